Source: an optimization exercise on an open RTL-to-GDS flow (aim: small area, a short achievable clock period and few clock cycles per item). Production flows keep margins and buffers that such runs may drop.
The RTL was checked by simulation tests, not by an equivalence proof against the original design.
Order is by start time. A run may have started before the one above it ended, and the first run may already hold edits.
Some runs may be left out. An edit can pass the tests and still lose a function that they never use.
Power figures rest on the tool's default switching activity, not on a simulated workload.

File: flow/run.sh
#!/bin/bash
# synth_recipe.tcl (not shown) runs the flow's synth.tcl, then flattens the netlist and writes it again
# the make line also repeats each setting of config.mk as NAME=value (left out here)
make -C /OpenROAD-flow-scripts/flow DESIGN_CONFIG=/design/flow/config.mk WORK_HOME=/design/flow/orfs CLKGATE_MAP_FILE= SYNTH_SCRIPT=/design/flow/synth_recipe.tcl finish
File: flow/config.mk
export PLATFORM = sky130hd
export DESIGN_NAME = MUL_radix_4
export DESIGN_NICKNAME = MUL_radix_4
export VERILOG_FILES = /design/flow/design.v
export SDC_FILE = /design/flow/constraint.sdc
export NUM_CORES = 4
export LEC_CHECK = 0
export CAP_MARGIN = 20
export CORE_MARGIN = 2
export CORE_UTILIZATION = 40
export SLEW_MARGIN = 20
File: flow/constraint.sdc
create_clock -name core_clock -period 8.0 [get_ports {clock}]
set_input_delay 1.6000 -clock core_clock [delete_from_list [all_inputs] [get_ports {clock}]]
set_output_delay 1.6000 -clock core_clock [all_outputs]
set_load 0.01 [all_outputs]
File: flow/design.v
module MUL_radix_4 (
  input clock, reset,
  input flush,
  output in_ready,
  input in_valid,
  input [1:0] in_sign,
  input [31:0] in_a, in_b,
  input out_ready,
  output out_valid,
  output [63:0] out_prod
);
  reg [5:0] state, state_next;
  wire st_idle = state == 0;
  wire st_hold = state == 6'd34;
  reg [33:0] a, a_next;
  reg [33:0] b, b_next;
  wire [67:0] s = {a, 34'b0};
  wire [67:0] ds = {s[66:0], 1'b0};
  wire [67:0] ms = {~a + 1, 34'b0};
  wire [67:0] mds = {ms[66:0], 1'b0};
  reg [67:0] prod, prod_next;
  reg [67:0] prod_next_add;
  always_comb begin
    case ({b[state+1], b[state], b[state-1]})
      3'b001, 3'b010 : prod_next_add = s;
      3'b011         : prod_next_add = ds;
      3'b100         : prod_next_add = mds;
      3'b101, 3'b110 : prod_next_add = ms;
      default        : prod_next_add = 0;
    endcase
  end
  wire [67:0] prod_next_uns = prod + prod_next_add;
  always @(posedge clock) begin
    if (reset) begin
      state <= 0;
    end else begin
      state <= state_next;
      prod <= prod_next;
      a <= a_next;
      b <= b_next;
    end
  end
  wire [33:0] in_sa = {{2{in_sign[1] & in_a[31]}}, in_a};
  wire [67:0] in_s = {in_sa, 34'b0};
  wire [67:0] in_ms = {~in_sa + 1, 34'b0};
  always_comb begin
    state_next = state;
    prod_next = prod;
    a_next = a;
    b_next = b;
    if (in_ready & in_valid) begin
      state_next = flush ? 0 : 6'd2;
      case (in_b[1:0])
        2'b01: prod_next = {{2{in_s[67]}}, in_s[67:2]};
        2'b10: prod_next = {in_ms[67], in_ms[67:1]};
        2'b11: prod_next = {{2{in_ms[67]}}, in_ms[67:2]};
        default: prod_next = 0;
      endcase
      a_next = in_sa;
      b_next = {{2{in_sign[0] & in_b[31]}}, in_b};
    end
    if (st_idle) begin
      if (in_valid) ;
    end else if (st_hold) begin
      if (flush | out_ready) begin
        state_next = 0;
      end
    end else begin
      if (flush) begin
        state_next = 0;
      end else begin
        state_next = state + 6'd2;
        prod_next = {{2{prod_next_uns[67]}}, prod_next_uns[67:2]};
      end
    end
  end
  assign in_ready = st_idle;
  assign out_valid = st_hold;
  assign out_prod = prod[63:0];
endmodule
==> results.sh, run 1 <==
export IMPL_run_status="complete, no violations"
export IMPL_grt_start_max_net_pins=57
export IMPL_fmax_mhz=145.5
export IMPL_cp_required_ns=8.27
export IMPL_postCtsSetupRepairBufs=0
export IMPL_endpoint="prod[67]"
export IMPL_global_route_met1_usage_pct=31.54
export IMPL_clk_path_buf_depth=2
export IMPL_insertion_delay_ns=0.44
export IMPL_post_route_antenna_net_violation_count=0
export IMPL_tritoncts="done"
export IMPL_final_count_of_pins_violating_max_slew=0
export IMPL_first_pass_grt_wire_length_um=52380
export IMPL_fin_nets=1401
export IMPL_relSlewSlack_pct=39.30
export IMPL_rows=62
export IMPL_grt_overflow_total=0
export IMPL_first_global_vias=9403
export IMPL_initial_antenna_violation_count=0
export IMPL_count_of_final_setup_violators=0
export IMPL_post_dp_hpwl_um=23480
export IMPL_tritoncts_num_buffers=17
export IMPL_powerDensity_nw_per_um2=203.7
export IMPL_area_inside_the_core_boundary_sq_um=28630
export IMPL_vdd_ir_drop_worst_v=0.0001289
export IMPL_grt_util_all_layers_pct=21.79
export IMPL_timing_setup_tns_ns=0
export IMPL_timing_rr_start="state[0]"
export IMPL_minimum_clock_period_after_layout_ns=6.872
export IMPL_num_antenna_cells=0
export IMPL_timing_final_crit_share_pct=85.90
export IMPL_synth_ff_latch_count=140
export IMPL_design_die_area_sq_um=30330
export IMPL_h_tree_depth=4
export IMPL_power_leakage_nw=4.707
export IMPL_cp_launch_point="state[0]"
export IMPL_io_pin_count=137
export IMPL_cts_sink_count=140
export IMPL_grt_setup_unrepaired="false"
export IMPL_layout_commonest_cell="sky130_fd_sc_hd__nand2_1"
export IMPL_post_route_cell_area_sq_um=13370
export IMPL_post_cts_hold_buffer_count=0
export IMPL_critical_path_peak_fanout=26
export IMPL_synth_cell_type_count=80
export IMPL_post_synthesis_cell_area_sq_um=11580
export IMPL_layout_drive_gt1_share_pct=7.296
export IMPL_seq_area_frac_synth_pct=35.79
export IMPL_critical_path_class="flop to flop"
export IMPL_vias_per_cell=5.849
export IMPL_area_delta_synth_final_pct=15.48
export IMPL_count_of_port_buffers_added_during_placement=136
export IMPL_synthArstFlopShare_pct=0
export IMPL_cp_arrival_ns=7.15
export IMPL_worst_pin_slew_ns=0.9084
export IMPL_detail_route_drc_violations=0
export IMPL_dr_first_iter_drc_count=924
export IMPL_detailroute_via_count=9862
export IMPL_busiest_layer="met2"
export IMPL_cts_resized_gates=0
export IMPL_worst_r2r_cell_count=22
export IMPL_wl_per_cell_um=19.58
export IMPL_worst_r2r_endpoint="prod[67]"
export IMPL_endpoint_kind="flop"
export IMPL_synth_net_count=1369
export IMPL_cts_clock_pin_slew_for_the_worst_setup_and_hold_paths_ns=0.08
export IMPL_critPathLaunchType="flop"
export IMPL_number_of_optimization_iterations_in_the_first_detailed_route_pass=5
export IMPL_place_area_sq_um=12770
export IMPL_globalplace_congestion=0.9034
export IMPL_ctsRootBufferMaster="sky130_fd_sc_hd__clkbuf_16"
export IMPL_leading_cell_types_in_the_layout_fill_and_taps_excluded="156 x sky130_fd_sc_hd__nand2_1, 136 x sky130_fd_sc_hd__clkdlybuf4s50_1, 134 x sky130_fd_sc_hd__edfxtp_1, 94 x sky130_fd_sc_hd__nor2_1, 88 x sky130_fd_sc_hd__a21oi_1"
export IMPL_synth_instances=1257
export IMPL_post_synth_cell_area_avg_sq_um=9.212
export IMPL_use_met2_pct=33.90
export IMPL_synth_edff_count=134
export IMPL_route_final_wire_length_um=33010
export IMPL_worst_hold_path_type="flop to flop"
export IMPL_floorplan_initialDensity_pct=40.45
export IMPL_yosysWarnings=1
export IMPL_chipHeight_um=174.1
export IMPL_final_hold_viol_count=0
export IMPL_die_width_um=174.1
export IMPL_rrSetupSlack_ns=1.13
export IMPL_grt_use_met3_pct=2.800
export IMPL_number_of_max_cap_violations=0
export IMPL_clock_skew_final_ns=0.01337
export IMPL_ys_flop_type="sky130_fd_sc_hd__edfxtp_1"
export IMPL_final_core_utilization_pct=46.72
worst min-delay path by stage:
stage	start	to	slack [ns]	cells after the start
final	prod[0]	prod[0]	0.63	2
after global routing	prod[0]	prod[0]	0.67	2
after CTS	prod[0]	prod[0]	0.64	2
after detailed placement	prod[0]	prod[0]	0.62	2
after global placement	prod[0]	prod[0]	0.62	2
after floorplan	prod[64]	prod[64]	0.58	2
stage by stage:
step           cells  total power, mW  setup WS, ns  hold WS [ns]
2_1_floorplan   1257            1.634         2.022        0.5842
3_3_place_gp    1654            1.891         1.361        0.6175
3_5_place_dp    1654            1.896         1.199        0.6246
4_1_cts         1686            2.730         1.164        0.6427
5_1_grt         1686            2.874        0.5519        0.6732
6_report        1686            2.725         1.128        0.6336
synth_stat cells (all sizes together), types with 5 or more instances:
cell | n | area, sq um
nand2 | 156 | 585.6
or2 | 6 | 37.54
o211ai | 26 | 195.2
a221o | 28 | 280.3
and2 | 6 | 37.54
buf | 78 | 559.3
inv | 26 | 97.59
or3 | 30 | 187.7
nand4 | 5 | 31.28
o21ai | 80 | 400.4
edfxtp | 134 | 4024
a32oi | 5 | 43.79
nor3b | 10 | 75.07
nand3 | 18 | 90.09
nor4 | 11 | 87.59
and3 | 7 | 43.79
nand2b | 14 | 87.58
o22ai | 9 | 56.30
or4 | 7 | 56.30
mux4 | 26 | 630.6
xor2 | 53 | 464.2
a31oi | 7 | 43.79
a21o | 21 | 158.9
xnor2 | 66 | 578.1
dfxtp | 6 | 120.1
o21a | 5 | 37.54
mux2 | 8 | 93.84
a21oi | 89 | 449.2
o311ai | 9 | 78.83
a21boi | 5 | 37.54
nor2 | 95 | 356.6
a221oi | 8 | 70.07
clkbuf | 60 | 226.5
ha | 40 | 500.5
o31ai | 5 | 37.54
nor3 | 44 | 225.2
flip-flops by register name, summed over array words and instances (netlist names):
signal	cells
b	33
state	6
a	33
prod	68
worst max-delay path, stage by stage, from the launching register on:
cell                       delay (ns)
sky130_fd_sc_hd__dfxtp_1         0.31
sky130_fd_sc_hd__buf_4           0.31
sky130_fd_sc_hd__inv_1           0.17
sky130_fd_sc_hd__ha_1            0.53
sky130_fd_sc_hd__mux4_1          0.40
sky130_fd_sc_hd__mux2_2          0.30
sky130_fd_sc_hd__a222oi_1        0.44
sky130_fd_sc_hd__a21oi_2         0.24
sky130_fd_sc_hd__nor2_1          0.25
sky130_fd_sc_hd__nand2_1         0.35
sky130_fd_sc_hd__buf_4           0.34
sky130_fd_sc_hd__o311ai_0        0.50
sky130_fd_sc_hd__ha_1            0.39
sky130_fd_sc_hd__a21oi_1         0.20
sky130_fd_sc_hd__nor2_1          0.06
sky130_fd_sc_hd__or3_1           0.36
sky130_fd_sc_hd__a41oi_1         0.22
sky130_fd_sc_hd__o41ai_1         0.12
sky130_fd_sc_hd__o211ai_1        0.26
sky130_fd_sc_hd__a21oi_1         0.14
sky130_fd_sc_hd__or3_1           0.38
sky130_fd_sc_hd__and3_1          0.19
sky130_fd_sc_hd__nor4_2          0.20
per-layer routing:
metal | part of all wire, % | wire (um) | vias up
li1 | - | - | 4690
met1 | 47 | 15400 | 4741
met2 | 45 | 14880 | 384
met5 | 0 | 0 | -
met4 | 2.1 | 697 | 0
met3 | 6.1 | 2028 | 47
cell type report:
cell class / count / area [sq um]
repair buffers: 151 / 1474
multi-input cells: 952 / 6566
inverters: 27 / 101.3
flip-flops and latches: 140 / 4144
well taps: 384 / 480.5
fillers: 2699 / 15250
clock inverters: 15 / 181.4
clock buffers: 17 / 425.4
cell families (layout without fill, tap and decap cells):
family          count (synthesis)  in the layout  share of synthesized area (%)
compound gates                329            329                          18.79
simple gates                  426            426                          17.64
mux                            36             36                          6.429
flops                         140            140                          35.79
xor+xnor                      120            120                          9.195
fa+ha+maj                      41             41                          4.495
buf+inv                       165            210                          7.661
power breakdown:
| group | internal, mW | switching, mW | leakage (nW) |
|---|---|---|---|
| Combinational | 0.420 | 0.519 | 3.07 |
| Sequential | 0.887 | 0.0672 | 1.34 |
| Clock | 0.426 | 0.406 | 0.297 |
| Total | 1.73 | 0.992 | 4.71 |
Testbench counts, summed over its fixed seeds: cycles 9,216, items 512.
==> run 2: changes to the inputs <==
==> flow/design.v (replaced) <==
module MUL_radix_4 (
  input clock, reset,
  input flush,
  output in_ready,
  input in_valid,
  input [1:0] in_sign,
  input [31:0] in_a, in_b,
  input out_ready,
  output out_valid,
  output [63:0] out_prod
);
  reg v0, v1;
  reg [31:0] a, b;
  reg as, bs;
  wire en1 = ~v1 | out_ready;
  wire en0 = ~v0 | en1;
  assign in_ready = en0;
  assign out_valid = v1;
  always @(posedge clock) begin
    if (reset | flush) begin
      v0 <= 1'b0;
      v1 <= 1'b0;
    end else begin
      if (en0) v0 <= in_valid;
      if (en1) v1 <= v0;
    end
    if (en0) begin
      a <= in_a;
      b <= in_b;
      as <= in_sign[1] & in_a[31];
      bs <= in_sign[0] & in_b[31];
    end
  end
  wire [34:0] ax = {as, as, a, 1'b0};      
  wire [34:0] bx = {bs, bs, b, 1'b0};      
  wire [16:0] neg, one, two;
  wire [33:0] pp [0:16];
  genvar j;
  generate for (j = 0; j < 17; j = j + 1) begin : g_pp
    wire x2 = bx[2*j+2], x1 = bx[2*j+1], x0 = bx[2*j];
    assign neg[j] = x2;
    assign one[j] = x1 ^ x0;
    assign two[j] = (x2 & ~x1 & ~x0) | (~x2 & x1 & x0);
    assign pp[j] = (({34{one[j]}} & ax[34:1]) | ({34{two[j]}} & ax[33:0])) ^ {34{neg[j]}};
  end endgenerate
  wire s1, k2;
  wire s3, k4;
  wire s5, k6;
  wire s7, k8;
  wire s9, k10;
  wire s11, k12;
  wire s13, k14;
  wire s15, k16;
  wire s17, k18;
  wire s19, k20;
  wire s21, k22;
  wire s23, k24;
  wire s25, k26;
  wire s27, k28;
  wire s29, k30;
  wire s31, k32;
  wire s33, k34;
  wire s35, k36;
  wire s37, k38;
  wire s39, k40;
  wire s41, k42;
  wire s43, k44;
  wire s45, k46;
  wire s47, k48;
  wire s49, k50;
  wire s51, k52;
  wire s53, k54;
  wire s55, k56;
  wire s57, k58;
  wire s59, k60;
  wire s61, k62;
  wire s63, k64;
  wire s65, k66;
  wire s67, k68;
  wire s69, k70;
  wire s71, k72;
  wire s73, k74;
  wire s75, k76;
  wire s77, k78;
  wire s79, k80;
  wire s81, k82;
  wire s83, k84;
  wire s85, k86;
  wire s87, k88;
  wire s89, k90;
  wire s91, k92;
  wire s93, k94;
  wire s95, k96;
  wire s97, k98;
  wire s99, k100;
  wire s101, k102;
  wire s103, k104;
  wire s105, k106;
  wire s107, k108;
  wire s109, k110;
  wire s111, k112;
  wire s113, k114;
  wire s115, k116;
  wire s117, k118;
  wire s119, k120;
  wire s121, k122;
  wire s123, k124;
  wire s125, k126;
  wire s127, k128;
  wire s129, k130;
  wire s131, k132;
  wire s133, k134;
  wire s135, k136;
  wire s137, k138;
  wire s139, k140;
  wire s141, k142;
  wire s143, k144;
  wire s145, k146;
  wire s147, k148;
  wire s149, k150;
  wire s151, k152;
  wire s153, k154;
  wire s155, k156;
  wire s157, k158;
  wire s159, k160;
  wire s161, k162;
  wire s163, k164;
  wire s165, k166;
  wire s167, k168;
  wire s169, k170;
  wire s171, k172;
  wire s173, k174;
  wire s175, k176;
  wire s177, k178;
  wire s179, k180;
  wire s181, k182;
  wire s183, k184;
  wire s185, k186;
  wire s187, k188;
  wire s189, k190;
  wire s191, k192;
  wire s193, k194;
  wire s195, k196;
  wire s197, k198;
  wire s199, k200;
  wire s201, k202;
  wire s203, k204;
  wire s205, k206;
  wire s207, k208;
  wire s209, k210;
  wire s211, k212;
  wire s213, k214;
  wire s215, k216;
  wire s217, k218;
  wire s219, k220;
  wire s221, k222;
  wire s223, k224;
  wire s225, k226;
  wire s227, k228;
  wire s229, k230;
  wire s231, k232;
  wire s233, k234;
  wire s235, k236;
  wire s237, k238;
  wire s239, k240;
  wire s241, k242;
  wire s243, k244;
  wire s245, k246;
  wire s247, k248;
  wire s249, k250;
  wire s251, k252;
  wire s253, k254;
  wire s255, k256;
  wire s257, k258;
  wire s259, k260;
  wire s261, k262;
  wire s263, k264;
  wire s265, k266;
  wire s267, k268;
  wire s269, k270;
  wire s271, k272;
  wire s273, k274;
  wire s275, k276;
  wire s277, k278;
  wire s279, k280;
  wire s281, k282;
  wire s283, k284;
  wire s285, k286;
  wire s287, k288;
  wire s289, k290;
  wire s291, k292;
  wire s293, k294;
  wire s295, k296;
  wire s297, k298;
  wire s299, k300;
  wire s301, k302;
  wire s303, k304;
  wire s305, k306;
  wire s307, k308;
  wire s309, k310;
  wire s311, k312;
  wire s313, k314;
  wire s315, k316;
  wire s317, k318;
  wire s319, k320;
  wire s321, k322;
  wire s323, k324;
  wire s325, k326;
  wire s327, k328;
  wire s329, k330;
  wire s331, k332;
  wire s333, k334;
  wire s335, k336;
  wire s337, k338;
  wire s339, k340;
  wire s341, k342;
  wire s343, k344;
  wire s345, k346;
  wire s347, k348;
  wire s349, k350;
  wire s351, k352;
  wire s353, k354;
  wire s355, k356;
  wire s357, k358;
  wire s359, k360;
  wire s361, k362;
  wire s363, k364;
  wire s365, k366;
  wire s367, k368;
  wire s369, k370;
  wire s371, k372;
  wire s373, k374;
  wire s375, k376;
  wire s377, k378;
  wire s379, k380;
  wire s381, k382;
  wire s383, k384;
  wire s385, k386;
  wire s387, k388;
  wire s389, k390;
  wire s391, k392;
  wire s393, k394;
  wire s395, k396;
  wire s397, k398;
  wire s399, k400;
  wire s401, k402;
  wire s403, k404;
  wire s405, k406;
  wire s407, k408;
  wire s409, k410;
  wire s411, k412;
  wire s413, k414;
  wire s415, k416;
  wire s417, k418;
  wire s419, k420;
  wire s421, k422;
  wire s423, k424;
  wire s425, k426;
  wire s427, k428;
  wire s429, k430;
  wire s431, k432;
  wire s433, k434;
  wire s435, k436;
  wire s437, k438;
  wire s439, k440;
  wire s441, k442;
  wire s443, k444;
  wire s445, k446;
  wire s447, k448;
  wire s449, k450;
  wire s451, k452;
  wire s453, k454;
  wire s455, k456;
  wire s457, k458;
  wire s459, k460;
  wire s461, k462;
  wire s463, k464;
  wire s465, k466;
  wire s467, k468;
  wire s469, k470;
  wire s471, k472;
  wire s473, k474;
  wire s475, k476;
  wire s477, k478;
  wire s479, k480;
  wire s481, k482;
  wire s483, k484;
  wire s485, k486;
  wire s487, k488;
  wire s489, k490;
  wire s491, k492;
  wire s493, k494;
  wire s495, k496;
  wire s497, k498;
  wire s499, k500;
  wire s501, k502;
  wire s503, k504;
  wire s505, k506;
  wire s507, k508;
  wire s509, k510;
  wire s511, k512;
  wire s513, k514;
  wire s515, k516;
  wire s517, k518;
  wire s519, k520;
  wire s521, k522;
  wire s523, k524;
  wire s525, k526;
  wire s527, k528;
  wire s529, k530;
  wire s531, k532;
  wire s533, k534;
  wire s535, k536;
  wire s537, k538;
  wire s539, k540;
  wire s541, k542;
  wire s543, k544;
  wire s545, k546;
  wire s547, k548;
  wire s549, k550;
  wire s551, k552;
  wire s553, k554;
  wire s555, k556;
  wire s557, k558;
  wire s559, k560;
  wire s561, k562;
  wire s563, k564;
  wire s565, k566;
  wire s567, k568;
  wire s569, k570;
  wire s571, k572;
  wire s573, k574;
  wire s575, k576;
  wire s577, k578;
  wire s579, k580;
  wire s581, k582;
  wire s583, k584;
  wire s585, k586;
  wire s587, k588;
  wire s589, k590;
  wire s591, k592;
  wire s593, k594;
  wire s595, k596;
  wire s597, k598;
  wire s599, k600;
  wire s601, k602;
  wire s603, k604;
  wire s605, k606;
  wire s607, k608;
  wire s609, k610;
  wire s611, k612;
  wire s613, k614;
  wire s615, k616;
  wire s617, k618;
  wire s619, k620;
  wire s621, k622;
  wire s623, k624;
  wire s625, k626;
  wire s627, k628;
  wire s629, k630;
  wire s631, k632;
  wire s633, k634;
  wire s635, k636;
  wire s637, k638;
  wire s639, k640;
  wire s641, k642;
  wire s643, k644;
  wire s645, k646;
  wire s647, k648;
  wire s649, k650;
  wire s651, k652;
  wire s653, k654;
  wire s655, k656;
  wire s657, k658;
  wire s659, k660;
  wire s661, k662;
  wire s663, k664;
  wire s665, k666;
  wire s667, k668;
  wire s669, k670;
  wire s671, k672;
  wire s673, k674;
  wire s675, k676;
  wire s677, k678;
  wire s679, k680;
  wire s681, k682;
  wire s683, k684;
  wire s685, k686;
  wire s687, k688;
  wire s689, k690;
  wire s691, k692;
  wire s693, k694;
  wire s695, k696;
  wire s697, k698;
  wire s699, k700;
  wire s701, k702;
  wire s703, k704;
  wire s705, k706;
  wire s707, k708;
  wire s709, k710;
  wire s711, k712;
  wire s713, k714;
  wire s715, k716;
  wire s717, k718;
  wire s719, k720;
  wire s721, k722;
  wire s723, k724;
  wire s725, k726;
  wire s727, k728;
  wire s729, k730;
  wire s731, k732;
  wire s733, k734;
  wire s735, k736;
  wire s737, k738;
  wire s739, k740;
  wire s741, k742;
  wire s743, k744;
  wire s745, k746;
  wire s747, k748;
  wire s749, k750;
  wire s751, k752;
  wire s753, k754;
  wire s755, k756;
  wire s757, k758;
  wire s759, k760;
  wire s761, k762;
  wire s763, k764;
  wire s765, k766;
  wire s767, k768;
  wire s769, k770;
  wire s771, k772;
  wire s773, k774;
  wire s775, k776;
  wire s777, k778;
  wire s779, k780;
  wire s781, k782;
  wire s783, k784;
  wire s785, k786;
  wire s787, k788;
  wire s789, k790;
  wire s791, k792;
  wire s793, k794;
  wire s795, k796;
  wire s797, k798;
  wire s799, k800;
  wire s801, k802;
  wire s803, k804;
  wire s805, k806;
  wire s807, k808;
  wire s809, k810;
  wire s811, k812;
  wire s813, k814;
  wire s815, k816;
  wire s817, k818;
  wire s819, k820;
  wire s821, k822;
  wire s823, k824;
  wire s825, k826;
  wire s827, k828;
  wire s829, k830;
  wire s831, k832;
  wire s833, k834;
  wire s835, k836;
  wire s837, k838;
  wire s839, k840;
  wire s841, k842;
  wire s843, k844;
  wire s845, k846;
  wire s847, k848;
  wire s849, k850;
  wire s851, k852;
  wire s853, k854;
  wire s855, k856;
  wire s857, k858;
  wire s859, k860;
  wire s861, k862;
  wire s863, k864;
  wire s865, k866;
  wire s867, k868;
  wire s869, k870;
  wire s871, k872;
  wire s873, k874;
  wire s875, k876;
  wire s877, k878;
  wire s879, k880;
  wire s881, k882;
  wire s883, k884;
  wire s885, k886;
  wire s887, k888;
  wire s889, k890;
  wire s891, k892;
  wire s893, k894;
  wire s895, k896;
  wire s897, k898;
  wire s899, k900;
  wire s901, k902;
  wire s903, k904;
  wire s905, k906;
  wire s907, k908;
  wire s909, k910;
  wire s911, k912;
  wire s913, k914;
  wire s915, k916;
  wire s917, k918;
  wire s919, k920;
  wire s921, k922;
  wire s923, k924;
  wire s925, k926;
  wire s927, k928;
  wire s929, k930;
  wire s931, k932;
  wire s933, k934;
  wire s935, k936;
  wire s937, k938;
  wire s939, k940;
  wire s941, k942;
  wire s943, k944;
  wire s945, k946;
  wire s947, k948;
  wire s949, k950;
  wire s951, k952;
  wire s953, k954;
  wire s955, k956;
  wire s957, k958;
  wire s959, k960;
  wire s961, k962;
  wire s963, k964;
  wire s965, k966;
  wire s967, k968;
  wire s969, k970;
  wire s971, k972;
  wire s973, k974;
  wire s975, k976;
  wire s977, k978;
  wire s979, k980;
  wire s981, k982;
  wire s983, k984;
  wire s985, k986;
  wire s987, k988;
  wire s989, k990;
  wire s991, k992;
  wire s993, k994;
  wire s995, k996;
  wire s997, k998;
  wire s999, k1000;
  wire s1001, k1002;
  wire s1003, k1004;
  wire s1005, k1006;
  wire s1007, k1008;
  wire s1009, k1010;
  wire s1011, k1012;
  wire s1013, k1014;
  wire s1015, k1016;
  wire s1017, k1018;
  wire s1019, k1020;
  wire s1021, k1022;
  wire s1023, k1024;
  wire s1025, k1026;
  wire s1027, k1028;
  wire s1029, k1030;
  wire s1031, k1032;
  wire s1033, k1034;
  wire s1035, k1036;
  wire s1037, k1038;
  wire s1039, k1040;
  wire s1041, k1042;
  wire s1043, k1044;
  wire s1045, k1046;
  wire s1047, k1048;
  wire s1049, k1050;
  wire s1051, k1052;
  wire s1053, k1054;
  wire s1055, k1056;
  wire s1057, k1058;
  wire s1059, k1060;
  wire s1061, k1062;
  wire s1063, k1064;
  wire s1065, k1066;
  wire s1067, k1068;
  wire s1069, k1070;
  wire s1071, k1072;
  wire s1073, k1074;
  wire s1075, k1076;
  wire s1077, k1078;
  wire s1079, k1080;
  wire s1081, k1082;
  wire s1083, k1084;
  assign s1 = neg[1] ^ pp[0][2];
  assign k2 = neg[1] & pp[0][2];
  assign s3 = pp[0][3] ^ pp[1][1];
  assign k4 = pp[0][3] & pp[1][1];
  assign s5 = neg[2] ^ pp[0][4] ^ pp[1][2];
  assign k6 = (neg[2] & pp[0][4]) | (neg[2] & pp[1][2]) | (pp[0][4] & pp[1][2]);
  assign s7 = pp[2][0] ^ k4;
  assign k8 = pp[2][0] & k4;
  assign s9 = pp[0][5] ^ pp[1][3] ^ pp[2][1];
  assign k10 = (pp[0][5] & pp[1][3]) | (pp[0][5] & pp[2][1]) | (pp[1][3] & pp[2][1]);
  assign s11 = k6 ^ s9;
  assign k12 = k6 & s9;
  assign s13 = neg[3] ^ pp[0][6] ^ pp[1][4];
  assign k14 = (neg[3] & pp[0][6]) | (neg[3] & pp[1][4]) | (pp[0][6] & pp[1][4]);
  assign s15 = pp[2][2] ^ pp[3][0] ^ k10;
  assign k16 = (pp[2][2] & pp[3][0]) | (pp[2][2] & k10) | (pp[3][0] & k10);
  assign s17 = s13 ^ k12;
  assign k18 = s13 & k12;
  assign s19 = pp[0][7] ^ pp[1][5] ^ pp[2][3];
  assign k20 = (pp[0][7] & pp[1][5]) | (pp[0][7] & pp[2][3]) | (pp[1][5] & pp[2][3]);
  assign s21 = pp[3][1] ^ k14 ^ s19;
  assign k22 = (pp[3][1] & k14) | (pp[3][1] & s19) | (k14 & s19);
  assign s23 = k16 ^ s21;
  assign k24 = k16 & s21;
  assign s25 = neg[4] ^ pp[0][8] ^ pp[1][6];
  assign k26 = (neg[4] & pp[0][8]) | (neg[4] & pp[1][6]) | (pp[0][8] & pp[1][6]);
  assign s27 = pp[2][4] ^ pp[3][2] ^ pp[4][0];
  assign k28 = (pp[2][4] & pp[3][2]) | (pp[2][4] & pp[4][0]) | (pp[3][2] & pp[4][0]);
  assign s29 = k20 ^ s25 ^ s27;
  assign k30 = (k20 & s25) | (k20 & s27) | (s25 & s27);
  assign s31 = k22 ^ s29;
  assign k32 = k22 & s29;
  assign s33 = pp[0][9] ^ pp[1][7] ^ pp[2][5];
  assign k34 = (pp[0][9] & pp[1][7]) | (pp[0][9] & pp[2][5]) | (pp[1][7] & pp[2][5]);
  assign s35 = pp[3][3] ^ pp[4][1] ^ k26;
  assign k36 = (pp[3][3] & pp[4][1]) | (pp[3][3] & k26) | (pp[4][1] & k26);
  assign s37 = k28 ^ s33 ^ k30;
  assign k38 = (k28 & s33) | (k28 & k30) | (s33 & k30);
  assign s39 = s35 ^ k32;
  assign k40 = s35 & k32;
  assign s41 = neg[5] ^ pp[0][10] ^ pp[1][8];
  assign k42 = (neg[5] & pp[0][10]) | (neg[5] & pp[1][8]) | (pp[0][10] & pp[1][8]);
  assign s43 = pp[2][6] ^ pp[3][4] ^ pp[4][2];
  assign k44 = (pp[2][6] & pp[3][4]) | (pp[2][6] & pp[4][2]) | (pp[3][4] & pp[4][2]);
  assign s45 = pp[5][0] ^ k34 ^ s41;
  assign k46 = (pp[5][0] & k34) | (pp[5][0] & s41) | (k34 & s41);
  assign s47 = s43 ^ k36 ^ s45;
  assign k48 = (s43 & k36) | (s43 & s45) | (k36 & s45);
  assign s49 = k38 ^ s47;
  assign k50 = k38 & s47;
  assign s51 = pp[0][11] ^ pp[1][9] ^ pp[2][7];
  assign k52 = (pp[0][11] & pp[1][9]) | (pp[0][11] & pp[2][7]) | (pp[1][9] & pp[2][7]);
  assign s53 = pp[3][5] ^ pp[4][3] ^ pp[5][1];
  assign k54 = (pp[3][5] & pp[4][3]) | (pp[3][5] & pp[5][1]) | (pp[4][3] & pp[5][1]);
  assign s55 = k42 ^ k44 ^ s51;
  assign k56 = (k42 & k44) | (k42 & s51) | (k44 & s51);
  assign s57 = s53 ^ k46 ^ s55;
  assign k58 = (s53 & k46) | (s53 & s55) | (k46 & s55);
  assign s59 = k48 ^ s57;
  assign k60 = k48 & s57;
  assign s61 = neg[6] ^ pp[0][12] ^ pp[1][10];
  assign k62 = (neg[6] & pp[0][12]) | (neg[6] & pp[1][10]) | (pp[0][12] & pp[1][10]);
  assign s63 = pp[2][8] ^ pp[3][6] ^ pp[4][4];
  assign k64 = (pp[2][8] & pp[3][6]) | (pp[2][8] & pp[4][4]) | (pp[3][6] & pp[4][4]);
  assign s65 = pp[5][2] ^ pp[6][0] ^ k52;
  assign k66 = (pp[5][2] & pp[6][0]) | (pp[5][2] & k52) | (pp[6][0] & k52);
  assign s67 = k54 ^ s61 ^ s63;
  assign k68 = (k54 & s61) | (k54 & s63) | (s61 & s63);
  assign s69 = k56 ^ s65 ^ s67;
  assign k70 = (k56 & s65) | (k56 & s67) | (s65 & s67);
  assign s71 = k58 ^ s69;
  assign k72 = k58 & s69;
  assign s73 = pp[0][13] ^ pp[1][11] ^ pp[2][9];
  assign k74 = (pp[0][13] & pp[1][11]) | (pp[0][13] & pp[2][9]) | (pp[1][11] & pp[2][9]);
  assign s75 = pp[3][7] ^ pp[4][5] ^ pp[5][3];
  assign k76 = (pp[3][7] & pp[4][5]) | (pp[3][7] & pp[5][3]) | (pp[4][5] & pp[5][3]);
  assign s77 = pp[6][1] ^ k62 ^ k64;
  assign k78 = (pp[6][1] & k62) | (pp[6][1] & k64) | (k62 & k64);
  assign s79 = s73 ^ s75 ^ k66;
  assign k80 = (s73 & s75) | (s73 & k66) | (s75 & k66);
  assign s81 = k68 ^ s77 ^ s79;
  assign k82 = (k68 & s77) | (k68 & s79) | (s77 & s79);
  assign s83 = k70 ^ k72;
  assign k84 = k70 & k72;
  assign s85 = neg[7] ^ pp[0][14] ^ pp[1][12];
  assign k86 = (neg[7] & pp[0][14]) | (neg[7] & pp[1][12]) | (pp[0][14] & pp[1][12]);
  assign s87 = pp[2][10] ^ pp[3][8] ^ pp[4][6];
  assign k88 = (pp[2][10] & pp[3][8]) | (pp[2][10] & pp[4][6]) | (pp[3][8] & pp[4][6]);
  assign s89 = pp[5][4] ^ pp[6][2] ^ pp[7][0];
  assign k90 = (pp[5][4] & pp[6][2]) | (pp[5][4] & pp[7][0]) | (pp[6][2] & pp[7][0]);
  assign s91 = k74 ^ k76 ^ s85;
  assign k92 = (k74 & k76) | (k74 & s85) | (k76 & s85);
  assign s93 = s87 ^ s89 ^ k78;
  assign k94 = (s87 & s89) | (s87 & k78) | (s89 & k78);
  assign s95 = s91 ^ k80 ^ s93;
  assign k96 = (s91 & k80) | (s91 & s93) | (k80 & s93);
  assign s97 = k82 ^ s95;
  assign k98 = k82 & s95;
  assign s99 = pp[0][15] ^ pp[1][13] ^ pp[2][11];
  assign k100 = (pp[0][15] & pp[1][13]) | (pp[0][15] & pp[2][11]) | (pp[1][13] & pp[2][11]);
  assign s101 = pp[3][9] ^ pp[4][7] ^ pp[5][5];
  assign k102 = (pp[3][9] & pp[4][7]) | (pp[3][9] & pp[5][5]) | (pp[4][7] & pp[5][5]);
  assign s103 = pp[6][3] ^ pp[7][1] ^ k86;
  assign k104 = (pp[6][3] & pp[7][1]) | (pp[6][3] & k86) | (pp[7][1] & k86);
  assign s105 = k88 ^ k90 ^ s99;
  assign k106 = (k88 & k90) | (k88 & s99) | (k90 & s99);
  assign s107 = s101 ^ k92 ^ s103;
  assign k108 = (s101 & k92) | (s101 & s103) | (k92 & s103);
  assign s109 = s105 ^ k94 ^ s107;
  assign k110 = (s105 & k94) | (s105 & s107) | (k94 & s107);
  assign s111 = k96 ^ s109;
  assign k112 = k96 & s109;
  assign s113 = neg[8] ^ pp[0][16] ^ pp[1][14];
  assign k114 = (neg[8] & pp[0][16]) | (neg[8] & pp[1][14]) | (pp[0][16] & pp[1][14]);
  assign s115 = pp[2][12] ^ pp[3][10] ^ pp[4][8];
  assign k116 = (pp[2][12] & pp[3][10]) | (pp[2][12] & pp[4][8]) | (pp[3][10] & pp[4][8]);
  assign s117 = pp[5][6] ^ pp[6][4] ^ pp[7][2];
  assign k118 = (pp[5][6] & pp[6][4]) | (pp[5][6] & pp[7][2]) | (pp[6][4] & pp[7][2]);
  assign s119 = pp[8][0] ^ k100 ^ k102;
  assign k120 = (pp[8][0] & k100) | (pp[8][0] & k102) | (k100 & k102);
  assign s121 = s113 ^ s115 ^ s117;
  assign k122 = (s113 & s115) | (s113 & s117) | (s115 & s117);
  assign s123 = k104 ^ k106 ^ s119;
  assign k124 = (k104 & k106) | (k104 & s119) | (k106 & s119);
  assign s125 = s121 ^ k108 ^ s123;
  assign k126 = (s121 & k108) | (s121 & s123) | (k108 & s123);
  assign s127 = k110 ^ s125;
  assign k128 = k110 & s125;
  assign s129 = pp[0][17] ^ pp[1][15] ^ pp[2][13];
  assign k130 = (pp[0][17] & pp[1][15]) | (pp[0][17] & pp[2][13]) | (pp[1][15] & pp[2][13]);
  assign s131 = pp[3][11] ^ pp[4][9] ^ pp[5][7];
  assign k132 = (pp[3][11] & pp[4][9]) | (pp[3][11] & pp[5][7]) | (pp[4][9] & pp[5][7]);
  assign s133 = pp[6][5] ^ pp[7][3] ^ pp[8][1];
  assign k134 = (pp[6][5] & pp[7][3]) | (pp[6][5] & pp[8][1]) | (pp[7][3] & pp[8][1]);
  assign s135 = k114 ^ k116 ^ k118;
  assign k136 = (k114 & k116) | (k114 & k118) | (k116 & k118);
  assign s137 = s129 ^ s131 ^ s133;
  assign k138 = (s129 & s131) | (s129 & s133) | (s131 & s133);
  assign s139 = k120 ^ k122 ^ s135;
  assign k140 = (k120 & k122) | (k120 & s135) | (k122 & s135);
  assign s141 = s137 ^ k124 ^ s139;
  assign k142 = (s137 & k124) | (s137 & s139) | (k124 & s139);
  assign s143 = k126 ^ s141;
  assign k144 = k126 & s141;
  assign s145 = neg[9] ^ pp[0][18] ^ pp[1][16];
  assign k146 = (neg[9] & pp[0][18]) | (neg[9] & pp[1][16]) | (pp[0][18] & pp[1][16]);
  assign s147 = pp[2][14] ^ pp[3][12] ^ pp[4][10];
  assign k148 = (pp[2][14] & pp[3][12]) | (pp[2][14] & pp[4][10]) | (pp[3][12] & pp[4][10]);
  assign s149 = pp[5][8] ^ pp[6][6] ^ pp[7][4];
  assign k150 = (pp[5][8] & pp[6][6]) | (pp[5][8] & pp[7][4]) | (pp[6][6] & pp[7][4]);
  assign s151 = pp[8][2] ^ pp[9][0] ^ k130;
  assign k152 = (pp[8][2] & pp[9][0]) | (pp[8][2] & k130) | (pp[9][0] & k130);
  assign s153 = k132 ^ k134 ^ s145;
  assign k154 = (k132 & k134) | (k132 & s145) | (k134 & s145);
  assign s155 = s147 ^ s149 ^ k136;
  assign k156 = (s147 & s149) | (s147 & k136) | (s149 & k136);
  assign s157 = k138 ^ s151 ^ s153;
  assign k158 = (k138 & s151) | (k138 & s153) | (s151 & s153);
  assign s159 = k140 ^ s155 ^ s157;
  assign k160 = (k140 & s155) | (k140 & s157) | (s155 & s157);
  assign s161 = k142 ^ s159;
  assign k162 = k142 & s159;
  assign s163 = pp[0][19] ^ pp[1][17] ^ pp[2][15];
  assign k164 = (pp[0][19] & pp[1][17]) | (pp[0][19] & pp[2][15]) | (pp[1][17] & pp[2][15]);
  assign s165 = pp[3][13] ^ pp[4][11] ^ pp[5][9];
  assign k166 = (pp[3][13] & pp[4][11]) | (pp[3][13] & pp[5][9]) | (pp[4][11] & pp[5][9]);
  assign s167 = pp[6][7] ^ pp[7][5] ^ pp[8][3];
  assign k168 = (pp[6][7] & pp[7][5]) | (pp[6][7] & pp[8][3]) | (pp[7][5] & pp[8][3]);
  assign s169 = pp[9][1] ^ k146 ^ k148;
  assign k170 = (pp[9][1] & k146) | (pp[9][1] & k148) | (k146 & k148);
  assign s171 = k150 ^ s163 ^ s165;
  assign k172 = (k150 & s163) | (k150 & s165) | (s163 & s165);
  assign s173 = s167 ^ k152 ^ k154;
  assign k174 = (s167 & k152) | (s167 & k154) | (k152 & k154);
  assign s175 = s169 ^ s171 ^ k156;
  assign k176 = (s169 & s171) | (s169 & k156) | (s171 & k156);
  assign s177 = k158 ^ s173 ^ s175;
  assign k178 = (k158 & s173) | (k158 & s175) | (s173 & s175);
  assign s179 = k160 ^ s177;
  assign k180 = k160 & s177;
  assign s181 = neg[10] ^ pp[0][20] ^ pp[1][18];
  assign k182 = (neg[10] & pp[0][20]) | (neg[10] & pp[1][18]) | (pp[0][20] & pp[1][18]);
  assign s183 = pp[2][16] ^ pp[3][14] ^ pp[4][12];
  assign k184 = (pp[2][16] & pp[3][14]) | (pp[2][16] & pp[4][12]) | (pp[3][14] & pp[4][12]);
  assign s185 = pp[5][10] ^ pp[6][8] ^ pp[7][6];
  assign k186 = (pp[5][10] & pp[6][8]) | (pp[5][10] & pp[7][6]) | (pp[6][8] & pp[7][6]);
  assign s187 = pp[8][4] ^ pp[9][2] ^ pp[10][0];
  assign k188 = (pp[8][4] & pp[9][2]) | (pp[8][4] & pp[10][0]) | (pp[9][2] & pp[10][0]);
  assign s189 = k164 ^ k166 ^ k168;
  assign k190 = (k164 & k166) | (k164 & k168) | (k166 & k168);
  assign s191 = s181 ^ s183 ^ s185;
  assign k192 = (s181 & s183) | (s181 & s185) | (s183 & s185);
  assign s193 = s187 ^ k170 ^ k172;
  assign k194 = (s187 & k170) | (s187 & k172) | (k170 & k172);
  assign s195 = s189 ^ s191 ^ k174;
  assign k196 = (s189 & s191) | (s189 & k174) | (s191 & k174);
  assign s197 = s193 ^ k176 ^ s195;
  assign k198 = (s193 & k176) | (s193 & s195) | (k176 & s195);
  assign s199 = k178 ^ s197;
  assign k200 = k178 & s197;
  assign s201 = pp[0][21] ^ pp[1][19] ^ pp[2][17];
  assign k202 = (pp[0][21] & pp[1][19]) | (pp[0][21] & pp[2][17]) | (pp[1][19] & pp[2][17]);
  assign s203 = pp[3][15] ^ pp[4][13] ^ pp[5][11];
  assign k204 = (pp[3][15] & pp[4][13]) | (pp[3][15] & pp[5][11]) | (pp[4][13] & pp[5][11]);
  assign s205 = pp[6][9] ^ pp[7][7] ^ pp[8][5];
  assign k206 = (pp[6][9] & pp[7][7]) | (pp[6][9] & pp[8][5]) | (pp[7][7] & pp[8][5]);
  assign s207 = pp[9][3] ^ pp[10][1] ^ k182;
  assign k208 = (pp[9][3] & pp[10][1]) | (pp[9][3] & k182) | (pp[10][1] & k182);
  assign s209 = k184 ^ k186 ^ k188;
  assign k210 = (k184 & k186) | (k184 & k188) | (k186 & k188);
  assign s211 = s201 ^ s203 ^ s205;
  assign k212 = (s201 & s203) | (s201 & s205) | (s203 & s205);
  assign s213 = k190 ^ k192 ^ s207;
  assign k214 = (k190 & k192) | (k190 & s207) | (k192 & s207);
  assign s215 = s209 ^ s211 ^ k194;
  assign k216 = (s209 & s211) | (s209 & k194) | (s211 & k194);
  assign s217 = s213 ^ k196 ^ s215;
  assign k218 = (s213 & k196) | (s213 & s215) | (k196 & s215);
  assign s219 = k198 ^ s217;
  assign k220 = k198 & s217;
  assign s221 = neg[11] ^ pp[0][22] ^ pp[1][20];
  assign k222 = (neg[11] & pp[0][22]) | (neg[11] & pp[1][20]) | (pp[0][22] & pp[1][20]);
  assign s223 = pp[2][18] ^ pp[3][16] ^ pp[4][14];
  assign k224 = (pp[2][18] & pp[3][16]) | (pp[2][18] & pp[4][14]) | (pp[3][16] & pp[4][14]);
  assign s225 = pp[5][12] ^ pp[6][10] ^ pp[7][8];
  assign k226 = (pp[5][12] & pp[6][10]) | (pp[5][12] & pp[7][8]) | (pp[6][10] & pp[7][8]);
  assign s227 = pp[8][6] ^ pp[9][4] ^ pp[10][2];
  assign k228 = (pp[8][6] & pp[9][4]) | (pp[8][6] & pp[10][2]) | (pp[9][4] & pp[10][2]);
  assign s229 = pp[11][0] ^ k202 ^ k204;
  assign k230 = (pp[11][0] & k202) | (pp[11][0] & k204) | (k202 & k204);
  assign s231 = k206 ^ s221 ^ s223;
  assign k232 = (k206 & s221) | (k206 & s223) | (s221 & s223);
  assign s233 = s225 ^ s227 ^ k208;
  assign k234 = (s225 & s227) | (s225 & k208) | (s227 & k208);
  assign s235 = k210 ^ k212 ^ s229;
  assign k236 = (k210 & k212) | (k210 & s229) | (k212 & s229);
  assign s237 = s231 ^ k214 ^ s233;
  assign k238 = (s231 & k214) | (s231 & s233) | (k214 & s233);
  assign s239 = s235 ^ k216 ^ s237;
  assign k240 = (s235 & k216) | (s235 & s237) | (k216 & s237);
  assign s241 = k218 ^ s239;
  assign k242 = k218 & s239;
  assign s243 = pp[0][23] ^ pp[1][21] ^ pp[2][19];
  assign k244 = (pp[0][23] & pp[1][21]) | (pp[0][23] & pp[2][19]) | (pp[1][21] & pp[2][19]);
  assign s245 = pp[3][17] ^ pp[4][15] ^ pp[5][13];
  assign k246 = (pp[3][17] & pp[4][15]) | (pp[3][17] & pp[5][13]) | (pp[4][15] & pp[5][13]);
  assign s247 = pp[6][11] ^ pp[7][9] ^ pp[8][7];
  assign k248 = (pp[6][11] & pp[7][9]) | (pp[6][11] & pp[8][7]) | (pp[7][9] & pp[8][7]);
  assign s249 = pp[9][5] ^ pp[10][3] ^ pp[11][1];
  assign k250 = (pp[9][5] & pp[10][3]) | (pp[9][5] & pp[11][1]) | (pp[10][3] & pp[11][1]);
  assign s251 = k222 ^ k224 ^ k226;
  assign k252 = (k222 & k224) | (k222 & k226) | (k224 & k226);
  assign s253 = k228 ^ s243 ^ s245;
  assign k254 = (k228 & s243) | (k228 & s245) | (s243 & s245);
  assign s255 = s247 ^ s249 ^ k230;
  assign k256 = (s247 & s249) | (s247 & k230) | (s249 & k230);
  assign s257 = k232 ^ s251 ^ s253;
  assign k258 = (k232 & s251) | (k232 & s253) | (s251 & s253);
  assign s259 = k234 ^ k236 ^ s255;
  assign k260 = (k234 & k236) | (k234 & s255) | (k236 & s255);
  assign s261 = s257 ^ k238 ^ s259;
  assign k262 = (s257 & k238) | (s257 & s259) | (k238 & s259);
  assign s263 = k240 ^ s261;
  assign k264 = k240 & s261;
  assign s265 = neg[12] ^ pp[0][24] ^ pp[1][22];
  assign k266 = (neg[12] & pp[0][24]) | (neg[12] & pp[1][22]) | (pp[0][24] & pp[1][22]);
  assign s267 = pp[2][20] ^ pp[3][18] ^ pp[4][16];
  assign k268 = (pp[2][20] & pp[3][18]) | (pp[2][20] & pp[4][16]) | (pp[3][18] & pp[4][16]);
  assign s269 = pp[5][14] ^ pp[6][12] ^ pp[7][10];
  assign k270 = (pp[5][14] & pp[6][12]) | (pp[5][14] & pp[7][10]) | (pp[6][12] & pp[7][10]);
  assign s271 = pp[8][8] ^ pp[9][6] ^ pp[10][4];
  assign k272 = (pp[8][8] & pp[9][6]) | (pp[8][8] & pp[10][4]) | (pp[9][6] & pp[10][4]);
  assign s273 = pp[11][2] ^ pp[12][0] ^ k244;
  assign k274 = (pp[11][2] & pp[12][0]) | (pp[11][2] & k244) | (pp[12][0] & k244);
  assign s275 = k246 ^ k248 ^ k250;
  assign k276 = (k246 & k248) | (k246 & k250) | (k248 & k250);
  assign s277 = s265 ^ s267 ^ s269;
  assign k278 = (s265 & s267) | (s265 & s269) | (s267 & s269);
  assign s279 = s271 ^ k252 ^ k254;
  assign k280 = (s271 & k252) | (s271 & k254) | (k252 & k254);
  assign s281 = s273 ^ s275 ^ s277;
  assign k282 = (s273 & s275) | (s273 & s277) | (s275 & s277);
  assign s283 = k256 ^ k258 ^ s279;
  assign k284 = (k256 & k258) | (k256 & s279) | (k258 & s279);
  assign s285 = s281 ^ k260 ^ s283;
  assign k286 = (s281 & k260) | (s281 & s283) | (k260 & s283);
  assign s287 = k262 ^ s285;
  assign k288 = k262 & s285;
  assign s289 = pp[0][25] ^ pp[1][23] ^ pp[2][21];
  assign k290 = (pp[0][25] & pp[1][23]) | (pp[0][25] & pp[2][21]) | (pp[1][23] & pp[2][21]);
  assign s291 = pp[3][19] ^ pp[4][17] ^ pp[5][15];
  assign k292 = (pp[3][19] & pp[4][17]) | (pp[3][19] & pp[5][15]) | (pp[4][17] & pp[5][15]);
  assign s293 = pp[6][13] ^ pp[7][11] ^ pp[8][9];
  assign k294 = (pp[6][13] & pp[7][11]) | (pp[6][13] & pp[8][9]) | (pp[7][11] & pp[8][9]);
  assign s295 = pp[9][7] ^ pp[10][5] ^ pp[11][3];
  assign k296 = (pp[9][7] & pp[10][5]) | (pp[9][7] & pp[11][3]) | (pp[10][5] & pp[11][3]);
  assign s297 = pp[12][1] ^ k266 ^ k268;
  assign k298 = (pp[12][1] & k266) | (pp[12][1] & k268) | (k266 & k268);
  assign s299 = k270 ^ k272 ^ s289;
  assign k300 = (k270 & k272) | (k270 & s289) | (k272 & s289);
  assign s301 = s291 ^ s293 ^ s295;
  assign k302 = (s291 & s293) | (s291 & s295) | (s293 & s295);
  assign s303 = k274 ^ k276 ^ k278;
  assign k304 = (k274 & k276) | (k274 & k278) | (k276 & k278);
  assign s305 = s297 ^ s299 ^ s301;
  assign k306 = (s297 & s299) | (s297 & s301) | (s299 & s301);
  assign s307 = k280 ^ k282 ^ s303;
  assign k308 = (k280 & k282) | (k280 & s303) | (k282 & s303);
  assign s309 = s305 ^ k284 ^ s307;
  assign k310 = (s305 & k284) | (s305 & s307) | (k284 & s307);
  assign s311 = k286 ^ s309;
  assign k312 = k286 & s309;
  assign s313 = neg[13] ^ pp[0][26] ^ pp[1][24];
  assign k314 = (neg[13] & pp[0][26]) | (neg[13] & pp[1][24]) | (pp[0][26] & pp[1][24]);
  assign s315 = pp[2][22] ^ pp[3][20] ^ pp[4][18];
  assign k316 = (pp[2][22] & pp[3][20]) | (pp[2][22] & pp[4][18]) | (pp[3][20] & pp[4][18]);
  assign s317 = pp[5][16] ^ pp[6][14] ^ pp[7][12];
  assign k318 = (pp[5][16] & pp[6][14]) | (pp[5][16] & pp[7][12]) | (pp[6][14] & pp[7][12]);
  assign s319 = pp[8][10] ^ pp[9][8] ^ pp[10][6];
  assign k320 = (pp[8][10] & pp[9][8]) | (pp[8][10] & pp[10][6]) | (pp[9][8] & pp[10][6]);
  assign s321 = pp[11][4] ^ pp[12][2] ^ pp[13][0];
  assign k322 = (pp[11][4] & pp[12][2]) | (pp[11][4] & pp[13][0]) | (pp[12][2] & pp[13][0]);
  assign s323 = k290 ^ k292 ^ k294;
  assign k324 = (k290 & k292) | (k290 & k294) | (k292 & k294);
  assign s325 = k296 ^ s313 ^ s315;
  assign k326 = (k296 & s313) | (k296 & s315) | (s313 & s315);
  assign s327 = s317 ^ s319 ^ s321;
  assign k328 = (s317 & s319) | (s317 & s321) | (s319 & s321);
  assign s329 = k298 ^ k300 ^ k302;
  assign k330 = (k298 & k300) | (k298 & k302) | (k300 & k302);
  assign s331 = s323 ^ s325 ^ s327;
  assign k332 = (s323 & s325) | (s323 & s327) | (s325 & s327);
  assign s333 = k304 ^ k306 ^ s329;
  assign k334 = (k304 & k306) | (k304 & s329) | (k306 & s329);
  assign s335 = s331 ^ k308 ^ s333;
  assign k336 = (s331 & k308) | (s331 & s333) | (k308 & s333);
  assign s337 = k310 ^ s335;
  assign k338 = k310 & s335;
  assign s339 = pp[0][27] ^ pp[1][25] ^ pp[2][23];
  assign k340 = (pp[0][27] & pp[1][25]) | (pp[0][27] & pp[2][23]) | (pp[1][25] & pp[2][23]);
  assign s341 = pp[3][21] ^ pp[4][19] ^ pp[5][17];
  assign k342 = (pp[3][21] & pp[4][19]) | (pp[3][21] & pp[5][17]) | (pp[4][19] & pp[5][17]);
  assign s343 = pp[6][15] ^ pp[7][13] ^ pp[8][11];
  assign k344 = (pp[6][15] & pp[7][13]) | (pp[6][15] & pp[8][11]) | (pp[7][13] & pp[8][11]);
  assign s345 = pp[9][9] ^ pp[10][7] ^ pp[11][5];
  assign k346 = (pp[9][9] & pp[10][7]) | (pp[9][9] & pp[11][5]) | (pp[10][7] & pp[11][5]);
  assign s347 = pp[12][3] ^ pp[13][1] ^ k314;
  assign k348 = (pp[12][3] & pp[13][1]) | (pp[12][3] & k314) | (pp[13][1] & k314);
  assign s349 = k316 ^ k318 ^ k320;
  assign k350 = (k316 & k318) | (k316 & k320) | (k318 & k320);
  assign s351 = k322 ^ s339 ^ s341;
  assign k352 = (k322 & s339) | (k322 & s341) | (s339 & s341);
  assign s353 = s343 ^ s345 ^ k324;
  assign k354 = (s343 & s345) | (s343 & k324) | (s345 & k324);
  assign s355 = k326 ^ k328 ^ s347;
  assign k356 = (k326 & k328) | (k326 & s347) | (k328 & s347);
  assign s357 = s349 ^ s351 ^ k330;
  assign k358 = (s349 & s351) | (s349 & k330) | (s351 & k330);
  assign s359 = s353 ^ k332 ^ s355;
  assign k360 = (s353 & k332) | (s353 & s355) | (k332 & s355);
  assign s361 = k334 ^ s357 ^ s359;
  assign k362 = (k334 & s357) | (k334 & s359) | (s357 & s359);
  assign s363 = k336 ^ s361;
  assign k364 = k336 & s361;
  assign s365 = neg[14] ^ pp[0][28] ^ pp[1][26];
  assign k366 = (neg[14] & pp[0][28]) | (neg[14] & pp[1][26]) | (pp[0][28] & pp[1][26]);
  assign s367 = pp[2][24] ^ pp[3][22] ^ pp[4][20];
  assign k368 = (pp[2][24] & pp[3][22]) | (pp[2][24] & pp[4][20]) | (pp[3][22] & pp[4][20]);
  assign s369 = pp[5][18] ^ pp[6][16] ^ pp[7][14];
  assign k370 = (pp[5][18] & pp[6][16]) | (pp[5][18] & pp[7][14]) | (pp[6][16] & pp[7][14]);
  assign s371 = pp[8][12] ^ pp[9][10] ^ pp[10][8];
  assign k372 = (pp[8][12] & pp[9][10]) | (pp[8][12] & pp[10][8]) | (pp[9][10] & pp[10][8]);
  assign s373 = pp[11][6] ^ pp[12][4] ^ pp[13][2];
  assign k374 = (pp[11][6] & pp[12][4]) | (pp[11][6] & pp[13][2]) | (pp[12][4] & pp[13][2]);
  assign s375 = pp[14][0] ^ k340 ^ k342;
  assign k376 = (pp[14][0] & k340) | (pp[14][0] & k342) | (k340 & k342);
  assign s377 = k344 ^ k346 ^ s365;
  assign k378 = (k344 & k346) | (k344 & s365) | (k346 & s365);
  assign s379 = s367 ^ s369 ^ s371;
  assign k380 = (s367 & s369) | (s367 & s371) | (s369 & s371);
  assign s381 = s373 ^ k348 ^ k350;
  assign k382 = (s373 & k348) | (s373 & k350) | (k348 & k350);
  assign s383 = k352 ^ s375 ^ s377;
  assign k384 = (k352 & s375) | (k352 & s377) | (s375 & s377);
  assign s385 = s379 ^ k354 ^ k356;
  assign k386 = (s379 & k354) | (s379 & k356) | (k354 & k356);
  assign s387 = s381 ^ s383 ^ k358;
  assign k388 = (s381 & s383) | (s381 & k358) | (s383 & k358);
  assign s389 = k360 ^ s385 ^ s387;
  assign k390 = (k360 & s385) | (k360 & s387) | (s385 & s387);
  assign s391 = k362 ^ k364;
  assign k392 = k362 & k364;
  assign s393 = pp[0][29] ^ pp[1][27] ^ pp[2][25];
  assign k394 = (pp[0][29] & pp[1][27]) | (pp[0][29] & pp[2][25]) | (pp[1][27] & pp[2][25]);
  assign s395 = pp[3][23] ^ pp[4][21] ^ pp[5][19];
  assign k396 = (pp[3][23] & pp[4][21]) | (pp[3][23] & pp[5][19]) | (pp[4][21] & pp[5][19]);
  assign s397 = pp[6][17] ^ pp[7][15] ^ pp[8][13];
  assign k398 = (pp[6][17] & pp[7][15]) | (pp[6][17] & pp[8][13]) | (pp[7][15] & pp[8][13]);
  assign s399 = pp[9][11] ^ pp[10][9] ^ pp[11][7];
  assign k400 = (pp[9][11] & pp[10][9]) | (pp[9][11] & pp[11][7]) | (pp[10][9] & pp[11][7]);
  assign s401 = pp[12][5] ^ pp[13][3] ^ pp[14][1];
  assign k402 = (pp[12][5] & pp[13][3]) | (pp[12][5] & pp[14][1]) | (pp[13][3] & pp[14][1]);
  assign s403 = k366 ^ k368 ^ k370;
  assign k404 = (k366 & k368) | (k366 & k370) | (k368 & k370);
  assign s405 = k372 ^ k374 ^ s393;
  assign k406 = (k372 & k374) | (k372 & s393) | (k374 & s393);
  assign s407 = s395 ^ s397 ^ s399;
  assign k408 = (s395 & s397) | (s395 & s399) | (s397 & s399);
  assign s409 = s401 ^ k376 ^ k378;
  assign k410 = (s401 & k376) | (s401 & k378) | (k376 & k378);
  assign s411 = k380 ^ s403 ^ s405;
  assign k412 = (k380 & s403) | (k380 & s405) | (s403 & s405);
  assign s413 = s407 ^ k382 ^ k384;
  assign k414 = (s407 & k382) | (s407 & k384) | (k382 & k384);
  assign s415 = s409 ^ s411 ^ k386;
  assign k416 = (s409 & s411) | (s409 & k386) | (s411 & k386);
  assign s417 = s413 ^ k388 ^ s415;
  assign k418 = (s413 & k388) | (s413 & s415) | (k388 & s415);
  assign s419 = k390 ^ s417;
  assign k420 = k390 & s417;
  assign s421 = neg[15] ^ pp[0][30] ^ pp[1][28];
  assign k422 = (neg[15] & pp[0][30]) | (neg[15] & pp[1][28]) | (pp[0][30] & pp[1][28]);
  assign s423 = pp[2][26] ^ pp[3][24] ^ pp[4][22];
  assign k424 = (pp[2][26] & pp[3][24]) | (pp[2][26] & pp[4][22]) | (pp[3][24] & pp[4][22]);
  assign s425 = pp[5][20] ^ pp[6][18] ^ pp[7][16];
  assign k426 = (pp[5][20] & pp[6][18]) | (pp[5][20] & pp[7][16]) | (pp[6][18] & pp[7][16]);
  assign s427 = pp[8][14] ^ pp[9][12] ^ pp[10][10];
  assign k428 = (pp[8][14] & pp[9][12]) | (pp[8][14] & pp[10][10]) | (pp[9][12] & pp[10][10]);
  assign s429 = pp[11][8] ^ pp[12][6] ^ pp[13][4];
  assign k430 = (pp[11][8] & pp[12][6]) | (pp[11][8] & pp[13][4]) | (pp[12][6] & pp[13][4]);
  assign s431 = pp[14][2] ^ pp[15][0] ^ k394;
  assign k432 = (pp[14][2] & pp[15][0]) | (pp[14][2] & k394) | (pp[15][0] & k394);
  assign s433 = k396 ^ k398 ^ k400;
  assign k434 = (k396 & k398) | (k396 & k400) | (k398 & k400);
  assign s435 = k402 ^ s421 ^ s423;
  assign k436 = (k402 & s421) | (k402 & s423) | (s421 & s423);
  assign s437 = s425 ^ s427 ^ s429;
  assign k438 = (s425 & s427) | (s425 & s429) | (s427 & s429);
  assign s439 = k404 ^ k406 ^ k408;
  assign k440 = (k404 & k406) | (k404 & k408) | (k406 & k408);
  assign s441 = s431 ^ s433 ^ s435;
  assign k442 = (s431 & s433) | (s431 & s435) | (s433 & s435);
  assign s443 = s437 ^ k410 ^ k412;
  assign k444 = (s437 & k410) | (s437 & k412) | (k410 & k412);
  assign s445 = s439 ^ s441 ^ k414;
  assign k446 = (s439 & s441) | (s439 & k414) | (s441 & k414);
  assign s447 = s443 ^ k416 ^ s445;
  assign k448 = (s443 & k416) | (s443 & s445) | (k416 & s445);
  assign s449 = k418 ^ s447;
  assign k450 = k418 & s447;
  assign s451 = pp[0][31] ^ pp[1][29] ^ pp[2][27];
  assign k452 = (pp[0][31] & pp[1][29]) | (pp[0][31] & pp[2][27]) | (pp[1][29] & pp[2][27]);
  assign s453 = pp[3][25] ^ pp[4][23] ^ pp[5][21];
  assign k454 = (pp[3][25] & pp[4][23]) | (pp[3][25] & pp[5][21]) | (pp[4][23] & pp[5][21]);
  assign s455 = pp[6][19] ^ pp[7][17] ^ pp[8][15];
  assign k456 = (pp[6][19] & pp[7][17]) | (pp[6][19] & pp[8][15]) | (pp[7][17] & pp[8][15]);
  assign s457 = pp[9][13] ^ pp[10][11] ^ pp[11][9];
  assign k458 = (pp[9][13] & pp[10][11]) | (pp[9][13] & pp[11][9]) | (pp[10][11] & pp[11][9]);
  assign s459 = pp[12][7] ^ pp[13][5] ^ pp[14][3];
  assign k460 = (pp[12][7] & pp[13][5]) | (pp[12][7] & pp[14][3]) | (pp[13][5] & pp[14][3]);
  assign s461 = pp[15][1] ^ k422 ^ k424;
  assign k462 = (pp[15][1] & k422) | (pp[15][1] & k424) | (k422 & k424);
  assign s463 = k426 ^ k428 ^ k430;
  assign k464 = (k426 & k428) | (k426 & k430) | (k428 & k430);
  assign s465 = s451 ^ s453 ^ s455;
  assign k466 = (s451 & s453) | (s451 & s455) | (s453 & s455);
  assign s467 = s457 ^ s459 ^ k432;
  assign k468 = (s457 & s459) | (s457 & k432) | (s459 & k432);
  assign s469 = k434 ^ k436 ^ k438;
  assign k470 = (k434 & k436) | (k434 & k438) | (k436 & k438);
  assign s471 = s461 ^ s463 ^ s465;
  assign k472 = (s461 & s463) | (s461 & s465) | (s463 & s465);
  assign s473 = k440 ^ s467 ^ k442;
  assign k474 = (k440 & s467) | (k440 & k442) | (s467 & k442);
  assign s475 = s469 ^ s471 ^ k444;
  assign k476 = (s469 & s471) | (s469 & k444) | (s471 & k444);
  assign s477 = s473 ^ k446 ^ s475;
  assign k478 = (s473 & k446) | (s473 & s475) | (k446 & s475);
  assign s479 = k448 ^ s477;
  assign k480 = k448 & s477;
  assign s481 = neg[16] ^ pp[0][32] ^ pp[1][30];
  assign k482 = (neg[16] & pp[0][32]) | (neg[16] & pp[1][30]) | (pp[0][32] & pp[1][30]);
  assign s483 = pp[2][28] ^ pp[3][26] ^ pp[4][24];
  assign k484 = (pp[2][28] & pp[3][26]) | (pp[2][28] & pp[4][24]) | (pp[3][26] & pp[4][24]);
  assign s485 = pp[5][22] ^ pp[6][20] ^ pp[7][18];
  assign k486 = (pp[5][22] & pp[6][20]) | (pp[5][22] & pp[7][18]) | (pp[6][20] & pp[7][18]);
  assign s487 = pp[8][16] ^ pp[9][14] ^ pp[10][12];
  assign k488 = (pp[8][16] & pp[9][14]) | (pp[8][16] & pp[10][12]) | (pp[9][14] & pp[10][12]);
  assign s489 = pp[11][10] ^ pp[12][8] ^ pp[13][6];
  assign k490 = (pp[11][10] & pp[12][8]) | (pp[11][10] & pp[13][6]) | (pp[12][8] & pp[13][6]);
  assign s491 = pp[14][4] ^ pp[15][2] ^ pp[16][0];
  assign k492 = (pp[14][4] & pp[15][2]) | (pp[14][4] & pp[16][0]) | (pp[15][2] & pp[16][0]);
  assign s493 = k452 ^ k454 ^ k456;
  assign k494 = (k452 & k454) | (k452 & k456) | (k454 & k456);
  assign s495 = k458 ^ k460 ^ s481;
  assign k496 = (k458 & k460) | (k458 & s481) | (k460 & s481);
  assign s497 = s483 ^ s485 ^ s487;
  assign k498 = (s483 & s485) | (s483 & s487) | (s485 & s487);
  assign s499 = s489 ^ s491 ^ k462;
  assign k500 = (s489 & s491) | (s489 & k462) | (s491 & k462);
  assign s501 = k464 ^ k466 ^ s493;
  assign k502 = (k464 & k466) | (k464 & s493) | (k466 & s493);
  assign s503 = s495 ^ s497 ^ k468;
  assign k504 = (s495 & s497) | (s495 & k468) | (s497 & k468);
  assign s505 = k470 ^ s499 ^ k472;
  assign k506 = (k470 & s499) | (k470 & k472) | (s499 & k472);
  assign s507 = s501 ^ s503 ^ k474;
  assign k508 = (s501 & s503) | (s501 & k474) | (s503 & k474);
  assign s509 = s505 ^ k476 ^ s507;
  assign k510 = (s505 & k476) | (s505 & s507) | (k476 & s507);
  assign s511 = k478 ^ s509;
  assign k512 = k478 & s509;
  assign s513 = pp[1][31] ^ pp[2][29] ^ pp[3][27];
  assign k514 = (pp[1][31] & pp[2][29]) | (pp[1][31] & pp[3][27]) | (pp[2][29] & pp[3][27]);
  assign s515 = pp[4][25] ^ pp[5][23] ^ pp[6][21];
  assign k516 = (pp[4][25] & pp[5][23]) | (pp[4][25] & pp[6][21]) | (pp[5][23] & pp[6][21]);
  assign s517 = pp[7][19] ^ pp[8][17] ^ pp[9][15];
  assign k518 = (pp[7][19] & pp[8][17]) | (pp[7][19] & pp[9][15]) | (pp[8][17] & pp[9][15]);
  assign s519 = pp[10][13] ^ pp[11][11] ^ pp[12][9];
  assign k520 = (pp[10][13] & pp[11][11]) | (pp[10][13] & pp[12][9]) | (pp[11][11] & pp[12][9]);
  assign s521 = pp[13][7] ^ pp[14][5] ^ pp[15][3];
  assign k522 = (pp[13][7] & pp[14][5]) | (pp[13][7] & pp[15][3]) | (pp[14][5] & pp[15][3]);
  assign s523 = pp[16][1] ^ pp[0][33] ^ k482;
  assign k524 = (pp[16][1] & pp[0][33]) | (pp[16][1] & k482) | (pp[0][33] & k482);
  assign s525 = k484 ^ k486 ^ k488;
  assign k526 = (k484 & k486) | (k484 & k488) | (k486 & k488);
  assign s527 = k490 ^ k492 ^ s513;
  assign k528 = (k490 & k492) | (k490 & s513) | (k492 & s513);
  assign s529 = s515 ^ s517 ^ s519;
  assign k530 = (s515 & s517) | (s515 & s519) | (s517 & s519);
  assign s531 = s521 ^ k494 ^ k496;
  assign k532 = (s521 & k494) | (s521 & k496) | (k494 & k496);
  assign s533 = k498 ^ s523 ^ s525;
  assign k534 = (k498 & s523) | (k498 & s525) | (s523 & s525);
  assign s535 = s527 ^ s529 ^ k500;
  assign k536 = (s527 & s529) | (s527 & k500) | (s529 & k500);
  assign s537 = k502 ^ s531 ^ s533;
  assign k538 = (k502 & s531) | (k502 & s533) | (s531 & s533);
  assign s539 = k504 ^ s535 ^ k506;
  assign k540 = (k504 & s535) | (k504 & k506) | (s535 & k506);
  assign s541 = s537 ^ k508 ^ s539;
  assign k542 = (s537 & k508) | (s537 & s539) | (k508 & s539);
  assign s543 = k510 ^ s541;
  assign k544 = k510 & s541;
  assign s545 = pp[2][30] ^ pp[3][28] ^ pp[4][26];
  assign k546 = (pp[2][30] & pp[3][28]) | (pp[2][30] & pp[4][26]) | (pp[3][28] & pp[4][26]);
  assign s547 = pp[5][24] ^ pp[6][22] ^ pp[7][20];
  assign k548 = (pp[5][24] & pp[6][22]) | (pp[5][24] & pp[7][20]) | (pp[6][22] & pp[7][20]);
  assign s549 = pp[8][18] ^ pp[9][16] ^ pp[10][14];
  assign k550 = (pp[8][18] & pp[9][16]) | (pp[8][18] & pp[10][14]) | (pp[9][16] & pp[10][14]);
  assign s551 = pp[11][12] ^ pp[12][10] ^ pp[13][8];
  assign k552 = (pp[11][12] & pp[12][10]) | (pp[11][12] & pp[13][8]) | (pp[12][10] & pp[13][8]);
  assign s553 = pp[14][6] ^ pp[15][4] ^ pp[16][2];
  assign k554 = (pp[14][6] & pp[15][4]) | (pp[14][6] & pp[16][2]) | (pp[15][4] & pp[16][2]);
  assign s555 = ~pp[0][33] ^ ~pp[1][32] ^ k514;
  assign k556 = (~pp[0][33] & ~pp[1][32]) | (~pp[0][33] & k514) | (~pp[1][32] & k514);
  assign s557 = k516 ^ k518 ^ k520;
  assign k558 = (k516 & k518) | (k516 & k520) | (k518 & k520);
  assign s559 = k522 ^ s545 ^ s547;
  assign k560 = (k522 & s545) | (k522 & s547) | (s545 & s547);
  assign s561 = s549 ^ s551 ^ s553;
  assign k562 = (s549 & s551) | (s549 & s553) | (s551 & s553);
  assign s563 = k524 ^ k526 ^ k528;
  assign k564 = (k524 & k526) | (k524 & k528) | (k526 & k528);
  assign s565 = k530 ^ s555 ^ s557;
  assign k566 = (k530 & s555) | (k530 & s557) | (s555 & s557);
  assign s567 = s559 ^ s561 ^ k532;
  assign k568 = (s559 & s561) | (s559 & k532) | (s561 & k532);
  assign s569 = k534 ^ s563 ^ s565;
  assign k570 = (k534 & s563) | (k534 & s565) | (s563 & s565);
  assign s571 = k536 ^ k538 ^ s567;
  assign k572 = (k536 & k538) | (k536 & s567) | (k538 & s567);
  assign s573 = s569 ^ k540 ^ s571;
  assign k574 = (s569 & k540) | (s569 & s571) | (k540 & s571);
  assign s575 = k542 ^ s573;
  assign k576 = k542 & s573;
  assign s577 = ~pp[1][33] ^ pp[2][31] ^ pp[3][29];
  assign k578 = (~pp[1][33] & pp[2][31]) | (~pp[1][33] & pp[3][29]) | (pp[2][31] & pp[3][29]);
  assign s579 = pp[4][27] ^ pp[5][25] ^ pp[6][23];
  assign k580 = (pp[4][27] & pp[5][25]) | (pp[4][27] & pp[6][23]) | (pp[5][25] & pp[6][23]);
  assign s581 = pp[7][21] ^ pp[8][19] ^ pp[9][17];
  assign k582 = (pp[7][21] & pp[8][19]) | (pp[7][21] & pp[9][17]) | (pp[8][19] & pp[9][17]);
  assign s583 = pp[10][15] ^ pp[11][13] ^ pp[12][11];
  assign k584 = (pp[10][15] & pp[11][13]) | (pp[10][15] & pp[12][11]) | (pp[11][13] & pp[12][11]);
  assign s585 = pp[13][9] ^ pp[14][7] ^ pp[15][5];
  assign k586 = (pp[13][9] & pp[14][7]) | (pp[13][9] & pp[15][5]) | (pp[14][7] & pp[15][5]);
  assign s587 = pp[16][3] ^ pp[1][32] ^ k546;
  assign k588 = (pp[16][3] & pp[1][32]) | (pp[16][3] & k546) | (pp[1][32] & k546);
  assign s589 = k548 ^ k550 ^ k552;
  assign k590 = (k548 & k550) | (k548 & k552) | (k550 & k552);
  assign s591 = k554 ^ s577 ^ s579;
  assign k592 = (k554 & s577) | (k554 & s579) | (s577 & s579);
  assign s593 = s581 ^ s583 ^ s585;
  assign k594 = (s581 & s583) | (s581 & s585) | (s583 & s585);
  assign s595 = k556 ^ k558 ^ k560;
  assign k596 = (k556 & k558) | (k556 & k560) | (k558 & k560);
  assign s597 = k562 ^ s587 ^ s589;
  assign k598 = (k562 & s587) | (k562 & s589) | (s587 & s589);
  assign s599 = s591 ^ s593 ^ k564;
  assign k600 = (s591 & s593) | (s591 & k564) | (s593 & k564);
  assign s601 = k566 ^ s595 ^ s597;
  assign k602 = (k566 & s595) | (k566 & s597) | (s595 & s597);
  assign s603 = k568 ^ k570 ^ s599;
  assign k604 = (k568 & k570) | (k568 & s599) | (k570 & s599);
  assign s605 = s601 ^ k572 ^ s603;
  assign k606 = (s601 & k572) | (s601 & s603) | (k572 & s603);
  assign s607 = k574 ^ s605;
  assign k608 = k574 & s605;
  assign s609 = pp[3][30] ^ pp[4][28] ^ pp[5][26];
  assign k610 = (pp[3][30] & pp[4][28]) | (pp[3][30] & pp[5][26]) | (pp[4][28] & pp[5][26]);
  assign s611 = pp[6][24] ^ pp[7][22] ^ pp[8][20];
  assign k612 = (pp[6][24] & pp[7][22]) | (pp[6][24] & pp[8][20]) | (pp[7][22] & pp[8][20]);
  assign s613 = pp[9][18] ^ pp[10][16] ^ pp[11][14];
  assign k614 = (pp[9][18] & pp[10][16]) | (pp[9][18] & pp[11][14]) | (pp[10][16] & pp[11][14]);
  assign s615 = pp[12][12] ^ pp[13][10] ^ pp[14][8];
  assign k616 = (pp[12][12] & pp[13][10]) | (pp[12][12] & pp[14][8]) | (pp[13][10] & pp[14][8]);
  assign s617 = pp[15][6] ^ pp[16][4] ^ ~pp[2][32];
  assign k618 = (pp[15][6] & pp[16][4]) | (pp[15][6] & ~pp[2][32]) | (pp[16][4] & ~pp[2][32]);
  assign s619 = k578 ^ k580 ^ k582;
  assign k620 = (k578 & k580) | (k578 & k582) | (k580 & k582);
  assign s621 = k584 ^ k586 ^ s609;
  assign k622 = (k584 & k586) | (k584 & s609) | (k586 & s609);
  assign s623 = s611 ^ s613 ^ s615;
  assign k624 = (s611 & s613) | (s611 & s615) | (s613 & s615);
  assign s625 = s617 ^ k588 ^ k590;
  assign k626 = (s617 & k588) | (s617 & k590) | (k588 & k590);
  assign s627 = k592 ^ k594 ^ s619;
  assign k628 = (k592 & k594) | (k592 & s619) | (k594 & s619);
  assign s629 = s621 ^ s623 ^ k596;
  assign k630 = (s621 & s623) | (s621 & k596) | (s623 & k596);
  assign s631 = k598 ^ s625 ^ s627;
  assign k632 = (k598 & s625) | (k598 & s627) | (s625 & s627);
  assign s633 = k600 ^ k602 ^ s629;
  assign k634 = (k600 & k602) | (k600 & s629) | (k602 & s629);
  assign s635 = s631 ^ k604 ^ s633;
  assign k636 = (s631 & k604) | (s631 & s633) | (k604 & s633);
  assign s637 = k606 ^ s635;
  assign k638 = k606 & s635;
  assign s639 = ~pp[2][33] ^ pp[3][31] ^ pp[4][29];
  assign k640 = (~pp[2][33] & pp[3][31]) | (~pp[2][33] & pp[4][29]) | (pp[3][31] & pp[4][29]);
  assign s641 = pp[5][27] ^ pp[6][25] ^ pp[7][23];
  assign k642 = (pp[5][27] & pp[6][25]) | (pp[5][27] & pp[7][23]) | (pp[6][25] & pp[7][23]);
  assign s643 = pp[8][21] ^ pp[9][19] ^ pp[10][17];
  assign k644 = (pp[8][21] & pp[9][19]) | (pp[8][21] & pp[10][17]) | (pp[9][19] & pp[10][17]);
  assign s645 = pp[11][15] ^ pp[12][13] ^ pp[13][11];
  assign k646 = (pp[11][15] & pp[12][13]) | (pp[11][15] & pp[13][11]) | (pp[12][13] & pp[13][11]);
  assign s647 = pp[14][9] ^ pp[15][7] ^ pp[16][5];
  assign k648 = (pp[14][9] & pp[15][7]) | (pp[14][9] & pp[16][5]) | (pp[15][7] & pp[16][5]);
  assign s649 = pp[2][32] ^ k610 ^ k612;
  assign k650 = (pp[2][32] & k610) | (pp[2][32] & k612) | (k610 & k612);
  assign s651 = k614 ^ k616 ^ k618;
  assign k652 = (k614 & k616) | (k614 & k618) | (k616 & k618);
  assign s653 = s639 ^ s641 ^ s643;
  assign k654 = (s639 & s641) | (s639 & s643) | (s641 & s643);
  assign s655 = s645 ^ s647 ^ k620;
  assign k656 = (s645 & s647) | (s645 & k620) | (s647 & k620);
  assign s657 = k622 ^ k624 ^ s649;
  assign k658 = (k622 & k624) | (k622 & s649) | (k624 & s649);
  assign s659 = s651 ^ s653 ^ k626;
  assign k660 = (s651 & s653) | (s651 & k626) | (s653 & k626);
  assign s661 = k628 ^ s655 ^ s657;
  assign k662 = (k628 & s655) | (k628 & s657) | (s655 & s657);
  assign s663 = k630 ^ s659 ^ k632;
  assign k664 = (k630 & s659) | (k630 & k632) | (s659 & k632);
  assign s665 = s661 ^ k634 ^ s663;
  assign k666 = (s661 & k634) | (s661 & s663) | (k634 & s663);
  assign s667 = k636 ^ s665;
  assign k668 = k636 & s665;
  assign s669 = pp[4][30] ^ pp[5][28] ^ pp[6][26];
  assign k670 = (pp[4][30] & pp[5][28]) | (pp[4][30] & pp[6][26]) | (pp[5][28] & pp[6][26]);
  assign s671 = pp[7][24] ^ pp[8][22] ^ pp[9][20];
  assign k672 = (pp[7][24] & pp[8][22]) | (pp[7][24] & pp[9][20]) | (pp[8][22] & pp[9][20]);
  assign s673 = pp[10][18] ^ pp[11][16] ^ pp[12][14];
  assign k674 = (pp[10][18] & pp[11][16]) | (pp[10][18] & pp[12][14]) | (pp[11][16] & pp[12][14]);
  assign s675 = pp[13][12] ^ pp[14][10] ^ pp[15][8];
  assign k676 = (pp[13][12] & pp[14][10]) | (pp[13][12] & pp[15][8]) | (pp[14][10] & pp[15][8]);
  assign s677 = pp[16][6] ^ ~pp[3][32] ^ k640;
  assign k678 = (pp[16][6] & ~pp[3][32]) | (pp[16][6] & k640) | (~pp[3][32] & k640);
  assign s679 = k642 ^ k644 ^ k646;
  assign k680 = (k642 & k644) | (k642 & k646) | (k644 & k646);
  assign s681 = k648 ^ s669 ^ s671;
  assign k682 = (k648 & s669) | (k648 & s671) | (s669 & s671);
  assign s683 = s673 ^ s675 ^ k650;
  assign k684 = (s673 & s675) | (s673 & k650) | (s675 & k650);
  assign s685 = k652 ^ k654 ^ s677;
  assign k686 = (k652 & k654) | (k652 & s677) | (k654 & s677);
  assign s687 = s679 ^ s681 ^ k656;
  assign k688 = (s679 & s681) | (s679 & k656) | (s681 & k656);
  assign s689 = k658 ^ s683 ^ s685;
  assign k690 = (k658 & s683) | (k658 & s685) | (s683 & s685);
  assign s691 = k660 ^ s687 ^ k662;
  assign k692 = (k660 & s687) | (k660 & k662) | (s687 & k662);
  assign s693 = s689 ^ k664 ^ s691;
  assign k694 = (s689 & k664) | (s689 & s691) | (k664 & s691);
  assign s695 = k666 ^ s693;
  assign k696 = k666 & s693;
  assign s697 = ~pp[3][33] ^ pp[4][31] ^ pp[5][29];
  assign k698 = (~pp[3][33] & pp[4][31]) | (~pp[3][33] & pp[5][29]) | (pp[4][31] & pp[5][29]);
  assign s699 = pp[6][27] ^ pp[7][25] ^ pp[8][23];
  assign k700 = (pp[6][27] & pp[7][25]) | (pp[6][27] & pp[8][23]) | (pp[7][25] & pp[8][23]);
  assign s701 = pp[9][21] ^ pp[10][19] ^ pp[11][17];
  assign k702 = (pp[9][21] & pp[10][19]) | (pp[9][21] & pp[11][17]) | (pp[10][19] & pp[11][17]);
  assign s703 = pp[12][15] ^ pp[13][13] ^ pp[14][11];
  assign k704 = (pp[12][15] & pp[13][13]) | (pp[12][15] & pp[14][11]) | (pp[13][13] & pp[14][11]);
  assign s705 = pp[15][9] ^ pp[16][7] ^ pp[3][32];
  assign k706 = (pp[15][9] & pp[16][7]) | (pp[15][9] & pp[3][32]) | (pp[16][7] & pp[3][32]);
  assign s707 = k670 ^ k672 ^ k674;
  assign k708 = (k670 & k672) | (k670 & k674) | (k672 & k674);
  assign s709 = k676 ^ s697 ^ s699;
  assign k710 = (k676 & s697) | (k676 & s699) | (s697 & s699);
  assign s711 = s701 ^ s703 ^ s705;
  assign k712 = (s701 & s703) | (s701 & s705) | (s703 & s705);
  assign s713 = k678 ^ k680 ^ k682;
  assign k714 = (k678 & k680) | (k678 & k682) | (k680 & k682);
  assign s715 = s707 ^ s709 ^ s711;
  assign k716 = (s707 & s709) | (s707 & s711) | (s709 & s711);
  assign s717 = k684 ^ k686 ^ s713;
  assign k718 = (k684 & k686) | (k684 & s713) | (k686 & s713);
  assign s719 = s715 ^ k688 ^ k690;
  assign k720 = (s715 & k688) | (s715 & k690) | (k688 & k690);
  assign s721 = s717 ^ k692 ^ s719;
  assign k722 = (s717 & k692) | (s717 & s719) | (k692 & s719);
  assign s723 = k694 ^ s721;
  assign k724 = k694 & s721;
  assign s725 = pp[5][30] ^ pp[6][28] ^ pp[7][26];
  assign k726 = (pp[5][30] & pp[6][28]) | (pp[5][30] & pp[7][26]) | (pp[6][28] & pp[7][26]);
  assign s727 = pp[8][24] ^ pp[9][22] ^ pp[10][20];
  assign k728 = (pp[8][24] & pp[9][22]) | (pp[8][24] & pp[10][20]) | (pp[9][22] & pp[10][20]);
  assign s729 = pp[11][18] ^ pp[12][16] ^ pp[13][14];
  assign k730 = (pp[11][18] & pp[12][16]) | (pp[11][18] & pp[13][14]) | (pp[12][16] & pp[13][14]);
  assign s731 = pp[14][12] ^ pp[15][10] ^ pp[16][8];
  assign k732 = (pp[14][12] & pp[15][10]) | (pp[14][12] & pp[16][8]) | (pp[15][10] & pp[16][8]);
  assign s733 = ~pp[4][32] ^ k698 ^ k700;
  assign k734 = (~pp[4][32] & k698) | (~pp[4][32] & k700) | (k698 & k700);
  assign s735 = k702 ^ k704 ^ k706;
  assign k736 = (k702 & k704) | (k702 & k706) | (k704 & k706);
  assign s737 = s725 ^ s727 ^ s729;
  assign k738 = (s725 & s727) | (s725 & s729) | (s727 & s729);
  assign s739 = s731 ^ k708 ^ k710;
  assign k740 = (s731 & k708) | (s731 & k710) | (k708 & k710);
  assign s741 = k712 ^ s733 ^ s735;
  assign k742 = (k712 & s733) | (k712 & s735) | (s733 & s735);
  assign s743 = s737 ^ k714 ^ k716;
  assign k744 = (s737 & k714) | (s737 & k716) | (k714 & k716);
  assign s745 = s739 ^ s741 ^ k718;
  assign k746 = (s739 & s741) | (s739 & k718) | (s741 & k718);
  assign s747 = s743 ^ k720 ^ s745;
  assign k748 = (s743 & k720) | (s743 & s745) | (k720 & s745);
  assign s749 = k722 ^ s747;
  assign k750 = k722 & s747;
  assign s751 = ~pp[4][33] ^ pp[5][31] ^ pp[6][29];
  assign k752 = (~pp[4][33] & pp[5][31]) | (~pp[4][33] & pp[6][29]) | (pp[5][31] & pp[6][29]);
  assign s753 = pp[7][27] ^ pp[8][25] ^ pp[9][23];
  assign k754 = (pp[7][27] & pp[8][25]) | (pp[7][27] & pp[9][23]) | (pp[8][25] & pp[9][23]);
  assign s755 = pp[10][21] ^ pp[11][19] ^ pp[12][17];
  assign k756 = (pp[10][21] & pp[11][19]) | (pp[10][21] & pp[12][17]) | (pp[11][19] & pp[12][17]);
  assign s757 = pp[13][15] ^ pp[14][13] ^ pp[15][11];
  assign k758 = (pp[13][15] & pp[14][13]) | (pp[13][15] & pp[15][11]) | (pp[14][13] & pp[15][11]);
  assign s759 = pp[16][9] ^ pp[4][32] ^ k726;
  assign k760 = (pp[16][9] & pp[4][32]) | (pp[16][9] & k726) | (pp[4][32] & k726);
  assign s761 = k728 ^ k730 ^ k732;
  assign k762 = (k728 & k730) | (k728 & k732) | (k730 & k732);
  assign s763 = s751 ^ s753 ^ s755;
  assign k764 = (s751 & s753) | (s751 & s755) | (s753 & s755);
  assign s765 = s757 ^ k734 ^ k736;
  assign k766 = (s757 & k734) | (s757 & k736) | (k734 & k736);
  assign s767 = k738 ^ s759 ^ s761;
  assign k768 = (k738 & s759) | (k738 & s761) | (s759 & s761);
  assign s769 = s763 ^ k740 ^ k742;
  assign k770 = (s763 & k740) | (s763 & k742) | (k740 & k742);
  assign s771 = s765 ^ s767 ^ k744;
  assign k772 = (s765 & s767) | (s765 & k744) | (s767 & k744);
  assign s773 = s769 ^ k746 ^ s771;
  assign k774 = (s769 & k746) | (s769 & s771) | (k746 & s771);
  assign s775 = k748 ^ s773;
  assign k776 = k748 & s773;
  assign s777 = pp[6][30] ^ pp[7][28] ^ pp[8][26];
  assign k778 = (pp[6][30] & pp[7][28]) | (pp[6][30] & pp[8][26]) | (pp[7][28] & pp[8][26]);
  assign s779 = pp[9][24] ^ pp[10][22] ^ pp[11][20];
  assign k780 = (pp[9][24] & pp[10][22]) | (pp[9][24] & pp[11][20]) | (pp[10][22] & pp[11][20]);
  assign s781 = pp[12][18] ^ pp[13][16] ^ pp[14][14];
  assign k782 = (pp[12][18] & pp[13][16]) | (pp[12][18] & pp[14][14]) | (pp[13][16] & pp[14][14]);
  assign s783 = pp[15][12] ^ pp[16][10] ^ ~pp[5][32];
  assign k784 = (pp[15][12] & pp[16][10]) | (pp[15][12] & ~pp[5][32]) | (pp[16][10] & ~pp[5][32]);
  assign s785 = k752 ^ k754 ^ k756;
  assign k786 = (k752 & k754) | (k752 & k756) | (k754 & k756);
  assign s787 = k758 ^ s777 ^ s779;
  assign k788 = (k758 & s777) | (k758 & s779) | (s777 & s779);
  assign s789 = s781 ^ s783 ^ k760;
  assign k790 = (s781 & s783) | (s781 & k760) | (s783 & k760);
  assign s791 = k762 ^ k764 ^ s785;
  assign k792 = (k762 & k764) | (k762 & s785) | (k764 & s785);
  assign s793 = s787 ^ k766 ^ k768;
  assign k794 = (s787 & k766) | (s787 & k768) | (k766 & k768);
  assign s795 = s789 ^ s791 ^ k770;
  assign k796 = (s789 & s791) | (s789 & k770) | (s791 & k770);
  assign s797 = s793 ^ k772 ^ s795;
  assign k798 = (s793 & k772) | (s793 & s795) | (k772 & s795);
  assign s799 = k774 ^ s797;
  assign k800 = k774 & s797;
  assign s801 = ~pp[5][33] ^ pp[6][31] ^ pp[7][29];
  assign k802 = (~pp[5][33] & pp[6][31]) | (~pp[5][33] & pp[7][29]) | (pp[6][31] & pp[7][29]);
  assign s803 = pp[8][27] ^ pp[9][25] ^ pp[10][23];
  assign k804 = (pp[8][27] & pp[9][25]) | (pp[8][27] & pp[10][23]) | (pp[9][25] & pp[10][23]);
  assign s805 = pp[11][21] ^ pp[12][19] ^ pp[13][17];
  assign k806 = (pp[11][21] & pp[12][19]) | (pp[11][21] & pp[13][17]) | (pp[12][19] & pp[13][17]);
  assign s807 = pp[14][15] ^ pp[15][13] ^ pp[16][11];
  assign k808 = (pp[14][15] & pp[15][13]) | (pp[14][15] & pp[16][11]) | (pp[15][13] & pp[16][11]);
  assign s809 = pp[5][32] ^ k778 ^ k780;
  assign k810 = (pp[5][32] & k778) | (pp[5][32] & k780) | (k778 & k780);
  assign s811 = k782 ^ k784 ^ s801;
  assign k812 = (k782 & k784) | (k782 & s801) | (k784 & s801);
  assign s813 = s803 ^ s805 ^ s807;
  assign k814 = (s803 & s805) | (s803 & s807) | (s805 & s807);
  assign s815 = k786 ^ k788 ^ s809;
  assign k816 = (k786 & k788) | (k786 & s809) | (k788 & s809);
  assign s817 = s811 ^ s813 ^ k790;
  assign k818 = (s811 & s813) | (s811 & k790) | (s813 & k790);
  assign s819 = k792 ^ s815 ^ k794;
  assign k820 = (k792 & s815) | (k792 & k794) | (s815 & k794);
  assign s821 = s817 ^ k796 ^ s819;
  assign k822 = (s817 & k796) | (s817 & s819) | (k796 & s819);
  assign s823 = k798 ^ s821;
  assign k824 = k798 & s821;
  assign s825 = pp[7][30] ^ pp[8][28] ^ pp[9][26];
  assign k826 = (pp[7][30] & pp[8][28]) | (pp[7][30] & pp[9][26]) | (pp[8][28] & pp[9][26]);
  assign s827 = pp[10][24] ^ pp[11][22] ^ pp[12][20];
  assign k828 = (pp[10][24] & pp[11][22]) | (pp[10][24] & pp[12][20]) | (pp[11][22] & pp[12][20]);
  assign s829 = pp[13][18] ^ pp[14][16] ^ pp[15][14];
  assign k830 = (pp[13][18] & pp[14][16]) | (pp[13][18] & pp[15][14]) | (pp[14][16] & pp[15][14]);
  assign s831 = pp[16][12] ^ ~pp[6][32] ^ k802;
  assign k832 = (pp[16][12] & ~pp[6][32]) | (pp[16][12] & k802) | (~pp[6][32] & k802);
  assign s833 = k804 ^ k806 ^ k808;
  assign k834 = (k804 & k806) | (k804 & k808) | (k806 & k808);
  assign s835 = s825 ^ s827 ^ s829;
  assign k836 = (s825 & s827) | (s825 & s829) | (s827 & s829);
  assign s837 = k810 ^ k812 ^ k814;
  assign k838 = (k810 & k812) | (k810 & k814) | (k812 & k814);
  assign s839 = s831 ^ s833 ^ s835;
  assign k840 = (s831 & s833) | (s831 & s835) | (s833 & s835);
  assign s841 = k816 ^ s837 ^ s839;
  assign k842 = (k816 & s837) | (k816 & s839) | (s837 & s839);
  assign s843 = k818 ^ s841 ^ k820;
  assign k844 = (k818 & s841) | (k818 & k820) | (s841 & k820);
  assign s845 = k822 ^ s843;
  assign k846 = k822 & s843;
  assign s847 = ~pp[6][33] ^ pp[7][31] ^ pp[8][29];
  assign k848 = (~pp[6][33] & pp[7][31]) | (~pp[6][33] & pp[8][29]) | (pp[7][31] & pp[8][29]);
  assign s849 = pp[9][27] ^ pp[10][25] ^ pp[11][23];
  assign k850 = (pp[9][27] & pp[10][25]) | (pp[9][27] & pp[11][23]) | (pp[10][25] & pp[11][23]);
  assign s851 = pp[12][21] ^ pp[13][19] ^ pp[14][17];
  assign k852 = (pp[12][21] & pp[13][19]) | (pp[12][21] & pp[14][17]) | (pp[13][19] & pp[14][17]);
  assign s853 = pp[15][15] ^ pp[16][13] ^ pp[6][32];
  assign k854 = (pp[15][15] & pp[16][13]) | (pp[15][15] & pp[6][32]) | (pp[16][13] & pp[6][32]);
  assign s855 = k826 ^ k828 ^ k830;
  assign k856 = (k826 & k828) | (k826 & k830) | (k828 & k830);
  assign s857 = s847 ^ s849 ^ s851;
  assign k858 = (s847 & s849) | (s847 & s851) | (s849 & s851);
  assign s859 = s853 ^ k832 ^ k834;
  assign k860 = (s853 & k832) | (s853 & k834) | (k832 & k834);
  assign s861 = k836 ^ s855 ^ s857;
  assign k862 = (k836 & s855) | (k836 & s857) | (s855 & s857);
  assign s863 = k838 ^ s859 ^ k840;
  assign k864 = (k838 & s859) | (k838 & k840) | (s859 & k840);
  assign s865 = s861 ^ k842 ^ s863;
  assign k866 = (s861 & k842) | (s861 & s863) | (k842 & s863);
  assign s867 = s865 ^ k844;
  assign k868 = s865 & k844;
  assign s869 = pp[8][30] ^ pp[9][28] ^ pp[10][26];
  assign k870 = (pp[8][30] & pp[9][28]) | (pp[8][30] & pp[10][26]) | (pp[9][28] & pp[10][26]);
  assign s871 = pp[11][24] ^ pp[12][22] ^ pp[13][20];
  assign k872 = (pp[11][24] & pp[12][22]) | (pp[11][24] & pp[13][20]) | (pp[12][22] & pp[13][20]);
  assign s873 = pp[14][18] ^ pp[15][16] ^ pp[16][14];
  assign k874 = (pp[14][18] & pp[15][16]) | (pp[14][18] & pp[16][14]) | (pp[15][16] & pp[16][14]);
  assign s875 = ~pp[7][32] ^ k848 ^ k850;
  assign k876 = (~pp[7][32] & k848) | (~pp[7][32] & k850) | (k848 & k850);
  assign s877 = k852 ^ k854 ^ s869;
  assign k878 = (k852 & k854) | (k852 & s869) | (k854 & s869);
  assign s879 = s871 ^ s873 ^ k856;
  assign k880 = (s871 & s873) | (s871 & k856) | (s873 & k856);
  assign s881 = k858 ^ s875 ^ s877;
  assign k882 = (k858 & s875) | (k858 & s877) | (s875 & s877);
  assign s883 = k860 ^ s879 ^ k862;
  assign k884 = (k860 & s879) | (k860 & k862) | (s879 & k862);
  assign s885 = s881 ^ k864 ^ s883;
  assign k886 = (s881 & k864) | (s881 & s883) | (k864 & s883);
  assign s887 = k866 ^ s885;
  assign k888 = k866 & s885;
  assign s889 = ~pp[7][33] ^ pp[8][31] ^ pp[9][29];
  assign k890 = (~pp[7][33] & pp[8][31]) | (~pp[7][33] & pp[9][29]) | (pp[8][31] & pp[9][29]);
  assign s891 = pp[10][27] ^ pp[11][25] ^ pp[12][23];
  assign k892 = (pp[10][27] & pp[11][25]) | (pp[10][27] & pp[12][23]) | (pp[11][25] & pp[12][23]);
  assign s893 = pp[13][21] ^ pp[14][19] ^ pp[15][17];
  assign k894 = (pp[13][21] & pp[14][19]) | (pp[13][21] & pp[15][17]) | (pp[14][19] & pp[15][17]);
  assign s895 = pp[16][15] ^ pp[7][32] ^ k870;
  assign k896 = (pp[16][15] & pp[7][32]) | (pp[16][15] & k870) | (pp[7][32] & k870);
  assign s897 = k872 ^ k874 ^ s889;
  assign k898 = (k872 & k874) | (k872 & s889) | (k874 & s889);
  assign s899 = s891 ^ s893 ^ k876;
  assign k900 = (s891 & s893) | (s891 & k876) | (s893 & k876);
  assign s901 = k878 ^ s895 ^ s897;
  assign k902 = (k878 & s895) | (k878 & s897) | (s895 & s897);
  assign s903 = k880 ^ s899 ^ k882;
  assign k904 = (k880 & s899) | (k880 & k882) | (s899 & k882);
  assign s905 = s901 ^ k884 ^ s903;
  assign k906 = (s901 & k884) | (s901 & s903) | (k884 & s903);
  assign s907 = k886 ^ s905;
  assign k908 = k886 & s905;
  assign s909 = pp[9][30] ^ pp[10][28] ^ pp[11][26];
  assign k910 = (pp[9][30] & pp[10][28]) | (pp[9][30] & pp[11][26]) | (pp[10][28] & pp[11][26]);
  assign s911 = pp[12][24] ^ pp[13][22] ^ pp[14][20];
  assign k912 = (pp[12][24] & pp[13][22]) | (pp[12][24] & pp[14][20]) | (pp[13][22] & pp[14][20]);
  assign s913 = pp[15][18] ^ pp[16][16] ^ ~pp[8][32];
  assign k914 = (pp[15][18] & pp[16][16]) | (pp[15][18] & ~pp[8][32]) | (pp[16][16] & ~pp[8][32]);
  assign s915 = k890 ^ k892 ^ k894;
  assign k916 = (k890 & k892) | (k890 & k894) | (k892 & k894);
  assign s917 = s909 ^ s911 ^ s913;
  assign k918 = (s909 & s911) | (s909 & s913) | (s911 & s913);
  assign s919 = k896 ^ k898 ^ s915;
  assign k920 = (k896 & k898) | (k896 & s915) | (k898 & s915);
  assign s921 = s917 ^ k900 ^ k902;
  assign k922 = (s917 & k900) | (s917 & k902) | (k900 & k902);
  assign s923 = s919 ^ k904 ^ s921;
  assign k924 = (s919 & k904) | (s919 & s921) | (k904 & s921);
  assign s925 = k906 ^ s923;
  assign k926 = k906 & s923;
  assign s927 = ~pp[8][33] ^ pp[9][31] ^ pp[10][29];
  assign k928 = (~pp[8][33] & pp[9][31]) | (~pp[8][33] & pp[10][29]) | (pp[9][31] & pp[10][29]);
  assign s929 = pp[11][27] ^ pp[12][25] ^ pp[13][23];
  assign k930 = (pp[11][27] & pp[12][25]) | (pp[11][27] & pp[13][23]) | (pp[12][25] & pp[13][23]);
  assign s931 = pp[14][21] ^ pp[15][19] ^ pp[16][17];
  assign k932 = (pp[14][21] & pp[15][19]) | (pp[14][21] & pp[16][17]) | (pp[15][19] & pp[16][17]);
  assign s933 = pp[8][32] ^ k910 ^ k912;
  assign k934 = (pp[8][32] & k910) | (pp[8][32] & k912) | (k910 & k912);
  assign s935 = k914 ^ s927 ^ s929;
  assign k936 = (k914 & s927) | (k914 & s929) | (s927 & s929);
  assign s937 = s931 ^ k916 ^ k918;
  assign k938 = (s931 & k916) | (s931 & k918) | (k916 & k918);
  assign s939 = s933 ^ s935 ^ k920;
  assign k940 = (s933 & s935) | (s933 & k920) | (s935 & k920);
  assign s941 = s937 ^ k922 ^ s939;
  assign k942 = (s937 & k922) | (s937 & s939) | (k922 & s939);
  assign s943 = k924 ^ s941;
  assign k944 = k924 & s941;
  assign s945 = pp[10][30] ^ pp[11][28] ^ pp[12][26];
  assign k946 = (pp[10][30] & pp[11][28]) | (pp[10][30] & pp[12][26]) | (pp[11][28] & pp[12][26]);
  assign s947 = pp[13][24] ^ pp[14][22] ^ pp[15][20];
  assign k948 = (pp[13][24] & pp[14][22]) | (pp[13][24] & pp[15][20]) | (pp[14][22] & pp[15][20]);
  assign s949 = pp[16][18] ^ ~pp[9][32] ^ k928;
  assign k950 = (pp[16][18] & ~pp[9][32]) | (pp[16][18] & k928) | (~pp[9][32] & k928);
  assign s951 = k930 ^ k932 ^ s945;
  assign k952 = (k930 & k932) | (k930 & s945) | (k932 & s945);
  assign s953 = s947 ^ k934 ^ k936;
  assign k954 = (s947 & k934) | (s947 & k936) | (k934 & k936);
  assign s955 = s949 ^ s951 ^ k938;
  assign k956 = (s949 & s951) | (s949 & k938) | (s951 & k938);
  assign s957 = s953 ^ k940 ^ s955;
  assign k958 = (s953 & k940) | (s953 & s955) | (k940 & s955);
  assign s959 = k942 ^ s957;
  assign k960 = k942 & s957;
  assign s961 = ~pp[9][33] ^ pp[10][31] ^ pp[11][29];
  assign k962 = (~pp[9][33] & pp[10][31]) | (~pp[9][33] & pp[11][29]) | (pp[10][31] & pp[11][29]);
  assign s963 = pp[12][27] ^ pp[13][25] ^ pp[14][23];
  assign k964 = (pp[12][27] & pp[13][25]) | (pp[12][27] & pp[14][23]) | (pp[13][25] & pp[14][23]);
  assign s965 = pp[15][21] ^ pp[16][19] ^ pp[9][32];
  assign k966 = (pp[15][21] & pp[16][19]) | (pp[15][21] & pp[9][32]) | (pp[16][19] & pp[9][32]);
  assign s967 = k946 ^ k948 ^ s961;
  assign k968 = (k946 & k948) | (k946 & s961) | (k948 & s961);
  assign s969 = s963 ^ s965 ^ k950;
  assign k970 = (s963 & s965) | (s963 & k950) | (s965 & k950);
  assign s971 = k952 ^ s967 ^ k954;
  assign k972 = (k952 & s967) | (k952 & k954) | (s967 & k954);
  assign s973 = s969 ^ k956 ^ s971;
  assign k974 = (s969 & k956) | (s969 & s971) | (k956 & s971);
  assign s975 = k958 ^ s973;
  assign k976 = k958 & s973;
  assign s977 = pp[11][30] ^ pp[12][28] ^ pp[13][26];
  assign k978 = (pp[11][30] & pp[12][28]) | (pp[11][30] & pp[13][26]) | (pp[12][28] & pp[13][26]);
  assign s979 = pp[14][24] ^ pp[15][22] ^ pp[16][20];
  assign k980 = (pp[14][24] & pp[15][22]) | (pp[14][24] & pp[16][20]) | (pp[15][22] & pp[16][20]);
  assign s981 = ~pp[10][32] ^ k962 ^ k964;
  assign k982 = (~pp[10][32] & k962) | (~pp[10][32] & k964) | (k962 & k964);
  assign s983 = k966 ^ s977 ^ s979;
  assign k984 = (k966 & s977) | (k966 & s979) | (s977 & s979);
  assign s985 = k968 ^ s981 ^ s983;
  assign k986 = (k968 & s981) | (k968 & s983) | (s981 & s983);
  assign s987 = k970 ^ s985 ^ k972;
  assign k988 = (k970 & s985) | (k970 & k972) | (s985 & k972);
  assign s989 = k974 ^ s987;
  assign k990 = k974 & s987;
  assign s991 = ~pp[10][33] ^ pp[11][31] ^ pp[12][29];
  assign k992 = (~pp[10][33] & pp[11][31]) | (~pp[10][33] & pp[12][29]) | (pp[11][31] & pp[12][29]);
  assign s993 = pp[13][27] ^ pp[14][25] ^ pp[15][23];
  assign k994 = (pp[13][27] & pp[14][25]) | (pp[13][27] & pp[15][23]) | (pp[14][25] & pp[15][23]);
  assign s995 = pp[16][21] ^ pp[10][32] ^ k978;
  assign k996 = (pp[16][21] & pp[10][32]) | (pp[16][21] & k978) | (pp[10][32] & k978);
  assign s997 = k980 ^ s991 ^ s993;
  assign k998 = (k980 & s991) | (k980 & s993) | (s991 & s993);
  assign s999 = k982 ^ k984 ^ s995;
  assign k1000 = (k982 & k984) | (k982 & s995) | (k984 & s995);
  assign s1001 = s997 ^ k986 ^ s999;
  assign k1002 = (s997 & k986) | (s997 & s999) | (k986 & s999);
  assign s1003 = s1001 ^ k988;
  assign k1004 = s1001 & k988;
  assign s1005 = pp[12][30] ^ pp[13][28] ^ pp[14][26];
  assign k1006 = (pp[12][30] & pp[13][28]) | (pp[12][30] & pp[14][26]) | (pp[13][28] & pp[14][26]);
  assign s1007 = pp[15][24] ^ pp[16][22] ^ ~pp[11][32];
  assign k1008 = (pp[15][24] & pp[16][22]) | (pp[15][24] & ~pp[11][32]) | (pp[16][22] & ~pp[11][32]);
  assign s1009 = k992 ^ k994 ^ s1005;
  assign k1010 = (k992 & k994) | (k992 & s1005) | (k994 & s1005);
  assign s1011 = s1007 ^ k996 ^ k998;
  assign k1012 = (s1007 & k996) | (s1007 & k998) | (k996 & k998);
  assign s1013 = s1009 ^ k1000 ^ s1011;
  assign k1014 = (s1009 & k1000) | (s1009 & s1011) | (k1000 & s1011);
  assign s1015 = k1002 ^ s1013;
  assign k1016 = k1002 & s1013;
  assign s1017 = ~pp[11][33] ^ pp[12][31] ^ pp[13][29];
  assign k1018 = (~pp[11][33] & pp[12][31]) | (~pp[11][33] & pp[13][29]) | (pp[12][31] & pp[13][29]);
  assign s1019 = pp[14][27] ^ pp[15][25] ^ pp[16][23];
  assign k1020 = (pp[14][27] & pp[15][25]) | (pp[14][27] & pp[16][23]) | (pp[15][25] & pp[16][23]);
  assign s1021 = pp[11][32] ^ k1006 ^ k1008;
  assign k1022 = (pp[11][32] & k1006) | (pp[11][32] & k1008) | (k1006 & k1008);
  assign s1023 = s1017 ^ s1019 ^ k1010;
  assign k1024 = (s1017 & s1019) | (s1017 & k1010) | (s1019 & k1010);
  assign s1025 = s1021 ^ k1012 ^ s1023;
  assign k1026 = (s1021 & k1012) | (s1021 & s1023) | (k1012 & s1023);
  assign s1027 = k1014 ^ s1025;
  assign k1028 = k1014 & s1025;
  assign s1029 = pp[13][30] ^ pp[14][28] ^ pp[15][26];
  assign k1030 = (pp[13][30] & pp[14][28]) | (pp[13][30] & pp[15][26]) | (pp[14][28] & pp[15][26]);
  assign s1031 = pp[16][24] ^ ~pp[12][32] ^ k1018;
  assign k1032 = (pp[16][24] & ~pp[12][32]) | (pp[16][24] & k1018) | (~pp[12][32] & k1018);
  assign s1033 = k1020 ^ s1029 ^ k1022;
  assign k1034 = (k1020 & s1029) | (k1020 & k1022) | (s1029 & k1022);
  assign s1035 = s1031 ^ k1024 ^ s1033;
  assign k1036 = (s1031 & k1024) | (s1031 & s1033) | (k1024 & s1033);
  assign s1037 = k1026 ^ s1035;
  assign k1038 = k1026 & s1035;
  assign s1039 = ~pp[12][33] ^ pp[13][31] ^ pp[14][29];
  assign k1040 = (~pp[12][33] & pp[13][31]) | (~pp[12][33] & pp[14][29]) | (pp[13][31] & pp[14][29]);
  assign s1041 = pp[15][27] ^ pp[16][25] ^ pp[12][32];
  assign k1042 = (pp[15][27] & pp[16][25]) | (pp[15][27] & pp[12][32]) | (pp[16][25] & pp[12][32]);
  assign s1043 = k1030 ^ s1039 ^ s1041;
  assign k1044 = (k1030 & s1039) | (k1030 & s1041) | (s1039 & s1041);
  assign s1045 = k1032 ^ s1043 ^ k1034;
  assign k1046 = (k1032 & s1043) | (k1032 & k1034) | (s1043 & k1034);
  assign s1047 = k1036 ^ s1045;
  assign k1048 = k1036 & s1045;
  assign s1049 = pp[14][30] ^ pp[15][28] ^ pp[16][26];
  assign k1050 = (pp[14][30] & pp[15][28]) | (pp[14][30] & pp[16][26]) | (pp[15][28] & pp[16][26]);
  assign s1051 = ~pp[13][32] ^ k1040 ^ k1042;
  assign k1052 = (~pp[13][32] & k1040) | (~pp[13][32] & k1042) | (k1040 & k1042);
  assign s1053 = s1049 ^ k1044 ^ s1051;
  assign k1054 = (s1049 & k1044) | (s1049 & s1051) | (k1044 & s1051);
  assign s1055 = s1053 ^ k1046;
  assign k1056 = s1053 & k1046;
  assign s1057 = ~pp[13][33] ^ pp[14][31] ^ pp[15][29];
  assign k1058 = (~pp[13][33] & pp[14][31]) | (~pp[13][33] & pp[15][29]) | (pp[14][31] & pp[15][29]);
  assign s1059 = pp[16][27] ^ pp[13][32] ^ k1050;
  assign k1060 = (pp[16][27] & pp[13][32]) | (pp[16][27] & k1050) | (pp[13][32] & k1050);
  assign s1061 = s1057 ^ k1052 ^ s1059;
  assign k1062 = (s1057 & k1052) | (s1057 & s1059) | (k1052 & s1059);
  assign s1063 = k1054 ^ s1061;
  assign k1064 = k1054 & s1061;
  assign s1065 = pp[15][30] ^ pp[16][28] ^ ~pp[14][32];
  assign k1066 = (pp[15][30] & pp[16][28]) | (pp[15][30] & ~pp[14][32]) | (pp[16][28] & ~pp[14][32]);
  assign s1067 = k1058 ^ s1065 ^ k1060;
  assign k1068 = (k1058 & s1065) | (k1058 & k1060) | (s1065 & k1060);
  assign s1069 = k1062 ^ s1067;
  assign k1070 = k1062 & s1067;
  assign s1071 = ~pp[14][33] ^ pp[15][31] ^ pp[16][29];
  assign k1072 = (~pp[14][33] & pp[15][31]) | (~pp[14][33] & pp[16][29]) | (pp[15][31] & pp[16][29]);
  assign s1073 = pp[14][32] ^ k1066 ^ s1071;
  assign k1074 = (pp[14][32] & k1066) | (pp[14][32] & s1071) | (k1066 & s1071);
  assign s1075 = s1073 ^ k1068;
  assign k1076 = s1073 & k1068;
  assign s1077 = pp[16][30] ^ ~pp[15][32] ^ k1072;
  assign k1078 = (pp[16][30] & ~pp[15][32]) | (pp[16][30] & k1072) | (~pp[15][32] & k1072);
  assign s1079 = k1074 ^ s1077;
  assign k1080 = k1074 & s1077;
  assign s1081 = ~pp[15][33] ^ pp[16][31] ^ pp[15][32];
  assign k1082 = (~pp[15][33] & pp[16][31]) | (~pp[15][33] & pp[15][32]) | (pp[16][31] & pp[15][32]);
  assign s1083 = s1081 ^ k1078;
  assign k1084 = s1081 & k1078;
  reg [63:0] sa, sb;
  always @(posedge clock) begin
    if (en1) begin
      sa[0] <= pp[0][0];
      sb[0] <= neg[0];
      sa[1] <= pp[0][1];
      sa[2] <= pp[1][0];
      sb[2] <= s1;
      sa[3] <= k2;
      sb[3] <= s3;
      sa[4] <= s5;
      sb[4] <= s7;
      sa[5] <= k8;
      sb[5] <= s11;
      sa[6] <= s15;
      sb[6] <= s17;
      sa[7] <= k18;
      sb[7] <= s23;
      sa[8] <= k24;
      sb[8] <= s31;
      sa[9] <= s37;
      sb[9] <= s39;
      sa[10] <= k40;
      sb[10] <= s49;
      sa[11] <= k50;
      sb[11] <= s59;
      sa[12] <= k60;
      sb[12] <= s71;
      sa[13] <= s81;
      sb[13] <= s83;
      sa[14] <= k84;
      sb[14] <= s97;
      sa[15] <= k98;
      sb[15] <= s111;
      sa[16] <= k112;
      sb[16] <= s127;
      sa[17] <= k128;
      sb[17] <= s143;
      sa[18] <= k144;
      sb[18] <= s161;
      sa[19] <= k162;
      sb[19] <= s179;
      sa[20] <= k180;
      sb[20] <= s199;
      sa[21] <= k200;
      sb[21] <= s219;
      sa[22] <= k220;
      sb[22] <= s241;
      sa[23] <= k242;
      sb[23] <= s263;
      sa[24] <= k264;
      sb[24] <= s287;
      sa[25] <= k288;
      sb[25] <= s311;
      sa[26] <= k312;
      sb[26] <= s337;
      sa[27] <= k338;
      sb[27] <= s363;
      sa[28] <= s389;
      sb[28] <= s391;
      sa[29] <= k392;
      sb[29] <= s419;
      sa[30] <= k420;
      sb[30] <= s449;
      sa[31] <= k450;
      sb[31] <= s479;
      sa[32] <= k480;
      sb[32] <= s511;
      sa[33] <= k512;
      sb[33] <= s543;
      sa[34] <= k544;
      sb[34] <= s575;
      sa[35] <= k576;
      sb[35] <= s607;
      sa[36] <= k608;
      sb[36] <= s637;
      sa[37] <= k638;
      sb[37] <= s667;
      sa[38] <= k668;
      sb[38] <= s695;
      sa[39] <= k696;
      sb[39] <= s723;
      sa[40] <= k724;
      sb[40] <= s749;
      sa[41] <= k750;
      sb[41] <= s775;
      sa[42] <= k776;
      sb[42] <= s799;
      sa[43] <= k800;
      sb[43] <= s823;
      sa[44] <= k824;
      sb[44] <= s845;
      sa[45] <= k846;
      sb[45] <= s867;
      sa[46] <= k868;
      sb[46] <= s887;
      sa[47] <= k888;
      sb[47] <= s907;
      sa[48] <= k908;
      sb[48] <= s925;
      sa[49] <= k926;
      sb[49] <= s943;
      sa[50] <= k944;
      sb[50] <= s959;
      sa[51] <= k960;
      sb[51] <= s975;
      sa[52] <= k976;
      sb[52] <= s989;
      sa[53] <= k990;
      sb[53] <= s1003;
      sa[54] <= k1004;
      sb[54] <= s1015;
      sa[55] <= k1016;
      sb[55] <= s1027;
      sa[56] <= k1028;
      sb[56] <= s1037;
      sa[57] <= k1038;
      sb[57] <= s1047;
      sa[58] <= k1048;
      sb[58] <= s1055;
      sa[59] <= k1056;
      sb[59] <= s1063;
      sa[60] <= k1064;
      sb[60] <= s1069;
      sa[61] <= k1070;
      sb[61] <= s1075;
      sa[62] <= k1076;
      sb[62] <= s1079;
      sa[63] <= k1080;
      sb[63] <= s1083;
    end
  end
  wire [63:0] fa_ = {sa[63], sa[62], sa[61], sa[60], sa[59], sa[58], sa[57], sa[56], sa[55], sa[54], sa[53], sa[52], sa[51], sa[50], sa[49], sa[48], sa[47], sa[46], sa[45], sa[44], sa[43], sa[42], sa[41], sa[40], sa[39], sa[38], sa[37], sa[36], sa[35], sa[34], sa[33], sa[32], sa[31], sa[30], sa[29], sa[28], sa[27], sa[26], sa[25], sa[24], sa[23], sa[22], sa[21], sa[20], sa[19], sa[18], sa[17], sa[16], sa[15], sa[14], sa[13], sa[12], sa[11], sa[10], sa[9], sa[8], sa[7], sa[6], sa[5], sa[4], sa[3], sa[2], sa[1], sa[0]};
  wire [63:0] fb_ = {sb[63], sb[62], sb[61], sb[60], sb[59], sb[58], sb[57], sb[56], sb[55], sb[54], sb[53], sb[52], sb[51], sb[50], sb[49], sb[48], sb[47], sb[46], sb[45], sb[44], sb[43], sb[42], sb[41], sb[40], sb[39], sb[38], sb[37], sb[36], sb[35], sb[34], sb[33], sb[32], sb[31], sb[30], sb[29], sb[28], sb[27], sb[26], sb[25], sb[24], sb[23], sb[22], sb[21], sb[20], sb[19], sb[18], sb[17], sb[16], sb[15], sb[14], sb[13], sb[12], sb[11], sb[10], sb[9], sb[8], sb[7], sb[6], sb[5], sb[4], sb[3], sb[2], 1'b0, sb[0]};
  assign out_prod = fa_ + fb_;
endmodule
==> run 2 against run 1 <==
  * Non-clock buffer count is 151 higher
  * Total power grew to 6.6 times the previous value
  * Setup slack better by 0.46 ns
  * Critical path depth is 10 lower
  * Sequential power grew to 2.6 times the previous value
  * Die area grew to 3.6 times the previous value
  * Routed wire length grew to 5.3 times the previous value
  * Global-route usage is 9.9 points higher
  * Cell count grew to 3.9 times the previous value
==> results.sh, run 2 <==
export IMPL_n_fill_cell=10550
export IMPL_run_status="complete, no violations"
export IMPL_tritoncts="done"
export IMPL_design_die_area_sq_um=107700
export IMPL_switching_share_pct=51.95
export IMPL_synth_net_count=6181
export IMPL_synthArstFlopShare_pct=0
export IMPL_grt_util_all_layers_pct=31.71
export IMPL_synth_commonest_cells="728 x sky130_fd_sc_hd__a21oi_1, 574 x sky130_fd_sc_hd__clkbuf_1, 516 x sky130_fd_sc_hd__inv_1, 502 x sky130_fd_sc_hd__nand2_1, 479 x sky130_fd_sc_hd__fa_1"
export IMPL_dr_first_iter_drc_count=6546
export IMPL_vdd_ir_drop_worst_v=0.0003083
export IMPL_largest_register_ffs=64
export IMPL_largest_register="sa"
export IMPL_ys_flop_type="sky130_fd_sc_hd__edfxtp_1"
export IMPL_cpMaxStageDelayCell="sky130_fd_sc_hd__nor3_1"
export IMPL_critical_path_peak_fanout=4
export IMPL_worst_hold_path_type="flop to flop"
export IMPL_leading_cell_type_by_number_of_instances_after_synthesis="sky130_fd_sc_hd__a21oi_1"
export IMPL_chipHeight_um=328.2
export IMPL_area_inside_the_core_boundary_sq_um=103900
export IMPL_h_tree_depth=4
export IMPL_rows=118
export IMPL_post_synthesis_cell_area_sq_um=42030
export IMPL_comb_power_share_pct=80.6
export IMPL_detailroute_via_count=42250
export IMPL_count_of_port_buffers_added_during_placement=136
export IMPL_initial_antenna_violation_count=10
export IMPL_leading_cell_types_in_the_layout_fill_and_taps_excluded="728 x sky130_fd_sc_hd__a21oi_1, 515 x sky130_fd_sc_hd__inv_1, 501 x sky130_fd_sc_hd__nand2_1, 479 x sky130_fd_sc_hd__fa_1, 421 x sky130_fd_sc_hd__nor2_1"
export IMPL_powerDensity_nw_per_um2=403.8
export IMPL_globalplace_congestion=0.9526
export IMPL_hp_start="v0"
export IMPL_min_delay_worst_endpoint="v1"
export IMPL_post_route_antenna_net_violation_count=0
export IMPL_critical_path_top_delay_family="compound AO/OA/AOI/OAI gates"
export IMPL_layout_drive_gt1_share_pct=4.584
export IMPL_worst_r2r_cell_count=15
export IMPL_cts_clock_pin_slew_for_the_worst_setup_and_hold_paths_ns=0.08
export IMPL_route_final_wire_length_um=174200
export IMPL_cell_with_the_most_instances_on_the_worst_path="sky130_fd_sc_hd__o21ai_0"
export IMPL_timing_critical_path_buf_inv=1
export IMPL_min_delay_path_depth=2
export IMPL_crit_path_max_incr_delay_ns=0.61
export IMPL_grt_start_max_net_pins=159
export IMPL_critical_path_class="flop to primary output"
export IMPL_synth_ff_latch_count=195
export IMPL_post_dp_hpwl_um=124400
export IMPL_reg_top3="sa: 64 flops, sb: 63 flops"
export IMPL_final_hold_viol_count=0
export IMPL_count_of_final_setup_violators=0
export IMPL_clock_skew_final_ns=0.03478
export IMPL_final_count_of_pins_violating_max_slew=0
export IMPL_synth_cell_type_count=62
export IMPL_fmax_mhz=156.0
export IMPL_insertion_delay_ns=0.56
export IMPL_grt_setup_unrepaired="false"
export IMPL_floorplan_initialDensity_pct=40.44
export IMPL_p_int_mw=8.645
export IMPL_post_route_cell_area_sq_um=44550
export IMPL_worst_pin_slew_ns=1.200
export IMPL_minimum_clock_period_after_layout_ns=6.409
export IMPL_cts_resized_gates=0
export IMPL_ctsRootBufferMaster="sky130_fd_sc_hd__clkbuf_16"
export IMPL_timing_setup_tns_ns=0
export IMPL_synth_instances=5507
export IMPL_clk_path_buf_depth=2
export IMPL_critPathLaunchType="flop"
export IMPL_number_of_max_cap_violations=0
export IMPL_cp_required_ns=6.40
export IMPL_grt_overflow_total=0
export IMPL_number_of_optimization_iterations_in_the_first_detailed_route_pass=6
export IMPL_timing_final_crit_share_pct=80.12
export IMPL_power_frac_clock_pct=5.5
export IMPL_power_leakage_nw=17.46
export IMPL_rrSetupSlack_ns=1.69
export IMPL_yosysWarnings=1
export IMPL_first_pass_grt_wire_length_um=257400
export IMPL_area_delta_synth_final_pct=6.001
export IMPL_synth_area_top_cells="sky130_fd_sc_hd__fa_1 23%, sky130_fd_sc_hd__edfxtp_1 14%, sky130_fd_sc_hd__a21oi_1 8.7%, sky130_fd_sc_hd__clkbuf_1 5.1%, sky130_fd_sc_hd__inv_1 4.6%"
export IMPL_synth_edff_count=193
export IMPL_tritoncts_num_buffers=17
export IMPL_netlist_area_leader_share_pct=22.81
export IMPL_relSlewSlack_pct=20.00
export IMPL_post_cts_hold_buffer_count=0
export IMPL_first_global_vias=38090
export IMPL_vias_per_cell=6.471
export IMPL_io_pin_count=137
export IMPL_cts_sink_count=195
export IMPL_detail_route_drc_violations=0
export IMPL_worst_r2r_endpoint="sb[33]"
export IMPL_postCtsSetupRepairBufs=0
export IMPL_cp_cell_instances="ha_1 -> o21ai_1 -> o21ai_0 -> a21o_1 -> a41o_1 -> a311oi_1 -> nor3_1 -> a21oi_1 -> o21ai_0 -> a31oi_1 -> a221oi_1 -> clkdlybuf4s50_1"
export IMPL_seq_area_frac_synth_pct=13.88
export IMPL_cp_arrival_ns=4.81
export IMPL_layout_commonest_cell="sky130_fd_sc_hd__a21oi_1"
export IMPL_place_area_sq_um=43930
export IMPL_switching_power_mw=9.346
export IMPL_fin_nets=5809
export IMPL_wl_per_cell_um=26.67
export IMPL_endpoint_kind="primary output"
export IMPL_timing_rr_start="b[19]"
export IMPL_power_sequential_fraction_pct=13.9
export IMPL_post_synth_cell_area_avg_sq_um=7.632
export IMPL_cell_type_with_the_largest_total_area_after_synthesis="sky130_fd_sc_hd__fa_1"
export IMPL_die_width_um=328.2
-- run 2: cell count changes in the layout (fill, tap and decap cells not counted), moves of 76 or more --
cell,delta
sky130_fd_sc_hd__a21oi_1,+640
sky130_fd_sc_hd__inv_1,+490
sky130_fd_sc_hd__fa_1,+478
sky130_fd_sc_hd__nand2_1,+345
sky130_fd_sc_hd__nor2_1,+327
sky130_fd_sc_hd__o22ai_1,+235
sky130_fd_sc_hd__o21ai_0,+228
sky130_fd_sc_hd__a22oi_1,+226
sky130_fd_sc_hd__a211oi_1,+169
sky130_fd_sc_hd__buf_4,+141
sky130_fd_sc_hd__maj3_1,+114
sky130_fd_sc_hd__a221oi_1,+97
sky130_fd_sc_hd__ha_1,+84
sky130_fd_sc_hd__nor2b_1,+76
-- run 2: kinds of logic (layout without fill, tap and decap cells) --
kind of cell / count (synthesis) / after routing / synth area share (%)
XOR/XNOR: 125 / 125 / 2.605
other: 0 / 2 / 0
multiplexers: 39 / 39 / 0.9705
AO/OA/AOI/OAI: 2076 / 2076 / 31.18
buffers and inverters: 1228 / 869 / 10.97
adder cells (fa/ha/maj): 717 / 717 / 29.22
AND/OR/NAND/NOR: 1127 / 1127 / 11.17
flip-flops: 195 / 195 / 13.88
-- run 2: worst max-delay path by stage --
stage,from,end,slack (ns),cells after the start
4_1_cts,sb[3],out_prod[60],1.50,12
3_5_place_dp,b[25],sb[31],1.83,16
6_report,sb[3],out_prod[60],1.59,12
2_1_floorplan,b[13],sb[38],2.71,14
5_1_grt,sa[0],out_prod[60],1.32,13
3_3_place_gp,b[17],sb[31],1.82,14
-- run 2: power groups by stage --
stage	Combinational [mW]	Clock (mW)	Sequential, mW
4_1_cts	14.3	1.02	2.50
3_3_place_gp	14.1	0	2.53
2_1_floorplan	8.42	0	2.45
3_5_place_dp	14.2	0	2.53
5_1_grt	16.2	1.03	2.53
6_report	14.5	0.983	2.50
-- run 2: worst register-to-register path: stages, from the launching register on --
cell	delay (ns)
sky130_fd_sc_hd__edfxtp_1	0.79
sky130_fd_sc_hd__clkinv_1	0.36
sky130_fd_sc_hd__nor2_1	0.70
sky130_fd_sc_hd__nor2_1	0.09
sky130_fd_sc_hd__a211oi_1	0.24
sky130_fd_sc_hd__nor2_1	0.06
sky130_fd_sc_hd__a221oi_1	0.87
sky130_fd_sc_hd__fa_1	0.44
sky130_fd_sc_hd__fa_1	0.19
sky130_fd_sc_hd__inv_1	0.06
sky130_fd_sc_hd__fa_1	0.42
sky130_fd_sc_hd__fa_1	0.48
sky130_fd_sc_hd__fa_1	0.52
sky130_fd_sc_hd__fa_1	0.54
sky130_fd_sc_hd__inv_1	0.04
sky130_fd_sc_hd__ha_1	0.28
-- run 2: routing by layer --
layer  routed length (um)  GRT usage, %  vias to the layer above  part of all wire (%)
met5                   83             0                        -                 0.048
met4                 6955         11.50                       12                   4.0
met3                24370         9.203                      377                    14
met1                70010         44.97                    20370                    40
met2                72740         45.59                     2913                    42
li1                     -             -                    18580                     -
-- run 2: layout make-up --
cell class	count	area [sq um]	share of cell area (%)
antenna	2	5.005	0.01123
multi-input combinational	4084	31630	71.00
clock buffer	17	425.4	0.9548
timing repair buffer	302	2733	6.133
inverter	535	2011	4.513
clock inverter	15	186.4	0.4184
sequential	195	5836	13.10
tap	1380	1727	3.876
-- run 2: per-stage QoR --
stage                     total power, mW  util, %  setup WS [ns]  instances  hold slack, ns
after CTS                           17.84    42.86          1.504       6528          0.5411
after detailed placement            16.75    42.27          1.832       6496          0.5273
after global routing                19.79    42.86          1.319       6529          0.5739
final                               17.99    42.86          1.591       6530          0.5408
after global placement              16.60    42.27          1.823       6496          0.5255
after floorplan                     10.87        -          2.707       5507          0.4244
Testbench counts for the RTL of run 2, summed over its fixed seeds: cycles 528, items 512.
==> run 3: changes to the inputs <==
==> flow/design.v (replaced) <==
module MUL_radix_4 (
  input clock, reset,
  input flush,
  output in_ready,
  input in_valid,
  input [1:0] in_sign,
  input [31:0] in_a, in_b,
  input out_ready,
  output out_valid,
  output [63:0] out_prod
);
  reg v0, v1, v2;
  reg full;               
  wire en2 = ~v2 | out_ready;
  wire en1 = ~v1 | en2;
  wire en0 = ~v0 | en1;
  assign in_ready = ~full | out_ready;
  assign out_valid = v2;
  wire kill = reset | flush;
  wire v0n = ~kill & (en0 ? in_valid : v0);
  wire v1n = ~kill & (en1 ? v0 : v1);
  wire v2n = ~kill & (en2 ? v1 : v2);
  always @(posedge clock) begin
    v0 <= v0n;
    v1 <= v1n;
    v2 <= v2n;
    full <= v0n & v1n & v2n;
  end
  wire sa_in = in_sign[1] & in_a[31];
  wire sb_in = in_sign[0] & in_b[31];
  wire [34:0] ae_in = {{3{sa_in}}, in_a};
  wire [34:0] a3_in = ae_in + {ae_in[33:0], 1'b0};
  wire [35:0] bx_in = {{3{sb_in}}, in_b, 1'b0};    
  reg [32:0] a;           
  reg [34:0] a3;          
  reg [10:0] neg, sel1, sel2, sel3, sel4;
  wire [10:0] neg_in, sel1_in, sel2_in, sel3_in, sel4_in;
  genvar j;
  generate for (j = 0; j < 11; j = j + 1) begin : g_rec
    wire x3 = bx_in[3*j+3], x2 = bx_in[3*j+2], x1 = bx_in[3*j+1], x0 = bx_in[3*j];
    wire y2 = x2 ^ x3, y1 = x1 ^ x3, y0 = x0 ^ x3;
    assign neg_in[j] = x3;
    assign sel1_in[j] = ~y2 & (y1 ^ y0);
    assign sel2_in[j] = (~y2 & y1 & y0) | (y2 & ~y1 & ~y0);
    assign sel3_in[j] = y2 & (y1 ^ y0);
    assign sel4_in[j] = y2 & y1 & y0;
  end endgenerate
  always @(posedge clock) begin
    if (en0) begin
      a <= ae_in[32:0];
      a3 <= a3_in;
      neg <= neg_in;
      sel1 <= sel1_in;
      sel2 <= sel2_in;
      sel3 <= sel3_in;
      sel4 <= sel4_in;
    end
  end
  wire [34:0] m1 = {{2{a[32]}}, a};
  wire [34:0] m2 = {a[32], a, 1'b0};
  wire [34:0] m4 = {a, 2'b0};
  wire [34:0] pp [0:10];
  generate for (j = 0; j < 11; j = j + 1) begin : g_pp
    assign pp[j] = (({35{sel1[j]}} & m1) | ({35{sel2[j]}} & m2) |
                    ({35{sel3[j]}} & a3) | ({35{sel4[j]}} & m4)) ^ {35{neg[j]}};
  end endgenerate
  wire s1, k2;
  wire s3, k4;
  wire s5, k6;
  wire s7, k8;
  wire s9, k10;
  wire s11, k12;
  wire s13, k14;
  wire s15, k16;
  wire s17, k18;
  wire s19, k20;
  wire s21, k22;
  wire s23, k24;
  wire s25, k26;
  wire s27, k28;
  wire s29, k30;
  wire s31, k32;
  wire s33, k34;
  wire s35, k36;
  wire s37, k38;
  wire s39, k40;
  wire s41, k42;
  wire s43, k44;
  wire s45, k46;
  wire s47, k48;
  wire s49, k50;
  wire s51, k52;
  wire s53, k54;
  wire s55, k56;
  wire s57, k58;
  wire s59, k60;
  wire s61, k62;
  wire s63, k64;
  wire s65, k66;
  wire s67, k68;
  wire s69, k70;
  wire s71, k72;
  wire s73, k74;
  wire s75, k76;
  wire s77, k78;
  wire s79, k80;
  wire s81, k82;
  wire s83, k84;
  wire s85, k86;
  wire s87, k88;
  wire s89, k90;
  wire s91, k92;
  wire s93, k94;
  wire s95, k96;
  wire s97, k98;
  wire s99, k100;
  wire s101, k102;
  wire s103, k104;
  wire s105, k106;
  wire s107, k108;
  wire s109, k110;
  wire s111, k112;
  wire s113, k114;
  wire s115, k116;
  wire s117, k118;
  wire s119, k120;
  wire s121, k122;
  wire s123, k124;
  wire s125, k126;
  wire s127, k128;
  wire s129, k130;
  wire s131, k132;
  wire s133, k134;
  wire s135, k136;
  wire s137, k138;
  wire s139, k140;
  wire s141, k142;
  wire s143, k144;
  wire s145, k146;
  wire s147, k148;
  wire s149, k150;
  wire s151, k152;
  wire s153, k154;
  wire s155, k156;
  wire s157, k158;
  wire s159, k160;
  wire s161, k162;
  wire s163, k164;
  wire s165, k166;
  wire s167, k168;
  wire s169, k170;
  wire s171, k172;
  wire s173, k174;
  wire s175, k176;
  wire s177, k178;
  wire s179, k180;
  wire s181, k182;
  wire s183, k184;
  wire s185, k186;
  wire s187, k188;
  wire s189, k190;
  wire s191, k192;
  wire s193, k194;
  wire s195, k196;
  wire s197, k198;
  wire s199, k200;
  wire s201, k202;
  wire s203, k204;
  wire s205, k206;
  wire s207, k208;
  wire s209, k210;
  wire s211, k212;
  wire s213, k214;
  wire s215, k216;
  wire s217, k218;
  wire s219, k220;
  wire s221, k222;
  wire s223, k224;
  wire s225, k226;
  wire s227, k228;
  wire s229, k230;
  wire s231, k232;
  wire s233, k234;
  wire s235, k236;
  wire s237, k238;
  wire s239, k240;
  wire s241, k242;
  wire s243, k244;
  wire s245, k246;
  wire s247, k248;
  wire s249, k250;
  wire s251, k252;
  wire s253, k254;
  wire s255, k256;
  wire s257, k258;
  wire s259, k260;
  wire s261, k262;
  wire s263, k264;
  wire s265, k266;
  wire s267, k268;
  wire s269, k270;
  wire s271, k272;
  wire s273, k274;
  wire s275, k276;
  wire s277, k278;
  wire s279, k280;
  wire s281, k282;
  wire s283, k284;
  wire s285, k286;
  wire s287, k288;
  wire s289, k290;
  wire s291, k292;
  wire s293, k294;
  wire s295, k296;
  wire s297, k298;
  wire s299, k300;
  wire s301, k302;
  wire s303, k304;
  wire s305, k306;
  wire s307, k308;
  wire s309, k310;
  wire s311, k312;
  wire s313, k314;
  wire s315, k316;
  wire s317, k318;
  wire s319, k320;
  wire s321, k322;
  wire s323, k324;
  wire s325, k326;
  wire s327, k328;
  wire s329, k330;
  wire s331, k332;
  wire s333, k334;
  wire s335, k336;
  wire s337, k338;
  wire s339, k340;
  wire s341, k342;
  wire s343, k344;
  wire s345, k346;
  wire s347, k348;
  wire s349, k350;
  wire s351, k352;
  wire s353, k354;
  wire s355, k356;
  wire s357, k358;
  wire s359, k360;
  wire s361, k362;
  wire s363, k364;
  wire s365, k366;
  wire s367, k368;
  wire s369, k370;
  wire s371, k372;
  wire s373, k374;
  wire s375, k376;
  wire s377, k378;
  wire s379, k380;
  wire s381, k382;
  wire s383, k384;
  wire s385, k386;
  wire s387, k388;
  wire s389, k390;
  wire s391, k392;
  wire s393, k394;
  wire s395, k396;
  wire s397, k398;
  wire s399, k400;
  wire s401, k402;
  wire s403, k404;
  wire s405, k406;
  wire s407, k408;
  wire s409, k410;
  wire s411, k412;
  wire s413, k414;
  wire s415, k416;
  wire s417, k418;
  wire s419, k420;
  wire s421, k422;
  wire s423, k424;
  wire s425, k426;
  wire s427, k428;
  wire s429, k430;
  wire s431, k432;
  wire s433, k434;
  wire s435, k436;
  wire s437, k438;
  wire s439, k440;
  wire s441, k442;
  wire s443, k444;
  wire s445, k446;
  wire s447, k448;
  wire s449, k450;
  wire s451, k452;
  wire s453, k454;
  wire s455, k456;
  wire s457, k458;
  wire s459, k460;
  wire s461, k462;
  wire s463, k464;
  wire s465, k466;
  wire s467, k468;
  wire s469, k470;
  wire s471, k472;
  wire s473, k474;
  wire s475, k476;
  wire s477, k478;
  wire s479, k480;
  wire s481, k482;
  wire s483, k484;
  wire s485, k486;
  wire s487, k488;
  wire s489, k490;
  wire s491, k492;
  wire s493, k494;
  wire s495, k496;
  wire s497, k498;
  wire s499, k500;
  wire s501, k502;
  wire s503, k504;
  wire s505, k506;
  wire s507, k508;
  wire s509, k510;
  wire s511, k512;
  wire s513, k514;
  wire s515, k516;
  wire s517, k518;
  wire s519, k520;
  wire s521, k522;
  wire s523, k524;
  wire s525, k526;
  wire s527, k528;
  wire s529, k530;
  wire s531, k532;
  wire s533, k534;
  wire s535, k536;
  wire s537, k538;
  wire s539, k540;
  wire s541, k542;
  wire s543, k544;
  wire s545, k546;
  wire s547, k548;
  wire s549, k550;
  wire s551, k552;
  wire s553, k554;
  wire s555, k556;
  wire s557, k558;
  wire s559, k560;
  wire s561, k562;
  wire s563, k564;
  wire s565, k566;
  wire s567, k568;
  wire s569, k570;
  wire s571, k572;
  wire s573, k574;
  wire s575, k576;
  mul_ha us1 (neg[2], pp[0][6], s1, k2);
  mul_ha us3 (pp[0][7], pp[1][4], s3, k4);
  mul_ha us5 (pp[0][8], pp[1][5], s5, k6);
  mul_fa us7 (neg[3], pp[0][9], pp[1][6], s7, k8);
  mul_ha us9 (pp[2][3], pp[3][0], s9, k10);
  mul_fa us11 (pp[0][10], pp[1][7], pp[2][4], s11, k12);
  mul_ha us13 (pp[3][1], k10, s13, k14);
  mul_fa us15 (pp[0][11], pp[1][8], pp[2][5], s15, k16);
  mul_ha us17 (pp[3][2], k12, s17, k18);
  mul_fa us19 (neg[4], pp[0][12], pp[1][9], s19, k20);
  mul_fa us21 (pp[2][6], pp[3][3], pp[4][0], s21, k22);
  mul_ha us23 (k16, s19, s23, k24);
  mul_fa us25 (pp[0][13], pp[1][10], pp[2][7], s25, k26);
  mul_fa us27 (pp[3][4], pp[4][1], k20, s27, k28);
  mul_ha us29 (k22, s25, s29, k30);
  mul_fa us31 (pp[0][14], pp[1][11], pp[2][8], s31, k32);
  mul_fa us33 (pp[3][5], pp[4][2], k26, s33, k34);
  mul_ha us35 (s31, k28, s35, k36);
  mul_fa us37 (neg[5], pp[0][15], pp[1][12], s37, k38);
  mul_fa us39 (pp[2][9], pp[3][6], pp[4][3], s39, k40);
  mul_fa us41 (pp[5][0], k32, s37, s41, k42);
  mul_ha us43 (s39, k34, s43, k44);
  mul_fa us45 (pp[0][16], pp[1][13], pp[2][10], s45, k46);
  mul_fa us47 (pp[3][7], pp[4][4], pp[5][1], s47, k48);
  mul_fa us49 (k38, k40, s45, s49, k50);
  mul_ha us51 (s47, k42, s51, k52);
  mul_fa us53 (pp[0][17], pp[1][14], pp[2][11], s53, k54);
  mul_fa us55 (pp[3][8], pp[4][5], pp[5][2], s55, k56);
  mul_fa us57 (k46, k48, s53, s57, k58);
  mul_ha us59 (s55, k50, s59, k60);
  mul_fa us61 (neg[6], pp[0][18], pp[1][15], s61, k62);
  mul_fa us63 (pp[2][12], pp[3][9], pp[4][6], s63, k64);
  mul_fa us65 (pp[5][3], pp[6][0], k54, s65, k66);
  mul_fa us67 (k56, s61, s63, s67, k68);
  mul_ha us69 (k58, s65, s69, k70);
  mul_fa us71 (pp[0][19], pp[1][16], pp[2][13], s71, k72);
  mul_fa us73 (pp[3][10], pp[4][7], pp[5][4], s73, k74);
  mul_fa us75 (pp[6][1], k62, k64, s75, k76);
  mul_fa us77 (s71, s73, k66, s77, k78);
  mul_ha us79 (k68, s75, s79, k80);
  mul_fa us81 (pp[0][20], pp[1][17], pp[2][14], s81, k82);
  mul_fa us83 (pp[3][11], pp[4][8], pp[5][5], s83, k84);
  mul_fa us85 (pp[6][2], k72, k74, s85, k86);
  mul_fa us87 (s81, s83, k76, s87, k88);
  mul_ha us89 (s85, k80, s89, k90);
  mul_fa us91 (neg[7], pp[0][21], pp[1][18], s91, k92);
  mul_fa us93 (pp[2][15], pp[3][12], pp[4][9], s93, k94);
  mul_fa us95 (pp[5][6], pp[6][3], pp[7][0], s95, k96);
  mul_fa us97 (k82, k84, s91, s97, k98);
  mul_fa us99 (s93, s95, k86, s99, k100);
  mul_ha us101 (s97, k88, s101, k102);
  mul_fa us103 (pp[0][22], pp[1][19], pp[2][16], s103, k104);
  mul_fa us105 (pp[3][13], pp[4][10], pp[5][7], s105, k106);
  mul_fa us107 (pp[6][4], pp[7][1], k92, s107, k108);
  mul_fa us109 (k94, k96, s103, s109, k110);
  mul_fa us111 (s105, k98, s107, s111, k112);
  mul_ha us113 (s109, k100, s113, k114);
  mul_fa us115 (pp[0][23], pp[1][20], pp[2][17], s115, k116);
  mul_fa us117 (pp[3][14], pp[4][11], pp[5][8], s117, k118);
  mul_fa us119 (pp[6][5], pp[7][2], k104, s119, k120);
  mul_fa us121 (k106, s115, s117, s121, k122);
  mul_fa us123 (k108, k110, s119, s123, k124);
  mul_ha us125 (s121, k112, s125, k126);
  mul_fa us127 (neg[8], pp[0][24], pp[1][21], s127, k128);
  mul_fa us129 (pp[2][18], pp[3][15], pp[4][12], s129, k130);
  mul_fa us131 (pp[5][9], pp[6][6], pp[7][3], s131, k132);
  mul_fa us133 (pp[8][0], k116, k118, s133, k134);
  mul_fa us135 (s127, s129, s131, s135, k136);
  mul_fa us137 (k120, k122, s133, s137, k138);
  mul_ha us139 (s135, k124, s139, k140);
  mul_fa us141 (pp[0][25], pp[1][22], pp[2][19], s141, k142);
  mul_fa us143 (pp[3][16], pp[4][13], pp[5][10], s143, k144);
  mul_fa us145 (pp[6][7], pp[7][4], pp[8][1], s145, k146);
  mul_fa us147 (k128, k130, k132, s147, k148);
  mul_fa us149 (s141, s143, s145, s149, k150);
  mul_fa us151 (k134, k136, s147, s151, k152);
  mul_ha us153 (s149, k138, s153, k154);
  mul_fa us155 (pp[0][26], pp[1][23], pp[2][20], s155, k156);
  mul_fa us157 (pp[3][17], pp[4][14], pp[5][11], s157, k158);
  mul_fa us159 (pp[6][8], pp[7][5], pp[8][2], s159, k160);
  mul_fa us161 (k142, k144, k146, s161, k162);
  mul_fa us163 (s155, s157, s159, s163, k164);
  mul_fa us165 (k148, k150, s161, s165, k166);
  mul_ha us167 (s163, k152, s167, k168);
  mul_fa us169 (neg[9], pp[0][27], pp[1][24], s169, k170);
  mul_fa us171 (pp[2][21], pp[3][18], pp[4][15], s171, k172);
  mul_fa us173 (pp[5][12], pp[6][9], pp[7][6], s173, k174);
  mul_fa us175 (pp[8][3], pp[9][0], k156, s175, k176);
  mul_fa us177 (k158, k160, s169, s177, k178);
  mul_fa us179 (s171, s173, k162, s179, k180);
  mul_fa us181 (k164, s175, s177, s181, k182);
  mul_ha us183 (k166, s179, s183, k184);
  mul_fa us185 (pp[0][28], pp[1][25], pp[2][22], s185, k186);
  mul_fa us187 (pp[3][19], pp[4][16], pp[5][13], s187, k188);
  mul_fa us189 (pp[6][10], pp[7][7], pp[8][4], s189, k190);
  mul_fa us191 (pp[9][1], k170, k172, s191, k192);
  mul_fa us193 (k174, s185, s187, s193, k194);
  mul_fa us195 (s189, k176, k178, s195, k196);
  mul_fa us197 (s191, s193, k180, s197, k198);
  mul_ha us199 (k182, s195, s199, k200);
  mul_fa us201 (pp[0][29], pp[1][26], pp[2][23], s201, k202);
  mul_fa us203 (pp[3][20], pp[4][17], pp[5][14], s203, k204);
  mul_fa us205 (pp[6][11], pp[7][8], pp[8][5], s205, k206);
  mul_fa us207 (pp[9][2], k186, k188, s207, k208);
  mul_fa us209 (k190, s201, s203, s209, k210);
  mul_fa us211 (s205, k192, k194, s211, k212);
  mul_fa us213 (s207, s209, k196, s213, k214);
  mul_ha us215 (s211, k198, s215, k216);
  mul_fa us217 (neg[10], pp[0][30], pp[1][27], s217, k218);
  mul_fa us219 (pp[2][24], pp[3][21], pp[4][18], s219, k220);
  mul_fa us221 (pp[5][15], pp[6][12], pp[7][9], s221, k222);
  mul_fa us223 (pp[8][6], pp[9][3], pp[10][0], s223, k224);
  mul_fa us225 (k202, k204, k206, s225, k226);
  mul_fa us227 (s217, s219, s221, s227, k228);
  mul_fa us229 (s223, k208, k210, s229, k230);
  mul_fa us231 (s225, s227, k212, s231, k232);
  mul_ha us233 (s229, k214, s233, k234);
  mul_fa us235 (pp[0][31], pp[1][28], pp[2][25], s235, k236);
  mul_fa us237 (pp[3][22], pp[4][19], pp[5][16], s237, k238);
  mul_fa us239 (pp[6][13], pp[7][10], pp[8][7], s239, k240);
  mul_fa us241 (pp[9][4], pp[10][1], k218, s241, k242);
  mul_fa us243 (k220, k222, k224, s243, k244);
  mul_fa us245 (s235, s237, s239, s245, k246);
  mul_fa us247 (k226, k228, s241, s247, k248);
  mul_fa us249 (s243, s245, k230, s249, k250);
  mul_ha us251 (s247, k232, s251, k252);
  mul_fa us253 (pp[0][32], pp[1][29], pp[2][26], s253, k254);
  mul_fa us255 (pp[3][23], pp[4][20], pp[5][17], s255, k256);
  mul_fa us257 (pp[6][14], pp[7][11], pp[8][8], s257, k258);
  mul_fa us259 (pp[9][5], pp[10][2], k236, s259, k260);
  mul_fa us261 (k238, k240, s253, s261, k262);
  mul_fa us263 (s255, s257, k242, s263, k264);
  mul_fa us265 (k244, k246, s259, s265, k266);
  mul_fa us267 (s261, k248, s263, s267, k268);
  mul_ha us269 (s265, k250, s269, k270);
  mul_fa us271 (pp[0][33], pp[1][30], pp[2][27], s271, k272);
  mul_fa us273 (pp[3][24], pp[4][21], pp[5][18], s273, k274);
  mul_fa us275 (pp[6][15], pp[7][12], pp[8][9], s275, k276);
  mul_fa us277 (pp[9][6], pp[10][3], k254, s277, k278);
  mul_fa us279 (k256, k258, s271, s279, k280);
  mul_fa us281 (s273, s275, k260, s281, k282);
  mul_fa us283 (k262, s277, s279, s283, k284);
  mul_fa us285 (k264, k266, s281, s285, k286);
  mul_ha us287 (s283, k268, s287, k288);
  mul_fa us289 (pp[1][31], pp[2][28], pp[3][25], s289, k290);
  mul_fa us291 (pp[4][22], pp[5][19], pp[6][16], s291, k292);
  mul_fa us293 (pp[7][13], pp[8][10], pp[9][7], s293, k294);
  mul_fa us295 (pp[10][4], pp[0][34], k272, s295, k296);
  mul_fa us297 (k274, k276, s289, s297, k298);
  mul_fa us299 (s291, s293, k278, s299, k300);
  mul_fa us301 (k280, s295, s297, s301, k302);
  mul_fa us303 (k282, s299, k284, s303, k304);
  mul_ha us305 (s301, k286, s305, k306);
  mul_fa us307 (pp[2][29], pp[3][26], pp[4][23], s307, k308);
  mul_fa us309 (pp[5][20], pp[6][17], pp[7][14], s309, k310);
  mul_fa us311 (pp[8][11], pp[9][8], pp[10][5], s311, k312);
  mul_fa us313 (~pp[0][34], ~pp[1][32], k290, s313, k314);
  mul_fa us315 (k292, k294, s307, s315, k316);
  mul_fa us317 (s309, s311, k296, s317, k318);
  mul_fa us319 (k298, s313, s315, s319, k320);
  mul_fa us321 (k300, s317, k302, s321, k322);
  mul_ha us323 (s319, k304, s323, k324);
  mul_fa us325 (pp[2][30], pp[3][27], pp[4][24], s325, k326);
  mul_fa us327 (pp[5][21], pp[6][18], pp[7][15], s327, k328);
  mul_fa us329 (pp[8][12], pp[9][9], pp[10][6], s329, k330);
  mul_fa us331 (pp[1][32], ~pp[1][33], k308, s331, k332);
  mul_fa us333 (k310, k312, s325, s333, k334);
  mul_fa us335 (s327, s329, k314, s335, k336);
  mul_fa us337 (k316, s331, s333, s337, k338);
  mul_fa us339 (k318, s335, k320, s339, k340);
  mul_ha us341 (s337, k322, s341, k342);
  mul_fa us343 (~pp[1][34], pp[2][31], pp[3][28], s343, k344);
  mul_fa us345 (pp[4][25], pp[5][22], pp[6][19], s345, k346);
  mul_fa us347 (pp[7][16], pp[8][13], pp[9][10], s347, k348);
  mul_fa us349 (pp[10][7], pp[1][33], k326, s349, k350);
  mul_fa us351 (k328, k330, s343, s351, k352);
  mul_fa us353 (s345, s347, k332, s353, k354);
  mul_fa us355 (k334, s349, s351, s355, k356);
  mul_fa us357 (k336, s353, k338, s357, k358);
  mul_ha us359 (s355, k340, s359, k360);
  mul_fa us361 (pp[3][29], pp[4][26], pp[5][23], s361, k362);
  mul_fa us363 (pp[6][20], pp[7][17], pp[8][14], s363, k364);
  mul_fa us365 (pp[9][11], pp[10][8], ~pp[2][32], s365, k366);
  mul_fa us367 (k344, k346, k348, s367, k368);
  mul_fa us369 (s361, s363, s365, s369, k370);
  mul_fa us371 (k350, k352, s367, s371, k372);
  mul_fa us373 (s369, k354, k356, s373, k374);
  mul_ha us375 (s371, k358, s375, k376);
  mul_fa us377 (pp[3][30], pp[4][27], pp[5][24], s377, k378);
  mul_fa us379 (pp[6][21], pp[7][18], pp[8][15], s379, k380);
  mul_fa us381 (pp[9][12], pp[10][9], pp[2][32], s381, k382);
  mul_fa us383 (~pp[2][33], k362, k364, s383, k384);
  mul_fa us385 (k366, s377, s379, s385, k386);
  mul_fa us387 (s381, k368, k370, s387, k388);
  mul_fa us389 (s383, s385, k372, s389, k390);
  mul_ha us391 (s387, k374, s391, k392);
  mul_fa us393 (~pp[2][34], pp[3][31], pp[4][28], s393, k394);
  mul_fa us395 (pp[5][25], pp[6][22], pp[7][19], s395, k396);
  mul_fa us397 (pp[8][16], pp[9][13], pp[10][10], s397, k398);
  mul_fa us399 (pp[2][33], k378, k380, s399, k400);
  mul_fa us401 (k382, s393, s395, s401, k402);
  mul_fa us403 (s397, k384, k386, s403, k404);
  mul_fa us405 (s399, s401, k388, s405, k406);
  mul_ha us407 (s403, k390, s407, k408);
  mul_fa us409 (pp[4][29], pp[5][26], pp[6][23], s409, k410);
  mul_fa us411 (pp[7][20], pp[8][17], pp[9][14], s411, k412);
  mul_fa us413 (pp[10][11], ~pp[3][32], k394, s413, k414);
  mul_fa us415 (k396, k398, s409, s415, k416);
  mul_fa us417 (s411, k400, k402, s417, k418);
  mul_fa us419 (s413, s415, k404, s419, k420);
  mul_ha us421 (s417, k406, s421, k422);
  mul_fa us423 (pp[4][30], pp[5][27], pp[6][24], s423, k424);
  mul_fa us425 (pp[7][21], pp[8][18], pp[9][15], s425, k426);
  mul_fa us427 (pp[10][12], pp[3][32], ~pp[3][33], s427, k428);
  mul_fa us429 (k410, k412, s423, s429, k430);
  mul_fa us431 (s425, s427, k414, s431, k432);
  mul_fa us433 (k416, s429, k418, s433, k434);
  mul_ha us435 (s431, k420, s435, k436);
  mul_fa us437 (~pp[3][34], pp[4][31], pp[5][28], s437, k438);
  mul_fa us439 (pp[6][25], pp[7][22], pp[8][19], s439, k440);
  mul_fa us441 (pp[9][16], pp[10][13], pp[3][33], s441, k442);
  mul_fa us443 (k424, k426, k428, s443, k444);
  mul_fa us445 (s437, s439, s441, s445, k446);
  mul_fa us447 (k430, s443, s445, s447, k448);
  mul_ha us449 (k432, s447, s449, k450);
  mul_fa us451 (pp[5][29], pp[6][26], pp[7][23], s451, k452);
  mul_fa us453 (pp[8][20], pp[9][17], pp[10][14], s453, k454);
  mul_fa us455 (~pp[4][32], k438, k440, s455, k456);
  mul_fa us457 (k442, s451, s453, s457, k458);
  mul_fa us459 (k444, k446, s455, s459, k460);
  mul_ha us461 (s457, k448, s461, k462);
  mul_fa us463 (pp[5][30], pp[6][27], pp[7][24], s463, k464);
  mul_fa us465 (pp[8][21], pp[9][18], pp[10][15], s465, k466);
  mul_fa us467 (pp[4][32], ~pp[4][33], k452, s467, k468);
  mul_fa us469 (k454, s463, s465, s469, k470);
  mul_fa us471 (k456, k458, s467, s471, k472);
  mul_ha us473 (s469, k460, s473, k474);
  mul_fa us475 (~pp[4][34], pp[5][31], pp[6][28], s475, k476);
  mul_fa us477 (pp[7][25], pp[8][22], pp[9][19], s477, k478);
  mul_fa us479 (pp[10][16], pp[4][33], k464, s479, k480);
  mul_fa us481 (k466, s475, s477, s481, k482);
  mul_fa us483 (k468, k470, s479, s483, k484);
  mul_ha us485 (s481, k472, s485, k486);
  mul_fa us487 (pp[6][29], pp[7][26], pp[8][23], s487, k488);
  mul_fa us489 (pp[9][20], pp[10][17], ~pp[5][32], s489, k490);
  mul_fa us491 (k476, k478, s487, s491, k492);
  mul_fa us493 (s489, k480, k482, s493, k494);
  mul_ha us495 (s491, k484, s495, k496);
  mul_fa us497 (pp[6][30], pp[7][27], pp[8][24], s497, k498);
  mul_fa us499 (pp[9][21], pp[10][18], pp[5][32], s499, k500);
  mul_fa us501 (~pp[5][33], k488, k490, s501, k502);
  mul_fa us503 (s497, s499, k492, s503, k504);
  mul_ha us505 (s501, k494, s505, k506);
  mul_fa us507 (~pp[5][34], pp[6][31], pp[7][28], s507, k508);
  mul_fa us509 (pp[8][25], pp[9][22], pp[10][19], s509, k510);
  mul_fa us511 (pp[5][33], k498, k500, s511, k512);
  mul_fa us513 (s507, s509, k502, s513, k514);
  mul_ha us515 (s511, k504, s515, k516);
  mul_fa us517 (pp[7][29], pp[8][26], pp[9][23], s517, k518);
  mul_fa us519 (pp[10][20], ~pp[6][32], k508, s519, k520);
  mul_fa us521 (k510, s517, k512, s521, k522);
  mul_ha us523 (s519, k514, s523, k524);
  mul_fa us525 (pp[7][30], pp[8][27], pp[9][24], s525, k526);
  mul_fa us527 (pp[10][21], pp[6][32], ~pp[6][33], s527, k528);
  mul_fa us529 (k518, s525, s527, s529, k530);
  mul_ha us531 (k520, s529, s531, k532);
  mul_fa us533 (~pp[6][34], pp[7][31], pp[8][28], s533, k534);
  mul_fa us535 (pp[9][25], pp[10][22], pp[6][33], s535, k536);
  mul_fa us537 (k526, k528, s533, s537, k538);
  mul_ha us539 (s535, k530, s539, k540);
  mul_fa us541 (pp[8][29], pp[9][26], pp[10][23], s541, k542);
  mul_fa us543 (~pp[7][32], k534, k536, s543, k544);
  mul_ha us545 (s541, k538, s545, k546);
  mul_fa us547 (pp[8][30], pp[9][27], pp[10][24], s547, k548);
  mul_fa us549 (pp[7][32], ~pp[7][33], k542, s549, k550);
  mul_ha us551 (s547, k544, s551, k552);
  mul_fa us553 (~pp[7][34], pp[8][31], pp[9][28], s553, k554);
  mul_fa us555 (pp[10][25], pp[7][33], k548, s555, k556);
  mul_ha us557 (s553, k550, s557, k558);
  mul_fa us559 (pp[9][29], pp[10][26], ~pp[8][32], s559, k560);
  mul_ha us561 (k554, s559, s561, k562);
  mul_fa us563 (pp[9][30], pp[10][27], pp[8][32], s563, k564);
  mul_ha us565 (~pp[8][33], k560, s565, k566);
  mul_fa us567 (~pp[8][34], pp[9][31], pp[10][28], s567, k568);
  mul_ha us569 (pp[8][33], k564, s569, k570);
  mul_ha us571 (pp[10][29], ~pp[9][32], s571, k572);
  mul_ha us573 (pp[10][30], pp[9][32], s573, k574);
  mul_ha us575 (~pp[9][34], pp[10][31], s575, k576);
  reg [63:0] c0, c1, c2;
  always @(posedge clock) begin
    if (en1) begin
      c0[0] <= pp[0][0];
      c1[0] <= neg[0];
      c0[1] <= pp[0][1];
      c0[2] <= pp[0][2];
      c0[3] <= pp[0][3];
      c1[3] <= pp[1][0];
      c2[3] <= neg[1];
      c0[4] <= pp[0][4];
      c1[4] <= pp[1][1];
      c0[5] <= pp[0][5];
      c1[5] <= pp[1][2];
      c0[6] <= pp[1][3];
      c1[6] <= pp[2][0];
      c2[6] <= s1;
      c0[7] <= pp[2][1];
      c1[7] <= k2;
      c2[7] <= s3;
      c0[8] <= pp[2][2];
      c1[8] <= k4;
      c2[8] <= s5;
      c0[9] <= k6;
      c1[9] <= s7;
      c2[9] <= s9;
      c0[10] <= k8;
      c1[10] <= s11;
      c2[10] <= s13;
      c0[11] <= s15;
      c1[11] <= k14;
      c2[11] <= s17;
      c0[12] <= s21;
      c1[12] <= k18;
      c2[12] <= s23;
      c0[13] <= k24;
      c1[13] <= s27;
      c2[13] <= s29;
      c0[14] <= k30;
      c1[14] <= s33;
      c2[14] <= s35;
      c0[15] <= s41;
      c1[15] <= k36;
      c2[15] <= s43;
      c0[16] <= s49;
      c1[16] <= k44;
      c2[16] <= s51;
      c0[17] <= s57;
      c1[17] <= k52;
      c2[17] <= s59;
      c0[18] <= s67;
      c1[18] <= k60;
      c2[18] <= s69;
      c0[19] <= k70;
      c1[19] <= s77;
      c2[19] <= s79;
      c0[20] <= k78;
      c1[20] <= s87;
      c2[20] <= s89;
      c0[21] <= s99;
      c1[21] <= k90;
      c2[21] <= s101;
      c0[22] <= s111;
      c1[22] <= k102;
      c2[22] <= s113;
      c0[23] <= s123;
      c1[23] <= k114;
      c2[23] <= s125;
      c0[24] <= s137;
      c1[24] <= k126;
      c2[24] <= s139;
      c0[25] <= s151;
      c1[25] <= k140;
      c2[25] <= s153;
      c0[26] <= s165;
      c1[26] <= k154;
      c2[26] <= s167;
      c0[27] <= s181;
      c1[27] <= k168;
      c2[27] <= s183;
      c0[28] <= k184;
      c1[28] <= s197;
      c2[28] <= s199;
      c0[29] <= k200;
      c1[29] <= s213;
      c2[29] <= s215;
      c0[30] <= s231;
      c1[30] <= k216;
      c2[30] <= s233;
      c0[31] <= s249;
      c1[31] <= k234;
      c2[31] <= s251;
      c0[32] <= s267;
      c1[32] <= k252;
      c2[32] <= s269;
      c0[33] <= s285;
      c1[33] <= k270;
      c2[33] <= s287;
      c0[34] <= s303;
      c1[34] <= k288;
      c2[34] <= s305;
      c0[35] <= s321;
      c1[35] <= k306;
      c2[35] <= s323;
      c0[36] <= s339;
      c1[36] <= k324;
      c2[36] <= s341;
      c0[37] <= s357;
      c1[37] <= k342;
      c2[37] <= s359;
      c0[38] <= s373;
      c1[38] <= k360;
      c2[38] <= s375;
      c0[39] <= s389;
      c1[39] <= k376;
      c2[39] <= s391;
      c0[40] <= s405;
      c1[40] <= k392;
      c2[40] <= s407;
      c0[41] <= s419;
      c1[41] <= k408;
      c2[41] <= s421;
      c0[42] <= s433;
      c1[42] <= k422;
      c2[42] <= s435;
      c0[43] <= k434;
      c1[43] <= k436;
      c2[43] <= s449;
      c0[44] <= s459;
      c1[44] <= k450;
      c2[44] <= s461;
      c0[45] <= s471;
      c1[45] <= k462;
      c2[45] <= s473;
      c0[46] <= s483;
      c1[46] <= k474;
      c2[46] <= s485;
      c0[47] <= s493;
      c1[47] <= k486;
      c2[47] <= s495;
      c0[48] <= s503;
      c1[48] <= k496;
      c2[48] <= s505;
      c0[49] <= s513;
      c1[49] <= k506;
      c2[49] <= s515;
      c0[50] <= s521;
      c1[50] <= k516;
      c2[50] <= s523;
      c0[51] <= k522;
      c1[51] <= k524;
      c2[51] <= s531;
      c0[52] <= s537;
      c1[52] <= k532;
      c2[52] <= s539;
      c0[53] <= s543;
      c1[53] <= k540;
      c2[53] <= s545;
      c0[54] <= s549;
      c1[54] <= k546;
      c2[54] <= s551;
      c0[55] <= s555;
      c1[55] <= k552;
      c2[55] <= s557;
      c0[56] <= k556;
      c1[56] <= k558;
      c2[56] <= s561;
      c0[57] <= s563;
      c1[57] <= k562;
      c2[57] <= s565;
      c0[58] <= s567;
      c1[58] <= k566;
      c2[58] <= s569;
      c0[59] <= k568;
      c1[59] <= k570;
      c2[59] <= s571;
      c0[60] <= ~pp[9][33];
      c1[60] <= k572;
      c2[60] <= s573;
      c0[61] <= pp[9][33];
      c1[61] <= k574;
      c2[61] <= s575;
      c0[62] <= k576;
      c1[62] <= ~pp[10][32];
      c0[63] <= pp[10][32];
      c1[63] <= ~pp[10][33];
    end
  end
  wire [63:0] r0 = {c0[63], c0[62], c0[61], c0[60], c0[59], c0[58], c0[57], c0[56], c0[55], c0[54], c0[53], c0[52], c0[51], c0[50], c0[49], c0[48], c0[47], c0[46], c0[45], c0[44], c0[43], c0[42], c0[41], c0[40], c0[39], c0[38], c0[37], c0[36], c0[35], c0[34], c0[33], c0[32], c0[31], c0[30], c0[29], c0[28], c0[27], c0[26], c0[25], c0[24], c0[23], c0[22], c0[21], c0[20], c0[19], c0[18], c0[17], c0[16], c0[15], c0[14], c0[13], c0[12], c0[11], c0[10], c0[9], c0[8], c0[7], c0[6], c0[5], c0[4], c0[3], c0[2], c0[1], c0[0]};
  wire [63:0] r1 = {c1[63], c1[62], c1[61], c1[60], c1[59], c1[58], c1[57], c1[56], c1[55], c1[54], c1[53], c1[52], c1[51], c1[50], c1[49], c1[48], c1[47], c1[46], c1[45], c1[44], c1[43], c1[42], c1[41], c1[40], c1[39], c1[38], c1[37], c1[36], c1[35], c1[34], c1[33], c1[32], c1[31], c1[30], c1[29], c1[28], c1[27], c1[26], c1[25], c1[24], c1[23], c1[22], c1[21], c1[20], c1[19], c1[18], c1[17], c1[16], c1[15], c1[14], c1[13], c1[12], c1[11], c1[10], c1[9], c1[8], c1[7], c1[6], c1[5], c1[4], c1[3], 1'b0, 1'b0, c1[0]};
  wire [63:0] r2 = {1'b0, 1'b0, c2[61], c2[60], c2[59], c2[58], c2[57], c2[56], c2[55], c2[54], c2[53], c2[52], c2[51], c2[50], c2[49], c2[48], c2[47], c2[46], c2[45], c2[44], c2[43], c2[42], c2[41], c2[40], c2[39], c2[38], c2[37], c2[36], c2[35], c2[34], c2[33], c2[32], c2[31], c2[30], c2[29], c2[28], c2[27], c2[26], c2[25], c2[24], c2[23], c2[22], c2[21], c2[20], c2[19], c2[18], c2[17], c2[16], c2[15], c2[14], c2[13], c2[12], c2[11], c2[10], c2[9], c2[8], c2[7], c2[6], 1'b0, 1'b0, c2[3], 1'b0, 1'b0, 1'b0};
  wire s577, k578;
  wire s579, k580;
  wire s581, k582;
  wire s583, k584;
  wire s585, k586;
  wire s587, k588;
  wire s589, k590;
  wire s591, k592;
  wire s593, k594;
  wire s595, k596;
  wire s597, k598;
  wire s599, k600;
  wire s601, k602;
  wire s603, k604;
  wire s605, k606;
  wire s607, k608;
  wire s609, k610;
  wire s611, k612;
  wire s613, k614;
  wire s615, k616;
  wire s617, k618;
  wire s619, k620;
  wire s621, k622;
  wire s623, k624;
  wire s625, k626;
  wire s627, k628;
  wire s629, k630;
  wire s631, k632;
  wire s633, k634;
  wire s635, k636;
  wire s637, k638;
  wire s639, k640;
  wire s641, k642;
  wire s643, k644;
  wire s645, k646;
  wire s647, k648;
  wire s649, k650;
  wire s651, k652;
  wire s653, k654;
  wire s655, k656;
  wire s657, k658;
  wire s659, k660;
  wire s661, k662;
  wire s663, k664;
  wire s665, k666;
  wire s667, k668;
  wire s669, k670;
  wire s671, k672;
  wire s673, k674;
  wire s675, k676;
  wire s677, k678;
  wire s679, k680;
  wire s681, k682;
  wire s683, k684;
  wire s685, k686;
  wire s687, k688;
  wire s689, k690;
  wire s691, k692;
  wire s693, k694;
  wire s695, k696;
  wire s697, k698;
  mul_ha us577 (c0[3], c1[3], s577, k578);
  mul_ha us579 (c0[4], c1[4], s579, k580);
  mul_ha us581 (c0[5], c1[5], s581, k582);
  mul_fa us583 (c0[6], c1[6], c2[6], s583, k584);
  mul_fa us585 (c0[7], c1[7], c2[7], s585, k586);
  mul_fa us587 (c0[8], c1[8], c2[8], s587, k588);
  mul_fa us589 (c0[9], c1[9], c2[9], s589, k590);
  mul_fa us591 (c0[10], c1[10], c2[10], s591, k592);
  mul_fa us593 (c0[11], c1[11], c2[11], s593, k594);
  mul_fa us595 (c0[12], c1[12], c2[12], s595, k596);
  mul_fa us597 (c0[13], c1[13], c2[13], s597, k598);
  mul_fa us599 (c0[14], c1[14], c2[14], s599, k600);
  mul_fa us601 (c0[15], c1[15], c2[15], s601, k602);
  mul_fa us603 (c0[16], c1[16], c2[16], s603, k604);
  mul_fa us605 (c0[17], c1[17], c2[17], s605, k606);
  mul_fa us607 (c0[18], c1[18], c2[18], s607, k608);
  mul_fa us609 (c0[19], c1[19], c2[19], s609, k610);
  mul_fa us611 (c0[20], c1[20], c2[20], s611, k612);
  mul_fa us613 (c0[21], c1[21], c2[21], s613, k614);
  mul_fa us615 (c0[22], c1[22], c2[22], s615, k616);
  mul_fa us617 (c0[23], c1[23], c2[23], s617, k618);
  mul_fa us619 (c0[24], c1[24], c2[24], s619, k620);
  mul_fa us621 (c0[25], c1[25], c2[25], s621, k622);
  mul_fa us623 (c0[26], c1[26], c2[26], s623, k624);
  mul_fa us625 (c0[27], c1[27], c2[27], s625, k626);
  mul_fa us627 (c0[28], c1[28], c2[28], s627, k628);
  mul_fa us629 (c0[29], c1[29], c2[29], s629, k630);
  mul_fa us631 (c0[30], c1[30], c2[30], s631, k632);
  mul_fa us633 (c0[31], c1[31], c2[31], s633, k634);
  mul_fa us635 (c0[32], c1[32], c2[32], s635, k636);
  mul_fa us637 (c0[33], c1[33], c2[33], s637, k638);
  mul_fa us639 (c0[34], c1[34], c2[34], s639, k640);
  mul_fa us641 (c0[35], c1[35], c2[35], s641, k642);
  mul_fa us643 (c0[36], c1[36], c2[36], s643, k644);
  mul_fa us645 (c0[37], c1[37], c2[37], s645, k646);
  mul_fa us647 (c0[38], c1[38], c2[38], s647, k648);
  mul_fa us649 (c0[39], c1[39], c2[39], s649, k650);
  mul_fa us651 (c0[40], c1[40], c2[40], s651, k652);
  mul_fa us653 (c0[41], c1[41], c2[41], s653, k654);
  mul_fa us655 (c0[42], c1[42], c2[42], s655, k656);
  mul_fa us657 (c0[43], c1[43], c2[43], s657, k658);
  mul_fa us659 (c0[44], c1[44], c2[44], s659, k660);
  mul_fa us661 (c0[45], c1[45], c2[45], s661, k662);
  mul_fa us663 (c0[46], c1[46], c2[46], s663, k664);
  mul_fa us665 (c0[47], c1[47], c2[47], s665, k666);
  mul_fa us667 (c0[48], c1[48], c2[48], s667, k668);
  mul_fa us669 (c0[49], c1[49], c2[49], s669, k670);
  mul_fa us671 (c0[50], c1[50], c2[50], s671, k672);
  mul_fa us673 (c0[51], c1[51], c2[51], s673, k674);
  mul_fa us675 (c0[52], c1[52], c2[52], s675, k676);
  mul_fa us677 (c0[53], c1[53], c2[53], s677, k678);
  mul_fa us679 (c0[54], c1[54], c2[54], s679, k680);
  mul_fa us681 (c0[55], c1[55], c2[55], s681, k682);
  mul_fa us683 (c0[56], c1[56], c2[56], s683, k684);
  mul_fa us685 (c0[57], c1[57], c2[57], s685, k686);
  mul_fa us687 (c0[58], c1[58], c2[58], s687, k688);
  mul_fa us689 (c0[59], c1[59], c2[59], s689, k690);
  mul_fa us691 (c0[60], c1[60], c2[60], s691, k692);
  mul_fa us693 (c0[61], c1[61], c2[61], s693, k694);
  mul_ha us695 (c0[62], c1[62], s695, k696);
  mul_ha us697 (c0[63], c1[63], s697, k698);
  wire [63:0] ra = {k696, k694, k692, k690, k688, k686, k684, k682, k680, k678, k676, k674, k672, k670, k668, k666, k664, k662, k660, k658, k656, k654, k652, k650, k648, k646, k644, k642, k640, k638, k636, k634, k632, k630, k628, k626, k624, k622, k620, k618, k616, k614, k612, k610, k608, k606, k604, k602, k600, k598, k596, k594, k592, k590, k588, k586, k584, k582, k580, k578, c2[3], c0[2], c0[1], c0[0]};
  wire [63:0] rb = {s697, s695, s693, s691, s689, s687, s685, s683, s681, s679, s677, s675, s673, s671, s669, s667, s665, s663, s661, s659, s657, s655, s653, s651, s649, s647, s645, s643, s641, s639, s637, s635, s633, s631, s629, s627, s625, s623, s621, s619, s617, s615, s613, s611, s609, s607, s605, s603, s601, s599, s597, s595, s593, s591, s589, s587, s585, s583, s581, s579, s577, 1'b0, 1'b0, c1[0]};
  wire [63:0] sum = ra + rb;
  reg [63:0] prod;
  always @(posedge clock) begin
    if (en2) prod <= sum;
  end
  assign out_prod = prod;
endmodule
module mul_fa (input x, y, z, output s, c);
  assign s = x ^ y ^ z;
  assign c = (x & y) | (x & z) | (y & z);
endmodule
module mul_ha (input x, y, output s, c);
  assign s = x ^ y;
  assign c = x & y;
endmodule
==> flow/flow/run.sh (new file) <==
#!/bin/bash
# The standard layout (standard.sh, unchanged synthesis), with the port buffers that
# buffer_ports inserts made plain buf_4 cells instead of its default delay-cell choice.
set -euo pipefail
echo 'export BUFFER_PORTS_ARGS = -buffer_cell sky130_fd_sc_hd__buf_4' >> config.mk
bash standard.sh > standard.log 2>&1
==> flow/standard.sh (new file) <==
#!/bin/bash
# synth_recipe.tcl (not shown) runs the flow's synth.tcl, then flattens the netlist and writes it again
# the make line also repeats each setting of config.mk as NAME=value (left out here)
make -C /OpenROAD-flow-scripts/flow DESIGN_CONFIG=/design/flow/config.mk WORK_HOME=/design/flow/orfs CLKGATE_MAP_FILE= SYNTH_SCRIPT=/design/flow/synth_recipe.tcl "${@:-finish}"
--- a/flow/config.mk
+++ b/flow/config.mk
@@ -9,3 +9,6 @@
 export CORE_MARGIN = 2
-export CORE_UTILIZATION = 40
+export CORE_UTILIZATION = 30
+export SETUP_SLACK_MARGIN = 4.4
 export SLEW_MARGIN = 20
+export SYNTH_HIERARCHICAL = 1
+export BUFFER_PORTS_ARGS = -buffer_cell sky130_fd_sc_hd__buf_4
removed: flow/run.sh
==> run 3 against run 2 <==
  * Sequential share of layout area increased by 13 points
  * Combinational power decreased by 5%
  * Via count decreased by 32%
  * Die area increased by 11%
  * Register-to-register slack improved by 2.6 ns
  * Hold slack got worse by 0.0082 ns
==> results.sh, run 3 <==
export IMPL_timing_critical_path_buf_inv=2
export IMPL_post_synth_cell_area_avg_sq_um=11.07
export IMPL_synth_edff_count=368
export IMPL_dr_first_iter_drc_count=4064
export IMPL_layout_commonest_cell="sky130_fd_sc_hd__xnor2_1"
export IMPL_count_of_port_buffers_added_during_placement=136
export IMPL_crit_path_max_incr_delay_ns=0.54
export IMPL_grt_overflow_total=0
export IMPL_final_hold_viol_count=0
export IMPL_leading_cell_types_in_the_layout_fill_and_taps_excluded="424 x sky130_fd_sc_hd__xnor2_1, 368 x sky130_fd_sc_hd__edfxtp_1, 331 x sky130_fd_sc_hd__a22o_1, 274 x sky130_fd_sc_hd__buf_4, 212 x sky130_fd_sc_hd__a221oi_1"
export IMPL_yosys_area_share_xor_xnor_pct=12.35
export IMPL_die_width_um=345.8
export IMPL_clk_path_buf_depth=3
export IMPL_critical_path_top_delay_family="adder cells"
export IMPL_vdd_ir_drop_worst_v=0.0002253
export IMPL_powerDensity_nw_per_um2=470.9
export IMPL_critPathLaunchType="flop"
export IMPL_cts_clock_pin_slew_for_the_worst_setup_and_hold_paths_ns=0.06
export IMPL_minimum_clock_period_after_layout_ns=3.663
export IMPL_cp_arrival_ns=4.01
export IMPL_synthArstFlopShare_pct=0
export IMPL_yosys_mux_area_fraction_pct=0
export IMPL_floorplan_initialDensity_pct=30.19
export IMPL_critical_path_depth=9
export IMPL_yosys_area_share_adder_pct=22.01
export IMPL_detailroute_via_count=28800
export IMPL_worst_pin_slew_ns=0.9863
export IMPL_synth_cell_type_count=66
export IMPL_ys_flop_type="sky130_fd_sc_hd__edfxtp_1"
export IMPL_reg_top3="c0: 64 flops, prod: 64 flops, c1: 62 flops"
export IMPL_critical_path_peak_fanout=12
export IMPL_first_global_vias=28360
export IMPL_timing_setup_tns_ns=0
export IMPL_endpoint_kind="flop"
export IMPL_relSlewSlack_pct=34.24
export IMPL_layout_drive_gt1_share_pct=24.18
export IMPL_synth_ff_latch_count=372
export IMPL_synthesized_area_fraction_occupied_by_ao_oa_aoi_and_oai_cells_pct=24.08
export IMPL_h_tree_depth=2
export IMPL_cts_sink_count=372
export IMPL_count_of_final_setup_violators=0
export IMPL_rrSetupSlack_ns=4.34
export IMPL_ctsRootBufferMaster="sky130_fd_sc_hd__clkbuf_16"
export IMPL_worst_r2r_endpoint="c2[35]"
export IMPL_post_dp_hpwl_um=80270
export IMPL_area_inside_the_core_boundary_sq_um=116000
export IMPL_insertion_delay_ns=0.61
export IMPL_grt_setup_unrepaired="true"
export IMPL_rows=125
export IMPL_netlist_area_leader_share_pct=31.54
export IMPL_detail_route_drc_violations=0
export IMPL_number_of_optimization_iterations_in_the_first_detailed_route_pass=9
export IMPL_fmax_mhz=273.0
export IMPL_area_delta_synth_final_pct=20.65
export IMPL_synth_simple_area_share_pct=4.831
export IMPL_grt_start_max_net_pins=160
export IMPL_numPlacedInstances=4511
export IMPL_final_count_of_pins_violating_max_slew=0
export IMPL_yosysWarnings=7
export IMPL_grt_util_all_layers_pct=20.87
export IMPL_worst_r2r_cell_count=9
export IMPL_synth_area_top_cells="sky130_fd_sc_hd__edfxtp_1 32%, sky130_fd_sc_hd__fa_1 17%, sky130_fd_sc_hd__xnor2_1 11%, sky130_fd_sc_hd__a221oi_1 8.3%, sky130_fd_sc_hd__a22o_1 8.3%"
export IMPL_leading_cell_type_by_number_of_instances_after_synthesis="sky130_fd_sc_hd__xnor2_1"
export IMPL_synth_top_family_by_area="compound AO/OA/AOI/OAI gates"
export IMPL_seq_area_frac_synth_pct=31.77
export IMPL_run_status="complete, no violations"
export IMPL_final_cell_count_no_fill=4722
export IMPL_post_synthesis_cell_area_sq_um=35040
export IMPL_clock_skew_final_ns=0.01903
export IMPL_globalplace_congestion=0.8855
export IMPL_timing_final_crit_share_pct=45.79
export IMPL_final_core_utilization_pct=36.43
export IMPL_post_route_antenna_net_violation_count=0
export IMPL_tritoncts="done"
export IMPL_endpoint="c2[35]"
export IMPL_cpMaxStageDelayCell="sky130_fd_sc_hd__fa_1"
export IMPL_first_pass_grt_wire_length_um=190400
export IMPL_tritoncts_num_buffers=44
export IMPL_worst_hold_path_type="flop to flop"
export IMPL_vias_per_cell=6.099
export IMPL_fin_nets=3676
export IMPL_critical_path_class="flop to flop"
export IMPL_hp_start="v1"
export IMPL_power_leakage_nw=15.29
export IMPL_timing_rr_start="a[7]"
export IMPL_cp_cell_instances="buf_8 -> buf_4 -> a221oi_2 -> xnor2_1 -> fa_2 -> fa_1 -> fa_2 -> fa_1 -> ha_1"
export IMPL_io_pin_count=137
export IMPL_cp_required_ns=8.35
export IMPL_chipHeight_um=345.8
export IMPL_cp_launch_point="a[7]"
export IMPL_number_of_max_cap_violations=0
export IMPL_route_final_wire_length_um=131200
export IMPL_cell_type_with_the_largest_total_area_after_synthesis="sky130_fd_sc_hd__edfxtp_1"
export IMPL_synth_net_count=3680
export IMPL_design_die_area_sq_um=119600
export IMPL_wl_per_cell_um=27.78
export IMPL_synth_instances=3166
export IMPL_total_power_mw=19.91
export IMPL_initial_antenna_violation_count=6
export IMPL_synth_commonest_cells="428 x sky130_fd_sc_hd__xnor2_1, 390 x sky130_fd_sc_hd__clkbuf_1, 368 x sky130_fd_sc_hd__edfxtp_1, 331 x sky130_fd_sc_hd__a221oi_1, 331 x sky130_fd_sc_hd__a22o_1"
## run 3: cells by family (layout without fill, tap and decap cells)
kind of cell / after synthesis / after routing
compound gates: 1060 / 1060
xor+xnor: 494 / 494
buf+inv: 463 / 494
fa+ha+maj: 443 / 443
flops: 372 / 372
simple gates: 334 / 334
other cells: 0 / 1
## run 3: where the power goes
group / leakage [nW] / internal (mW) / switching (mW) / total [mW]
registers: 4.03 / 3.66 / 0.338 / 4.00
logic: 10.5 / 5.79 / 8.00 / 13.8
clock network: 0.736 / 1.26 / 0.853 / 2.12
## run 3: timing repair
item,in CTS,in global routing
cloned,9,5
setup endpoints to repair,85,73
buffers inserted,96,19
pin swaps,59,124
gates resized for setup,223,195
hold buffers,0,0
## run 3: metal layers
layer,part of all wire (%),up-vias,GRT usage (%)
li1,-,12030,-
met3,13,613,6.670
met5,0.097,-,0.4402
met4,6.7,10,10.12
met1,38,13970,27.00
met2,42,2174,31.38
## run 3: how the worst min path moves through the flow
stage	endpoint	depth (start not counted)
floorplan	c1[0]	0
global placement	v2	2
detailed placement	v2	2
CTS	v2	2
global route	prod[0]	1
finish	v2	2
## run 3: final cells by class
class | instances | area [sq um]
Multi-Input combinational cell | 2331 | 23880
Clock buffer | 53 | 1187
Timing Repair Buffer | 365 | 3640
Tap cell | 1524 | 1907
Inverter | 48 | 183.9
Fill cell | 11240 | 73770
Antenna cell | 1 | 2.502
Clock inverter | 28 | 341.6
Sequential cell | 372 | 11130
## run 3: modules after synthesis (local to each module, per instance)
module       cell area (sq um)  flops+latches  cells inside  times used
mul_fa                   20.02              0             1         288
mul_ha                   12.51              0             1          61
MUL_radix_4              28510            372          2817           1
## run 3: metrics by stage
stage | worst slack [ns] | hold WS [ns] | area, sq um
global route | 4.269 | 0.5700 | 42280
detailed placement | 3.556 | 0.5169 | 37500
floorplan | 3.017 | 0.4244 | 35420
CTS | 4.319 | 0.5338 | 41070
finish | 4.337 | 0.5326 | 42280
global placement | 3.533 | 0.5193 | 37500
## run 3: worst register-to-register path: cells and delay by family, from the launching register on
family | cells | cell delay [ns]
buf+inv | 2 | 0.38
fa+ha+maj | 5 | 2.12
compound gates | 1 | 0.27
flops | 1 | 0.50
xor+xnor | 1 | 0.15
Testbench counts for the RTL of run 3, summed over its fixed seeds: cycles 536, items 512.
==> run 4: changes to the inputs <==
==> flow/design.v (replaced) <==
module MUL_radix_4 (
  input clock, reset,
  input flush,
  output in_ready,
  input in_valid,
  input [1:0] in_sign,
  input [31:0] in_a, in_b,
  input out_ready,
  output out_valid,
  output [63:0] out_prod
);
  reg v0, v1, v2;
  reg full;               
  wire en2 = ~v2 | out_ready;
  wire en1 = ~v1 | en2;
  wire en0 = ~v0 | en1;
  assign in_ready = ~full | out_ready;
  assign out_valid = v2;
  wire kill = reset | flush;
  wire v0n = ~kill & (en0 ? in_valid : v0);
  wire v1n = ~kill & (en1 ? v0 : v1);
  wire v2n = ~kill & (en2 ? v1 : v2);
  always @(posedge clock) begin
    v0 <= v0n;
    v1 <= v1n;
    v2 <= v2n;
    full <= v0n & v1n & v2n;
  end
  wire sa_in = in_sign[1] & in_a[31];
  wire sb_in = in_sign[0] & in_b[31];
  wire [34:0] ae_in = {{3{sa_in}}, in_a};
  wire [34:0] ae2_in = {ae_in[33:0], 1'b0};
  wire [34:0] a3_in;
  wire [34:0] tg0 = ae_in & ae2_in, tp0 = ae_in ^ ae2_in;
  wire tG1 = tg0[1] | (tp0[1] & tg0[0]); wire tP1 = tp0[1] & tp0[0];
  wire tG2 = tg0[3] | (tp0[3] & tg0[2]); wire tP2 = tp0[3] & tp0[2];
  wire tG3 = tg0[5] | (tp0[5] & tg0[4]); wire tP3 = tp0[5] & tp0[4];
  wire tG4 = tg0[7] | (tp0[7] & tg0[6]); wire tP4 = tp0[7] & tp0[6];
  wire tG5 = tg0[9] | (tp0[9] & tg0[8]); wire tP5 = tp0[9] & tp0[8];
  wire tG6 = tg0[11] | (tp0[11] & tg0[10]); wire tP6 = tp0[11] & tp0[10];
  wire tG7 = tg0[13] | (tp0[13] & tg0[12]); wire tP7 = tp0[13] & tp0[12];
  wire tG8 = tg0[15] | (tp0[15] & tg0[14]); wire tP8 = tp0[15] & tp0[14];
  wire tG9 = tg0[17] | (tp0[17] & tg0[16]); wire tP9 = tp0[17] & tp0[16];
  wire tG10 = tg0[19] | (tp0[19] & tg0[18]); wire tP10 = tp0[19] & tp0[18];
  wire tG11 = tg0[21] | (tp0[21] & tg0[20]); wire tP11 = tp0[21] & tp0[20];
  wire tG12 = tg0[23] | (tp0[23] & tg0[22]); wire tP12 = tp0[23] & tp0[22];
  wire tG13 = tg0[25] | (tp0[25] & tg0[24]); wire tP13 = tp0[25] & tp0[24];
  wire tG14 = tg0[27] | (tp0[27] & tg0[26]); wire tP14 = tp0[27] & tp0[26];
  wire tG15 = tg0[29] | (tp0[29] & tg0[28]); wire tP15 = tp0[29] & tp0[28];
  wire tG16 = tg0[31] | (tp0[31] & tg0[30]); wire tP16 = tp0[31] & tp0[30];
  wire tG17 = tg0[33] | (tp0[33] & tg0[32]); wire tP17 = tp0[33] & tp0[32];
  wire tG18 = tg0[2] | (tp0[2] & tG1); wire tP18 = tp0[2] & tP1;
  wire tG19 = tG2 | (tP2 & tG1); wire tP19 = tP2 & tP1;
  wire tG20 = tg0[6] | (tp0[6] & tG3); wire tP20 = tp0[6] & tP3;
  wire tG21 = tG4 | (tP4 & tG3); wire tP21 = tP4 & tP3;
  wire tG22 = tg0[10] | (tp0[10] & tG5); wire tP22 = tp0[10] & tP5;
  wire tG23 = tG6 | (tP6 & tG5); wire tP23 = tP6 & tP5;
  wire tG24 = tg0[14] | (tp0[14] & tG7); wire tP24 = tp0[14] & tP7;
  wire tG25 = tG8 | (tP8 & tG7); wire tP25 = tP8 & tP7;
  wire tG26 = tg0[18] | (tp0[18] & tG9); wire tP26 = tp0[18] & tP9;
  wire tG27 = tG10 | (tP10 & tG9); wire tP27 = tP10 & tP9;
  wire tG28 = tg0[22] | (tp0[22] & tG11); wire tP28 = tp0[22] & tP11;
  wire tG29 = tG12 | (tP12 & tG11); wire tP29 = tP12 & tP11;
  wire tG30 = tg0[26] | (tp0[26] & tG13); wire tP30 = tp0[26] & tP13;
  wire tG31 = tG14 | (tP14 & tG13); wire tP31 = tP14 & tP13;
  wire tG32 = tg0[30] | (tp0[30] & tG15); wire tP32 = tp0[30] & tP15;
  wire tG33 = tG16 | (tP16 & tG15); wire tP33 = tP16 & tP15;
  wire tG34 = tg0[34] | (tp0[34] & tG17); wire tP34 = tp0[34] & tP17;
  wire tG35 = tg0[4] | (tp0[4] & tG19); wire tP35 = tp0[4] & tP19;
  wire tG36 = tG3 | (tP3 & tG19); wire tP36 = tP3 & tP19;
  wire tG37 = tG20 | (tP20 & tG19); wire tP37 = tP20 & tP19;
  wire tG38 = tG21 | (tP21 & tG19); wire tP38 = tP21 & tP19;
  wire tG39 = tg0[12] | (tp0[12] & tG23); wire tP39 = tp0[12] & tP23;
  wire tG40 = tG7 | (tP7 & tG23); wire tP40 = tP7 & tP23;
  wire tG41 = tG24 | (tP24 & tG23); wire tP41 = tP24 & tP23;
  wire tG42 = tG25 | (tP25 & tG23); wire tP42 = tP25 & tP23;
  wire tG43 = tg0[20] | (tp0[20] & tG27); wire tP43 = tp0[20] & tP27;
  wire tG44 = tG11 | (tP11 & tG27); wire tP44 = tP11 & tP27;
  wire tG45 = tG28 | (tP28 & tG27); wire tP45 = tP28 & tP27;
  wire tG46 = tG29 | (tP29 & tG27); wire tP46 = tP29 & tP27;
  wire tG47 = tg0[28] | (tp0[28] & tG31); wire tP47 = tp0[28] & tP31;
  wire tG48 = tG15 | (tP15 & tG31); wire tP48 = tP15 & tP31;
  wire tG49 = tG32 | (tP32 & tG31); wire tP49 = tP32 & tP31;
  wire tG50 = tG33 | (tP33 & tG31); wire tP50 = tP33 & tP31;
  wire tG51 = tg0[8] | (tp0[8] & tG38); wire tP51 = tp0[8] & tP38;
  wire tG52 = tG5 | (tP5 & tG38); wire tP52 = tP5 & tP38;
  wire tG53 = tG22 | (tP22 & tG38); wire tP53 = tP22 & tP38;
  wire tG54 = tG23 | (tP23 & tG38); wire tP54 = tP23 & tP38;
  wire tG55 = tG39 | (tP39 & tG38); wire tP55 = tP39 & tP38;
  wire tG56 = tG40 | (tP40 & tG38); wire tP56 = tP40 & tP38;
  wire tG57 = tG41 | (tP41 & tG38); wire tP57 = tP41 & tP38;
  wire tG58 = tG42 | (tP42 & tG38); wire tP58 = tP42 & tP38;
  wire tG59 = tg0[24] | (tp0[24] & tG46); wire tP59 = tp0[24] & tP46;
  wire tG60 = tG13 | (tP13 & tG46); wire tP60 = tP13 & tP46;
  wire tG61 = tG30 | (tP30 & tG46); wire tP61 = tP30 & tP46;
  wire tG62 = tG31 | (tP31 & tG46); wire tP62 = tP31 & tP46;
  wire tG63 = tG47 | (tP47 & tG46); wire tP63 = tP47 & tP46;
  wire tG64 = tG48 | (tP48 & tG46); wire tP64 = tP48 & tP46;
  wire tG65 = tG49 | (tP49 & tG46); wire tP65 = tP49 & tP46;
  wire tG66 = tG50 | (tP50 & tG46); wire tP66 = tP50 & tP46;
  wire tG67 = tg0[16] | (tp0[16] & tG58); wire tP67 = tp0[16] & tP58;
  wire tG68 = tG9 | (tP9 & tG58); wire tP68 = tP9 & tP58;
  wire tG69 = tG26 | (tP26 & tG58); wire tP69 = tP26 & tP58;
  wire tG70 = tG27 | (tP27 & tG58); wire tP70 = tP27 & tP58;
  wire tG71 = tG43 | (tP43 & tG58); wire tP71 = tP43 & tP58;
  wire tG72 = tG44 | (tP44 & tG58); wire tP72 = tP44 & tP58;
  wire tG73 = tG45 | (tP45 & tG58); wire tP73 = tP45 & tP58;
  wire tG74 = tG46 | (tP46 & tG58); wire tP74 = tP46 & tP58;
  wire tG75 = tG59 | (tP59 & tG58); wire tP75 = tP59 & tP58;
  wire tG76 = tG60 | (tP60 & tG58); wire tP76 = tP60 & tP58;
  wire tG77 = tG61 | (tP61 & tG58); wire tP77 = tP61 & tP58;
  wire tG78 = tG62 | (tP62 & tG58); wire tP78 = tP62 & tP58;
  wire tG79 = tG63 | (tP63 & tG58); wire tP79 = tP63 & tP58;
  wire tG80 = tG64 | (tP64 & tG58); wire tP80 = tP64 & tP58;
  wire tG81 = tG65 | (tP65 & tG58); wire tP81 = tP65 & tP58;
  wire tG82 = tG66 | (tP66 & tG58); wire tP82 = tP66 & tP58;
  wire tG83 = tg0[32] | (tp0[32] & tG82); wire tP83 = tp0[32] & tP82;
  wire tG84 = tG17 | (tP17 & tG82); wire tP84 = tP17 & tP82;
  wire tG85 = tG34 | (tP34 & tG82); wire tP85 = tP34 & tP82;
  assign a3_in = {tp0[34] ^ tG84, tp0[33] ^ tG83, tp0[32] ^ tG82, tp0[31] ^ tG81, tp0[30] ^ tG80, tp0[29] ^ tG79, tp0[28] ^ tG78, tp0[27] ^ tG77, tp0[26] ^ tG76, tp0[25] ^ tG75, tp0[24] ^ tG74, tp0[23] ^ tG73, tp0[22] ^ tG72, tp0[21] ^ tG71, tp0[20] ^ tG70, tp0[19] ^ tG69, tp0[18] ^ tG68, tp0[17] ^ tG67, tp0[16] ^ tG58, tp0[15] ^ tG57, tp0[14] ^ tG56, tp0[13] ^ tG55, tp0[12] ^ tG54, tp0[11] ^ tG53, tp0[10] ^ tG52, tp0[9] ^ tG51, tp0[8] ^ tG38, tp0[7] ^ tG37, tp0[6] ^ tG36, tp0[5] ^ tG35, tp0[4] ^ tG19, tp0[3] ^ tG18, tp0[2] ^ tG1, tp0[1] ^ tg0[0], tp0[0]};
  wire [35:0] bx_in = {{3{sb_in}}, in_b, 1'b0};    
  reg [32:0] a;           
  reg [34:0] a3;          
  reg [10:0] neg, sel1, sel2, sel3, sel4;
  wire [10:0] neg_in, sel1_in, sel2_in, sel3_in, sel4_in;
  genvar j;
  generate for (j = 0; j < 11; j = j + 1) begin : g_rec
    wire x3 = bx_in[3*j+3], x2 = bx_in[3*j+2], x1 = bx_in[3*j+1], x0 = bx_in[3*j];
    wire y2 = x2 ^ x3, y1 = x1 ^ x3, y0 = x0 ^ x3;
    assign neg_in[j] = x3;
    assign sel1_in[j] = ~y2 & (y1 ^ y0);
    assign sel2_in[j] = (~y2 & y1 & y0) | (y2 & ~y1 & ~y0);
    assign sel3_in[j] = y2 & (y1 ^ y0);
    assign sel4_in[j] = y2 & y1 & y0;
  end endgenerate
  always @(posedge clock) begin
    if (en0) begin
      a <= ae_in[32:0];
      a3 <= a3_in;
      neg <= neg_in;
      sel1 <= sel1_in;
      sel2 <= sel2_in;
      sel3 <= sel3_in;
      sel4 <= sel4_in;
    end
  end
  wire [34:0] m1 = {{2{a[32]}}, a};
  wire [34:0] m2 = {a[32], a, 1'b0};
  wire [34:0] m4 = {a, 2'b0};
  wire [34:0] pp [0:10];
  generate for (j = 0; j < 11; j = j + 1) begin : g_pp
    assign pp[j] = (({35{sel1[j]}} & m1) | ({35{sel2[j]}} & m2) |
                    ({35{sel3[j]}} & a3) | ({35{sel4[j]}} & m4)) ^ {35{neg[j]}};
  end endgenerate
  wire s1, k2;
  wire s3, k4;
  wire s5, k6;
  wire s7, k8;
  wire s9, k10;
  wire s11, k12;
  wire s13, k14;
  wire s15, k16;
  wire s17, k18;
  wire s19, k20;
  wire s21, k22;
  wire s23, k24;
  wire s25, k26;
  wire s27, k28;
  wire s29, k30;
  wire s31, k32;
  wire s33, k34;
  wire s35, k36;
  wire s37, k38;
  wire s39, k40;
  wire s41, k42;
  wire s43, k44;
  wire s45, k46;
  wire s47, k48;
  wire s49, k50;
  wire s51, k52;
  wire s53, k54;
  wire s55, k56;
  wire s57, k58;
  wire s59, k60;
  wire s61, k62;
  wire s63, k64;
  wire s65, k66;
  wire s67, k68;
  wire s69, k70;
  wire s71, k72;
  wire s73, k74;
  wire s75, k76;
  wire s77, k78;
  wire s79, k80;
  wire s81, k82;
  wire s83, k84;
  wire s85, k86;
  wire s87, k88;
  wire s89, k90;
  wire s91, k92;
  wire s93, k94;
  wire s95, k96;
  wire s97, k98;
  wire s99, k100;
  wire s101, k102;
  wire s103, k104;
  wire s105, k106;
  wire s107, k108;
  wire s109, k110;
  wire s111, k112;
  wire s113, k114;
  wire s115, k116;
  wire s117, k118;
  wire s119, k120;
  wire s121, k122;
  wire s123, k124;
  wire s125, k126;
  wire s127, k128;
  wire s129, k130;
  wire s131, k132;
  wire s133, k134;
  wire s135, k136;
  wire s137, k138;
  wire s139, k140;
  wire s141, k142;
  wire s143, k144;
  wire s145, k146;
  wire s147, k148;
  wire s149, k150;
  wire s151, k152;
  wire s153, k154;
  wire s155, k156;
  wire s157, k158;
  wire s159, k160;
  wire s161, k162;
  wire s163, k164;
  wire s165, k166;
  wire s167, k168;
  wire s169, k170;
  wire s171, k172;
  wire s173, k174;
  wire s175, k176;
  wire s177, k178;
  wire s179, k180;
  wire s181, k182;
  wire s183, k184;
  wire s185, k186;
  wire s187, k188;
  wire s189, k190;
  wire s191, k192;
  wire s193, k194;
  wire s195, k196;
  wire s197, k198;
  wire s199, k200;
  wire s201, k202;
  wire s203, k204;
  wire s205, k206;
  wire s207, k208;
  wire s209, k210;
  wire s211, k212;
  wire s213, k214;
  wire s215, k216;
  wire s217, k218;
  wire s219, k220;
  wire s221, k222;
  wire s223, k224;
  wire s225, k226;
  wire s227, k228;
  wire s229, k230;
  wire s231, k232;
  wire s233, k234;
  wire s235, k236;
  wire s237, k238;
  wire s239, k240;
  wire s241, k242;
  wire s243, k244;
  wire s245, k246;
  wire s247, k248;
  wire s249, k250;
  wire s251, k252;
  wire s253, k254;
  wire s255, k256;
  wire s257, k258;
  wire s259, k260;
  wire s261, k262;
  wire s263, k264;
  wire s265, k266;
  wire s267, k268;
  wire s269, k270;
  wire s271, k272;
  wire s273, k274;
  wire s275, k276;
  wire s277, k278;
  wire s279, k280;
  wire s281, k282;
  wire s283, k284;
  wire s285, k286;
  wire s287, k288;
  wire s289, k290;
  wire s291, k292;
  wire s293, k294;
  wire s295, k296;
  wire s297, k298;
  wire s299, k300;
  wire s301, k302;
  wire s303, k304;
  wire s305, k306;
  wire s307, k308;
  wire s309, k310;
  wire s311, k312;
  wire s313, k314;
  wire s315, k316;
  wire s317, k318;
  wire s319, k320;
  wire s321, k322;
  wire s323, k324;
  wire s325, k326;
  wire s327, k328;
  wire s329, k330;
  wire s331, k332;
  wire s333, k334;
  wire s335, k336;
  wire s337, k338;
  wire s339, k340;
  wire s341, k342;
  wire s343, k344;
  wire s345, k346;
  wire s347, k348;
  wire s349, k350;
  wire s351, k352;
  wire s353, k354;
  wire s355, k356;
  wire s357, k358;
  wire s359, k360;
  wire s361, k362;
  wire s363, k364;
  wire s365, k366;
  wire s367, k368;
  wire s369, k370;
  wire s371, k372;
  wire s373, k374;
  wire s375, k376;
  wire s377, k378;
  wire s379, k380;
  wire s381, k382;
  wire s383, k384;
  wire s385, k386;
  wire s387, k388;
  wire s389, k390;
  wire s391, k392;
  wire s393, k394;
  wire s395, k396;
  wire s397, k398;
  wire s399, k400;
  wire s401, k402;
  wire s403, k404;
  wire s405, k406;
  wire s407, k408;
  wire s409, k410;
  wire s411, k412;
  wire s413, k414;
  wire s415, k416;
  wire s417, k418;
  wire s419, k420;
  wire s421, k422;
  wire s423, k424;
  wire s425, k426;
  wire s427, k428;
  wire s429, k430;
  wire s431, k432;
  wire s433, k434;
  wire s435, k436;
  wire s437, k438;
  wire s439, k440;
  wire s441, k442;
  wire s443, k444;
  wire s445, k446;
  wire s447, k448;
  wire s449, k450;
  wire s451, k452;
  wire s453, k454;
  wire s455, k456;
  wire s457, k458;
  wire s459, k460;
  wire s461, k462;
  wire s463, k464;
  wire s465, k466;
  wire s467, k468;
  wire s469, k470;
  wire s471, k472;
  wire s473, k474;
  wire s475, k476;
  wire s477, k478;
  wire s479, k480;
  wire s481, k482;
  wire s483, k484;
  wire s485, k486;
  wire s487, k488;
  wire s489, k490;
  wire s491, k492;
  wire s493, k494;
  wire s495, k496;
  wire s497, k498;
  wire s499, k500;
  wire s501, k502;
  wire s503, k504;
  wire s505, k506;
  wire s507, k508;
  wire s509, k510;
  wire s511, k512;
  wire s513, k514;
  wire s515, k516;
  wire s517, k518;
  wire s519, k520;
  wire s521, k522;
  wire s523, k524;
  wire s525, k526;
  wire s527, k528;
  wire s529, k530;
  wire s531, k532;
  wire s533, k534;
  wire s535, k536;
  wire s537, k538;
  wire s539, k540;
  wire s541, k542;
  wire s543, k544;
  wire s545, k546;
  wire s547, k548;
  wire s549, k550;
  wire s551, k552;
  wire s553, k554;
  wire s555, k556;
  wire s557, k558;
  wire s559, k560;
  wire s561, k562;
  wire s563, k564;
  wire s565, k566;
  wire s567, k568;
  wire s569, k570;
  wire s571, k572;
  wire s573, k574;
  wire s575, k576;
  wire s577, k578;
  wire s579, k580;
  wire s581, k582;
  wire s583, k584;
  wire s585, k586;
  wire s587, k588;
  wire s589, k590;
  wire s591, k592;
  wire s593, k594;
  wire s595, k596;
  wire s597, k598;
  wire s599, k600;
  wire s601, k602;
  wire s603, k604;
  wire s605, k606;
  wire s607, k608;
  wire s609, k610;
  wire s611, k612;
  wire s613, k614;
  mul_ha us1 (neg[1], pp[0][3], s1, k2);
  mul_ha us3 (pp[0][4], pp[1][1], s3, k4);
  mul_ha us5 (pp[0][5], pp[1][2], s5, k6);
  mul_fa us7 (neg[2], pp[0][6], pp[1][3], s7, k8);
  mul_ha us9 (pp[2][0], k6, s9, k10);
  mul_fa us11 (pp[0][7], pp[1][4], pp[2][1], s11, k12);
  mul_ha us13 (k8, s11, s13, k14);
  mul_fa us15 (pp[0][8], pp[1][5], pp[2][2], s15, k16);
  mul_ha us17 (k12, s15, s17, k18);
  mul_fa us19 (neg[3], pp[0][9], pp[1][6], s19, k20);
  mul_fa us21 (pp[2][3], pp[3][0], k16, s21, k22);
  mul_ha us23 (s19, k18, s23, k24);
  mul_fa us25 (pp[0][10], pp[1][7], pp[2][4], s25, k26);
  mul_fa us27 (pp[3][1], k20, s25, s27, k28);
  mul_ha us29 (k22, s27, s29, k30);
  mul_fa us31 (pp[0][11], pp[1][8], pp[2][5], s31, k32);
  mul_fa us33 (pp[3][2], k26, s31, s33, k34);
  mul_ha us35 (k28, s33, s35, k36);
  mul_fa us37 (neg[4], pp[0][12], pp[1][9], s37, k38);
  mul_fa us39 (pp[2][6], pp[3][3], pp[4][0], s39, k40);
  mul_fa us41 (k32, s37, s39, s41, k42);
  mul_ha us43 (k34, s41, s43, k44);
  mul_fa us45 (pp[0][13], pp[1][10], pp[2][7], s45, k46);
  mul_fa us47 (pp[3][4], pp[4][1], k38, s47, k48);
  mul_fa us49 (k40, s45, k42, s49, k50);
  mul_ha us51 (s47, k44, s51, k52);
  mul_fa us53 (pp[0][14], pp[1][11], pp[2][8], s53, k54);
  mul_fa us55 (pp[3][5], pp[4][2], k46, s55, k56);
  mul_fa us57 (s53, k48, s55, s57, k58);
  mul_ha us59 (k50, s57, s59, k60);
  mul_fa us61 (neg[5], pp[0][15], pp[1][12], s61, k62);
  mul_fa us63 (pp[2][9], pp[3][6], pp[4][3], s63, k64);
  mul_fa us65 (pp[5][0], k54, s61, s65, k66);
  mul_fa us67 (s63, k56, s65, s67, k68);
  mul_ha us69 (k58, s67, s69, k70);
  mul_fa us71 (pp[0][16], pp[1][13], pp[2][10], s71, k72);
  mul_fa us73 (pp[3][7], pp[4][4], pp[5][1], s73, k74);
  mul_fa us75 (k62, k64, s71, s75, k76);
  mul_fa us77 (s73, k66, s75, s77, k78);
  mul_ha us79 (k68, s77, s79, k80);
  mul_fa us81 (pp[0][17], pp[1][14], pp[2][11], s81, k82);
  mul_fa us83 (pp[3][8], pp[4][5], pp[5][2], s83, k84);
  mul_fa us85 (k72, k74, s81, s85, k86);
  mul_fa us87 (s83, k76, s85, s87, k88);
  mul_ha us89 (k78, s87, s89, k90);
  mul_fa us91 (neg[6], pp[0][18], pp[1][15], s91, k92);
  mul_fa us93 (pp[2][12], pp[3][9], pp[4][6], s93, k94);
  mul_fa us95 (pp[5][3], pp[6][0], k82, s95, k96);
  mul_fa us97 (k84, s91, s93, s97, k98);
  mul_fa us99 (k86, s95, s97, s99, k100);
  mul_ha us101 (k88, s99, s101, k102);
  mul_fa us103 (pp[0][19], pp[1][16], pp[2][13], s103, k104);
  mul_fa us105 (pp[3][10], pp[4][7], pp[5][4], s105, k106);
  mul_fa us107 (pp[6][1], k92, k94, s107, k108);
  mul_fa us109 (s103, s105, k96, s109, k110);
  mul_fa us111 (k98, s107, s109, s111, k112);
  mul_ha us113 (k100, k102, s113, k114);
  mul_fa us115 (pp[0][20], pp[1][17], pp[2][14], s115, k116);
  mul_fa us117 (pp[3][11], pp[4][8], pp[5][5], s117, k118);
  mul_fa us119 (pp[6][2], k104, k106, s119, k120);
  mul_fa us121 (s115, s117, k108, s121, k122);
  mul_fa us123 (s119, k110, s121, s123, k124);
  mul_ha us125 (k112, s123, s125, k126);
  mul_fa us127 (neg[7], pp[0][21], pp[1][18], s127, k128);
  mul_fa us129 (pp[2][15], pp[3][12], pp[4][9], s129, k130);
  mul_fa us131 (pp[5][6], pp[6][3], pp[7][0], s131, k132);
  mul_fa us133 (k116, k118, s127, s133, k134);
  mul_fa us135 (s129, s131, k120, s135, k136);
  mul_fa us137 (s133, k122, s135, s137, k138);
  mul_ha us139 (k124, s137, s139, k140);
  mul_fa us141 (pp[0][22], pp[1][19], pp[2][16], s141, k142);
  mul_fa us143 (pp[3][13], pp[4][10], pp[5][7], s143, k144);
  mul_fa us145 (pp[6][4], pp[7][1], k128, s145, k146);
  mul_fa us147 (k130, k132, s141, s147, k148);
  mul_fa us149 (s143, k134, s145, s149, k150);
  mul_fa us151 (s147, k136, s149, s151, k152);
  mul_fa us153 (pp[0][23], pp[1][20], pp[2][17], s153, k154);
  mul_fa us155 (pp[3][14], pp[4][11], pp[5][8], s155, k156);
  mul_fa us157 (pp[6][5], pp[7][2], k142, s157, k158);
  mul_fa us159 (k144, s153, s155, s159, k160);
  mul_fa us161 (k146, k148, s157, s161, k162);
  mul_ha us163 (s159, k150, s163, k164);
  mul_fa us165 (neg[8], pp[0][24], pp[1][21], s165, k166);
  mul_fa us167 (pp[2][18], pp[3][15], pp[4][12], s167, k168);
  mul_fa us169 (pp[5][9], pp[6][6], pp[7][3], s169, k170);
  mul_fa us171 (pp[8][0], k154, k156, s171, k172);
  mul_fa us173 (s165, s167, s169, s173, k174);
  mul_fa us175 (k158, k160, s171, s175, k176);
  mul_ha us177 (s173, k162, s177, k178);
  mul_fa us179 (pp[0][25], pp[1][22], pp[2][19], s179, k180);
  mul_fa us181 (pp[3][16], pp[4][13], pp[5][10], s181, k182);
  mul_fa us183 (pp[6][7], pp[7][4], pp[8][1], s183, k184);
  mul_fa us185 (k166, k168, k170, s185, k186);
  mul_fa us187 (s179, s181, s183, s187, k188);
  mul_fa us189 (k172, k174, s185, s189, k190);
  mul_ha us191 (s187, k176, s191, k192);
  mul_fa us193 (pp[0][26], pp[1][23], pp[2][20], s193, k194);
  mul_fa us195 (pp[3][17], pp[4][14], pp[5][11], s195, k196);
  mul_fa us197 (pp[6][8], pp[7][5], pp[8][2], s197, k198);
  mul_fa us199 (k180, k182, k184, s199, k200);
  mul_fa us201 (s193, s195, s197, s201, k202);
  mul_fa us203 (k186, k188, s199, s203, k204);
  mul_ha us205 (s201, k190, s205, k206);
  mul_fa us207 (neg[9], pp[0][27], pp[1][24], s207, k208);
  mul_fa us209 (pp[2][21], pp[3][18], pp[4][15], s209, k210);
  mul_fa us211 (pp[5][12], pp[6][9], pp[7][6], s211, k212);
  mul_fa us213 (pp[8][3], pp[9][0], k194, s213, k214);
  mul_fa us215 (k196, k198, s207, s215, k216);
  mul_fa us217 (s209, s211, k200, s217, k218);
  mul_fa us219 (k202, s213, s215, s219, k220);
  mul_ha us221 (k204, s217, s221, k222);
  mul_fa us223 (pp[0][28], pp[1][25], pp[2][22], s223, k224);
  mul_fa us225 (pp[3][19], pp[4][16], pp[5][13], s225, k226);
  mul_fa us227 (pp[6][10], pp[7][7], pp[8][4], s227, k228);
  mul_fa us229 (pp[9][1], k208, k210, s229, k230);
  mul_fa us231 (k212, s223, s225, s231, k232);
  mul_fa us233 (s227, k214, k216, s233, k234);
  mul_fa us235 (s229, s231, k218, s235, k236);
  mul_ha us237 (k220, s233, s237, k238);
  mul_fa us239 (pp[0][29], pp[1][26], pp[2][23], s239, k240);
  mul_fa us241 (pp[3][20], pp[4][17], pp[5][14], s241, k242);
  mul_fa us243 (pp[6][11], pp[7][8], pp[8][5], s243, k244);
  mul_fa us245 (pp[9][2], k224, k226, s245, k246);
  mul_fa us247 (k228, s239, s241, s247, k248);
  mul_fa us249 (s243, k230, k232, s249, k250);
  mul_fa us251 (s245, s247, k234, s251, k252);
  mul_ha us253 (s249, k236, s253, k254);
  mul_fa us255 (neg[10], pp[0][30], pp[1][27], s255, k256);
  mul_fa us257 (pp[2][24], pp[3][21], pp[4][18], s257, k258);
  mul_fa us259 (pp[5][15], pp[6][12], pp[7][9], s259, k260);
  mul_fa us261 (pp[8][6], pp[9][3], pp[10][0], s261, k262);
  mul_fa us263 (k240, k242, k244, s263, k264);
  mul_fa us265 (s255, s257, s259, s265, k266);
  mul_fa us267 (s261, k246, k248, s267, k268);
  mul_fa us269 (s263, s265, k250, s269, k270);
  mul_ha us271 (s267, k252, s271, k272);
  mul_fa us273 (pp[0][31], pp[1][28], pp[2][25], s273, k274);
  mul_fa us275 (pp[3][22], pp[4][19], pp[5][16], s275, k276);
  mul_fa us277 (pp[6][13], pp[7][10], pp[8][7], s277, k278);
  mul_fa us279 (pp[9][4], pp[10][1], k256, s279, k280);
  mul_fa us281 (k258, k260, k262, s281, k282);
  mul_fa us283 (s273, s275, s277, s283, k284);
  mul_fa us285 (k264, k266, s279, s285, k286);
  mul_fa us287 (s281, s283, k268, s287, k288);
  mul_ha us289 (s285, k270, s289, k290);
  mul_fa us291 (pp[0][32], pp[1][29], pp[2][26], s291, k292);
  mul_fa us293 (pp[3][23], pp[4][20], pp[5][17], s293, k294);
  mul_fa us295 (pp[6][14], pp[7][11], pp[8][8], s295, k296);
  mul_fa us297 (pp[9][5], pp[10][2], k274, s297, k298);
  mul_fa us299 (k276, k278, s291, s299, k300);
  mul_fa us301 (s293, s295, k280, s301, k302);
  mul_fa us303 (k282, k284, s297, s303, k304);
  mul_fa us305 (s299, k286, s301, s305, k306);
  mul_ha us307 (s303, k288, s307, k308);
  mul_fa us309 (pp[0][33], pp[1][30], pp[2][27], s309, k310);
  mul_fa us311 (pp[3][24], pp[4][21], pp[5][18], s311, k312);
  mul_fa us313 (pp[6][15], pp[7][12], pp[8][9], s313, k314);
  mul_fa us315 (pp[9][6], pp[10][3], k292, s315, k316);
  mul_fa us317 (k294, k296, s309, s317, k318);
  mul_fa us319 (s311, s313, k298, s319, k320);
  mul_fa us321 (k300, s315, s317, s321, k322);
  mul_fa us323 (k302, k304, s319, s323, k324);
  mul_ha us325 (s321, k306, s325, k326);
  mul_fa us327 (pp[1][31], pp[2][28], pp[3][25], s327, k328);
  mul_fa us329 (pp[4][22], pp[5][19], pp[6][16], s329, k330);
  mul_fa us331 (pp[7][13], pp[8][10], pp[9][7], s331, k332);
  mul_fa us333 (pp[10][4], pp[0][34], k310, s333, k334);
  mul_fa us335 (k312, k314, s327, s335, k336);
  mul_fa us337 (s329, s331, k316, s337, k338);
  mul_fa us339 (k318, s333, s335, s339, k340);
  mul_fa us341 (k320, s337, k322, s341, k342);
  mul_ha us343 (s339, k324, s343, k344);
  mul_fa us345 (pp[2][29], pp[3][26], pp[4][23], s345, k346);
  mul_fa us347 (pp[5][20], pp[6][17], pp[7][14], s347, k348);
  mul_fa us349 (pp[8][11], pp[9][8], pp[10][5], s349, k350);
  mul_fa us351 (~pp[0][34], ~pp[1][32], k328, s351, k352);
  mul_fa us353 (k330, k332, s345, s353, k354);
  mul_fa us355 (s347, s349, k334, s355, k356);
  mul_fa us357 (k336, s351, s353, s357, k358);
  mul_fa us359 (k338, s355, k340, s359, k360);
  mul_ha us361 (s357, k342, s361, k362);
  mul_fa us363 (pp[2][30], pp[3][27], pp[4][24], s363, k364);
  mul_fa us365 (pp[5][21], pp[6][18], pp[7][15], s365, k366);
  mul_fa us367 (pp[8][12], pp[9][9], pp[10][6], s367, k368);
  mul_fa us369 (pp[1][32], ~pp[1][33], k346, s369, k370);
  mul_fa us371 (k348, k350, s363, s371, k372);
  mul_fa us373 (s365, s367, k352, s373, k374);
  mul_fa us375 (k354, s369, s371, s375, k376);
  mul_fa us377 (k356, s373, k358, s377, k378);
  mul_ha us379 (s375, k360, s379, k380);
  mul_fa us381 (~pp[1][34], pp[2][31], pp[3][28], s381, k382);
  mul_fa us383 (pp[4][25], pp[5][22], pp[6][19], s383, k384);
  mul_fa us385 (pp[7][16], pp[8][13], pp[9][10], s385, k386);
  mul_fa us387 (pp[10][7], pp[1][33], k364, s387, k388);
  mul_fa us389 (k366, k368, s381, s389, k390);
  mul_fa us391 (s383, s385, k370, s391, k392);
  mul_fa us393 (k372, s387, s389, s393, k394);
  mul_fa us395 (k374, s391, k376, s395, k396);
  mul_ha us397 (s393, k378, s397, k398);
  mul_fa us399 (pp[3][29], pp[4][26], pp[5][23], s399, k400);
  mul_fa us401 (pp[6][20], pp[7][17], pp[8][14], s401, k402);
  mul_fa us403 (pp[9][11], pp[10][8], ~pp[2][32], s403, k404);
  mul_fa us405 (k382, k384, k386, s405, k406);
  mul_fa us407 (s399, s401, s403, s407, k408);
  mul_fa us409 (k388, k390, s405, s409, k410);
  mul_fa us411 (s407, k392, k394, s411, k412);
  mul_ha us413 (s409, k396, s413, k414);
  mul_fa us415 (pp[3][30], pp[4][27], pp[5][24], s415, k416);
  mul_fa us417 (pp[6][21], pp[7][18], pp[8][15], s417, k418);
  mul_fa us419 (pp[9][12], pp[10][9], pp[2][32], s419, k420);
  mul_fa us421 (~pp[2][33], k400, k402, s421, k422);
  mul_fa us423 (k404, s415, s417, s423, k424);
  mul_fa us425 (s419, k406, k408, s425, k426);
  mul_fa us427 (s421, s423, k410, s427, k428);
  mul_ha us429 (s425, k412, s429, k430);
  mul_fa us431 (~pp[2][34], pp[3][31], pp[4][28], s431, k432);
  mul_fa us433 (pp[5][25], pp[6][22], pp[7][19], s433, k434);
  mul_fa us435 (pp[8][16], pp[9][13], pp[10][10], s435, k436);
  mul_fa us437 (pp[2][33], k416, k418, s437, k438);
  mul_fa us439 (k420, s431, s433, s439, k440);
  mul_fa us441 (s435, k422, k424, s441, k442);
  mul_fa us443 (s437, s439, k426, s443, k444);
  mul_ha us445 (s441, k428, s445, k446);
  mul_fa us447 (pp[4][29], pp[5][26], pp[6][23], s447, k448);
  mul_fa us449 (pp[7][20], pp[8][17], pp[9][14], s449, k450);
  mul_fa us451 (pp[10][11], ~pp[3][32], k432, s451, k452);
  mul_fa us453 (k434, k436, s447, s453, k454);
  mul_fa us455 (s449, k438, k440, s455, k456);
  mul_fa us457 (s451, s453, k442, s457, k458);
  mul_ha us459 (s455, k444, s459, k460);
  mul_fa us461 (pp[4][30], pp[5][27], pp[6][24], s461, k462);
  mul_fa us463 (pp[7][21], pp[8][18], pp[9][15], s463, k464);
  mul_fa us465 (pp[10][12], pp[3][32], ~pp[3][33], s465, k466);
  mul_fa us467 (k448, k450, s461, s467, k468);
  mul_fa us469 (s463, s465, k452, s469, k470);
  mul_fa us471 (k454, s467, k456, s471, k472);
  mul_ha us473 (s469, k458, s473, k474);
  mul_fa us475 (~pp[3][34], pp[4][31], pp[5][28], s475, k476);
  mul_fa us477 (pp[6][25], pp[7][22], pp[8][19], s477, k478);
  mul_fa us479 (pp[9][16], pp[10][13], pp[3][33], s479, k480);
  mul_fa us481 (k462, k464, k466, s481, k482);
  mul_fa us483 (s475, s477, s479, s483, k484);
  mul_fa us485 (k468, s481, s483, s485, k486);
  mul_ha us487 (k470, s485, s487, k488);
  mul_fa us489 (pp[5][29], pp[6][26], pp[7][23], s489, k490);
  mul_fa us491 (pp[8][20], pp[9][17], pp[10][14], s491, k492);
  mul_fa us493 (~pp[4][32], k476, k478, s493, k494);
  mul_fa us495 (k480, s489, s491, s495, k496);
  mul_fa us497 (k482, k484, s493, s497, k498);
  mul_fa us499 (s495, k486, s497, s499, k500);
  mul_fa us501 (pp[5][30], pp[6][27], pp[7][24], s501, k502);
  mul_fa us503 (pp[8][21], pp[9][18], pp[10][15], s503, k504);
  mul_fa us505 (pp[4][32], ~pp[4][33], k490, s505, k506);
  mul_fa us507 (k492, s501, s503, s507, k508);
  mul_fa us509 (k494, k496, s505, s509, k510);
  mul_fa us511 (s507, k498, s509, s511, k512);
  mul_fa us513 (~pp[4][34], pp[5][31], pp[6][28], s513, k514);
  mul_fa us515 (pp[7][25], pp[8][22], pp[9][19], s515, k516);
  mul_fa us517 (pp[10][16], pp[4][33], k502, s517, k518);
  mul_fa us519 (k504, s513, s515, s519, k520);
  mul_fa us521 (k506, k508, s517, s521, k522);
  mul_fa us523 (s519, k510, s521, s523, k524);
  mul_fa us525 (pp[6][29], pp[7][26], pp[8][23], s525, k526);
  mul_fa us527 (pp[9][20], pp[10][17], ~pp[5][32], s527, k528);
  mul_fa us529 (k514, k516, s525, s529, k530);
  mul_fa us531 (s527, k518, k520, s531, k532);
  mul_fa us533 (s529, k522, s531, s533, k534);
  mul_fa us535 (pp[6][30], pp[7][27], pp[8][24], s535, k536);
  mul_fa us537 (pp[9][21], pp[10][18], pp[5][32], s537, k538);
  mul_fa us539 (~pp[5][33], k526, k528, s539, k540);
  mul_fa us541 (s535, s537, k530, s541, k542);
  mul_fa us543 (s539, k532, s541, s543, k544);
  mul_fa us545 (~pp[5][34], pp[6][31], pp[7][28], s545, k546);
  mul_fa us547 (pp[8][25], pp[9][22], pp[10][19], s547, k548);
  mul_fa us549 (pp[5][33], k536, k538, s549, k550);
  mul_fa us551 (s545, s547, k540, s551, k552);
  mul_fa us553 (s549, k542, s551, s553, k554);
  mul_fa us555 (pp[7][29], pp[8][26], pp[9][23], s555, k556);
  mul_fa us557 (pp[10][20], ~pp[6][32], k546, s557, k558);
  mul_fa us559 (k548, s555, k550, s559, k560);
  mul_fa us561 (s557, k552, s559, s561, k562);
  mul_fa us563 (pp[7][30], pp[8][27], pp[9][24], s563, k564);
  mul_fa us565 (pp[10][21], pp[6][32], ~pp[6][33], s565, k566);
  mul_fa us567 (k556, s563, s565, s567, k568);
  mul_fa us569 (k558, s567, k560, s569, k570);
  mul_fa us571 (~pp[6][34], pp[7][31], pp[8][28], s571, k572);
  mul_fa us573 (pp[9][25], pp[10][22], pp[6][33], s573, k574);
  mul_fa us575 (k564, k566, s571, s575, k576);
  mul_fa us577 (s573, k568, s575, s577, k578);
  mul_fa us579 (pp[8][29], pp[9][26], pp[10][23], s579, k580);
  mul_fa us581 (~pp[7][32], k572, k574, s581, k582);
  mul_fa us583 (s579, k576, s581, s583, k584);
  mul_fa us585 (pp[8][30], pp[9][27], pp[10][24], s585, k586);
  mul_fa us587 (pp[7][32], ~pp[7][33], k580, s587, k588);
  mul_fa us589 (s585, k582, s587, s589, k590);
  mul_fa us591 (~pp[7][34], pp[8][31], pp[9][28], s591, k592);
  mul_fa us593 (pp[10][25], pp[7][33], k586, s593, k594);
  mul_fa us595 (s591, k588, s593, s595, k596);
  mul_fa us597 (pp[9][29], pp[10][26], ~pp[8][32], s597, k598);
  mul_fa us599 (k592, s597, k594, s599, k600);
  mul_fa us601 (pp[9][30], pp[10][27], pp[8][32], s601, k602);
  mul_fa us603 (~pp[8][33], k598, s601, s603, k604);
  mul_fa us605 (~pp[8][34], pp[9][31], pp[10][28], s605, k606);
  mul_fa us607 (pp[8][33], k602, s605, s607, k608);
  mul_fa us609 (pp[10][29], ~pp[9][32], k606, s609, k610);
  mul_fa us611 (pp[10][30], pp[9][32], ~pp[9][33], s611, k612);
  mul_fa us613 (~pp[9][34], pp[10][31], pp[9][33], s613, k614);
  reg [63:0] c0, c1, c2;
  always @(posedge clock) begin
    if (en1) begin
      c0[0] <= pp[0][0];
      c1[0] <= neg[0];
      c0[1] <= pp[0][1];
      c0[2] <= pp[0][2];
      c0[3] <= pp[1][0];
      c1[3] <= s1;
      c0[4] <= k2;
      c1[4] <= s3;
      c0[5] <= k4;
      c1[5] <= s5;
      c0[6] <= s7;
      c1[6] <= s9;
      c0[7] <= k10;
      c1[7] <= s13;
      c0[8] <= k14;
      c1[8] <= s17;
      c0[9] <= s21;
      c1[9] <= s23;
      c0[10] <= k24;
      c1[10] <= s29;
      c0[11] <= k30;
      c1[11] <= s35;
      c0[12] <= k36;
      c1[12] <= s43;
      c0[13] <= s49;
      c1[13] <= s51;
      c0[14] <= k52;
      c1[14] <= s59;
      c0[15] <= k60;
      c1[15] <= s69;
      c0[16] <= k70;
      c1[16] <= s79;
      c0[17] <= k80;
      c1[17] <= s89;
      c0[18] <= k90;
      c1[18] <= s101;
      c0[19] <= s111;
      c1[19] <= s113;
      c0[20] <= k114;
      c1[20] <= s125;
      c0[21] <= k126;
      c1[21] <= s139;
      c0[22] <= k138;
      c1[22] <= k140;
      c2[22] <= s151;
      c0[23] <= s161;
      c1[23] <= k152;
      c2[23] <= s163;
      c0[24] <= s175;
      c1[24] <= k164;
      c2[24] <= s177;
      c0[25] <= s189;
      c1[25] <= k178;
      c2[25] <= s191;
      c0[26] <= s203;
      c1[26] <= k192;
      c2[26] <= s205;
      c0[27] <= s219;
      c1[27] <= k206;
      c2[27] <= s221;
      c0[28] <= k222;
      c1[28] <= s235;
      c2[28] <= s237;
      c0[29] <= k238;
      c1[29] <= s251;
      c2[29] <= s253;
      c0[30] <= s269;
      c1[30] <= k254;
      c2[30] <= s271;
      c0[31] <= s287;
      c1[31] <= k272;
      c2[31] <= s289;
      c0[32] <= s305;
      c1[32] <= k290;
      c2[32] <= s307;
      c0[33] <= s323;
      c1[33] <= k308;
      c2[33] <= s325;
      c0[34] <= s341;
      c1[34] <= k326;
      c2[34] <= s343;
      c0[35] <= s359;
      c1[35] <= k344;
      c2[35] <= s361;
      c0[36] <= s377;
      c1[36] <= k362;
      c2[36] <= s379;
      c0[37] <= s395;
      c1[37] <= k380;
      c2[37] <= s397;
      c0[38] <= s411;
      c1[38] <= k398;
      c2[38] <= s413;
      c0[39] <= s427;
      c1[39] <= k414;
      c2[39] <= s429;
      c0[40] <= s443;
      c1[40] <= k430;
      c2[40] <= s445;
      c0[41] <= s457;
      c1[41] <= k446;
      c2[41] <= s459;
      c0[42] <= s471;
      c1[42] <= k460;
      c2[42] <= s473;
      c0[43] <= k472;
      c1[43] <= k474;
      c2[43] <= s487;
      c0[44] <= k488;
      c1[44] <= s499;
      c0[45] <= k500;
      c1[45] <= s511;
      c0[46] <= k512;
      c1[46] <= s523;
      c0[47] <= k524;
      c1[47] <= s533;
      c0[48] <= k534;
      c1[48] <= s543;
      c0[49] <= k544;
      c1[49] <= s553;
      c0[50] <= k554;
      c1[50] <= s561;
      c0[51] <= k562;
      c1[51] <= s569;
      c0[52] <= k570;
      c1[52] <= s577;
      c0[53] <= k578;
      c1[53] <= s583;
      c0[54] <= k584;
      c1[54] <= s589;
      c0[55] <= k590;
      c1[55] <= s595;
      c0[56] <= k596;
      c1[56] <= s599;
      c0[57] <= k600;
      c1[57] <= s603;
      c0[58] <= k604;
      c1[58] <= s607;
      c0[59] <= k608;
      c1[59] <= s609;
      c0[60] <= k610;
      c1[60] <= s611;
      c0[61] <= k612;
      c1[61] <= s613;
      c0[62] <= k614;
      c1[62] <= ~pp[10][32];
      c0[63] <= pp[10][32];
      c1[63] <= ~pp[10][33];
    end
  end
  wire [63:0] r0 = {c0[63], c0[62], c0[61], c0[60], c0[59], c0[58], c0[57], c0[56], c0[55], c0[54], c0[53], c0[52], c0[51], c0[50], c0[49], c0[48], c0[47], c0[46], c0[45], c0[44], c0[43], c0[42], c0[41], c0[40], c0[39], c0[38], c0[37], c0[36], c0[35], c0[34], c0[33], c0[32], c0[31], c0[30], c0[29], c0[28], c0[27], c0[26], c0[25], c0[24], c0[23], c0[22], c0[21], c0[20], c0[19], c0[18], c0[17], c0[16], c0[15], c0[14], c0[13], c0[12], c0[11], c0[10], c0[9], c0[8], c0[7], c0[6], c0[5], c0[4], c0[3], c0[2], c0[1], c0[0]};
  wire [63:0] r1 = {c1[63], c1[62], c1[61], c1[60], c1[59], c1[58], c1[57], c1[56], c1[55], c1[54], c1[53], c1[52], c1[51], c1[50], c1[49], c1[48], c1[47], c1[46], c1[45], c1[44], c1[43], c1[42], c1[41], c1[40], c1[39], c1[38], c1[37], c1[36], c1[35], c1[34], c1[33], c1[32], c1[31], c1[30], c1[29], c1[28], c1[27], c1[26], c1[25], c1[24], c1[23], c1[22], c1[21], c1[20], c1[19], c1[18], c1[17], c1[16], c1[15], c1[14], c1[13], c1[12], c1[11], c1[10], c1[9], c1[8], c1[7], c1[6], c1[5], c1[4], c1[3], 1'b0, 1'b0, c1[0]};
  wire [63:0] r2 = {1'b0, 1'b0, 1'b0, 1'b0, 1'b0, 1'b0, 1'b0, 1'b0, 1'b0, 1'b0, 1'b0, 1'b0, 1'b0, 1'b0, 1'b0, 1'b0, 1'b0, 1'b0, 1'b0, 1'b0, c2[43], c2[42], c2[41], c2[40], c2[39], c2[38], c2[37], c2[36], c2[35], c2[34], c2[33], c2[32], c2[31], c2[30], c2[29], c2[28], c2[27], c2[26], c2[25], c2[24], c2[23], c2[22], 1'b0, 1'b0, 1'b0, 1'b0, 1'b0, 1'b0, 1'b0, 1'b0, 1'b0, 1'b0, 1'b0, 1'b0, 1'b0, 1'b0, 1'b0, 1'b0, 1'b0, 1'b0, 1'b0, 1'b0, 1'b0, 1'b0};
  wire s615, k616;
  wire s617, k618;
  wire s619, k620;
  wire s621, k622;
  wire s623, k624;
  wire s625, k626;
  wire s627, k628;
  wire s629, k630;
  wire s631, k632;
  wire s633, k634;
  wire s635, k636;
  wire s637, k638;
  wire s639, k640;
  wire s641, k642;
  wire s643, k644;
  wire s645, k646;
  wire s647, k648;
  wire s649, k650;
  wire s651, k652;
  wire s653, k654;
  wire s655, k656;
  wire s657, k658;
  wire s659, k660;
  wire s661, k662;
  wire s663, k664;
  wire s665, k666;
  wire s667, k668;
  wire s669, k670;
  wire s671, k672;
  wire s673, k674;
  wire s675, k676;
  wire s677, k678;
  wire s679, k680;
  wire s681, k682;
  wire s683, k684;
  wire s685, k686;
  wire s687, k688;
  wire s689, k690;
  wire s691, k692;
  wire s693, k694;
  wire s695, k696;
  wire s697, k698;
  mul_ha us615 (c0[22], c1[22], s615, k616);
  mul_fa us617 (c0[23], c1[23], c2[23], s617, k618);
  mul_fa us619 (c0[24], c1[24], c2[24], s619, k620);
  mul_fa us621 (c0[25], c1[25], c2[25], s621, k622);
  mul_fa us623 (c0[26], c1[26], c2[26], s623, k624);
  mul_fa us625 (c0[27], c1[27], c2[27], s625, k626);
  mul_fa us627 (c0[28], c1[28], c2[28], s627, k628);
  mul_fa us629 (c0[29], c1[29], c2[29], s629, k630);
  mul_fa us631 (c0[30], c1[30], c2[30], s631, k632);
  mul_fa us633 (c0[31], c1[31], c2[31], s633, k634);
  mul_fa us635 (c0[32], c1[32], c2[32], s635, k636);
  mul_fa us637 (c0[33], c1[33], c2[33], s637, k638);
  mul_fa us639 (c0[34], c1[34], c2[34], s639, k640);
  mul_fa us641 (c0[35], c1[35], c2[35], s641, k642);
  mul_fa us643 (c0[36], c1[36], c2[36], s643, k644);
  mul_fa us645 (c0[37], c1[37], c2[37], s645, k646);
  mul_fa us647 (c0[38], c1[38], c2[38], s647, k648);
  mul_fa us649 (c0[39], c1[39], c2[39], s649, k650);
  mul_fa us651 (c0[40], c1[40], c2[40], s651, k652);
  mul_fa us653 (c0[41], c1[41], c2[41], s653, k654);
  mul_fa us655 (c0[42], c1[42], c2[42], s655, k656);
  mul_fa us657 (c0[43], c1[43], c2[43], s657, k658);
  mul_ha us659 (c0[44], c1[44], s659, k660);
  mul_ha us661 (c0[45], c1[45], s661, k662);
  mul_ha us663 (c0[46], c1[46], s663, k664);
  mul_ha us665 (c0[47], c1[47], s665, k666);
  mul_ha us667 (c0[48], c1[48], s667, k668);
  mul_ha us669 (c0[49], c1[49], s669, k670);
  mul_ha us671 (c0[50], c1[50], s671, k672);
  mul_ha us673 (c0[51], c1[51], s673, k674);
  mul_ha us675 (c0[52], c1[52], s675, k676);
  mul_ha us677 (c0[53], c1[53], s677, k678);
  mul_ha us679 (c0[54], c1[54], s679, k680);
  mul_ha us681 (c0[55], c1[55], s681, k682);
  mul_ha us683 (c0[56], c1[56], s683, k684);
  mul_ha us685 (c0[57], c1[57], s685, k686);
  mul_ha us687 (c0[58], c1[58], s687, k688);
  mul_ha us689 (c0[59], c1[59], s689, k690);
  mul_ha us691 (c0[60], c1[60], s691, k692);
  mul_ha us693 (c0[61], c1[61], s693, k694);
  mul_ha us695 (c0[62], c1[62], s695, k696);
  mul_ha us697 (c0[63], c1[63], s697, k698);
  wire [63:0] ra = {k696, k694, k692, k690, k688, k686, k684, k682, k680, k678, k676, k674, k672, k670, k668, k666, k664, k662, k660, k658, k656, k654, k652, k650, k648, k646, k644, k642, k640, k638, k636, k634, k632, k630, k628, k626, k624, k622, k620, k618, k616, c2[22], c0[21], c0[20], c0[19], c0[18], c0[17], c0[16], c0[15], c0[14], c0[13], c0[12], c0[11], c0[10], c0[9], c0[8], c0[7], c0[6], c0[5], c0[4], c0[3], c0[2], c0[1], c0[0]};
  wire [63:0] rb = {s697, s695, s693, s691, s689, s687, s685, s683, s681, s679, s677, s675, s673, s671, s669, s667, s665, s663, s661, s659, s657, s655, s653, s651, s649, s647, s645, s643, s641, s639, s637, s635, s633, s631, s629, s627, s625, s623, s621, s619, s617, s615, c1[21], c1[20], c1[19], c1[18], c1[17], c1[16], c1[15], c1[14], c1[13], c1[12], c1[11], c1[10], c1[9], c1[8], c1[7], c1[6], c1[5], c1[4], c1[3], 1'b0, 1'b0, c1[0]};
  wire [63:0] sum = ra + rb;
  reg [63:0] prod;
  always @(posedge clock) begin
    if (en2) prod <= sum;
  end
  assign out_prod = prod;
endmodule
module mul_fa (input x, y, z, output s, c);
  assign s = x ^ y ^ z;
  assign c = (x & y) | (x & z) | (y & z);
endmodule
module mul_ha (input x, y, output s, c);
  assign s = x ^ y;
  assign c = x & y;
endmodule
--- a/flow/config.mk
+++ b/flow/config.mk
@@ -9,4 +9,4 @@
 export CORE_MARGIN = 2
-export CORE_UTILIZATION = 30
-export SETUP_SLACK_MARGIN = 4.4
+export CORE_UTILIZATION = 45
+export SETUP_SLACK_MARGIN = 4.3
 export SLEW_MARGIN = 20
==> run 4 against run 3 <==
  * Still clean on timing, DRC and antenna
  * Flip-flop and latch count decreased by 35
  * Total power decreased by 11%
  * Routed wire length decreased by 2.8%
  * Register-to-register slack got worse by 0.13 ns
  * Maximum frequency decreased by 3.5%
  * Largest power group unchanged
==> results.sh, run 4 <==
export IMPL_run_status="complete, no violations"
export IMPL_synth_instances=3044
export IMPL_cp_arrival_ns=4.13
export IMPL_endpoint_kind="flop"
export IMPL_vdd_ir_drop_worst_v=0.0002446
export IMPL_area_delta_synth_final_pct=18.31
export IMPL_post_route_antenna_net_violation_count=0
export IMPL_area_inside_the_core_boundary_sq_um=74200
export IMPL_minimum_clock_period_after_layout_ns=3.797
export IMPL_globalplace_congestion=0.9239
export IMPL_post_cts_hold_buffer_count=0
export IMPL_relSlewSlack_pct=38.84
export IMPL_grt_setup_unrepaired="true"
export IMPL_total_power_mw=17.78
export IMPL_tritoncts_num_buffers=40
export IMPL_critical_path_class="flop to flop"
export IMPL_critical_path_peak_fanout=17
export IMPL_layout_commonest_cell="sky130_fd_sc_hd__xnor2_1"
export IMPL_chipHeight_um=277.4
export IMPL_vias_per_cell=7.038
export IMPL_timing_final_crit_share_pct=47.46
export IMPL_timing_hold_ws_ns=0.5257
export IMPL_leading_cell_type_by_number_of_instances_after_synthesis="sky130_fd_sc_hd__xnor2_1"
export IMPL_synth_commonest_cells="417 x sky130_fd_sc_hd__xnor2_1, 401 x sky130_fd_sc_hd__clkbuf_1, 334 x sky130_fd_sc_hd__a221oi_1, 333 x sky130_fd_sc_hd__edfxtp_1, 332 x sky130_fd_sc_hd__a22o_1"
export IMPL_cts_sink_count=337
export IMPL_power_frac_clock_pct=10.0
export IMPL_powerDensity_nw_per_um2=446.8
export IMPL_seq_area_frac_synth_pct=29.97
export IMPL_route_final_wire_length_um=127500
export IMPL_design_die_area_sq_um=76930
export IMPL_power_leakage_nw=14.70
export IMPL_cp_required_ns=8.33
export IMPL_layout_drive_gt1_share_pct=25.32
export IMPL_dr_first_iter_drc_count=4120
export IMPL_io_pin_count=137
export IMPL_count_of_port_buffers_added_during_placement=136
export IMPL_clock_skew_final_ns=0.04107
export IMPL_netlist_area_leader_share_pct=29.73
export IMPL_rows=100
export IMPL_synth_area_top_cells="sky130_fd_sc_hd__edfxtp_1 30%, sky130_fd_sc_hd__fa_1 17%, sky130_fd_sc_hd__xnor2_1 11%, sky130_fd_sc_hd__a221oi_1 8.7%, sky130_fd_sc_hd__a22o_1 8.6%"
export IMPL_leading_cell_types_in_the_layout_fill_and_taps_excluded="412 x sky130_fd_sc_hd__xnor2_1, 333 x sky130_fd_sc_hd__edfxtp_1, 332 x sky130_fd_sc_hd__a22o_1, 278 x sky130_fd_sc_hd__buf_4, 185 x sky130_fd_sc_hd__fa_1"
export IMPL_grt_util_all_layers_pct=31.21
export IMPL_insertion_delay_ns=0.59
export IMPL_power_sequential_fraction_pct=20.2
export IMPL_post_dp_hpwl_um=75130
export IMPL_timing_setup_tns_ns=0
export IMPL_switching_power_mw=8.095
export IMPL_switching_share_pct=45.53
export IMPL_post_synth_cell_area_avg_sq_um=11.05
export IMPL_grt_start_max_net_pins=77
export IMPL_cell_type_with_the_largest_total_area_after_synthesis="sky130_fd_sc_hd__edfxtp_1"
export IMPL_critPathLaunchType="flop"
export IMPL_final_count_of_pins_violating_max_slew=0
export IMPL_yosysWarnings=7
export IMPL_n_fill_cell=6297
export IMPL_h_tree_depth=2
export IMPL_wl_per_cell_um=31.67
export IMPL_ctsRootBufferMaster="sky130_fd_sc_hd__clkbuf_16"
export IMPL_cts_clock_pin_slew_for_the_worst_setup_and_hold_paths_ns=0.06
export IMPL_clk_path_buf_depth=3
export IMPL_dp_worst_setup_slack_ns=3.369
export IMPL_reg_top3="c0: 64 flops, prod: 64 flops, c1: 62 flops"
export IMPL_p_int_mw=9.683
export IMPL_layout_setup_ws_ns=4.203
export IMPL_first_global_vias=27810
export IMPL_first_pass_grt_wire_length_um=182200
export IMPL_final_hold_viol_count=0
export IMPL_comb_power_share_pct=69.8
export IMPL_number_of_optimization_iterations_in_the_first_detailed_route_pass=10
export IMPL_place_area_sq_um=35040
export IMPL_initial_antenna_violation_count=3
export IMPL_fmax_mhz=263.4
export IMPL_fin_nets=3544
export IMPL_detail_route_drc_violations=0
export IMPL_die_width_um=277.4
export IMPL_synth_edff_count=333
export IMPL_floorplan_initialDensity_pct=45.33
export IMPL_worst_hold_path_type="flop to flop"
export IMPL_count_of_final_setup_violators=0
export IMPL_detailroute_via_count=28340
export IMPL_ys_flop_type="sky130_fd_sc_hd__edfxtp_1"
export IMPL_synth_ff_latch_count=337
export IMPL_tritoncts="done"
export IMPL_grt_overflow_total=0
export IMPL_synth_net_count=3562
export IMPL_synthArstFlopShare_pct=0
export IMPL_post_route_cell_area_sq_um=39790
export IMPL_worst_pin_slew_ns=0.9174
export IMPL_number_of_max_cap_violations=0
export IMPL_post_synthesis_cell_area_sq_um=33630
export IMPL_synth_cell_type_count=68
-- run 4: cell types whose count changed after synthesis, sizes merged, moves of 8 or more --
cell / previous run / this run
nand4: 21 / 33
clkbuf: 390 / 401
a21oi: 122 / 86
o21a: 14 / 6
nor2: 68 / 42
a31oi: 7 / 15
xnor2: 428 / 417
nor3: 19 / 9
nand2: 110 / 82
edfxtp: 368 / 333
o21ai: 90 / 74
-- run 4: Yosys stat by module (local to each module, per instance) --
module,cells inside,copies in the design,cell area [sq um],flip-flops and latches
MUL_radix_4,2695,1,27100,337
mul_ha,1,61,12.51,0
mul_fa,1,288,20.02,0
-- run 4: stage by stage --
| stage | std cells | util [%] |
|---|---|---|
| after global placement | 3817 | 47.23 |
| after global routing | 4026 | 53.62 |
| after CTS | 3987 | 51.39 |
| after detailed placement | 3817 | 47.23 |
| final | 4027 | 53.62 |
| after floorplan | 3044 | - |
-- run 4: critical path, cell delays in order (launching register included) --
cell,delay (ns)
sky130_fd_sc_hd__edfxtp_1,0.41
sky130_fd_sc_hd__buf_4,0.17
sky130_fd_sc_hd__buf_4,0.16
sky130_fd_sc_hd__clkbuf_16,0.21
sky130_fd_sc_hd__a22o_1,0.25
sky130_fd_sc_hd__a221oi_2,0.23
sky130_fd_sc_hd__xnor2_1,0.19
sky130_fd_sc_hd__fa_2,0.52
sky130_fd_sc_hd__fa_2,0.62
sky130_fd_sc_hd__fa_2,0.47
sky130_fd_sc_hd__ha_1,0.30
-- run 4: routing by layer --
layer	global-route usage, %	wire, um
met2	43.94	51150
met5	0	115
met1	43.09	49990
met3	11.60	19130
met4	12.79	7130
-- run 4: kinds of logic (layout without fill, tap and decap cells) --
family | after synthesis | after routing | share of synthesized area, %
flip-flops | 337 | 337 | 29.97
other | 0 | 1 | 0
adder cells (fa/ha/maj) | 447 | 447 | 23.15
buffers and inverters | 478 | 491 | 5.413
AO/OA/AOI/OAI | 995 | 995 | 23.89
AND/OR/NAND/NOR | 297 | 297 | 4.818
XOR/XNOR | 490 | 490 | 12.76
-- run 4: area by class of cell --
class                      instances  area, sq um  area share, %
multi-input combinational       2229        23480          59.02
sequential                       337        10080          25.33
timing repair buffer             369         3561          8.950
tap                              969         1212          3.047
clock buffer                      54         1096          2.755
inverter                          49        187.7         0.4717
clock inverter                    19        166.4         0.4183
antenna                            1        2.502       0.006290
-- run 4: final timing paths --
check               start     end  slack [ns]  cells after the start
setup reg to reg  sel3[4]  c1[20]        4.20                     10
hold reg to reg        v1      v2        0.53                      2
setup / recovery  sel3[4]  c1[20]        4.20                     10
hold / removal         v1      v2        0.53                      2
-- run 4: power by group through the flow --
| stage | logic, mW | clock network, mW | registers (mW) |
|---|---|---|---|
| global route | 13.4 | 1.88 | 3.67 |
| floorplan | 7.10 | 0 | 3.66 |
| detailed placement | 10.7 | 0 | 3.82 |
| CTS | 11.4 | 1.82 | 3.61 |
| finish | 12.4 | 1.78 | 3.60 |
| global placement | 10.6 | 0 | 3.80 |
-- run 4: repair_timing --
action	4_1_cts	5_1_grt
gates cloned	3	11
setup endpoints to repair	73	73
gates resized for setup	209	251
pin swaps	55	119
buffers inserted	94	28
Testbench counts for the RTL of run 4, summed over its fixed seeds: cycles 536, items 512.
==> run 5: changes to the inputs <==
--- a/flow/config.mk
+++ b/flow/config.mk
@@ -9,3 +9,3 @@
 export CORE_MARGIN = 2
-export CORE_UTILIZATION = 45
+export CORE_UTILIZATION = 55
 export SETUP_SLACK_MARGIN = 4.3
@@ -13,2 +13,3 @@
 export SYNTH_HIERARCHICAL = 1
+export TNS_END_PERCENT = 10
 export BUFFER_PORTS_ARGS = -buffer_cell sky130_fd_sc_hd__buf_4
==> run 5 against run 4 <==
  * Area after synthesis did not move
  * Largest power group unchanged
  * Flip-flop and latch count stayed put
  * Critical endpoint is now c2[31]
  * Design area decreased by 3.5%
  * Register-to-register slack got worse by 0.07 ns
  * Non-clock buffer count decreased by 22
  * Routed wire length shrank 6.3%
  * Sequential power about the same
  * Global-route usage is 5.5 points higher
  * Largest cell class unchanged
  * Setup slack worse by 0.073 ns
==> results.sh, run 5 <==
export IMPL_final_hold_viol_count=0
export IMPL_post_dp_hpwl_um=71970
export IMPL_synth_area_top_cells="sky130_fd_sc_hd__edfxtp_1 30%, sky130_fd_sc_hd__fa_1 17%, sky130_fd_sc_hd__xnor2_1 11%, sky130_fd_sc_hd__a221oi_1 8.7%, sky130_fd_sc_hd__a22o_1 8.6%"
export IMPL_die_width_um=251.3
export IMPL_h_tree_depth=2
export IMPL_fmax_mhz=258.4
export IMPL_busiest_layer="met2"
export IMPL_worst_r2r_cell_count=9
export IMPL_chipHeight_um=251.3
export IMPL_numPlacedInstances=3627
export IMPL_cts_sink_count=337
export IMPL_cp_required_ns=8.31
export IMPL_min_delay_path_depth=2
export IMPL_worst_hold_path_type="flop to flop"
export IMPL_rrSetupSlack_ns=4.13
export IMPL_grt_setup_unrepaired="true"
export IMPL_timing_final_crit_share_pct=48.38
export IMPL_rows=90
export IMPL_number_of_optimization_iterations_in_the_first_detailed_route_pass=7
export IMPL_run_status="complete, no violations"
export IMPL_synth_edff_count=333
export IMPL_synth_cell_type_count=68
export IMPL_yosys_mux_area_fraction_pct=0
export IMPL_design_die_area_sq_um=63140
export IMPL_area_delta_synth_final_pct=14.17
export IMPL_detail_route_drc_violations=0
export IMPL_first_global_vias=27400
export IMPL_cts_clock_pin_slew_for_the_worst_setup_and_hold_paths_ns=0.06
export IMPL_initial_antenna_violation_count=3
export IMPL_vdd_ir_drop_worst_v=0.0002165
export IMPL_tritoncts_num_buffers=39
export IMPL_cell_type_with_the_largest_total_area_after_synthesis="sky130_fd_sc_hd__edfxtp_1"
export IMPL_dr_first_iter_drc_count=3866
export IMPL_seq_area_frac_synth_pct=29.97
export IMPL_floorplan_initialDensity_pct=55.72
export IMPL_clk_path_buf_depth=3
export IMPL_layout_setup_ws_ns=4.129
export IMPL_yosys_area_share_adder_pct=23.15
export IMPL_ctsRootBufferMaster="sky130_fd_sc_hd__clkbuf_16"
export IMPL_final_cell_count_no_fill=3813
export IMPL_leading_cell_type_by_number_of_instances_after_synthesis="sky130_fd_sc_hd__xnor2_1"
export IMPL_count_of_final_setup_violators=0
export IMPL_clock_skew_final_ns=0.02737
export IMPL_synth_top_family_by_area="compound AO/OA/AOI/OAI gates"
export IMPL_grt_overflow_total=0
export IMPL_netlist_area_leader_share_pct=29.73
export IMPL_grt_use_met3_pct=15.65
export IMPL_timing_hold_ws_ns=0.5210
export IMPL_final_count_of_pins_violating_max_slew=0
export IMPL_vias_per_cell=7.382
export IMPL_critical_path_peak_fanout=33
export IMPL_fin_nets=3521
export IMPL_use_met2_pct=50.97
export IMPL_detailroute_via_count=28150
export IMPL_cp_arrival_ns=4.18
export IMPL_post_synthesis_cell_area_sq_um=33630
export IMPL_grt_start_max_net_pins=82
export IMPL_ys_flop_type="sky130_fd_sc_hd__edfxtp_1"
export IMPL_route_final_wire_length_um=119500
export IMPL_dp_worst_setup_slack_ns=3.056
export IMPL_first_pass_grt_wire_length_um=175000
export IMPL_layout_drive_gt1_share_pct=19.80
export IMPL_area_inside_the_core_boundary_sq_um=60360
export IMPL_post_cts_hold_buffer_count=0
export IMPL_total_power_mw=17.21
export IMPL_critical_path_class="flop to flop"
export IMPL_synth_instances=3044
export IMPL_count_of_port_buffers_added_during_placement=136
export IMPL_yosysWarnings=7
export IMPL_leading_cell_types_in_the_layout_fill_and_taps_excluded="412 x sky130_fd_sc_hd__xnor2_1, 333 x sky130_fd_sc_hd__edfxtp_1, 332 x sky130_fd_sc_hd__a22o_1, 275 x sky130_fd_sc_hd__buf_4, 249 x sky130_fd_sc_hd__a221oi_1"
export IMPL_global_route_met1_usage_pct=50.32
export IMPL_n_fill_cell=4784
export IMPL_critPathLaunchType="flop"
export IMPL_reg_top3="c0: 64 flops, prod: 64 flops, c1: 62 flops"
export IMPL_grt_util_all_layers_pct=36.71
export IMPL_tritoncts="done"
export IMPL_endpoint_kind="flop"
export IMPL_synth_net_count=3562
export IMPL_synth_commonest_cells="417 x sky130_fd_sc_hd__xnor2_1, 401 x sky130_fd_sc_hd__clkbuf_1, 334 x sky130_fd_sc_hd__a221oi_1, 333 x sky130_fd_sc_hd__edfxtp_1, 332 x sky130_fd_sc_hd__a22o_1"
export IMPL_post_synth_cell_area_avg_sq_um=11.05
export IMPL_insertion_delay_ns=0.57
export IMPL_power_leakage_nw=14.40
export IMPL_yosys_area_share_xor_xnor_pct=12.76
export IMPL_post_route_antenna_net_violation_count=0
export IMPL_number_of_max_cap_violations=0
export IMPL_globalplace_congestion=0.9366
export IMPL_io_pin_count=137
export IMPL_synthesized_area_fraction_occupied_by_ao_oa_aoi_and_oai_cells_pct=23.89
export IMPL_worst_pin_slew_ns=0.9860
export IMPL_timing_setup_tns_ns=0
export IMPL_wl_per_cell_um=31.35
export IMPL_synth_ff_latch_count=337
export IMPL_powerDensity_nw_per_um2=448.3
export IMPL_synthArstFlopShare_pct=0
export IMPL_layout_commonest_cell="sky130_fd_sc_hd__xnor2_1"
export IMPL_minimum_clock_period_after_layout_ns=3.871
export IMPL_relSlewSlack_pct=34.27
export IMPL_synth_simple_area_share_pct=4.818
[run 5: cell counts after synthesis]
Identical to the previous run, type by type.
[run 5: where the power goes]
part	leakage (nW)	internal [mW]	switching (mW)
Sequential	3.65	3.37	0.236
Combinational	10.2	5.04	6.83
Clock	0.595	1.02	0.719
Total	14.4	9.42	7.79
[run 5: timing repair]
action / in CTS / in global routing
hold endpoints to repair: 0 / 0
gates cloned: 3 / 2
gates resized for setup: 153 / 146
pin swaps: 41 / 59
endpoints found under the setup margin: 80 / 77
buffers inserted: 93 / 19
[run 5: path summary, 6_finish.rpt]
kind                                to  startpoint
worst min-delay path                v2          v1
worst max-delay path            c2[31]       a[23]
worst max register to register  c2[31]       a[23]
worst min register to register      v2          v1
[run 5: cell type report]
type	instances	area (sq um)	area share, %
multi-input cells	2229	22760	59.29
flip-flops and latches	337	10080	26.25
repair buffers	347	3154	8.215
clock buffers	44	994.7	2.591
well taps	782	978.4	2.548
clock inverters	24	234.0	0.6094
inverters	49	187.7	0.4888
diodes	1	2.502	0.006517
[run 5: metal layers]
metal | up-vias | share of wire (%) | wire length, um
li1 | 11500 | - | -
met1 | 13740 | 39 | 46970
met2 | 2350 | 40 | 47520
met3 | 556 | 16 | 18550
met4 | 6 | 5.3 | 6365
met5 | - | 0.11 | 137
[run 5: cells by family after synthesis]
group                      Yosys count
AOI/OAI and AO/OA                  995
buffers and inverters              478
DFF                                337
and+or+nand+nor                    297
adders and majority gates          447
xor gates and xnor gates           490
[run 5: modules after synthesis (local to each module, per instance)]
module	flip-flops and latches	cells inside	times used	area, sq um
mul_ha	0	1	61	12.51
MUL_radix_4	337	2695	1	27100
mul_fa	0	1	288	20.02
[run 5: metrics by stage]
stage / instance area [sq um] / util, %
after floorplan: 33650 / -
after global routing: 38390 / 63.61
after CTS: 37440 / 62.03
after detailed placement: 34720 / 57.52
after global placement: 34720 / 57.52
final: 38400 / 63.61
[run 5: critical path, cell delays in order, from the launching register on]
cell and delay, ns:
sky130_fd_sc_hd__edfxtp_1 0.40, sky130_fd_sc_hd__buf_8 0.22, sky130_fd_sc_hd__a22o_1 0.24, sky130_fd_sc_hd__a221oi_1 0.32
sky130_fd_sc_hd__xnor2_1 0.21, sky130_fd_sc_hd__fa_2 0.52, sky130_fd_sc_hd__fa_1 0.46, sky130_fd_sc_hd__fa_1 0.46
sky130_fd_sc_hd__fa_2 0.45, sky130_fd_sc_hd__ha_1 0.32
==> run 6: changes to the inputs <==
==> flow/flow/run.sh (replaced) <==
#!/bin/bash
# The standard layout (standard.sh, unchanged synthesis), with the port buffers that
# buffer_ports inserts made plain buf_2 cells instead of its default delay-cell choice.
set -euo pipefail
echo 'export BUFFER_PORTS_ARGS = -buffer_cell sky130_fd_sc_hd__buf_2' >> config.mk
bash standard.sh > standard.log 2>&1
--- a/flow/config.mk
+++ b/flow/config.mk
@@ -14,2 +14,2 @@
 export TNS_END_PERCENT = 10
-export BUFFER_PORTS_ARGS = -buffer_cell sky130_fd_sc_hd__buf_4
+export BUFFER_PORTS_ARGS = -buffer_cell sky130_fd_sc_hd__buf_2
==> run 6 against run 5 <==
  * Design area decreased by 1.2%
  * Core utilization decreased by 0.76 points
  * Still clean on timing, DRC and antenna
  * Sequential share of layout area increased by 0.32 points
  * Hold slack got worse by 0.0082 ns
  * Setup slack improved by 0.036 ns
  * Cell count unchanged
  * Non-clock buffer count increased by 1
  * Area after synthesis unchanged
  * Sequential power about the same
  * Critical path depth unchanged
  * Clock skew decreased by 0.0055 ns
  * Flip-flop and latch count unchanged
==> results.sh, run 6 <==
export IMPL_first_global_vias=27460
export IMPL_cp_required_ns=8.31
export IMPL_critical_path_class="flop to flop"
export IMPL_timing_hold_ws_ns=0.5128
export IMPL_cpMaxStageDelayCell="sky130_fd_sc_hd__fa_2"
export IMPL_critical_path_peak_fanout=18
export IMPL_cp_arrival_ns=4.14
export IMPL_final_count_of_pins_violating_max_slew=0
export IMPL_globalplace_congestion=0.9213
export IMPL_minimum_clock_period_after_layout_ns=3.834
export IMPL_cts_clock_pin_slew_for_the_worst_setup_and_hold_paths_ns=0.05
export IMPL_grt_setup_unrepaired="true"
export IMPL_clk_path_buf_depth=3
export IMPL_insertion_delay_ns=0.57
export IMPL_timing_setup_tns_ns=0
export IMPL_area_inside_the_core_boundary_sq_um=60360
export IMPL_cp_launch_point="sel3[0]"
export IMPL_reg_top3="c0: 64 flops, prod: 64 flops, c1: 62 flops"
export IMPL_worst_hold_path_type="flop to flop"
export IMPL_yosys_area_share_xor_xnor_pct=12.76
export IMPL_cts_sink_count=337
export IMPL_tritoncts="done"
export IMPL_powerDensity_nw_per_um2=453.6
export IMPL_h_tree_depth=2
export IMPL_io_pin_count=137
export IMPL_post_route_antenna_net_violation_count=0
export IMPL_worst_r2r_cell_count=9
export IMPL_detailroute_via_count=28240
export IMPL_dr_first_iter_drc_count=3841
export IMPL_synth_cell_type_count=68
export IMPL_switching_power_mw=7.863
export IMPL_synthArstFlopShare_pct=0
export IMPL_endpoint_kind="flop"
export IMPL_rows=90
export IMPL_yosys_area_share_adder_pct=23.15
export IMPL_count_of_port_buffers_added_during_placement=136
export IMPL_floorplan_initialDensity_pct=55.72
export IMPL_synth_top_family_by_area="compound AO/OA/AOI/OAI gates"
export IMPL_count_of_final_setup_violators=0
export IMPL_grt_start_max_net_pins=68
export IMPL_synth_area_top_cells="sky130_fd_sc_hd__edfxtp_1 30%, sky130_fd_sc_hd__fa_1 17%, sky130_fd_sc_hd__xnor2_1 11%, sky130_fd_sc_hd__a221oi_1 8.7%, sky130_fd_sc_hd__a22o_1 8.6%"
export IMPL_ctsRootBufferMaster="sky130_fd_sc_hd__clkbuf_16"
export IMPL_worst_pin_slew_ns=0.8834
export IMPL_relSlewSlack_pct=41.11
export IMPL_vias_per_cell=7.407
export IMPL_timing_rr_start="sel3[0]"
export IMPL_final_hold_viol_count=0
export IMPL_endpoint="c2[31]"
export IMPL_post_cts_hold_buffer_count=0
export IMPL_seq_area_frac_synth_pct=29.97
export IMPL_leading_cell_types_in_the_layout_fill_and_taps_excluded="413 x sky130_fd_sc_hd__xnor2_1, 333 x sky130_fd_sc_hd__edfxtp_1, 332 x sky130_fd_sc_hd__a22o_1, 252 x sky130_fd_sc_hd__a221oi_1, 234 x sky130_fd_sc_hd__fa_1"
export IMPL_detail_route_drc_violations=0
export IMPL_final_core_utilization_pct=62.85
export IMPL_crit_path_max_incr_delay_ns=0.51
export IMPL_rrSetupSlack_ns=4.17
export IMPL_clock_skew_final_ns=0.02190
export IMPL_post_synthesis_cell_area_sq_um=33630
export IMPL_first_pass_grt_wire_length_um=179600
export IMPL_grt_overflow_total=0
export IMPL_chipHeight_um=251.3
export IMPL_synth_edff_count=333
export IMPL_fin_nets=3522
export IMPL_yosys_mux_area_fraction_pct=0
export IMPL_comb_power_share_pct=69.5
export IMPL_ys_flop_type="sky130_fd_sc_hd__edfxtp_1"
export IMPL_netlist_area_leader_share_pct=29.73
export IMPL_area_delta_synth_final_pct=12.81
export IMPL_cell_type_with_the_largest_total_area_after_synthesis="sky130_fd_sc_hd__edfxtp_1"
export IMPL_post_dp_hpwl_um=72230
export IMPL_power_sequential_fraction_pct=20.9
export IMPL_route_final_wire_length_um=122300
export IMPL_leading_cell_type_by_number_of_instances_after_synthesis="sky130_fd_sc_hd__xnor2_1"
export IMPL_worst_r2r_endpoint="c2[31]"
export IMPL_cp_cell_instances="buf_12 -> a22o_1 -> a221oi_1 -> xnor2_1 -> fa_2 -> fa_2 -> fa_1 -> fa_1 -> ha_1"
export IMPL_synth_simple_area_share_pct=4.818
export IMPL_synth_net_count=3562
export IMPL_critPathLaunchType="flop"
export IMPL_tritoncts_num_buffers=39
export IMPL_grt_util_all_layers_pct=37.83
export IMPL_run_status="complete, no violations"
export IMPL_initial_antenna_violation_count=0
export IMPL_layout_commonest_cell="sky130_fd_sc_hd__xnor2_1"
export IMPL_layout_drive_gt1_share_pct=19.79
export IMPL_wl_per_cell_um=32.08
export IMPL_power_leakage_nw=14.23
export IMPL_yosysWarnings=7
export IMPL_number_of_max_cap_violations=0
export IMPL_die_width_um=251.3
export IMPL_vdd_ir_drop_worst_v=0.0002136
export IMPL_synth_commonest_cells="417 x sky130_fd_sc_hd__xnor2_1, 401 x sky130_fd_sc_hd__clkbuf_1, 334 x sky130_fd_sc_hd__a221oi_1, 333 x sky130_fd_sc_hd__edfxtp_1, 332 x sky130_fd_sc_hd__a22o_1"
export IMPL_synthesized_area_fraction_occupied_by_ao_oa_aoi_and_oai_cells_pct=23.89
export IMPL_p_int_mw=9.345
export IMPL_synth_instances=3044
export IMPL_power_frac_clock_pct=9.6
export IMPL_post_synth_cell_area_avg_sq_um=11.05
export IMPL_synth_ff_latch_count=337
export IMPL_number_of_optimization_iterations_in_the_first_detailed_route_pass=8
export IMPL_fmax_mhz=260.8
export IMPL_switching_share_pct=45.69
export IMPL_timing_final_crit_share_pct=47.93
export IMPL_design_die_area_sq_um=63140
==> run 6: cell counts after synthesis <==
Identical to the previous run, type by type.
==> run 6: layer usage <==
metal	part of all wire (%)	wire length, um	vias to the layer above	track usage (%)
met5	0.097	119	-	0.9266
met3	16	19650	588	17.79
li1	-	-	11490	-
met1	39	47580	13840	51.68
met4	5.4	6599	4	15.15
met2	40	48370	2325	51.52
==> run 6: timing repair <==
action	CTS	global route
resized for setup	177	124
endpoints found under the setup margin	74	145
gates cloned	4	2
pin swaps	46	49
setup buffers	98	13
==> run 6: Yosys stat by module (local to each module, per instance) <==
module       cells inside  cell area [sq um]  flip-flops and latches
mul_ha                  1              12.51                       0
MUL_radix_4          2695              27100                     337
mul_fa                  1              20.02                       0
==> run 6: cell families after synthesis <==
logic type               count (synthesis)
AND/OR/NAND/NOR                        297
buffers and inverters                  478
AO/OA/AOI/OAI                          995
flip-flops                             337
XOR/XNOR                               490
adder cells (fa/ha/maj)                447
==> run 6: worst min path at each step <==
| stage | cells after the start | start | slack (ns) | end |
|---|---|---|---|---|
| finish | 2 | v1 | 0.51 | v2 |
| global route | 2 | v1 | 0.54 | v2 |
| CTS | 2 | v1 | 0.51 | v2 |
| detailed placement | 2 | v1 | 0.50 | v2 |
| global placement | 2 | v1 | 0.48 | v2 |
| floorplan | 0 | neg[0] | 0.42 | c1[0] |
==> run 6: layout make-up <==
cell class                      count  area [sq um]
Multi-Input combinational cell   2229         22670
Fill cell                        4823         22420
Timing Repair Buffer              348          2860
Inverter                           49         187.7
Clock inverter                     21         156.4
Clock buffer                       43         991.0
Tap cell                          782         978.4
Antenna cell                        4         10.01
Sequential cell                   337         10080
==> run 6: per-stage QoR <==
stage                     cell area, sq um  total power, mW  cells  setup slack [ns]
after global placement               34390            14.18   3628             3.085
final                                37940            17.21   3813             4.166
after floorplan                      33650            10.76   3044             3.532
after global routing                 37930            18.30   3809             4.135
after detailed placement             34390            14.36   3628             3.075
after CTS                            37200            16.44   3794             4.239
==> run 6: power groups by stage <==
stage	sequential, mW	clock [mW]	combinational (mW)
finish	3.59	1.66	12.0
floorplan	3.66	0	7.09
global placement	3.80	0	10.4
global route	3.66	1.75	12.9
CTS	3.60	1.69	11.1
detailed placement	3.81	0	10.5
==> run 6: worst max-delay path, delay by kind of cell, from the launching register on <==
family / cells / cell delay [ns]
buf+inv: 1 / 0.20
fa+ha+maj: 5 / 2.21
compound gates: 2 / 0.51
xor+xnor: 1 / 0.20
flops: 1 / 0.44
==> run 7: changes to the inputs <==
--- a/flow/config.mk
+++ b/flow/config.mk
@@ -9,3 +9,3 @@
 export CORE_MARGIN = 2
-export CORE_UTILIZATION = 55
+export CORE_UTILIZATION = 35
 export SETUP_SLACK_MARGIN = 4.3
==> run 7 against run 6 <==
  * Highest routed layer unchanged
  * Still clean on timing, DRC and antenna
  * Non-clock buffer count down 11
  * Area after synthesis unchanged
  * Clock skew about the same
  * Clock power up 13%
  * Largest power group unchanged
  * Register-to-register slack better by 0.04 ns
  * Maximum frequency up 1.2%
  * Count of clock-buffer cells in the layout up 4
  * Flip-flop and latch count unchanged
  * Setup slack better by 0.045 ns
  * Largest cell class unchanged
  * Critical endpoint is now c2[38]
==> results.sh, run 7 <==
export IMPL_run_status="complete, no violations"
export IMPL_post_route_antenna_net_violation_count=0
export IMPL_timing_final_crit_share_pct=47.37
export IMPL_detailroute_via_count=27600
export IMPL_critical_path_class="flop to flop"
export IMPL_floorplan_initialDensity_pct=35.34
export IMPL_grt_util_all_layers_pct=23.49
export IMPL_grt_setup_unrepaired="true"
export IMPL_p_int_mw=9.282
export IMPL_ys_flop_type="sky130_fd_sc_hd__edfxtp_1"
export IMPL_area_inside_the_core_boundary_sq_um=95150
export IMPL_synth_edff_count=333
export IMPL_netlist_area_leader_share_pct=29.73
export IMPL_globalplace_congestion=0.8793
export IMPL_post_dp_hpwl_um=73420
export IMPL_critPathLaunchType="flop"
export IMPL_switching_share_pct=45.33
export IMPL_leading_cell_type_by_number_of_instances_after_synthesis="sky130_fd_sc_hd__xnor2_1"
export IMPL_reg_top3="c0: 64 flops, prod: 64 flops, c1: 62 flops"
export IMPL_total_power_mw=16.98
export IMPL_cell_with_the_most_instances_on_the_worst_path="sky130_fd_sc_hd__fa_1"
export IMPL_final_hold_viol_count=0
export IMPL_synth_area_top_cells="sky130_fd_sc_hd__edfxtp_1 30%, sky130_fd_sc_hd__fa_1 17%, sky130_fd_sc_hd__xnor2_1 11%, sky130_fd_sc_hd__a221oi_1 8.7%, sky130_fd_sc_hd__a22o_1 8.6%"
export IMPL_detail_route_drc_violations=0
export IMPL_synth_net_count=3562
export IMPL_endpoint_kind="flop"
export IMPL_chipHeight_um=314.0
export IMPL_count_of_port_buffers_added_during_placement=136
export IMPL_power_leakage_nw=14.29
export IMPL_crit_path_max_incr_delay_ns=0.60
export IMPL_synth_commonest_cells="417 x sky130_fd_sc_hd__xnor2_1, 401 x sky130_fd_sc_hd__clkbuf_1, 334 x sky130_fd_sc_hd__a221oi_1, 333 x sky130_fd_sc_hd__edfxtp_1, 332 x sky130_fd_sc_hd__a22o_1"
export IMPL_fin_nets=3512
export IMPL_synth_instances=3044
export IMPL_cts_sink_count=337
export IMPL_dr_first_iter_drc_count=3852
export IMPL_vdd_ir_drop_worst_v=0.0002173
export IMPL_grt_overflow_total=0
export IMPL_switching_power_mw=7.698
export IMPL_leading_cell_types_in_the_layout_fill_and_taps_excluded="414 x sky130_fd_sc_hd__xnor2_1, 333 x sky130_fd_sc_hd__edfxtp_1, 332 x sky130_fd_sc_hd__a22o_1, 239 x sky130_fd_sc_hd__fa_1, 235 x sky130_fd_sc_hd__a221oi_1"
export IMPL_count_of_final_setup_violators=0
export IMPL_post_synthesis_cell_area_sq_um=33630
export IMPL_synthArstFlopShare_pct=0
export IMPL_design_die_area_sq_um=98580
export IMPL_insertion_delay_ns=0.60
export IMPL_power_frac_clock_pct=11.1
export IMPL_tritoncts="done"
export IMPL_layout_commonest_cell="sky130_fd_sc_hd__xnor2_1"
export IMPL_cp_required_ns=8.33
export IMPL_worst_pin_slew_ns=0.9439
export IMPL_synth_cell_type_count=68
export IMPL_power_sequential_fraction_pct=21.3
export IMPL_seq_area_frac_synth_pct=29.97
export IMPL_tritoncts_num_buffers=40
export IMPL_synth_ff_latch_count=337
export IMPL_cp_arrival_ns=4.12
export IMPL_grt_start_max_net_pins=78
export IMPL_critical_path_peak_fanout=11
export IMPL_rows=113
export IMPL_wl_per_cell_um=27.91
export IMPL_area_delta_synth_final_pct=15.22
export IMPL_number_of_max_cap_violations=0
export IMPL_cp_cell_instances="buf_4 -> buf_12 -> a22o_1 -> a221oi_1 -> xnor2_1 -> fa_1 -> fa_1 -> fa_1 -> fa_1 -> ha_1"
export IMPL_clk_path_buf_depth=3
export IMPL_n_fill_cell=8975
export IMPL_h_tree_depth=2
export IMPL_first_global_vias=27330
export IMPL_minimum_clock_period_after_layout_ns=3.790
export IMPL_comb_power_share_pct=67.7
export IMPL_ctsRootBufferMaster="sky130_fd_sc_hd__clkbuf_16"
export IMPL_busiest_layer="met2"
export IMPL_grt_use_met3_pct=8.781
export IMPL_initial_antenna_violation_count=2
export IMPL_fmax_mhz=263.9
export IMPL_worst_hold_path_type="flop to flop"
export IMPL_global_route_met1_usage_pct=31.80
export IMPL_io_pin_count=137
export IMPL_vias_per_cell=6.432
export IMPL_final_count_of_pins_violating_max_slew=0
export IMPL_number_of_optimization_iterations_in_the_first_detailed_route_pass=6
export IMPL_yosysWarnings=7
export IMPL_cell_type_with_the_largest_total_area_after_synthesis="sky130_fd_sc_hd__edfxtp_1"
export IMPL_die_width_um=314.0
export IMPL_clock_skew_final_ns=0.02231
export IMPL_first_pass_grt_wire_length_um=176800
export IMPL_layout_drive_gt1_share_pct=20.17
export IMPL_cpMaxStageDelayCell="sky130_fd_sc_hd__fa_1"
export IMPL_relSlewSlack_pct=37.07
export IMPL_timing_critical_path_buf_inv=2
export IMPL_post_synth_cell_area_avg_sq_um=11.05
export IMPL_cts_clock_pin_slew_for_the_worst_setup_and_hold_paths_ns=0.06
export IMPL_powerDensity_nw_per_um2=438.2
export IMPL_timing_setup_tns_ns=0
export IMPL_use_met2_pct=33.48
export IMPL_route_final_wire_length_um=119800
export IMPL_critical_path_top_delay_family="adder cells"
-- run 7: final timing paths --
path	start	to	slack (ns)	cells after the start
max reg2reg	sel4[3]	c2[38]	4.21	10
min	v1	v2	0.51	2
min reg2reg	v1	v2	0.51	2
max	sel4[3]	c2[38]	4.21	10
-- run 7: kinds of logic (layout without fill, tap and decap cells) --
kind of cell	Yosys count	count (layout)	synth area share, %
other	0	1	0
AO/OA/AOI/OAI	995	995	23.89
buffers and inverters	478	459	5.413
adder cells (fa/ha/maj)	447	447	23.15
XOR/XNOR	490	490	12.76
AND/OR/NAND/NOR	297	297	4.818
flip-flops	337	337	29.97
-- run 7: worst reg2reg max path: stages, from the launching register on --
cell                       delay [ns]
sky130_fd_sc_hd__edfxtp_1        0.37
sky130_fd_sc_hd__buf_4           0.19
sky130_fd_sc_hd__buf_12          0.17
sky130_fd_sc_hd__a22o_1          0.18
sky130_fd_sc_hd__a221oi_1        0.29
sky130_fd_sc_hd__xnor2_1         0.15
sky130_fd_sc_hd__fa_1            0.60
sky130_fd_sc_hd__fa_1            0.46
sky130_fd_sc_hd__fa_1            0.43
sky130_fd_sc_hd__fa_1            0.41
sky130_fd_sc_hd__ha_1            0.29
-- run 7: cell type report --
type,count,area (sq um),area share [%]
Sequential cell,337,10080,26.01
Multi-Input combinational cell,2229,22760,58.75
Tap cell,1265,1583,4.085
Antenna cell,1,2.502,0.006458
Clock inverter,26,292.8,0.7556
Inverter,49,187.7,0.4844
Clock buffer,47,1049,2.706
Timing Repair Buffer,337,2789,7.198
-- run 7: power groups by stage --
stage | Clock, mW | Combinational, mW | Sequential (mW)
5_1_grt | 1.99 | 12.5 | 3.68
3_5_place_dp | 0 | 10.4 | 3.84
3_3_place_gp | 0 | 10.3 | 3.83
6_report | 1.88 | 11.5 | 3.61
4_1_cts | 1.93 | 11.0 | 3.63
2_1_floorplan | 0 | 7.09 | 3.66
-- run 7: metrics by stage --
step	hold WS, ns	setup WS [ns]	util [%]	cell area, sq um	std cells
3_3_place_gp	0.4923	3.010	36.77	34980	4110
2_1_floorplan	0.4244	3.532	-	33650	3044
6_report	0.5144	4.210	40.72	38750	4291
3_5_place_dp	0.5063	2.976	36.77	34980	4110
4_1_cts	0.5166	4.211	39.78	37850	4280
5_1_grt	0.5546	4.147	40.72	38740	4290
-- run 7: per-module statistics from Yosys (local to each module, per instance) --
module,times used,flops+latches
mul_ha,61,0
mul_fa,288,0
MUL_radix_4,1,337
-- run 7: layer usage --
metal / vias up / share of wire (%) / routed length, um
met1: 13470 / 40 / 47940
li1: 11480 / - / -
met5: - / 0.022 / 26
met4: 4 / 5.2 / 6187
met2: 2151 / 41 / 49290
met3: 497 / 14 / 16310
-- run 7: what timing repair did --
| action | CTS | global route |
|---|---|---|
| endpoints found under the hold margin | 0 | 0 |
| setup endpoints to repair | 83 | 72 |
| cloned | 3 | 2 |
| hold buffers | 0 | 0 |
| resized for setup | 154 | 165 |
| buffers inserted | 94 | 8 |
| pin swaps | 37 | 48 |
==> run 8: changes to the inputs <==
==> flow/design.v (replaced) <==
module MUL_radix_4 (
  input clock, reset,
  input flush,
  output in_ready,
  input in_valid,
  input [1:0] in_sign,
  input [31:0] in_a, in_b,
  input out_ready,
  output out_valid,
  output [63:0] out_prod
);
  reg v0, v1, v2;
  reg full;               
  wire en2 = ~v2 | out_ready;
  wire en1 = ~v1 | en2;
  wire en0 = ~v0 | en1;
  assign in_ready = ~full | out_ready;
  assign out_valid = v2;
  wire kill = reset | flush;
  wire v0n = ~kill & (en0 ? in_valid : v0);
  wire v1n = ~kill & (en1 ? v0 : v1);
  wire v2n = ~kill & (en2 ? v1 : v2);
  always @(posedge clock) begin
    v0 <= v0n;
    v1 <= v1n;
    v2 <= v2n;
    full <= v0n & v1n & v2n;
  end
  wire sa_in = in_sign[1] & in_a[31];
  wire sb_in = in_sign[0] & in_b[31];
  wire [34:0] ae_in = {{3{sa_in}}, in_a};
  wire [34:0] ae2_in = {ae_in[33:0], 1'b0};
  wire [34:0] a3_in;
  wire [34:0] tg0 = ae_in & ae2_in, tp0 = ae_in ^ ae2_in;
  wire tG1 = tg0[1] | (tp0[1] & tg0[0]); wire tP1 = tp0[1] & tp0[0];
  wire tG2 = tg0[3] | (tp0[3] & tg0[2]); wire tP2 = tp0[3] & tp0[2];
  wire tG3 = tg0[5] | (tp0[5] & tg0[4]); wire tP3 = tp0[5] & tp0[4];
  wire tG4 = tg0[7] | (tp0[7] & tg0[6]); wire tP4 = tp0[7] & tp0[6];
  wire tG5 = tg0[9] | (tp0[9] & tg0[8]); wire tP5 = tp0[9] & tp0[8];
  wire tG6 = tg0[11] | (tp0[11] & tg0[10]); wire tP6 = tp0[11] & tp0[10];
  wire tG7 = tg0[13] | (tp0[13] & tg0[12]); wire tP7 = tp0[13] & tp0[12];
  wire tG8 = tg0[15] | (tp0[15] & tg0[14]); wire tP8 = tp0[15] & tp0[14];
  wire tG9 = tg0[17] | (tp0[17] & tg0[16]); wire tP9 = tp0[17] & tp0[16];
  wire tG10 = tg0[19] | (tp0[19] & tg0[18]); wire tP10 = tp0[19] & tp0[18];
  wire tG11 = tg0[21] | (tp0[21] & tg0[20]); wire tP11 = tp0[21] & tp0[20];
  wire tG12 = tg0[23] | (tp0[23] & tg0[22]); wire tP12 = tp0[23] & tp0[22];
  wire tG13 = tg0[25] | (tp0[25] & tg0[24]); wire tP13 = tp0[25] & tp0[24];
  wire tG14 = tg0[27] | (tp0[27] & tg0[26]); wire tP14 = tp0[27] & tp0[26];
  wire tG15 = tg0[29] | (tp0[29] & tg0[28]); wire tP15 = tp0[29] & tp0[28];
  wire tG16 = tg0[31] | (tp0[31] & tg0[30]); wire tP16 = tp0[31] & tp0[30];
  wire tG17 = tg0[33] | (tp0[33] & tg0[32]); wire tP17 = tp0[33] & tp0[32];
  wire tG18 = tg0[2] | (tp0[2] & tG1); wire tP18 = tp0[2] & tP1;
  wire tG19 = tG2 | (tP2 & tG1); wire tP19 = tP2 & tP1;
  wire tG20 = tg0[6] | (tp0[6] & tG3); wire tP20 = tp0[6] & tP3;
  wire tG21 = tG4 | (tP4 & tG3); wire tP21 = tP4 & tP3;
  wire tG22 = tg0[10] | (tp0[10] & tG5); wire tP22 = tp0[10] & tP5;
  wire tG23 = tG6 | (tP6 & tG5); wire tP23 = tP6 & tP5;
  wire tG24 = tg0[14] | (tp0[14] & tG7); wire tP24 = tp0[14] & tP7;
  wire tG25 = tG8 | (tP8 & tG7); wire tP25 = tP8 & tP7;
  wire tG26 = tg0[18] | (tp0[18] & tG9); wire tP26 = tp0[18] & tP9;
  wire tG27 = tG10 | (tP10 & tG9); wire tP27 = tP10 & tP9;
  wire tG28 = tg0[22] | (tp0[22] & tG11); wire tP28 = tp0[22] & tP11;
  wire tG29 = tG12 | (tP12 & tG11); wire tP29 = tP12 & tP11;
  wire tG30 = tg0[26] | (tp0[26] & tG13); wire tP30 = tp0[26] & tP13;
  wire tG31 = tG14 | (tP14 & tG13); wire tP31 = tP14 & tP13;
  wire tG32 = tg0[30] | (tp0[30] & tG15); wire tP32 = tp0[30] & tP15;
  wire tG33 = tG16 | (tP16 & tG15); wire tP33 = tP16 & tP15;
  wire tG34 = tg0[34] | (tp0[34] & tG17); wire tP34 = tp0[34] & tP17;
  wire tG35 = tg0[4] | (tp0[4] & tG19); wire tP35 = tp0[4] & tP19;
  wire tG36 = tG3 | (tP3 & tG19); wire tP36 = tP3 & tP19;
  wire tG37 = tG20 | (tP20 & tG19); wire tP37 = tP20 & tP19;
  wire tG38 = tG21 | (tP21 & tG19); wire tP38 = tP21 & tP19;
  wire tG39 = tg0[12] | (tp0[12] & tG23); wire tP39 = tp0[12] & tP23;
  wire tG40 = tG7 | (tP7 & tG23); wire tP40 = tP7 & tP23;
  wire tG41 = tG24 | (tP24 & tG23); wire tP41 = tP24 & tP23;
  wire tG42 = tG25 | (tP25 & tG23); wire tP42 = tP25 & tP23;
  wire tG43 = tg0[20] | (tp0[20] & tG27); wire tP43 = tp0[20] & tP27;
  wire tG44 = tG11 | (tP11 & tG27); wire tP44 = tP11 & tP27;
  wire tG45 = tG28 | (tP28 & tG27); wire tP45 = tP28 & tP27;
  wire tG46 = tG29 | (tP29 & tG27); wire tP46 = tP29 & tP27;
  wire tG47 = tg0[28] | (tp0[28] & tG31); wire tP47 = tp0[28] & tP31;
  wire tG48 = tG15 | (tP15 & tG31); wire tP48 = tP15 & tP31;
  wire tG49 = tG32 | (tP32 & tG31); wire tP49 = tP32 & tP31;
  wire tG50 = tG33 | (tP33 & tG31); wire tP50 = tP33 & tP31;
  wire tG51 = tg0[8] | (tp0[8] & tG38); wire tP51 = tp0[8] & tP38;
  wire tG52 = tG5 | (tP5 & tG38); wire tP52 = tP5 & tP38;
  wire tG53 = tG22 | (tP22 & tG38); wire tP53 = tP22 & tP38;
  wire tG54 = tG23 | (tP23 & tG38); wire tP54 = tP23 & tP38;
  wire tG55 = tG39 | (tP39 & tG38); wire tP55 = tP39 & tP38;
  wire tG56 = tG40 | (tP40 & tG38); wire tP56 = tP40 & tP38;
  wire tG57 = tG41 | (tP41 & tG38); wire tP57 = tP41 & tP38;
  wire tG58 = tG42 | (tP42 & tG38); wire tP58 = tP42 & tP38;
  wire tG59 = tg0[24] | (tp0[24] & tG46); wire tP59 = tp0[24] & tP46;
  wire tG60 = tG13 | (tP13 & tG46); wire tP60 = tP13 & tP46;
  wire tG61 = tG30 | (tP30 & tG46); wire tP61 = tP30 & tP46;
  wire tG62 = tG31 | (tP31 & tG46); wire tP62 = tP31 & tP46;
  wire tG63 = tG47 | (tP47 & tG46); wire tP63 = tP47 & tP46;
  wire tG64 = tG48 | (tP48 & tG46); wire tP64 = tP48 & tP46;
  wire tG65 = tG49 | (tP49 & tG46); wire tP65 = tP49 & tP46;
  wire tG66 = tG50 | (tP50 & tG46); wire tP66 = tP50 & tP46;
  wire tG67 = tg0[16] | (tp0[16] & tG58); wire tP67 = tp0[16] & tP58;
  wire tG68 = tG9 | (tP9 & tG58); wire tP68 = tP9 & tP58;
  wire tG69 = tG26 | (tP26 & tG58); wire tP69 = tP26 & tP58;
  wire tG70 = tG27 | (tP27 & tG58); wire tP70 = tP27 & tP58;
  wire tG71 = tG43 | (tP43 & tG58); wire tP71 = tP43 & tP58;
  wire tG72 = tG44 | (tP44 & tG58); wire tP72 = tP44 & tP58;
  wire tG73 = tG45 | (tP45 & tG58); wire tP73 = tP45 & tP58;
  wire tG74 = tG46 | (tP46 & tG58); wire tP74 = tP46 & tP58;
  wire tG75 = tG59 | (tP59 & tG58); wire tP75 = tP59 & tP58;
  wire tG76 = tG60 | (tP60 & tG58); wire tP76 = tP60 & tP58;
  wire tG77 = tG61 | (tP61 & tG58); wire tP77 = tP61 & tP58;
  wire tG78 = tG62 | (tP62 & tG58); wire tP78 = tP62 & tP58;
  wire tG79 = tG63 | (tP63 & tG58); wire tP79 = tP63 & tP58;
  wire tG80 = tG64 | (tP64 & tG58); wire tP80 = tP64 & tP58;
  wire tG81 = tG65 | (tP65 & tG58); wire tP81 = tP65 & tP58;
  wire tG82 = tG66 | (tP66 & tG58); wire tP82 = tP66 & tP58;
  wire tG83 = tg0[32] | (tp0[32] & tG82); wire tP83 = tp0[32] & tP82;
  wire tG84 = tG17 | (tP17 & tG82); wire tP84 = tP17 & tP82;
  wire tG85 = tG34 | (tP34 & tG82); wire tP85 = tP34 & tP82;
  assign a3_in = {tp0[34] ^ tG84, tp0[33] ^ tG83, tp0[32] ^ tG82, tp0[31] ^ tG81, tp0[30] ^ tG80, tp0[29] ^ tG79, tp0[28] ^ tG78, tp0[27] ^ tG77, tp0[26] ^ tG76, tp0[25] ^ tG75, tp0[24] ^ tG74, tp0[23] ^ tG73, tp0[22] ^ tG72, tp0[21] ^ tG71, tp0[20] ^ tG70, tp0[19] ^ tG69, tp0[18] ^ tG68, tp0[17] ^ tG67, tp0[16] ^ tG58, tp0[15] ^ tG57, tp0[14] ^ tG56, tp0[13] ^ tG55, tp0[12] ^ tG54, tp0[11] ^ tG53, tp0[10] ^ tG52, tp0[9] ^ tG51, tp0[8] ^ tG38, tp0[7] ^ tG37, tp0[6] ^ tG36, tp0[5] ^ tG35, tp0[4] ^ tG19, tp0[3] ^ tG18, tp0[2] ^ tG1, tp0[1] ^ tg0[0], tp0[0]};
  wire [35:0] bx_in = {{3{sb_in}}, in_b, 1'b0};    
  reg [32:0] a;           
  reg [34:0] a3;          
  reg [10:0] neg, sel1, sel2, sel3, sel4;
  wire [10:0] neg_in, sel1_in, sel2_in, sel3_in, sel4_in;
  genvar j;
  generate for (j = 0; j < 11; j = j + 1) begin : g_rec
    wire x3 = bx_in[3*j+3], x2 = bx_in[3*j+2], x1 = bx_in[3*j+1], x0 = bx_in[3*j];
    wire y2 = x2 ^ x3, y1 = x1 ^ x3, y0 = x0 ^ x3;
    assign neg_in[j] = x3;
    assign sel1_in[j] = ~y2 & (y1 ^ y0);
    assign sel2_in[j] = (~y2 & y1 & y0) | (y2 & ~y1 & ~y0);
    assign sel3_in[j] = y2 & (y1 ^ y0);
    assign sel4_in[j] = y2 & y1 & y0;
  end endgenerate
  always @(posedge clock) begin
    if (en0) begin
      a <= ae_in[32:0];
      a3 <= a3_in;
      neg <= neg_in;
      sel1 <= sel1_in;
      sel2 <= sel2_in;
      sel3 <= sel3_in;
      sel4 <= sel4_in;
    end
  end
  wire [34:0] m1 = {{2{a[32]}}, a};
  wire [34:0] m2 = {a[32], a, 1'b0};
  wire [34:0] m4 = {a, 2'b0};
  wire [34:0] pp [0:10];
  generate for (j = 0; j < 11; j = j + 1) begin : g_pp
    assign pp[j] = (({35{sel1[j]}} & m1) | ({35{sel2[j]}} & m2) |
                    ({35{sel3[j]}} & a3) | ({35{sel4[j]}} & m4)) ^ {35{neg[j]}};
  end endgenerate
  wire s1, k2;
  wire s3, k4;
  wire s5, k6;
  wire s7, k8;
  wire s9, k10;
  wire s11, k12;
  wire s13, k14;
  wire s15, k16;
  wire s17, k18;
  wire s19, k20;
  wire s21, k22;
  wire s23, k24;
  wire s25, k26;
  wire s27, k28;
  wire s29, k30;
  wire s31, k32;
  wire s33, k34;
  wire s35, k36;
  wire s37, k38;
  wire s39, k40;
  wire s41, k42;
  wire s43, k44;
  wire s45, k46;
  wire s47, k48;
  wire s49, k50;
  wire s51, k52;
  wire s53, k54;
  wire s55, k56;
  wire s57, k58;
  wire s59, k60;
  wire s61, k62;
  wire s63, k64;
  wire s65, k66;
  wire s67, k68;
  wire s69, k70;
  wire s71, k72;
  wire s73, k74;
  wire s75, k76;
  wire s77, k78;
  wire s79, k80;
  wire s81, k82;
  wire s83, k84;
  wire s85, k86;
  wire s87, k88;
  wire s89, k90;
  wire s91, k92;
  wire s93, k94;
  wire s95, k96;
  wire s97, k98;
  wire s99, k100;
  wire s101, k102;
  wire s103, k104;
  wire s105, k106;
  wire s107, k108;
  wire s109, k110;
  wire s111, k112;
  wire s113, k114;
  wire s115, k116;
  wire s117, k118;
  wire s119, k120;
  wire s121, k122;
  wire s123, k124;
  wire s125, k126;
  wire s127, k128;
  wire s129, k130;
  wire s131, k132;
  wire s133, k134;
  wire s135, k136;
  wire s137, k138;
  wire s139, k140;
  wire s141, k142;
  wire s143, k144;
  wire s145, k146;
  wire s147, k148;
  wire s149, k150;
  wire s151, k152;
  wire s153, k154;
  wire s155, k156;
  wire s157, k158;
  wire s159, k160;
  wire s161, k162;
  wire s163, k164;
  wire s165, k166;
  wire s167, k168;
  wire s169, k170;
  wire s171, k172;
  wire s173, k174;
  wire s175, k176;
  wire s177, k178;
  wire s179, k180;
  wire s181, k182;
  wire s183, k184;
  wire s185, k186;
  wire s187, k188;
  wire s189, k190;
  wire s191, k192;
  wire s193, k194;
  wire s195, k196;
  wire s197, k198;
  wire s199, k200;
  wire s201, k202;
  wire s203, k204;
  wire s205, k206;
  wire s207, k208;
  wire s209, k210;
  wire s211, k212;
  wire s213, k214;
  wire s215, k216;
  wire s217, k218;
  wire s219, k220;
  wire s221, k222;
  wire s223, k224;
  wire s225, k226;
  wire s227, k228;
  wire s229, k230;
  wire s231, k232;
  wire s233, k234;
  wire s235, k236;
  wire s237, k238;
  wire s239, k240;
  wire s241, k242;
  wire s243, k244;
  wire s245, k246;
  wire s247, k248;
  wire s249, k250;
  wire s251, k252;
  wire s253, k254;
  wire s255, k256;
  wire s257, k258;
  wire s259, k260;
  wire s261, k262;
  wire s263, k264;
  wire s265, k266;
  wire s267, k268;
  wire s269, k270;
  wire s271, k272;
  wire s273, k274;
  wire s275, k276;
  wire s277, k278;
  wire s279, k280;
  wire s281, k282;
  wire s283, k284;
  wire s285, k286;
  wire s287, k288;
  wire s289, k290;
  wire s291, k292;
  wire s293, k294;
  wire s295, k296;
  wire s297, k298;
  wire s299, k300;
  wire s301, k302;
  wire s303, k304;
  wire s305, k306;
  wire s307, k308;
  wire s309, k310;
  wire s311, k312;
  wire s313, k314;
  wire s315, k316;
  wire s317, k318;
  wire s319, k320;
  wire s321, k322;
  wire s323, k324;
  wire s325, k326;
  wire s327, k328;
  wire s329, k330;
  wire s331, k332;
  wire s333, k334;
  wire s335, k336;
  wire s337, k338;
  wire s339, k340;
  wire s341, k342;
  wire s343, k344;
  wire s345, k346;
  wire s347, k348;
  wire s349, k350;
  wire s351, k352;
  wire s353, k354;
  wire s355, k356;
  wire s357, k358;
  wire s359, k360;
  wire s361, k362;
  wire s363, k364;
  wire s365, k366;
  wire s367, k368;
  wire s369, k370;
  wire s371, k372;
  wire s373, k374;
  wire s375, k376;
  wire s377, k378;
  wire s379, k380;
  wire s381, k382;
  wire s383, k384;
  wire s385, k386;
  wire s387, k388;
  wire s389, k390;
  wire s391, k392;
  wire s393, k394;
  wire s395, k396;
  wire s397, k398;
  wire s399, k400;
  wire s401, k402;
  wire s403, k404;
  wire s405, k406;
  wire s407, k408;
  wire s409, k410;
  wire s411, k412;
  wire s413, k414;
  wire s415, k416;
  wire s417, k418;
  wire s419, k420;
  wire s421, k422;
  wire s423, k424;
  wire s425, k426;
  wire s427, k428;
  wire s429, k430;
  wire s431, k432;
  wire s433, k434;
  wire s435, k436;
  wire s437, k438;
  wire s439, k440;
  wire s441, k442;
  wire s443, k444;
  wire s445, k446;
  wire s447, k448;
  wire s449, k450;
  wire s451, k452;
  wire s453, k454;
  wire s455, k456;
  wire s457, k458;
  wire s459, k460;
  wire s461, k462;
  wire s463, k464;
  wire s465, k466;
  wire s467, k468;
  wire s469, k470;
  wire s471, k472;
  wire s473, k474;
  wire s475, k476;
  wire s477, k478;
  wire s479, k480;
  wire s481, k482;
  wire s483, k484;
  wire s485, k486;
  wire s487, k488;
  wire s489, k490;
  wire s491, k492;
  wire s493, k494;
  wire s495, k496;
  wire s497, k498;
  wire s499, k500;
  wire s501, k502;
  wire s503, k504;
  wire s505, k506;
  wire s507, k508;
  wire s509, k510;
  wire s511, k512;
  wire s513, k514;
  wire s515, k516;
  wire s517, k518;
  wire s519, k520;
  wire s521, k522;
  wire s523, k524;
  wire s525, k526;
  wire s527, k528;
  wire s529, k530;
  wire s531, k532;
  wire s533, k534;
  wire s535, k536;
  wire s537, k538;
  wire s539, k540;
  wire s541, k542;
  wire s543, k544;
  wire s545, k546;
  wire s547, k548;
  wire s549, k550;
  wire s551, k552;
  wire s553, k554;
  wire s555, k556;
  wire s557, k558;
  wire s559, k560;
  wire s561, k562;
  wire s563, k564;
  wire s565, k566;
  wire s567, k568;
  wire s569, k570;
  wire s571, k572;
  wire s573, k574;
  wire s575, k576;
  wire s577, k578;
  wire s579, k580;
  wire s581, k582;
  wire s583, k584;
  wire s585, k586;
  wire s587, k588;
  wire s589, k590;
  wire s591, k592;
  wire s593, k594;
  wire s595, k596;
  wire s597, k598;
  wire s599, k600;
  wire s601, k602;
  wire s603, k604;
  wire s605, k606;
  wire s607, k608;
  wire s609, k610;
  wire s611, k612;
  wire s613, k614;
  wire s615, k616;
  wire s617, k618;
  wire s619, k620;
  mul_ha us1 (neg[1], pp[0][3], s1, k2);
  mul_ha us3 (pp[0][4], pp[1][1], s3, k4);
  mul_ha us5 (pp[0][5], pp[1][2], s5, k6);
  mul_ha us7 (neg[2], pp[0][6], s7, k8);
  mul_fa us9 (pp[1][3], pp[2][0], k6, s9, k10);
  mul_ha us11 (pp[0][7], pp[1][4], s11, k12);
  mul_fa us13 (pp[2][1], k8, s11, s13, k14);
  mul_ha us15 (pp[0][8], pp[1][5], s15, k16);
  mul_fa us17 (pp[2][2], k12, s15, s17, k18);
  mul_ha us19 (neg[3], pp[0][9], s19, k20);
  mul_fa us21 (pp[1][6], pp[2][3], pp[3][0], s21, k22);
  mul_fa us23 (k16, s19, s21, s23, k24);
  mul_ha us25 (pp[0][10], pp[1][7], s25, k26);
  mul_fa us27 (pp[2][4], pp[3][1], k20, s27, k28);
  mul_fa us29 (s25, k22, s27, s29, k30);
  mul_ha us31 (pp[0][11], pp[1][8], s31, k32);
  mul_fa us33 (pp[2][5], pp[3][2], k26, s33, k34);
  mul_fa us35 (s31, k28, s33, s35, k36);
  mul_ha us37 (neg[4], pp[0][12], s37, k38);
  mul_fa us39 (pp[1][9], pp[2][6], pp[3][3], s39, k40);
  mul_fa us41 (pp[4][0], k32, s37, s41, k42);
  mul_fa us43 (s39, k34, s41, s43, k44);
  mul_ha us45 (pp[0][13], pp[1][10], s45, k46);
  mul_fa us47 (pp[2][7], pp[3][4], pp[4][1], s47, k48);
  mul_fa us49 (k38, s45, k40, s49, k50);
  mul_fa us51 (s47, k42, s49, s51, k52);
  mul_ha us53 (pp[0][14], pp[1][11], s53, k54);
  mul_fa us55 (pp[2][8], pp[3][5], pp[4][2], s55, k56);
  mul_fa us57 (k46, s53, k48, s57, k58);
  mul_fa us59 (s55, k50, s57, s59, k60);
  mul_ha us61 (neg[5], pp[0][15], s61, k62);
  mul_fa us63 (pp[1][12], pp[2][9], pp[3][6], s63, k64);
  mul_fa us65 (pp[4][3], pp[5][0], k54, s65, k66);
  mul_fa us67 (s61, k56, s63, s67, k68);
  mul_fa us69 (k58, s65, s67, s69, k70);
  mul_ha us71 (pp[0][16], pp[1][13], s71, k72);
  mul_fa us73 (pp[2][10], pp[3][7], pp[4][4], s73, k74);
  mul_fa us75 (pp[5][1], k62, s71, s75, k76);
  mul_fa us77 (k64, s73, k66, s77, k78);
  mul_fa us79 (s75, k68, s77, s79, k80);
  mul_ha us81 (pp[0][17], pp[1][14], s81, k82);
  mul_fa us83 (pp[2][11], pp[3][8], pp[4][5], s83, k84);
  mul_fa us85 (pp[5][2], k72, s81, s85, k86);
  mul_fa us87 (k74, s83, k76, s87, k88);
  mul_fa us89 (s85, k78, s87, s89, k90);
  mul_ha us91 (neg[6], pp[0][18], s91, k92);
  mul_fa us93 (pp[1][15], pp[2][12], pp[3][9], s93, k94);
  mul_fa us95 (pp[4][6], pp[5][3], pp[6][0], s95, k96);
  mul_fa us97 (k82, s91, k84, s97, k98);
  mul_fa us99 (s93, s95, k86, s99, k100);
  mul_fa us101 (s97, k88, s99, s101, k102);
  mul_ha us103 (pp[0][19], pp[1][16], s103, k104);
  mul_fa us105 (pp[2][13], pp[3][10], pp[4][7], s105, k106);
  mul_fa us107 (pp[5][4], pp[6][1], k92, s107, k108);
  mul_fa us109 (s103, k94, k96, s109, k110);
  mul_fa us111 (s105, k98, s107, s111, k112);
  mul_fa us113 (s109, k100, s111, s113, k114);
  mul_ha us115 (pp[0][20], pp[1][17], s115, k116);
  mul_fa us117 (pp[2][14], pp[3][11], pp[4][8], s117, k118);
  mul_fa us119 (pp[5][5], pp[6][2], k104, s119, k120);
  mul_fa us121 (s115, k106, s117, s121, k122);
  mul_fa us123 (k108, k110, s119, s123, k124);
  mul_fa us125 (s121, k112, s123, s125, k126);
  mul_ha us127 (neg[7], pp[0][21], s127, k128);
  mul_fa us129 (pp[1][18], pp[2][15], pp[3][12], s129, k130);
  mul_fa us131 (pp[4][9], pp[5][6], pp[6][3], s131, k132);
  mul_fa us133 (pp[7][0], k116, s127, s133, k134);
  mul_fa us135 (k118, s129, s131, s135, k136);
  mul_fa us137 (k120, s133, k122, s137, k138);
  mul_fa us139 (s135, k124, s137, s139, k140);
  mul_ha us141 (pp[0][22], pp[1][19], s141, k142);
  mul_fa us143 (pp[2][16], pp[3][13], pp[4][10], s143, k144);
  mul_fa us145 (pp[5][7], pp[6][4], pp[7][1], s145, k146);
  mul_fa us147 (k128, s141, k130, s147, k148);
  mul_fa us149 (k132, s143, s145, s149, k150);
  mul_fa us151 (k134, k136, s147, s151, k152);
  mul_fa us153 (s149, k138, s151, s153, k154);
  mul_ha us155 (pp[0][23], pp[1][20], s155, k156);
  mul_fa us157 (pp[2][17], pp[3][14], pp[4][11], s157, k158);
  mul_fa us159 (pp[5][8], pp[6][5], pp[7][2], s159, k160);
  mul_fa us161 (k142, s155, k144, s161, k162);
  mul_fa us163 (k146, s157, s159, s163, k164);
  mul_fa us165 (k148, k150, s161, s165, k166);
  mul_fa us167 (s163, k152, s165, s167, k168);
  mul_ha us169 (neg[8], pp[0][24], s169, k170);
  mul_fa us171 (pp[1][21], pp[2][18], pp[3][15], s171, k172);
  mul_fa us173 (pp[4][12], pp[5][9], pp[6][6], s173, k174);
  mul_fa us175 (pp[7][3], pp[8][0], k156, s175, k176);
  mul_fa us177 (s169, k158, k160, s177, k178);
  mul_fa us179 (s171, s173, k162, s179, k180);
  mul_fa us181 (s175, k164, s177, s181, k182);
  mul_fa us183 (k166, s179, s181, s183, k184);
  mul_fa us185 (pp[0][25], pp[1][22], pp[2][19], s185, k186);
  mul_fa us187 (pp[3][16], pp[4][13], pp[5][10], s187, k188);
  mul_fa us189 (pp[6][7], pp[7][4], pp[8][1], s189, k190);
  mul_fa us191 (k170, k172, k174, s191, k192);
  mul_fa us193 (s185, s187, s189, s193, k194);
  mul_fa us195 (k176, k178, s191, s195, k196);
  mul_fa us197 (s193, k180, k182, s197, k198);
  mul_ha us199 (pp[0][26], pp[1][23], s199, k200);
  mul_fa us201 (pp[2][20], pp[3][17], pp[4][14], s201, k202);
  mul_fa us203 (pp[5][11], pp[6][8], pp[7][5], s203, k204);
  mul_fa us205 (pp[8][2], s199, k186, s205, k206);
  mul_fa us207 (k188, k190, s201, s207, k208);
  mul_fa us209 (s203, k192, k194, s209, k210);
  mul_fa us211 (s205, s207, k196, s211, k212);
  mul_ha us213 (neg[9], pp[0][27], s213, k214);
  mul_fa us215 (pp[1][24], pp[2][21], pp[3][18], s215, k216);
  mul_fa us217 (pp[4][15], pp[5][12], pp[6][9], s217, k218);
  mul_fa us219 (pp[7][6], pp[8][3], pp[9][0], s219, k220);
  mul_fa us221 (k200, s213, k202, s221, k222);
  mul_fa us223 (k204, s215, s217, s223, k224);
  mul_fa us225 (s219, k206, k208, s225, k226);
  mul_fa us227 (s221, s223, k210, s227, k228);
  mul_ha us229 (pp[0][28], pp[1][25], s229, k230);
  mul_fa us231 (pp[2][22], pp[3][19], pp[4][16], s231, k232);
  mul_fa us233 (pp[5][13], pp[6][10], pp[7][7], s233, k234);
  mul_fa us235 (pp[8][4], pp[9][1], k214, s235, k236);
  mul_fa us237 (s229, k216, k218, s237, k238);
  mul_fa us239 (k220, s231, s233, s239, k240);
  mul_fa us241 (k222, s235, k224, s241, k242);
  mul_fa us243 (s237, s239, k226, s243, k244);
  mul_ha us245 (pp[0][29], pp[1][26], s245, k246);
  mul_fa us247 (pp[2][23], pp[3][20], pp[4][17], s247, k248);
  mul_fa us249 (pp[5][14], pp[6][11], pp[7][8], s249, k250);
  mul_fa us251 (pp[8][5], pp[9][2], k230, s251, k252);
  mul_fa us253 (s245, k232, k234, s253, k254);
  mul_fa us255 (s247, s249, k236, s255, k256);
  mul_fa us257 (k238, s251, k240, s257, k258);
  mul_fa us259 (s253, s255, k242, s259, k260);
  mul_ha us261 (neg[10], pp[0][30], s261, k262);
  mul_fa us263 (pp[1][27], pp[2][24], pp[3][21], s263, k264);
  mul_fa us265 (pp[4][18], pp[5][15], pp[6][12], s265, k266);
  mul_fa us267 (pp[7][9], pp[8][6], pp[9][3], s267, k268);
  mul_fa us269 (pp[10][0], k246, s261, s269, k270);
  mul_fa us271 (k248, k250, s263, s271, k272);
  mul_fa us273 (s265, s267, k252, s273, k274);
  mul_fa us275 (k254, s269, s271, s275, k276);
  mul_fa us277 (k256, s273, k258, s277, k278);
  mul_ha us279 (pp[0][31], pp[1][28], s279, k280);
  mul_fa us281 (pp[2][25], pp[3][22], pp[4][19], s281, k282);
  mul_fa us283 (pp[5][16], pp[6][13], pp[7][10], s283, k284);
  mul_fa us285 (pp[8][7], pp[9][4], pp[10][1], s285, k286);
  mul_fa us287 (k262, s279, k264, s287, k288);
  mul_fa us289 (k266, k268, s281, s289, k290);
  mul_fa us291 (s283, s285, k270, s291, k292);
  mul_fa us293 (k272, s287, s289, s293, k294);
  mul_fa us295 (k274, s291, k276, s295, k296);
  mul_ha us297 (pp[0][32], pp[1][29], s297, k298);
  mul_fa us299 (pp[2][26], pp[3][23], pp[4][20], s299, k300);
  mul_fa us301 (pp[5][17], pp[6][14], pp[7][11], s301, k302);
  mul_fa us303 (pp[8][8], pp[9][5], pp[10][2], s303, k304);
  mul_fa us305 (k280, s297, k282, s305, k306);
  mul_fa us307 (k284, k286, s299, s307, k308);
  mul_fa us309 (s301, s303, k288, s309, k310);
  mul_fa us311 (k290, s305, s307, s311, k312);
  mul_fa us313 (k292, s309, k294, s313, k314);
  mul_ha us315 (pp[0][33], pp[1][30], s315, k316);
  mul_fa us317 (pp[2][27], pp[3][24], pp[4][21], s317, k318);
  mul_fa us319 (pp[5][18], pp[6][15], pp[7][12], s319, k320);
  mul_fa us321 (pp[8][9], pp[9][6], pp[10][3], s321, k322);
  mul_fa us323 (k298, s315, k300, s323, k324);
  mul_fa us325 (k302, k304, s317, s325, k326);
  mul_fa us327 (s319, s321, k306, s327, k328);
  mul_fa us329 (k308, s323, s325, s329, k330);
  mul_fa us331 (k310, s327, k312, s331, k332);
  mul_ha us333 (pp[1][31], pp[2][28], s333, k334);
  mul_fa us335 (pp[3][25], pp[4][22], pp[5][19], s335, k336);
  mul_fa us337 (pp[6][16], pp[7][13], pp[8][10], s337, k338);
  mul_fa us339 (pp[9][7], pp[10][4], pp[0][34], s339, k340);
  mul_fa us341 (k316, s333, k318, s341, k342);
  mul_fa us343 (k320, k322, s335, s343, k344);
  mul_fa us345 (s337, s339, k324, s345, k346);
  mul_fa us347 (k326, s341, s343, s347, k348);
  mul_fa us349 (k328, s345, k330, s349, k350);
  mul_ha us351 (pp[2][29], pp[3][26], s351, k352);
  mul_fa us353 (pp[4][23], pp[5][20], pp[6][17], s353, k354);
  mul_fa us355 (pp[7][14], pp[8][11], pp[9][8], s355, k356);
  mul_fa us357 (pp[10][5], ~pp[0][34], ~pp[1][32], s357, k358);
  mul_fa us359 (k334, s351, k336, s359, k360);
  mul_fa us361 (k338, k340, s353, s361, k362);
  mul_fa us363 (s355, s357, k342, s363, k364);
  mul_fa us365 (k344, s359, s361, s365, k366);
  mul_fa us367 (k346, s363, k348, s367, k368);
  mul_ha us369 (pp[2][30], pp[3][27], s369, k370);
  mul_fa us371 (pp[4][24], pp[5][21], pp[6][18], s371, k372);
  mul_fa us373 (pp[7][15], pp[8][12], pp[9][9], s373, k374);
  mul_fa us375 (pp[10][6], pp[1][32], ~pp[1][33], s375, k376);
  mul_fa us377 (k352, s369, k354, s377, k378);
  mul_fa us379 (k356, k358, s371, s379, k380);
  mul_fa us381 (s373, s375, k360, s381, k382);
  mul_fa us383 (k362, s377, s379, s383, k384);
  mul_fa us385 (k364, s381, k366, s385, k386);
  mul_ha us387 (~pp[1][34], pp[2][31], s387, k388);
  mul_fa us389 (pp[3][28], pp[4][25], pp[5][22], s389, k390);
  mul_fa us391 (pp[6][19], pp[7][16], pp[8][13], s391, k392);
  mul_fa us393 (pp[9][10], pp[10][7], pp[1][33], s393, k394);
  mul_fa us395 (k370, s387, k372, s395, k396);
  mul_fa us397 (k374, k376, s389, s397, k398);
  mul_fa us399 (s391, s393, k378, s399, k400);
  mul_fa us401 (k380, s395, s397, s401, k402);
  mul_fa us403 (k382, s399, k384, s403, k404);
  mul_ha us405 (pp[3][29], pp[4][26], s405, k406);
  mul_fa us407 (pp[5][23], pp[6][20], pp[7][17], s407, k408);
  mul_fa us409 (pp[8][14], pp[9][11], pp[10][8], s409, k410);
  mul_fa us411 (~pp[2][32], k388, s405, s411, k412);
  mul_fa us413 (k390, k392, k394, s413, k414);
  mul_fa us415 (s407, s409, k396, s415, k416);
  mul_fa us417 (s411, k398, s413, s417, k418);
  mul_fa us419 (k400, s415, k402, s419, k420);
  mul_ha us421 (pp[3][30], pp[4][27], s421, k422);
  mul_fa us423 (pp[5][24], pp[6][21], pp[7][18], s423, k424);
  mul_fa us425 (pp[8][15], pp[9][12], pp[10][9], s425, k426);
  mul_fa us427 (pp[2][32], ~pp[2][33], k406, s427, k428);
  mul_fa us429 (s421, k408, k410, s429, k430);
  mul_fa us431 (s423, s425, k412, s431, k432);
  mul_fa us433 (k414, s427, s429, s433, k434);
  mul_fa us435 (k416, s431, k418, s435, k436);
  mul_ha us437 (~pp[2][34], pp[3][31], s437, k438);
  mul_fa us439 (pp[4][28], pp[5][25], pp[6][22], s439, k440);
  mul_fa us441 (pp[7][19], pp[8][16], pp[9][13], s441, k442);
  mul_fa us443 (pp[10][10], pp[2][33], k422, s443, k444);
  mul_fa us445 (s437, k424, k426, s445, k446);
  mul_fa us447 (s439, s441, k428, s447, k448);
  mul_fa us449 (k430, s443, s445, s449, k450);
  mul_fa us451 (k432, s447, k434, s451, k452);
  mul_ha us453 (pp[4][29], pp[5][26], s453, k454);
  mul_fa us455 (pp[6][23], pp[7][20], pp[8][17], s455, k456);
  mul_fa us457 (pp[9][14], pp[10][11], ~pp[3][32], s457, k458);
  mul_fa us459 (k438, s453, k440, s459, k460);
  mul_fa us461 (k442, s455, s457, s461, k462);
  mul_fa us463 (k444, k446, s459, s463, k464);
  mul_fa us465 (s461, k448, k450, s465, k466);
  mul_fa us467 (pp[4][30], pp[5][27], pp[6][24], s467, k468);
  mul_fa us469 (pp[7][21], pp[8][18], pp[9][15], s469, k470);
  mul_fa us471 (pp[10][12], pp[3][32], ~pp[3][33], s471, k472);
  mul_fa us473 (k454, k456, k458, s473, k474);
  mul_fa us475 (s467, s469, s471, s475, k476);
  mul_fa us477 (k460, k462, s473, s477, k478);
  mul_fa us479 (s475, k464, s477, s479, k480);
  mul_fa us481 (~pp[3][34], pp[4][31], pp[5][28], s481, k482);
  mul_fa us483 (pp[6][25], pp[7][22], pp[8][19], s483, k484);
  mul_fa us485 (pp[9][16], pp[10][13], pp[3][33], s485, k486);
  mul_fa us487 (k468, k470, k472, s487, k488);
  mul_fa us489 (s481, s483, s485, s489, k490);
  mul_fa us491 (k474, k476, s487, s491, k492);
  mul_fa us493 (s489, k478, s491, s493, k494);
  mul_fa us495 (pp[5][29], pp[6][26], pp[7][23], s495, k496);
  mul_fa us497 (pp[8][20], pp[9][17], pp[10][14], s497, k498);
  mul_fa us499 (~pp[4][32], k482, k484, s499, k500);
  mul_fa us501 (k486, s495, s497, s501, k502);
  mul_fa us503 (k488, k490, s499, s503, k504);
  mul_fa us505 (s501, k492, s503, s505, k506);
  mul_fa us507 (pp[5][30], pp[6][27], pp[7][24], s507, k508);
  mul_fa us509 (pp[8][21], pp[9][18], pp[10][15], s509, k510);
  mul_fa us511 (pp[4][32], ~pp[4][33], k496, s511, k512);
  mul_fa us513 (k498, s507, s509, s513, k514);
  mul_fa us515 (k500, k502, s511, s515, k516);
  mul_fa us517 (s513, k504, s515, s517, k518);
  mul_fa us519 (~pp[4][34], pp[5][31], pp[6][28], s519, k520);
  mul_fa us521 (pp[7][25], pp[8][22], pp[9][19], s521, k522);
  mul_fa us523 (pp[10][16], pp[4][33], k508, s523, k524);
  mul_fa us525 (k510, s519, s521, s525, k526);
  mul_fa us527 (k512, k514, s523, s527, k528);
  mul_fa us529 (s525, k516, s527, s529, k530);
  mul_fa us531 (pp[6][29], pp[7][26], pp[8][23], s531, k532);
  mul_fa us533 (pp[9][20], pp[10][17], ~pp[5][32], s533, k534);
  mul_fa us535 (k520, k522, s531, s535, k536);
  mul_fa us537 (s533, k524, k526, s537, k538);
  mul_fa us539 (s535, k528, s537, s539, k540);
  mul_fa us541 (pp[6][30], pp[7][27], pp[8][24], s541, k542);
  mul_fa us543 (pp[9][21], pp[10][18], pp[5][32], s543, k544);
  mul_fa us545 (~pp[5][33], k532, k534, s545, k546);
  mul_fa us547 (s541, s543, k536, s547, k548);
  mul_fa us549 (s545, k538, s547, s549, k550);
  mul_fa us551 (~pp[5][34], pp[6][31], pp[7][28], s551, k552);
  mul_fa us553 (pp[8][25], pp[9][22], pp[10][19], s553, k554);
  mul_fa us555 (pp[5][33], k542, k544, s555, k556);
  mul_fa us557 (s551, s553, k546, s557, k558);
  mul_fa us559 (s555, k548, s557, s559, k560);
  mul_fa us561 (pp[7][29], pp[8][26], pp[9][23], s561, k562);
  mul_fa us563 (pp[10][20], ~pp[6][32], k552, s563, k564);
  mul_fa us565 (k554, s561, k556, s565, k566);
  mul_fa us567 (s563, k558, s565, s567, k568);
  mul_fa us569 (pp[7][30], pp[8][27], pp[9][24], s569, k570);
  mul_fa us571 (pp[10][21], pp[6][32], ~pp[6][33], s571, k572);
  mul_fa us573 (k562, s569, s571, s573, k574);
  mul_fa us575 (k564, s573, k566, s575, k576);
  mul_fa us577 (~pp[6][34], pp[7][31], pp[8][28], s577, k578);
  mul_fa us579 (pp[9][25], pp[10][22], pp[6][33], s579, k580);
  mul_fa us581 (k570, k572, s577, s581, k582);
  mul_fa us583 (s579, k574, s581, s583, k584);
  mul_fa us585 (pp[8][29], pp[9][26], pp[10][23], s585, k586);
  mul_fa us587 (~pp[7][32], k578, k580, s587, k588);
  mul_fa us589 (s585, k582, s587, s589, k590);
  mul_fa us591 (pp[8][30], pp[9][27], pp[10][24], s591, k592);
  mul_fa us593 (pp[7][32], ~pp[7][33], k586, s593, k594);
  mul_fa us595 (s591, k588, s593, s595, k596);
  mul_fa us597 (~pp[7][34], pp[8][31], pp[9][28], s597, k598);
  mul_fa us599 (pp[10][25], pp[7][33], k592, s599, k600);
  mul_fa us601 (s597, k594, s599, s601, k602);
  mul_fa us603 (pp[9][29], pp[10][26], ~pp[8][32], s603, k604);
  mul_fa us605 (k598, s603, k600, s605, k606);
  mul_fa us607 (pp[9][30], pp[10][27], pp[8][32], s607, k608);
  mul_fa us609 (~pp[8][33], k604, s607, s609, k610);
  mul_fa us611 (~pp[8][34], pp[9][31], pp[10][28], s611, k612);
  mul_fa us613 (pp[8][33], k608, s611, s613, k614);
  mul_fa us615 (pp[10][29], ~pp[9][32], k612, s615, k616);
  mul_fa us617 (pp[10][30], pp[9][32], ~pp[9][33], s617, k618);
  mul_fa us619 (~pp[9][34], pp[10][31], pp[9][33], s619, k620);
  reg [63:0] c0, c1, c2;
  always @(posedge clock) begin
    if (en1) begin
      c0[0] <= pp[0][0];
      c1[0] <= neg[0];
      c0[1] <= pp[0][1];
      c0[2] <= pp[0][2];
      c0[3] <= pp[1][0];
      c1[3] <= s1;
      c0[4] <= k2;
      c1[4] <= s3;
      c0[5] <= k4;
      c1[5] <= s5;
      c0[6] <= s7;
      c1[6] <= s9;
      c0[7] <= k10;
      c1[7] <= s13;
      c0[8] <= k14;
      c1[8] <= s17;
      c0[9] <= k18;
      c1[9] <= s23;
      c0[10] <= k24;
      c1[10] <= s29;
      c0[11] <= k30;
      c1[11] <= s35;
      c0[12] <= k36;
      c1[12] <= s43;
      c0[13] <= k44;
      c1[13] <= s51;
      c0[14] <= k52;
      c1[14] <= s59;
      c0[15] <= k60;
      c1[15] <= s69;
      c0[16] <= k70;
      c1[16] <= s79;
      c0[17] <= k80;
      c1[17] <= s89;
      c0[18] <= k90;
      c1[18] <= s101;
      c0[19] <= k102;
      c1[19] <= s113;
      c0[20] <= k114;
      c1[20] <= s125;
      c0[21] <= k126;
      c1[21] <= s139;
      c0[22] <= k140;
      c1[22] <= s153;
      c0[23] <= k154;
      c1[23] <= s167;
      c0[24] <= k168;
      c1[24] <= s183;
      c0[25] <= s195;
      c1[25] <= k184;
      c2[25] <= s197;
      c0[26] <= s209;
      c1[26] <= k198;
      c2[26] <= s211;
      c0[27] <= s225;
      c1[27] <= k212;
      c2[27] <= s227;
      c0[28] <= s241;
      c1[28] <= k228;
      c2[28] <= s243;
      c0[29] <= s257;
      c1[29] <= k244;
      c2[29] <= s259;
      c0[30] <= s275;
      c1[30] <= k260;
      c2[30] <= s277;
      c0[31] <= s293;
      c1[31] <= k278;
      c2[31] <= s295;
      c0[32] <= s311;
      c1[32] <= k296;
      c2[32] <= s313;
      c0[33] <= s329;
      c1[33] <= k314;
      c2[33] <= s331;
      c0[34] <= s347;
      c1[34] <= k332;
      c2[34] <= s349;
      c0[35] <= s365;
      c1[35] <= k350;
      c2[35] <= s367;
      c0[36] <= s383;
      c1[36] <= k368;
      c2[36] <= s385;
      c0[37] <= s401;
      c1[37] <= k386;
      c2[37] <= s403;
      c0[38] <= s417;
      c1[38] <= k404;
      c2[38] <= s419;
      c0[39] <= s433;
      c1[39] <= k420;
      c2[39] <= s435;
      c0[40] <= s449;
      c1[40] <= k436;
      c2[40] <= s451;
      c0[41] <= s463;
      c1[41] <= k452;
      c2[41] <= s465;
      c0[42] <= k466;
      c1[42] <= s479;
      c0[43] <= k480;
      c1[43] <= s493;
      c0[44] <= k494;
      c1[44] <= s505;
      c0[45] <= k506;
      c1[45] <= s517;
      c0[46] <= k518;
      c1[46] <= s529;
      c0[47] <= k530;
      c1[47] <= s539;
      c0[48] <= k540;
      c1[48] <= s549;
      c0[49] <= k550;
      c1[49] <= s559;
      c0[50] <= k560;
      c1[50] <= s567;
      c0[51] <= k568;
      c1[51] <= s575;
      c0[52] <= k576;
      c1[52] <= s583;
      c0[53] <= k584;
      c1[53] <= s589;
      c0[54] <= k590;
      c1[54] <= s595;
      c0[55] <= k596;
      c1[55] <= s601;
      c0[56] <= k602;
      c1[56] <= s605;
      c0[57] <= k606;
      c1[57] <= s609;
      c0[58] <= k610;
      c1[58] <= s613;
      c0[59] <= k614;
      c1[59] <= s615;
      c0[60] <= k616;
      c1[60] <= s617;
      c0[61] <= k618;
      c1[61] <= s619;
      c0[62] <= k620;
      c1[62] <= ~pp[10][32];
      c0[63] <= pp[10][32];
      c1[63] <= ~pp[10][33];
    end
  end
  wire [63:0] r0 = {c0[63], c0[62], c0[61], c0[60], c0[59], c0[58], c0[57], c0[56], c0[55], c0[54], c0[53], c0[52], c0[51], c0[50], c0[49], c0[48], c0[47], c0[46], c0[45], c0[44], c0[43], c0[42], c0[41], c0[40], c0[39], c0[38], c0[37], c0[36], c0[35], c0[34], c0[33], c0[32], c0[31], c0[30], c0[29], c0[28], c0[27], c0[26], c0[25], c0[24], c0[23], c0[22], c0[21], c0[20], c0[19], c0[18], c0[17], c0[16], c0[15], c0[14], c0[13], c0[12], c0[11], c0[10], c0[9], c0[8], c0[7], c0[6], c0[5], c0[4], c0[3], c0[2], c0[1], c0[0]};
  wire [63:0] r1 = {c1[63], c1[62], c1[61], c1[60], c1[59], c1[58], c1[57], c1[56], c1[55], c1[54], c1[53], c1[52], c1[51], c1[50], c1[49], c1[48], c1[47], c1[46], c1[45], c1[44], c1[43], c1[42], c1[41], c1[40], c1[39], c1[38], c1[37], c1[36], c1[35], c1[34], c1[33], c1[32], c1[31], c1[30], c1[29], c1[28], c1[27], c1[26], c1[25], c1[24], c1[23], c1[22], c1[21], c1[20], c1[19], c1[18], c1[17], c1[16], c1[15], c1[14], c1[13], c1[12], c1[11], c1[10], c1[9], c1[8], c1[7], c1[6], c1[5], c1[4], c1[3], 1'b0, 1'b0, c1[0]};
  wire [63:0] r2 = {1'b0, 1'b0, 1'b0, 1'b0, 1'b0, 1'b0, 1'b0, 1'b0, 1'b0, 1'b0, 1'b0, 1'b0, 1'b0, 1'b0, 1'b0, 1'b0, 1'b0, 1'b0, 1'b0, 1'b0, 1'b0, 1'b0, c2[41], c2[40], c2[39], c2[38], c2[37], c2[36], c2[35], c2[34], c2[33], c2[32], c2[31], c2[30], c2[29], c2[28], c2[27], c2[26], c2[25], 1'b0, 1'b0, 1'b0, 1'b0, 1'b0, 1'b0, 1'b0, 1'b0, 1'b0, 1'b0, 1'b0, 1'b0, 1'b0, 1'b0, 1'b0, 1'b0, 1'b0, 1'b0, 1'b0, 1'b0, 1'b0, 1'b0, 1'b0, 1'b0, 1'b0};
  wire s621, k622;
  wire s623, k624;
  wire s625, k626;
  wire s627, k628;
  wire s629, k630;
  wire s631, k632;
  wire s633, k634;
  wire s635, k636;
  wire s637, k638;
  wire s639, k640;
  wire s641, k642;
  wire s643, k644;
  wire s645, k646;
  wire s647, k648;
  wire s649, k650;
  wire s651, k652;
  wire s653, k654;
  wire s655, k656;
  wire s657, k658;
  wire s659, k660;
  wire s661, k662;
  wire s663, k664;
  wire s665, k666;
  wire s667, k668;
  wire s669, k670;
  wire s671, k672;
  wire s673, k674;
  wire s675, k676;
  wire s677, k678;
  wire s679, k680;
  wire s681, k682;
  wire s683, k684;
  wire s685, k686;
  wire s687, k688;
  wire s689, k690;
  wire s691, k692;
  wire s693, k694;
  wire s695, k696;
  wire s697, k698;
  mul_ha us621 (c0[25], c1[25], s621, k622);
  mul_fa us623 (c0[26], c1[26], c2[26], s623, k624);
  mul_fa us625 (c0[27], c1[27], c2[27], s625, k626);
  mul_fa us627 (c0[28], c1[28], c2[28], s627, k628);
  mul_fa us629 (c0[29], c1[29], c2[29], s629, k630);
  mul_fa us631 (c0[30], c1[30], c2[30], s631, k632);
  mul_fa us633 (c0[31], c1[31], c2[31], s633, k634);
  mul_fa us635 (c0[32], c1[32], c2[32], s635, k636);
  mul_fa us637 (c0[33], c1[33], c2[33], s637, k638);
  mul_fa us639 (c0[34], c1[34], c2[34], s639, k640);
  mul_fa us641 (c0[35], c1[35], c2[35], s641, k642);
  mul_fa us643 (c0[36], c1[36], c2[36], s643, k644);
  mul_fa us645 (c0[37], c1[37], c2[37], s645, k646);
  mul_fa us647 (c0[38], c1[38], c2[38], s647, k648);
  mul_fa us649 (c0[39], c1[39], c2[39], s649, k650);
  mul_fa us651 (c0[40], c1[40], c2[40], s651, k652);
  mul_fa us653 (c0[41], c1[41], c2[41], s653, k654);
  mul_ha us655 (c0[42], c1[42], s655, k656);
  mul_ha us657 (c0[43], c1[43], s657, k658);
  mul_ha us659 (c0[44], c1[44], s659, k660);
  mul_ha us661 (c0[45], c1[45], s661, k662);
  mul_ha us663 (c0[46], c1[46], s663, k664);
  mul_ha us665 (c0[47], c1[47], s665, k666);
  mul_ha us667 (c0[48], c1[48], s667, k668);
  mul_ha us669 (c0[49], c1[49], s669, k670);
  mul_ha us671 (c0[50], c1[50], s671, k672);
  mul_ha us673 (c0[51], c1[51], s673, k674);
  mul_ha us675 (c0[52], c1[52], s675, k676);
  mul_ha us677 (c0[53], c1[53], s677, k678);
  mul_ha us679 (c0[54], c1[54], s679, k680);
  mul_ha us681 (c0[55], c1[55], s681, k682);
  mul_ha us683 (c0[56], c1[56], s683, k684);
  mul_ha us685 (c0[57], c1[57], s685, k686);
  mul_ha us687 (c0[58], c1[58], s687, k688);
  mul_ha us689 (c0[59], c1[59], s689, k690);
  mul_ha us691 (c0[60], c1[60], s691, k692);
  mul_ha us693 (c0[61], c1[61], s693, k694);
  mul_ha us695 (c0[62], c1[62], s695, k696);
  mul_ha us697 (c0[63], c1[63], s697, k698);
  wire [63:0] ra = {k696, k694, k692, k690, k688, k686, k684, k682, k680, k678, k676, k674, k672, k670, k668, k666, k664, k662, k660, k658, k656, k654, k652, k650, k648, k646, k644, k642, k640, k638, k636, k634, k632, k630, k628, k626, k624, k622, c2[25], c0[24], c0[23], c0[22], c0[21], c0[20], c0[19], c0[18], c0[17], c0[16], c0[15], c0[14], c0[13], c0[12], c0[11], c0[10], c0[9], c0[8], c0[7], c0[6], c0[5], c0[4], c0[3], c0[2], c0[1], c0[0]};
  wire [63:0] rb = {s697, s695, s693, s691, s689, s687, s685, s683, s681, s679, s677, s675, s673, s671, s669, s667, s665, s663, s661, s659, s657, s655, s653, s651, s649, s647, s645, s643, s641, s639, s637, s635, s633, s631, s629, s627, s625, s623, s621, c1[24], c1[23], c1[22], c1[21], c1[20], c1[19], c1[18], c1[17], c1[16], c1[15], c1[14], c1[13], c1[12], c1[11], c1[10], c1[9], c1[8], c1[7], c1[6], c1[5], c1[4], c1[3], 1'b0, 1'b0, c1[0]};
  wire [63:0] sum = ra + rb;
  reg [63:0] prod;
  always @(posedge clock) begin
    if (en2) prod <= sum;
  end
  assign out_prod = prod;
endmodule
module mul_fa (input x, y, z, output s, c);
  assign s = x ^ y ^ z;
  assign c = (x & y) | (x & z) | (y & z);
endmodule
module mul_ha (input x, y, output s, c);
  assign s = x ^ y;
  assign c = x & y;
endmodule
--- a/flow/config.mk
+++ b/flow/config.mk
@@ -9,3 +9,3 @@
 export CORE_MARGIN = 2
-export CORE_UTILIZATION = 35
+export CORE_UTILIZATION = 40
 export SETUP_SLACK_MARGIN = 4.3
==> run 8 against run 7 <==
  * Clock power down 4%
  * Core utilization up 4.1 points
  * Flip-flop and latch count down 5
  * Via count increased by 0.14%
==> results.sh, run 8 <==
export IMPL_run_status="complete, no violations"
export IMPL_multi_input_area_sq_um=22240
export IMPL_dp_worst_setup_slack_ns=2.882
export IMPL_seq_area_frac_synth_pct=29.64
export IMPL_final_count_of_pins_violating_max_slew=0
export IMPL_timing_final_crit_share_pct=47.29
export IMPL_ctsRootBufferMaster="sky130_fd_sc_hd__clkbuf_16"
export IMPL_grt_overflow_total=0
export IMPL_chipHeight_um=293.4
export IMPL_total_power_mw=17.34
export IMPL_post_cts_hold_buffer_count=0
export IMPL_detail_route_drc_violations=0
export IMPL_layout_commonest_cell="sky130_fd_sc_hd__xnor2_1"
export IMPL_sequential_cell_area_sq_um=9930
export IMPL_power_leakage_nw=13.83
export IMPL_rows=106
export IMPL_timing_setup_tns_ns=0
export IMPL_relSlewSlack_pct=32.44
export IMPL_switching_power_mw=8.131
export IMPL_comb_power_share_pct=69.1
export IMPL_area_delta_synth_final_pct=11.50
export IMPL_worst_r2r_endpoint="c1[23]"
export IMPL_number_of_optimization_iterations_in_the_first_detailed_route_pass=6
export IMPL_yosysWarnings=7
export IMPL_leading_cell_types_in_the_layout_fill_and_taps_excluded="420 x sky130_fd_sc_hd__xnor2_1, 331 x sky130_fd_sc_hd__a22o_1, 328 x sky130_fd_sc_hd__edfxtp_1, 313 x sky130_fd_sc_hd__a221oi_1, 280 x sky130_fd_sc_hd__fa_1"
export IMPL_cts_clock_pin_slew_for_the_worst_setup_and_hold_paths_ns=0.06
export IMPL_wl_per_cell_um=29.44
export IMPL_grt_util_all_layers_pct=27.61
export IMPL_cts_sink_count=332
export IMPL_powerDensity_nw_per_um2=464.1
export IMPL_post_route_cell_area_sq_um=37350
export IMPL_dr_first_iter_drc_count=3571
export IMPL_min_delay_worst_endpoint="prod[0]"
export IMPL_floorplan_initialDensity_pct=40.22
export IMPL_switching_share_pct=46.90
export IMPL_worst_pin_slew_ns=1.013
export IMPL_post_synthesis_cell_area_sq_um=33500
export IMPL_vias_per_cell=6.718
export IMPL_synth_cell_type_count=70
export IMPL_detailroute_via_count=27640
export IMPL_post_synth_cell_area_avg_sq_um=10.96
export IMPL_grt_setup_unrepaired="true"
export IMPL_rrSetupSlack_ns=4.22
export IMPL_initial_antenna_violation_count=4
export IMPL_design_die_area_sq_um=86080
export IMPL_place_area_sq_um=34700
export IMPL_synth_ff_latch_count=332
export IMPL_cp_arrival_ns=4.06
export IMPL_worst_r2r_cell_count=8
export IMPL_reg_top3="c0: 64 flops, prod: 64 flops, c1: 62 flops"
export IMPL_layout_setup_ws_ns=4.217
export IMPL_critPathLaunchType="flop"
export IMPL_count_of_port_buffers_added_during_placement=136
export IMPL_min_delay_path_depth=1
export IMPL_post_route_antenna_net_violation_count=0
export IMPL_synth_area_top_cells="sky130_fd_sc_hd__edfxtp_1 29%, sky130_fd_sc_hd__fa_1 17%, sky130_fd_sc_hd__xnor2_1 11%, sky130_fd_sc_hd__a221oi_1 8.7%, sky130_fd_sc_hd__a22o_1 8.7%"
export IMPL_number_of_max_cap_violations=0
export IMPL_tritoncts="done"
export IMPL_n_fill_cell=7649
export IMPL_power_sequential_fraction_pct=20.5
export IMPL_worst_hold_path_type="flop to flop"
export IMPL_critical_path_class="flop to flop"
export IMPL_io_pin_count=137
export IMPL_leading_cell_type_by_number_of_instances_after_synthesis="sky130_fd_sc_hd__xnor2_1"
export IMPL_h_tree_depth=2
export IMPL_endpoint_kind="flop"
export IMPL_die_width_um=293.4
export IMPL_minimum_clock_period_after_layout_ns=3.783
export IMPL_fmax_mhz=264.3
export IMPL_vdd_ir_drop_worst_v=0.0002371
export IMPL_area_inside_the_core_boundary_sq_um=83290
export IMPL_first_global_vias=27570
export IMPL_p_int_mw=9.206
export IMPL_layout_drive_gt1_share_pct=15.90
export IMPL_synth_commonest_cells="421 x sky130_fd_sc_hd__xnor2_1, 395 x sky130_fd_sc_hd__clkbuf_1, 333 x sky130_fd_sc_hd__a221oi_1, 331 x sky130_fd_sc_hd__a22o_1, 328 x sky130_fd_sc_hd__edfxtp_1"
export IMPL_final_hold_viol_count=0
export IMPL_count_of_final_setup_violators=0
export IMPL_netlist_area_leader_share_pct=29.40
export IMPL_grt_start_max_net_pins=84
export IMPL_clk_path_buf_depth=3
export IMPL_synthArstFlopShare_pct=0
export IMPL_insertion_delay_ns=0.59
export IMPL_power_frac_clock_pct=10.4
export IMPL_post_dp_hpwl_um=76660
export IMPL_cell_type_with_the_largest_total_area_after_synthesis="sky130_fd_sc_hd__edfxtp_1"
export IMPL_clock_skew_final_ns=0.03981
export IMPL_synth_edff_count=328
export IMPL_first_pass_grt_wire_length_um=180800
export IMPL_hp_start="c1[0]"
export IMPL_ys_flop_type="sky130_fd_sc_hd__edfxtp_1"
export IMPL_tritoncts_num_buffers=39
export IMPL_timing_rr_start="sel4[2]"
export IMPL_critical_path_peak_fanout=33
export IMPL_route_final_wire_length_um=121100
export IMPL_globalplace_congestion=0.9195
export IMPL_cp_required_ns=8.27
export IMPL_fin_nets=3521
export IMPL_synth_net_count=3576
export IMPL_synth_instances=3058
-- run 8: changes by cell type in the layout (fill, tap and decap cells not counted), moves of 15 or more --
cell / previous run / this run
sky130_fd_sc_hd__a221oi_2: 100 / 22
sky130_fd_sc_hd__fa_1: 239 / 280
sky130_fd_sc_hd__fa_2: 53 / 12
sky130_fd_sc_hd__nand2_1: 81 / 96
sky130_fd_sc_hd__a221oi_1: 235 / 313
sky130_fd_sc_hd__nor2_1: 42 / 58
-- run 8: worst max-delay path, stage by stage, from the launching register on --
cell	delay (ns)
sky130_fd_sc_hd__edfxtp_1	0.32
sky130_fd_sc_hd__buf_4	0.44
sky130_fd_sc_hd__a22o_1	0.23
sky130_fd_sc_hd__a221oi_2	0.05
sky130_fd_sc_hd__xnor2_1	0.36
sky130_fd_sc_hd__fa_1	0.53
sky130_fd_sc_hd__fa_1	0.48
sky130_fd_sc_hd__fa_1	0.57
sky130_fd_sc_hd__fa_1	0.49
-- run 8: what timing repair did --
item / CTS / global route
resized for setup: 42 / 92
setup endpoints to repair: 75 / 73
pin swaps: 18 / 22
endpoints found under the hold margin: 0 / 0
buffers inserted: 80 / 8
-- run 8: metrics by stage --
step | instances | utilization, % | hold slack [ns]
2_1_floorplan | 3058 | - | 0.4244
3_3_place_gp | 3954 | 41.67 | 0.4836
3_5_place_dp | 3954 | 41.67 | 0.5159
4_1_cts | 4104 | 44.30 | 0.5444
5_1_grt | 4113 | 44.84 | 0.5691
6_report | 4114 | 44.85 | 0.5419
-- run 8: routing by layer --
metal	GRT usage (%)	vias to the layer above	share of wire (%)
met4	9.557	2	4.1
met3	9.924	415	14
met2	40.63	2071	42
met1	37.48	13670	40
met5	0	-	0.015
li1	-	11480	-
-- run 8: kinds of logic (layout without fill, tap and decap cells) --
kind of cell    count (synthesis)  after routing  share of synthesized area (%)
buf+inv                       470            444                          5.326
simple gates                  313            313                          4.840
xor+xnor                      490            490                          12.81
compound gates               1006           1006                          24.15
fa+ha+maj                     447            447                          23.24
flops                         332            332                          29.64
other cells                     0              2                              0
-- run 8: worst max-delay path by stage --
stage / from / to / cells after the start / slack [ns]
6_report: sel4[2] / c1[23] / 8 / 4.22
2_1_floorplan: out_ready / c0[0] / 3 / 3.62
3_5_place_dp: in_a[1] / a3[33] / 13 / 2.88
5_1_grt: in_a[13] / a3[33] / 13 / 4.17
3_3_place_gp: in_a[1] / a3[33] / 13 / 2.85
4_1_cts: a3[25] / c1[44] / 7 / 4.24
-- run 8: final cells by class --
| cell class | count | share of cell area (%) |
|---|---|---|
| Multi-Input combinational cell | 2256 | 59.53 |
| Sequential cell | 332 | 26.58 |
| Timing Repair Buffer | 320 | 6.254 |
| Tap cell | 1080 | 3.618 |
| Clock buffer | 45 | 2.787 |
| Clock inverter | 25 | 0.6632 |
| Inverter | 54 | 0.5527 |
| Antenna cell | 2 | 0.01340 |
-- run 8: power by group through the flow --
| stage | Sequential [mW] | Clock, mW | Combinational (mW) |
|---|---|---|---|
| after global routing | 3.62 | 1.92 | 12.9 |
| after detailed placement | 3.77 | 0 | 11.0 |
| after global placement | 3.76 | 0 | 10.9 |
| final | 3.55 | 1.81 | 12.0 |
| after floorplan | 3.60 | 0 | 7.18 |
| after CTS | 3.57 | 1.85 | 11.5 |
-- run 8: per-module statistics from Yosys, one instance, submodules excluded --
module / times used / area [sq um] / cells inside
mul_ha: 61 / 12.51 / 1
mul_fa: 288 / 20.02 / 1
MUL_radix_4: 1 / 26970 / 2709
Testbench counts for the RTL of run 8, summed over its fixed seeds: cycles 536, items 512.
==> run 9: changes to the inputs <==
--- a/flow/config.mk
+++ b/flow/config.mk
@@ -9,3 +9,3 @@
 export CORE_MARGIN = 2
-export CORE_UTILIZATION = 40
+export CORE_UTILIZATION = 32
 export SETUP_SLACK_MARGIN = 4.3
==> run 9 against run 8 <==
  * Design area rose by 1.1%
  * First-iteration DRC count fell by 1.8%
  * Count of clock-buffer cells in the layout did not move
  * Setup slack improved by 0.046 ns
  * Global-route usage fell by 6.8 points
  * Critical path depth did not move
  * Largest cell class unchanged
  * Cell count rose by 7.2%
  * Hold slack got worse by 0.032 ns
  * Highest routed layer unchanged
==> results.sh, run 9 <==
export IMPL_run_status="complete, no violations"
export IMPL_vdd_ir_drop_worst_v=0.0002747
export IMPL_post_route_antenna_net_violation_count=0
export IMPL_clock_skew_final_ns=0.02693
export IMPL_final_count_of_pins_violating_max_slew=0
export IMPL_count_of_port_buffers_added_during_placement=136
export IMPL_number_of_max_cap_violations=0
export IMPL_comb_power_share_pct=67.9
export IMPL_layout_commonest_cell="sky130_fd_sc_hd__xnor2_1"
export IMPL_floorplan_initialDensity_pct=32.32
export IMPL_seq_area_frac_synth_pct=29.64
export IMPL_worst_pin_slew_ns=0.9790
export IMPL_cts_sink_count=332
export IMPL_synthArstFlopShare_pct=0
export IMPL_area_delta_synth_final_pct=12.77
export IMPL_endpoint_kind="flop"
export IMPL_power_frac_clock_pct=11.1
export IMPL_power_sequential_fraction_pct=21.1
export IMPL_post_synth_cell_area_avg_sq_um=10.96
export IMPL_synth_commonest_cells="421 x sky130_fd_sc_hd__xnor2_1, 395 x sky130_fd_sc_hd__clkbuf_1, 333 x sky130_fd_sc_hd__a221oi_1, 331 x sky130_fd_sc_hd__a22o_1, 328 x sky130_fd_sc_hd__edfxtp_1"
export IMPL_synth_edff_count=328
export IMPL_cp_required_ns=8.30
export IMPL_reg_top3="c0: 64 flops, prod: 64 flops, c1: 62 flops"
export IMPL_relSlewSlack_pct=34.73
export IMPL_grt_setup_unrepaired="true"
export IMPL_ys_flop_type="sky130_fd_sc_hd__edfxtp_1"
export IMPL_synth_instances=3058
export IMPL_min_delay_path_depth=0
export IMPL_met3_wirelength_um=13640
export IMPL_cp_arrival_ns=4.04
export IMPL_die_width_um=327.6
export IMPL_detail_route_drc_violations=0
export IMPL_critPathLaunchType="flop"
export IMPL_leading_cell_type_by_number_of_instances_after_synthesis="sky130_fd_sc_hd__xnor2_1"
export IMPL_critical_path_peak_fanout=35
export IMPL_timing_hold_ws_ns=0.5101
export IMPL_p_int_mw=9.228
export IMPL_timing_rr_start="sel3[1]"
export IMPL_dp_worst_setup_slack_ns=2.781
export IMPL_critical_path_class="flop to flop"
export IMPL_synth_area_top_cells="sky130_fd_sc_hd__edfxtp_1 29%, sky130_fd_sc_hd__fa_1 17%, sky130_fd_sc_hd__xnor2_1 11%, sky130_fd_sc_hd__a221oi_1 8.7%, sky130_fd_sc_hd__a22o_1 8.7%"
export IMPL_fin_nets=3517
export IMPL_first_global_vias=26300
export IMPL_yosysWarnings=7
export IMPL_tritoncts="done"
export IMPL_number_of_optimization_iterations_in_the_first_detailed_route_pass=6
export IMPL_detailroute_via_count=26920
export IMPL_minimum_clock_period_after_layout_ns=3.738
export IMPL_globalplace_congestion=0.9042
export IMPL_layout_drive_gt1_share_pct=15.86
export IMPL_final_hold_viol_count=0
export IMPL_post_cts_hold_buffer_count=0
export IMPL_min_delay_worst_endpoint="c1[0]"
export IMPL_dr_wl_met2_um=50530
export IMPL_layout_setup_ws_ns=4.262
export IMPL_initial_antenna_violation_count=8
export IMPL_timing_setup_tns_ns=0
export IMPL_grt_util_all_layers_pct=20.82
export IMPL_io_pin_count=137
export IMPL_rrSetupSlack_ns=4.26
export IMPL_hp_start="neg[0]"
export IMPL_timing_final_crit_share_pct=46.72
export IMPL_vias_per_cell=6.105
export IMPL_grt_start_max_net_pins=74
export IMPL_route_final_wire_length_um=115400
export IMPL_synth_net_count=3576
export IMPL_insertion_delay_ns=0.59
export IMPL_h_tree_depth=2
export IMPL_chipHeight_um=327.6
export IMPL_post_dp_hpwl_um=75550
export IMPL_cts_clock_pin_slew_for_the_worst_setup_and_hold_paths_ns=0.06
export IMPL_wl_per_cell_um=26.16
export IMPL_powerDensity_nw_per_um2=450.0
export IMPL_worst_r2r_cell_count=8
export IMPL_design_die_area_sq_um=107300
export IMPL_switching_share_pct=45.72
export IMPL_drt_met1_wl_um=46370
export IMPL_worst_hold_path_type="flop to flop"
export IMPL_ctsRootBufferMaster="sky130_fd_sc_hd__clkbuf_16"
export IMPL_area_inside_the_core_boundary_sq_um=103600
export IMPL_grt_overflow_total=0
export IMPL_rows=118
export IMPL_dr_first_iter_drc_count=3508
export IMPL_switching_power_mw=7.774
export IMPL_cell_type_with_the_largest_total_area_after_synthesis="sky130_fd_sc_hd__edfxtp_1"
export IMPL_first_pass_grt_wire_length_um=171700
export IMPL_post_synthesis_cell_area_sq_um=33500
export IMPL_fmax_mhz=267.5
export IMPL_netlist_area_leader_share_pct=29.40
export IMPL_leading_cell_types_in_the_layout_fill_and_taps_excluded="421 x sky130_fd_sc_hd__xnor2_1, 331 x sky130_fd_sc_hd__a22o_1, 328 x sky130_fd_sc_hd__edfxtp_1, 312 x sky130_fd_sc_hd__a221oi_1, 282 x sky130_fd_sc_hd__fa_1"
export IMPL_top_layer="met5"
export IMPL_synth_cell_type_count=70
export IMPL_n_fill_cell=10180
export IMPL_count_of_final_setup_violators=0
export IMPL_worst_r2r_endpoint="c2[29]"
export IMPL_power_leakage_nw=13.83
export IMPL_synth_ff_latch_count=332
export IMPL_tritoncts_num_buffers=38
export IMPL_clk_path_buf_depth=3
## run 9: cell type report
| class | count | area (sq um) | area share, % |
|---|---|---|---|
| inverter | 54 | 206.4 | 0.5465 |
| antenna | 3 | 7.507 | 0.01987 |
| tap | 1380 | 1727 | 4.570 |
| timing repair buffer | 317 | 2302 | 6.094 |
| sequential | 332 | 9930 | 26.28 |
| clock inverter | 23 | 325.3 | 0.8611 |
| multi-input combinational | 2256 | 22270 | 58.96 |
| clock buffer | 45 | 1008 | 2.669 |
## run 9: how the worst max path moves through the flow
stage	startpoint	depth (start not counted)	endpoint	slack, ns
CTS	c1[30]	11	prod[63]	4.21
floorplan	out_ready	3	c0[0]	3.62
finish	sel3[1]	8	c2[29]	4.26
global placement	in_a[1]	13	a3[33]	2.78
detailed placement	in_a[1]	13	a3[33]	2.78
global route	in_a[16]	14	a3[33]	4.18
## run 9: power by group through the flow
| stage | Combinational [mW] | Sequential [mW] | Clock [mW] |
|---|---|---|---|
| final | 11.5 | 3.58 | 1.88 |
| after global routing | 12.6 | 3.65 | 2.00 |
| after CTS | 11.1 | 3.63 | 1.94 |
| after detailed placement | 10.8 | 3.80 | 0 |
| after global placement | 10.6 | 3.79 | 0 |
| after floorplan | 7.18 | 3.60 | 0 |
## run 9: repair_timing
| action | CTS | global route |
|---|---|---|
| setup endpoints to repair | 75 | 77 |
| gates resized for setup | 28 | 112 |
| pin swaps | 9 | 28 |
| setup buffers | 65 | 22 |
## run 9: stage by stage
step / util (%) / std cells / power (mW) / cell area, sq um
floorplan: - / 3058 / 10.78 / 33530
global placement: 33.83 / 4252 / 14.39 / 35060
detailed placement: 33.83 / 4252 / 14.56 / 35060
CTS: 35.75 / 4385 / 16.62 / 37060
global route: 36.45 / 4410 / 18.24 / 37780
finish: 36.45 / 4410 / 17.00 / 37780
## run 9: worst max-delay path: stages (launching register included)
cell and delay (ns):
sky130_fd_sc_hd__edfxtp_1 0.35, sky130_fd_sc_hd__buf_4 0.28, sky130_fd_sc_hd__a22o_1 0.29, sky130_fd_sc_hd__a221oi_1 0.30, sky130_fd_sc_hd__xnor2_1 0.19, sky130_fd_sc_hd__fa_1 0.50, sky130_fd_sc_hd__fa_1 0.55, sky130_fd_sc_hd__fa_1 0.46
sky130_fd_sc_hd__fa_1 0.51
## run 9: modules after synthesis (local to each module, per instance)
module / times used / cells inside
mul_fa: 288 / 1
mul_ha: 61 / 1
MUL_radix_4: 1 / 2709
## run 9: cell families after synthesis
kind of cell | synth area share (%)
buffers and inverters | 5.326
flip-flops | 29.64
XOR/XNOR | 12.81
adder cells (fa/ha/maj) | 23.24
AND/OR/NAND/NOR | 4.840
AO/OA/AOI/OAI | 24.15
## run 9: layer usage
layer | up-vias | GRT usage (%)
li1 | 11470 | -
met1 | 13350 | 27.87
met2 | 1703 | 32.23
met4 | 2 | 6.781
met3 | 398 | 6.074
met5 | - | 0
==> run 10: changes to the inputs <==
--- a/flow/design.v
+++ b/flow/design.v
@@ -498,3 +498,3 @@
   mul_fa us67 (s61, k56, s63, s67, k68);
-  mul_fa us69 (k58, s65, s67, s69, k70);
+  mul_fa us69 (s65, k58, s67, s69, k70);
   mul_ha us71 (pp[0][16], pp[1][13], s71, k72);
@@ -519,3 +519,3 @@
   mul_fa us109 (s103, k94, k96, s109, k110);
-  mul_fa us111 (s105, k98, s107, s111, k112);
+  mul_fa us111 (s105, s107, k98, s111, k112);
   mul_fa us113 (s109, k100, s111, s113, k114);
@@ -525,3 +525,3 @@
   mul_fa us121 (s115, k106, s117, s121, k122);
-  mul_fa us123 (k108, k110, s119, s123, k124);
+  mul_fa us123 (k108, s119, k110, s123, k124);
   mul_fa us125 (s121, k112, s123, s125, k126);
@@ -553,5 +553,5 @@
   mul_fa us177 (s169, k158, k160, s177, k178);
-  mul_fa us179 (s171, s173, k162, s179, k180);
-  mul_fa us181 (s175, k164, s177, s181, k182);
-  mul_fa us183 (k166, s179, s181, s183, k184);
+  mul_fa us179 (s171, s173, s175, s179, k180);
+  mul_fa us181 (k162, k164, s177, s181, k182);
+  mul_fa us183 (s179, k166, s181, s183, k184);
   mul_fa us185 (pp[0][25], pp[1][22], pp[2][19], s185, k186);
@@ -584,3 +584,3 @@
   mul_fa us239 (k220, s231, s233, s239, k240);
-  mul_fa us241 (k222, s235, k224, s241, k242);
+  mul_fa us241 (s235, k222, k224, s241, k242);
   mul_fa us243 (s237, s239, k226, s243, k244);
@@ -592,3 +592,3 @@
   mul_fa us255 (s247, s249, k236, s255, k256);
-  mul_fa us257 (k238, s251, k240, s257, k258);
+  mul_fa us257 (s251, k238, k240, s257, k258);
   mul_fa us259 (s253, s255, k242, s259, k260);
@@ -601,3 +601,3 @@
   mul_fa us273 (s265, s267, k252, s273, k274);
-  mul_fa us275 (k254, s269, s271, s275, k276);
+  mul_fa us275 (s269, k254, s271, s275, k276);
   mul_fa us277 (k256, s273, k258, s277, k278);
@@ -671,5 +671,5 @@
   mul_fa us413 (k390, k392, k394, s413, k414);
-  mul_fa us415 (s407, s409, k396, s415, k416);
-  mul_fa us417 (s411, k398, s413, s417, k418);
-  mul_fa us419 (k400, s415, k402, s419, k420);
+  mul_fa us415 (s407, s409, s411, s415, k416);
+  mul_fa us417 (k396, k398, s413, s417, k418);
+  mul_fa us419 (s415, k400, k402, s419, k420);
   mul_ha us421 (pp[3][30], pp[4][27], s421, k422);
@@ -680,3 +680,3 @@
   mul_fa us431 (s423, s425, k412, s431, k432);
-  mul_fa us433 (k414, s427, s429, s433, k434);
+  mul_fa us433 (s427, k414, s429, s433, k434);
   mul_fa us435 (k416, s431, k418, s435, k436);
@@ -688,3 +688,3 @@
   mul_fa us447 (s439, s441, k428, s447, k448);
-  mul_fa us449 (k430, s443, s445, s449, k450);
+  mul_fa us449 (s443, k430, s445, s449, k450);
   mul_fa us451 (k432, s447, k434, s451, k452);
==> run 10 against run 9 <==
  * Core utilization hardly changed
  * Register-to-register slack worse by 0.03 ns
  * Total power is 0.40% lower
  * Via count is 0.30% higher
  * Routed wire length is 0.57% higher
  * Area after synthesis stayed put
==> results.sh, run 10 <==
export IMPL_fin_nets=3523
export IMPL_cp_arrival_ns=4.04
export IMPL_design_die_area_sq_um=107300
export IMPL_cell_type_with_the_largest_total_area_after_synthesis="sky130_fd_sc_hd__edfxtp_1"
export IMPL_powerDensity_nw_per_um2=448.7
export IMPL_chipHeight_um=327.6
export IMPL_ctsRootBufferMaster="sky130_fd_sc_hd__clkbuf_16"
export IMPL_fmax_mhz=265.3
export IMPL_first_global_vias=26100
export IMPL_final_cell_count_no_fill=4416
export IMPL_count_of_port_buffers_added_during_placement=136
export IMPL_yosysWarnings=7
export IMPL_grt_setup_unrepaired="true"
export IMPL_detail_route_drc_violations=0
export IMPL_yosys_mux_area_fraction_pct=0
export IMPL_timing_hold_ws_ns=0.5252
export IMPL_relSlewSlack_pct=34.97
export IMPL_layout_drive_gt1_share_pct=15.62
export IMPL_rows=118
export IMPL_tritoncts_num_buffers=38
export IMPL_number_of_optimization_iterations_in_the_first_detailed_route_pass=7
export IMPL_post_cts_hold_buffer_count=0
export IMPL_numPlacedInstances=4253
export IMPL_netlist_area_leader_share_pct=29.40
export IMPL_post_route_antenna_net_violation_count=0
export IMPL_final_hold_viol_count=0
export IMPL_clk_path_buf_depth=3
export IMPL_endpoint="c1[46]"
export IMPL_detailroute_via_count=27000
export IMPL_first_pass_grt_wire_length_um=172200
export IMPL_globalplace_congestion=0.9041
export IMPL_reg_top3="c0: 64 flops, prod: 64 flops, c1: 62 flops"
export IMPL_io_pin_count=137
export IMPL_floorplan_initialDensity_pct=32.32
export IMPL_count_of_final_setup_violators=0
export IMPL_post_synth_cell_area_avg_sq_um=10.96
export IMPL_cts_sink_count=332
export IMPL_worst_pin_slew_ns=0.9755
export IMPL_final_count_of_pins_violating_max_slew=0
export IMPL_area_delta_synth_final_pct=12.65
export IMPL_grt_overflow_total=0
export IMPL_synth_cell_type_count=70
export IMPL_wl_per_cell_um=26.27
export IMPL_synth_edff_count=328
export IMPL_timing_rr_start="sel3[10]"
export IMPL_synth_instances=3058
export IMPL_insertion_delay_ns=0.60
export IMPL_synth_commonest_cells="421 x sky130_fd_sc_hd__xnor2_1, 395 x sky130_fd_sc_hd__clkbuf_1, 333 x sky130_fd_sc_hd__a221oi_1, 331 x sky130_fd_sc_hd__a22o_1, 328 x sky130_fd_sc_hd__edfxtp_1"
export IMPL_post_synthesis_cell_area_sq_um=33500
export IMPL_h_tree_depth=2
export IMPL_synth_area_top_cells="sky130_fd_sc_hd__edfxtp_1 29%, sky130_fd_sc_hd__fa_1 17%, sky130_fd_sc_hd__xnor2_1 11%, sky130_fd_sc_hd__a221oi_1 8.7%, sky130_fd_sc_hd__a22o_1 8.7%"
export IMPL_power_leakage_nw=13.87
export IMPL_critPathLaunchType="flop"
export IMPL_ys_flop_type="sky130_fd_sc_hd__edfxtp_1"
export IMPL_timing_final_crit_share_pct=47.12
export IMPL_cp_required_ns=8.27
export IMPL_grt_util_all_layers_pct=20.99
export IMPL_synth_top_family_by_area="compound AO/OA/AOI/OAI gates"
export IMPL_dp_worst_setup_slack_ns=2.789
export IMPL_rrSetupSlack_ns=4.23
export IMPL_route_final_wire_length_um=116000
export IMPL_leading_cell_types_in_the_layout_fill_and_taps_excluded="421 x sky130_fd_sc_hd__xnor2_1, 331 x sky130_fd_sc_hd__a22o_1, 328 x sky130_fd_sc_hd__edfxtp_1, 306 x sky130_fd_sc_hd__a221oi_1, 285 x sky130_fd_sc_hd__fa_1"
export IMPL_worst_r2r_cell_count=8
export IMPL_synthArstFlopShare_pct=0
export IMPL_layout_commonest_cell="sky130_fd_sc_hd__xnor2_1"
export IMPL_minimum_clock_period_after_layout_ns=3.770
export IMPL_hp_start="v1"
export IMPL_vdd_ir_drop_worst_v=0.0002810
export IMPL_cp_launch_point="sel3[10]"
export IMPL_dr_first_iter_drc_count=3464
export IMPL_cts_clock_pin_slew_for_the_worst_setup_and_hold_paths_ns=0.06
export IMPL_min_delay_path_depth=2
export IMPL_tritoncts="done"
export IMPL_die_width_um=327.6
export IMPL_seq_area_frac_synth_pct=29.64
export IMPL_synth_net_count=3576
export IMPL_clock_skew_final_ns=0.03884
export IMPL_critical_path_class="flop to flop"
export IMPL_worst_hold_path_type="flop to flop"
export IMPL_yosys_area_share_adder_pct=23.24
export IMPL_grt_start_max_net_pins=80
export IMPL_synthesized_area_fraction_occupied_by_ao_oa_aoi_and_oai_cells_pct=24.15
export IMPL_run_status="complete, no violations"
export IMPL_area_inside_the_core_boundary_sq_um=103600
export IMPL_synth_ff_latch_count=332
export IMPL_post_dp_hpwl_um=75460
export IMPL_timing_setup_tns_ns=0
export IMPL_yosys_area_share_xor_xnor_pct=12.81
export IMPL_endpoint_kind="flop"
export IMPL_worst_r2r_endpoint="c1[46]"
export IMPL_synth_simple_area_share_pct=4.840
export IMPL_leading_cell_type_by_number_of_instances_after_synthesis="sky130_fd_sc_hd__xnor2_1"
export IMPL_layout_setup_ws_ns=4.230
export IMPL_initial_antenna_violation_count=11
export IMPL_vias_per_cell=6.115
export IMPL_number_of_max_cap_violations=0
export IMPL_critical_path_peak_fanout=34
## run 10: critical path, stage by stage, from the launching register on
cell and delay [ns]:
sky130_fd_sc_hd__edfxtp_1 0.37, sky130_fd_sc_hd__buf_6 0.21, sky130_fd_sc_hd__a22o_1 0.24, sky130_fd_sc_hd__a221oi_1 0.25, sky130_fd_sc_hd__xnor2_1 0.25, sky130_fd_sc_hd__fa_1 0.54, sky130_fd_sc_hd__fa_1 0.46, sky130_fd_sc_hd__fa_1 0.52
sky130_fd_sc_hd__fa_1 0.60
## run 10: layout make-up
class / count / area, sq um
fill: 10220 / 65910
multi-input combinational: 2256 / 22200
sequential: 332 / 9930
timing repair buffer: 323 / 2409
tap: 1380 / 1727
clock buffer: 45 / 1008
clock inverter: 24 / 255.2
inverter: 54 / 206.4
antenna: 2 / 5.005
## run 10: metrics by stage
stage          area [sq um]  utilization, %  power, mW
2_1_floorplan         33530               -      10.78
3_3_place_gp          35070           33.84      14.48
3_5_place_dp          35070           33.84      14.63
4_1_cts               37050           35.75      16.63
5_1_grt               37740           36.41      18.22
6_report              37740           36.41      16.93
## run 10: repair_timing
action / in CTS / in global routing
setup buffers: 75 / 16
endpoints found under the setup margin: 51 / 75
resized for setup: 20 / 125
pin swaps: 8 / 22
cloned: 0 / 1
## run 10: logic make-up after synthesis
| family | count (synthesis) |
|---|---|
| simple gates | 313 |
| fa+ha+maj | 447 |
| xor+xnor | 490 |
| compound gates | 1006 |
| buf+inv | 470 |
| flops | 332 |
## run 10: power breakdown
| group | internal, mW | leakage [nW] | switching (mW) | total (mW) |
|---|---|---|---|---|
| clock network | 1.04 | 0.613 | 0.738 | 1.78 |
| registers | 3.31 | 3.57 | 0.258 | 3.57 |
| logic | 4.75 | 9.69 | 6.84 | 11.6 |
## run 10: worst min-delay path by stage
stage,endpoint,slack [ns]
after floorplan,c1[0],0.42
after global placement,v2,0.51
after detailed placement,v2,0.51
after CTS,v2,0.52
after global routing,v1,0.58
final,v2,0.53
## run 10: layer usage
metal	track usage [%]	vias to the layer above	wire, um
li1	-	11490	-
met1	27.98	13480	46530
met2	32.30	1645	50490
met3	6.734	377	13850
met4	6.572	10	5045
met5	0	-	105
## run 10: Yosys stat by module, one instance, submodules excluded
module	flip-flops and latches	copies in the design
MUL_radix_4	332	1
mul_fa	0	288
mul_ha	0	61
Testbench counts for the RTL of run 10, summed over its fixed seeds: cycles 536, items 512.
==> run 11: changes to the inputs <==
==> flow/design.v: back to that of run 8 <==
--- a/flow/config.mk
+++ b/flow/config.mk
@@ -10,3 +10,3 @@
 export CORE_UTILIZATION = 32
-export SETUP_SLACK_MARGIN = 4.3
+export SETUP_SLACK_MARGIN = 4.45
 export SLEW_MARGIN = 20
==> run 11 against run 10 <==
  * Flip-flop and latch count unchanged
  * Total power is 1.4% higher
  * Die area stayed put
  * Setup slack better by 0.0060 ns
  * Count of clock-buffer cells in the layout stayed put
  * Cell count rose by 0.45%
  * Design area rose by 1.9%
  * Clock power rose by 6%
  * Area after synthesis unchanged
  * Hold slack lost 0.013 ns
  * Non-clock buffer count is 20 higher
  * Critical endpoint is now c1[24]
  * Largest cell class unchanged
==> results.sh, run 11 <==
export IMPL_fmax_mhz=265.7
export IMPL_detail_route_drc_violations=0
export IMPL_tritoncts="done"
export IMPL_io_pin_count=137
export IMPL_count_of_final_setup_violators=0
export IMPL_yosysWarnings=7
export IMPL_globalplace_congestion=0.9042
export IMPL_powerDensity_nw_per_um2=446.3
export IMPL_reg_top3="c0: 64 flops, prod: 64 flops, c1: 62 flops"
export IMPL_leading_cell_type_by_number_of_instances_after_synthesis="sky130_fd_sc_hd__xnor2_1"
export IMPL_endpoint_kind="flop"
export IMPL_timing_final_crit_share_pct=47.04
export IMPL_power_leakage_nw=14.08
export IMPL_count_of_port_buffers_added_during_placement=136
export IMPL_insertion_delay_ns=0.59
export IMPL_synth_instances=3058
export IMPL_synth_ff_latch_count=332
export IMPL_die_width_um=327.6
export IMPL_synth_commonest_cells="421 x sky130_fd_sc_hd__xnor2_1, 395 x sky130_fd_sc_hd__clkbuf_1, 333 x sky130_fd_sc_hd__a221oi_1, 331 x sky130_fd_sc_hd__a22o_1, 328 x sky130_fd_sc_hd__edfxtp_1"
export IMPL_post_dp_hpwl_um=75550
export IMPL_layout_drive_gt1_share_pct=18.02
export IMPL_critPathLaunchType="flop"
export IMPL_tritoncts_num_buffers=38
export IMPL_clk_path_buf_depth=3
export IMPL_first_pass_grt_wire_length_um=172700
export IMPL_rows=118
export IMPL_grt_setup_unrepaired="true"
export IMPL_first_global_vias=26470
export IMPL_post_route_antenna_net_violation_count=0
export IMPL_floorplan_initialDensity_pct=32.32
export IMPL_post_synthesis_cell_area_sq_um=33500
export IMPL_worst_r2r_endpoint="c1[24]"
export IMPL_synth_edff_count=328
export IMPL_post_synth_cell_area_avg_sq_um=10.96
export IMPL_design_die_area_sq_um=107300
export IMPL_area_delta_synth_final_pct=14.82
export IMPL_worst_r2r_cell_count=9
export IMPL_number_of_max_cap_violations=0
export IMPL_cp_arrival_ns=4.07
export IMPL_synth_net_count=3576
export IMPL_timing_setup_tns_ns=0
export IMPL_final_count_of_pins_violating_max_slew=0
export IMPL_vdd_ir_drop_worst_v=0.0002659
export IMPL_synthArstFlopShare_pct=0
export IMPL_clock_skew_final_ns=0.02973
export IMPL_timing_rr_start="sel3[5]"
export IMPL_endpoint="c1[24]"
export IMPL_dr_first_iter_drc_count=3441
export IMPL_ctsRootBufferMaster="sky130_fd_sc_hd__clkbuf_16"
export IMPL_synth_cell_type_count=70
export IMPL_rrSetupSlack_ns=4.24
export IMPL_final_hold_viol_count=0
export IMPL_seq_area_frac_synth_pct=29.64
export IMPL_cp_launch_point="sel3[5]"
export IMPL_wl_per_cell_um=26.85
export IMPL_ys_flop_type="sky130_fd_sc_hd__edfxtp_1"
export IMPL_fin_nets=3543
export IMPL_n_fill_cell=10120
export IMPL_synth_area_top_cells="sky130_fd_sc_hd__edfxtp_1 29%, sky130_fd_sc_hd__fa_1 17%, sky130_fd_sc_hd__xnor2_1 11%, sky130_fd_sc_hd__a221oi_1 8.7%, sky130_fd_sc_hd__a22o_1 8.7%"
export IMPL_cts_sink_count=332
export IMPL_final_core_utilization_pct=37.11
export IMPL_number_of_optimization_iterations_in_the_first_detailed_route_pass=8
export IMPL_grt_util_all_layers_pct=20.97
export IMPL_minimum_clock_period_after_layout_ns=3.764
export IMPL_netlist_area_leader_share_pct=29.40
export IMPL_relSlewSlack_pct=34.96
export IMPL_leading_cell_types_in_the_layout_fill_and_taps_excluded="420 x sky130_fd_sc_hd__xnor2_1, 331 x sky130_fd_sc_hd__a22o_1, 328 x sky130_fd_sc_hd__edfxtp_1, 296 x sky130_fd_sc_hd__a221oi_1, 260 x sky130_fd_sc_hd__fa_1"
export IMPL_worst_pin_slew_ns=0.9756
export IMPL_detailroute_via_count=27310
export IMPL_grt_overflow_total=0
export IMPL_vias_per_cell=6.156
export IMPL_cp_required_ns=8.31
export IMPL_route_final_wire_length_um=119100
export IMPL_h_tree_depth=2
export IMPL_layout_commonest_cell="sky130_fd_sc_hd__xnor2_1"
export IMPL_grt_start_max_net_pins=74
export IMPL_cell_type_with_the_largest_total_area_after_synthesis="sky130_fd_sc_hd__edfxtp_1"
export IMPL_run_status="complete, no violations"
export IMPL_initial_antenna_violation_count=8
export IMPL_worst_hold_path_type="flop to flop"
export IMPL_chipHeight_um=327.6
export IMPL_cts_clock_pin_slew_for_the_worst_setup_and_hold_paths_ns=0.06
export IMPL_critical_path_peak_fanout=18
export IMPL_area_inside_the_core_boundary_sq_um=103600
export IMPL_critical_path_class="flop to flop"
-- run 11: changes by cell type in the layout (fill, tap and decap cells not counted), moves of 10 or more --
cell and delta:
sky130_fd_sc_hd__fa_2 +25, sky130_fd_sc_hd__buf_4 +13, sky130_fd_sc_hd__a221oi_1 -10, sky130_fd_sc_hd__fa_1 -25
sky130_fd_sc_hd__a221oi_2 +11
-- run 11: report_power, final --
part           switching [mW]  internal, mW
registers               0.264          3.31
clock network           0.750          1.14
logic                    6.85          4.85
-- run 11: cell families after synthesis --
family,count (synthesis),share of synthesized area [%]
compound gates,1006,24.15
xor+xnor,490,12.81
fa+ha+maj,447,23.24
buf+inv,470,5.326
flops,332,29.64
simple gates,313,4.840
-- run 11: metrics by stage --
step                setup slack (ns)  power [mW]  instance area [sq um]  instances  hold slack (ns)
finish                         4.236       17.17                  38470       4436           0.5125
global placement               2.781       14.39                  35060       4252           0.4825
CTS                            4.336       16.83                  37610       4409           0.5129
global route                   4.185       18.38                  38460       4435           0.5384
floorplan                      3.617       10.78                  33530       3058           0.4244
detailed placement             2.781       14.56                  35060       4252           0.4979
-- run 11: Yosys stat by module (local to each module, per instance) --
module / cells / times used / flip-flops and latches / area [sq um]
MUL_radix_4: 2709 / 1 / 332 / 26970
mul_ha: 1 / 61 / 0 / 12.51
mul_fa: 1 / 288 / 0 / 20.02
-- run 11: what timing repair did --
action	4_1_cts	5_1_grt
pin swaps	27	38
cloned	0	9
buffers inserted	89	15
hold buffers	0	0
gates resized for setup	105	115
endpoints found under the setup margin	89	89
-- run 11: layer usage --
metal | GRT usage, % | routed length (um) | up-vias
li1 | - | - | 11530
met1 | 28.05 | 47220 | 13480
met2 | 32.26 | 51490 | 1860
met3 | 6.207 | 14820 | 430
met4 | 7.210 | 5548 | 6
met5 | 0 | 40 | -
-- run 11: final cells by class --
cell class	count	area, sq um	area share (%)
antenna	3	7.507	0.01952
clock buffer	45	1008	2.622
clock inverter	23	325.3	0.8457
inverter	54	206.4	0.5367
multi-input combinational	2256	22500	58.50
sequential	332	9930	25.81
tap	1380	1727	4.489
timing repair buffer	343	2761	7.179
-- run 11: critical path, cell delays in order (launching register included) --
cell and delay [ns]:
sky130_fd_sc_hd__edfxtp_1 0.44, sky130_fd_sc_hd__buf_6 0.17, sky130_fd_sc_hd__clkbuf_16 0.20, sky130_fd_sc_hd__a22o_1 0.24, sky130_fd_sc_hd__a221oi_1 0.27, sky130_fd_sc_hd__xnor2_1 0.21
sky130_fd_sc_hd__fa_2 0.50, sky130_fd_sc_hd__fa_2 0.41, sky130_fd_sc_hd__fa_1 0.57, sky130_fd_sc_hd__fa_1 0.46
-- run 11: worst min-delay path by stage --
stage / startpoint / slack, ns / endpoint / cells after the start
floorplan: neg[0] / 0.42 / c1[0] / 0
global placement: neg[0] / 0.48 / c1[0] / 0
detailed placement: neg[0] / 0.50 / c1[0] / 0
CTS: neg[0] / 0.51 / c1[0] / 0
global route: neg[0] / 0.54 / c1[0] / 0
finish: neg[0] / 0.51 / c1[0] / 0
Testbench counts for the RTL of run 11, summed over its fixed seeds: cycles 536, items 512.
==> run 12: changes to the inputs <==
--- a/flow/config.mk
+++ b/flow/config.mk
@@ -9,4 +9,4 @@
 export CORE_MARGIN = 2
-export CORE_UTILIZATION = 32
-export SETUP_SLACK_MARGIN = 4.45
+export CORE_UTILIZATION = 27
+export SETUP_SLACK_MARGIN = 4.3
 export SLEW_MARGIN = 20
==> run 12 against run 11 <==
  * Sequential power increased by 2%
  * Total power decreased by 3.4%
  * Via count decreased by 0.57%
  * Still clean
  * Flip-flop and latch count unchanged
  * Clock power decreased by 9%
  * Global-route usage decreased by 3.1 points
  * Clock skew increased by 0.00067 ns
  * Critical endpoint is now c1[22]
  * Routed wire length decreased by 0.67%
  * Cell count increased by 4.9%
==> results.sh, run 12 <==
export IMPL_run_status="complete, no violations"
export IMPL_numPlacedInstances=4510
export IMPL_final_cell_count_no_fill=4652
export IMPL_post_route_antenna_net_violation_count=0
export IMPL_crit_path_max_incr_delay_ns=0.69
export IMPL_synth_instances=3058
export IMPL_synth_area_top_cells="sky130_fd_sc_hd__edfxtp_1 29%, sky130_fd_sc_hd__fa_1 17%, sky130_fd_sc_hd__xnor2_1 11%, sky130_fd_sc_hd__a221oi_1 8.7%, sky130_fd_sc_hd__a22o_1 8.7%"
export IMPL_io_pin_count=137
export IMPL_initial_antenna_violation_count=20
export IMPL_yosysWarnings=7
export IMPL_min_delay_path_depth=2
export IMPL_tritoncts_num_buffers=39
export IMPL_cp_required_ns=8.30
export IMPL_endpoint_kind="flop"
export IMPL_fmax_mhz=268.2
export IMPL_post_dp_hpwl_um=77580
export IMPL_seq_area_frac_synth_pct=29.64
export IMPL_timing_setup_tns_ns=0
export IMPL_wl_per_cell_um=25.43
export IMPL_grt_start_max_net_pins=144
export IMPL_ctsRootBufferMaster="sky130_fd_sc_hd__clkbuf_16"
export IMPL_cell_type_with_the_largest_total_area_after_synthesis="sky130_fd_sc_hd__edfxtp_1"
export IMPL_post_synthesis_cell_area_sq_um=33500
export IMPL_critPathLaunchType="flop"
export IMPL_synth_ff_latch_count=332
export IMPL_power_leakage_nw=13.64
export IMPL_critical_path_class="flop to flop"
export IMPL_tritoncts="done"
export IMPL_leading_cell_types_in_the_layout_fill_and_taps_excluded="421 x sky130_fd_sc_hd__xnor2_1, 331 x sky130_fd_sc_hd__a22o_1, 328 x sky130_fd_sc_hd__edfxtp_1, 321 x sky130_fd_sc_hd__a221oi_1, 287 x sky130_fd_sc_hd__fa_1"
export IMPL_timing_final_crit_share_pct=46.61
export IMPL_critical_path_peak_fanout=11
export IMPL_reg_top3="c0: 64 flops, prod: 64 flops, c1: 62 flops"
export IMPL_worst_pin_slew_ns=0.8672
export IMPL_floorplan_initialDensity_pct=27.13
export IMPL_synth_cell_type_count=70
export IMPL_rrSetupSlack_ns=4.27
export IMPL_synth_edff_count=328
export IMPL_rows=129
export IMPL_clk_path_buf_depth=3
export IMPL_post_cts_hold_buffer_count=0
export IMPL_cp_arrival_ns=4.03
export IMPL_cts_clock_pin_slew_for_the_worst_setup_and_hold_paths_ns=0.06
export IMPL_first_global_vias=26610
export IMPL_detailroute_via_count=27150
export IMPL_final_core_utilization_pct=30.48
export IMPL_synth_commonest_cells="421 x sky130_fd_sc_hd__xnor2_1, 395 x sky130_fd_sc_hd__clkbuf_1, 333 x sky130_fd_sc_hd__a221oi_1, 331 x sky130_fd_sc_hd__a22o_1, 328 x sky130_fd_sc_hd__edfxtp_1"
export IMPL_cts_sink_count=332
export IMPL_ys_flop_type="sky130_fd_sc_hd__edfxtp_1"
export IMPL_worst_hold_path_type="flop to flop"
export IMPL_insertion_delay_ns=0.59
export IMPL_vias_per_cell=5.836
export IMPL_count_of_port_buffers_added_during_placement=136
export IMPL_cp_cell_instances="a22o_1 -> a221oi_1 -> xnor2_1 -> fa_1 -> fa_1 -> fa_1 -> fa_1"
export IMPL_powerDensity_nw_per_um2=440.5
export IMPL_grt_util_all_layers_pct=17.92
export IMPL_h_tree_depth=2
export IMPL_dr_first_iter_drc_count=3100
export IMPL_first_pass_grt_wire_length_um=173900
export IMPL_vdd_ir_drop_worst_v=0.0002492
export IMPL_grt_setup_unrepaired="true"
export IMPL_globalplace_congestion=0.8824
export IMPL_worst_r2r_endpoint="c1[22]"
export IMPL_layout_drive_gt1_share_pct=14.45
export IMPL_synthArstFlopShare_pct=0
export IMPL_route_final_wire_length_um=118300
export IMPL_chipHeight_um=356.2
export IMPL_fin_nets=3501
export IMPL_min_delay_worst_endpoint="v2"
export IMPL_clock_skew_final_ns=0.03040
export IMPL_area_delta_synth_final_pct=12.35
export IMPL_number_of_max_cap_violations=0
export IMPL_post_synth_cell_area_avg_sq_um=10.96
export IMPL_detail_route_drc_violations=0
export IMPL_count_of_final_setup_violators=0
export IMPL_worst_r2r_cell_count=7
export IMPL_minimum_clock_period_after_layout_ns=3.728
export IMPL_cpMaxStageDelayCell="sky130_fd_sc_hd__edfxtp_1"
export IMPL_timing_rr_start="a3[9]"
export IMPL_leading_cell_type_by_number_of_instances_after_synthesis="sky130_fd_sc_hd__xnor2_1"
export IMPL_layout_commonest_cell="sky130_fd_sc_hd__xnor2_1"
export IMPL_final_count_of_pins_violating_max_slew=0
export IMPL_design_die_area_sq_um=126900
export IMPL_cell_with_the_most_instances_on_the_worst_path="sky130_fd_sc_hd__fa_1"
export IMPL_number_of_optimization_iterations_in_the_first_detailed_route_pass=6
export IMPL_area_inside_the_core_boundary_sq_um=123500
export IMPL_die_width_um=356.2
export IMPL_final_hold_viol_count=0
export IMPL_hp_start="v1"
export IMPL_grt_overflow_total=0
export IMPL_relSlewSlack_pct=42.19
export IMPL_netlist_area_leader_share_pct=29.40
export IMPL_synth_net_count=3576
-- run 12: cell counts after synthesis --
No cell type changed its count.
-- run 12: critical path, delay by kind of cell (launching register included) --
family / cells / cell delay [ns]
adder cells (fa/ha/maj): 4 / 2.03
flip-flops: 1 / 0.69
XOR/XNOR: 1 / 0.19
AO/OA/AOI/OAI: 2 / 0.56
-- run 12: worst max path at each step --
stage | start | to | slack [ns]
4_1_cts | a3[28] | c1[47] | 4.24
6_report | a3[9] | c1[22] | 4.27
2_1_floorplan | out_ready | c0[0] | 3.62
3_3_place_gp | in_a[1] | a3[33] | 2.84
3_5_place_dp | in_a[1] | a3[33] | 2.84
5_1_grt | sel2[3] | c1[43] | 4.18
-- run 12: cell type report --
class	count	area (sq um)
Fill cell	12650	85830
Multi-Input combinational cell	2256	22120
Sequential cell	332	9930
Timing Repair Buffer	300	2127
Tap cell	1637	2048
Clock buffer	44	994.7
Inverter	54	206.4
Clock inverter	25	203.9
Antenna cell	4	10.01
-- run 12: per-module statistics from Yosys (local to each module, per instance) --
module / times used / flops+latches
MUL_radix_4: 1 / 332
mul_ha: 61 / 0
mul_fa: 288 / 0
-- run 12: per-stage QoR --
| step | setup slack [ns] | area, sq um | total power, mW | hold slack, ns |
|---|---|---|---|---|
| after CTS | 4.241 | 37070 | 16.35 | 0.5123 |
| after global routing | 4.181 | 37630 | 17.84 | 0.5675 |
| after detailed placement | 2.841 | 35410 | 14.49 | 0.5001 |
| after global placement | 2.841 | 35410 | 14.33 | 0.4954 |
| final | 4.272 | 37640 | 16.58 | 0.5127 |
| after floorplan | 3.617 | 33530 | 10.78 | 0.4244 |
-- run 12: timing repair --
action	CTS	global route
gates resized for setup	19	80
buffers inserted	42	27
pin swaps	8	17
endpoints found under the setup margin	49	71
-- run 12: cells by family after synthesis --
| group | Yosys count | share of synthesized area [%] |
|---|---|---|
| AO/OA/AOI/OAI | 1006 | 24.15 |
| XOR/XNOR | 490 | 12.81 |
| buffers and inverters | 470 | 5.326 |
| adder cells (fa/ha/maj) | 447 | 23.24 |
| flip-flops | 332 | 29.64 |
| AND/OR/NAND/NOR | 313 | 4.840 |
-- run 12: report_power, final --
part	switching [mW]	internal (mW)	total [mW]	leakage (nW)
Sequential	0.318	3.32	3.64	3.57
Combinational	6.61	4.61	11.2	9.50
Clock	0.755	0.966	1.72	0.569
Total	7.69	8.89	16.6	13.6
-- run 12: layer usage --
metal	global-route usage, %	wire length (um)	vias to the layer above
met5	0	24	-
met4	6.793	5330	4
met1	23.31	47290	13410
met2	27.37	51140	1858
met3	6.143	14530	444
li1	-	-	11440
==> run 13: changes to the inputs <==
--- a/flow/config.mk
+++ b/flow/config.mk
@@ -9,4 +9,4 @@
 export CORE_MARGIN = 2
-export CORE_UTILIZATION = 27
-export SETUP_SLACK_MARGIN = 4.3
+export CORE_UTILIZATION = 25
+export SETUP_SLACK_MARGIN = 4.2
 export SLEW_MARGIN = 20
==> run 13 against run 12 <==
  * Clock power grew 3%
  * Critical path type unchanged
  * Combinational power barely moved
  * Register-to-register slack lost 0.07 ns
  * Flip-flop and latch count is the same
  * Core utilization is 2.2 points lower
  * Still clean
==> results.sh, run 13 <==
export IMPL_synth_edff_count=328
export IMPL_grt_setup_unrepaired="true"
export IMPL_total_power_mw=16.77
export IMPL_reg_top3="c0: 64 flops, prod: 64 flops, c1: 62 flops"
export IMPL_synth_commonest_cells="421 x sky130_fd_sc_hd__xnor2_1, 395 x sky130_fd_sc_hd__clkbuf_1, 333 x sky130_fd_sc_hd__a221oi_1, 331 x sky130_fd_sc_hd__a22o_1, 328 x sky130_fd_sc_hd__edfxtp_1"
export IMPL_initial_antenna_violation_count=25
export IMPL_synth_instances=3058
export IMPL_dr_first_iter_drc_count=3198
export IMPL_post_synthesis_cell_area_sq_um=33500
export IMPL_clock_skew_final_ns=0.03333
export IMPL_die_width_um=370.1
export IMPL_number_of_max_cap_violations=0
export IMPL_floorplan_initialDensity_pct=25.13
export IMPL_cp_arrival_ns=4.09
export IMPL_crit_path_max_incr_delay_ns=0.74
export IMPL_fin_nets=3505
export IMPL_area_delta_synth_final_pct=12.59
export IMPL_number_of_optimization_iterations_in_the_first_detailed_route_pass=6
export IMPL_post_route_antenna_net_violation_count=0
export IMPL_cp_launch_point="a3[5]"
export IMPL_timing_final_crit_share_pct=47.49
export IMPL_first_global_vias=26530
export IMPL_synthArstFlopShare_pct=0
export IMPL_insertion_delay_ns=0.58
export IMPL_timing_setup_tns_ns=0
export IMPL_grt_start_max_net_pins=77
export IMPL_detailroute_via_count=27010
export IMPL_minimum_clock_period_after_layout_ns=3.799
export IMPL_cpMaxStageDelayCell="sky130_fd_sc_hd__edfxtp_1"
export IMPL_leading_cell_type_by_number_of_instances_after_synthesis="sky130_fd_sc_hd__xnor2_1"
export IMPL_io_pin_count=137
export IMPL_cp_cell_instances="a22o_1 -> a221oi_1 -> xnor2_1 -> fa_1 -> fa_1 -> fa_1 -> fa_1"
export IMPL_critical_path_class="flop to flop"
export IMPL_chipHeight_um=370.1
export IMPL_synth_area_top_cells="sky130_fd_sc_hd__edfxtp_1 29%, sky130_fd_sc_hd__fa_1 17%, sky130_fd_sc_hd__xnor2_1 11%, sky130_fd_sc_hd__a221oi_1 8.7%, sky130_fd_sc_hd__a22o_1 8.7%"
export IMPL_design_die_area_sq_um=136900
export IMPL_critPathLaunchType="flop"
export IMPL_cell_with_the_most_instances_on_the_worst_path="sky130_fd_sc_hd__fa_1"
export IMPL_critical_path_peak_fanout=11
export IMPL_hp_start="v1"
export IMPL_globalplace_congestion=0.8908
export IMPL_layout_drive_gt1_share_pct=14.09
export IMPL_wl_per_cell_um=24.67
export IMPL_count_of_final_setup_violators=0
export IMPL_cell_type_with_the_largest_total_area_after_synthesis="sky130_fd_sc_hd__edfxtp_1"
export IMPL_ctsRootBufferMaster="sky130_fd_sc_hd__clkbuf_16"
export IMPL_run_status="complete, no violations"
export IMPL_powerDensity_nw_per_um2=444.5
export IMPL_synth_cell_type_count=70
export IMPL_tritoncts="done"
export IMPL_timing_critical_path_buf_inv=0
export IMPL_vdd_ir_drop_worst_v=0.0003199
export IMPL_first_pass_grt_wire_length_um=175400
export IMPL_clk_path_buf_depth=3
export IMPL_post_synth_cell_area_avg_sq_um=10.96
export IMPL_post_dp_hpwl_um=78690
export IMPL_relSlewSlack_pct=38.90
export IMPL_layout_commonest_cell="sky130_fd_sc_hd__xnor2_1"
export IMPL_critical_path_top_delay_family="adder cells"
export IMPL_cts_clock_pin_slew_for_the_worst_setup_and_hold_paths_ns=0.06
export IMPL_final_count_of_pins_violating_max_slew=0
export IMPL_route_final_wire_length_um=118200
export IMPL_yosysWarnings=7
export IMPL_power_leakage_nw=13.65
export IMPL_detail_route_drc_violations=0
export IMPL_synth_ff_latch_count=332
export IMPL_leading_cell_types_in_the_layout_fill_and_taps_excluded="421 x sky130_fd_sc_hd__xnor2_1, 332 x sky130_fd_sc_hd__a221oi_1, 331 x sky130_fd_sc_hd__a22o_1, 328 x sky130_fd_sc_hd__edfxtp_1, 289 x sky130_fd_sc_hd__fa_1"
export IMPL_area_inside_the_core_boundary_sq_um=133300
export IMPL_seq_area_frac_synth_pct=29.64
export IMPL_final_hold_viol_count=0
export IMPL_vias_per_cell=5.640
export IMPL_grt_util_all_layers_pct=16.61
export IMPL_h_tree_depth=2
export IMPL_synth_net_count=3576
export IMPL_rows=134
export IMPL_timing_rr_start="a3[5]"
export IMPL_fmax_mhz=263.2
export IMPL_ys_flop_type="sky130_fd_sc_hd__edfxtp_1"
export IMPL_tritoncts_num_buffers=39
export IMPL_worst_hold_path_type="flop to flop"
export IMPL_netlist_area_leader_share_pct=29.40
export IMPL_cts_sink_count=332
export IMPL_worst_pin_slew_ns=0.9165
export IMPL_count_of_port_buffers_added_during_placement=136
export IMPL_cp_required_ns=8.29
export IMPL_grt_overflow_total=0
export IMPL_endpoint_kind="flop"
==> run 13: changes by cell type in the layout (fill, tap and decap cells not counted), sizes merged <==
cell	before	now
diode	4	5
buf	299	304
clkinvlp	7	5
inv	57	59
bufinv	2	3
clkinv	13	15
clkbuf	45	42
==> run 13: final cells by class <==
class,count,area (sq um)
Antenna cell,5,12.51
Clock buffer,42,987.2
Clock inverter,28,261.5
Fill cell,13850,95570
Inverter,54,206.4
Multi-Input combinational cell,2256,22020
Sequential cell,332,9930
Tap cell,1768,2212
Timing Repair Buffer,304,2093
==> run 13: worst min-delay path, delay by kind of cell, from the launching register on <==
| kind | cells | cell delay [ns] |
|---|---|---|
| flip-flops | 1 | 0.31 |
| AND/OR/NAND/NOR | 2 | 0.15 |
==> run 13: worst paths after layout <==
check | endpoint | slack, ns | depth (start not counted)
worst max-delay path | c1[24] | 4.20 | 7
worst min-delay path | v2 | 0.51 | 2
worst max register to register | c1[24] | 4.20 | 7
worst min register to register | v2 | 0.51 | 2
==> run 13: logic make-up after synthesis <==
group,synth area share [%]
buf+inv,5.326
fa+ha+maj,23.24
xor+xnor,12.81
flops,29.64
simple gates,4.840
compound gates,24.15
==> run 13: modules after synthesis (local to each module, per instance) <==
module,cells,area [sq um]
MUL_radix_4,2709,26970
mul_fa,1,20.02
mul_ha,1,12.51
==> run 13: routing by layer <==
| layer | GRT usage [%] | share of wire (%) | vias to the layer above |
|---|---|---|---|
| li1 | - | - | 11440 |
| met1 | 21.78 | 40 | 13350 |
| met2 | 25.83 | 44 | 1813 |
| met3 | 4.770 | 12 | 390 |
| met4 | 6.082 | 4.2 | 12 |
| met5 | 0.5944 | 0.15 | - |
==> run 13: power by group <==
group / total [mW] / switching [mW] / internal (mW) / leakage (nW)
clock network: 1.78 / 0.774 / 1.01 / 0.605
registers: 3.69 / 0.366 / 3.32 / 3.57
logic: 11.3 / 6.67 / 4.63 / 9.48
total: 16.8 / 7.81 / 8.96 / 13.7
==> run 13: stage by stage <==
step	hold slack (ns)	setup slack [ns]	cells	instance area (sq um)	util [%]
2_1_floorplan	0.4244	3.617	3058	33530	-
3_3_place_gp	0.4992	2.919	4640	35550	26.67
3_5_place_dp	0.4995	2.919	4640	35550	26.67
4_1_cts	0.5108	4.155	4724	36970	27.73
5_1_grt	0.5337	4.119	4789	37720	28.30
6_report	0.5122	4.201	4789	37720	28.30
==> run 13: what timing repair did <==
item                       CTS  global route
gates resized for setup     10            45
pin swaps                    6            14
hold buffers                 0             0
buffers inserted            14            60
cloned                       0             0
setup endpoints to repair   23            64
==> run 14: changes to the inputs <==
--- a/flow/config.mk
+++ b/flow/config.mk
@@ -9,4 +9,4 @@
 export CORE_MARGIN = 2
-export CORE_UTILIZATION = 25
-export SETUP_SLACK_MARGIN = 4.2
+export CORE_UTILIZATION = 22
+export SETUP_SLACK_MARGIN = 4.3
 export SLEW_MARGIN = 20
==> run 14 against run 13 <==
  * Largest cell class unchanged
  * Count of clock-buffer cells in the layout is 2 lower
  * Flip-flop and latch count did not move
  * Synthesized cell count did not move
  * Routed wire length grew 2.7%
  * Critical path type unchanged
  * Sequential power is 1% lower
  * Sequential share of layout area down 0.70 points
  * Cell count grew 5.6%
  * Non-clock buffer count grew 10
  * First-iteration DRC count is 0.13% lower
  * Register-to-register slack gained 0.08 ns
  * Area after synthesis did not move
  * Clock power up 7%
==> results.sh, run 14 <==
export IMPL_grt_util_all_layers_pct=14.95
export IMPL_numPlacedInstances=4902
export IMPL_layout_drive_gt1_share_pct=16.40
export IMPL_h_tree_depth=2
export IMPL_first_global_vias=26650
export IMPL_timing_critical_path_buf_inv=1
export IMPL_endpoint_kind="flop"
export IMPL_vias_per_cell=5.406
export IMPL_cpMaxStageDelayCell="sky130_fd_sc_hd__fa_1"
export IMPL_critical_path_depth=8
export IMPL_ctsRootBufferMaster="sky130_fd_sc_hd__clkbuf_16"
export IMPL_timing_rr_start="sel3[6]"
export IMPL_post_route_antenna_net_violation_count=0
export IMPL_initial_antenna_violation_count=16
export IMPL_chipHeight_um=394.2
export IMPL_io_pin_count=137
export IMPL_critical_path_peak_fanout=35
export IMPL_run_status="complete, no violations"
export IMPL_netlist_area_leader_share_pct=29.40
export IMPL_reg_top3="c0: 64 flops, prod: 64 flops, c1: 62 flops"
export IMPL_clock_skew_final_ns=0.02514
export IMPL_area_inside_the_core_boundary_sq_um=151500
export IMPL_first_pass_grt_wire_length_um=179000
export IMPL_count_of_port_buffers_added_during_placement=136
export IMPL_worst_pin_slew_ns=0.9309
export IMPL_synth_commonest_cells="421 x sky130_fd_sc_hd__xnor2_1, 395 x sky130_fd_sc_hd__clkbuf_1, 333 x sky130_fd_sc_hd__a221oi_1, 331 x sky130_fd_sc_hd__a22o_1, 328 x sky130_fd_sc_hd__edfxtp_1"
export IMPL_final_cell_count_no_fill=5057
export IMPL_ys_flop_type="sky130_fd_sc_hd__edfxtp_1"
export IMPL_insertion_delay_ns=0.60
export IMPL_post_synth_cell_area_avg_sq_um=10.96
export IMPL_cp_arrival_ns=4.02
export IMPL_cell_with_the_most_instances_on_the_worst_path="sky130_fd_sc_hd__fa_1"
export IMPL_critPathLaunchType="flop"
export IMPL_n_fill_cell=15950
export IMPL_cts_clock_pin_slew_for_the_worst_setup_and_hold_paths_ns=0.06
export IMPL_rrSetupSlack_ns=4.28
export IMPL_globalplace_congestion=0.8781
export IMPL_number_of_optimization_iterations_in_the_first_detailed_route_pass=7
export IMPL_number_of_max_cap_violations=0
export IMPL_cell_type_with_the_largest_total_area_after_synthesis="sky130_fd_sc_hd__edfxtp_1"
export IMPL_cp_launch_point="sel3[6]"
export IMPL_final_core_utilization_pct=25.57
export IMPL_synth_cell_type_count=70
export IMPL_design_die_area_sq_um=155400
export IMPL_timing_final_crit_share_pct=46.46
export IMPL_synth_instances=3058
export IMPL_tritoncts="done"
export IMPL_critical_path_class="flop to flop"
export IMPL_post_dp_hpwl_um=80530
export IMPL_post_route_cell_area_sq_um=38740
export IMPL_fmax_mhz=269.0
export IMPL_vdd_ir_drop_worst_v=0.0003360
export IMPL_endpoint="c1[46]"
export IMPL_wl_per_cell_um=23.99
export IMPL_synth_net_count=3576
export IMPL_place_area_sq_um=35880
export IMPL_floorplan_initialDensity_pct=22.11
export IMPL_timing_setup_tns_ns=0
export IMPL_synthArstFlopShare_pct=0
export IMPL_post_cts_hold_buffer_count=0
export IMPL_count_of_final_setup_violators=0
export IMPL_cts_sink_count=332
export IMPL_detail_route_drc_violations=0
export IMPL_layout_commonest_cell="sky130_fd_sc_hd__xnor2_1"
export IMPL_route_final_wire_length_um=121300
export IMPL_cp_required_ns=8.30
export IMPL_rows=143
export IMPL_synth_edff_count=328
export IMPL_worst_r2r_endpoint="c1[46]"
export IMPL_grt_start_max_net_pins=76
export IMPL_grt_setup_unrepaired="true"
export IMPL_crit_path_max_incr_delay_ns=0.59
export IMPL_synth_area_top_cells="sky130_fd_sc_hd__edfxtp_1 29%, sky130_fd_sc_hd__fa_1 17%, sky130_fd_sc_hd__xnor2_1 11%, sky130_fd_sc_hd__a221oi_1 8.7%, sky130_fd_sc_hd__a22o_1 8.7%"
export IMPL_area_delta_synth_final_pct=15.65
export IMPL_synth_ff_latch_count=332
export IMPL_final_count_of_pins_violating_max_slew=0
export IMPL_critical_path_top_delay_family="adder cells"
export IMPL_leading_cell_type_by_number_of_instances_after_synthesis="sky130_fd_sc_hd__xnor2_1"
export IMPL_cp_cell_instances="buf_6 -> a22o_1 -> a221oi_1 -> xnor2_1 -> fa_1 -> fa_1 -> fa_1 -> fa_2"
export IMPL_fin_nets=3515
export IMPL_clk_path_buf_depth=3
export IMPL_worst_r2r_cell_count=8
export IMPL_yosysWarnings=7
export IMPL_powerDensity_nw_per_um2=447.4
export IMPL_dr_first_iter_drc_count=3194
export IMPL_final_hold_viol_count=0
export IMPL_grt_overflow_total=0
export IMPL_detailroute_via_count=27340
export IMPL_relSlewSlack_pct=37.94
export IMPL_worst_hold_path_type="flop to flop"
export IMPL_seq_area_frac_synth_pct=29.64
export IMPL_power_leakage_nw=13.88
export IMPL_tritoncts_num_buffers=39
export IMPL_post_synthesis_cell_area_sq_um=33500
export IMPL_die_width_um=394.2
export IMPL_leading_cell_types_in_the_layout_fill_and_taps_excluded="421 x sky130_fd_sc_hd__xnor2_1, 331 x sky130_fd_sc_hd__a22o_1, 328 x sky130_fd_sc_hd__edfxtp_1, 300 x sky130_fd_sc_hd__a221oi_1, 278 x sky130_fd_sc_hd__fa_1"
export IMPL_minimum_clock_period_after_layout_ns=3.717
[run 14: cell count changes in the layout (fill, tap and decap cells not counted), sizes merged]
cell,before,now
buf,304,313
bufinv,3,6
clkbuf,42,41
clkinv,15,13
clkinvlp,5,2
diode,5,2
inv,59,62
[run 14: worst min-delay path: cells and delay by family (launching register included)]
family / cells / cell delay (ns)
flip-flops: 1 / 0.31
AND/OR/NAND/NOR: 2 / 0.17
[run 14: logic make-up after synthesis]
family                     after synthesis  synth area share, %
AOI/OAI and AO/OA                     1006                24.15
xor gates and xnor gates               490                12.81
buffers and inverters                  470                5.326
adders and majority gates              447                23.24
DFF                                    332                29.64
and+or+nand+nor                        313                4.840
[run 14: layout make-up]
cell class	count	area (sq um)	area share, %
repair buffers	314	2312	5.968
inverters	54	206.4	0.5329
clock buffers	40	979.7	2.529
clock inverters	29	375.4	0.9688
diodes	2	5.005	0.01292
multi-input cells	2256	22400	57.80
well taps	2030	2540	6.556
flip-flops and latches	332	9930	25.63
[run 14: how the worst min path moves through the flow]
| stage | cells after the start | to | slack, ns | start |
|---|---|---|---|---|
| final | 2 | v2 | 0.52 | v1 |
| after global routing | 1 | prod[0] | 0.56 | c1[0] |
| after global placement | 2 | v2 | 0.51 | v1 |
| after detailed placement | 2 | v2 | 0.52 | v1 |
| after CTS | 2 | v2 | 0.53 | v1 |
| after floorplan | 0 | c1[0] | 0.42 | neg[0] |
[run 14: routing by layer]
| layer | vias up | wire length (um) | track usage (%) |
|---|---|---|---|
| li1 | 11470 | - | - |
| met1 | 13470 | 49310 | 19.83 |
| met2 | 1925 | 51910 | 22.66 |
| met3 | 469 | 14710 | 4.810 |
| met4 | 8 | 5342 | 5.378 |
| met5 | - | 51 | 0.06158 |
[run 14: what timing repair did]
item / in CTS / in global routing
buffers inserted: 39 / 45
gates resized for setup: 22 / 148
gates cloned: 0 / 0
pin swaps: 9 / 31
endpoints found under the setup margin: 56 / 82
[run 14: stage by stage]
stage                     total power, mW  hold WS (ns)  setup WS (ns)
after floorplan                     10.78        0.4244          3.617
after global placement              14.72        0.5117          2.874
after detailed placement            14.83        0.5229          2.862
after CTS                           16.91        0.5346          4.204
after global routing                18.66        0.5589          4.213
final                               17.33        0.5237          4.283
[run 14: per-module statistics from Yosys, one instance, submodules excluded]
| module | cell area [sq um] | cells inside |
|---|---|---|
| MUL_radix_4 | 26970 | 2709 |
| mul_fa | 20.02 | 1 |
| mul_ha | 12.51 | 1 |
[run 14: where the power goes]
part | total [mW] | internal [mW] | leakage, nW | switching, mW
clock | 1.91 | 1.11 | 0.660 | 0.799
combinational | 11.8 | 4.80 | 9.66 | 6.97
sequential | 3.65 | 3.32 | 3.57 | 0.334
total | 17.3 | 9.23 | 13.9 | 8.10

==> port drivers added, routing unchanged <==
Ports are ideal in the flow. The routed layouts listed here were re-timed in OpenROAD.
Step 1 (the two cells are an assumption about what drives the block):
set clk [get_ports {clock}]
set_driving_cell -lib_cell sky130_fd_sc_hd__clkbuf_16 $clk
set_driving_cell -lib_cell sky130_fd_sc_hd__buf_2 [delete_from_list [all_inputs] $clk]
Step 2 adds t to the input delays and takes it off the output delays; t is the mean of the earliest and latest rising clock arrival at the registers after step 1. Input paths then give back, and output paths get back, about the clock's delay inside the block.
a / b / c = ideal / step 1 / step 2; a / b = the first two.
run	t (ns)	setup WS [ns]	slew at the worst register clock pin (ns)
run 1	0.485	1.128 / 1.128 / 1.128	0.08 / 0.08
run 2	0.623	1.591 / 1.513 / 1.688	0.10 / 0.10
run 3	0.669	4.337 / 4.337 / 3.737	0.07 / 0.07
run 4	0.634	4.203 / 4.203 / 3.727	0.07 / 0.07
run 5	0.623	4.129 / 4.129 / 3.639	0.06 / 0.06
run 6	0.633	4.166 / 4.166 / 3.629	0.07 / 0.07
run 7	0.657	4.210 / 4.210 / 3.651	0.06 / 0.06
run 8	0.643	4.217 / 4.217 / 3.644	0.08 / 0.08
run 9	0.647	4.262 / 4.262 / 3.686	0.07 / 0.07
run 10	0.655	4.230 / 4.230 / 3.655	0.06 / 0.06
run 11	0.649	4.236 / 4.236 / 3.702	0.07 / 0.07
run 12	0.651	4.272 / 4.272 / 3.754	0.08 / 0.08
run 13	0.631	4.201 / 4.201 / 3.740	0.07 / 0.07
run 14	0.673	4.283 / 4.259 / 3.586	0.07 / 0.07
After both steps every run listed still meets setup and hold. The setup slack of run 14, which loses most, moves by -0.024 ns with the drivers and by -0.697 ns with both steps.
